Source: an optimization exercise on an open RTL-to-GDS flow (aim: a short achievable clock period and few clock cycles). Production flows keep margins and buffers that such runs may drop. RTL that was checked went through simulation tests only; none was proved equivalent to the original. Order is by start time. A run may have started before the one above it ended, and the first run may already hold edits. Some runs may be left out. An edit can pass the tests and still lose a function that they never use. For runs 2 and 3, only the layout was checked, not whether the RTL still works. Power is estimated from default activity; no workload was simulated.

<file path="design/flow/config.mk">
export PLATFORM = sky130hd
export DESIGN_NAME = myCPU
export DESIGN_NICKNAME = myCPU
export VERILOG_FILES = /design/flow/design.v
export SDC_FILE = /design/flow/constraint.sdc
export NUM_CORES = 8
export LEC_CHECK = 0
export CAP_MARGIN = 20
export CORE_MARGIN = 2
export CORE_UTILIZATION = 40
export SLEW_MARGIN = 20
</file>
<file path="design/flow/constraint.sdc">
create_clock -name core_clock -period 8.0 [get_ports {cpu_clk}]
set_input_delay 1.6000 -clock core_clock [delete_from_list [all_inputs] [get_ports {cpu_clk}]]
set_output_delay 1.6000 -clock core_clock [all_outputs]
set_load 0.01 [all_outputs]
</file>
<file path="design/flow/design.v">
module ALU (
    input  wire signed [31:0] a,
    input  wire signed [31:0] b,
    input  wire        [ 3:0] op,
    output reg         [31:0] c,
    output reg                comp
);
  always @(*) begin
    case (op)
      'b0000:  c = a + b;
      'b0001:  c = a - b;
      'b0010:  c = a & b;
      'b0011:   c = a | b;
      'b0100:  c = a ^ b;
      'b0101:  c = a << b[4:0];
      'b0110:  c = a >> b[4:0];
      'b0111:  c = a >>> b[4:0];
      'b1100:  c = a < b;
      'b1101: c = $unsigned(a) < $unsigned(b);
      default:   c = 32'd0;
    endcase
  end
  always @(*) begin
    case (op)
      'b1000:  comp = a == b;
      'b1001:  comp = a != b;
      'b1010:  comp = a < b;
      'b1011:  comp = a >= b;
      'b1110: comp = $unsigned(a) < $unsigned(b);
      'b1111: comp = $unsigned(a) >= $unsigned(b);
      default:  comp = 1'b0;
    endcase
  end
endmodule
module Controller (
    input  wire [6:0] opcode,
    input  wire [2:0] funct3,
    input  wire [6:0] funct7,
    output reg  [1:0] npc_op,
    output reg        rf_we,
    output reg  [1:0] rf_wsel,
    output reg  [2:0] sext_op,
    output reg  [3:0] alu_op,
    output reg        alu_asel,
    output reg        alu_bsel,
    output reg        ram_we,
    output reg  [2:0] ram_r_op,
    output reg  [1:0] ram_w_op,
    output reg        rf_rf1,     
    output reg        rf_rf2      
);
  always @(*) begin
    case (opcode)
      7'b0110011, 7'b0010011, 7'b0000011, 7'b0100011, 7'b0110111, 7'b0010111: npc_op = 'b00;
      7'b1100111: npc_op = 'b01;
      7'b1101111: npc_op = 'b11;
      7'b1100011: npc_op = 'b10;
      default: npc_op = 'b00;
    endcase
  end
  always @(*) begin
    case (opcode)
      7'b0110011, 7'b0010011, 7'b0000011, 7'b1100111, 7'b0110111, 7'b1101111, 7'b0010111: rf_we = 1'b1;
      7'b0100011, 7'b1100011: rf_we = 1'b0;
      default: rf_we = 1'b0;
    endcase
  end
  always @(*) begin
    case (opcode)
      7'b0110011, 7'b0010011, 7'b0010111: rf_wsel = 'b00;
      7'b0000011: rf_wsel = 'b01;
      7'b1100111, 7'b1101111: rf_wsel = 'b10;
      7'b0110111: rf_wsel = 'b11;
      default: rf_wsel = 'b00;
    endcase
  end
  always @(*) begin
    case (opcode)
      7'b0010011, 7'b0000011, 7'b1100111: sext_op = 'b000;
      7'b0100011: sext_op = 'b001;
      7'b1100011: sext_op = 'b010;
      7'b0110111, 7'b0010111: sext_op = 'b011;
      7'b1101111: sext_op = 'b100;
      default: sext_op = 'b000;
    endcase
  end
  always @(*) begin
    case (opcode)
      7'b0110011: begin
        case (funct3)
          3'b000:  alu_op = (funct7[5]) ? 'b0001 : 'b0000;
          3'b111:  alu_op = 'b0010;
          3'b110:  alu_op = 'b0011;
          3'b100:  alu_op = 'b0100;
          3'b001:  alu_op = 'b0101;
          3'b101:  alu_op = (funct7[5]) ? 'b0111 : 'b0110;
          3'b010:  alu_op = 'b1100;
          3'b011:  alu_op = 'b1101;
          default: alu_op = 'b0000;
        endcase
      end
      7'b0010011: begin
        case (funct3)
          3'b000:  alu_op = 'b0000;
          3'b111:  alu_op = 'b0010;
          3'b110:  alu_op = 'b0011;
          3'b100:  alu_op = 'b0100;
          3'b001:  alu_op = 'b0101;
          3'b101:  alu_op = (funct7[5]) ? 'b0111 : 'b0110;
          3'b010:  alu_op = 'b1100;
          3'b011:  alu_op = 'b1101;
          default: alu_op = 'b0000;
        endcase
      end
      7'b0000011, 7'b1100111, 7'b0100011, 7'b0010111: begin
        alu_op = 'b0000;
      end
      7'b1100011: begin
        case (funct3)
          3'b000:  alu_op = 'b1000;
          3'b001:  alu_op = 'b1001;
          3'b100:  alu_op = 'b1010;
          3'b101:  alu_op = 'b1011;
          3'b110:  alu_op = 'b1110;
          3'b111:  alu_op = 'b1111;
          default: alu_op = 'b1000;
        endcase
      end
      default: alu_op = 'b0000;
    endcase
  end
  always @(*) begin
    case (opcode)
      7'b0010111: alu_asel = 'b1;
      default:   alu_asel = 'b0;
    endcase
  end
  always @(*) begin
    case (opcode)
      7'b0110011, 7'b1100011: alu_bsel = 'b0;
      7'b0010011, 7'b0000011, 7'b1100111, 7'b0100011, 7'b0010111: alu_bsel = 'b1;
      default: alu_bsel = 'b0;
    endcase
  end
  always @(*) begin
    case (opcode)
      7'b0100011:   ram_we = 1'b1;
      default: ram_we = 1'b0;
    endcase
  end
  always @(*) begin
    case (opcode)
      7'b0000011: begin
        case (funct3)
          3'b000:  ram_r_op = 'b000;
          3'b100:  ram_r_op = 'b001;
          3'b001:  ram_r_op = 'b010;
          3'b101:  ram_r_op = 'b011;
          3'b010:  ram_r_op = 'b100;
          default: ram_r_op = 'b100;
        endcase
      end
      default: ram_r_op = 'b100;
    endcase
  end
  always @(*) begin
    case (opcode)
      7'b0100011: begin
        case (funct3)
          3'b000:  ram_w_op = 'b00;
          3'b001:  ram_w_op = 'b01;
          3'b010:  ram_w_op = 'b10;
          default: ram_w_op = 'b10;
        endcase
      end
      default: ram_w_op = 'b10;
    endcase
  end
  always @(*) begin
    case (opcode)
      7'b0110011, 7'b0010011, 7'b0000011, 7'b1100111, 7'b0100011, 7'b1100011: rf_rf1 = 1'd1;
      7'b0110111, 7'b1101111, 7'b0010111: rf_rf1 = 1'd0;
      default: rf_rf1 = 1'd0;
    endcase
  end
  always @(*) begin
    case (opcode)
      7'b0110011, 7'b0100011, 7'b1100011: rf_rf2 = 1'b1;
      7'b0010011, 7'b0000011, 7'b1100111, 7'b0110111, 7'b1101111, 7'b0010111: rf_rf2 = 1'b0;
      default: rf_rf2 = 1'b0;
    endcase
  end
endmodule
module EX_MEM (
    input  wire        clk,
    input  wire        rst,
    input  wire        pipeline_stop,
    input  wire        id_mem_hazard,
    input  wire        ex_have_inst,
    input  wire [31:0] ex_pc,
    input  wire [31:0] ex_c,
    input  wire        ex_comp,
    input  wire [31:0] ex_ext,
    input  wire [31:0] ex_pc4,
    input  wire [31:0] ex_rD2,
    input  wire [ 1:0] ex_npc_op,
    input  wire        ex_ram_we,
    input  wire [ 2:0] ex_ram_r_op,
    input  wire [ 1:0] ex_ram_w_op,
    input  wire        ex_rf_we,
    input  wire [ 1:0] ex_rf_wsel,
    input  wire [ 4:0] ex_wR,
    output reg         mem_have_inst,
    output reg  [31:0] mem_pc,
    output reg  [31:0] mem_c,
    output reg  [31:0] mem_ext,
    output reg  [31:0] mem_pc4,
    output reg  [31:0] mem_rD2,
    output reg         mem_ram_we,
    output reg  [ 2:0] mem_ram_r_op,
    output reg  [ 1:0] mem_ram_w_op,
    output reg         mem_rf_we,
    output reg  [ 1:0] mem_rf_wsel,
    output reg  [ 4:0] mem_wR,
    output reg  [31:0] if_pc,
    output reg  [31:0] if_c,
    output reg         if_comp,
    output reg  [31:0] if_ext,
    output reg  [ 1:0] if_npc_op
);
  always @(posedge clk or posedge rst) begin
    if (rst) mem_have_inst <= 1'd0;
    else if (id_mem_hazard) mem_have_inst <= 1'd0;
    else mem_have_inst <= ex_have_inst;
  end
  always @(posedge clk or posedge rst) begin
    if (rst) mem_c <= 32'd0;
    else if (pipeline_stop) mem_c <= mem_c;
    else mem_c <= ex_c;
  end
  always @(posedge clk or posedge rst) begin
    if (rst) mem_ext <= 32'd0;
    else if (pipeline_stop) mem_ext <= mem_ext;
    else mem_ext <= ex_ext;
  end
  always @(posedge clk or posedge rst) begin
    if (rst) mem_pc <= 32'd0;
    else if (pipeline_stop) mem_pc <= mem_pc;
    else mem_pc <= ex_pc;
  end
  always @(posedge clk or posedge rst) begin
    if (rst) mem_pc4 <= 32'd0;
    else if (pipeline_stop) mem_pc4 <= mem_pc4;
    else mem_pc4 <= ex_pc4;
  end
  always @(posedge clk or posedge rst) begin
    if (rst) mem_rD2 <= 32'd0;
    else if (pipeline_stop) mem_rD2 <= mem_rD2;
    else mem_rD2 <= ex_rD2;
  end
  always @(posedge clk or posedge rst) begin
    if (rst) mem_ram_we <= 1'd0;
    else if (pipeline_stop) mem_ram_we <= mem_ram_we;
    else mem_ram_we <= ex_ram_we;
  end
  always @(posedge clk or posedge rst) begin
    if (rst) mem_ram_r_op <= 3'd0;
    else if (pipeline_stop) mem_ram_r_op <= ex_ram_r_op;
    else mem_ram_r_op <= ex_ram_r_op;
  end
  always @(posedge clk or posedge rst) begin
    if (rst) mem_ram_w_op <= 2'd0;
    else if (pipeline_stop) mem_ram_w_op <= ex_ram_w_op;
    else mem_ram_w_op <= ex_ram_w_op;
  end
  always @(posedge clk or posedge rst) begin
    if (rst) mem_rf_we <= 1'd0;
    else if (pipeline_stop) mem_rf_we <= mem_rf_we;
    else mem_rf_we <= ex_rf_we;
  end
  always @(posedge clk or posedge rst) begin
    if (rst) mem_rf_wsel <= 2'd0;
    else if (pipeline_stop) mem_rf_wsel <= mem_rf_wsel;
    else mem_rf_wsel <= ex_rf_wsel;
  end
  always @(posedge clk or posedge rst) begin
    if (rst) mem_wR <= 5'd0;
    else if (pipeline_stop) mem_wR <= mem_wR;
    else mem_wR <= ex_wR;
  end
  always @(posedge clk or posedge rst) begin
    if (rst) if_pc <= 32'd0;
    else if (pipeline_stop) if_pc <= if_pc;
    else if_pc <= ex_pc;
  end
  always @(posedge clk or posedge rst) begin
    if (rst) if_c <= 32'd0;
    else if (pipeline_stop) if_c <= if_c;
    else if_c <= ex_c;
  end
  always @(posedge clk or posedge rst) begin
    if (rst) if_comp <= 1'd0;
    else if (pipeline_stop) if_comp <= if_comp;
    else if_comp <= ex_comp;
  end
  always @(posedge clk or posedge rst) begin
    if (rst) if_ext <= 32'd0;
    else if (pipeline_stop) if_ext <= if_ext;
    else if_ext <= ex_ext;
  end
  always @(posedge clk or posedge rst) begin
    if (rst) if_npc_op <= 2'd0;
    else if (pipeline_stop) if_npc_op <= if_npc_op;
    else if_npc_op <= ex_npc_op;
  end
endmodule
module HazardDetection (
    input  wire        clk,
    input  wire        rst,
    input  wire [ 6:0] id_opcode,
    input  wire [ 4:0] id_rR1,
    input  wire [ 4:0] id_rR2,
    input  wire        id_rf_rf1,
    input  wire        id_rf_rf2,
    input  wire [ 6:0] ex_opcode,
    input  wire [ 4:0] ex_wR,
    input  wire        ex_rf_we,
    input  wire [ 1:0] ex_rf_wsel,
    input  wire [31:0] ex_c,
    input  wire [31:0] ex_ext,
    input  wire [31:0] ex_pc4,
    input  wire [ 4:0] mem_wR,
    input  wire        mem_rf_we,
    input  wire [ 1:0] mem_rf_wsel,
    input  wire [31:0] mem_c,
    input  wire [31:0] mem_ext,
    input  wire [31:0] mem_pc4,
    input  wire [31:0] mem_rdo,
    input  wire [ 4:0] wb_wR,
    input  wire        wb_rf_we,
    input  wire [ 1:0] wb_rf_wsel,
    input  wire [31:0] wb_c,
    input  wire [31:0] wb_ext,
    input  wire [31:0] wb_pc4,
    input  wire [31:0] wb_rdo,
    output reg  [31:0] forward_rD1,
    output reg  [31:0] forward_rD2,
    output wire        rs1_id_data_hazard,
    output wire        rs2_id_data_hazard,
    output wire        control_hazard_update_pc,
    output wire        id_ex_hazard,
    output wire        id_mem_hazard,
    output wire        id_wb_hazard,
    output wire        id_control_hazard,
    output wire        if_id_pipeline_stop,
    output wire        id_ex_pipeline_stop,
    output wire        ex_mem_pipeline_stop,
    output wire        mem_wb_pipeline_stop
);
  wire rs1_id_ex_hazard;
  wire rs2_id_ex_hazard;
  wire rs1_id_mem_hazard;
  wire rs2_id_mem_hazard;
  wire rs1_id_wb_hazard;
  wire rs2_id_wb_hazard;
  wire id_ex_ld_hazard;
  reg [3:0] data_hazard_cycle_cnt;
  reg [3:0] control_hazard_cycle_cnt;
  reg start;
  always @(posedge clk or posedge rst) begin
    if (rst) start <= 1'd0;
    else start <= 1'd1;
  end
  assign rs1_id_ex_hazard = (ex_wR == id_rR1) && ex_rf_we && id_rf_rf1 && ex_wR;
  assign rs2_id_ex_hazard = (ex_wR == id_rR2) && ex_rf_we && id_rf_rf2 && ex_wR;
  assign rs1_id_mem_hazard = (mem_wR == id_rR1) && mem_rf_we && id_rf_rf1 && mem_wR;
  assign rs2_id_mem_hazard = (mem_wR == id_rR2) && mem_rf_we && id_rf_rf2 && mem_wR;
  assign rs1_id_wb_hazard = (wb_wR == id_rR1) && wb_rf_we && id_rf_rf1 && wb_wR;
  assign rs2_id_wb_hazard = (wb_wR == id_rR2) && wb_rf_we && id_rf_rf2 && wb_wR;
  assign rs1_id_data_hazard = rs1_id_ex_hazard || rs1_id_mem_hazard || rs1_id_wb_hazard;
  assign rs2_id_data_hazard = rs2_id_ex_hazard || rs2_id_mem_hazard || rs2_id_wb_hazard;
  assign id_ex_ld_hazard = (rs1_id_ex_hazard || rs2_id_ex_hazard) && (ex_opcode == 7'b0000011) && (data_hazard_cycle_cnt < 4'd1);
  assign id_control_hazard = ((id_opcode == 7'b1100011) || (id_opcode == 7'b1101111) || (id_opcode == 7'b1100111))
                                && (control_hazard_cycle_cnt < 4'd3) && (!id_ex_ld_hazard) && (start);
  assign control_hazard_update_pc = control_hazard_cycle_cnt == 4'd2;
  assign id_ex_hazard = id_ex_ld_hazard;
  assign id_mem_hazard = 0;
  assign id_wb_hazard = 0;
  assign if_id_pipeline_stop = id_ex_hazard || id_mem_hazard || id_wb_hazard || id_control_hazard;  
  assign id_ex_pipeline_stop = id_ex_hazard || id_mem_hazard || id_wb_hazard;   
  assign ex_mem_pipeline_stop = id_mem_hazard || id_wb_hazard;   
  assign mem_wb_pipeline_stop = id_wb_hazard;   
  always @(posedge clk or posedge rst) begin
    if (rst) data_hazard_cycle_cnt <= 4'd0;
    else if (id_ex_ld_hazard) data_hazard_cycle_cnt <= data_hazard_cycle_cnt + 4'd1;
    else if (!id_control_hazard) data_hazard_cycle_cnt <= 4'd0;
  end
  always @(posedge clk or posedge rst) begin
    if (rst) control_hazard_cycle_cnt <= 4'd0;
    else if (id_control_hazard) control_hazard_cycle_cnt <= control_hazard_cycle_cnt + 4'd1;
    else control_hazard_cycle_cnt <= 4'd0;
  end
  always @(*) begin
    if (rs1_id_ex_hazard && (ex_opcode != 7'b0000011)) begin
      case (ex_rf_wsel)
        'b00: forward_rD1 = ex_c;
        'b10: forward_rD1 = ex_pc4;
        'b11: forward_rD1 = ex_ext;
        default: forward_rD1 = ex_c;
      endcase
    end else if (rs1_id_mem_hazard) begin
      case (mem_rf_wsel)
        'b00: forward_rD1 = mem_c;
        'b01: forward_rD1 = mem_rdo;
        'b10: forward_rD1 = mem_pc4;
        'b11: forward_rD1 = mem_ext;
        default: forward_rD1 = mem_c;
      endcase
    end else if (rs1_id_wb_hazard) begin
      case (wb_rf_wsel)
        'b00: forward_rD1 = wb_c;
        'b01: forward_rD1 = wb_rdo;
        'b10: forward_rD1 = wb_pc4;
        'b11: forward_rD1 = wb_ext;
        default: forward_rD1 = wb_c;
      endcase
    end else begin
      forward_rD1 = 32'd0;
    end
  end
  always @(*) begin
    if (rs2_id_ex_hazard && (ex_opcode != 7'b0000011)) begin
      case (ex_rf_wsel)
        'b00: forward_rD2 = ex_c;
        'b10: forward_rD2 = ex_pc4;
        'b11: forward_rD2 = ex_ext;
        default: forward_rD2 = ex_c;
      endcase
    end else if (rs2_id_mem_hazard) begin
      case (mem_rf_wsel)
        'b00: forward_rD2 = mem_c;
        'b01: forward_rD2 = mem_rdo;
        'b10: forward_rD2 = mem_pc4;
        'b11: forward_rD2 = mem_ext;
        default: forward_rD2 = mem_c;
      endcase
    end else if (rs2_id_wb_hazard) begin
      case (wb_rf_wsel)
        'b00: forward_rD2 = wb_c;
        'b01: forward_rD2 = wb_rdo;
        'b10: forward_rD2 = wb_pc4;
        'b11: forward_rD2 = wb_ext;
        default: forward_rD2 = wb_c;
      endcase
    end else begin
      forward_rD2 = 32'd0;
    end
  end
endmodule
module ID_EX (
    input  wire        clk,
    input  wire        rst,
    input  wire        pipeline_stop,
    input  wire        id_ex_hazard,
    input  wire        id_have_inst,
    input  wire [ 6:0] id_opcode,
    input  wire [31:0] id_ext,
    input  wire [31:0] id_pc,
    input  wire [31:0] id_pc4,
    input  wire [31:0] id_rD1,
    input  wire [31:0] id_rD2,
    input  wire [ 1:0] id_npc_op,
    input  wire        id_ram_we,
    input  wire [ 2:0] id_ram_r_op,
    input  wire [ 1:0] id_ram_w_op,
    input  wire [ 3:0] id_alu_op,
    input  wire        id_alu_asel,
    input  wire        id_alu_bsel,
    input  wire        id_rf_we,
    input  wire [ 1:0] id_rf_wsel,
    input  wire [ 4:0] id_wR,
    output reg         ex_have_inst,
    output reg  [ 6:0] ex_opcode,
    output reg  [31:0] ex_ext,
    output reg  [31:0] ex_pc,
    output reg  [31:0] ex_pc4,
    output reg  [31:0] ex_rD1,
    output reg  [31:0] ex_rD2,
    output reg  [ 1:0] ex_npc_op,
    output reg         ex_ram_we,
    output reg  [ 2:0] ex_ram_r_op,
    output reg  [ 1:0] ex_ram_w_op,
    output reg  [ 3:0] ex_alu_op,
    output reg         ex_alu_asel,
    output reg         ex_alu_bsel,
    output reg         ex_rf_we,
    output reg  [ 1:0] ex_rf_wsel,
    output reg  [ 4:0] ex_wR
);
  always @(posedge clk or posedge rst) begin
    if (rst) ex_have_inst <= 1'd0;
    else if (id_ex_hazard) ex_have_inst <= 1'd0;
    else ex_have_inst <= id_have_inst;
  end
  always @(posedge clk or posedge rst) begin
    if (rst) ex_opcode <= 7'd0;
    else if (pipeline_stop) ex_opcode <= ex_opcode;
    else ex_opcode <= id_opcode;
  end
  always @(posedge clk or posedge rst) begin
    if (rst) ex_ext <= 32'd0;
    else if (pipeline_stop) ex_ext <= ex_ext;
    else ex_ext <= id_ext;
  end
  always @(posedge clk or posedge rst) begin
    if (rst) ex_pc <= 32'd0;
    else if (pipeline_stop) ex_pc <= ex_pc;
    else ex_pc <= id_pc;
  end
  always @(posedge clk or posedge rst) begin
    if (rst) ex_pc4 <= 32'd0;
    else if (pipeline_stop) ex_pc4 <= ex_pc4;
    else ex_pc4 <= id_pc4;
  end
  always @(posedge clk or posedge rst) begin
    if (rst) ex_rD1 <= 32'd0;
    else if (pipeline_stop) ex_rD1 <= ex_rD1;
    else ex_rD1 <= id_rD1;
  end
  always @(posedge clk or posedge rst) begin
    if (rst) ex_rD2 <= 32'd0;
    else if (pipeline_stop) ex_rD2 <= ex_rD2;
    else ex_rD2 <= id_rD2;
  end
  always @(posedge clk or posedge rst) begin
    if (rst) ex_npc_op <= 2'd0;
    else if (pipeline_stop) ex_npc_op <= ex_npc_op;
    else ex_npc_op <= id_npc_op;
  end
  always @(posedge clk or posedge rst) begin
    if (rst) ex_ram_we <= 1'd0;
    else if (pipeline_stop) ex_ram_we <= ex_ram_we;
    else ex_ram_we <= id_ram_we;
  end
  always @(posedge clk or posedge rst) begin
    if (rst) ex_ram_r_op <= 3'd0;
    else if (pipeline_stop) ex_ram_r_op <= ex_ram_r_op;
    else ex_ram_r_op <= id_ram_r_op;
  end
  always @(posedge clk or posedge rst) begin
    if (rst) ex_ram_w_op <= 2'd0;
    else if (pipeline_stop) ex_ram_w_op <= ex_ram_w_op;
    else ex_ram_w_op <= id_ram_w_op;
  end
  always @(posedge clk or posedge rst) begin
    if (rst) ex_alu_op <= 4'd0;
    else if (pipeline_stop) ex_alu_op <= ex_alu_op;
    else ex_alu_op <= id_alu_op;
  end
  always @(posedge clk or posedge rst) begin
    if (rst) ex_alu_asel <= 1'd0;
    else if (pipeline_stop) ex_alu_asel <= ex_alu_asel;
    else ex_alu_asel <= id_alu_asel;
  end
  always @(posedge clk or posedge rst) begin
    if (rst) ex_alu_bsel <= 1'd0;
    else if (pipeline_stop) ex_alu_bsel <= ex_alu_bsel;
    else ex_alu_bsel <= id_alu_bsel;
  end
  always @(posedge clk or posedge rst) begin
    if (rst) ex_rf_we <= 1'd0;
    else if (pipeline_stop) ex_rf_we <= ex_rf_we;
    else ex_rf_we <= id_rf_we;
  end
  always @(posedge clk or posedge rst) begin
    if (rst) ex_rf_wsel <= 2'd0;
    else if (pipeline_stop) ex_rf_wsel <= ex_rf_wsel;
    else ex_rf_wsel <= id_rf_wsel;
  end
  always @(posedge clk or posedge rst) begin
    if (rst) ex_wR <= 5'd0;
    else if (pipeline_stop) ex_wR <= ex_wR;
    else ex_wR <= id_wR;
  end
endmodule
module IF_ID (
    input  wire        clk,
    input  wire        rst,
    input  wire        pipeline_stop,
    input  wire        control_hazard,
    input  wire [31:0] if_inst,
    input  wire [31:0] if_pc,
    input  wire [31:0] if_pc4,
    output reg         id_have_inst,
    output reg  [31:0] id_inst,
    output reg  [31:0] id_pc,
    output reg  [31:0] id_pc4
);
  always @(posedge clk or posedge rst) begin
    if (rst) id_have_inst <= 1'd0;
    else if (control_hazard) id_have_inst <= 1'd0;
    else id_have_inst <= 1'd1;
  end
  always @(posedge clk or posedge rst) begin
    if (rst) id_inst <= 32'd0;
    else if (pipeline_stop) id_inst <= id_inst;
    else id_inst <= if_inst;
  end
  always @(posedge clk or posedge rst) begin
    if (rst) id_pc <= 32'd0;
    else if (pipeline_stop) id_pc <= id_pc;
    else id_pc <= if_pc;
  end
  always @(posedge clk or posedge rst) begin
    if (rst) id_pc4 <= 32'd0;
    else if (pipeline_stop) id_pc4 <= id_pc4;
    else id_pc4 <= if_pc4;
  end
endmodule
module MEM_WB (
    input  wire        clk,
    input  wire        rst,
    input  wire        pipeline_stop,
    input  wire        id_wb_hazard,
    input  wire        mem_have_inst,
    input  wire [31:0] mem_c,
    input  wire [31:0] mem_ext,
    input  wire [31:0] mem_pc,
    input  wire [31:0] mem_pc4,
    input  wire [31:0] mem_rdo,
    input  wire        mem_rf_we,
    input  wire [ 1:0] mem_rf_wsel,
    input  wire [ 4:0] mem_wR,
    output reg         wb_have_inst,
    output reg  [31:0] wb_pc,
    output reg  [31:0] wb_c,
    output reg  [31:0] wb_ext,
    output reg  [31:0] wb_pc4,
    output reg  [31:0] wb_rdo,
    output reg         wb_rf_we,
    output reg  [ 1:0] wb_rf_wsel,
    output reg  [ 4:0] wb_wR
);
  always @(posedge clk or posedge rst) begin
    if (rst) wb_have_inst <= 1'd0;
    else if (id_wb_hazard) wb_have_inst <= 1'd0;
    else wb_have_inst <= mem_have_inst;
  end
  always @(posedge clk or posedge rst) begin
    if (rst) wb_pc <= 32'd0;
    else if (pipeline_stop) wb_pc <= wb_pc;
    else wb_pc <= mem_pc;
  end
  always @(posedge clk or posedge rst) begin
    if (rst) wb_c <= 32'd0;
    else if (pipeline_stop) wb_c <= wb_c;
    else wb_c <= mem_c;
  end
  always @(posedge clk or posedge rst) begin
    if (rst) wb_ext <= 32'd0;
    else if (pipeline_stop) wb_ext <= wb_ext;
    else wb_ext <= mem_ext;
  end
  always @(posedge clk or posedge rst) begin
    if (rst) wb_pc4 <= 32'd0;
    else if (pipeline_stop) wb_pc4 <= wb_pc4;
    else wb_pc4 <= mem_pc4;
  end
  always @(posedge clk or posedge rst) begin
    if (rst) wb_rdo <= 32'd0;
    else if (pipeline_stop) wb_rdo <= wb_rdo;
    else wb_rdo <= mem_rdo;
  end
  always @(posedge clk or posedge rst) begin
    if (rst) wb_rf_we <= 1'd0;
    else if (pipeline_stop) wb_rf_we <= wb_rf_we;
    else wb_rf_we <= mem_rf_we;
  end
  always @(posedge clk or posedge rst) begin
    if (rst) wb_rf_wsel <= 2'd0;
    else if (pipeline_stop) wb_rf_wsel <= wb_rf_wsel;
    else wb_rf_wsel <= mem_rf_wsel;
  end
  always @(posedge clk or posedge rst) begin
    if (rst) wb_wR <= 5'd0;
    else if (pipeline_stop) wb_wR <= wb_wR;
    else wb_wR <= mem_wR;
  end
endmodule
module MUX (
    input wire [ 1:0] rf_wsel,
    input wire [31:0] rf_wD_npc_pc4,
    input wire [31:0] rf_wD_sext_ext,
    input wire [31:0] rf_wD_alu_c,
    input wire [31:0] rf_wD_dram_rdo,
    input wire        alu_asel,
    input wire [31:0] alu_a_rf_rD1,
    input wire [31:0] alu_a_pc_pc,
    input wire        alu_bsel,
    input wire [31:0] alu_b_rf_rD2,
    input wire [31:0] alu_b_sext_ext,
    output reg [31:0] rf_wD,
    output reg [31:0] alu_a,
    output reg [31:0] alu_b
);
  always @(*) begin
    case (rf_wsel)
      'b00: rf_wD = rf_wD_alu_c;
      'b01: rf_wD = rf_wD_dram_rdo;
      'b10: rf_wD = rf_wD_npc_pc4;
      'b11: rf_wD = rf_wD_sext_ext;
      default: rf_wD = 32'd0;
    endcase
  end
  always @(*) begin
    case (alu_asel)
      'b0: alu_a = alu_a_rf_rD1;
      'b1: alu_a = alu_a_pc_pc;
      default: alu_a = 32'd0;
    endcase
  end
  always @(*) begin
    case (alu_bsel)
      'b0: alu_b = alu_b_rf_rD2;
      'b1: alu_b = alu_b_sext_ext;
      default: alu_b = 32'd0;
    endcase
  end
endmodule
module NPC (
    input  wire [31:0] if_pc,
    input  wire        control_hazard_update_pc,
    input  wire        pipeline_stop,
    input  wire [31:0] pc,
    input  wire [31:0] offset,
    input  wire        br,
    input  wire [31:0] next,
    input  wire [ 1:0] op,
    output reg  [31:0] npc,
    output wire [31:0] pc4
);
  assign pc4 = pc + 32'd4;
  always @(*) begin
    if (control_hazard_update_pc) begin
      case (op)
        'b00: npc = if_pc + 32'd4;
        'b01: npc = next;
        'b10: npc = br ? if_pc + offset : if_pc + 32'd4;
        'b11: npc = if_pc + offset;
        default:  npc = if_pc + 32'd4;
      endcase
    end else if (pipeline_stop) begin
      npc = pc;
    end else begin
      npc = pc + 32'd4;
    end
  end
endmodule
module PC (
    input  wire        rst,
    input  wire        clk,
    input  wire [31:0] din,
    output reg  [31:0] pc
);
  always @(posedge clk or posedge rst) begin
    if (rst) pc <= 0;
    else pc <= din;
  end
endmodule
module RAM (
    input  wire [31:0] Bus_rdata,
    input  wire [31:0] Bus_addr,
    input  wire [31:0] wdin,
    input  wire [ 2:0] r_op,
    input  wire [ 1:0] w_op,
    output reg  [31:0] Bus_wdata,
    output reg  [31:0] rdo
);
  wire [1:0] low_addr;
  assign low_addr = Bus_addr[1:0];
  always @(*) begin
    case (r_op)
      'b000: begin
        case (low_addr)
          2'b00:   rdo = {{24{Bus_rdata[7]}}, Bus_rdata[7:0]};
          2'b01:   rdo = {{24{Bus_rdata[15]}}, Bus_rdata[15:8]};
          2'b10:   rdo = {{24{Bus_rdata[23]}}, Bus_rdata[23:16]};
          2'b11:   rdo = {{24{Bus_rdata[31]}}, Bus_rdata[31:24]};
          default: rdo = {{24{Bus_rdata[7]}}, Bus_rdata[7:0]};
        endcase
      end
      'b001: begin
        case (low_addr)
          2'b00:   rdo = {24'd0, Bus_rdata[7:0]};
          2'b01:   rdo = {24'd0, Bus_rdata[15:8]};
          2'b10:   rdo = {24'd0, Bus_rdata[23:16]};
          2'b11:   rdo = {24'd0, Bus_rdata[31:24]};
          default: rdo = {24'd0, Bus_rdata[7:0]};
        endcase
      end
      'b010: begin
        case (low_addr[1])
          1'b0: rdo = {{16{Bus_rdata[15]}}, Bus_rdata[15:0]};
          1'b1: rdo = {{16{Bus_rdata[31]}}, Bus_rdata[31:16]};
          default: rdo = {{16{Bus_rdata[15]}}, Bus_rdata[15:0]};
        endcase
      end
      'b011: begin
        case (low_addr[1])
          1'b0: rdo = {16'd0, Bus_rdata[15:0]};
          1'b1: rdo = {16'd0, Bus_rdata[31:16]};
          default: rdo = {16'd0, Bus_rdata[15:0]};
        endcase
      end
      'b100: rdo = Bus_rdata;
      default:  rdo = Bus_rdata;
    endcase
  end
  always @(*) begin
    case (w_op)
      'b00: begin
        case (low_addr)
          2'b00:   Bus_wdata = {Bus_rdata[31:8], wdin[7:0]};
          2'b01:   Bus_wdata = {Bus_rdata[31:16], wdin[7:0], Bus_rdata[7:0]};
          2'b10:   Bus_wdata = {Bus_rdata[31:24], wdin[7:0], Bus_rdata[15:0]};
          2'b11:   Bus_wdata = {wdin[7:0], Bus_rdata[23:0]};
          default: Bus_wdata = {Bus_rdata[31:8], wdin[7:0]};
        endcase
      end
      'b01: begin
        case (low_addr[1])
          1'b0: Bus_wdata = {Bus_rdata[31:16], wdin[15:0]};
          1'b1: Bus_wdata = {wdin[15:0], Bus_rdata[15:0]};
          default: Bus_wdata = {Bus_rdata[31:16], wdin[15:0]};
        endcase
      end
      'b10: Bus_wdata = wdin;
      default:  Bus_wdata = wdin;
    endcase
  end
endmodule
module RF (
    input  wire        rst,
    input  wire        clk,
    input  wire [ 4:0] rR1,
    input  wire [ 4:0] rR2,
    input  wire [31:0] forward_rD1,
    input  wire [31:0] forward_rD2,
    input  wire        rs1_id_data_hazard,
    input  wire        rs2_id_data_hazard,
    input  wire [ 4:0] wR,
    input  wire        we,
    input  wire [31:0] wD,
    output wire [31:0] rD1,
    output wire [31:0] rD2
);
  reg [31:0] rf[0:31];
  assign rD1 = rs1_id_data_hazard ? forward_rD1 : rf[rR1];
  assign rD2 = rs2_id_data_hazard ? forward_rD2 : rf[rR2];
  integer i;
  always @(posedge clk or posedge rst) begin
    if (rst) begin
      for (i = 0; i < 32; i = i + 1) begin
        rf[i] <= 32'd0;
      end
    end else if (we && (wR != 5'd0)) begin
      rf[wR] <= wD;
    end
  end
endmodule
module SEXT (
    input  wire [ 2:0] op,
    input  wire [24:0] din,
    output reg  [31:0] ext
);
  always @(*) begin
    case (op)
      'b000:  ext = {{20{din[24]}}, din[24:13]};
      'b001:  ext = {{20{din[24]}}, din[24:18], din[4:0]};
      'b010:  ext = {{20{din[24]}}, din[0], din[23:18], din[4:1], 1'b0};
      'b011:  ext = {din[24:5], 12'd0};
      'b100:  ext = {{12{din[24]}}, din[12:5], din[13], din[23:14], 1'b0};
      default: ext = 32'd0;
    endcase
  end
endmodule
`timescale 1ns / 1ps
module myCPU (
    input wire cpu_rst,
    input wire cpu_clk,
    output wire [13:0] inst_addr,
    input  wire [31:0] inst,
    output wire [31:0] Bus_addr,
    input  wire [31:0] Bus_rdata,
    output wire        Bus_wen,
    output wire [31:0] Bus_wdata
    , 
    (*mark_debug = "true"*) output wire        debug_wb_have_inst,
    (*mark_debug = "true"*) output wire [31:0] debug_wb_pc,
    (*mark_debug = "true"*) output             debug_wb_ena,
    (*mark_debug = "true"*) output wire [ 4:0] debug_wb_reg,
    (*mark_debug = "true"*) output wire [31:0] debug_wb_value
);
  wire [31:0] pc;
  wire [31:0] npc_npc;
  wire [31:0] if_inst;
  wire [31:0] if_pc;
  wire [31:0] if_pc4;
  wire        id_ex_hazard;
  wire        id_mem_hazard;
  wire        id_wb_hazard;
  wire        id_control_hazard;
  wire        id_have_inst;
  wire [31:0] id_inst;
  wire [ 6:0] id_opcode;
  wire [31:0] id_pc;
  wire [31:0] id_pc4;
  wire [31:0] id_ext;
  wire [31:0] id_rD1;
  wire [31:0] id_rD2;
  wire [ 1:0] id_npc_op;
  wire [ 2:0] id_sext_op;
  wire        id_ram_we;
  wire [ 2:0] id_ram_r_op;
  wire [ 1:0] id_ram_w_op;
  wire [ 3:0] id_alu_op;
  wire        id_alu_asel;
  wire        id_alu_bsel;
  wire        id_rf_rf1;
  wire        id_rf_rf2;
  wire        id_rf_we;
  wire [ 1:0] id_rf_wsel;
  wire [ 4:0] id_rR1;
  wire [ 4:0] id_rR2;
  wire [ 4:0] id_wR;
  wire        ex_have_inst;
  wire [ 6:0] ex_opcode;
  wire [31:0] ex_a;
  wire [31:0] ex_b;
  wire [31:0] ex_c;
  wire        ex_comp;
  wire [31:0] ex_ext;
  wire [31:0] ex_pc;
  wire [31:0] ex_pc4;
  wire [31:0] ex_rD1;
  wire [31:0] ex_rD2;
  wire [ 1:0] ex_npc_op;
  wire        ex_ram_we;
  wire [ 2:0] ex_ram_r_op;
  wire [ 1:0] ex_ram_w_op;
  wire [ 3:0] ex_alu_op;
  wire        ex_alu_asel;
  wire        ex_alu_bsel;
  wire        ex_rf_we;
  wire [ 1:0] ex_rf_wsel;
  wire [ 4:0] ex_wR;
  wire        mem_have_inst;
  wire [31:0] mem_c;
  wire [31:0] mem_ext;
  wire [31:0] mem_pc;
  wire [31:0] mem_pc4;
  wire [31:0] mem_rD2;
  wire [31:0] mem_rdo;
  wire [31:0] mem_addr;
  wire [31:0] mem_rdata;
  wire [31:0] mem_wdata;
  wire        mem_ram_we;
  wire [ 2:0] mem_ram_r_op;
  wire [ 1:0] mem_ram_w_op;
  wire        mem_rf_we;
  wire [ 1:0] mem_rf_wsel;
  wire [ 4:0] mem_wR;
  wire [31:0] if_c;
  wire        if_comp;
  wire [31:0] if_ext;
  wire [ 1:0] if_npc_op;
  (*mark_debug = "true"*) wire        wb_have_inst;
  (*mark_debug = "true"*) wire [31:0] wb_pc;
  wire [31:0] wb_c;
  wire [31:0] wb_ext;
  wire [31:0] wb_pc4;
  wire [31:0] wb_rdo;
  (*mark_debug = "true"*) wire [31:0] wb_wD;
  wire        wb_rf_we;
  wire [ 1:0] wb_rf_wsel;
  (*mark_debug = "true"*) wire [ 4:0] wb_wR;
  wire [31:0] forward_rD1;
  wire [31:0] forward_rD2;
  wire        rs1_id_data_hazard;
  wire        rs2_id_data_hazard;
  wire        if_id_pipeline_stop;
  wire        id_ex_pipeline_stop;
  wire        ex_mem_pipeline_stop;
  wire        mem_wb_pipeline_stop;
  wire        control_hazard_update_pc;
  assign if_inst = inst;
  assign id_opcode = id_inst[6:0];
  assign id_rR1 = id_inst[19:15];
  assign id_rR2 = id_inst[24:20];
  assign id_wR = id_inst[11:7];
  assign inst_addr = pc[15:2];
  assign Bus_wdata = mem_wdata;
  assign mem_rdata = Bus_rdata;
  assign mem_addr = mem_c;
  assign Bus_wen = mem_ram_we;
  assign Bus_addr = mem_addr;
  NPC U_NPC (
      .if_pc                   (if_pc),
      .control_hazard_update_pc(control_hazard_update_pc),
      .pipeline_stop           (if_id_pipeline_stop),
      .pc                      (pc),
      .offset                  (if_ext),
      .br                      (if_comp),
      .next                    (if_c),
      .op                      (if_npc_op),
      .npc                     (npc_npc),
      .pc4                     (if_pc4)
  );
  PC U_PC (
      .rst(cpu_rst),
      .clk(cpu_clk),
      .din(npc_npc),
      .pc (pc)
  );
  SEXT U_SEXT (
      .op (id_sext_op),
      .din(id_inst[31:7]),
      .ext(id_ext)
  );
  ALU U_ALU (
      .a   (ex_a),
      .b   (ex_b),
      .op  (ex_alu_op),
      .c   (ex_c),
      .comp(ex_comp)
  );
  RAM U_RAM (
      .Bus_rdata(mem_rdata),
      .Bus_addr (mem_addr),
      .wdin     (mem_rD2),
      .r_op     (mem_ram_r_op),
      .w_op     (mem_ram_w_op),
      .Bus_wdata(mem_wdata),
      .rdo      (mem_rdo)
  );
  Controller U_Controller (
      .opcode  (id_inst[6:0]),
      .funct3  (id_inst[14:12]),
      .funct7  (id_inst[31:25]),
      .npc_op  (id_npc_op),
      .rf_we   (id_rf_we),
      .rf_wsel (id_rf_wsel),
      .sext_op (id_sext_op),
      .alu_op  (id_alu_op),
      .alu_asel(id_alu_asel),
      .alu_bsel(id_alu_bsel),
      .ram_we  (id_ram_we),
      .ram_r_op(id_ram_r_op),
      .ram_w_op(id_ram_w_op),
      .rf_rf1  (id_rf_rf1),
      .rf_rf2  (id_rf_rf2)
  );
  RF U_RF (
      .rst               (cpu_rst),
      .clk               (cpu_clk),
      .rR1               (id_rR1),
      .rR2               (id_rR2),
      .forward_rD1       (forward_rD1),
      .forward_rD2       (forward_rD2),
      .rs1_id_data_hazard(rs1_id_data_hazard),
      .rs2_id_data_hazard(rs2_id_data_hazard),
      .wR                (wb_wR),
      .we                (wb_rf_we),
      .wD                (wb_wD),
      .rD1               (id_rD1),
      .rD2               (id_rD2)
  );
  MUX U_MUX (
      .rf_wsel       (wb_rf_wsel),
      .rf_wD_npc_pc4 (wb_pc4),
      .rf_wD_sext_ext(wb_ext),
      .rf_wD_alu_c   (wb_c),
      .rf_wD_dram_rdo(wb_rdo),
      .alu_asel      (ex_alu_asel),
      .alu_a_rf_rD1  (ex_rD1),
      .alu_a_pc_pc   (ex_pc),
      .alu_bsel      (ex_alu_bsel),
      .alu_b_rf_rD2  (ex_rD2),
      .alu_b_sext_ext(ex_ext),
      .rf_wD         (wb_wD),
      .alu_a         (ex_a),
      .alu_b         (ex_b)
  );
  IF_ID U_IF_ID (
      .clk           (cpu_clk),
      .rst           (cpu_rst),
      .pipeline_stop (if_id_pipeline_stop),
      .control_hazard(id_control_hazard),
      .if_inst       (if_inst),
      .if_pc         (pc),
      .if_pc4        (if_pc4),
      .id_have_inst  (id_have_inst),
      .id_inst       (id_inst),
      .id_pc         (id_pc),
      .id_pc4        (id_pc4)
  );
  ID_EX U_ID_EX (
      .clk          (cpu_clk),
      .rst          (cpu_rst),
      .pipeline_stop(id_ex_pipeline_stop),
      .id_ex_hazard (id_ex_hazard),
      .id_have_inst (id_have_inst),
      .id_opcode    (id_opcode),
      .id_ext       (id_ext),
      .id_pc        (id_pc),
      .id_pc4       (id_pc4),
      .id_rD1       (id_rD1),
      .id_rD2       (id_rD2),
      .id_npc_op    (id_npc_op),
      .id_ram_we    (id_ram_we),
      .id_ram_r_op  (id_ram_r_op),
      .id_ram_w_op  (id_ram_w_op),
      .id_alu_op    (id_alu_op),
      .id_alu_asel  (id_alu_asel),
      .id_alu_bsel  (id_alu_bsel),
      .id_rf_we     (id_rf_we),
      .id_rf_wsel   (id_rf_wsel),
      .id_wR        (id_wR),
      .ex_have_inst (ex_have_inst),
      .ex_opcode    (ex_opcode),
      .ex_ext       (ex_ext),
      .ex_pc        (ex_pc),
      .ex_pc4       (ex_pc4),
      .ex_rD1       (ex_rD1),
      .ex_rD2       (ex_rD2),
      .ex_npc_op    (ex_npc_op),
      .ex_ram_we    (ex_ram_we),
      .ex_ram_r_op  (ex_ram_r_op),
      .ex_ram_w_op  (ex_ram_w_op),
      .ex_alu_op    (ex_alu_op),
      .ex_alu_asel  (ex_alu_asel),
      .ex_alu_bsel  (ex_alu_bsel),
      .ex_rf_we     (ex_rf_we),
      .ex_rf_wsel   (ex_rf_wsel),
      .ex_wR        (ex_wR)
  );
  EX_MEM U_EX_MEM (
      .clk          (cpu_clk),
      .rst          (cpu_rst),
      .pipeline_stop(ex_mem_pipeline_stop),
      .id_mem_hazard(id_mem_hazard),
      .ex_have_inst (ex_have_inst),
      .ex_pc        (ex_pc),
      .ex_c         (ex_c),
      .ex_comp      (ex_comp),
      .ex_ext       (ex_ext),
      .ex_pc4       (ex_pc4),
      .ex_rD2       (ex_rD2),
      .ex_npc_op    (ex_npc_op),
      .ex_ram_we    (ex_ram_we),
      .ex_ram_r_op  (ex_ram_r_op),
      .ex_ram_w_op  (ex_ram_w_op),
      .ex_rf_we     (ex_rf_we),
      .ex_rf_wsel   (ex_rf_wsel),
      .ex_wR        (ex_wR),
      .mem_have_inst(mem_have_inst),
      .mem_pc       (mem_pc),
      .mem_c        (mem_c),
      .mem_ext      (mem_ext),
      .mem_pc4      (mem_pc4),
      .mem_rD2      (mem_rD2),
      .mem_ram_we   (mem_ram_we),
      .mem_ram_r_op (mem_ram_r_op),
      .mem_ram_w_op (mem_ram_w_op),
      .mem_rf_we    (mem_rf_we),
      .mem_rf_wsel  (mem_rf_wsel),
      .mem_wR       (mem_wR),
      .if_pc        (if_pc),
      .if_c         (if_c),
      .if_comp      (if_comp),
      .if_ext       (if_ext),
      .if_npc_op    (if_npc_op)
  );
  MEM_WB U_MEM_WB (
      .clk          (cpu_clk),
      .rst          (cpu_rst),
      .pipeline_stop(mem_wb_pipeline_stop),
      .id_wb_hazard (id_wb_hazard),
      .mem_have_inst(mem_have_inst),
      .mem_pc       (mem_pc),
      .mem_c        (mem_c),
      .mem_ext      (mem_ext),
      .mem_pc4      (mem_pc4),
      .mem_rdo      (mem_rdo),
      .mem_rf_we    (mem_rf_we),
      .mem_rf_wsel  (mem_rf_wsel),
      .mem_wR       (mem_wR),
      .wb_have_inst (wb_have_inst),
      .wb_pc        (wb_pc),
      .wb_c         (wb_c),
      .wb_ext       (wb_ext),
      .wb_pc4       (wb_pc4),
      .wb_rdo       (wb_rdo),
      .wb_rf_we     (wb_rf_we),
      .wb_rf_wsel   (wb_rf_wsel),
      .wb_wR        (wb_wR)
  );
  HazardDetection U_HazardDetection (
      .clk                     (cpu_clk),
      .rst                     (cpu_rst),
      .id_opcode               (id_opcode),
      .id_rR1                  (id_rR1),
      .id_rR2                  (id_rR2),
      .id_rf_rf1               (id_rf_rf1),
      .id_rf_rf2               (id_rf_rf2),
      .ex_opcode               (ex_opcode),
      .ex_wR                   (ex_wR),
      .ex_rf_we                (ex_rf_we),
      .ex_rf_wsel              (ex_rf_wsel),
      .ex_c                    (ex_c),
      .ex_ext                  (ex_ext),
      .ex_pc4                  (ex_pc4),
      .mem_wR                  (mem_wR),
      .mem_rf_we               (mem_rf_we),
      .mem_rf_wsel             (mem_rf_wsel),
      .mem_c                   (mem_c),
      .mem_rdo                 (mem_rdo),
      .mem_ext                 (mem_ext),
      .mem_pc4                 (mem_pc4),
      .wb_wR                   (wb_wR),
      .wb_rf_we                (wb_rf_we),
      .wb_rf_wsel              (wb_rf_wsel),
      .wb_c                    (wb_c),
      .wb_rdo                  (wb_rdo),
      .wb_ext                  (wb_ext),
      .wb_pc4                  (wb_pc4),
      .forward_rD1             (forward_rD1),
      .forward_rD2             (forward_rD2),
      .rs1_id_data_hazard      (rs1_id_data_hazard),
      .rs2_id_data_hazard      (rs2_id_data_hazard),
      .control_hazard_update_pc(control_hazard_update_pc),
      .id_ex_hazard            (id_ex_hazard),
      .id_mem_hazard           (id_mem_hazard),
      .id_wb_hazard            (id_wb_hazard),
      .id_control_hazard       (id_control_hazard),
      .if_id_pipeline_stop     (if_id_pipeline_stop),
      .id_ex_pipeline_stop     (id_ex_pipeline_stop),
      .ex_mem_pipeline_stop    (ex_mem_pipeline_stop),
      .mem_wb_pipeline_stop    (mem_wb_pipeline_stop)
  );
  assign debug_wb_have_inst = wb_have_inst;
  assign debug_wb_pc        = wb_pc;
  assign debug_wb_ena       = wb_rf_we;
  assign debug_wb_reg       = wb_wR;
  assign debug_wb_value     = wb_wD;
endmodule
</file>
<file path="design/flow/run.sh">
#!/bin/bash
# synth_recipe.tcl (not shown) runs the flow's synth.tcl, then flattens the netlist and writes it again
# the make line also repeats each setting of config.mk as NAME=value (left out here)
make -C /OpenROAD-flow-scripts/flow DESIGN_CONFIG=/design/flow/config.mk WORK_HOME=/design/flow/orfs CLKGATE_MAP_FILE= SYNTH_SCRIPT=/design/flow/synth_recipe.tcl finish
</file>
==> results of run 1 <==
==> cells by family after synthesis <==
family	Yosys count	share of synthesized area, %
other	2	0.008474
buffers and inverters	1051	4.677
AO/OA/AOI/OAI	3283	23.42
adder cells (fa/ha/maj)	139	1.988
XOR/XNOR	148	1.463
AND/OR/NAND/NOR	3211	15.16
flip-flops	1691	47.75
multiplexers	397	5.545
==> cell type report <==
| cell class | count | area [sq um] |
|---|---|---|
| Clock buffer | 271 | 5415 |
| Inverter | 172 | 651.9 |
| Antenna cell | 32 | 80.08 |
| Timing Repair Buffer | 516 | 4667 |
| Tap cell | 2958 | 3701 |
| Sequential cell | 1691 | 42330 |
| Clock inverter | 63 | 782.0 |
| Fill cell | 21320 | 119100 |
| Multi-Input combinational cell | 7181 | 43240 |
==> flip-flops by register name, summed over array words and instances (netlist names), 32 cells and up <==
register          flops
U_ID_EX.ex_ext       32
U_PC.pc              32
U_EX_MEM.mem_pc      32
U_EX_MEM.if_c        32
U_ID_EX.ex_pc4       32
U_IF_ID.id_pc        32
U_MEM_WB.wb_ext      32
U_ID_EX.ex_rD1       32
U_IF_ID.id_inst      32
U_EX_MEM.mem_rD2     32
U_MEM_WB.wb_pc4      32
U_RF.rf            1024
U_MEM_WB.wb_c        32
U_MEM_WB.wb_rdo      32
U_EX_MEM.if_ext      32
U_ID_EX.ex_rD2       32
==> final timing paths <==
| kind | startpoint | slack (ns) | depth (start not counted) | to |
|---|---|---|---|---|
| max in group asynchronous | cpu_rst | 4.78 | 5 | U_ID_EX.ex_ram_we |
| min | U_EX_MEM.mem_have_inst | 0.36 | 0 | U_MEM_WB.wb_have_inst |
| max | U_MEM_WB.wb_rf_wsel[0] | 1.77 | 5 | debug_wb_value[5] |
| min reg2reg | U_EX_MEM.mem_have_inst | 0.36 | 0 | U_MEM_WB.wb_have_inst |
| max reg2reg | U_ID_EX.ex_alu_bsel | 1.93 | 13 | U_ID_EX.ex_rD2[31] |
| min in group asynchronous | cpu_rst | 1.18 | 2 | U_RF.rf[28][24] |
==> routing by layer <==
layer	vias to the layer above	global-route usage, %	wire [um]
met5	-	0.6057	457
met4	48	27.60	39320
met3	1990	18.44	77490
met2	7600	57.43	192800
met1	43030	58.40	193100
li1	35200	-	-
==> power breakdown <==
group          switching (uW)  total (uW)  internal [uW]  leakage (uW)
Clock                    3890        8890           5000       0.00304
Sequential                638        9610           8970        0.0229
Combinational            2070        2920            856        0.0186
==> synthesized netlist by cell type (all sizes together), types with 28 or more instances <==
master     n
mux2i    265
o211ai    83
o21ai   1317
a222oi    29
a31oi     43
a21oi    397
nor4      82
nand2   2196
nor2     385
buf      142
nand3    114
a211oi    60
ha       136
inv      169
o31ai     29
a22oi    971
nand4    101
mux2      78
a221oi    48
mux4      54
clkbuf   737
o221ai    28
xnor2     75
nor3     138
nor2b     28
xor2      73
a221o     28
o22ai     34
dfrtp   1691
a21o      39
==> through the flow <==
| step | util, % | setup WS (ns) | power (uW) | cells | area, sq um |
|---|---|---|---|---|---|
| 4_1_cts | 45.76 | 1.814 | 21260 | 12850 | 100600 |
| 3_5_place_dp | 42.94 | 2.172 | 12520 | 12510 | 94440 |
| 5_1_grt | 45.83 | 1.751 | 21880 | 12850 | 100800 |
| 2_1_floorplan | - | -17.04 | 10940 | 9923 | 88640 |
| 3_3_place_gp | 42.92 | 2.010 | 12490 | 12510 | 94400 |
| 6_report | 45.86 | 1.774 | 21420 | 12880 | 100900 |
==> critical path: cells and delay by family, from the launching register on <==
family	cells	cell delay (ns)
DFF	1	0.88
buffers and inverters	3	1.55
muxes	1	0.42
AOI/OAI and AO/OA	1	0.84
==> impl_metrics.csv, run 1 <==
group,metric,value,unit
run_status,status,"timing/DRC/antenna clean",
power,power.density,212.4,nW/um^2
clock_network,clk_latency,0.91,ns
floorplanning,core_area,219900,sq um
setup_path,cpMaxStageDelayCell,"dfrtp_4",
timing,relSlewSlack,9.114,%
floorplanning,dieArea,225400,sq um
route,wl,503.1,mm
route,drtIter0Drc,15800,
timing,post-route-min-period,6.226,ns
clock_network,path_clk_slew,0.06,ns
worst_hold_path,hp-class,"flip-flop to flip-flop",
clock_network,hold_buffers,0,
power,p_leak,0.04455,uW
route,via_per_inst,6.820,
clock_network,cts-buffers-inserted,183,
logic_synthesis,yosysTopAreaCell,"dfrtp_1",
global_routing,grt_usage,43.71,%
global_routing,grt-ovfl-total,0,
logic_synthesis,ys_async_sr_fraction,100.0,%
route,wl_per_cell,39.05,um
logic_synthesis,ys_ff_latch,1691,
finish,drive_gt1_share,9.753,%
global_routing,grt_max_degree,163,
floorplanning,dieWidth,474.7,um
logic_synthesis,synth_area,88630,sq um
setup_path,path_max_fanout,39,
clock_network,cts-root-buf,"clkbuf_16",
logic_synthesis,ys_seq_area_share,47.75,%
finish,layout_common_cells,"nand2_1, dfrtp_1, o21ai_0, a22oi_1, a21oi_1",
route,drcViolationCount,0,
timing,hold_slack,0.3591,ns
setup_path,worstPathRequired,6.40,ns
floorplanning,start_util,40.30,%
clock_network,clockBufferDepth,3,
finish,final_common_cell,"nand2_1",
global_routing,grt_first_pass_wirelength,683.2,mm
global_routing,grt_pass1_vias,81870,
placed_design,port_buffers,215,
logic_synthesis,syn_avg_cell_area,8.932,sq um
logic_synthesis,netlist-cell-type-count,97,
timing,slew_violations,0,
placed_design,place_hpwl,329.8,mm
setup_path,worstSetupEndpointType,"output pin",
timing,rsz0062_at_grt,"no",
finish,nNetsFinal,9950,
timing,min_period_over_period,77.82,%
timing,timing_hold_violations_final,0,
global_routing,antenna_found_initial,62,
logic_synthesis,yosys_warnings,14,
route,vias,87870,
timing,fin_skew,0.06630,ns
power,irDropWorstVdd,0.2320,mV
logic_synthesis,synth_edf_count,0,
route,antenna_left,0,
timing,worst_pin_slew,1.355,ns
setup_path,crit_chain,"buf_4, mux2_2, o21ai_4, inv_1, clkdlybuf4s50_1",
floorplanning,num_io_pins,216,
logic_synthesis,yosys.area.top_type_share,47.75,%
logic_synthesis,ys.flop_type,"dfrtp_1",
setup_path,worst_setup_path_start_kind,"flip-flop",
setup_path,worstPathArrival,4.63,ns
timing,max_freq,160.6,MHz
placed_design,place_congestion,1.063,
finish,syn2layout_area_growth,13.82,%
floorplanning,die_y,474.7,um
clock_network,cts_sinks,1691,
route,dr.pass1.iters,13,
flow_run,drv_cap,0,
clock_network,cts_tree,"yes",
setup_path,path_class,"flip-flop to output pin",
clock_network,htree_levels,4,
timing,setup_viol,0,
floorplanning,num_rows,172,
timing,setup-tns-final,0,ns
logic_synthesis,yosys-top-cells-area,"dfrtp_1, nand2_1, a22oi_1",
clock_network,cts_setup_buffers,0,
setup_path,crit_path_max_incr_delay,0.88,ns
logic_synthesis,synthCells,9922,
clock_network,cts_resized,0,
Testbench counts, summed over its fixed seeds: cycles 130,781.
==> run 2: changes to the inputs <==
==> design/flow/design.v (replaced) <==
`timescale 1ns / 1ps
module myCPU (
    input wire cpu_rst,
    input wire cpu_clk,
    output wire [13:0] inst_addr,
    input  wire [31:0] inst,
    output wire [31:0] Bus_addr,
    input  wire [31:0] Bus_rdata,
    output wire        Bus_wen,
    output wire [31:0] Bus_wdata
    , 
    output wire        debug_wb_have_inst,
    output wire [31:0] debug_wb_pc,
    output             debug_wb_ena,
    output wire [ 4:0] debug_wb_reg,
    output wire [31:0] debug_wb_value
);
  localparam IB = 5;             
  localparam NB = 1 << IB;       
  localparam TB = 14 - IB;       
  wire clk = cpu_clk;
  wire rst = cpu_rst;
  reg  [31:0] pc_f;
  reg         d_valid;
  reg  [31:0] d_inst;
  reg  [31:0] d_pc;
  reg  [31:0] d_pnpc;
  reg         d_hit;
  reg         d_ptaken;
  reg  [ 1:0] d_ctr;
  reg         e_valid;
  reg  [31:0] e_pc;
  reg  [31:0] e_pc4;
  reg  [31:0] e_tgt;
  reg  [31:0] e_pnpc;
  reg  [31:0] e_a;
  reg  [31:0] e_b;
  reg  [31:0] e_sd;
  reg  [31:0] e_pre;
  reg         e_aM, e_aW, e_bM, e_bW, e_sM, e_sW;
  reg         e_r_add, e_r_slt, e_r_sltu, e_r_and, e_r_or, e_r_xor, e_r_sll, e_r_sr, e_r_pre;
  reg         e_sub, e_sra;
  reg  [ 4:0] e_rd;
  reg         e_rfwe;
  reg         e_ld;
  reg         e_st;
  reg         e_sw;
  reg         e_sbsh;
  reg  [ 2:0] e_f3;
  reg         e_br;
  reg         e_jal;
  reg         e_jalr;
  reg         e_tok;
  reg         e_nok;
  reg         e_hit;
  reg  [ 1:0] e_ctr;
  reg         e_ret;
  reg         e_call;
  reg         m_valid;
  reg  [31:0] m_pc;
  reg  [31:0] m_res;
  reg  [ 4:0] m_rd;
  reg         m_rfwe;
  reg         m_ld;
  reg  [ 2:0] m_f3;
  reg  [ 1:0] m_alo;
  reg         m_sbsh;
  reg  [31:0] m_sd;
  reg         w_valid;
  reg  [31:0] w_pc;
  reg         w_rfwe;
  reg  [ 4:0] w_rd;
  reg  [31:0] w_val;
  reg  [31:0] bus_addr_r;
  reg         bus_wen_r;
  reg  [31:0] bus_wdata_r;
  reg         r_redir;
  reg  [31:0] r_rpc;
  reg         r_call;
  reg  [31:0] r_link;
  reg         u_valid;
  reg  [IB-1:0] u_idx;
  reg  [TB-1:0] u_tag;
  reg  [13:0] u_tgt;
  reg         u_taken;
  reg         u_br;
  reg         u_hit;
  reg  [ 1:0] u_ctr;
  reg         u_ret;
  reg         u_call;
  reg  [31:0] ras;
  reg         btb_v   [0:NB-1];
  reg  [TB-1:0] btb_tag [0:NB-1];
  reg  [13:0] btb_tgt [0:NB-1];
  reg  [ 1:0] btb_ctr [0:NB-1];
  reg         btb_ret [0:NB-1];
  reg         btb_call[0:NB-1];
  reg  [31:0] rf      [1:31];
  wire [IB-1:0] f_idx = pc_f[IB+1:2];
  wire          f_hit = btb_v[f_idx] && (btb_tag[f_idx] == pc_f[15:IB+2]);
  wire [ 1:0]   f_ctr = btb_ctr[f_idx];
  wire          f_ptaken = f_hit && f_ctr[1];
  wire [31:0]   f_pc4 = pc_f + 32'd4;
  wire [31:0]   f_btgt = btb_ret[f_idx] ? ras : {pc_f[31:16], btb_tgt[f_idx], 2'b00};
  wire [31:0]   f_pnpc = f_ptaken ? f_btgt : f_pc4;
  wire          f_call = f_ptaken && btb_call[f_idx];
  assign inst_addr = pc_f[15:2];
  wire [ 6:0] d_op  = d_inst[6:0];
  wire [ 4:0] d_rd  = d_inst[11:7];
  wire [ 2:0] d_f3  = d_inst[14:12];
  wire [ 4:0] d_rs1 = d_inst[19:15];
  wire [ 4:0] d_rs2 = d_inst[24:20];
  wire        d_f7b = d_inst[30];
  wire d_is_lui   = d_op == 7'b0110111;
  wire d_is_auipc = d_op == 7'b0010111;
  wire d_is_jal   = d_op == 7'b1101111;
  wire d_is_jalr  = d_op == 7'b1100111;
  wire d_is_br    = d_op == 7'b1100011;
  wire d_is_ld    = d_op == 7'b0000011;
  wire d_is_st    = d_op == 7'b0100011;
  wire d_is_opi   = d_op == 7'b0010011;
  wire d_is_op    = d_op == 7'b0110011;
  wire d_is_ctl   = d_is_jal | d_is_jalr | d_is_br;
  wire d_is_mem   = d_is_ld | d_is_st;
  wire [31:0] d_immI = {{20{d_inst[31]}}, d_inst[31:20]};
  wire [31:0] d_immS = {{20{d_inst[31]}}, d_inst[31:25], d_inst[11:7]};
  wire [31:0] d_immB = {{20{d_inst[31]}}, d_inst[7], d_inst[30:25], d_inst[11:8], 1'b0};
  wire [31:0] d_immU = {d_inst[31:12], 12'd0};
  wire [31:0] d_immJ = {{12{d_inst[31]}}, d_inst[19:12], d_inst[20], d_inst[30:21], 1'b0};
  wire [31:0] d_pc4   = d_pc + 32'd4;
  wire [31:0] d_tgtB  = d_pc + d_immB;
  wire [31:0] d_tgtJ  = d_pc + d_immJ;
  wire [31:0] d_auipc = d_pc + d_immU;
  wire [31:0] d_tgt   = d_is_jal ? d_tgtJ : d_tgtB;
  wire d_use1 = ~(d_is_lui | d_is_auipc | d_is_jal);
  wire d_use2 = d_is_op | d_is_br | d_is_st;
  wire d_rfwe = ~(d_is_br | d_is_st);
  wire        w_we = w_valid && w_rfwe && (w_rd != 5'd0);
  wire [31:0] d_rv1 = (d_rs1 == 5'd0) ? 32'd0 : (w_we && w_rd == d_rs1) ? w_val : rf[d_rs1];
  wire [31:0] d_rv2 = (d_rs2 == 5'd0) ? 32'd0 : (w_we && w_rd == d_rs2) ? w_val : rf[d_rs2];
  wire e_wr = e_valid && e_rfwe && (e_rd != 5'd0);
  wire m_wr = m_valid && m_rfwe && (m_rd != 5'd0);
  wire d_1E = e_wr && (e_rd == d_rs1);
  wire d_2E = e_wr && (e_rd == d_rs2);
  wire d_1M = m_wr && (m_rd == d_rs1);
  wire d_2M = m_wr && (m_rd == d_rs2);
  wire d_lduse = e_ld && ((d_use1 && d_1E) || (d_use2 && d_2E));
  wire d_memrmw = e_valid && e_sbsh && d_is_mem;
  wire stall_d = d_valid && (d_lduse || d_memrmw);
  wire d_back = d_inst[31];
  wire d_rd_tgt = (d_is_jal && !d_ptaken) || (d_is_br && d_back && !d_hit);
  wire d_rd_seq = !d_is_ctl && d_ptaken;
  wire redir_d = d_valid && !stall_d && !r_redir && (d_rd_tgt || d_rd_seq);
  wire [31:0] d_rdpc = d_rd_seq ? d_pc4 : d_tgt;
  wire [31:0] d_pnpc2 = redir_d ? d_rdpc : d_pnpc;
  wire d_tok = (d_pnpc2 == d_tgt);
  wire d_nok = (d_pnpc2 == d_pc4);
  wire d_alu = d_is_op || d_is_opi;
  wire d_r_add  = (d_alu && d_f3 == 3'b000) || d_is_mem;
  wire d_r_sll  = d_alu && d_f3 == 3'b001;
  wire d_r_slt  = d_alu && d_f3 == 3'b010;
  wire d_r_sltu = d_alu && d_f3 == 3'b011;
  wire d_r_xor  = d_alu && d_f3 == 3'b100;
  wire d_r_sr   = d_alu && d_f3 == 3'b101;
  wire d_r_or   = d_alu && d_f3 == 3'b110;
  wire d_r_and  = d_alu && d_f3 == 3'b111;
  wire d_r_pre  = d_is_lui || d_is_auipc || d_is_jal || d_is_jalr;
  wire [31:0] d_pre = d_is_lui ? d_immU : d_is_auipc ? d_auipc : d_pc4;
  wire [31:0] d_bimm = d_is_st ? d_immS : d_immI;
  wire [31:0] m_fwd = m_res;
  wire [31:0] ea = e_aM ? m_fwd : e_aW ? w_val : e_a;
  wire [31:0] eb = e_bM ? m_fwd : e_bW ? w_val : e_b;
  wire [31:0] es = e_sM ? m_fwd : e_sW ? w_val : e_sd;
  wire [31:0] e_sum = ea + (e_sub ? ~eb : eb) + {31'd0, e_sub};
  wire        e_eq  = (ea == eb);
  wire        e_lt  = ($signed(ea) < $signed(eb));
  wire        e_ltu = (ea < eb);
  wire [31:0] e_sll = ea << eb[4:0];
  wire [31:0] e_sr  = $signed({e_sra & ea[31], ea}) >>> eb[4:0];
  wire [31:0] e_res = ({32{e_r_add}} & e_sum)
                    | ({32{e_r_slt}} & {31'd0, e_lt})
                    | ({32{e_r_sltu}} & {31'd0, e_ltu})
                    | ({32{e_r_and}} & (ea & eb))
                    | ({32{e_r_or}} & (ea | eb))
                    | ({32{e_r_xor}} & (ea ^ eb))
                    | ({32{e_r_sll}} & e_sll)
                    | ({32{e_r_sr}} & e_sr)
                    | ({32{e_r_pre}} & e_pre);
  wire e_cond = (e_f3[2] ? (e_f3[1] ? e_ltu : e_lt) : e_eq) ^ e_f3[0];
  wire e_taken = e_jal || (e_br && e_cond);
  wire [31:0] e_jt = {e_sum[31:1], 1'b0};
  wire e_mis = e_jalr ? (e_jt != e_pnpc) : (e_taken ? !e_tok : !e_nok);
  wire [31:0] e_rpc = e_jalr ? e_jt : e_taken ? e_tgt : e_pc4;
  wire e_live = e_valid && !r_redir;
  wire [31:0] m_rsh = Bus_rdata >> {m_alo, 3'b000};
  wire [31:0] m_ldv = m_f3[1] ? Bus_rdata :
                      m_f3[0] ? {{16{~m_f3[2] & m_rsh[15]}}, m_rsh[15:0]} :
                                {{24{~m_f3[2] & m_rsh[7]}}, m_rsh[7:0]};
  wire [31:0] m_merge;
  assign m_merge[7:0]   = (m_f3[0] ? !m_alo[1] : m_alo == 2'd0) ? m_sd[7:0] : Bus_rdata[7:0];
  assign m_merge[15:8]  = m_f3[0] ? (!m_alo[1] ? m_sd[15:8] : Bus_rdata[15:8])
                                  : (m_alo == 2'd1 ? m_sd[7:0] : Bus_rdata[15:8]);
  assign m_merge[23:16] = (m_f3[0] ? m_alo[1] : m_alo == 2'd2) ? m_sd[7:0] : Bus_rdata[23:16];
  assign m_merge[31:24] = m_f3[0] ? (m_alo[1] ? m_sd[15:8] : Bus_rdata[31:24])
                                  : (m_alo == 2'd3 ? m_sd[7:0] : Bus_rdata[31:24]);
  assign Bus_addr  = bus_addr_r;
  assign Bus_wen   = bus_wen_r;
  assign Bus_wdata = bus_wdata_r;
  integer i;
  always @(posedge clk or posedge rst) begin
    if (rst) begin
      pc_f <= 32'd0;
    end else if (r_redir) begin
      pc_f <= r_rpc;
    end else if (redir_d) begin
      pc_f <= d_rdpc;
    end else if (!stall_d) begin
      pc_f <= f_pnpc;
    end
  end
  always @(posedge clk or posedge rst) begin
    if (rst) begin
      d_valid <= 1'b0;
    end else if (r_redir || redir_d) begin
      d_valid <= 1'b0;
    end else if (!stall_d) begin
      d_valid <= 1'b1;
    end
  end
  always @(posedge clk) begin
    if (!stall_d) begin
      d_inst   <= inst;
      d_pc     <= pc_f;
      d_pnpc   <= f_pnpc;
      d_hit    <= f_hit;
      d_ptaken <= f_ptaken;
      d_ctr    <= f_ctr;
    end
  end
  always @(posedge clk or posedge rst) begin
    if (rst) begin
      e_valid <= 1'b0;
    end else begin
      e_valid <= d_valid && !stall_d && !r_redir;
    end
  end
  always @(posedge clk) begin
    e_pc    <= d_pc;
    e_pc4   <= d_pc4;
    e_tgt   <= d_tgt;
    e_pnpc  <= d_pnpc2;
    e_a     <= d_rv1;
    e_b     <= d_use2 && !d_is_st ? d_rv2 : d_bimm;
    e_sd    <= d_rv2;
    e_pre   <= d_pre;
    e_aM    <= d_1E;
    e_aW    <= !d_1E && d_1M;
    e_bM    <= d_use2 && !d_is_st && d_2E;
    e_bW    <= d_use2 && !d_is_st && !d_2E && d_2M;
    e_sM    <= d_2E;
    e_sW    <= !d_2E && d_2M;
    e_r_add <= d_r_add;
    e_r_slt <= d_r_slt;
    e_r_sltu <= d_r_sltu;
    e_r_and <= d_r_and;
    e_r_or  <= d_r_or;
    e_r_xor <= d_r_xor;
    e_r_sll <= d_r_sll;
    e_r_sr  <= d_r_sr;
    e_r_pre <= d_r_pre;
    e_sub   <= d_is_op && d_f7b && d_f3 == 3'b000;
    e_sra   <= d_f7b;
    e_rd    <= d_rd;
    e_rfwe  <= d_rfwe;
    e_ld    <= d_is_ld;
    e_st    <= d_is_st;
    e_sw    <= d_is_st && d_f3[1];
    e_sbsh  <= d_is_st && !d_f3[1];
    e_f3    <= d_f3;
    e_br    <= d_is_br;
    e_jal   <= d_is_jal;
    e_jalr  <= d_is_jalr;
    e_tok   <= d_tok;
    e_nok   <= d_nok;
    e_hit   <= d_hit;
    e_ctr   <= d_ctr;
    e_ret   <= d_is_jalr && d_rd == 5'd0 && d_inst[31:20] == 12'd0;
    e_call  <= (d_is_jal || d_is_jalr) && d_rd != 5'd0;
  end
  always @(posedge clk or posedge rst) begin
    if (rst) begin
      m_valid <= 1'b0;
      m_sbsh  <= 1'b0;
      bus_wen_r <= 1'b0;
      r_redir <= 1'b0;
      r_call  <= 1'b0;
      u_valid <= 1'b0;
    end else begin
      m_valid <= e_live;
      m_sbsh  <= e_live && e_sbsh;
      bus_wen_r <= (e_live && e_sw) || m_sbsh;
      r_redir <= e_live && e_mis;
      r_call  <= e_live && e_mis && e_call;
      u_valid <= e_live && (e_taken || e_jalr || (e_br && e_hit));
    end
  end
  always @(posedge clk) begin
    m_pc   <= e_pc;
    m_res  <= e_res;
    m_rd   <= e_rd;
    m_rfwe <= e_rfwe;
    m_ld   <= e_ld;
    m_f3   <= e_f3;
    m_alo  <= e_sum[1:0];
    m_sd   <= es;
    if (!m_sbsh) bus_addr_r <= e_sum;
    bus_wdata_r <= m_sbsh ? m_merge : es;
    r_rpc  <= e_rpc;
    r_link <= e_pc4;
    u_idx  <= e_pc[IB+1:2];
    u_tag  <= e_pc[15:IB+2];
    u_tgt  <= e_jalr ? e_jt[15:2] : e_tgt[15:2];
    u_taken <= e_taken || e_jalr;
    u_br   <= e_br;
    u_hit  <= e_hit;
    u_ctr  <= e_ctr;
    u_ret  <= e_ret;
    u_call <= e_call;
  end
  always @(posedge clk or posedge rst) begin
    if (rst) begin
      w_valid <= 1'b0;
    end else begin
      w_valid <= m_valid;
    end
  end
  always @(posedge clk) begin
    w_pc   <= m_pc;
    w_rfwe <= m_rfwe;
    w_rd   <= m_rd;
    w_val  <= m_ld ? m_ldv : m_res;
  end
  always @(posedge clk or posedge rst) begin
    if (rst) begin
      for (i = 1; i < 32; i = i + 1) rf[i] <= 32'd0;
    end else if (w_we) begin
      rf[w_rd] <= w_val;
    end
  end
  always @(posedge clk or posedge rst) begin
    if (rst) begin
      ras <= 32'd0;
    end else if (r_redir) begin
      if (r_call) ras <= r_link;
    end else if (redir_d) begin
      if (d_is_jal && d_rd != 5'd0) ras <= d_pc4;
    end else if (!stall_d && f_call) begin
      ras <= f_pc4;
    end
  end
  wire [1:0] u_ctr_inc = (u_ctr == 2'b11) ? 2'b11 : u_ctr + 2'b01;
  wire [1:0] u_ctr_dec = (u_ctr == 2'b00) ? 2'b00 : u_ctr - 2'b01;
  always @(posedge clk or posedge rst) begin
    if (rst) begin
      for (i = 0; i < NB; i = i + 1) begin
        btb_v[i]   <= 1'b0;
        btb_ctr[i] <= 2'b00;
      end
    end else if (u_valid) begin
      btb_v[u_idx] <= 1'b1;
      if (!u_br) btb_ctr[u_idx] <= 2'b11;
      else if (u_taken) btb_ctr[u_idx] <= u_hit ? u_ctr_inc : 2'b10;
      else btb_ctr[u_idx] <= u_ctr_dec;
    end
  end
  always @(posedge clk) begin
    if (u_valid) begin
      btb_tag[u_idx]  <= u_tag;
      btb_ret[u_idx]  <= u_ret;
      btb_call[u_idx] <= u_call;
      if (u_taken) btb_tgt[u_idx] <= u_tgt;
    end
  end
  assign debug_wb_have_inst = w_valid;
  assign debug_wb_pc        = w_pc;
  assign debug_wb_ena       = w_rfwe;
  assign debug_wb_reg       = w_rd;
  assign debug_wb_value     = w_val;
endmodule
--- a/design/flow/config.mk
+++ b/design/flow/config.mk
@@ -8,4 +8,5 @@
 export CAP_MARGIN = 20
 export CORE_MARGIN = 2
 export CORE_UTILIZATION = 40
+export SETUP_SLACK_MARGIN = 4.5
 export SLEW_MARGIN = 20
==> impl_metrics.csv, run 2 <==
group,metric,value,unit
run_status,status,"timing/DRC/antenna clean",
floorplanning,dieWidth,562.1,um
logic_synthesis,yosys_warnings,4,
floorplanning,core_area,309400,sq um
timing,setup-tns-final,0,ns
route,vias,102800,
power,irDropWorstVdd,0.2404,mV
timing,post-route-min-period,4.988,ns
global_routing,grt_usage,35.67,%
timing,worst_pin_slew,1.289,ns
clock_network,hold_buffers,0,
clock_network,clockBufferDepth,4,
logic_synthesis,synth_area,124600,sq um
timing,fin_skew,0.08877,ns
global_routing,antenna_found_initial,38,
logic_synthesis,yosys.area.top_type_share,23.32,%
power,p_switching,15690,uW
power,seqPwrFrac,39.6,%
finish,finalInstanceArea,152900,sq um
timing,max_freq,200.5,MHz
setup_path,worstPathArrival,5.78,ns
power,p_leak,0.06201,uW
flow_run,drv_cap,0,
clock_network,cts_tree,"yes",
route,drtIter0Drc,17460,
floorplanning,num_rows,204,
logic_synthesis,ys.flop_type,"dfrtp_1",
floorplanning,dieArea,316000,sq um
logic_synthesis,ys_seq_area_share,54.92,%
route,drcViolationCount,0,
timing,timing_hold_violations_final,0,
logic_synthesis,synthTopCellsByCount,"dfrtp_1, mux2_2, edfxtp_1",
timing,relSlewSlack,13.86,%
timing,worst_slack,3.012,ns
clock_network,cts-buffers-inserted,291,
power,p_comb_share,29.8,%
timing,slew_violations,0,
setup_path,worst_setup_path_start_kind,"flip-flop",
finish,drive_gt1_share,30.56,%
power,cellInternalPower,29420,uW
placed_design,port_buffers,215,
route,wl,581.8,mm
power,power_switching_share,34.78,%
setup_path,path_max_fanout,9,
setup_path,worstSetupEndpointType,"flip-flop",
logic_synthesis,yosys-top-cells-area,"dfrtp_1, edfxtp_1, mux2_2",
finish,final_common_cell,"dfrtp_1",
worst_hold_path,hp-class,"flip-flop to flip-flop",
clock_network,htree_levels,5,
clock_network,clk_latency,0.96,ns
power,p_clk_share,30.6,%
floorplanning,start_util,40.27,%
clock_network,cts-root-buf,"clkbuf_16",
route,antenna_left,0,
logic_synthesis,netlist-cell-type-count,94,
finish,largest_reg_flops,992,
global_routing,grt_pass1_vias,97870,
finish,nNetsFinal,11170,
setup_path,path_class,"flip-flop to flip-flop",
logic_synthesis,ys_async_sr_fraction,43.61,%
logic_synthesis,yosysTopAreaCell,"dfrtp_1",
logic_synthesis,syn_avg_cell_area,11.99,sq um
timing,min_period_over_period,62.35,%
power,power.density,295.0,nW/um^2
finish,top_regs,"rf x992, btb_tgt x448, btb_tag x288",
placed_design,dp_slack,1.584,ns
clock_network,cts_sinks,2662,
global_routing,grt-ovfl-total,0,
floorplanning,num_io_pins,216,
finish,syn2layout_area_growth,22.74,%
finish,layout_common_cells,"dfrtp_1, mux2_2, edfxtp_1, a22oi_1, nor2_1",
logic_synthesis,yosysMostFrequentCell,"dfrtp_1",
timing,setup_viol,0,
route,wl_per_cell,38.03,um
timing,rsz0062_at_grt,"yes",
placed_design,place_hpwl,347.7,mm
clock_network,path_clk_slew,0.06,ns
logic_synthesis,synth_edf_count,932,
route,dr.pass1.iters,10,
placed_design,place_congestion,1.012,
finish,regMostFlops,"rf",
route,via_per_inst,6.720,
global_routing,grt_first_pass_wirelength,795.5,mm
global_routing,grt_max_degree,158,
placed_design,placed_area,132500,sq um
floorplanning,die_y,562.1,um
setup_path,worstPathRequired,8.80,ns
logic_synthesis,ys_ff_latch,2662,
logic_synthesis,synthCells,10390,
## run 2: final timing paths
path                           from   endpoint  slack (ns)  cells past startpoint
setup reg to reg               e_aW     r_call        3.01                     17
setup / recovery               e_aW     r_call        3.01                     17
max in group asynchronous   cpu_rst  rf[7][14]        4.88                      5
hold / removal             m_pc[25]   w_pc[25]        0.24                      0
hold reg to reg            m_pc[25]   w_pc[25]        0.24                      0
min in group asynchronous   cpu_rst     m_sbsh        1.16                      2
## run 2: power groups by stage
stage	registers (uW)	clock network, uW	logic (uW)
2_1_floorplan	17100	0	6420
3_3_place_gp	18300	0	9990
4_1_cts	17800	13900	12200
5_1_grt	18000	14400	13900
6_report	17900	13800	13400
3_5_place_dp	18300	0	10100
## run 2: what timing repair did
action | in CTS | in global routing
gates cloned | 35 | 5
gates resized for setup | 957 | 500
setup buffers | 328 | 120
setup endpoints to repair | 563 | 391
pin swaps | 153 | 212
## run 2: cells by family (layout without fill, tap and decap cells)
logic type | after synthesis | in the layout | share of synthesized area (%)
buffers and inverters | 1054 | 1801 | 3.262
XOR/XNOR | 292 | 292 | 2.237
AO/OA/AOI/OAI | 2567 | 2567 | 14.21
adder cells (fa/ha/maj) | 189 | 189 | 1.916
other | 0 | 30 | 0
AND/OR/NAND/NOR | 2145 | 2151 | 8.011
flip-flops | 2662 | 2662 | 54.92
multiplexers | 1484 | 1484 | 15.44
## run 2: final cells by class
class | instances | area (sq um)
Clock buffer | 402 | 8159
Timing Repair Buffer | 1064 | 11390
Sequential cell | 2662 | 68610
Antenna cell | 30 | 75.07
Inverter | 207 | 823.3
Multi-Input combinational cell | 6683 | 57180
Fill cell | 26960 | 156400
Tap cell | 4120 | 5155
Timing Repair inverter | 1 | 8.758
Clock inverter | 127 | 1520
## run 2: worst max-delay path, stage by stage, from the launching register on
cell       delay, ns
dfxtp_4         0.43
buf_4           0.20
mux2_2          0.37
mux2i_4         0.26
inv_1           0.14
ha_1            0.57
nand4_1         0.22
buf_4           0.21
nor3_2          0.34
a211oi_1        0.20
a2111oi_4       0.27
nand4_1         0.17
nor4_1          0.21
or4b_4          0.54
nor4b_4         0.26
nand4_1         0.16
nor4_2          0.23
a211oi_1        0.12
## run 2: stage by stage
| step | utilization [%] | hold WS [ns] | cells | total power (uW) |
|---|---|---|---|---|
| 2_1_floorplan | - | 0.3096 | 10390 | 23500 |
| 3_3_place_gp | 42.83 | 0.3101 | 14250 | 28250 |
| 3_5_place_dp | 42.84 | 0.3121 | 14250 | 28360 |
| 4_1_cts | 48.38 | 0.2937 | 15140 | 43860 |
| 5_1_grt | 49.42 | 0.2884 | 15280 | 46310 |
| 6_report | 49.43 | 0.2426 | 15300 | 45110 |
## run 2: routing by layer
layer / GRT usage (%) / part of all wire, %
met2: 50.99 / 41
met5: 0.6777 / 0.050
met3: 11.23 / 13
met4: 24.08 / 8.6
met1: 46.13 / 37
==> run 3: changes to the inputs <==
--- a/design/flow/config.mk
+++ b/design/flow/config.mk
@@ -8,5 +8,4 @@
 export CAP_MARGIN = 20
 export CORE_MARGIN = 2
 export CORE_UTILIZATION = 40
-export SETUP_SLACK_MARGIN = 4.5
 export SLEW_MARGIN = 20
==> impl_metrics.csv, run 3 <==
group,metric,value,unit
setup_path,r2r_cells,16,
timing,worst_pin_slew,1.361,ns
logic_synthesis,ys.flop_type,"dfrtp_1",
global_routing,grt-ovfl-total,0,
clock_network,hold_buffers,0,
logic_synthesis,yosysMostFrequentCell,"dfrtp_1",
setup_path,path_max_fanout,24,
finish,stdcell_count,14830,
setup_path,worstSetupEndpointType,"flip-flop",
floorplanning,num_io_pins,216,
setup_path,worstPathArrival,7.61,ns
timing,slew_violations,0,
route,vias,98850,
route,antenna_left,0,
setup_path,crit_buf_inv,1,
clock_network,cts_sinks,2662,
setup_path,cp-endpoint,"r_call",
global_routing,grt_usage,33.85,%
floorplanning,dieArea,316000,sq um
floorplanning,num_rows,204,
timing,post-route-min-period,6.833,ns
logic_synthesis,yosysTopAreaCell,"dfrtp_1",
timing,worst_slack,1.167,ns
floorplanning,core_area,309400,sq um
floorplanning,start_util,40.27,%
setup_path,crit_path_max_incr_delay,0.87,ns
global_routing,grt_max_degree,184,
finish,fin_util,46.14,%
clock_network,cts-buffers-inserted,295,
power,irDropWorstVdd,0.2122,mV
setup_path,cpMaxStageDelayCell,"o21ai_0",
setup_path,crit_cells,16,
power,p_comb_share,24.4,%
power,cellInternalPower,28100,uW
route,dr.pass1.iters,11,
clock_network,clk_latency,0.92,ns
placed_design,port_buffers,215,
global_routing,grt_first_pass_wirelength,758.9,mm
logic_synthesis,ys_async_sr_fraction,43.61,%
logic_synthesis,synthTopCellsByCount,"dfrtp_1, mux2_2, edfxtp_1",
finish,layout_common_cells,"dfrtp_1, mux2_2, edfxtp_1, a22oi_1, nand2_1",
setup_path,timing.rr.end,"r_call",
setup_path,cp_top_family,"simple AND/OR/NAND/NOR gates",
finish,nNetsFinal,10690,
logic_synthesis,synth_area,124600,sq um
logic_synthesis,ys_seq_area_share,54.92,%
timing,setup_viol,0,
global_routing,antenna_found_initial,48,
setup_path,crit_chain,"buf_4, mux2i_1, o21ai_0, ha_1, a21oi_1, o21ai_0, o2bb2ai_1, nor4_1, nor2_1, a41oi_1, xnor3_1, or4b_1, nor4b_1, nand4_1, nor4_1, a211oi_1",
floorplanning,dieWidth,562.1,um
route,wl,550.3,mm
timing,min_period_over_period,85.42,%
timing,relSlewSlack,8.525,%
placed_design,place_hpwl,350.4,mm
setup_path,r2r_slack,1.17,ns
logic_synthesis,ys_ff_latch,2662,
placed_design,dp_slack,1.372,ns
logic_synthesis,synthCells,10390,
logic_synthesis,yosys.area.top_type_share,23.32,%
finish,syn2layout_area_growth,14.56,%
finish,final_common_cell,"dfrtp_1",
placed_design,dp.cells,14250,
power,seqPwrFrac,42.5,%
power,p_leak,0.05791,uW
clock_network,clockBufferDepth,4,
setup_path,worstPathRequired,8.77,ns
route,drtIter0Drc,16730,
timing,max_freq,146.3,MHz
route,drcViolationCount,0,
worst_hold_path,hp-class,"flip-flop to flip-flop",
clock_network,cts_setup_buffers,0,
floorplanning,die_y,562.1,um
timing,rsz0062_at_grt,"no",
route,via_per_inst,6.667,
timing,fin_skew,0.08027,ns
setup_path,r2r_start,"e_aW",
setup_path,worst_setup_path_start_kind,"flip-flop",
logic_synthesis,synth_edf_count,932,
setup_path,crit_start,"e_aW",
clock_network,cts_resized,0,
setup_path,path_class,"flip-flop to flip-flop",
global_routing,grt_pass1_vias,95020,
power,power_switching_share,33.78,%
placed_design,place_congestion,1.010,
power,power.density,297.3,nW/um^2
logic_synthesis,yosys-top-cells-area,"dfrtp_1, edfxtp_1, mux2_2",
power,p_clk_share,33.2,%
clock_network,path_clk_slew,0.06,ns
timing,setup-tns-final,0,ns
run_status,status,"timing/DRC/antenna clean",
finish,top_regs,"rf x992, btb_tgt x448, btb_tag x288",
logic_synthesis,yosys_warnings,4,
finish,drive_gt1_share,22.00,%
flow_run,drv_cap,0,
route,wl_per_cell,37.11,um
timing,timing_hold_violations_final,0,
logic_synthesis,netlist-cell-type-count,94,
finish,regMostFlops,"rf",
clock_network,htree_levels,5,
logic_synthesis,syn_avg_cell_area,11.99,sq um
clock_network,cts_tree,"yes",
power,p_switching,14340,uW
clock_network,cts-root-buf,"clkbuf_16",
finish,largest_reg_flops,992,
==> run 3: cell counts after synthesis <==
Identical to the previous run, type by type.
==> run 3: cell type report <==
class	instances	area (sq um)
antenna	30	75.07
clock buffer	422	8572
clock inverter	120	1349
fill	27860	166600
inverter	207	785.8
multi-input combinational	6677	53090
sequential	2662	68480
tap	4120	5155
timing repair buffer	590	5226
==> run 3: metrics by stage <==
step | hold slack (ns) | area (sq um) | total power, uW
2_1_floorplan | 0.3096 | 124600 | 23490
3_3_place_gp | 0.3144 | 132500 | 28230
3_5_place_dp | 0.3121 | 132600 | 28350
4_1_cts | 0.3169 | 142600 | 42330
5_1_grt | 0.3241 | 142700 | 43770
6_report | 0.2830 | 142700 | 42440
==> run 3: cell families (layout without fill, tap and decap cells) <==
| logic type | after synthesis | after routing | synth area share (%) |
|---|---|---|---|
| flops | 2662 | 2662 | 54.92 |
| buf+inv | 1054 | 1339 | 3.262 |
| simple gates | 2145 | 2145 | 8.011 |
| xor+xnor | 292 | 292 | 2.237 |
| fa+ha+maj | 189 | 189 | 1.916 |
| compound gates | 2567 | 2567 | 14.21 |
| other cells | 0 | 30 | 0 |
| mux | 1484 | 1484 | 15.44 |
==> run 3: metal layers <==
| layer | vias up | wire [um] | share of wire [%] | GRT usage [%] |
|---|---|---|---|---|
| met5 | - | 189 | 0.034 | 0.1205 |
| met4 | 26 | 43790 | 8.0 | 22.29 |
| met3 | 2075 | 67010 | 12 | 10.48 |
| met2 | 7348 | 230200 | 42 | 48.59 |
| met1 | 49900 | 209100 | 38 | 43.97 |
| li1 | 39500 | - | - | - |
==> run 3: power by group through the flow <==
stage	Clock (uW)	Combinational, uW	Sequential, uW
global route	14700	10900	18200
CTS	14200	10200	18000
floorplan	0	6410	17100
global placement	0	10100	18200
detailed placement	0	10100	18200
finish	14100	10300	18000
==> run 3: how the worst min path moves through the flow <==
| stage | startpoint | endpoint | slack, ns | depth (start not counted) |
|---|---|---|---|---|
| after floorplan | e_pc[15] | m_pc[15] | 0.31 | 0 |
| after global placement | e_pc[7] | u_tag[0] | 0.31 | 0 |
| after detailed placement | e_ret | u_ret | 0.31 | 0 |
| final | m_pc[24] | w_pc[24] | 0.28 | 0 |
| after global routing | m_pc[22] | w_pc[22] | 0.32 | 0 |
| after CTS | e_pc[10] | u_tag[3] | 0.32 | 0 |
==> run 4: changes to the inputs <==
==> design/flow/design.v (replaced) <==
`timescale 1ns / 1ps
module myCPU (
    input wire cpu_rst,
    input wire cpu_clk,
    output wire [13:0] inst_addr,
    input  wire [31:0] inst,
    output wire [31:0] Bus_addr,
    input  wire [31:0] Bus_rdata,
    output wire        Bus_wen,
    output wire [31:0] Bus_wdata
    , 
    output wire        debug_wb_have_inst,
    output wire [31:0] debug_wb_pc,
    output             debug_wb_ena,
    output wire [ 4:0] debug_wb_reg,
    output wire [31:0] debug_wb_value
);
  localparam IB = 5;             
  localparam NB = 1 << IB;       
  localparam TB = 14 - IB;       
  wire clk = cpu_clk;
  wire rst = cpu_rst;
  reg  [31:0] pc_f;
  reg  [13:0] pc_o;              
  reg         d_valid;
  reg  [31:0] d_inst;
  reg  [31:0] d_pc;
  reg  [31:0] d_pc4;
  reg  [31:0] d_tq;              
  reg  [31:0] d_pnpc;
  reg         d_hit;
  reg         d_ptaken;
  reg  [ 1:0] d_ctr;
  reg         d_is_lui, d_is_auipc, d_is_jal, d_is_jalr, d_is_br, d_is_ld, d_is_st, d_is_alu;
  reg         d_use1, d_use2;
  reg         e_valid;
  reg  [31:0] e_pc;
  reg  [31:0] e_pc4;
  reg  [31:0] e_tgt;
  reg  [31:0] e_pnpc;
  reg  [31:0] e_a;
  reg  [31:0] e_b;
  reg  [31:0] e_sd;
  reg  [31:0] e_pre;
  reg         e_fas, e_fao, e_fbs, e_fbo, e_fss, e_fso;
  reg         e_r_add, e_r_slt, e_r_sltu, e_r_and, e_r_or, e_r_xor, e_r_sll, e_r_sr, e_r_pre;
  reg         e_sub, e_sra;
  reg  [ 4:0] e_rd;
  reg         e_rfwe;
  reg         e_ld;
  reg         e_sw;
  reg         e_sbsh;
  reg  [ 2:0] e_f3;
  reg         e_br;
  reg         e_jal;
  reg         e_jalr;
  reg         e_tok;
  reg         e_nok;
  reg         e_hit;
  reg  [ 1:0] e_ctr;
  reg         e_ret;
  reg         e_call;
  reg         m_valid;
  reg  [31:0] m_pc;
  reg  [31:0] m_sum;
  reg  [31:0] m_oth;
  reg         m_add;
  reg  [ 4:0] m_rd;
  reg         m_rfwe;
  reg         m_ld;
  reg  [ 2:0] m_f3;
  reg  [ 1:0] m_alo;
  reg         m_sbsh;
  reg  [31:0] m_sd;
  reg         w_we;
  reg  [ 4:0] w_rd;
  reg  [31:0] w_val;
  reg  [31:1] w_sel;
  reg         o_have;
  reg  [31:0] o_pc;
  reg         o_ena;
  reg  [ 4:0] o_rd;
  reg  [31:0] o_val;
  reg  [31:0] bus_addr_r;
  reg         bus_wen_r;
  reg  [31:0] bus_wdata_r;
  reg         r_redir;
  reg         r_sj, r_st;
  reg  [31:0] r_jt;
  reg  [31:0] r_tgt;
  reg  [31:0] r_pc4;
  reg         u_valid;
  reg  [IB-1:0] u_idx;
  reg  [TB-1:0] u_tag;
  reg  [13:0] u_tgt;
  reg         u_taken;
  reg         u_br;
  reg         u_hit;
  reg  [ 1:0] u_ctr;
  reg         u_ret;
  reg         u_call;
  reg  [31:0] ras;
  reg         btb_v   [0:NB-1];
  reg  [TB-1:0] btb_tag [0:NB-1];
  reg  [13:0] btb_tgt [0:NB-1];
  reg  [ 1:0] btb_ctr [0:NB-1];
  reg         btb_ret [0:NB-1];
  reg         btb_call[0:NB-1];
  reg  [31:0] rf      [1:31];
  reg  [31:1] rf_ok;             
  wire [IB-1:0] f_idx = pc_f[IB+1:2];
  wire          f_hit = btb_v[f_idx] && (btb_tag[f_idx] == pc_f[15:IB+2]);
  wire [ 1:0]   f_ctr = btb_ctr[f_idx];
  wire          f_ptaken = f_hit && f_ctr[1];
  wire [31:0]   f_pc4 = pc_f + 32'd4;
  wire [31:0]   f_btgt = btb_ret[f_idx] ? ras : {pc_f[31:16], btb_tgt[f_idx], 2'b00};
  wire [31:0]   f_pnpc = f_ptaken ? f_btgt : f_pc4;
  assign inst_addr = pc_o;
  wire [6:0] f_op = inst[6:0];
  wire f_is_lui   = f_op == 7'b0110111;
  wire f_is_auipc = f_op == 7'b0010111;
  wire f_is_jal   = f_op == 7'b1101111;
  wire f_is_jalr  = f_op == 7'b1100111;
  wire f_is_br    = f_op == 7'b1100011;
  wire f_is_ld    = f_op == 7'b0000011;
  wire f_is_st    = f_op == 7'b0100011;
  wire f_is_opi   = f_op == 7'b0010011;
  wire f_is_op    = f_op == 7'b0110011;
  wire [15:0] f_immB = {{4{inst[31]}}, inst[7], inst[30:25], inst[11:8], 1'b0};
  wire [15:0] f_immJ = {inst[15:12], inst[20], inst[30:21], 1'b0};
  wire [15:0] f_tqB  = pc_f[15:0] + f_immB;
  wire [15:0] f_tqJ  = pc_f[15:0] + f_immJ;
  wire [31:0] f_tq   = {pc_f[31:16], f_is_jal ? f_tqJ : f_tqB};
  wire [ 4:0] d_rd  = d_inst[11:7];
  wire [ 2:0] d_f3  = d_inst[14:12];
  wire [ 4:0] d_rs1 = d_inst[19:15];
  wire [ 4:0] d_rs2 = d_inst[24:20];
  wire        d_f7b = d_inst[30];
  wire        d_is_ctl = d_is_jal | d_is_jalr | d_is_br;
  wire        d_is_mem = d_is_ld | d_is_st;
  wire        d_rfwe = ~(d_is_br | d_is_st);
  wire        d_sub = d_is_alu && d_inst[5] && d_f7b && d_f3 == 3'b000;
  wire        d_call = (d_is_jal || d_is_jalr) && d_rd != 5'd0;
  wire [31:0] d_immI = {{20{d_inst[31]}}, d_inst[31:20]};
  wire [31:0] d_immS = {{20{d_inst[31]}}, d_inst[31:25], d_inst[11:7]};
  wire [31:0] d_immB = {{20{d_inst[31]}}, d_inst[7], d_inst[30:25], d_inst[11:8], 1'b0};
  wire [31:0] d_immJ = {{12{d_inst[31]}}, d_inst[19:12], d_inst[20], d_inst[30:21], 1'b0};
  wire [31:0] d_immU = {d_inst[31:12], 12'd0};
  wire [31:0] d_timm = d_is_jal ? d_immJ : d_immB;
  wire [31:0] d_tgt  = d_pc + d_timm;
  wire [31:0] d_auipc = {d_pc[31:12] + d_inst[31:12], d_pc[11:0]};
  function automatic addeq(input [31:0] a, input [31:0] b, input [31:0] x);
    reg [31:0] k, co;
    begin
      k  = a ^ b ^ x;
      co = (a & b) | ((a ^ b) & k);
      addeq = !k[0] && (k[31:1] == co[30:0]);
    end
  endfunction
  wire [31:0] m_rsh = Bus_rdata >> {m_alo, 3'b000};
  wire [31:0] m_ldv = m_f3[1] ? Bus_rdata :
                      m_f3[0] ? {{16{~m_f3[2] & m_rsh[15]}}, m_rsh[15:0]} :
                                {{24{~m_f3[2] & m_rsh[7]}}, m_rsh[7:0]};
  wire [31:0] m_val = m_ld ? m_ldv : m_add ? m_sum : m_oth;
  wire e_wr = e_valid && e_rfwe && (e_rd != 5'd0);
  wire m_wr = m_valid && m_rfwe && (m_rd != 5'd0);
  wire d_1E = e_wr && (e_rd == d_rs1);
  wire d_2E = e_wr && (e_rd == d_rs2);
  wire d_1M = m_wr && (m_rd == d_rs1);
  wire d_2M = m_wr && (m_rd == d_rs2);
  wire d_1W = w_we && (w_rd == d_rs1);
  wire d_2W = w_we && (w_rd == d_rs2);
  wire [31:0] d_rf1 = (d_rs1 != 5'd0 && rf_ok[d_rs1]) ? rf[d_rs1] : 32'd0;
  wire [31:0] d_rf2 = (d_rs2 != 5'd0 && rf_ok[d_rs2]) ? rf[d_rs2] : 32'd0;
  wire [31:0] d_v1 = d_1M ? m_val : d_1W ? w_val : d_rf1;
  wire [31:0] d_v2 = d_2M ? m_val : d_2W ? w_val : d_rf2;
  wire d_bsel = d_use2 && !d_is_st;    
  wire d_lduse = e_ld && ((d_use1 && d_1E) || (d_use2 && d_2E));
  wire d_subfw = d_sub && d_2E;
  wire d_memrmw = e_valid && e_sbsh && d_is_mem;
  wire stall_d = d_valid && (d_lduse || d_subfw || d_memrmw);
  wire d_back = d_inst[31];
  wire d_rd_tgt = (d_is_jal && !d_ptaken) || (d_is_br && d_back && !d_hit);
  wire d_rd_seq = !d_is_ctl && d_ptaken;
  wire redir_d = d_valid && !stall_d && !r_redir && (d_rd_tgt || d_rd_seq);
  wire [31:0] d_rdpc = d_rd_seq ? d_pc4 : d_tq;
  wire d_tok_p = addeq(d_pc, d_timm, d_pnpc);
  wire d_tok_q = addeq(d_pc, d_timm, d_tq);
  wire d_tok = d_rd_tgt ? d_tok_q : (!d_rd_seq && d_tok_p);
  wire d_nok = d_rd_seq || (!d_rd_tgt && d_pnpc == d_pc4);
  wire d_r_add  = (d_is_alu && d_f3 == 3'b000) || d_is_mem;
  wire d_r_sll  = d_is_alu && d_f3 == 3'b001;
  wire d_r_slt  = d_is_alu && d_f3 == 3'b010;
  wire d_r_sltu = d_is_alu && d_f3 == 3'b011;
  wire d_r_xor  = d_is_alu && d_f3 == 3'b100;
  wire d_r_sr   = d_is_alu && d_f3 == 3'b101;
  wire d_r_or   = d_is_alu && d_f3 == 3'b110;
  wire d_r_and  = d_is_alu && d_f3 == 3'b111;
  wire d_r_pre  = d_is_lui || d_is_auipc || d_is_jal || d_is_jalr;
  wire [31:0] d_pre = d_is_lui ? d_immU : d_is_auipc ? d_auipc : d_pc4;
  wire [31:0] ea = e_a  | ({32{e_fas}} & m_sum) | ({32{e_fao}} & m_oth);
  wire [31:0] eb = e_b  | ({32{e_fbs}} & m_sum) | ({32{e_fbo}} & m_oth);
  wire [31:0] es = e_sd | ({32{e_fss}} & m_sum) | ({32{e_fso}} & m_oth);
  wire [31:0] e_sum = ea + eb + {31'd0, e_sub};
  wire        e_eq  = (ea == eb);
  wire        e_ltu = (ea < eb);
  wire        e_lt  = (ea[31] != eb[31]) ? ea[31] : e_ltu;
  wire [31:0] e_sll = ea << eb[4:0];
  wire signed [32:0] e_srx = {e_sra & ea[31], ea};
  wire [32:0] e_srs = e_srx >>> eb[4:0];
  wire [31:0] e_sr  = e_srs[31:0];
  wire [31:0] e_oth = ({32{e_r_slt}} & {31'd0, e_lt})
                    | ({32{e_r_sltu}} & {31'd0, e_ltu})
                    | ({32{e_r_and}} & (ea & eb))
                    | ({32{e_r_or}} & (ea | eb))
                    | ({32{e_r_xor}} & (ea ^ eb))
                    | ({32{e_r_sll}} & e_sll)
                    | ({32{e_r_sr}} & e_sr)
                    | ({32{e_r_pre}} & e_pre);
  wire [31:0] e_jk = ea ^ eb ^ e_pnpc;
  wire [31:0] e_jg = ea & eb;
  wire [31:0] e_jco = e_jg | ((ea ^ eb) & e_jk);
  wire        e_jok = (e_jk[1] == e_jg[0]) && (e_jk[31:2] == e_jco[30:1]);
  wire e_cond = (e_f3[2] ? (e_f3[1] ? e_ltu : e_lt) : e_eq) ^ e_f3[0];
  wire e_taken = e_jal || (e_br && e_cond);
  wire [31:0] e_jt = {e_sum[31:1], 1'b0};
  wire e_mis = e_jalr ? !e_jok : (e_taken ? !e_tok : !e_nok);
  wire e_live = e_valid && !r_redir;
  wire [31:0] r_rpc = r_sj ? r_jt : r_st ? r_tgt : r_pc4;
  wire [31:0] m_merge;
  assign m_merge[7:0]   = (m_f3[0] ? !m_alo[1] : m_alo == 2'd0) ? m_sd[7:0] : Bus_rdata[7:0];
  assign m_merge[15:8]  = m_f3[0] ? (!m_alo[1] ? m_sd[15:8] : Bus_rdata[15:8])
                                  : (m_alo == 2'd1 ? m_sd[7:0] : Bus_rdata[15:8]);
  assign m_merge[23:16] = (m_f3[0] ? m_alo[1] : m_alo == 2'd2) ? m_sd[7:0] : Bus_rdata[23:16];
  assign m_merge[31:24] = m_f3[0] ? (m_alo[1] ? m_sd[15:8] : Bus_rdata[31:24])
                                  : (m_alo == 2'd3 ? m_sd[7:0] : Bus_rdata[31:24]);
  assign Bus_addr  = bus_addr_r;
  assign Bus_wen   = bus_wen_r;
  assign Bus_wdata = bus_wdata_r;
  integer i;
  wire [31:0] pc_next = r_redir ? r_rpc : redir_d ? d_rdpc : f_pnpc;
  always @(posedge clk or posedge rst) begin
    if (rst) begin
      pc_f <= 32'd0;
    end else if (r_redir || redir_d || !stall_d) begin
      pc_f <= pc_next;
    end
  end
  always @(posedge clk or posedge rst) begin
    if (rst) begin
      pc_o <= 14'd0;
    end else begin
      pc_o <= (r_redir || redir_d || !stall_d) ? pc_next[15:2] : pc_f[15:2];
    end
  end
  always @(posedge clk or posedge rst) begin
    if (rst) begin
      d_valid <= 1'b0;
    end else if (r_redir || redir_d) begin
      d_valid <= 1'b0;
    end else if (!stall_d) begin
      d_valid <= 1'b1;
    end
  end
  always @(posedge clk) begin
    if (!stall_d) begin
      d_inst     <= inst;
      d_pc       <= pc_f;
      d_pc4      <= f_pc4;
      d_tq       <= f_tq;
      d_pnpc     <= f_pnpc;
      d_hit      <= f_hit;
      d_ptaken   <= f_ptaken;
      d_ctr      <= f_ctr;
      d_is_lui   <= f_is_lui;
      d_is_auipc <= f_is_auipc;
      d_is_jal   <= f_is_jal;
      d_is_jalr  <= f_is_jalr;
      d_is_br    <= f_is_br;
      d_is_ld    <= f_is_ld;
      d_is_st    <= f_is_st;
      d_is_alu   <= f_is_op || f_is_opi;
      d_use1     <= !(f_is_lui || f_is_auipc || f_is_jal);
      d_use2     <= f_is_op || f_is_br || f_is_st;
    end
  end
  always @(posedge clk or posedge rst) begin
    if (rst) begin
      e_valid <= 1'b0;
    end else begin
      e_valid <= d_valid && !stall_d && !r_redir;
    end
  end
  always @(posedge clk) begin
    e_pc    <= d_pc;
    e_pc4   <= d_pc4;
    e_tgt   <= d_tgt;
    e_pnpc  <= redir_d ? d_rdpc : d_pnpc;
    e_a     <= d_1E ? 32'd0 : d_v1;
    e_b     <= !d_bsel ? (d_is_st ? d_immS : d_immI) : d_2E ? 32'd0 : d_sub ? ~d_v2 : d_v2;
    e_sd    <= d_2E ? 32'd0 : d_v2;
    e_fas   <= d_1E && e_r_add;
    e_fao   <= d_1E && !e_r_add;
    e_fbs   <= d_bsel && d_2E && e_r_add;
    e_fbo   <= d_bsel && d_2E && !e_r_add;
    e_fss   <= d_2E && e_r_add;
    e_fso   <= d_2E && !e_r_add;
    e_pre   <= d_pre;
    e_r_add <= d_r_add;
    e_r_slt <= d_r_slt;
    e_r_sltu <= d_r_sltu;
    e_r_and <= d_r_and;
    e_r_or  <= d_r_or;
    e_r_xor <= d_r_xor;
    e_r_sll <= d_r_sll;
    e_r_sr  <= d_r_sr;
    e_r_pre <= d_r_pre;
    e_sub   <= d_sub;
    e_sra   <= d_f7b;
    e_rd    <= d_rd;
    e_rfwe  <= d_rfwe;
    e_ld    <= d_is_ld;
    e_sw    <= d_is_st && d_f3[1];
    e_sbsh  <= d_is_st && !d_f3[1];
    e_f3    <= d_f3;
    e_br    <= d_is_br;
    e_jal   <= d_is_jal;
    e_jalr  <= d_is_jalr;
    e_tok   <= d_tok;
    e_nok   <= d_nok;
    e_hit   <= d_hit;
    e_ctr   <= d_ctr;
    e_ret   <= d_is_jalr && d_rd == 5'd0 && d_inst[31:20] == 12'd0;
    e_call  <= d_call;
  end
  always @(posedge clk or posedge rst) begin
    if (rst) begin
      m_valid <= 1'b0;
      m_sbsh  <= 1'b0;
      bus_wen_r <= 1'b0;
      r_redir <= 1'b0;
      u_valid <= 1'b0;
    end else begin
      m_valid <= e_live;
      m_sbsh  <= e_live && e_sbsh;
      bus_wen_r <= (e_live && e_sw) || m_sbsh;
      r_redir <= e_live && e_mis;
      u_valid <= e_live && (e_taken || e_jalr || (e_br && e_hit));
    end
  end
  always @(posedge clk) begin
    m_pc   <= e_pc;
    m_sum  <= e_sum;
    m_oth  <= e_oth;
    m_add  <= e_r_add;
    m_rd   <= e_rd;
    m_rfwe <= e_rfwe;
    m_ld   <= e_ld;
    m_f3   <= e_f3;
    m_alo  <= e_sum[1:0];
    m_sd   <= es;
    if (!m_sbsh) bus_addr_r <= e_sum;
    bus_wdata_r <= m_sbsh ? m_merge : es;
    r_sj   <= e_jalr;
    r_st   <= e_taken;
    r_jt   <= e_jt;
    r_tgt  <= e_tgt;
    r_pc4  <= e_pc4;
    u_idx  <= e_pc[IB+1:2];
    u_tag  <= e_pc[15:IB+2];
    u_tgt  <= e_jalr ? e_jt[15:2] : e_tgt[15:2];
    u_taken <= e_taken || e_jalr;
    u_br   <= e_br;
    u_hit  <= e_hit;
    u_ctr  <= e_ctr;
    u_ret  <= e_ret;
    u_call <= e_call;
  end
  always @(posedge clk or posedge rst) begin
    if (rst) begin
      w_we  <= 1'b0;
      w_sel <= 31'd0;
    end else begin
      w_we  <= m_wr;
      for (i = 1; i < 32; i = i + 1) w_sel[i] <= m_wr && m_rd == i;
    end
  end
  always @(posedge clk) begin
    w_rd  <= m_rd;
    w_val <= m_val;
  end
  always @(posedge clk or posedge rst) begin
    if (rst) begin
      o_have <= 1'b0;
    end else begin
      o_have <= m_valid;
    end
  end
  always @(posedge clk) begin
    if (m_valid) begin
      o_pc  <= m_pc;
      o_ena <= m_rfwe;
      o_rd  <= m_rd;
      o_val <= m_val;
    end
  end
  always @(posedge clk) begin
    for (i = 1; i < 32; i = i + 1) begin
      if (w_sel[i]) rf[i] <= w_val;
    end
  end
  always @(posedge clk or posedge rst) begin
    if (rst) begin
      rf_ok <= 31'd0;
    end else begin
      rf_ok <= rf_ok | w_sel;
    end
  end
  always @(posedge clk or posedge rst) begin
    if (rst) begin
      ras <= 32'd0;
    end else if (d_valid && !stall_d && !r_redir && d_call) begin
      ras <= d_pc4;
    end
  end
  wire [1:0] u_ctr_inc = (u_ctr == 2'b11) ? 2'b11 : u_ctr + 2'b01;
  wire [1:0] u_ctr_dec = (u_ctr == 2'b00) ? 2'b00 : u_ctr - 2'b01;
  always @(posedge clk or posedge rst) begin
    if (rst) begin
      for (i = 0; i < NB; i = i + 1) begin
        btb_v[i]   <= 1'b0;
        btb_ctr[i] <= 2'b00;
      end
    end else if (u_valid) begin
      btb_v[u_idx] <= 1'b1;
      if (!u_br) btb_ctr[u_idx] <= 2'b11;
      else if (u_taken) btb_ctr[u_idx] <= u_hit ? u_ctr_inc : 2'b10;
      else btb_ctr[u_idx] <= u_ctr_dec;
    end
  end
  always @(posedge clk) begin
    if (u_valid) begin
      btb_tag[u_idx]  <= u_tag;
      btb_ret[u_idx]  <= u_ret;
      btb_call[u_idx] <= u_call;
      if (u_taken) btb_tgt[u_idx] <= u_tgt;
    end
  end
  assign debug_wb_have_inst = o_have;
  assign debug_wb_pc        = o_pc;
  assign debug_wb_ena       = o_ena;
  assign debug_wb_reg       = o_rd;
  assign debug_wb_value     = o_val;
endmodule
--- a/design/flow/config.mk
+++ b/design/flow/config.mk
@@ -8,4 +8,5 @@
 export CAP_MARGIN = 20
 export CORE_MARGIN = 2
 export CORE_UTILIZATION = 40
+export SETUP_SLACK_MARGIN = 4.5
 export SLEW_MARGIN = 20
==> impl_metrics.csv, run 4 <==
group,metric,value,unit
floorplanning,dieWidth,557.2,um
logic_synthesis,yosysTopAreaCell,"edfxtp_1",
clock_network,cts_tree,"yes",
logic_synthesis,yosys_warnings,36,
logic_synthesis,synth_area,122400,sq um
route,wl_per_cell,38.26,um
setup_path,crit_chain,"buf_8, ha_4, buf_12, clkinv_8, nor3_4, ha_2, a222oi_1, o2111ai_2, a2111oi_4, nor4_4, and3_4, buf_12, mux2_4, a221oi_4, a21oi_2",
setup_path,worstPathArrival,4.65,ns
logic_synthesis,synthCells,9071,
clock_network,cts-buffers-inserted,305,
timing,fin_skew,0.09949,ns
logic_synthesis,netlist-cell-type-count,96,
logic_synthesis,synth_edf_count,2011,
logic_synthesis,yosysMostFrequentCell,"edfxtp_1",
logic_synthesis,syn_avg_cell_area,13.50,sq um
route,routed-wl-met3,78.00,mm
power,p_leak,0.05370,uW
placed_design,placed_area,130600,sq um
finish,layout_common_cells,"edfxtp_1, dfxtp_1, buf_4, nand2_1, nor2_1",
timing,min_period_over_period,48.86,%
floorplanning,dieArea,310500,sq um
route,via_per_inst,6.691,
setup_path,crit_path_max_incr_delay,0.63,ns
finish,finalInstanceArea,150100,sq um
clock_network,clockBufferDepth,4,
finish,top_regs,"rf x992, btb_tgt x448, btb_tag x288",
logic_synthesis,yosys-top-cells-area,"edfxtp_1, dfxtp_1, dfrtp_1",
route,wl,540.8,mm
floorplanning,core_area,305000,sq um
worst_hold_path,hp-class,"flip-flop to flip-flop",
global_routing,grt_max_degree,147,
timing,worst_pin_slew,1.246,ns
setup_path,worst_setup_path_start_kind,"flip-flop",
logic_synthesis,ys_async_sr_fraction,8.685,%
placed_design,port_buffers,215,
flow_run,drv_cap,0,
finish,final_common_cell,"edfxtp_1",
logic_synthesis,ys_ff_latch,2821,
route,drcViolationCount,0,
timing,slew_violations,0,
finish,regMostFlops,"rf",
finish,n_fill_cell,25910,
floorplanning,num_rows,203,
global_routing,antenna_found_initial,43,
global_routing,grt_first_pass_wirelength,727.4,mm
power,irDropWorstVdd,0.1932,mV
route,antenna_left,0,
route,vias,94590,
finish,nNetsFinal,10090,
timing,post-route-min-period,3.909,ns
route,drtIter0Drc,20060,
setup_path,cp_common_cell,"buf_12",
finish,largest_reg_flops,992,
route,dr.pass1.iters,14,
route,wl_met2,222.9,mm
finish,fin_util,49.21,%
logic_synthesis,yosys.area.top_type_share,49.33,%
setup_path,path_max_fanout,7,
timing,max_freq,255.8,MHz
logic_synthesis,synthTopCellsByCount,"edfxtp_1, dfxtp_1, nor2_1",
timing,rsz0062_at_grt,"yes",
setup_path,path_class,"flip-flop to flip-flop",
setup_path,worstPathRequired,8.74,ns
route,m1WireLength,196.7,mm
floorplanning,start_util,40.13,%
placed_design,place_congestion,1.027,
timing,setup_viol,0,
global_routing,grt_usage,33.55,%
finish,syn2layout_area_growth,22.63,%
global_routing,grt-ovfl-total,0,
timing,timing_hold_violations_final,0,
setup_path,cpMaxStageDelayCell,"a222oi_1",
clock_network,cts-root-buf,"clkbuf_16",
clock_network,cts_sinks,2821,
timing,worst_slack,4.091,ns
timing,relSlewSlack,16.92,%
route,topRoutingLayerUsed,"met5",
logic_synthesis,ys.flop_type,"edfxtp_1",
placed_design,place_hpwl,322.1,mm
finish,drive_gt1_share,23.00,%
clock_network,clk_latency,0.97,ns
floorplanning,die_y,557.2,um
clock_network,htree_levels,5,
timing,setup-tns-final,0,ns
floorplanning,num_io_pins,216,
clock_network,path_clk_slew,0.06,ns
placed_design,dp_slack,2.164,ns
setup_path,worstSetupEndpointType,"flip-flop",
logic_synthesis,ys_seq_area_share,63.58,%
run_status,status,"timing/DRC/antenna clean",
power,power.density,325.1,nW/um^2
global_routing,grt_pass1_vias,88970,
## run 4: changes by cell type after synthesis, sizes merged, moves of 103 or more
| cell | delta |
|---|---|
| clkbuf | -223 |
| a22oi | -198 |
| o21ai | -103 |
| edfxtp | +1079 |
| mux2 | -949 |
| dfrtp | -916 |
| nor2 | -115 |
## run 4: final cells by class
class	instances	area, sq um	area share [%]
Clock buffer	401	8362	5.570
Multi-Input combinational cell	5352	45240	30.13
Timing Repair inverter	2	13.76	0.009168
Antenna cell	29	72.57	0.04834
Tap cell	4100	5130	3.417
Timing Repair Buffer	966	10330	6.880
Clock inverter	161	1747	1.163
Sequential cell	2821	78020	51.97
Inverter	305	1211	0.8068
## run 4: where the power goes
part	internal [uW]	switching, uW	total (uW)
clock	8250	6160	14400
sequential	17900	2330	20300
combinational	5940	8210	14100
## run 4: critical path, delay by kind of cell, from the launching register on
family | cells | cell delay (ns)
AOI/OAI and AO/OA | 5 | 1.71
DFF | 1 | 0.52
buffers and inverters | 4 | 0.48
adders and majority gates | 2 | 0.35
and+or+nand+nor | 3 | 0.33
muxes | 1 | 0.33
## run 4: worst paths after layout
check | startpoint | end | slack [ns] | depth (start not counted)
max | pc_f[2] | pc_f[3] | 4.09 | 15
min | e_pc4[6] | r_pc4[6] | 0.30 | 0
max reg2reg | pc_f[2] | pc_f[3] | 4.09 | 15
min reg2reg | e_pc4[6] | r_pc4[6] | 0.30 | 0
max in group asynchronous | cpu_rst | pc_o[13] | 5.30 | 4
min in group asynchronous | cpu_rst | o_have | 0.99 | 2
## run 4: cells by family after synthesis
| group | share of synthesized area (%) |
|---|---|
| adder cells (fa/ha/maj) | 3.271 |
| multiplexers | 6.774 |
| buffers and inverters | 2.957 |
| XOR/XNOR | 2.118 |
| AND/OR/NAND/NOR | 7.221 |
| flip-flops | 63.58 |
| AO/OA/AOI/OAI | 14.08 |
## run 4: metrics by stage
stage	cells	hold WS [ns]	power, uW
6_report	14140	0.3039	48800
3_5_place_dp	13090	0.3121	31660
5_1_grt	14120	0.3123	50040
2_1_floorplan	9071	0.3096	26110
3_3_place_gp	13090	0.3098	31580
4_1_cts	13950	0.3052	47440
## run 4: per-layer routing
| metal | up-vias | global-route usage, % |
|---|---|---|
| li1 | 36770 | - |
| met1 | 46860 | 44.11 |
| met2 | 8719 | 47.81 |
| met3 | 2211 | 10.99 |
| met4 | 30 | 20.79 |
| met5 | - | 0.04631 |
## run 4: what timing repair did
action	4_1_cts	5_1_grt
hold buffers	0	0
gates cloned	32	13
setup buffers	266	143
resized for setup	752	363
endpoints found under the setup margin	565	287
pin swaps	163	210
Testbench counts for the RTL of run 4, summed over its fixed seeds: cycles 88,022.
==> run 5: changes to the inputs <==
--- a/design/flow/design.v
+++ b/design/flow/design.v
@@ -1,3 +1,141 @@
+module ks_inv (input a, output y);
+  assign y = ~a;
+endmodule
+module ks_nand2 (input a, input b, output y);
+  assign y = ~(a & b);
+endmodule
+module ks_nor2 (input a, input b, output y);
+  assign y = ~(a | b);
+endmodule
+module ks_xor2 (input a, input b, output y);
+  assign y = a ^ b;
+endmodule
+module ks_xnor2 (input a, input b, output y);
+  assign y = ~(a ^ b);
+endmodule
+module ks_aoi21 (input a, input b, input c, output y);
+  assign y = ~(a | (b & c));
+endmodule
+module ks_oai21 (input a, input b, input c, output y);
+  assign y = ~(a & (b | c));
+endmodule
+module ks_majn (input a, input b, input c, output y);
+  assign y = ~((a & b) | ((a | b) & c));
+endmodule
+module ks_prefix #(parameter N = 32) (
+    input  [N-1:0] gn,    
+    input  [N-1:0] tn,    
+    output [N-1:0] c      
+);
+  localparam L = (N <= 2) ? 1 : (N <= 4) ? 2 : (N <= 8) ? 3 : (N <= 16) ? 4 : 5;
+  wire [N-1:0] G[0:L];
+  wire [N-1:0] T[0:L];
+  assign G[0] = gn;
+  assign T[0] = tn;
+  genvar l, i;
+  generate
+    for (l = 1; l <= L; l = l + 1) begin : LV
+      for (i = 0; i < N; i = i + 1) begin : C
+        if (i >= (1 << (l - 1))) begin : CMB
+          if (l % 2 == 1) begin : LH
+            ks_oai21 ug (.a(G[l-1][i]), .b(T[l-1][i]), .c(G[l-1][i-(1<<(l-1))]), .y(G[l][i]));
+            if (i >= (1 << l)) begin : BT
+              ks_nor2 ut (.a(T[l-1][i]), .b(T[l-1][i-(1<<(l-1))]), .y(T[l][i]));
+            end else begin : NT
+              assign T[l][i] = 1'b0;
+            end
+          end else begin : HL
+            ks_aoi21 ug (.a(G[l-1][i]), .b(T[l-1][i]), .c(G[l-1][i-(1<<(l-1))]), .y(G[l][i]));
+            if (i >= (1 << l)) begin : BT
+              ks_nand2 ut (.a(T[l-1][i]), .b(T[l-1][i-(1<<(l-1))]), .y(T[l][i]));
+            end else begin : NT
+              assign T[l][i] = 1'b0;
+            end
+          end
+        end else begin : PASS
+          ks_inv ug (.a(G[l-1][i]), .y(G[l][i]));
+          assign T[l][i] = 1'b0;
+        end
+      end
+    end
+    if (L % 2 == 1) begin : OH
+      assign c = G[L];
+    end else begin : OL
+      for (i = 0; i < N; i = i + 1) begin : CI
+        ks_inv u (.a(G[L][i]), .y(c[i]));
+      end
+    end
+  endgenerate
+endmodule
+module ks_add #(parameter N = 32) (
+    input  [N-1:0] a,
+    input  [N-1:0] b,
+    input          cin,
+    output [N-1:0] s
+);
+  wire [N-1:0] x, gn, tn, c;
+  genvar i;
+  generate
+    for (i = 0; i < N; i = i + 1) begin : B
+      ks_xor2 ux (.a(a[i]), .b(b[i]), .y(x[i]));
+      if (i == 0) begin : B0
+        ks_majn ug (.a(a[0]), .b(b[0]), .c(cin), .y(gn[0]));
+        assign tn[0] = 1'b1;
+        ks_xor2 us (.a(x[0]), .b(cin), .y(s[0]));
+      end else begin : BI
+        ks_nand2 ug (.a(a[i]), .b(b[i]), .y(gn[i]));
+        ks_nor2  ut (.a(a[i]), .b(b[i]), .y(tn[i]));
+        ks_xor2  us (.a(x[i]), .b(c[i-1]), .y(s[i]));
+      end
+    end
+  endgenerate
+  ks_prefix #(.N(N)) up (.gn(gn), .tn(tn), .c(c));
+endmodule
+module ks_inc #(parameter N = 30) (
+    input  [N-1:0] a,
+    output [N-1:0] s
+);
+  wire [N-1:0] gn, tn, c;
+  genvar i;
+  generate
+    for (i = 0; i < N; i = i + 1) begin : B
+      if (i == 0) begin : B0
+        ks_inv ug (.a(a[0]), .y(gn[0]));
+        assign tn[0] = 1'b1;
+        ks_inv us (.a(a[0]), .y(s[0]));
+      end else begin : BI
+        assign gn[i] = 1'b1;
+        ks_inv ut (.a(a[i]), .y(tn[i]));
+        ks_xor2 us (.a(a[i]), .b(c[i-1]), .y(s[i]));
+      end
+    end
+  endgenerate
+  ks_prefix #(.N(N)) up (.gn(gn), .tn(tn), .c(c));
+endmodule
+module ks_lt #(parameter N = 32) (
+    input  [N-1:0] a,
+    input  [N-1:0] b,
+    input          sgn,
+    output         lt
+);
+  wire [N-1:0] aa, bn, gn, tn, c;
+  assign aa = {a[N-1] ^ sgn, a[N-2:0]};
+  assign bn = ~{b[N-1] ^ sgn, b[N-2:0]};
+  genvar i;
+  generate
+    for (i = 0; i < N; i = i + 1) begin : B
+      if (i == 0) begin : B0
+        ks_nor2 ug (.a(aa[0]), .b(bn[0]), .y(gn[0]));
+        assign tn[0] = 1'b1;
+      end else begin : BI
+        ks_nand2 ug (.a(aa[i]), .b(bn[i]), .y(gn[i]));
+        ks_nor2  ut (.a(aa[i]), .b(bn[i]), .y(tn[i]));
+      end
+    end
+  endgenerate
+  ks_prefix #(.N(N)) up (.gn(gn), .tn(tn), .c(c));
+  assign lt = ~c[N-1];
+endmodule
 `timescale 1ns / 1ps
 module myCPU (
     input wire cpu_rst,
@@ -22,6 +160,7 @@
   wire rst = cpu_rst;
   reg  [31:0] pc_f;
   reg  [13:0] pc_o;              
+  reg  [13:0] pc_b;              
   reg         d_valid;
   reg  [31:0] d_inst;
   reg  [31:0] d_pc;
@@ -36,15 +175,14 @@
   reg         e_valid;
   reg  [31:0] e_pc;
   reg  [31:0] e_pc4;
-  reg  [31:0] e_tgt;
   reg  [31:0] e_pnpc;
   reg  [31:0] e_a;
   reg  [31:0] e_b;
   reg  [31:0] e_sd;
-  reg  [31:0] e_pre;
+  reg  [31:0] e_timm;
   reg         e_fas, e_fao, e_fbs, e_fbo, e_fss, e_fso;
   reg         e_r_add, e_r_slt, e_r_sltu, e_r_and, e_r_or, e_r_xor, e_r_sll, e_r_sr, e_r_pre;
-  reg         e_sub, e_sra;
+  reg         e_sub, e_sra, e_sgn;
   reg  [ 4:0] e_rd;
   reg         e_rfwe;
   reg         e_ld;
@@ -69,7 +207,7 @@
   reg         m_rfwe;
   reg         m_ld;
   reg  [ 2:0] m_f3;
-  reg  [ 1:0] m_alo;
+  reg  [31:0] m_addr;
   reg         m_sbsh;
   reg  [31:0] m_sd;
   reg         w_we;
@@ -108,11 +246,13 @@
   reg         btb_call[0:NB-1];
   reg  [31:0] rf      [1:31];
   reg  [31:1] rf_ok;             
-  wire [IB-1:0] f_idx = pc_f[IB+1:2];
-  wire          f_hit = btb_v[f_idx] && (btb_tag[f_idx] == pc_f[15:IB+2]);
+  wire [IB-1:0] f_idx = pc_b[IB-1:0];
+  wire          f_hit = btb_v[f_idx] && (btb_tag[f_idx] == pc_b[13:IB]);
   wire [ 1:0]   f_ctr = btb_ctr[f_idx];
   wire          f_ptaken = f_hit && f_ctr[1];
-  wire [31:0]   f_pc4 = pc_f + 32'd4;
+  wire [31:0]   f_pc4;
+  assign f_pc4[1:0] = pc_f[1:0];
+  ks_inc #(.N(30)) u_finc (.a(pc_f[31:2]), .s(f_pc4[31:2]));
   wire [31:0]   f_btgt = btb_ret[f_idx] ? ras : {pc_f[31:16], btb_tgt[f_idx], 2'b00};
   wire [31:0]   f_pnpc = f_ptaken ? f_btgt : f_pc4;
   assign inst_addr = pc_o;
@@ -128,8 +268,9 @@
   wire f_is_op    = f_op == 7'b0110011;
   wire [15:0] f_immB = {{4{inst[31]}}, inst[7], inst[30:25], inst[11:8], 1'b0};
   wire [15:0] f_immJ = {inst[15:12], inst[20], inst[30:21], 1'b0};
-  wire [15:0] f_tqB  = pc_f[15:0] + f_immB;
-  wire [15:0] f_tqJ  = pc_f[15:0] + f_immJ;
+  wire [15:0] f_tqB, f_tqJ;
+  ks_add #(.N(16)) u_ftqb (.a(pc_f[15:0]), .b(f_immB), .cin(1'b0), .s(f_tqB));
+  ks_add #(.N(16)) u_ftqj (.a(pc_f[15:0]), .b(f_immJ), .cin(1'b0), .s(f_tqJ));
   wire [31:0] f_tq   = {pc_f[31:16], f_is_jal ? f_tqJ : f_tqB};
   wire [ 4:0] d_rd  = d_inst[11:7];
   wire [ 2:0] d_f3  = d_inst[14:12];
@@ -147,8 +288,6 @@
   wire [31:0] d_immJ = {{12{d_inst[31]}}, d_inst[19:12], d_inst[20], d_inst[30:21], 1'b0};
   wire [31:0] d_immU = {d_inst[31:12], 12'd0};
   wire [31:0] d_timm = d_is_jal ? d_immJ : d_immB;
-  wire [31:0] d_tgt  = d_pc + d_timm;
-  wire [31:0] d_auipc = {d_pc[31:12] + d_inst[31:12], d_pc[11:0]};
   function automatic addeq(input [31:0] a, input [31:0] b, input [31:0] x);
     reg [31:0] k, co;
     begin
@@ -157,6 +296,7 @@
       addeq = !k[0] && (k[31:1] == co[30:0]);
     end
   endfunction
+  wire [1:0]  m_alo = m_addr[1:0];
   wire [31:0] m_rsh = Bus_rdata >> {m_alo, 3'b000};
   wire [31:0] m_ldv = m_f3[1] ? Bus_rdata :
                       m_f3[0] ? {{16{~m_f3[2] & m_rsh[15]}}, m_rsh[15:0]} :
@@ -188,7 +328,7 @@
   wire d_tok_q = addeq(d_pc, d_timm, d_tq);
   wire d_tok = d_rd_tgt ? d_tok_q : (!d_rd_seq && d_tok_p);
   wire d_nok = d_rd_seq || (!d_rd_tgt && d_pnpc == d_pc4);
-  wire d_r_add  = (d_is_alu && d_f3 == 3'b000) || d_is_mem;
+  wire d_r_add  = (d_is_alu && d_f3 == 3'b000) || d_is_mem || d_is_lui || d_is_auipc;
   wire d_r_sll  = d_is_alu && d_f3 == 3'b001;
   wire d_r_slt  = d_is_alu && d_f3 == 3'b010;
   wire d_r_sltu = d_is_alu && d_f3 == 3'b011;
@@ -196,32 +336,33 @@
   wire d_r_sr   = d_is_alu && d_f3 == 3'b101;
   wire d_r_or   = d_is_alu && d_f3 == 3'b110;
   wire d_r_and  = d_is_alu && d_f3 == 3'b111;
-  wire d_r_pre  = d_is_lui || d_is_auipc || d_is_jal || d_is_jalr;
-  wire [31:0] d_pre = d_is_lui ? d_immU : d_is_auipc ? d_auipc : d_pc4;
+  wire d_r_pre  = d_is_jal || d_is_jalr;
   wire [31:0] ea = e_a  | ({32{e_fas}} & m_sum) | ({32{e_fao}} & m_oth);
   wire [31:0] eb = e_b  | ({32{e_fbs}} & m_sum) | ({32{e_fbo}} & m_oth);
   wire [31:0] es = e_sd | ({32{e_fss}} & m_sum) | ({32{e_fso}} & m_oth);
-  wire [31:0] e_sum = ea + eb + {31'd0, e_sub};
+  wire [31:0] e_sum;
+  ks_add #(.N(32)) u_eadd (.a(ea), .b(eb), .cin(e_sub), .s(e_sum));
   wire        e_eq  = (ea == eb);
-  wire        e_ltu = (ea < eb);
-  wire        e_lt  = (ea[31] != eb[31]) ? ea[31] : e_ltu;
+  wire        e_lt;              
+  ks_lt #(.N(32)) u_elt (.a(ea), .b(eb), .sgn(e_sgn), .lt(e_lt));
+  wire [31:0] e_tgt;
+  ks_add #(.N(32)) u_etgt (.a(e_pc), .b(e_timm), .cin(1'b0), .s(e_tgt));
   wire [31:0] e_sll = ea << eb[4:0];
   wire signed [32:0] e_srx = {e_sra & ea[31], ea};
   wire [32:0] e_srs = e_srx >>> eb[4:0];
   wire [31:0] e_sr  = e_srs[31:0];
-  wire [31:0] e_oth = ({32{e_r_slt}} & {31'd0, e_lt})
-                    | ({32{e_r_sltu}} & {31'd0, e_ltu})
+  wire [31:0] e_oth = ({32{e_r_slt | e_r_sltu}} & {31'd0, e_lt})
                     | ({32{e_r_and}} & (ea & eb))
                     | ({32{e_r_or}} & (ea | eb))
                     | ({32{e_r_xor}} & (ea ^ eb))
                     | ({32{e_r_sll}} & e_sll)
                     | ({32{e_r_sr}} & e_sr)
-                    | ({32{e_r_pre}} & e_pre);
+                    | ({32{e_r_pre}} & e_pc4);
   wire [31:0] e_jk = ea ^ eb ^ e_pnpc;
   wire [31:0] e_jg = ea & eb;
   wire [31:0] e_jco = e_jg | ((ea ^ eb) & e_jk);
   wire        e_jok = (e_jk[1] == e_jg[0]) && (e_jk[31:2] == e_jco[30:1]);
-  wire e_cond = (e_f3[2] ? (e_f3[1] ? e_ltu : e_lt) : e_eq) ^ e_f3[0];
+  wire e_cond = (e_f3[2] ? e_lt : e_eq) ^ e_f3[0];
   wire e_taken = e_jal || (e_br && e_cond);
   wire [31:0] e_jt = {e_sum[31:1], 1'b0};
   wire e_mis = e_jalr ? !e_jok : (e_taken ? !e_tok : !e_nok);
@@ -242,15 +383,18 @@
   always @(posedge clk or posedge rst) begin
     if (rst) begin
       pc_f <= 32'd0;
-    end else if (r_redir || redir_d || !stall_d) begin
+    end else if (pc_upd) begin
       pc_f <= pc_next;
     end
   end
+  wire pc_upd = r_redir || redir_d || !stall_d;
   always @(posedge clk or posedge rst) begin
     if (rst) begin
       pc_o <= 14'd0;
+      pc_b <= 14'd0;
     end else begin
-      pc_o <= (r_redir || redir_d || !stall_d) ? pc_next[15:2] : pc_f[15:2];
+      pc_o <= pc_upd ? pc_next[15:2] : pc_f[15:2];
+      pc_b <= pc_upd ? pc_next[15:2] : pc_o;
     end
   end
   always @(posedge clk or posedge rst) begin
@@ -294,18 +438,18 @@
   always @(posedge clk) begin
     e_pc    <= d_pc;
     e_pc4   <= d_pc4;
-    e_tgt   <= d_tgt;
+    e_timm  <= d_timm;
     e_pnpc  <= redir_d ? d_rdpc : d_pnpc;
-    e_a     <= d_1E ? 32'd0 : d_v1;
-    e_b     <= !d_bsel ? (d_is_st ? d_immS : d_immI) : d_2E ? 32'd0 : d_sub ? ~d_v2 : d_v2;
+    e_a     <= d_is_auipc ? d_pc : (!d_use1 || d_1E) ? 32'd0 : d_v1;
+    e_b     <= !d_bsel ? (d_is_st ? d_immS : (d_is_lui || d_is_auipc) ? d_immU : d_immI)
+             : d_2E ? 32'd0 : d_sub ? ~d_v2 : d_v2;
     e_sd    <= d_2E ? 32'd0 : d_v2;
-    e_fas   <= d_1E && e_r_add;
-    e_fao   <= d_1E && !e_r_add;
+    e_fas   <= d_use1 && d_1E && e_r_add;
+    e_fao   <= d_use1 && d_1E && !e_r_add;
     e_fbs   <= d_bsel && d_2E && e_r_add;
     e_fbo   <= d_bsel && d_2E && !e_r_add;
     e_fss   <= d_2E && e_r_add;
     e_fso   <= d_2E && !e_r_add;
-    e_pre   <= d_pre;
     e_r_add <= d_r_add;
     e_r_slt <= d_r_slt;
     e_r_sltu <= d_r_sltu;
@@ -317,6 +461,7 @@
     e_r_pre <= d_r_pre;
     e_sub   <= d_sub;
     e_sra   <= d_f7b;
+    e_sgn   <= d_is_br ? !d_f3[1] : !d_f3[0];
     e_rd    <= d_rd;
     e_rfwe  <= d_rfwe;
     e_ld    <= d_is_ld;
@@ -357,9 +502,9 @@
     m_rfwe <= e_rfwe;
     m_ld   <= e_ld;
     m_f3   <= e_f3;
-    m_alo  <= e_sum[1:0];
+    m_addr <= e_sum;
     m_sd   <= es;
-    if (!m_sbsh) bus_addr_r <= e_sum;
+    bus_addr_r <= m_sbsh ? m_addr : e_sum;
     bus_wdata_r <= m_sbsh ? m_merge : es;
     r_sj   <= e_jalr;
     r_st   <= e_taken;
@@ -386,8 +531,10 @@
     end
   end
   always @(posedge clk) begin
-    w_rd  <= m_rd;
-    w_val <= m_val;
+    if (m_wr) begin
+      w_rd  <= m_rd;
+      w_val <= m_val;
+    end
   end
   always @(posedge clk or posedge rst) begin
     if (rst) begin
@@ -397,12 +544,10 @@
     end
   end
   always @(posedge clk) begin
-    if (m_valid) begin
-      o_pc  <= m_pc;
-      o_ena <= m_rfwe;
-      o_rd  <= m_rd;
-      o_val <= m_val;
-    end
+    o_pc  <= m_pc;
+    o_ena <= m_rfwe;
+    o_rd  <= m_rd;
+    o_val <= m_val;
   end
   always @(posedge clk) begin
     for (i = 1; i < 32; i = i + 1) begin
--- a/design/flow/config.mk
+++ b/design/flow/config.mk
@@ -8,5 +8,6 @@
 export CAP_MARGIN = 20
 export CORE_MARGIN = 2
 export CORE_UTILIZATION = 40
-export SETUP_SLACK_MARGIN = 4.5
+export SETUP_SLACK_MARGIN = 5
 export SLEW_MARGIN = 20
+export SYNTH_HIERARCHICAL = 1
==> impl_metrics.csv, run 5 <==
group,metric,value,unit
floorplanning,start_util,40.18,%
finish,largest_reg_flops,992,
global_routing,grt_pass1_vias,99020,
placed_design,placed_area,136800,sq um
clock_network,cts-root-buf,"clkbuf_16",
timing,slew_violations,0,
setup_path,crit_start,"d_inst[21]",
logic_synthesis,yosys_warnings,77,
finish,n_fill_cell,26670,
route,drcViolationCount,0,
finish,seqCellArea,76980,sq um
finish,finalInstanceArea,162400,sq um
route,antenna_left,0,
timing,post-route-min-period,3.744,ns
setup_path,timing.rr.end,"e_b[12]",
power,irDropWorstVdd,0.2298,mV
setup_path,worst_setup_path_start_kind,"flip-flop",
route,wl,633.1,mm
route,vias,107100,
floorplanning,num_rows,207,
timing,relSlewSlack,14.08,%
finish,syn2layout_area_growth,27.11,%
logic_synthesis,syn_avg_cell_area,12.71,sq um
global_routing,antenna_found_initial,60,
finish,nNetsFinal,11290,
timing,worst_slack,4.256,ns
floorplanning,dieWidth,569.2,um
floorplanning,dieArea,324000,sq um
global_routing,grt_util_met3,16.46,%
global_routing,grt_first_pass_wirelength,834.3,mm
placed_design,place_congestion,1.005,
setup_path,path_max_fanout,6,
timing,setup-tns-final,0,ns
worst_hold_path,hp-class,"flip-flop to flip-flop",
route,dr.pass1.iters,14,
route,wl_per_cell,40.81,um
logic_synthesis,synthCells,10060,
placed_design,place_hpwl,360.5,mm
timing,setup_viol,0,
setup_path,cp-endpoint,"e_b[12]",
global_routing,busiest_layer,"met2",
clock_network,path_clk_slew,0.06,ns
timing,min_period_over_period,46.80,%
finish,layout_common_cells,"edfxtp_1, nand2_1, nor2_1, buf_4, dfxtp_1",
setup_path,r2r_slack,4.26,ns
setup_path,worstPathRequired,8.82,ns
flow_run,drv_cap,0,
timing,fin_skew,0.1078,ns
setup_path,worstSetupEndpointType,"flip-flop",
floorplanning,die_y,569.2,um
power,total_power,56010,uW
power,power.density,344.8,nW/um^2
power,p_leak,0.06001,uW
clock_network,cts_sinks,2794,
clock_network,hold_buffers,0,
placed_design,port_buffers,215,
timing,max_freq,267.1,MHz
route,drtIter0Drc,21410,
clock_network,cts-buffers-inserted,303,
timing,worst_pin_slew,1.289,ns
global_routing,grt-ovfl-total,0,
global_routing,grt_util_met2,51.30,%
clock_network,cts_tree,"yes",
logic_synthesis,synth_area,127800,sq um
finish,drive_gt1_share,29.47,%
clock_network,clockBufferDepth,4,
route,via_per_inst,6.903,
finish,multiInputGateArea,53910,sq um
finish,top_regs,"rf x992, btb_tgt x448, btb_tag x288",
setup_path,path_class,"flip-flop to flip-flop",
global_routing,use_met1,46.69,%
global_routing,grt_max_degree,134,
finish,final_common_cell,"edfxtp_1",
finish,regMostFlops,"rf",
setup_path,worstPathArrival,4.56,ns
clock_network,htree_levels,5,
timing,rsz0062_at_grt,"yes",
setup_path,r2r_start,"d_inst[21]",
placed_design,dp_slack,2.033,ns
global_routing,grt_usage,37.35,%
setup_path,r2r_cells,15,
run_status,status,"timing/DRC/antenna clean",
floorplanning,num_io_pins,216,
floorplanning,core_area,318100,sq um
timing,timing_hold_violations_final,0,
clock_network,clk_latency,1.00,ns
## run 5: worst min-delay path by stage
stage | startpoint | cells after the start | to | slack [ns]
floorplan | e_f3[1] | 0 | m_f3[1] | 0.31
global placement | m_pc[16] | 0 | o_pc[16] | 0.31
detailed placement | e_f3[1] | 0 | m_f3[1] | 0.31
CTS | m_pc[17] | 0 | o_pc[17] | 0.33
global route | e_f3[1] | 0 | m_f3[1] | 0.33
finish | m_pc[17] | 0 | o_pc[17] | 0.32
## run 5: layout make-up
class,count,area share (%)
multi-input cells,6290,33.19
repair buffers,1212,8.944
flip-flops and latches,2794,47.39
clock buffers,381,5.099
repair inverters,3,0.01309
inverters,441,1.122
diodes,42,0.06470
well taps,4180,3.220
clock inverters,170,0.9612
## run 5: critical path, cell delays in order, from the launching register on
cell      delay [ns]
edfxtp_1        0.41
buf_12          0.16
buf_6           0.11
buf_12          0.12
ha_4            0.17
buf_12          0.15
buf_12          0.14
and4b_4         0.28
buf_12          0.17
a22o_1          0.25
a221oi_2        0.29
nand4_1         0.21
a2111o_1        0.53
a31oi_4         0.28
mux2i_1         0.11
a211o_1         0.24
## run 5: layer usage
layer	wire, um	share of wire [%]	vias to the layer above
met2	250400	40	10380
li1	-	-	40850
met3	100400	16	3140
met4	60730	9.6	57
met1	220700	35	52660
met5	884	0.14	-
## run 5: where the power goes
| group | switching [uW] | leakage (uW) | internal, uW |
|---|---|---|---|
| logic | 12000 | 0.0291 | 7860 |
| registers | 3530 | 0.0261 | 18500 |
| clock network | 6150 | 0.00482 | 8010 |
| total | 21600 | 0.0600 | 34400 |
## run 5: per-stage QoR
step	hold WS, ns	util (%)	std cells
floorplan	0.3096	-	10130
finish	0.3245	51.08	15510
CTS	0.3268	49.48	15230
detailed placement	0.3121	43.01	14180
global route	0.3316	51.05	15480
global placement	0.3145	43.01	14180
## run 5: what timing repair did
action	4_1_cts	5_1_grt
setup buffers	401	202
cloned	97	25
gates resized for setup	1841	592
pin swaps	307	257
setup endpoints to repair	788	523
Testbench counts for the RTL of run 5, summed over its fixed seeds: cycles 88,022.
==> run 6: changes to the inputs <==
--- a/design/flow/design.v
+++ b/design/flow/design.v
@@ -136,6 +136,40 @@
   ks_prefix #(.N(N)) up (.gn(gn), .tn(tn), .c(c));
   assign lt = ~c[N-1];
 endmodule
+module ks_eq #(parameter N = 32) (
+    input  [N-1:0] a,
+    input  [N-1:0] b,
+    output         eq
+);
+  wire [N-1:0] e;
+  genvar i;
+  generate
+    for (i = 0; i < N; i = i + 1) begin : B
+      ks_xnor2 u (.a(a[i]), .b(b[i]), .y(e[i]));
+    end
+  endgenerate
+  wire [15:0] l1;
+  wire [7:0]  l2;
+  wire [3:0]  l3;
+  wire [1:0]  l4;
+  wire        l5;
+  generate
+    for (i = 0; i < 16; i = i + 1) begin : C1
+      ks_nand2 u (.a(e[2*i]), .b(e[2*i+1]), .y(l1[i]));
+    end
+    for (i = 0; i < 8; i = i + 1) begin : C2
+      ks_nor2 u (.a(l1[2*i]), .b(l1[2*i+1]), .y(l2[i]));
+    end
+    for (i = 0; i < 4; i = i + 1) begin : C3
+      ks_nand2 u (.a(l2[2*i]), .b(l2[2*i+1]), .y(l3[i]));
+    end
+    for (i = 0; i < 2; i = i + 1) begin : C4
+      ks_nor2 u (.a(l3[2*i]), .b(l3[2*i+1]), .y(l4[i]));
+    end
+  endgenerate
+  ks_nand2 u5 (.a(l4[0]), .b(l4[1]), .y(l5));
+  ks_inv u6 (.a(l5), .y(eq));
+endmodule
 `timescale 1ns / 1ps
 module myCPU (
     input wire cpu_rst,
@@ -153,9 +187,8 @@
     output wire [ 4:0] debug_wb_reg,
     output wire [31:0] debug_wb_value
 );
-  localparam IB = 5;             
-  localparam NB = 1 << IB;       
-  localparam TB = 14 - IB;       
+  localparam NB = 8;             
+  localparam NL = 4;             
   wire clk = cpu_clk;
   wire rst = cpu_rst;
   reg  [31:0] pc_f;
@@ -165,13 +198,14 @@
   reg  [31:0] d_inst;
   reg  [31:0] d_pc;
   reg  [31:0] d_pc4;
-  reg  [31:0] d_tq;              
   reg  [31:0] d_pnpc;
   reg         d_hit;
   reg         d_ptaken;
-  reg  [ 1:0] d_ctr;
   reg         d_is_lui, d_is_auipc, d_is_jal, d_is_jalr, d_is_br, d_is_ld, d_is_st, d_is_alu;
   reg         d_use1, d_use2;
+  reg         p_1E, p_2E, p_1M, p_2M, p_1W, p_2W;    
+  reg  [31:1]  q_oh1, q_oh2;     
+  reg         d_bpos, d_bneg;    
   reg         e_valid;
   reg  [31:0] e_pc;
   reg  [31:0] e_pc4;
@@ -180,7 +214,9 @@
   reg  [31:0] e_b;
   reg  [31:0] e_sd;
   reg  [31:0] e_timm;
-  reg         e_fas, e_fao, e_fbs, e_fbo, e_fss, e_fso;
+  reg         e_fan, e_fas, e_fao, e_fbn, e_fbs, e_fbo, e_fsn, e_fss, e_fso;
+  reg         e_xan, e_xas, e_xao, e_xbn, e_xbs, e_xbo;    
+  reg         e_t1, e_t0, e_m1, e_m0, e_uselt;
   reg         e_r_add, e_r_slt, e_r_sltu, e_r_and, e_r_or, e_r_xor, e_r_sll, e_r_sr, e_r_pre;
   reg         e_sub, e_sra, e_sgn;
   reg  [ 4:0] e_rd;
@@ -194,8 +230,6 @@
   reg         e_jalr;
   reg         e_tok;
   reg         e_nok;
-  reg         e_hit;
-  reg  [ 1:0] e_ctr;
   reg         e_ret;
   reg         e_call;
   reg         m_valid;
@@ -228,32 +262,65 @@
   reg  [31:0] r_tgt;
   reg  [31:0] r_pc4;
   reg         u_valid;
-  reg  [IB-1:0] u_idx;
-  reg  [TB-1:0] u_tag;
+  reg  [13:0] u_tag;
   reg  [13:0] u_tgt;
   reg         u_taken;
   reg         u_br;
-  reg         u_hit;
-  reg  [ 1:0] u_ctr;
   reg         u_ret;
   reg         u_call;
   reg  [31:0] ras;
+  reg  [NL-1:0] lv;
+  reg  [13:0] ltag  [0:NL-1];
+  reg  [ 6:0] llast [0:NL-1];
+  reg  [ 6:0] lcur  [0:NL-1];
+  reg  [ 6:0] lccur [0:NL-1];
+  reg  [NL-1:0] lex;
+  reg  [ 1:0] lptr;
+  reg         d_lhit, d_lx;
+  reg  [NL-1:0] d_lsel;
+  reg         e_lback, e_lx;
+  reg  [NL-1:0] e_lsel;
+  reg  [ 6:0] e_lcnt;
+  reg         u_lv, u_lx;
+  reg  [NL-1:0] u_lsel;
+  reg  [ 6:0] u_lcnt;
+  reg  [NL-1:0] u_lok;
   reg         btb_v   [0:NB-1];
-  reg  [TB-1:0] btb_tag [0:NB-1];
+  reg  [13:0] btb_tag [0:NB-1];
+  reg  [ 2:0] btb_ptr;
   reg  [13:0] btb_tgt [0:NB-1];
   reg  [ 1:0] btb_ctr [0:NB-1];
   reg         btb_ret [0:NB-1];
   reg         btb_call[0:NB-1];
   reg  [31:0] rf      [1:31];
   reg  [31:1] rf_ok;             
-  wire [IB-1:0] f_idx = pc_b[IB-1:0];
-  wire          f_hit = btb_v[f_idx] && (btb_tag[f_idx] == pc_b[13:IB]);
-  wire [ 1:0]   f_ctr = btb_ctr[f_idx];
-  wire          f_ptaken = f_hit && f_ctr[1];
+  reg  [NB-1:0] f_m;
+  reg           f_hit, f_ret;
+  reg  [ 1:0]   f_ctr;
+  reg  [13:0]   f_tgt;
+  integer k;
+  always @(*) begin
+    f_hit = 1'b0; f_ret = 1'b0; f_ctr = 2'b00; f_tgt = 14'd0;
+    for (k = 0; k < NB; k = k + 1) begin
+      f_m[k] = btb_v[k] && (btb_tag[k] == pc_b);
+      f_hit  = f_hit | f_m[k];
+      f_ret  = f_ret | (f_m[k] & btb_ret[k]);
+      f_ctr  = f_ctr | ({2{f_m[k]}} & btb_ctr[k]);
+      f_tgt  = f_tgt | ({14{f_m[k]}} & btb_tgt[k]);
+    end
+  end
+  reg  [NL-1:0] f_lm;
+  integer kk;
+  always @(*) begin
+    for (kk = 0; kk < NL; kk = kk + 1) f_lm[kk] = lv[kk] && (ltag[kk] == pc_b);
+  end
+  wire          f_lhit = |f_lm;
+  wire          f_lx = |(f_lm & lex & ~({NL{d_valid && d_lhit}} & d_lsel));
+  wire          f_ptaken = f_hit && f_ctr[1] && !f_lx;
   wire [31:0]   f_pc4;
   assign f_pc4[1:0] = pc_f[1:0];
   ks_inc #(.N(30)) u_finc (.a(pc_f[31:2]), .s(f_pc4[31:2]));
-  wire [31:0]   f_btgt = btb_ret[f_idx] ? ras : {pc_f[31:16], btb_tgt[f_idx], 2'b00};
+  wire [31:0]   f_btgt = f_ret ? ras : {pc_f[31:16], f_tgt, 2'b00};
   wire [31:0]   f_pnpc = f_ptaken ? f_btgt : f_pc4;
   assign inst_addr = pc_o;
   wire [6:0] f_op = inst[6:0];
@@ -272,6 +339,13 @@
   ks_add #(.N(16)) u_ftqb (.a(pc_f[15:0]), .b(f_immB), .cin(1'b0), .s(f_tqB));
   ks_add #(.N(16)) u_ftqj (.a(pc_f[15:0]), .b(f_immJ), .cin(1'b0), .s(f_tqJ));
   wire [31:0] f_tq   = {pc_f[31:16], f_is_jal ? f_tqJ : f_tqB};
+  wire f_rdt_n = f_is_jal || (f_is_br && inst[31] && !f_lx);
+  wire f_rdr_n = f_is_jalr && inst[11:7] == 5'd0 && inst[31:20] == 12'd0;
+  wire f_rd_t = (f_is_jal && !f_ptaken) || (f_is_br && inst[31] && !f_hit && !f_lx);
+  wire f_rd_r = f_rdr_n && !f_ptaken;
+  wire [31:0] f_nohit = f_rdt_n ? f_tq : f_rdr_n ? ras : f_pc4;
+  wire [31:0] f_yhit  = (f_ctr[1] && !f_lx) ? f_btgt : f_pc4;
+  wire [31:0] f_pnpc2 = f_hit ? f_yhit : f_nohit;
   wire [ 4:0] d_rd  = d_inst[11:7];
   wire [ 2:0] d_f3  = d_inst[14:12];
   wire [ 4:0] d_rs1 = d_inst[19:15];
@@ -304,30 +378,70 @@
   wire [31:0] m_val = m_ld ? m_ldv : m_add ? m_sum : m_oth;
   wire e_wr = e_valid && e_rfwe && (e_rd != 5'd0);
   wire m_wr = m_valid && m_rfwe && (m_rd != 5'd0);
-  wire d_1E = e_wr && (e_rd == d_rs1);
-  wire d_2E = e_wr && (e_rd == d_rs2);
-  wire d_1M = m_wr && (m_rd == d_rs1);
-  wire d_2M = m_wr && (m_rd == d_rs2);
-  wire d_1W = w_we && (w_rd == d_rs1);
-  wire d_2W = w_we && (w_rd == d_rs2);
-  wire [31:0] d_rf1 = (d_rs1 != 5'd0 && rf_ok[d_rs1]) ? rf[d_rs1] : 32'd0;
-  wire [31:0] d_rf2 = (d_rs2 != 5'd0 && rf_ok[d_rs2]) ? rf[d_rs2] : 32'd0;
-  wire [31:0] d_v1 = d_1M ? m_val : d_1W ? w_val : d_rf1;
-  wire [31:0] d_v2 = d_2M ? m_val : d_2W ? w_val : d_rf2;
+  wire d_1E = p_1E;
+  wire d_2E = p_2E;
+  wire d_1M = p_1M;
+  wire d_2M = p_2M;
+  wire d_1W = p_1W;
+  wire d_2W = p_2W;
+  reg  [31:0] d_rf1, d_rf2;
+  always @(*) begin
+    d_rf1 = 32'd0;
+    d_rf2 = 32'd0;
+    for (k = 1; k < 32; k = k + 1) begin
+      d_rf1 = d_rf1 | ({32{q_oh1[k]}} & rf[k]);
+      d_rf2 = d_rf2 | ({32{q_oh2[k]}} & rf[k]);
+    end
+  end
+  wire [31:0] d_v1 = ({32{d_1M}} & m_val) | ({32{d_1W}} & w_val) | d_rf1;
+  wire [31:0] d_v2 = ({32{d_2M}} & m_val) | ({32{d_2W}} & w_val) | d_rf2;
   wire d_bsel = d_use2 && !d_is_st;    
   wire d_lduse = e_ld && ((d_use1 && d_1E) || (d_use2 && d_2E));
-  wire d_subfw = d_sub && d_2E;
+  wire d_subfw = d_bneg && d_2E;
   wire d_memrmw = e_valid && e_sbsh && d_is_mem;
   wire stall_d = d_valid && (d_lduse || d_subfw || d_memrmw);
+  wire       d_wr   = d_valid && d_rfwe && (d_rd != 5'd0);
+  wire       e_wrl  = e_live && e_rfwe && (e_rd != 5'd0);
+  wire [4:0] i_rs1 = inst[19:15];
+  wire [4:0] i_rs2 = inst[24:20];
+  wire n_1E = !stall_d && d_wr && (d_rd == i_rs1);
+  wire n_2E = !stall_d && d_wr && (d_rd == i_rs2);
+  wire f_1M = e_wrl && (e_rd == i_rs1);
+  wire f_2M = e_wrl && (e_rd == i_rs2);
+  wire f_1W = m_wr && (m_rd == i_rs1) && !f_1M;
+  wire f_2W = m_wr && (m_rd == i_rs2) && !f_2M;
+  wire s_1M = e_wrl && (e_rd == d_rs1);
+  wire s_2M = e_wrl && (e_rd == d_rs2);
+  wire s_1W = m_wr && (m_rd == d_rs1) && !s_1M;
+  wire s_2W = m_wr && (m_rd == d_rs2) && !s_2M;
+  wire n_1M = stall_d ? s_1M : f_1M;
+  wire n_2M = stall_d ? s_2M : f_2M;
+  wire n_1W = stall_d ? s_1W : f_1W;
+  wire n_2W = stall_d ? s_2W : f_2W;
+  reg  [31:1] f_oh1, f_oh2, s_oh1, s_oh2;
+  integer q;
+  always @(*) begin
+    for (q = 1; q < 32; q = q + 1) begin
+      f_oh1[q] = (i_rs1 == q) && (rf_ok[q] || w_sel[q]) && !f_1M && !f_1W;
+      f_oh2[q] = (i_rs2 == q) && (rf_ok[q] || w_sel[q]) && !f_2M && !f_2W;
+      s_oh1[q] = (d_rs1 == q) && (rf_ok[q] || w_sel[q]) && !s_1M && !s_1W;
+      s_oh2[q] = (d_rs2 == q) && (rf_ok[q] || w_sel[q]) && !s_2M && !s_2W;
+    end
+  end
+  wire [31:1] n_oh1 = stall_d ? s_oh1 : f_oh1;
+  wire [31:1] n_oh2 = stall_d ? s_oh2 : f_oh2;
   wire d_back = d_inst[31];
-  wire d_rd_tgt = (d_is_jal && !d_ptaken) || (d_is_br && d_back && !d_hit);
   wire d_rd_seq = !d_is_ctl && d_ptaken;
-  wire redir_d = d_valid && !stall_d && !r_redir && (d_rd_tgt || d_rd_seq);
-  wire [31:0] d_rdpc = d_rd_seq ? d_pc4 : d_tq;
+  wire redir_d = d_valid && !stall_d && !r_redir && d_rd_seq;
+  wire [31:0] d_rdpc = d_pc4;
   wire d_tok_p = addeq(d_pc, d_timm, d_pnpc);
-  wire d_tok_q = addeq(d_pc, d_timm, d_tq);
-  wire d_tok = d_rd_tgt ? d_tok_q : (!d_rd_seq && d_tok_p);
-  wire d_nok = d_rd_seq || (!d_rd_tgt && d_pnpc == d_pc4);
+  wire d_tok = !d_rd_seq && d_tok_p;
+  wire d_nok = d_rd_seq || d_pnpc == d_pc4;
+  wire d_t1 = d_is_jal || (d_is_br && !d_f3[0]);
+  wire d_t0 = d_is_jal || (d_is_br && d_f3[0]);
+  wire d_m1 = d_t1 ? !d_tok : !d_nok;
+  wire d_m0 = d_t0 ? !d_tok : !d_nok;
+  wire d_shift = d_is_alu && d_f3[1:0] == 2'b01;
   wire d_r_add  = (d_is_alu && d_f3 == 3'b000) || d_is_mem || d_is_lui || d_is_auipc;
   wire d_r_sll  = d_is_alu && d_f3 == 3'b001;
   wire d_r_slt  = d_is_alu && d_f3 == 3'b010;
@@ -337,19 +451,22 @@
   wire d_r_or   = d_is_alu && d_f3 == 3'b110;
   wire d_r_and  = d_is_alu && d_f3 == 3'b111;
   wire d_r_pre  = d_is_jal || d_is_jalr;
-  wire [31:0] ea = e_a  | ({32{e_fas}} & m_sum) | ({32{e_fao}} & m_oth);
-  wire [31:0] eb = e_b  | ({32{e_fbs}} & m_sum) | ({32{e_fbo}} & m_oth);
-  wire [31:0] es = e_sd | ({32{e_fss}} & m_sum) | ({32{e_fso}} & m_oth);
+  wire [31:0] ea = ({32{e_fan}} & e_a)  | ({32{e_fas}} & m_sum) | ({32{e_fao}} & m_oth);
+  wire [31:0] eb = ({32{e_fbn}} & e_b)  | ({32{e_fbs}} & m_sum) | ({32{e_fbo}} & m_oth);
+  wire [31:0] es = ({32{e_fsn}} & e_sd) | ({32{e_fss}} & m_sum) | ({32{e_fso}} & m_oth);
+  wire [31:0] xa = ({32{e_xan}} & e_a)  | ({32{e_xas}} & m_sum) | ({32{e_xao}} & m_oth);
+  wire [ 4:0] xb = ({5{e_xbn}} & e_b[4:0]) | ({5{e_xbs}} & m_sum[4:0]) | ({5{e_xbo}} & m_oth[4:0]);
   wire [31:0] e_sum;
   ks_add #(.N(32)) u_eadd (.a(ea), .b(eb), .cin(e_sub), .s(e_sum));
-  wire        e_eq  = (ea == eb);
+  wire        e_eq;
+  ks_eq #(.N(32)) u_eeq (.a(ea), .b(eb), .eq(e_eq));
   wire        e_lt;              
   ks_lt #(.N(32)) u_elt (.a(ea), .b(eb), .sgn(e_sgn), .lt(e_lt));
   wire [31:0] e_tgt;
   ks_add #(.N(32)) u_etgt (.a(e_pc), .b(e_timm), .cin(1'b0), .s(e_tgt));
-  wire [31:0] e_sll = ea << eb[4:0];
-  wire signed [32:0] e_srx = {e_sra & ea[31], ea};
-  wire [32:0] e_srs = e_srx >>> eb[4:0];
+  wire [31:0] e_sll = xa << xb;
+  wire signed [32:0] e_srx = {e_sra & xa[31], xa};
+  wire [32:0] e_srs = e_srx >>> xb;
   wire [31:0] e_sr  = e_srs[31:0];
   wire [31:0] e_oth = ({32{e_r_slt | e_r_sltu}} & {31'd0, e_lt})
                     | ({32{e_r_and}} & (ea & eb))
@@ -362,10 +479,10 @@
   wire [31:0] e_jg = ea & eb;
   wire [31:0] e_jco = e_jg | ((ea ^ eb) & e_jk);
   wire        e_jok = (e_jk[1] == e_jg[0]) && (e_jk[31:2] == e_jco[30:1]);
-  wire e_cond = (e_f3[2] ? e_lt : e_eq) ^ e_f3[0];
-  wire e_taken = e_jal || (e_br && e_cond);
+  wire e_raw = e_uselt ? e_lt : e_eq;
+  wire e_taken = e_raw ? e_t1 : e_t0;
   wire [31:0] e_jt = {e_sum[31:1], 1'b0};
-  wire e_mis = e_jalr ? !e_jok : (e_taken ? !e_tok : !e_nok);
+  wire e_mis = e_jalr ? !e_jok : (e_raw ? e_m1 : e_m0);
   wire e_live = e_valid && !r_redir;
   wire [31:0] r_rpc = r_sj ? r_jt : r_st ? r_tgt : r_pc4;
   wire [31:0] m_merge;
@@ -379,7 +496,7 @@
   assign Bus_wen   = bus_wen_r;
   assign Bus_wdata = bus_wdata_r;
   integer i;
-  wire [31:0] pc_next = r_redir ? r_rpc : redir_d ? d_rdpc : f_pnpc;
+  wire [31:0] pc_next = r_redir ? r_rpc : redir_d ? d_rdpc : f_pnpc2;
   always @(posedge clk or posedge rst) begin
     if (rst) begin
       pc_f <= 32'd0;
@@ -411,11 +528,12 @@
       d_inst     <= inst;
       d_pc       <= pc_f;
       d_pc4      <= f_pc4;
-      d_tq       <= f_tq;
-      d_pnpc     <= f_pnpc;
+      d_pnpc     <= f_pnpc2;
       d_hit      <= f_hit;
-      d_ptaken   <= f_ptaken;
-      d_ctr      <= f_ctr;
+      d_ptaken   <= f_ptaken || f_rd_t || f_rd_r;
+      d_lhit     <= f_lhit;
+      d_lsel     <= f_lm;
+      d_lx       <= f_lx;
       d_is_lui   <= f_is_lui;
       d_is_auipc <= f_is_auipc;
       d_is_jal   <= f_is_jal;
@@ -426,8 +544,20 @@
       d_is_alu   <= f_is_op || f_is_opi;
       d_use1     <= !(f_is_lui || f_is_auipc || f_is_jal);
       d_use2     <= f_is_op || f_is_br || f_is_st;
+      d_bpos     <= f_is_br || (f_is_op && !(inst[30] && inst[14:12] == 3'b000));
+      d_bneg     <= f_is_op && inst[30] && inst[14:12] == 3'b000;
     end
   end
+  always @(posedge clk) begin
+    p_1E <= n_1E;
+    p_2E <= n_2E;
+    p_1M <= n_1M;
+    p_2M <= n_2M;
+    p_1W <= n_1W;
+    p_2W <= n_2W;
+    q_oh1 <= n_oh1;
+    q_oh2 <= n_oh2;
+  end
   always @(posedge clk or posedge rst) begin
     if (rst) begin
       e_valid <= 1'b0;
@@ -440,10 +570,24 @@
     e_pc4   <= d_pc4;
     e_timm  <= d_timm;
     e_pnpc  <= redir_d ? d_rdpc : d_pnpc;
-    e_a     <= d_is_auipc ? d_pc : (!d_use1 || d_1E) ? 32'd0 : d_v1;
-    e_b     <= !d_bsel ? (d_is_st ? d_immS : (d_is_lui || d_is_auipc) ? d_immU : d_immI)
-             : d_2E ? 32'd0 : d_sub ? ~d_v2 : d_v2;
-    e_sd    <= d_2E ? 32'd0 : d_v2;
+    e_a     <= ({32{d_is_auipc}} & d_pc) | ({32{d_use1}} & d_v1);
+    e_b     <= ({32{!d_bsel}} & (d_is_st ? d_immS : (d_is_lui || d_is_auipc) ? d_immU : d_immI))
+             | ({32{d_bpos}} & d_v2) | ({32{d_bneg}} & ~d_v2);
+    e_sd    <= d_v2;
+    e_fan   <= !(d_use1 && d_1E);
+    e_fbn   <= !(d_bsel && d_2E);
+    e_fsn   <= !d_2E;
+    e_xan   <= d_shift && !d_1E;
+    e_xas   <= d_shift && d_1E && e_r_add;
+    e_xao   <= d_shift && d_1E && !e_r_add;
+    e_xbn   <= d_shift && !(d_bsel && d_2E);
+    e_xbs   <= d_shift && d_bsel && d_2E && e_r_add;
+    e_xbo   <= d_shift && d_bsel && d_2E && !e_r_add;
+    e_t1    <= d_t1;
+    e_t0    <= d_t0;
+    e_m1    <= d_m1;
+    e_m0    <= d_m0;
+    e_uselt <= d_f3[2];
     e_fas   <= d_use1 && d_1E && e_r_add;
     e_fao   <= d_use1 && d_1E && !e_r_add;
     e_fbs   <= d_bsel && d_2E && e_r_add;
@@ -473,10 +617,12 @@
     e_jalr  <= d_is_jalr;
     e_tok   <= d_tok;
     e_nok   <= d_nok;
-    e_hit   <= d_hit;
-    e_ctr   <= d_ctr;
     e_ret   <= d_is_jalr && d_rd == 5'd0 && d_inst[31:20] == 12'd0;
     e_call  <= d_call;
+    e_lback <= d_is_br && d_back;
+    e_lx    <= d_lx;
+    e_lsel  <= d_lhit ? d_lsel : l_new;
+    e_lcnt  <= d_lhit ? d_lcur : 7'd0;
   end
   always @(posedge clk or posedge rst) begin
     if (rst) begin
@@ -485,12 +631,14 @@
       bus_wen_r <= 1'b0;
       r_redir <= 1'b0;
       u_valid <= 1'b0;
+      u_lv    <= 1'b0;
     end else begin
       m_valid <= e_live;
       m_sbsh  <= e_live && e_sbsh;
       bus_wen_r <= (e_live && e_sw) || m_sbsh;
       r_redir <= e_live && e_mis;
-      u_valid <= e_live && (e_taken || e_jalr || (e_br && e_hit));
+      u_valid <= e_live && (e_jal || e_jalr || e_br);
+      u_lv    <= e_live && e_lback;
     end
   end
   always @(posedge clk) begin
@@ -511,13 +659,14 @@
     r_jt   <= e_jt;
     r_tgt  <= e_tgt;
     r_pc4  <= e_pc4;
-    u_idx  <= e_pc[IB+1:2];
-    u_tag  <= e_pc[15:IB+2];
+    u_tag  <= e_pc[15:2];
     u_tgt  <= e_jalr ? e_jt[15:2] : e_tgt[15:2];
     u_taken <= e_taken || e_jalr;
+    u_lx    <= e_lx;
+    u_lsel  <= e_lsel;
+    u_lcnt  <= e_lcnt;
+    for (i = 0; i < NL; i = i + 1) u_lok[i] <= e_lsel[i] && ltag[i] == e_pc[15:2];
     u_br   <= e_br;
-    u_hit  <= e_hit;
-    u_ctr  <= e_ctr;
     u_ret  <= e_ret;
     u_call <= e_call;
   end
@@ -568,27 +717,115 @@
       ras <= d_pc4;
     end
   end
+  reg  [ 6:0] d_lcur;
+  reg  [NL-1:0] l_new;
+  integer kl;
+  always @(*) begin
+    d_lcur = 7'd0;
+    for (kl = 0; kl < NL; kl = kl + 1) begin
+      d_lcur   = d_lcur | ({7{d_lsel[kl]}} & lcur[kl]);
+      l_new[kl] = (lptr == kl);
+    end
+  end
+  wire       l_dgo = d_valid && !stall_d && !r_redir && d_is_br && d_back;
+  wire [6:0] u_lcnt1 = (u_lcnt == 7'h7f) ? 7'h7f : u_lcnt + 7'd1;
+  reg  [6:0] l_cur_n  [0:NL-1];
+  reg  [6:0] l_last_n [0:NL-1];
+  reg  [6:0] l_ccur_n [0:NL-1];
+  reg  [NL-1:0] l_ex_n;
+  always @(*) begin
+    for (kl = 0; kl < NL; kl = kl + 1) begin
+      l_last_n[kl] = llast[kl];
+      l_ccur_n[kl] = lccur[kl];
+      l_cur_n[kl]  = lcur[kl];
+      if (u_lv && u_lok[kl]) begin
+        if (u_taken) begin
+          l_ccur_n[kl] = u_lcnt1;
+          if (u_lx) l_last_n[kl] = 7'd0;
+        end else begin
+          l_ccur_n[kl] = 7'd0;
+          l_last_n[kl] = (u_lcnt == 7'h7f) ? 7'd0 : u_lcnt1;
+        end
+      end
+      l_ex_n[kl] = (l_last_n[kl] != 7'd0) &&
+                   (r_redir ? (l_ccur_n[kl] + 7'd1 == l_last_n[kl]) :
+                    (l_dgo && d_lhit && d_lsel[kl]) ? (d_lx ? (l_last_n[kl] == 7'd1) : (lcur[kl] + 7'd2 == l_last_n[kl])) :
+                    (l_dgo && !d_lhit && l_new[kl]) ? 1'b0 :
+                    (lcur[kl] + 7'd1 == l_last_n[kl]));
+      if (r_redir) begin
+        l_cur_n[kl] = l_ccur_n[kl];
+      end else if (l_dgo && d_lhit && d_lsel[kl]) begin
+        l_cur_n[kl] = d_lx ? 7'd0 : (lcur[kl] == 7'h7f) ? 7'h7f : lcur[kl] + 7'd1;
+      end else if (l_dgo && !d_lhit && l_new[kl]) begin
+        l_cur_n[kl]  = 7'd1;
+        l_last_n[kl] = 7'd0;
+        l_ccur_n[kl] = 7'd0;
+      end
+    end
+  end
+  always @(posedge clk or posedge rst) begin
+    if (rst) begin
+      lv   <= {NL{1'b0}};
+      lptr <= 2'd0;
+      lex  <= {NL{1'b0}};
+    end else begin
+      if (l_dgo && !d_lhit) begin
+        lv   <= lv | l_new;
+        lptr <= lptr + 2'd1;
+      end
+      for (i = 0; i < NL; i = i + 1)
+        lex[i] <= l_ex_n[i];
+    end
+  end
+  always @(posedge clk) begin
+    for (i = 0; i < NL; i = i + 1) begin
+      lcur[i]  <= l_cur_n[i];
+      llast[i] <= l_last_n[i];
+      lccur[i] <= l_ccur_n[i];
+      if (l_dgo && !d_lhit && l_new[i]) ltag[i] <= d_pc[15:2];
+    end
+  end
+  reg  [NB-1:0] u_m;
+  integer j;
+  reg           u_hit;
+  reg  [ 1:0]   u_ctr;
+  always @(*) begin
+    u_hit = 1'b0; u_ctr = 2'b00;
+    for (j = 0; j < NB; j = j + 1) begin
+      u_m[j] = btb_v[j] && (btb_tag[j] == u_tag);
+      u_hit  = u_hit | u_m[j];
+      u_ctr  = u_ctr | ({2{u_m[j]}} & btb_ctr[j]);
+    end
+  end
   wire [1:0] u_ctr_inc = (u_ctr == 2'b11) ? 2'b11 : u_ctr + 2'b01;
   wire [1:0] u_ctr_dec = (u_ctr == 2'b00) ? 2'b00 : u_ctr - 2'b01;
+  wire       u_alloc = u_valid && !u_hit && u_taken;
+  wire [1:0] u_ctr_new = !u_br ? 2'b11 : !u_hit ? 2'b10 : u_taken ? u_ctr_inc : u_ctr_dec;
   always @(posedge clk or posedge rst) begin
     if (rst) begin
+      btb_ptr <= 3'd0;
       for (i = 0; i < NB; i = i + 1) begin
         btb_v[i]   <= 1'b0;
         btb_ctr[i] <= 2'b00;
       end
-    end else if (u_valid) begin
-      btb_v[u_idx] <= 1'b1;
-      if (!u_br) btb_ctr[u_idx] <= 2'b11;
-      else if (u_taken) btb_ctr[u_idx] <= u_hit ? u_ctr_inc : 2'b10;
-      else btb_ctr[u_idx] <= u_ctr_dec;
+    end else begin
+      if (u_alloc) btb_ptr <= btb_ptr + 3'd1;
+      for (i = 0; i < NB; i = i + 1) begin
+        if (u_valid && (u_hit ? u_m[i] : (u_taken && btb_ptr == i))) begin
+          btb_v[i]   <= 1'b1;
+          btb_ctr[i] <= u_ctr_new;
+        end
+      end
     end
   end
   always @(posedge clk) begin
-    if (u_valid) begin
-      btb_tag[u_idx]  <= u_tag;
-      btb_ret[u_idx]  <= u_ret;
-      btb_call[u_idx] <= u_call;
-      if (u_taken) btb_tgt[u_idx] <= u_tgt;
+    for (i = 0; i < NB; i = i + 1) begin
+      if (u_valid && (u_hit ? u_m[i] : (u_taken && btb_ptr == i))) begin
+        btb_tag[i]  <= u_tag;
+        btb_ret[i]  <= u_ret;
+        btb_call[i] <= u_call;
+        if (u_taken) btb_tgt[i] <= u_tgt;
+      end
     end
   end
   assign debug_wb_have_inst = o_have;
--- a/design/flow/config.mk
+++ b/design/flow/config.mk
@@ -7,7 +7,7 @@
 export LEC_CHECK = 0
 export CAP_MARGIN = 20
 export CORE_MARGIN = 2
-export CORE_UTILIZATION = 40
+export CORE_UTILIZATION = 45
 export SETUP_SLACK_MARGIN = 5
 export SLEW_MARGIN = 20
 export SYNTH_HIERARCHICAL = 1
==> impl_metrics.csv, run 6 <==
group,metric,value,unit
setup_path,worstPathRequired,8.82,ns
timing,rsz0062_at_grt,"yes",
setup_path,worstSetupEndpointType,"flip-flop",
timing,worst_pin_slew,1.352,ns
route,drcViolationCount,0,
finish,largest_reg_flops,992,
route,vias,100200,
run_status,status,"timing/DRC/antenna clean",
finish,nNetsFinal,10970,
timing,relSlewSlack,9.041,%
finish,drive_gt1_share,23.55,%
finish,syn2layout_area_growth,21.51,%
power,power.density,326.5,nW/um^2
floorplanning,start_util,45.16,%
floorplanning,dieWidth,508.3,um
logic_synthesis,synthCells,10010,
route,wl,566.7,mm
logic_synthesis,synth_area,114500,sq um
placed_design,place_congestion,1.015,
route,drtIter0Drc,19520,
clock_network,path_clk_slew,0.06,ns
route,via_per_inst,6.983,
finish,top_regs,"rf x992, btb_tag x112, btb_tgt x112",
clock_network,cts_sinks,2421,
worst_hold_path,hp-class,"flip-flop to flip-flop",
clock_network,clk_latency,0.99,ns
global_routing,grt-ovfl-total,0,
timing,max_freq,303.1,MHz
power,p_leak,0.05130,uW
timing,post-route-min-period,3.299,ns
timing,slew_violations,0,
floorplanning,die_y,508.3,um
timing,fin_skew,0.1309,ns
global_routing,grt_usage,42.01,%
placed_design,place_hpwl,355.2,mm
clock_network,cts-buffers-inserted,281,
power,irDropWorstVdd,0.2660,mV
clock_network,clockBufferDepth,4,
clock_network,cts-root-buf,"clkbuf_16",
clock_network,cts_tree,"yes",
global_routing,grt_max_degree,106,
flow_run,drv_cap,0,
route,dr.pass1.iters,17,
timing,setup_viol,0,
setup_path,path_max_fanout,10,
timing,setup-tns-final,0,ns
setup_path,worst_setup_path_start_kind,"flip-flop",
finish,regMostFlops,"rf",
logic_synthesis,syn_avg_cell_area,11.43,sq um
route,wl_per_cell,39.49,um
floorplanning,core_area,253500,sq um
finish,seqCellArea,64820,sq um
finish,n_fill_cell,21460,
placed_design,port_buffers,215,
floorplanning,num_io_pins,216,
logic_synthesis,yosys_warnings,24,
finish,layout_common_cells,"edfxtp_1, nand2_1, nor2_1, dfxtp_1, buf_4",
finish,multiInputGateArea,50120,sq um
clock_network,hold_buffers,0,
route,antenna_left,0,
global_routing,grt_pass1_vias,92920,
global_routing,grt_first_pass_wirelength,754.8,mm
finish,final_common_cell,"edfxtp_1",
global_routing,antenna_found_initial,40,
timing,timing_hold_violations_final,0,
floorplanning,num_rows,185,
setup_path,worstPathArrival,4.11,ns
power,total_power,45400,uW
clock_network,htree_levels,5,
timing,min_period_over_period,41.24,%
setup_path,path_class,"flip-flop to flip-flop",
floorplanning,dieArea,258400,sq um
[run 6: cell type report]
| type | count | share of cell area (%) |
|---|---|---|
| Clock buffer | 388 | 5.734 |
| Inverter | 427 | 1.226 |
| Sequential cell | 2421 | 46.61 |
| Clock inverter | 98 | 0.7108 |
| Antenna cell | 25 | 0.04499 |
| Multi-Input combinational cell | 6669 | 36.04 |
| Timing Repair Buffer | 956 | 6.604 |
| Tap cell | 3366 | 3.028 |
[run 6: timing repair]
action                     in CTS  in global routing
pin swaps                     178                194
gates resized for setup      1478                452
buffers inserted              262                175
cloned                         33                  8
setup endpoints to repair    1016                516
[run 6: worst max-delay path: stages, from the launching register on]
cell and delay, ns:
dfrtp_4 0.50, buf_12 0.16, buf_4 0.14, xnor2_1 0.16, nand3_1 0.15, nor4_4 0.06, buf_12 0.16, buf_4 0.14
a22oi_2 0.18, nand4_1 0.46, mux2_4 0.47, mux2i_4 0.19, a211oi_2 0.11, a211o_1 0.26
[run 6: final timing paths]
kind / from / to / slack (ns) / cells after the start
worst min register to register: e_lcnt[1] / u_lcnt[1] / 0.32 / 0
min in group asynchronous: cpu_rst / rf_ok[26] / 1.04 / 2
worst min-delay path: e_lcnt[1] / u_lcnt[1] / 0.32 / 0
max in group asynchronous: cpu_rst / r_redir / 5.61 / 3
worst max register to register: pc_b[10] / pc_o[10] / 4.70 / 13
worst max-delay path: pc_b[10] / pc_o[10] / 4.70 / 13
[run 6: per-layer routing]
metal	GRT usage (%)	wire [um]	up-vias
met5	0.2037	332	-
li1	-	-	39490
met3	14.94	83490	2528
met2	60.10	233300	9079
met4	27.99	48460	42
met1	53.35	201200	49070
[run 6: where the power goes]
| group | switching [uW] | internal (uW) | leakage [uW] |
|---|---|---|---|
| Clock | 5280 | 7480 | 0.00441 |
| Combinational | 8440 | 4960 | 0.0245 |
| Sequential | 3400 | 15900 | 0.0224 |
[run 6: through the flow]
| stage | hold WS [ns] | instance area (sq um) | utilization, % | instances | worst slack [ns] |
|---|---|---|---|---|---|
| floorplan | 0.3096 | 115200 | - | 10080 | 3.812 |
| global placement | 0.3096 | 121500 | 47.92 | 13350 | 2.939 |
| detailed placement | 0.3121 | 121500 | 47.94 | 13350 | 2.884 |
| CTS | 0.3218 | 135500 | 53.46 | 14130 | 4.781 |
| global route | 0.3301 | 139000 | 54.85 | 14330 | 4.655 |
| finish | 0.3216 | 139100 | 54.87 | 14350 | 4.701 |
Testbench counts for the RTL of run 6, summed over its fixed seeds: cycles 83,222.
==> run 7: changes to the inputs <==
--- a/design/flow/design.v
+++ b/design/flow/design.v
@@ -344,8 +344,22 @@
   wire f_rd_t = (f_is_jal && !f_ptaken) || (f_is_br && inst[31] && !f_hit && !f_lx);
   wire f_rd_r = f_rdr_n && !f_ptaken;
   wire [31:0] f_nohit = f_rdt_n ? f_tq : f_rdr_n ? ras : f_pc4;
-  wire [31:0] f_yhit  = (f_ctr[1] && !f_lx) ? f_btgt : f_pc4;
-  wire [31:0] f_pnpc2 = f_hit ? f_yhit : f_nohit;
+  reg  [13:0] f_tsel;
+  reg         f_anyt, f_anyr, f_any4;
+  integer kt;
+  always @(*) begin
+    f_tsel = 14'd0; f_anyt = 1'b0; f_anyr = 1'b0; f_any4 = 1'b0;
+    for (kt = 0; kt < NB; kt = kt + 1) begin
+      f_tsel = f_tsel | ({14{f_m[kt] & btb_ctr[kt][1] & !btb_ret[kt] & !f_lx}} & btb_tgt[kt]);
+      f_anyt = f_anyt | (f_m[kt] & btb_ctr[kt][1] & !btb_ret[kt] & !f_lx);
+      f_anyr = f_anyr | (f_m[kt] & btb_ctr[kt][1] & btb_ret[kt] & !f_lx);
+      f_any4 = f_any4 | (f_m[kt] & (!btb_ctr[kt][1] | f_lx));
+    end
+  end
+  wire [31:0] f_pnpc2 = {({16{f_anyt}} & pc_f[31:16]), f_tsel, 2'b00}
+                      | ({32{f_anyr}} & ras)
+                      | ({32{f_any4}} & f_pc4)
+                      | ({32{!f_hit}} & f_nohit);
   wire [ 4:0] d_rd  = d_inst[11:7];
   wire [ 2:0] d_f3  = d_inst[14:12];
   wire [ 4:0] d_rs1 = d_inst[19:15];
@@ -505,13 +519,14 @@
     end
   end
   wire pc_upd = r_redir || redir_d || !stall_d;
+  always @(posedge clk) begin
+    pc_b <= pc_upd ? pc_next[15:2] : pc_o;
+  end
   always @(posedge clk or posedge rst) begin
     if (rst) begin
       pc_o <= 14'd0;
-      pc_b <= 14'd0;
     end else begin
       pc_o <= pc_upd ? pc_next[15:2] : pc_f[15:2];
-      pc_b <= pc_upd ? pc_next[15:2] : pc_o;
     end
   end
   always @(posedge clk or posedge rst) begin
==> impl_metrics.csv, run 7 <==
group,metric,value,unit
timing,post-route-min-period,3.353,ns
clock_network,clk_latency,0.98,ns
route,dr.pass1.iters,17,
setup_path,worst_setup_path_start_kind,"input port",
timing,fin_skew,0.1112,ns
timing,setup-tns-final,0,ns
power,seqPwrFrac,42.0,%
global_routing,grt_usage,40.93,%
power,irDropWorstVdd,0.2622,mV
power,power_switching_share,37.12,%
global_routing,antenna_found_initial,52,
run_status,status,"timing/DRC/antenna clean",
route,wl_per_cell,38.60,um
global_routing,grt-ovfl-total,0,
flow_run,drv_cap,0,
finish,syn2layout_area_growth,20.62,%
power,p_leak,0.05017,uW
finish,top_regs,"rf x992, btb_tag x112, btb_tgt x112",
placed_design,port_buffers,215,
finish,n_fill_cell,21310,
setup_path,crit_path_max_incr_delay,0.40,ns
floorplanning,num_rows,184,
power,p_comb_share,29.1,%
power,total_power,45330,uW
timing,max_freq,298.3,MHz
finish,regMostFlops,"rf",
worst_hold_path,min_from,"m_pc[16]",
setup_path,crit_chain,"buf_6, nand3b_1, buf_6, nor2_4, and3_4, nand2_2, or3_4, buf_4, buf_6, o221a_4, a22oi_2, nor3b_4, inv_1",
setup_path,r2r_cells,16,
clock_network,hold_buffers,0,
logic_synthesis,yosys_warnings,24,
finish,drive_gt1_share,22.11,%
clock_network,path_clk_slew,0.06,ns
floorplanning,num_io_pins,216,
clock_network,clockBufferDepth,4,
setup_path,crit_cells,13,
timing,relSlewSlack,10.09,%
setup_path,cpMaxStageDelayCell,"or3_4",
power,p_clk_share,29.0,%
logic_synthesis,synth_area,113900,sq um
global_routing,grt_first_pass_wirelength,737.7,mm
clock_network,cts_tree,"yes",
setup_path,worstSetupEndpointType,"flip-flop",
logic_synthesis,syn_avg_cell_area,11.36,sq um
timing,setup_viol,0,
power,cellInternalPower,28500,uW
clock_network,cts-root-buf,"clkbuf_16",
clock_network,cts-buffers-inserted,282,
setup_path,cp_top_family,"simple AND/OR/NAND/NOR gates",
route,drcViolationCount,0,
logic_synthesis,synthCells,10030,
power,power.density,330.0,nW/um^2
floorplanning,start_util,45.29,%
route,drtIter0Drc,19490,
placed_design,place_hpwl,343.6,mm
finish,layout_common_cells,"edfxtp_1, nand2_1, nor2_1, dfxtp_1, a22oi_1",
timing,rsz0062_at_grt,"yes",
setup_path,cp_common_cell,"buf_6",
placed_design,place_congestion,1.012,
timing,min_period_over_period,41.91,%
floorplanning,core_area,251400,sq um
timing,slew_violations,0,
route,vias,99650,
setup_path,crit_start,"inst[3]",
route,wl,549.9,mm
setup_path,worstPathArrival,4.05,ns
floorplanning,dieWidth,507.0,um
clock_network,cts_sinks,2421,
setup_path,worstPathRequired,8.70,ns
clock_network,htree_levels,5,
route,via_per_inst,6.996,
finish,final_common_cell,"edfxtp_1",
floorplanning,die_y,507.0,um
global_routing,grt_pass1_vias,92270,
setup_path,r2r_start,"e_fbs",
worst_hold_path,hp-class,"flip-flop to flip-flop",
setup_path,crit_buf_inv,5,
power,p_switching,16830,uW
finish,nNetsFinal,10880,
timing,timing_hold_violations_final,0,
setup_path,path_max_fanout,5,
worst_hold_path,hold_depth,0,
timing,worst_pin_slew,1.340,ns
setup_path,path_class,"input port to flip-flop",
finish,largest_reg_flops,992,
global_routing,grt_max_degree,119,
floorplanning,dieArea,257100,sq um
route,antenna_left,0,
[run 7: layer usage]
layer | track usage (%) | up-vias | share of wire [%]
li1 | - | 39310 | -
met2 | 57.60 | 9261 | 40
met1 | 52.22 | 48440 | 35
met5 | 0.1852 | - | 0.11
met3 | 15.80 | 2597 | 15
met4 | 26.82 | 46 | 8.5
[run 7: repair_timing]
action                                   CTS  global route
pin swaps                                148           164
setup buffers                            220           130
resized for setup                       1352           467
endpoints found under the setup margin  1050           592
cloned                                    16             7
[run 7: power by group through the flow]
stage               Sequential (uW)  Clock [uW]  Combinational, uW
finish                        19000       13100              13200
global route                  19000       13600              13800
global placement              19000           0              11400
CTS                           18800       13100              12100
floorplan                     17400           0               6930
detailed placement            19000           0              11400
[run 7: cell type report]
class,instances,area [sq um],share of cell area [%]
clock buffers,364,7884,5.740
diodes,22,55.05,0.04008
multi-input cells,6629,48960,35.64
clock inverters,125,1389,1.011
flip-flops and latches,2421,64740,47.13
well taps,3348,4189,3.050
inverters,474,1879,1.368
repair buffers,862,8262,6.015
[run 7: worst paths after layout]
check / endpoint / slack, ns
hold / removal: o_pc[16] / 0.31
setup reg to reg: u_taken / 4.74
max in group asynchronous: m_sbsh / 5.25
setup / recovery: d_pnpc[15] / 4.65
min in group asynchronous: rf_ok[8] / 1.19
hold reg to reg: o_pc[16] / 0.31
[run 7: per-stage QoR]
| step | setup slack, ns | instances | util (%) | hold slack, ns | instance area (sq um) |
|---|---|---|---|---|---|
| after CTS | 4.676 | 14080 | 53.44 | 0.3140 | 134300 |
| after floorplan | 4.007 | 10090 | - | 0.3096 | 114800 |
| after global placement | 2.658 | 13350 | 48.19 | 0.3098 | 121100 |
| final | 4.647 | 14250 | 54.64 | 0.3080 | 137400 |
| after global routing | 4.671 | 14230 | 54.62 | 0.3124 | 137300 |
| after detailed placement | 2.682 | 13360 | 48.20 | 0.3121 | 121200 |
Testbench counts for the RTL of run 7, summed over its fixed seeds: cycles 83,222.
==> run 8: changes to the inputs <==
--- a/design/flow/design.v
+++ b/design/flow/design.v
@@ -214,8 +214,8 @@
   reg  [31:0] e_b;
   reg  [31:0] e_sd;
   reg  [31:0] e_timm;
-  reg         e_fan, e_fas, e_fao, e_fbn, e_fbs, e_fbo, e_fsn, e_fss, e_fso;
-  reg         e_xan, e_xas, e_xao, e_xbn, e_xbs, e_xbo;    
+  reg  [31:0] m_fa, m_fb, m_fs, m_fxa;
+  reg  [ 4:0] m_fxb;
   reg         e_t1, e_t0, e_m1, e_m0, e_uselt;
   reg         e_r_add, e_r_slt, e_r_sltu, e_r_and, e_r_or, e_r_xor, e_r_sll, e_r_sr, e_r_pre;
   reg         e_sub, e_sra, e_sgn;
@@ -465,11 +465,11 @@
   wire d_r_or   = d_is_alu && d_f3 == 3'b110;
   wire d_r_and  = d_is_alu && d_f3 == 3'b111;
   wire d_r_pre  = d_is_jal || d_is_jalr;
-  wire [31:0] ea = ({32{e_fan}} & e_a)  | ({32{e_fas}} & m_sum) | ({32{e_fao}} & m_oth);
-  wire [31:0] eb = ({32{e_fbn}} & e_b)  | ({32{e_fbs}} & m_sum) | ({32{e_fbo}} & m_oth);
-  wire [31:0] es = ({32{e_fsn}} & e_sd) | ({32{e_fss}} & m_sum) | ({32{e_fso}} & m_oth);
-  wire [31:0] xa = ({32{e_xan}} & e_a)  | ({32{e_xas}} & m_sum) | ({32{e_xao}} & m_oth);
-  wire [ 4:0] xb = ({5{e_xbn}} & e_b[4:0]) | ({5{e_xbs}} & m_sum[4:0]) | ({5{e_xbo}} & m_oth[4:0]);
+  wire [31:0] ea = e_a  | m_fa;
+  wire [31:0] eb = e_b  | m_fb;
+  wire [31:0] es = e_sd | m_fs;
+  wire [31:0] xa = e_a  | m_fxa;
+  wire [ 4:0] xb = e_b[4:0] | m_fxb;
   wire [31:0] e_sum;
   ks_add #(.N(32)) u_eadd (.a(ea), .b(eb), .cin(e_sub), .s(e_sum));
   wire        e_eq;
@@ -585,30 +585,20 @@
     e_pc4   <= d_pc4;
     e_timm  <= d_timm;
     e_pnpc  <= redir_d ? d_rdpc : d_pnpc;
-    e_a     <= ({32{d_is_auipc}} & d_pc) | ({32{d_use1}} & d_v1);
+    e_a     <= ({32{d_is_auipc}} & d_pc) | ({32{d_use1 && !d_1E}} & d_v1);
     e_b     <= ({32{!d_bsel}} & (d_is_st ? d_immS : (d_is_lui || d_is_auipc) ? d_immU : d_immI))
-             | ({32{d_bpos}} & d_v2) | ({32{d_bneg}} & ~d_v2);
-    e_sd    <= d_v2;
-    e_fan   <= !(d_use1 && d_1E);
-    e_fbn   <= !(d_bsel && d_2E);
-    e_fsn   <= !d_2E;
-    e_xan   <= d_shift && !d_1E;
-    e_xas   <= d_shift && d_1E && e_r_add;
-    e_xao   <= d_shift && d_1E && !e_r_add;
-    e_xbn   <= d_shift && !(d_bsel && d_2E);
-    e_xbs   <= d_shift && d_bsel && d_2E && e_r_add;
-    e_xbo   <= d_shift && d_bsel && d_2E && !e_r_add;
+             | ({32{d_bpos && !d_2E}} & d_v2) | ({32{d_bneg}} & ~d_v2);
+    e_sd    <= {32{!d_2E}} & d_v2;
+    m_fa    <= ({32{d_use1 && d_1E && e_r_add}} & e_sum) | ({32{d_use1 && d_1E && !e_r_add}} & e_oth);
+    m_fb    <= ({32{d_bsel && d_2E && e_r_add}} & e_sum) | ({32{d_bsel && d_2E && !e_r_add}} & e_oth);
+    m_fs    <= ({32{d_2E && e_r_add}} & e_sum) | ({32{d_2E && !e_r_add}} & e_oth);
+    m_fxa   <= ({32{d_shift && d_1E && e_r_add}} & e_sum) | ({32{d_shift && d_1E && !e_r_add}} & e_oth);
+    m_fxb   <= ({5{d_shift && d_bsel && d_2E && e_r_add}} & e_sum[4:0]) | ({5{d_shift && d_bsel && d_2E && !e_r_add}} & e_oth[4:0]);
     e_t1    <= d_t1;
     e_t0    <= d_t0;
     e_m1    <= d_m1;
     e_m0    <= d_m0;
     e_uselt <= d_f3[2];
-    e_fas   <= d_use1 && d_1E && e_r_add;
-    e_fao   <= d_use1 && d_1E && !e_r_add;
-    e_fbs   <= d_bsel && d_2E && e_r_add;
-    e_fbo   <= d_bsel && d_2E && !e_r_add;
-    e_fss   <= d_2E && e_r_add;
-    e_fso   <= d_2E && !e_r_add;
     e_r_add <= d_r_add;
     e_r_slt <= d_r_slt;
     e_r_sltu <= d_r_sltu;
==> impl_metrics.csv, run 8 <==
group,metric,value,unit
setup_path,crit_cells,17,
timing,max_freq,305.8,MHz
setup_path,cp_common_cell,"buf_6",
clock_network,cts_sinks,2539,
timing,rsz0062_at_grt,"yes",
floorplanning,dieWidth,515.4,um
route,wl_per_cell,38.75,um
worst_hold_path,hold_depth,0,
setup_path,worstPathRequired,8.62,ns
setup_path,r2r_slack,4.73,ns
floorplanning,core_area,259900,sq um
timing,relSlewSlack,18.36,%
clock_network,cts_tree,"yes",
setup_path,crit_buf_inv,10,
finish,final_common_cell,"edfxtp_1",
setup_path,crit_path_max_incr_delay,0.39,ns
global_routing,grt_max_degree,99,
logic_synthesis,synth_area,117700,sq um
logic_synthesis,yosys_warnings,24,
global_routing,grt_usage,41.51,%
global_routing,antenna_found_initial,46,
setup_path,cp_top_family,"buffers and inverters",
timing,setup_viol,0,
clock_network,hold_buffers,0,
timing,worst_pin_slew,1.225,ns
power,power.density,328.9,nW/um^2
run_status,status,"timing/DRC/antenna clean",
placed_design,port_buffers,215,
worst_hold_path,hp-class,"flip-flop to flip-flop",
timing,timing_hold_violations_final,0,
clock_network,clk_latency,0.92,ns
placed_design,place_congestion,1.036,
clock_network,cts-buffers-inserted,285,
global_routing,grt-ovfl-total,0,
logic_synthesis,syn_avg_cell_area,11.32,sq um
route,drtIter0Drc,18920,
setup_path,worst_setup_path_start_kind,"flip-flop",
timing,fin_skew,0.09088,ns
finish,drive_gt1_share,23.21,%
power,p_leak,0.05170,uW
route,via_per_inst,6.889,
global_routing,grt_pass1_vias,95200,
finish,layout_common_cells,"edfxtp_1, nor2_1, dfxtp_1, nand2_1, a22oi_1",
floorplanning,num_rows,187,
route,wl,573.7,mm
worst_hold_path,min_from,"e_lcnt[0]",
finish,regMostFlops,"rf",
floorplanning,die_y,515.4,um
floorplanning,dieArea,265600,sq um
setup_path,worstPathArrival,3.89,ns
finish,syn2layout_area_growth,21.68,%
setup_path,r2r_start,"pc_b[9]",
timing,slew_violations,0,
finish,largest_reg_flops,992,
logic_synthesis,synthCells,10400,
timing,hold_slack,0.3258,ns
route,drcViolationCount,0,
clock_network,cts-root-buf,"clkbuf_16",
setup_path,crit_start,"pc_b[9]",
route,dr.pass1.iters,8,
finish,nNetsFinal,11280,
timing,min_period_over_period,40.88,%
placed_design,place_hpwl,368.4,mm
setup_path,path_max_fanout,8,
global_routing,grt_first_pass_wirelength,769.6,mm
flow_run,drv_cap,0,
setup_path,path_class,"flip-flop to flip-flop",
clock_network,htree_levels,5,
power,total_power,47110,uW
timing,post-route-min-period,3.270,ns
setup_path,cpMaxStageDelayCell,"a221oi_4",
floorplanning,start_util,45.28,%
route,antenna_left,0,
floorplanning,num_io_pins,216,
setup_path,r2r_cells,17,
route,vias,102000,
setup_path,worstSetupEndpointType,"flip-flop",
timing,setup-tns-final,0,ns
power,irDropWorstVdd,0.2012,mV
clock_network,path_clk_slew,0.06,ns
finish,top_regs,"rf x992, btb_tag x112, btb_tgt x112",
clock_network,clockBufferDepth,4,
setup_path,crit_chain,"buf_12, buf_12, xnor2_2, nand3b_1, nor4_4, buf_6, buf_4, buf_6, a22oi_2, and4_4, o221ai_4, buf_4, buf_6, buf_12, buf_6, a221oi_4, inv_1",
## run 8: changes by cell type in the layout (fill, tap and decap cells not counted), moves of 38 or more
cell / delta
o21ai_0: -69
nor2_1: +143
a222oi_1: -150
dfxtp_1: +153
nand2_1: -79
inv_1: +52
or2_4: +47
inv_2: -41
a21oi_1: +63
buf_2: +38
## run 8: repair_timing
item / CTS / global route
gates resized for setup: 1554 / 484
setup endpoints to repair: 1213 / 592
cloned: 13 / 12
buffers inserted: 210 / 150
pin swaps: 125 / 137
## run 8: worst paths after layout
kind                        endpoint
setup / recovery           d_pnpc[3]
hold reg to reg            u_lcnt[0]
min in group asynchronous  w_sel[18]
max in group asynchronous       u_lv
hold / removal             u_lcnt[0]
setup reg to reg           d_pnpc[3]
## run 8: stage by stage
step / utilization (%) / area, sq um / instances / setup slack (ns)
finish: 55.09 / 143200 / 14810 / 4.730
global route: 55.06 / 143100 / 14780 / 4.702
CTS: 53.55 / 139200 / 14610 / 4.736
detailed placement: 48.12 / 125100 / 13880 / 2.310
global placement: 48.07 / 125000 / 13880 / 2.087
floorplan: - / 118500 / 10460 / 4.007
## run 8: per-layer routing
metal  share of wire, %  track usage, %
met1                 35           51.40
met2                 42           60.51
met3                 15           14.86
met4                8.8           28.20
met5               0.10          0.7489
## run 8: cell type report
type	instances	area, sq um
Sequential cell	2539	67020
Fill cell	21850	116700
Timing Repair Buffer	870	8394
Inverter	464	1823
Multi-Input combinational cell	6902	52320
Clock inverter	126	1227
Timing Repair inverter	1	8.758
Tap cell	3496	4374
Clock buffer	379	7959
Antenna cell	30	75.07
## run 8: where the power goes
| group | leakage, uW | internal (uW) | switching (uW) |
|---|---|---|---|
| sequential | 0.0233 | 16400 | 3230 |
| combinational | 0.0239 | 5180 | 9100 |
| clock | 0.00449 | 7580 | 5610 |
| total | 0.0517 | 29200 | 17900 |
## run 8: worst register-to-register path, delay by kind of cell (launching register included)
family / cells / cell delay [ns]
flops: 1 / 0.33
buf+inv: 10 / 1.37
xor+xnor: 1 / 0.14
simple gates: 3 / 0.49
compound gates: 3 / 0.69
Testbench counts for the RTL of run 8, summed over its fixed seeds: cycles 83,222.
==> run 9: changes to the inputs <==
--- a/design/flow/design.v
+++ b/design/flow/design.v
@@ -198,7 +198,6 @@
   reg  [31:0] d_inst;
   reg  [31:0] d_pc;
   reg  [31:0] d_pc4;
-  reg  [31:0] d_pnpc;
   reg         d_hit;
   reg         d_ptaken;
   reg         d_is_lui, d_is_auipc, d_is_jal, d_is_jalr, d_is_br, d_is_ld, d_is_st, d_is_alu;
@@ -448,6 +447,7 @@
   wire d_rd_seq = !d_is_ctl && d_ptaken;
   wire redir_d = d_valid && !stall_d && !r_redir && d_rd_seq;
   wire [31:0] d_rdpc = d_pc4;
+  wire [31:0] d_pnpc = pc_f;
   wire d_tok_p = addeq(d_pc, d_timm, d_pnpc);
   wire d_tok = !d_rd_seq && d_tok_p;
   wire d_nok = d_rd_seq || d_pnpc == d_pc4;
@@ -543,7 +543,6 @@
       d_inst     <= inst;
       d_pc       <= pc_f;
       d_pc4      <= f_pc4;
-      d_pnpc     <= f_pnpc2;
       d_hit      <= f_hit;
       d_ptaken   <= f_ptaken || f_rd_t || f_rd_r;
       d_lhit     <= f_lhit;
==> impl_metrics.csv, run 9 <==
group,metric,value,unit
run_status,status,"timing/DRC/antenna clean",
setup_path,timing.rr.end,"e_b[0]",
power,p_leak,0.05234,uW
timing,fin_skew,0.09355,ns
power,power.density,331.3,nW/um^2
clock_network,cts_tree,"yes",
finish,fin_util,55.99,%
timing,post-route-min-period,3.164,ns
global_routing,grt_max_degree,127,
finish,final_common_cell,"edfxtp_1",
route,wl_per_cell,39.58,um
worst_hold_path,holdPathEnd,"o_pc[18]",
power,p_clk_share,28.3,%
floorplanning,dieWidth,512.9,um
floorplanning,dieArea,263100,sq um
timing,rsz0062_at_grt,"yes",
setup_path,r2r_cells,7,
setup_path,worstPathArrival,3.88,ns
setup_path,worst_setup_path_start_kind,"flip-flop",
clock_network,cts-buffers-inserted,293,
route,via_per_inst,6.924,
global_routing,antenna_found_initial,45,
logic_synthesis,synth_area,116500,sq um
finish,top_regs,"rf x992, btb_tag x112, btb_tgt x112",
global_routing,grt_first_pass_wirelength,770.2,mm
clock_network,htree_levels,5,
finish,nNetsFinal,11280,
finish,finalInstanceArea,144000,sq um
floorplanning,core_area,257200,sq um
route,vias,101800,
global_routing,grt_pass1_vias,94410,
clock_network,path_clk_slew,0.07,ns
placed_design,placed_area,124400,sq um
floorplanning,num_rows,186,
timing,setup_viol,0,
placed_design,place_congestion,1.030,
timing,timing_hold_violations_final,0,
route,dr.pass1.iters,8,
timing,worst_pin_slew,1.244,ns
floorplanning,num_io_pins,216,
power,cellInternalPower,29580,uW
timing,setup-tns-final,0,ns
logic_synthesis,synthCells,10310,
setup_path,r2r_start,"q_oh2[18]",
global_routing,grt_usage,42.11,%
timing,slew_violations,0,
finish,regMostFlops,"rf",
setup_path,path_class,"flip-flop to flip-flop",
timing,worst_slack,4.836,ns
worst_hold_path,min_from,"m_pc[18]",
timing,relSlewSlack,16.58,%
route,wl,581.6,mm
clock_network,cts-root-buf,"clkbuf_16",
finish,drive_gt1_share,24.75,%
timing,max_freq,316.1,MHz
setup_path,worstSetupEndpointType,"flip-flop",
placed_design,dp_slack,2.848,ns
placed_design,port_buffers,215,
logic_synthesis,yosys_warnings,24,
route,drtIter0Drc,18440,
placed_design,place_hpwl,372.0,mm
floorplanning,start_util,45.32,%
setup_path,crit_start,"q_oh2[18]",
global_routing,grt-ovfl-total,0,
finish,seqCellArea,66140,sq um
finish,n_fill_cell,21370,
finish,multiInputGateArea,52630,sq um
route,drcViolationCount,0,
setup_path,worstPathRequired,8.72,ns
power,seqPwrFrac,40.9,%
worst_hold_path,hp-class,"flip-flop to flip-flop",
finish,largest_reg_flops,992,
finish,layout_common_cells,"edfxtp_1, nand2_1, nor2_1, dfxtp_1, a22oi_1",
power,p_switching,18120,uW
power,p_comb_share,30.8,%
power,power_switching_share,37.99,%
worst_hold_path,hold_depth,0,
power,total_power,47700,uW
setup_path,path_max_fanout,18,
finish,syn2layout_area_growth,23.54,%
timing,min_period_over_period,39.55,%
clock_network,cts_sinks,2507,
floorplanning,die_y,512.9,um
clock_network,clk_latency,0.98,ns
setup_path,r2r_slack,4.84,ns
flow_run,drv_cap,0,
power,irDropWorstVdd,0.2968,mV
logic_synthesis,syn_avg_cell_area,11.30,sq um
route,antenna_left,0,
clock_network,clockBufferDepth,4,
## run 9: critical path, stage by stage (launching register included)
cell	delay, ns
dfxtp_2	0.62
buf_4	0.49
a22oi_1	0.25
nand4_1	0.19
nor4_4	0.63
o21ai_2	0.16
mux2i_1	0.25
o211ai_1	0.35
## run 9: power by group through the flow
stage	Combinational [uW]	Sequential, uW	Clock [uW]
after floorplan	7510	17600	0
after global placement	12300	19400	0
after detailed placement	12400	19400	0
after CTS	13100	19200	13500
after global routing	15300	19400	14000
final	14700	19500	13500
## run 9: worst max-delay path by stage
stage / end / slack [ns] / depth (start not counted)
after global placement: e_a[15] / 2.52 / 8
after floorplan: btb_ctr[0][0] / 4.01 / 1
final: e_b[0] / 4.84 / 7
after detailed placement: pc_f[21] / 2.85 / 8
after CTS: Bus_wen / 4.82 / 1
after global routing: lex[1] / 4.78 / 10
## run 9: metrics by stage
stage | hold WS, ns | cells
after floorplan | 0.3096 | 10380
after global placement | 0.3104 | 13730
after detailed placement | 0.3121 | 13730
after CTS | 0.3258 | 14440
after global routing | 0.3273 | 14670
final | 0.3245 | 14700
## run 9: repair_timing
item	4_1_cts	5_1_grt
hold buffers	0	0
gates cloned	19	22
resized for setup	1611	591
endpoints found under the setup margin	1013	620
pin swaps	132	187
buffers inserted	181	194
## run 9: routing by layer
metal	part of all wire [%]	up-vias	track usage, %
li1	-	40180	-
met1	35	49590	52.09
met2	41	9237	60.86
met3	15	2726	15.08
met4	9.1	34	30.01
met5	0.048	-	0
## run 9: cell type report
cell class,count,area share (%)
Antenna cell,30,0.05214
Clock buffer,373,5.568
Clock inverter,142,1.023
Inverter,453,1.202
Multi-Input combinational cell,6875,36.56
Sequential cell,2507,45.94
Tap cell,3384,2.941
Timing Repair Buffer,933,6.715
Testbench counts for the RTL of run 9, summed over its fixed seeds: cycles 83,222.
==> run 10: changes to the inputs <==
--- a/design/flow/design.v
+++ b/design/flow/design.v
@@ -243,6 +243,9 @@
   reg  [31:0] m_addr;
   reg         m_sbsh;
   reg  [31:0] m_sd;
+  reg  [ 3:0] l_b0, l_s7;
+  reg  [ 1:0] l_b1;
+  reg         l_b2, l_b3, l_sx1, l_sx23, l_sum, l_oth;
   reg         w_we;
   reg  [ 4:0] w_rd;
   reg  [31:0] w_val;
@@ -384,11 +387,17 @@
     end
   endfunction
   wire [1:0]  m_alo = m_addr[1:0];
-  wire [31:0] m_rsh = Bus_rdata >> {m_alo, 3'b000};
-  wire [31:0] m_ldv = m_f3[1] ? Bus_rdata :
-                      m_f3[0] ? {{16{~m_f3[2] & m_rsh[15]}}, m_rsh[15:0]} :
-                                {{24{~m_f3[2] & m_rsh[7]}}, m_rsh[7:0]};
-  wire [31:0] m_val = m_ld ? m_ldv : m_add ? m_sum : m_oth;
+  wire [31:0] r = Bus_rdata;
+  wire        l_sgn = (l_s7[0] & r[7]) | (l_s7[1] & r[15]) | (l_s7[2] & r[23]) | (l_s7[3] & r[31]);
+  wire [31:0] m_val;
+  assign m_val[7:0]   = ({8{l_b0[0]}} & r[7:0]) | ({8{l_b0[1]}} & r[15:8]) | ({8{l_b0[2]}} & r[23:16])
+                      | ({8{l_b0[3]}} & r[31:24]) | ({8{l_sum}} & m_sum[7:0]) | ({8{l_oth}} & m_oth[7:0]);
+  assign m_val[15:8]  = ({8{l_b1[0]}} & r[15:8]) | ({8{l_b1[1]}} & r[31:24]) | {8{l_sx1 & l_sgn}}
+                      | ({8{l_sum}} & m_sum[15:8]) | ({8{l_oth}} & m_oth[15:8]);
+  assign m_val[23:16] = ({8{l_b2}} & r[23:16]) | {8{l_sx23 & l_sgn}}
+                      | ({8{l_sum}} & m_sum[23:16]) | ({8{l_oth}} & m_oth[23:16]);
+  assign m_val[31:24] = ({8{l_b3}} & r[31:24]) | {8{l_sx23 & l_sgn}}
+                      | ({8{l_sum}} & m_sum[31:24]) | ({8{l_oth}} & m_oth[31:24]);
   wire e_wr = e_valid && e_rfwe && (e_rd != 5'd0);
   wire m_wr = m_valid && m_rfwe && (m_rd != 5'd0);
   wire d_1E = p_1E;
@@ -654,6 +663,18 @@
     m_rfwe <= e_rfwe;
     m_ld   <= e_ld;
     m_f3   <= e_f3;
+    l_b0   <= {4{e_ld}} & (e_f3[1] ? 4'b0001 :
+                           e_f3[0] ? (e_sum[1] ? 4'b0100 : 4'b0001) :
+                                     (4'b0001 << e_sum[1:0]));
+    l_b1   <= {2{e_ld}} & (e_f3[1] ? 2'b01 : e_f3[0] ? (e_sum[1] ? 2'b10 : 2'b01) : 2'b00);
+    l_b2   <= e_ld && e_f3[1];
+    l_b3   <= e_ld && e_f3[1];
+    l_sx1  <= e_ld && !e_f3[1] && !e_f3[0];
+    l_sx23 <= e_ld && !e_f3[1];
+    l_s7   <= {4{e_ld && !e_f3[2] && !e_f3[1]}} &
+              (e_f3[0] ? (e_sum[1] ? 4'b1000 : 4'b0010) : (4'b0001 << e_sum[1:0]));
+    l_sum  <= !e_ld && e_r_add;
+    l_oth  <= !e_ld && !e_r_add;
     m_addr <= e_sum;
     m_sd   <= es;
     bus_addr_r <= m_sbsh ? m_addr : e_sum;
==> impl_metrics.csv, run 10 <==
group,metric,value,unit
finish,drive_gt1_share,24.81,%
logic_synthesis,syn_avg_cell_area,11.37,sq um
clock_network,clk_latency,1.03,ns
power,cellInternalPower,29390,uW
timing,rsz0062_at_grt,"yes",
logic_synthesis,yosys_warnings,24,
logic_synthesis,synthCells,10200,
clock_network,path_clk_slew,0.06,ns
global_routing,grt_first_pass_wirelength,772.6,mm
power,power_switching_share,37.53,%
floorplanning,core_area,256500,sq um
setup_path,worstPathRequired,8.78,ns
clock_network,clockBufferDepth,4,
global_routing,antenna_found_initial,42,
route,dr.pass1.iters,11,
timing,relSlewSlack,18.53,%
power,p_clk_share,28.7,%
global_routing,grt_usage,42.36,%
power,seqPwrFrac,41.1,%
setup_path,path_max_fanout,5,
worst_hold_path,hp-class,"flip-flop to flip-flop",
route,vias,101500,
placed_design,port_buffers,215,
finish,nNetsFinal,11210,
route,wl,582.3,mm
placed_design,place_congestion,1.059,
power,irDropWorstVdd,0.2868,mV
route,via_per_inst,6.940,
placed_design,dp.cells,13610,
finish,n_fill_cell,21370,
timing,timing_hold_violations_final,0,
route,antenna_left,0,
power,p_leak,0.05236,uW
global_routing,grt_max_degree,101,
route,drcViolationCount,0,
power,p_switching,17660,uW
global_routing,grt_pass1_vias,94200,
floorplanning,die_y,511.5,um
finish,regMostFlops,"rf",
timing,min_period_over_period,40.13,%
setup_path,worstSetupEndpointType,"flip-flop",
route,wl_per_cell,39.81,um
run_status,status,"timing/DRC/antenna clean",
floorplanning,num_io_pins,216,
timing,slew_violations,0,
finish,syn2layout_area_growth,23.33,%
timing,setup_viol,0,
floorplanning,dieWidth,511.5,um
timing,fin_skew,0.1621,ns
placed_design,place_hpwl,373.5,mm
finish,layout_common_cells,"edfxtp_1, nand2_1, nor2_1, dfxtp_1, buf_4",
timing,max_freq,311.5,MHz
clock_network,htree_levels,5,
finish,top_regs,"rf x992, btb_tag x112, btb_tgt x112",
setup_path,worstPathArrival,3.99,ns
clock_network,hold_buffers,0,
timing,setup-tns-final,0,ns
power,power.density,329.1,nW/um^2
clock_network,cts_tree,"yes",
floorplanning,dieArea,261700,sq um
clock_network,cts-buffers-inserted,292,
clock_network,cts-root-buf,"clkbuf_16",
floorplanning,num_rows,186,
setup_path,path_class,"flip-flop to flip-flop",
global_routing,grt-ovfl-total,0,
clock_network,cts_sinks,2518,
power,p_comb_share,30.3,%
route,drtIter0Drc,19780,
timing,worst_pin_slew,1.222,ns
logic_synthesis,synth_area,115900,sq um
finish,final_common_cell,"edfxtp_1",
finish,stdcell_count,14630,
flow_run,drv_cap,0,
setup_path,worst_setup_path_start_kind,"flip-flop",
timing,post-route-min-period,3.211,ns
floorplanning,start_util,45.20,%
finish,largest_reg_flops,992,
[run 10: final cells by class]
type / instances / area, sq um / share of cell area [%]
antenna: 27 / 67.56 / 0.04726
tap: 3384 / 4234 / 2.962
timing repair buffer: 971 / 9792 / 6.850
clock buffer: 362 / 7951 / 5.562
multi-input combinational: 6789 / 51470 / 36.00
clock inverter: 149 / 1490 / 1.042
sequential: 2518 / 66300 / 46.38
inverter: 427 / 1653 / 1.156
[run 10: what timing repair did]
| item | CTS | global route |
|---|---|---|
| buffers inserted | 242 | 202 |
| setup endpoints to repair | 1040 | 457 |
| pin swaps | 158 | 232 |
| gates cloned | 17 | 14 |
| gates resized for setup | 1615 | 592 |
[run 10: worst paths after layout]
| check | startpoint | slack, ns | cells past startpoint | end |
|---|---|---|---|---|
| setup / recovery | m_fxb[0] | 4.79 | 11 | m_fs[10] |
| hold / removal | m_pc[23] | 0.29 | 0 | o_pc[23] |
| setup reg to reg | m_fxb[0] | 4.79 | 11 | m_fs[10] |
| hold reg to reg | m_pc[23] | 0.29 | 0 | o_pc[23] |
| max in group asynchronous | cpu_rst | 5.37 | 4 | m_sbsh |
| min in group asynchronous | cpu_rst | 1.23 | 3 | btb_v[5] |
[run 10: metal layers]
layer  track usage [%]  up-vias  wire length [um]
met5            0.1096        -               346
met4             30.48       26             55840
met3             15.67     2867             83890
met2             61.15     9313            239500
met1             52.05    49410            202700
li1                  -    39890                 -
[run 10: worst max-delay path, cell delays in order, from the launching register on]
cell and delay, ns:
dfxtp_4 0.36, buf_12 0.14, buf_16 0.15, nor4_4 0.38
a21oi_2 0.09, mux4_2 0.49, and2_4 0.18, a311oi_2 0.29
a21oi_2 0.09, a221o_2 0.51, mux2i_4 0.28, nor2_2 0.07
[run 10: metrics by stage]
stage / hold WS, ns / setup WS, ns / area (sq um) / util, % / total power (uW)
3_5_place_dp: 0.3121 / 2.786 / 123100 / 48.01 / 30840
4_1_cts: 0.3004 / 4.800 / 138400 / 53.98 / 45090
3_3_place_gp: 0.3113 / 2.877 / 123100 / 48.00 / 30800
6_report: 0.2884 / 4.789 / 143000 / 55.74 / 47040
5_1_grt: 0.3065 / 4.767 / 142900 / 55.72 / 47960
2_1_floorplan: 0.3096 / 4.007 / 116600 / - / 24500
[run 10: power groups by stage]
| stage | Combinational (uW) | Sequential, uW | Clock, uW |
|---|---|---|---|
| floorplan | 6920 | 17600 | 0 |
| global placement | 11600 | 19200 | 0 |
| detailed placement | 11600 | 19200 | 0 |
| CTS | 12600 | 19100 | 13400 |
| global route | 14700 | 19300 | 14000 |
| finish | 14200 | 19300 | 13500 |
Testbench counts for the RTL of run 10, summed over its fixed seeds: cycles 83,222.
==> run 11: changes to the inputs <==
--- a/design/flow/design.v
+++ b/design/flow/design.v
@@ -243,9 +243,6 @@
   reg  [31:0] m_addr;
   reg         m_sbsh;
   reg  [31:0] m_sd;
-  reg  [ 3:0] l_b0, l_s7;
-  reg  [ 1:0] l_b1;
-  reg         l_b2, l_b3, l_sx1, l_sx23, l_sum, l_oth;
   reg         w_we;
   reg  [ 4:0] w_rd;
   reg  [31:0] w_val;
@@ -387,17 +384,11 @@
     end
   endfunction
   wire [1:0]  m_alo = m_addr[1:0];
-  wire [31:0] r = Bus_rdata;
-  wire        l_sgn = (l_s7[0] & r[7]) | (l_s7[1] & r[15]) | (l_s7[2] & r[23]) | (l_s7[3] & r[31]);
-  wire [31:0] m_val;
-  assign m_val[7:0]   = ({8{l_b0[0]}} & r[7:0]) | ({8{l_b0[1]}} & r[15:8]) | ({8{l_b0[2]}} & r[23:16])
-                      | ({8{l_b0[3]}} & r[31:24]) | ({8{l_sum}} & m_sum[7:0]) | ({8{l_oth}} & m_oth[7:0]);
-  assign m_val[15:8]  = ({8{l_b1[0]}} & r[15:8]) | ({8{l_b1[1]}} & r[31:24]) | {8{l_sx1 & l_sgn}}
-                      | ({8{l_sum}} & m_sum[15:8]) | ({8{l_oth}} & m_oth[15:8]);
-  assign m_val[23:16] = ({8{l_b2}} & r[23:16]) | {8{l_sx23 & l_sgn}}
-                      | ({8{l_sum}} & m_sum[23:16]) | ({8{l_oth}} & m_oth[23:16]);
-  assign m_val[31:24] = ({8{l_b3}} & r[31:24]) | {8{l_sx23 & l_sgn}}
-                      | ({8{l_sum}} & m_sum[31:24]) | ({8{l_oth}} & m_oth[31:24]);
+  wire [31:0] m_rsh = Bus_rdata >> {m_alo, 3'b000};
+  wire [31:0] m_ldv = m_f3[1] ? Bus_rdata :
+                      m_f3[0] ? {{16{~m_f3[2] & m_rsh[15]}}, m_rsh[15:0]} :
+                                {{24{~m_f3[2] & m_rsh[7]}}, m_rsh[7:0]};
+  wire [31:0] m_val = m_ld ? m_ldv : m_add ? m_sum : m_oth;
   wire e_wr = e_valid && e_rfwe && (e_rd != 5'd0);
   wire m_wr = m_valid && m_rfwe && (m_rd != 5'd0);
   wire d_1E = p_1E;
@@ -663,18 +654,6 @@
     m_rfwe <= e_rfwe;
     m_ld   <= e_ld;
     m_f3   <= e_f3;
-    l_b0   <= {4{e_ld}} & (e_f3[1] ? 4'b0001 :
-                           e_f3[0] ? (e_sum[1] ? 4'b0100 : 4'b0001) :
-                                     (4'b0001 << e_sum[1:0]));
-    l_b1   <= {2{e_ld}} & (e_f3[1] ? 2'b01 : e_f3[0] ? (e_sum[1] ? 2'b10 : 2'b01) : 2'b00);
-    l_b2   <= e_ld && e_f3[1];
-    l_b3   <= e_ld && e_f3[1];
-    l_sx1  <= e_ld && !e_f3[1] && !e_f3[0];
-    l_sx23 <= e_ld && !e_f3[1];
-    l_s7   <= {4{e_ld && !e_f3[2] && !e_f3[1]}} &
-              (e_f3[0] ? (e_sum[1] ? 4'b1000 : 4'b0010) : (4'b0001 << e_sum[1:0]));
-    l_sum  <= !e_ld && e_r_add;
-    l_oth  <= !e_ld && !e_r_add;
     m_addr <= e_sum;
     m_sd   <= es;
     bus_addr_r <= m_sbsh ? m_addr : e_sum;
--- a/design/flow/config.mk
+++ b/design/flow/config.mk
@@ -7,7 +7,7 @@
 export LEC_CHECK = 0
 export CAP_MARGIN = 20
 export CORE_MARGIN = 2
-export CORE_UTILIZATION = 45
+export CORE_UTILIZATION = 50
 export SETUP_SLACK_MARGIN = 5
 export SLEW_MARGIN = 20
 export SYNTH_HIERARCHICAL = 1
==> impl_metrics.csv, run 11 <==
group,metric,value,unit
clock_network,cts-root-buf,"clkbuf_16",
route,wl_per_cell,40.22,um
setup_path,worstPathRequired,8.81,ns
run_status,status,"timing/DRC/antenna clean",
clock_network,path_clk_slew,0.06,ns
power,irDropWorstVdd,0.2173,mV
global_routing,grt_usage,46.55,%
placed_design,dp_slack,2.584,ns
setup_path,cp-endpoint,"pc_f[19]",
route,antenna_left,0,
flow_run,drv_cap,0,
route,dr.pass1.iters,10,
route,drtIter0Drc,18360,
global_routing,grt_max_degree,120,
floorplanning,die_y,486.8,um
setup_path,r2r_cells,14,
global_routing,grt_util_met2,66.01,%
route,drcViolationCount,0,
logic_synthesis,synth_area,116500,sq um
setup_path,crit_path_max_incr_delay,0.68,ns
finish,final_common_cell,"edfxtp_1",
setup_path,worstPathArrival,4.10,ns
clock_network,clockBufferDepth,4,
clock_network,cts_tree,"yes",
global_routing,busiest_layer,"met2",
global_routing,grt-ovfl-total,0,
floorplanning,core_area,232100,sq um
setup_path,worst_setup_path_start_kind,"flip-flop",
timing,worst_pin_slew,1.266,ns
global_routing,grt_pass1_vias,94700,
floorplanning,start_util,50.21,%
global_routing,grt_first_pass_wirelength,765.4,mm
finish,nNetsFinal,11230,
timing,slew_violations,0,
global_routing,use_met1,58.54,%
clock_network,htree_levels,5,
floorplanning,num_rows,177,
timing,setup-tns-final,0,ns
placed_design,dp.cells,13390,
setup_path,r2r_start,"pc_b[12]",
route,via_per_inst,7.113,
finish,regMostFlops,"rf",
logic_synthesis,synthCells,10310,
finish,stdcell_count,14300,
timing,max_freq,304.7,MHz
power,p_leak,0.05214,uW
setup_path,crit_chain,"buf_6, buf_16, buf_6, xor2_4, nand3b_1, nor4_4, a2111oi_4, a211oi_4, o21bai_4, buf_12, buf_16, a31o_4, a211oi_2, a211oi_2",
setup_path,crit_start,"pc_b[12]",
floorplanning,dieArea,237000,sq um
worst_hold_path,hp-class,"flip-flop to flip-flop",
timing,relSlewSlack,14.85,%
placed_design,place_congestion,1.026,
timing,fin_skew,0.1304,ns
timing,worst_slack,4.718,ns
global_routing,grt_util_met3,17.49,%
timing,rsz0062_at_grt,"yes",
finish,drive_gt1_share,24.74,%
route,wl,575.4,mm
route,vias,101700,
timing,min_period_over_period,41.03,%
timing,timing_hold_violations_final,0,
power,power.density,331.4,nW/um^2
logic_synthesis,yosys_warnings,24,
global_routing,antenna_found_initial,43,
placed_design,place_hpwl,367.8,mm
logic_synthesis,syn_avg_cell_area,11.30,sq um
setup_path,worstSetupEndpointType,"flip-flop",
clock_network,cts-buffers-inserted,287,
placed_design,port_buffers,215,
setup_path,timing.rr.end,"pc_f[19]",
setup_path,cpMaxStageDelayCell,"a2111oi_4",
setup_path,path_max_fanout,7,
timing,post-route-min-period,3.282,ns
finish,layout_common_cells,"edfxtp_1, nand2_1, nor2_1, dfxtp_1, a22oi_1",
finish,syn2layout_area_growth,22.53,%
timing,setup_viol,0,
floorplanning,num_io_pins,216,
finish,largest_reg_flops,992,
floorplanning,dieWidth,486.8,um
setup_path,r2r_slack,4.72,ns
clock_network,cts_sinks,2507,
finish,top_regs,"rf x992, btb_tag x112, btb_tgt x112",
clock_network,clk_latency,1.03,ns
clock_network,hold_buffers,0,
setup_path,path_class,"flip-flop to flip-flop",
-- run 11: metrics by stage --
step | cell area, sq um | util [%] | hold slack (ns) | power (uW)
after floorplan | 117700 | - | 0.3096 | 25110
final | 142800 | 61.53 | 0.3231 | 47320
after CTS | 139000 | 59.88 | 0.3236 | 45830
after global routing | 142700 | 61.50 | 0.3230 | 48400
after global placement | 123900 | 53.39 | 0.3103 | 31370
after detailed placement | 124000 | 53.43 | 0.3121 | 31480
-- run 11: where the power goes --
part | total, uW | internal, uW | switching [uW]
Clock | 13300 | 7780 | 5550
Combinational | 14800 | 5540 | 9220
Sequential | 19200 | 16100 | 3100
-- run 11: repair_timing --
item,in CTS,in global routing
gates resized for setup,1646,474
setup endpoints to repair,1034,553
cloned,20,16
endpoints found under the hold margin,0,0
buffers inserted,206,135
pin swaps,167,180
-- run 11: worst min-delay path by stage --
stage / from / end / cells past startpoint
finish: e_lcnt[3] / u_lcnt[3] / 0
global placement: e_f3[1] / m_f3[1] / 0
floorplan: e_f3[0] / m_f3[0] / 0
global route: e_lcnt[3] / u_lcnt[3] / 0
CTS: e_lcnt[2] / u_lcnt[2] / 0
detailed placement: e_lcnt[2] / u_lcnt[2] / 0
-- run 11: critical path, delay by kind of cell (launching register included) --
family                 cells  cell delay [ns]
flip-flops                 1             0.37
AND/OR/NAND/NOR            2             0.24
AO/OA/AOI/OAI              6             1.64
XOR/XNOR                   1             0.17
buffers and inverters      5             0.71
-- run 11: final cells by class --
class / count / area (sq um)
diodes: 33 / 82.58
clock buffers: 378 / 7944
clock inverters: 122 / 1344
fillers: 18350 / 89300
inverters: 453 / 1743
multi-input cells: 6875 / 52700
flip-flops and latches: 2507 / 66120
well taps: 3043 / 3807
repair buffers: 893 / 9052
-- run 11: routing by layer --
metal  part of all wire [%]  up-vias  wire length [um]
met1                     35    49730            203200
met4                    9.1       31             52290
met3                     15     2754             84490
li1                       -    40060                 -
met2                     41     9175            235100
met5                  0.061        -               353
Testbench counts for the RTL of run 11, summed over its fixed seeds: cycles 83,222.
==> run 12: changes to the inputs <==
--- a/design/flow/config.mk
+++ b/design/flow/config.mk
@@ -7,7 +7,8 @@
 export LEC_CHECK = 0
 export CAP_MARGIN = 20
 export CORE_MARGIN = 2
-export CORE_UTILIZATION = 50
+export CORE_UTILIZATION = 45
+export PLACE_DENSITY = 0.7
 export SETUP_SLACK_MARGIN = 5
 export SLEW_MARGIN = 20
 export SYNTH_HIERARCHICAL = 1
==> impl_metrics.csv, run 12 <==
group,metric,value,unit
logic_synthesis,synthCells,10310,
timing,fin_skew,0.1368,ns
global_routing,grt-ovfl-total,0,
timing,timing_hold_violations_final,0,
global_routing,grt_pass1_vias,94640,
timing,max_freq,304.3,MHz
finish,top_regs,"rf x992, btb_tag x112, btb_tgt x112",
floorplanning,core_area,257200,sq um
timing,post-route-min-period,3.287,ns
floorplanning,start_util,45.32,%
setup_path,path_class,"flip-flop to flip-flop",
power,p_leak,0.05211,uW
floorplanning,num_rows,186,
run_status,status,"timing/DRC/antenna clean",
global_routing,grt_usage,40.78,%
route,dr.pass1.iters,12,
power,irDropWorstVdd,0.2955,mV
placed_design,port_buffers,215,
floorplanning,dieWidth,512.9,um
timing,slew_violations,0,
clock_network,path_clk_slew,0.06,ns
route,antenna_left,0,
finish,drive_gt1_share,24.62,%
setup_path,path_max_fanout,12,
floorplanning,dieArea,263100,sq um
finish,finalInstanceArea,143700,sq um
flow_run,drv_cap,0,
floorplanning,die_y,512.9,um
timing,min_period_over_period,41.08,%
route,vias,103000,
finish,nNetsFinal,11190,
clock_network,clk_latency,1.03,ns
setup_path,worstSetupEndpointType,"flip-flop",
clock_network,htree_levels,5,
global_routing,antenna_found_initial,54,
clock_network,cts_sinks,2507,
timing,rsz0062_at_grt,"yes",
finish,final_common_cell,"edfxtp_1",
finish,n_fill_cell,20790,
setup_path,worstPathArrival,4.11,ns
finish,layout_common_cells,"edfxtp_1, nand2_1, nor2_1, dfxtp_1, a22oi_1",
route,drcViolationCount,0,
global_routing,grt_first_pass_wirelength,751.4,mm
power,power.density,333.4,nW/um^2
timing,relSlewSlack,16.07,%
worst_hold_path,hp-class,"flip-flop to flip-flop",
route,wl_per_cell,38.86,um
finish,regMostFlops,"rf",
logic_synthesis,yosys_warnings,24,
clock_network,cts_tree,"yes",
route,via_per_inst,7.055,
global_routing,grt_max_degree,126,
placed_design,placed_area,124000,sq um
clock_network,cts-buffers-inserted,283,
placed_design,place_congestion,1.055,
logic_synthesis,synth_area,116500,sq um
route,wl,567.6,mm
placed_design,place_hpwl,356.4,mm
route,drtIter0Drc,20380,
finish,largest_reg_flops,992,
timing,setup_viol,0,
setup_path,worst_setup_path_start_kind,"flip-flop",
floorplanning,num_io_pins,216,
setup_path,worstPathRequired,8.82,ns
clock_network,clockBufferDepth,4,
finish,syn2layout_area_growth,23.31,%
clock_network,cts-root-buf,"clkbuf_16",
finish,fin_util,55.88,%
logic_synthesis,syn_avg_cell_area,11.30,sq um
timing,worst_pin_slew,1.246,ns
timing,setup-tns-final,0,ns
run 12: cell count changes in the layout (fill, tap and decap cells not counted), moves of 13 or more:
cell	delta
buf_4	-46
dfrtp_2	-38
a21oi_2	+27
dfxtp_4	+23
dfrtp_4	+22
buf_6	+21
dfxtp_2	-20
a21oi_1	-18
buf_2	-16
dfrtp_1	+16
nor2_1	-15
nor4_2	-15
or2_4	+14
or2_2	-13
run 12: final timing paths:
check	slack, ns	endpoint	cells after the start	from
worst min-delay path	0.31	m_f3[0]	0	e_f3[0]
worst max-delay path	4.71	pc_f[20]	13	pc_b[10]
min in group asynchronous	0.94	pc_o[10]	2	cpu_rst
worst max register to register	4.71	pc_f[20]	13	pc_b[10]
worst min register to register	0.31	m_f3[0]	0	e_f3[0]
max in group asynchronous	5.48	pc_o[1]	4	cpu_rst
run 12: power breakdown:
part	switching (uW)	internal (uW)
logic	9540	5640
clock network	5510	7950
registers	3150	16100
run 12: layout make-up:
class	count	area [sq um]	area share (%)
Multi-Input combinational cell	6871	53050	36.91
Tap cell	3384	4234	2.946
Inverter	453	1749	1.217
Antenna cell	37	92.59	0.06443
Sequential cell	2507	66220	46.08
Timing Repair Buffer	860	8974	6.244
Clock buffer	373	8008	5.572
Clock inverter	119	1380	0.9603
Timing Repair inverter	1	5.005	0.003483
run 12: through the flow:
step                hold WS, ns  setup slack, ns  total power [uW]  std cells
floorplan                0.3096            4.007             25110      10380
global placement         0.3103            1.541             31440      13650
detailed placement       0.3128            2.741             31570      13660
CTS                      0.3129            4.778             45670      14360
global route             0.3183            4.687             48780      14570
finish                   0.3094            4.713             47920      14610
run 12: worst max-delay path, stage by stage, from the launching register on:
cell and delay (ns):
dfxtp_1 0.32, buf_8 0.18, xnor2_1 0.27, nand4_1 0.18, nor4_4 0.36, a32o_2 0.39, buf_6 0.15, nor3_4 0.05
or4_4 0.52, a21oi_4 0.20, buf_6 0.12, buf_12 0.14, nor2_4 0.04, a211oi_2 0.18
run 12: per-layer routing:
| metal | wire length, um | share of wire (%) | track usage (%) |
|---|---|---|---|
| met5 | 520 | 0.092 | 0.5662 |
| met4 | 53960 | 9.5 | 28.75 |
| met3 | 89380 | 16 | 16.18 |
| met2 | 230500 | 41 | 57.91 |
| met1 | 193200 | 34 | 50.39 |
run 12: repair_timing:
action / in CTS / in global routing
gates cloned: 18 / 15
resized for setup: 1591 / 661
endpoints found under the setup margin: 1087 / 613
pin swaps: 165 / 229
hold buffers: 0 / 0
setup buffers: 187 / 193
==> run 13: changes to the inputs <==
==> design/flow/config.mk (replaced) <==
export PLATFORM = sky130hd
export DESIGN_NAME = myCPU
export DESIGN_NICKNAME = myCPU
export VERILOG_FILES = /design/flow/design.v
export SDC_FILE = /design/flow/constraint.sdc
export NUM_CORES = 8
export LEC_CHECK = 0
export CAP_MARGIN = 60
export CORE_MARGIN = 2
export CORE_UTILIZATION = 45
export SETUP_SLACK_MARGIN = 5
export SLEW_MARGIN = 60
export SYNTH_HIERARCHICAL = 1
==> impl_metrics.csv, run 13 <==
group,metric,value,unit
placed_design,placed_area,127600,sq um
floorplanning,dieArea,263100,sq um
finish,stdcell_count,14760,
power,irDropWorstVdd,0.2825,mV
clock_network,cts-root-buf,"clkbuf_16",
clock_network,cts-buffers-inserted,291,
finish,finalInstanceArea,144700,sq um
worst_hold_path,holdPathEnd,"o_pc[16]",
finish,drive_gt1_share,24.97,%
floorplanning,dieWidth,512.9,um
worst_hold_path,hold_depth,0,
global_routing,grt_max_degree,78,
finish,final_common_cell,"edfxtp_1",
setup_path,path_class,"flip-flop to output pin",
route,vias,102200,
finish,regMostFlops,"rf",
clock_network,cts_tree,"yes",
finish,largest_reg_flops,992,
timing,min_period_over_period,39.66,%
route,dr.pass1.iters,10,
finish,top_regs,"rf x992, btb_tag x112, btb_tgt x112",
floorplanning,core_area,257200,sq um
setup_path,worst_setup_path_start_kind,"flip-flop",
finish,n_fill_cell,21250,
placed_design,place_congestion,1.030,
setup_path,crit_path_max_incr_delay,0.44,ns
clock_network,path_clk_slew,0.06,ns
timing,relSlewSlack,52.02,%
setup_path,timing.rr.end,"pc_f[17]",
power,power.density,329.2,nW/um^2
timing,hold_slack,0.3193,ns
floorplanning,die_y,512.9,um
global_routing,grt_first_pass_wirelength,772.7,mm
route,wl_per_cell,39.31,um
flow_run,drv_cap,0,
setup_path,cp_top_family,"flip-flops",
logic_synthesis,syn_avg_cell_area,11.30,sq um
timing,worst_pin_slew,0.7198,ns
timing,setup-tns-final,0,ns
floorplanning,start_util,45.32,%
logic_synthesis,yosys_warnings,24,
setup_path,crit_chain,"buf_2",
finish,syn2layout_area_growth,24.18,%
placed_design,place_hpwl,385.3,mm
global_routing,grt-ovfl-total,0,
clock_network,htree_levels,5,
clock_network,clk_latency,1.01,ns
timing,slew_violations,0,
floorplanning,num_rows,186,
timing,rsz0062_at_grt,"yes",
timing,fin_skew,0.1301,ns
global_routing,grt_pass1_vias,94650,
clock_network,clockBufferDepth,4,
setup_path,worstPathRequired,6.40,ns
setup_path,r2r_cells,14,
route,drtIter0Drc,17940,
logic_synthesis,synth_area,116500,sq um
finish,layout_common_cells,"edfxtp_1, nand2_1, nor2_1, dfxtp_1, a22oi_1",
timing,post-route-min-period,3.173,ns
run_status,status,"timing/DRC/antenna clean",
worst_hold_path,min_from,"m_pc[16]",
setup_path,worstPathArrival,1.57,ns
placed_design,dp.cells,13900,
route,via_per_inst,6.924,
route,drcViolationCount,0,
finish,nNetsFinal,11340,
route,antenna_left,0,
timing,timing_hold_violations_final,0,
setup_path,r2r_start,"pc_b[5]",
timing,max_freq,315.2,MHz
power,p_leak,0.05261,uW
route,wl,580.2,mm
setup_path,path_max_fanout,2,
timing,setup_viol,0,
clock_network,cts_sinks,2507,
placed_design,port_buffers,215,
global_routing,grt_usage,42.24,%
floorplanning,num_io_pins,216,
setup_path,crit_buf_inv,1,
global_routing,antenna_found_initial,43,
worst_hold_path,hp-class,"flip-flop to flip-flop",
setup_path,cpMaxStageDelayCell,"dfrtp_1",
setup_path,worstSetupEndpointType,"output pin",
logic_synthesis,synthCells,10310,
power,total_power,47650,uW
setup_path,r2r_slack,4.87,ns
==> run 13: changes by cell type in the layout (fill, tap and decap cells not counted), moves of 23 or more <==
cell     previous run  this run
buf_4             435       458
buf_6             185       221
buf_8              22        66
dfrtp_2            12        45
dfrtp_4            32         2
dfxtp_1           653       627
dfxtp_2           140       165
xnor2_1           423       467
xnor2_2            53        17
==> run 13: what timing repair did <==
action / 4_1_cts / 5_1_grt
pin swaps: 102 / 120
setup endpoints to repair: 863 / 516
resized for setup: 1422 / 439
hold buffers: 0 / 0
gates cloned: 18 / 17
setup buffers: 147 / 127
==> run 13: report_power, final <==
group	internal, uW	total [uW]	switching, uW
Combinational	5640	15200	9550
Sequential	16100	19100	2980
Clock	7770	13300	5560
Total	29500	47600	18100
==> run 13: layout make-up <==
| cell class | count | area [sq um] | area share, % |
|---|---|---|---|
| Antenna cell | 33 | 82.58 | 0.05706 |
| Clock buffer | 371 | 7941 | 5.487 |
| Clock inverter | 137 | 1383 | 0.9553 |
| Inverter | 453 | 1730 | 1.196 |
| Multi-Input combinational cell | 6874 | 52150 | 36.03 |
| Sequential cell | 2507 | 66180 | 45.73 |
| Tap cell | 3384 | 4234 | 2.926 |
| Timing Repair Buffer | 1001 | 11020 | 7.614 |
==> run 13: layer usage <==
metal	track usage, %	vias up	share of wire [%]
met3	15.54	2652	15
met1	51.84	49820	35
met5	0.4201	-	0.084
li1	-	40320	-
met2	61.27	9360	42
met4	29.91	45	9.0
==> run 13: per-stage QoR <==
stage | utilization, % | setup WS (ns)
floorplan | - | 4.007
global placement | 48.36 | 2.524
detailed placement | 49.61 | 3.310
CTS | 54.75 | 4.797
global route | 56.25 | 4.791
finish | 56.28 | 4.827
==> run 13: worst max-delay path by stage <==
stage          cells after the start            end          start  slack (ns)
2_1_floorplan                      1  btb_ctr[0][0]        cpu_rst        4.01
3_3_place_gp                       8        e_a[15]  Bus_rdata[31]        2.52
3_5_place_dp                      10        e_a[15]  Bus_rdata[31]        3.31
4_1_cts                            1   inst_addr[4]        pc_o[4]        4.80
5_1_grt                            1   inst_addr[4]        pc_o[4]        4.79
6_report                           1   inst_addr[4]        pc_o[4]        4.83
==> run 14: changes to the inputs <==
--- a/design/flow/design.v
+++ b/design/flow/design.v
@@ -205,6 +205,10 @@
   reg         p_1E, p_2E, p_1M, p_2M, p_1W, p_2W;    
   reg  [31:1]  q_oh1, q_oh2;     
   reg         d_bpos, d_bneg;    
+  reg  [31:0] d_tq;              
+  reg         d_fz;              
+  reg         d_zeq, d_zgt, d_zinv;    
+  reg         e_dec;             
   reg         e_valid;
   reg  [31:0] e_pc;
   reg  [31:0] e_pc4;
@@ -445,12 +449,24 @@
   wire [31:1] n_oh2 = stall_d ? s_oh2 : f_oh2;
   wire d_back = d_inst[31];
   wire d_rd_seq = !d_is_ctl && d_ptaken;
-  wire redir_d = d_valid && !stall_d && !r_redir && d_rd_seq;
-  wire [31:0] d_rdpc = d_pc4;
+  wire [31:0] ea;
+  wire [4:0] d_brr = (d_rs1 == 5'd0) ? d_rs2 : d_rs1;
+  wire d_early = d_fz && e_live && e_dec && (e_rd == d_brr);
+  wire d_eq1 = (ea == 32'd1);
+  wire d_imin = ea[31] && (ea[30:0] == 31'd0);
+  wire d_gt1 = (!ea[31] && (ea[30:1] != 30'd0)) || d_imin;
+  wire d_lt1 = (ea[31] && !d_imin) || (ea == 32'd0);
+  wire d_et = (d_zeq ? d_eq1 : d_zgt ? d_gt1 : d_lt1) ^ d_zinv;
+  wire d_emis = d_early && (d_et != d_ptaken);
+  wire redir_d = d_valid && !stall_d && !r_redir && (d_rd_seq || d_emis);
+  wire d_rdt = d_emis && d_et;
+  wire [31:0] d_rdpc = d_rdt ? d_tq : d_pc4;
+  wire d_lxe = d_early ? !d_et : d_lx;
   wire [31:0] d_pnpc = pc_f;
   wire d_tok_p = addeq(d_pc, d_timm, d_pnpc);
-  wire d_tok = !d_rd_seq && d_tok_p;
-  wire d_nok = d_rd_seq || d_pnpc == d_pc4;
+  wire d_tok_q = addeq(d_pc, d_timm, d_tq);
+  wire d_tok = d_emis ? (d_et && d_tok_q) : (!d_rd_seq && d_tok_p);
+  wire d_nok = d_emis ? !d_et : (d_rd_seq || d_pnpc == d_pc4);
   wire d_t1 = d_is_jal || (d_is_br && !d_f3[0]);
   wire d_t0 = d_is_jal || (d_is_br && d_f3[0]);
   wire d_m1 = d_t1 ? !d_tok : !d_nok;
@@ -465,7 +481,7 @@
   wire d_r_or   = d_is_alu && d_f3 == 3'b110;
   wire d_r_and  = d_is_alu && d_f3 == 3'b111;
   wire d_r_pre  = d_is_jal || d_is_jalr;
-  wire [31:0] ea = e_a  | m_fa;
+  assign ea = e_a | m_fa;
   wire [31:0] eb = e_b  | m_fb;
   wire [31:0] es = e_sd | m_fs;
   wire [31:0] xa = e_a  | m_fxa;
@@ -560,6 +576,11 @@
       d_use2     <= f_is_op || f_is_br || f_is_st;
       d_bpos     <= f_is_br || (f_is_op && !(inst[30] && inst[14:12] == 3'b000));
       d_bneg     <= f_is_op && inst[30] && inst[14:12] == 3'b000;
+      d_tq       <= f_tq;
+      d_fz       <= f_is_br && ((inst[19:15] == 5'd0) != (inst[24:20] == 5'd0)) && inst[13] == 1'b0;
+      d_zeq      <= !inst[14];
+      d_zgt      <= inst[14] && inst[19:15] == 5'd0;
+      d_zinv     <= inst[12];
     end
   end
   always @(posedge clk) begin
@@ -624,7 +645,8 @@
     e_ret   <= d_is_jalr && d_rd == 5'd0 && d_inst[31:20] == 12'd0;
     e_call  <= d_call;
     e_lback <= d_is_br && d_back;
-    e_lx    <= d_lx;
+    e_lx    <= d_lxe;
+    e_dec   <= d_is_alu && !d_inst[5] && d_f3 == 3'b000 && d_rd == d_rs1 && d_rd != 5'd0 && d_inst[31:20] == 12'hfff;
     e_lsel  <= d_lhit ? d_lsel : l_new;
     e_lcnt  <= d_lhit ? d_lcur : 7'd0;
   end
@@ -753,13 +775,13 @@
       end
       l_ex_n[kl] = (l_last_n[kl] != 7'd0) &&
                    (r_redir ? (l_ccur_n[kl] + 7'd1 == l_last_n[kl]) :
-                    (l_dgo && d_lhit && d_lsel[kl]) ? (d_lx ? (l_last_n[kl] == 7'd1) : (lcur[kl] + 7'd2 == l_last_n[kl])) :
+                    (l_dgo && d_lhit && d_lsel[kl]) ? (d_lxe ? (l_last_n[kl] == 7'd1) : (lcur[kl] + 7'd2 == l_last_n[kl])) :
                     (l_dgo && !d_lhit && l_new[kl]) ? 1'b0 :
                     (lcur[kl] + 7'd1 == l_last_n[kl]));
       if (r_redir) begin
         l_cur_n[kl] = l_ccur_n[kl];
       end else if (l_dgo && d_lhit && d_lsel[kl]) begin
-        l_cur_n[kl] = d_lx ? 7'd0 : (lcur[kl] == 7'h7f) ? 7'h7f : lcur[kl] + 7'd1;
+        l_cur_n[kl] = d_lxe ? 7'd0 : (lcur[kl] == 7'h7f) ? 7'h7f : lcur[kl] + 7'd1;
       end else if (l_dgo && !d_lhit && l_new[kl]) begin
         l_cur_n[kl]  = 7'd1;
         l_last_n[kl] = 7'd0;
==> design/flow/config.mk (replaced) <==
export PLATFORM = sky130hd
export DESIGN_NAME = myCPU
export DESIGN_NICKNAME = myCPU
export VERILOG_FILES = /design/flow/design.v
export SDC_FILE = /design/flow/constraint.sdc
export NUM_CORES = 8
export LEC_CHECK = 0
export CAP_MARGIN = 20
export CORE_MARGIN = 2
export CORE_UTILIZATION = 45
export SETUP_SLACK_MARGIN = 5
export SLEW_MARGIN = 20
export SYNTH_HIERARCHICAL = 1
==> impl_metrics.csv, run 14 <==
group,metric,value,unit
run_status,status,"timing/DRC/antenna clean",
global_routing,grt_max_degree,136,
clock_network,path_clk_slew,0.07,ns
worst_hold_path,holdPathEnd,"o_pc[31]",
placed_design,placed_area,125300,sq um
power,p_leak,0.05219,uW
route,via_per_inst,6.918,
placed_design,port_buffers,215,
setup_path,path_class,"flip-flop to flip-flop",
setup_path,path_max_fanout,8,
floorplanning,num_io_pins,216,
setup_path,worstPathArrival,4.62,ns
setup_path,crit_buf_inv,2,
route,wl,591.2,mm
setup_path,cp_top_family,"simple AND/OR/NAND/NOR gates",
worst_hold_path,min_from,"m_pc[31]",
setup_path,worstSetupEndpointType,"flip-flop",
global_routing,grt_usage,42.91,%
route,vias,102200,
route,dr.pass1.iters,12,
timing,max_freq,263.3,MHz
clock_network,cts-root-buf,"clkbuf_16",
placed_design,place_hpwl,381.1,mm
logic_synthesis,syn_avg_cell_area,11.26,sq um
finish,largest_reg_flops,992,
clock_network,hold_buffers,0,
floorplanning,num_rows,187,
setup_path,crit_path_max_incr_delay,0.58,ns
setup_path,cpMaxStageDelayCell,"or4_4",
setup_path,worst_setup_path_start_kind,"flip-flop",
logic_synthesis,yosys_warnings,24,
placed_design,place_congestion,1.055,
finish,drive_gt1_share,23.66,%
timing,setup-tns-final,0,ns
clock_network,cts_sinks,2527,
logic_synthesis,synthCells,10420,
floorplanning,dieWidth,514.6,um
timing,timing_hold_violations_final,0,
setup_path,r2r_start,"d_inst[16]",
floorplanning,dieArea,264800,sq um
timing,min_period_over_period,47.48,%
timing,worst_pin_slew,1.231,ns
finish,syn2layout_area_growth,22.56,%
finish,nNetsFinal,11400,
global_routing,grt-ovfl-total,0,
route,drcViolationCount,0,
finish,seqCellArea,66640,sq um
logic_synthesis,synth_area,117300,sq um
setup_path,cp_common_cell,"or4_4",
setup_path,crit_chain,"buf_12, nor2b_4, a2111oi_4, nand4_1, or4_4, or2_4, or4_4, buf_6, mux2i_1, o22ai_2, a21oi_1, nor3_1",
setup_path,r2r_slack,4.20,ns
clock_network,clockBufferDepth,4,
clock_network,cts_tree,"yes",
worst_hold_path,hp-class,"flip-flop to flip-flop",
route,antenna_left,0,
timing,setup_viol,0,
global_routing,grt_pass1_vias,95210,
setup_path,r2r_cells,12,
floorplanning,core_area,259500,sq um
floorplanning,start_util,45.22,%
timing,rsz0062_at_grt,"yes",
worst_hold_path,hold_depth,0,
finish,finalInstanceArea,143800,sq um
finish,top_regs,"rf x992, btb_tag x112, btb_tgt x112",
finish,n_fill_cell,21760,
finish,layout_common_cells,"edfxtp_1, nor2_1, nand2_1, dfxtp_1, a22oi_1",
clock_network,htree_levels,5,
setup_path,timing.rr.end,"pc_f[1]",
timing,slew_violations,0,
finish,regMostFlops,"rf",
flow_run,drv_cap,0,
timing,relSlewSlack,17.04,%
floorplanning,die_y,514.6,um
route,wl_per_cell,40.01,um
global_routing,antenna_found_initial,50,
clock_network,cts-buffers-inserted,288,
route,drtIter0Drc,18780,
finish,multiInputGateArea,52590,sq um
finish,final_common_cell,"edfxtp_1",
timing,fin_skew,0.1066,ns
clock_network,clk_latency,0.99,ns
power,power.density,334.9,nW/um^2
setup_path,worstPathRequired,8.82,ns
timing,post-route-min-period,3.798,ns
power,irDropWorstVdd,0.2943,mV
global_routing,grt_first_pass_wirelength,786.3,mm
run 14: layout make-up:
type                            instances  area share (%)
Multi-Input combinational cell       6959           36.57
Timing Repair Buffer                  908           6.361
Antenna cell                           28         0.04872
Sequential cell                      2527           46.34
Tap cell                             3402           2.960
Clock inverter                        130          0.9744
Inverter                              454           1.250
Clock buffer                          368           5.499
run 14: repair_timing:
item,in CTS,in global routing
gates cloned,23,14
resized for setup,1578,601
pin swaps,108,183
setup buffers,228,123
endpoints found under the setup margin,1270,767
run 14: worst max path at each step:
stage	startpoint	endpoint	slack, ns	cells after the start
after floorplan	cpu_rst	btb_ctr[0][0]	4.01	1
after global placement	Bus_rdata[13]	e_a[5]	1.32	8
after detailed placement	inst[5]	pc_f[14]	2.34	9
after CTS	d_inst[16]	pc_f[13]	4.13	11
after global routing	d_inst[16]	pc_f[12]	4.14	11
final	d_inst[16]	pc_f[1]	4.20	12
run 14: report_power, final:
part	leakage (uW)	switching (uW)	internal [uW]	total (uW)
logic	0.0244	9770	5510	15300
clock network	0.00457	5540	7800	13300
registers	0.0232	3250	16300	19500
run 14: metal layers:
metal	track usage (%)	wire length (um)	up-vias
met3	15.89	86290	2752
met1	52.79	205900	49910
li1	-	-	40330
met4	31.56	56180	34
met5	0.5114	242	-
met2	61.44	242700	9198
run 14: stage by stage:
stage	std cells	hold WS, ns	total power (uW)	worst slack (ns)	util [%]
6_report	14780	0.2909	48160	4.202	55.42
5_1_grt	14750	0.3048	49160	4.139	55.40
4_1_cts	14600	0.3003	46660	4.135	53.93
3_5_place_dp	13860	0.3121	32640	2.344	48.28
3_3_place_gp	13850	0.3118	32630	1.316	48.23
2_1_floorplan	10490	0.3096	25480	4.007	-
Testbench counts for the RTL of run 14, summed over its fixed seeds: cycles 81,724.
==> run 15: changes to the inputs <==
--- a/design/flow/design.v
+++ b/design/flow/design.v
@@ -203,12 +203,18 @@
   reg         d_is_lui, d_is_auipc, d_is_jal, d_is_jalr, d_is_br, d_is_ld, d_is_st, d_is_alu;
   reg         d_use1, d_use2;
   reg         p_1E, p_2E, p_1M, p_2M, p_1W, p_2W;    
-  reg  [31:1]  q_oh1, q_oh2;     
+  reg         p_1X, p_2X;
+  reg  [31:0] d_rv1, d_rv2;      
+  reg         x_we;              
+  reg  [ 4:0] x_rd;
+  reg  [31:0] x_val;
   reg         d_bpos, d_bneg;    
   reg  [31:0] d_tq;              
   reg         d_fz;              
   reg         d_zeq, d_zgt, d_zinv;    
   reg         e_dec;             
+  reg         e_zeq1, e_zgt1, e_zlt1;    
+  reg         p_dec;             
   reg         e_valid;
   reg  [31:0] e_pc;
   reg  [31:0] e_pc4;
@@ -220,6 +226,10 @@
   reg  [31:0] m_fa, m_fb, m_fs, m_fxa;
   reg  [ 4:0] m_fxb;
   reg         e_t1, e_t0, e_m1, e_m0, e_uselt;
+  reg         e_m1a, e_m0a;      
+  reg         q_fr;              
+  reg         e_er, e_ed;        
+  reg  [31:0] e_tq;
   reg         e_r_add, e_r_slt, e_r_sltu, e_r_and, e_r_or, e_r_xor, e_r_sll, e_r_sr, e_r_pre;
   reg         e_sub, e_sra, e_sgn;
   reg  [ 4:0] e_rd;
@@ -231,8 +241,6 @@
   reg         e_br;
   reg         e_jal;
   reg         e_jalr;
-  reg         e_tok;
-  reg         e_nok;
   reg         e_ret;
   reg         e_call;
   reg         m_valid;
@@ -246,6 +254,8 @@
   reg  [ 2:0] m_f3;
   reg  [31:0] m_addr;
   reg         m_sbsh;
+  reg         e_rdy;             
+  reg  [ 1:0] e_ralo;
   reg  [31:0] m_sd;
   reg         w_we;
   reg  [ 4:0] w_rd;
@@ -277,7 +287,13 @@
   reg  [ 6:0] llast [0:NL-1];
   reg  [ 6:0] lcur  [0:NL-1];
   reg  [ 6:0] lccur [0:NL-1];
-  reg  [NL-1:0] lex;
+  wire [NL-1:0] lex;             
+  genvar gl;
+  generate
+    for (gl = 0; gl < NL; gl = gl + 1) begin : LEX
+      assign lex[gl] = (llast[gl] != 7'd0) && (lcur[gl] + 7'd1 == llast[gl]);
+    end
+  endgenerate
   reg  [ 1:0] lptr;
   reg         d_lhit, d_lx;
   reg  [NL-1:0] d_lsel;
@@ -401,22 +417,16 @@
   wire d_2M = p_2M;
   wire d_1W = p_1W;
   wire d_2W = p_2W;
-  reg  [31:0] d_rf1, d_rf2;
-  always @(*) begin
-    d_rf1 = 32'd0;
-    d_rf2 = 32'd0;
-    for (k = 1; k < 32; k = k + 1) begin
-      d_rf1 = d_rf1 | ({32{q_oh1[k]}} & rf[k]);
-      d_rf2 = d_rf2 | ({32{q_oh2[k]}} & rf[k]);
-    end
-  end
-  wire [31:0] d_v1 = ({32{d_1M}} & m_val) | ({32{d_1W}} & w_val) | d_rf1;
-  wire [31:0] d_v2 = ({32{d_2M}} & m_val) | ({32{d_2W}} & w_val) | d_rf2;
+  wire [31:0] d_u1 = ({32{p_1W}} & w_val) | ({32{p_1X}} & x_val) | d_rv1;
+  wire [31:0] d_u2 = ({32{p_2W}} & w_val) | ({32{p_2X}} & x_val) | d_rv2;
+  wire [31:0] d_v1 = ({32{d_1M}} & m_val) | d_u1;
+  wire [31:0] d_v2 = ({32{d_2M}} & m_val) | d_u2;
   wire d_bsel = d_use2 && !d_is_st;    
   wire d_lduse = e_ld && ((d_use1 && d_1E) || (d_use2 && d_2E));
   wire d_subfw = d_bneg && d_2E;
-  wire d_memrmw = e_valid && e_sbsh && d_is_mem;
+  wire d_memrmw = e_valid && e_sbsh && !e_rdy && d_is_mem;
   wire stall_d = d_valid && (d_lduse || d_subfw || d_memrmw);
+  wire e_live = e_valid && !r_redir;
   wire       d_wr   = d_valid && d_rfwe && (d_rd != 5'd0);
   wire       e_wrl  = e_live && e_rfwe && (e_rd != 5'd0);
   wire [4:0] i_rs1 = inst[19:15];
@@ -431,42 +441,57 @@
   wire s_2M = e_wrl && (e_rd == d_rs2);
   wire s_1W = m_wr && (m_rd == d_rs1) && !s_1M;
   wire s_2W = m_wr && (m_rd == d_rs2) && !s_2M;
+  wire f_1X = w_we && (w_rd == i_rs1) && !f_1M && !f_1W;
+  wire f_2X = w_we && (w_rd == i_rs2) && !f_2M && !f_2W;
+  wire s_1X = w_we && (w_rd == d_rs1) && !s_1M && !s_1W;
+  wire s_2X = w_we && (w_rd == d_rs2) && !s_2M && !s_2W;
+  wire n_1X = stall_d ? s_1X : f_1X;
+  wire n_2X = stall_d ? s_2X : f_2X;
   wire n_1M = stall_d ? s_1M : f_1M;
   wire n_2M = stall_d ? s_2M : f_2M;
   wire n_1W = stall_d ? s_1W : f_1W;
   wire n_2W = stall_d ? s_2W : f_2W;
-  reg  [31:1] f_oh1, f_oh2, s_oh1, s_oh2;
+  reg  [31:0] f_rv1, f_rv2;
   integer q;
   always @(*) begin
+    f_rv1 = 32'd0; f_rv2 = 32'd0;
     for (q = 1; q < 32; q = q + 1) begin
-      f_oh1[q] = (i_rs1 == q) && (rf_ok[q] || w_sel[q]) && !f_1M && !f_1W;
-      f_oh2[q] = (i_rs2 == q) && (rf_ok[q] || w_sel[q]) && !f_2M && !f_2W;
-      s_oh1[q] = (d_rs1 == q) && (rf_ok[q] || w_sel[q]) && !s_1M && !s_1W;
-      s_oh2[q] = (d_rs2 == q) && (rf_ok[q] || w_sel[q]) && !s_2M && !s_2W;
+      f_rv1 = f_rv1 | ({32{i_rs1 == q && rf_ok[q]}} & rf[q]);
+      f_rv2 = f_rv2 | ({32{i_rs2 == q && rf_ok[q]}} & rf[q]);
     end
   end
-  wire [31:1] n_oh1 = stall_d ? s_oh1 : f_oh1;
-  wire [31:1] n_oh2 = stall_d ? s_oh2 : f_oh2;
+  wire [31:0] s_rv1 = p_1X ? x_val : d_rv1;
+  wire [31:0] s_rv2 = p_2X ? x_val : d_rv2;
+  wire [31:0] n_rv1 = stall_d ? ({32{!(s_1M || s_1W || s_1X)}} & s_rv1) : ({32{!(f_1M || f_1W || f_1X)}} & f_rv1);
+  wire [31:0] n_rv2 = stall_d ? ({32{!(s_2M || s_2W || s_2X)}} & s_rv2) : ({32{!(f_2M || f_2W || f_2X)}} & f_rv2);
   wire d_back = d_inst[31];
   wire d_rd_seq = !d_is_ctl && d_ptaken;
   wire [31:0] ea;
-  wire [4:0] d_brr = (d_rs1 == 5'd0) ? d_rs2 : d_rs1;
-  wire d_early = d_fz && e_live && e_dec && (e_rd == d_brr);
-  wire d_eq1 = (ea == 32'd1);
-  wire d_imin = ea[31] && (ea[30:0] == 31'd0);
-  wire d_gt1 = (!ea[31] && (ea[30:1] != 30'd0)) || d_imin;
-  wire d_lt1 = (ea[31] && !d_imin) || (ea == 32'd0);
-  wire d_et = (d_zeq ? d_eq1 : d_zgt ? d_gt1 : d_lt1) ^ d_zinv;
+  wire d_isdec = d_is_alu && !d_inst[5] && d_f3 == 3'b000 && d_rd == d_rs1 && d_rd != 5'd0 && d_inst[31:20] == 12'hfff;
+  wire d_imin = d_u1[31] && (d_u1[30:0] == 31'd0);
+  wire d_xeq1 = (d_u1 == 32'd1);
+  wire d_xgt1 = (!d_u1[31] && (d_u1[30:1] != 30'd0)) || d_imin;
+  wire d_xlt1 = (d_u1[31] && !d_imin) || (d_u1 == 32'd0);
+  wire d_edec = (d_zeq ? e_zeq1 : d_zgt ? e_zgt1 : e_zlt1) ^ d_zinv;
+  wire d_efar = d_is_br && !p_1E && !p_2E && !p_1M && !p_2M;
+  wire d_feq;
+  ks_eq #(.N(32)) u_deq (.a(d_u1), .b(d_u2), .eq(d_feq));
+  wire d_flt;
+  ks_lt #(.N(32)) u_dlt (.a(d_u1), .b(d_u2), .sgn(!d_f3[1]), .lt(d_flt));
+  wire d_fet = (d_f3[2] ? d_flt : d_feq) ^ d_f3[0];
+  wire kd = r_redir || q_fr;    
+  wire d_early = p_dec && e_live && e_dec;
+  wire d_et = d_edec;
   wire d_emis = d_early && (d_et != d_ptaken);
-  wire redir_d = d_valid && !stall_d && !r_redir && (d_rd_seq || d_emis);
+  wire redir_d = d_valid && !stall_d && !kd && (d_rd_seq || d_emis);
+  wire d_fmis = d_valid && !stall_d && !kd && d_efar && (d_fet != d_ptaken);
   wire d_rdt = d_emis && d_et;
   wire [31:0] d_rdpc = d_rdt ? d_tq : d_pc4;
-  wire d_lxe = d_early ? !d_et : d_lx;
   wire [31:0] d_pnpc = pc_f;
   wire d_tok_p = addeq(d_pc, d_timm, d_pnpc);
   wire d_tok_q = addeq(d_pc, d_timm, d_tq);
-  wire d_tok = d_emis ? (d_et && d_tok_q) : (!d_rd_seq && d_tok_p);
-  wire d_nok = d_emis ? !d_et : (d_rd_seq || d_pnpc == d_pc4);
+  wire d_tok = !d_rd_seq && d_tok_p;
+  wire d_nok = d_rd_seq || d_pnpc == d_pc4;
   wire d_t1 = d_is_jal || (d_is_br && !d_f3[0]);
   wire d_t0 = d_is_jal || (d_is_br && d_f3[0]);
   wire d_m1 = d_t1 ? !d_tok : !d_nok;
@@ -512,21 +537,30 @@
   wire e_raw = e_uselt ? e_lt : e_eq;
   wire e_taken = e_raw ? e_t1 : e_t0;
   wire [31:0] e_jt = {e_sum[31:1], 1'b0};
-  wire e_mis = e_jalr ? !e_jok : (e_raw ? e_m1 : e_m0);
-  wire e_live = e_valid && !r_redir;
+  wire e_m1x = e_er ? (e_ed ? e_m1a : e_t1) : e_m1;
+  wire e_m0x = e_er ? (e_ed ? e_m0a : e_t0) : e_m0;
+  wire e_mis = e_jalr ? !e_jok : (e_raw ? e_m1x : e_m0x);
   wire [31:0] r_rpc = r_sj ? r_jt : r_st ? r_tgt : r_pc4;
-  wire [31:0] m_merge;
-  assign m_merge[7:0]   = (m_f3[0] ? !m_alo[1] : m_alo == 2'd0) ? m_sd[7:0] : Bus_rdata[7:0];
-  assign m_merge[15:8]  = m_f3[0] ? (!m_alo[1] ? m_sd[15:8] : Bus_rdata[15:8])
-                                  : (m_alo == 2'd1 ? m_sd[7:0] : Bus_rdata[15:8]);
-  assign m_merge[23:16] = (m_f3[0] ? m_alo[1] : m_alo == 2'd2) ? m_sd[7:0] : Bus_rdata[23:16];
-  assign m_merge[31:24] = m_f3[0] ? (m_alo[1] ? m_sd[15:8] : Bus_rdata[31:24])
-                                  : (m_alo == 2'd3 ? m_sd[7:0] : Bus_rdata[31:24]);
+  function automatic [31:0] merge(input [31:0] w, input [31:0] sd, input [1:0] a, input h);
+    begin
+      merge[7:0]   = (h ? !a[1] : a == 2'd0) ? sd[7:0] : w[7:0];
+      merge[15:8]  = h ? (!a[1] ? sd[15:8] : w[15:8]) : (a == 2'd1 ? sd[7:0] : w[15:8]);
+      merge[23:16] = (h ? a[1] : a == 2'd2) ? sd[7:0] : w[23:16];
+      merge[31:24] = h ? (a[1] ? sd[15:8] : w[31:24]) : (a == 2'd3 ? sd[7:0] : w[31:24]);
+    end
+  endfunction
+  wire [31:0] m_merge = merge(Bus_rdata, m_sd, m_alo, m_f3[0]);
+  wire [31:0] e_merge = merge(Bus_rdata, es, e_ralo, e_f3[0]);
   assign Bus_addr  = bus_addr_r;
   assign Bus_wen   = bus_wen_r;
   assign Bus_wdata = bus_wdata_r;
+  wire [31:0] d_saddr;
+  ks_add #(.N(32)) u_dsa (.a(d_u1), .b(d_immS), .cin(1'b0), .s(d_saddr));
+  wire d_er = d_valid && !stall_d && !kd && d_is_st && !d_f3[1] && !p_1E && !p_1M &&
+              !m_sbsh && !(e_live && (e_ld || e_sw || e_sbsh));
   integer i;
-  wire [31:0] pc_next = r_redir ? r_rpc : redir_d ? d_rdpc : f_pnpc2;
+  wire [31:0] pc_next = r_redir ? r_rpc : q_fr ? (e_ed ? e_tq : e_pc4) : redir_d ? d_rdpc : f_pnpc2;
+  wire pc_upd = r_redir || q_fr || redir_d || !stall_d;
   always @(posedge clk or posedge rst) begin
     if (rst) begin
       pc_f <= 32'd0;
@@ -534,7 +568,6 @@
       pc_f <= pc_next;
     end
   end
-  wire pc_upd = r_redir || redir_d || !stall_d;
   always @(posedge clk) begin
     pc_b <= pc_upd ? pc_next[15:2] : pc_o;
   end
@@ -548,7 +581,7 @@
   always @(posedge clk or posedge rst) begin
     if (rst) begin
       d_valid <= 1'b0;
-    end else if (r_redir || redir_d) begin
+    end else if (kd || redir_d) begin
       d_valid <= 1'b0;
     end else if (!stall_d) begin
       d_valid <= 1'b1;
@@ -590,21 +623,28 @@
     p_2M <= n_2M;
     p_1W <= n_1W;
     p_2W <= n_2W;
-    q_oh1 <= n_oh1;
-    q_oh2 <= n_oh2;
+    p_1X <= n_1X;
+    p_dec <= !stall_d && d_valid && d_isdec && f_is_br && inst[13] == 1'b0 &&
+             ((inst[19:15] == 5'd0) != (inst[24:20] == 5'd0)) &&
+             (d_rd == ((inst[19:15] == 5'd0) ? inst[24:20] : inst[19:15]));
+    p_2X <= n_2X;
+    d_rv1 <= n_rv1;
+    d_rv2 <= n_rv2;
+    x_rd  <= w_rd;
+    x_val <= w_val;
   end
   always @(posedge clk or posedge rst) begin
     if (rst) begin
       e_valid <= 1'b0;
     end else begin
-      e_valid <= d_valid && !stall_d && !r_redir;
+      e_valid <= d_valid && !stall_d && !kd;
     end
   end
   always @(posedge clk) begin
     e_pc    <= d_pc;
     e_pc4   <= d_pc4;
     e_timm  <= d_timm;
-    e_pnpc  <= redir_d ? d_rdpc : d_pnpc;
+    e_pnpc  <= d_pnpc;    
     e_a     <= ({32{d_is_auipc}} & d_pc) | ({32{d_use1 && !d_1E}} & d_v1);
     e_b     <= ({32{!d_bsel}} & (d_is_st ? d_immS : (d_is_lui || d_is_auipc) ? d_immU : d_immI))
              | ({32{d_bpos && !d_2E}} & d_v2) | ({32{d_bneg}} & ~d_v2);
@@ -618,6 +658,11 @@
     e_t0    <= d_t0;
     e_m1    <= d_m1;
     e_m0    <= d_m0;
+    e_m1a   <= d_t1 ? !d_tok_q : 1'b1;
+    e_m0a   <= d_t0 ? !d_tok_q : 1'b1;
+    e_er    <= d_emis || (d_efar && (d_fet != d_ptaken));
+    e_ed    <= d_efar ? d_fet : d_et;
+    e_tq    <= d_tq;
     e_uselt <= d_f3[2];
     e_r_add <= d_r_add;
     e_r_slt <= d_r_slt;
@@ -636,17 +681,20 @@
     e_ld    <= d_is_ld;
     e_sw    <= d_is_st && d_f3[1];
     e_sbsh  <= d_is_st && !d_f3[1];
+    e_rdy   <= d_er;
+    e_ralo  <= d_saddr[1:0];
     e_f3    <= d_f3;
     e_br    <= d_is_br;
     e_jal   <= d_is_jal;
     e_jalr  <= d_is_jalr;
-    e_tok   <= d_tok;
-    e_nok   <= d_nok;
     e_ret   <= d_is_jalr && d_rd == 5'd0 && d_inst[31:20] == 12'd0;
     e_call  <= d_call;
     e_lback <= d_is_br && d_back;
-    e_lx    <= d_lxe;
-    e_dec   <= d_is_alu && !d_inst[5] && d_f3 == 3'b000 && d_rd == d_rs1 && d_rd != 5'd0 && d_inst[31:20] == 12'hfff;
+    e_lx    <= d_lx;
+    e_dec   <= d_isdec && !p_1E && !p_1M;
+    e_zeq1  <= d_xeq1;
+    e_zgt1  <= d_xgt1;
+    e_zlt1  <= d_xlt1;
     e_lsel  <= d_lhit ? d_lsel : l_new;
     e_lcnt  <= d_lhit ? d_lcur : 7'd0;
   end
@@ -656,13 +704,15 @@
       m_sbsh  <= 1'b0;
       bus_wen_r <= 1'b0;
       r_redir <= 1'b0;
+      q_fr    <= 1'b0;
       u_valid <= 1'b0;
       u_lv    <= 1'b0;
     end else begin
       m_valid <= e_live;
-      m_sbsh  <= e_live && e_sbsh;
-      bus_wen_r <= (e_live && e_sw) || m_sbsh;
+      m_sbsh  <= e_live && e_sbsh && !e_rdy;
+      bus_wen_r <= (e_live && (e_sw || (e_sbsh && e_rdy))) || m_sbsh;
       r_redir <= e_live && e_mis;
+      q_fr    <= d_fmis;
       u_valid <= e_live && (e_jal || e_jalr || e_br);
       u_lv    <= e_live && e_lback;
     end
@@ -678,8 +728,8 @@
     m_f3   <= e_f3;
     m_addr <= e_sum;
     m_sd   <= es;
-    bus_addr_r <= m_sbsh ? m_addr : e_sum;
-    bus_wdata_r <= m_sbsh ? m_merge : es;
+    bus_addr_r <= m_sbsh ? m_addr : (e_live && (e_ld || e_sw || e_sbsh)) ? e_sum : d_saddr;
+    bus_wdata_r <= m_sbsh ? m_merge : e_rdy ? e_merge : es;
     r_sj   <= e_jalr;
     r_st   <= e_taken;
     r_jt   <= e_jt;
@@ -699,9 +749,11 @@
   always @(posedge clk or posedge rst) begin
     if (rst) begin
       w_we  <= 1'b0;
+      x_we  <= 1'b0;
       w_sel <= 31'd0;
     end else begin
       w_we  <= m_wr;
+      x_we  <= w_we;
       for (i = 1; i < 32; i = i + 1) w_sel[i] <= m_wr && m_rd == i;
     end
   end
@@ -739,7 +791,7 @@
   always @(posedge clk or posedge rst) begin
     if (rst) begin
       ras <= 32'd0;
-    end else if (d_valid && !stall_d && !r_redir && d_call) begin
+    end else if (d_valid && !stall_d && !kd && d_call) begin
       ras <= d_pc4;
     end
   end
@@ -753,12 +805,11 @@
       l_new[kl] = (lptr == kl);
     end
   end
-  wire       l_dgo = d_valid && !stall_d && !r_redir && d_is_br && d_back;
+  wire       l_dgo = d_valid && !stall_d && !kd && d_is_br && d_back;
   wire [6:0] u_lcnt1 = (u_lcnt == 7'h7f) ? 7'h7f : u_lcnt + 7'd1;
   reg  [6:0] l_cur_n  [0:NL-1];
   reg  [6:0] l_last_n [0:NL-1];
   reg  [6:0] l_ccur_n [0:NL-1];
-  reg  [NL-1:0] l_ex_n;
   always @(*) begin
     for (kl = 0; kl < NL; kl = kl + 1) begin
       l_last_n[kl] = llast[kl];
@@ -771,17 +822,13 @@
         end else begin
           l_ccur_n[kl] = 7'd0;
           l_last_n[kl] = (u_lcnt == 7'h7f) ? 7'd0 : u_lcnt1;
+          l_cur_n[kl]  = 7'd0;
         end
       end
-      l_ex_n[kl] = (l_last_n[kl] != 7'd0) &&
-                   (r_redir ? (l_ccur_n[kl] + 7'd1 == l_last_n[kl]) :
-                    (l_dgo && d_lhit && d_lsel[kl]) ? (d_lxe ? (l_last_n[kl] == 7'd1) : (lcur[kl] + 7'd2 == l_last_n[kl])) :
-                    (l_dgo && !d_lhit && l_new[kl]) ? 1'b0 :
-                    (lcur[kl] + 7'd1 == l_last_n[kl]));
       if (r_redir) begin
         l_cur_n[kl] = l_ccur_n[kl];
       end else if (l_dgo && d_lhit && d_lsel[kl]) begin
-        l_cur_n[kl] = d_lxe ? 7'd0 : (lcur[kl] == 7'h7f) ? 7'h7f : lcur[kl] + 7'd1;
+        l_cur_n[kl] = d_lx ? 7'd0 : (l_cur_n[kl] == 7'h7f) ? 7'h7f : l_cur_n[kl] + 7'd1;
       end else if (l_dgo && !d_lhit && l_new[kl]) begin
         l_cur_n[kl]  = 7'd1;
         l_last_n[kl] = 7'd0;
@@ -793,14 +840,11 @@
     if (rst) begin
       lv   <= {NL{1'b0}};
       lptr <= 2'd0;
-      lex  <= {NL{1'b0}};
     end else begin
       if (l_dgo && !d_lhit) begin
         lv   <= lv | l_new;
         lptr <= lptr + 2'd1;
       end
-      for (i = 0; i < NL; i = i + 1)
-        lex[i] <= l_ex_n[i];
     end
   end
   always @(posedge clk) begin
==> impl_metrics.csv, run 15 <==
group,metric,value,unit
placed_design,port_buffers,215,
power,irDropWorstVdd,0.2194,mV
power,p_leak,0.05875,uW
finish,layout_common_cells,"edfxtp_1, nand2_1, dfxtp_1, nor2_1, buf_4",
setup_path,r2r_cells,17,
timing,fin_skew,0.1012,ns
route,drtIter0Drc,22390,
floorplanning,die_y,530.8,um
clock_network,cts_tree,"yes",
power,total_power,52570,uW
global_routing,grt-ovfl-total,0,
clock_network,path_clk_slew,0.06,ns
clock_network,cts-root-buf,"clkbuf_16",
finish,top_regs,"rf x992, btb_tag x112, btb_tgt x112",
worst_hold_path,min_from,"m_pc[23]",
global_routing,grt_usage,44.49,%
finish,multiInputGateArea,62130,sq um
finish,nNetsFinal,12700,
finish,finalInstanceArea,158200,sq um
setup_path,worstSetupEndpointType,"flip-flop",
timing,rsz0062_at_grt,"yes",
setup_path,path_class,"input port to flip-flop",
timing,post-route-min-period,3.453,ns
logic_synthesis,syn_avg_cell_area,10.88,sq um
finish,drive_gt1_share,28.70,%
route,wl,655.2,mm
floorplanning,core_area,276300,sq um
global_routing,grt_max_degree,129,
timing,setup-tns-final,0,ns
clock_network,clockBufferDepth,4,
worst_hold_path,hp-class,"flip-flop to flip-flop",
global_routing,grt_first_pass_wirelength,867.2,mm
placed_design,place_hpwl,389.7,mm
setup_path,worst_setup_path_start_kind,"input port",
floorplanning,num_rows,193,
clock_network,clk_latency,1.00,ns
placed_design,place_congestion,1.040,
clock_network,cts-buffers-inserted,288,
floorplanning,start_util,45.21,%
route,antenna_left,0,
setup_path,worstPathRequired,8.80,ns
setup_path,timing.rr.end,"pc_f[20]",
finish,final_common_cell,"edfxtp_1",
finish,syn2layout_area_growth,26.69,%
timing,setup_viol,0,
route,drcViolationCount,0,
clock_network,htree_levels,5,
flow_run,drv_cap,0,
floorplanning,num_io_pins,216,
setup_path,worstPathArrival,4.25,ns
worst_hold_path,hold_depth,0,
setup_path,r2r_start,"pc_b[12]",
setup_path,r2r_slack,4.57,ns
finish,seqCellArea,67560,sq um
route,vias,115200,
floorplanning,dieArea,281800,sq um
logic_synthesis,synthCells,11480,
route,dr.pass1.iters,19,
logic_synthesis,yosys_warnings,24,
route,wl_per_cell,39.83,um
worst_hold_path,holdPathEnd,"o_pc[23]",
finish,largest_reg_flops,992,
placed_design,placed_area,134700,sq um
logic_synthesis,synth_area,124900,sq um
timing,max_freq,289.6,MHz
run_status,status,"timing/DRC/antenna clean",
setup_path,path_max_fanout,11,
timing,slew_violations,0,
finish,n_fill_cell,22870,
timing,worst_pin_slew,1.354,ns
route,via_per_inst,7.005,
timing,min_period_over_period,43.16,%
finish,regMostFlops,"rf",
timing,relSlewSlack,9.740,%
global_routing,antenna_found_initial,71,
power,power.density,332.2,nW/um^2
global_routing,grt_pass1_vias,105300,
timing,timing_hold_violations_final,0,
floorplanning,dieWidth,530.8,um
clock_network,cts_sinks,2592,
## run 15: where the power goes
| part | switching, uW | leakage [uW] | internal, uW | total (uW) |
|---|---|---|---|---|
| clock network | 5980 | 0.00461 | 7610 | 13600 |
| registers | 3120 | 0.0236 | 16800 | 19900 |
| logic | 12100 | 0.0305 | 7020 | 19100 |
| total | 21200 | 0.0587 | 31400 | 52600 |
## run 15: final cells by class
cell class | count | share of cell area, %
clock inverter | 130 | 0.8405
sequential | 2592 | 42.70
inverter | 518 | 1.252
timing repair inverter | 2 | 0.006326
antenna | 66 | 0.1044
clock buffer | 395 | 5.163
timing repair buffer | 1228 | 7.746
multi-input combinational | 7813 | 39.26
tap | 3705 | 2.930
## run 15: layer usage
layer	GRT usage [%]	vias to the layer above	part of all wire, %
met5	3.863	-	0.31
met2	61.65	11040	40
met4	35.04	65	10
met1	53.96	55900	35
met3	18.51	3588	15
li1	-	44640	-
## run 15: through the flow
step	cells	worst slack [ns]	utilization (%)	hold slack (ns)
floorplan	11560	3.346	-	0.3096
global placement	15080	2.155	48.73	0.3115
detailed placement	15080	2.272	48.75	0.3121
CTS	16150	4.692	55.49	0.3252
global route	16400	4.496	57.24	0.3281
finish	16450	4.547	57.28	0.3246
## run 15: how the worst max path moves through the flow
| stage | start | to | slack (ns) |
|---|---|---|---|
| after floorplan | d_inst[31] | e_m0 | 3.35 |
| after global placement | inst[26] | pc_b[0] | 2.16 |
| after detailed placement | inst[26] | pc_b[0] | 2.27 |
| after CTS | inst[29] | pc_b[0] | 4.69 |
| after global routing | pc_b[12] | pc_f[23] | 4.50 |
| final | inst[1] | pc_f[20] | 4.55 |
## run 15: timing repair
item,CTS,global route
gates cloned,49,14
pin swaps,199,213
gates resized for setup,1743,627
setup endpoints to repair,1147,713
hold buffers,0,0
setup buffers,500,215
## run 15: critical path: stages
cell             delay [ns]
clkdlybuf4s50_1        0.50
nand2_4                0.15
nand4b_1               0.29
nor2_4                 0.23
and2_1                 0.20
and3_4                 0.32
nand2_8                0.10
a31o_4                 0.30
clkbuf_16              0.20
a221oi_2               0.24
nor2_1                 0.07
Testbench counts for the RTL of run 15, summed over its fixed seeds: cycles 80,275.
==> run 16: changes to the inputs <==
==> design/flow/config.mk (replaced) <==
export PLATFORM = sky130hd
export DESIGN_NAME = myCPU
export DESIGN_NICKNAME = myCPU
export VERILOG_FILES = /design/flow/design.v
export SDC_FILE = /design/flow/constraint.sdc
export NUM_CORES = 8
export LEC_CHECK = 0
export CAP_MARGIN = 60
export CORE_MARGIN = 2
export CORE_UTILIZATION = 45
export SETUP_SLACK_MARGIN = 5
export SLEW_MARGIN = 60
export SYNTH_HIERARCHICAL = 1
==> impl_metrics.csv, run 16 <==
group,metric,value,unit
setup_path,path_max_fanout,7,
setup_path,worstSetupEndpointType,"flip-flop",
placed_design,place_congestion,1.040,
floorplanning,dieWidth,530.8,um
logic_synthesis,yosys_warnings,24,
timing,fin_skew,0.1110,ns
clock_network,cts-buffers-inserted,286,
setup_path,worst_setup_path_start_kind,"flip-flop",
route,wl,626.0,mm
timing,timing_hold_violations_final,0,
finish,fin_util,58.09,%
floorplanning,dieArea,281800,sq um
timing,relSlewSlack,46.81,%
floorplanning,core_area,276300,sq um
finish,syn2layout_area_growth,28.47,%
clock_network,cts-root-buf,"clkbuf_16",
global_routing,busiest_layer,"met2",
floorplanning,start_util,45.21,%
finish,drive_gt1_share,29.03,%
global_routing,grt_max_degree,69,
clock_network,cts_tree,"yes",
finish,top_regs,"rf x992, btb_tag x112, btb_tgt x112",
route,vias,112500,
logic_synthesis,synthCells,11480,
finish,nNetsFinal,12750,
timing,hold_slack,0.3224,ns
logic_synthesis,synth_area,124900,sq um
power,irDropWorstVdd,0.1935,mV
timing,setup_viol,0,
placed_design,port_buffers,215,
setup_path,worstPathRequired,8.81,ns
timing,slew_violations,0,
timing,post-route-min-period,3.311,ns
power,total_power,52730,uW
floorplanning,num_io_pins,216,
placed_design,placed_area,138900,sq um
timing,rsz0062_at_grt,"yes",
placed_design,place_hpwl,415.7,mm
clock_network,clk_latency,1.02,ns
finish,largest_reg_flops,992,
floorplanning,die_y,530.8,um
route,wl_per_cell,38.01,um
floorplanning,num_rows,193,
power,p_leak,0.05985,uW
finish,n_fill_cell,22480,
global_routing,grt_util_met2,60.91,%
route,drtIter0Drc,20740,
finish,finalInstanceArea,160500,sq um
timing,setup-tns-final,0,ns
global_routing,antenna_found_initial,51,
timing,max_freq,302.0,MHz
timing,worst_pin_slew,0.7978,ns
logic_synthesis,syn_avg_cell_area,10.88,sq um
worst_hold_path,hp-class,"flip-flop to flip-flop",
clock_network,path_clk_slew,0.06,ns
run_status,status,"timing/DRC/antenna clean",
finish,regMostFlops,"rf",
finish,layout_common_cells,"edfxtp_1, nand2_1, nor2_1, dfxtp_1, buf_4",
timing,min_period_over_period,41.39,%
global_routing,use_met1,52.71,%
clock_network,cts_sinks,2592,
setup_path,worstPathArrival,4.12,ns
clock_network,htree_levels,5,
clock_network,clockBufferDepth,4,
route,drcViolationCount,0,
route,antenna_left,0,
route,via_per_inst,6.831,
global_routing,grt-ovfl-total,0,
route,dr.pass1.iters,12,
power,power.density,328.6,nW/um^2
setup_path,path_class,"flip-flop to flip-flop",
global_routing,grt_usage,42.38,%
finish,final_common_cell,"edfxtp_1",
flow_run,drv_cap,0,
global_routing,grt_pass1_vias,104100,
global_routing,grt_first_pass_wirelength,835.3,mm
global_routing,grt_util_met3,14.64,%
## run 16: layout make-up
type | instances | area [sq um] | share of cell area, %
timing repair buffer | 1312 | 14370 | 8.957
multi-input combinational | 7787 | 61910 | 38.58
sequential | 2592 | 67560 | 42.10
tap | 3705 | 4636 | 2.889
clock inverter | 141 | 1832 | 1.142
timing repair inverter | 1 | 5.005 | 0.003119
antenna | 33 | 82.58 | 0.05146
inverter | 518 | 1983 | 1.236
clock buffer | 382 | 8083 | 5.037
## run 16: critical path, cell delays in order (launching register included)
cell      delay (ns)
dfxtp_2         0.34
buf_12          0.16
buf_4           0.17
xnor2_2         0.19
nand4_1         0.16
nor4_4          0.40
nand4_1         0.34
buf_6           0.27
and2b_4         0.21
buf_6           0.12
buf_6           0.11
buf_6           0.12
nand3_2         0.07
o21ai_2         0.06
a211oi_2        0.32
nor3_2          0.09
## run 16: through the flow
| stage | setup WS, ns | cells |
|---|---|---|
| after floorplan | 3.346 | 11560 |
| after global placement | 2.155 | 15080 |
| after detailed placement | 2.681 | 15280 |
| after CTS | 4.678 | 16170 |
| after global routing | 4.610 | 16450 |
| final | 4.689 | 16470 |
## run 16: metal layers
layer	vias up	share of wire (%)
met5	-	0.11
met4	30	9.2
met3	2916	14
met2	10150	41
met1	54750	36
li1	44670	-
## run 16: final timing paths
check / start / to / slack [ns] / cells after the start
worst min-delay path: m_pc[17] / o_pc[17] / 0.32 / 0
worst max register to register: pc_b[3] / pc_f[6] / 4.69 / 15
worst min register to register: m_pc[17] / o_pc[17] / 0.32 / 0
min in group asynchronous: cpu_rst / btb_v[3] / 1.23 / 2
worst max-delay path: pc_b[3] / pc_f[6] / 4.69 / 15
max in group asynchronous: cpu_rst / pc_f[24] / 5.36 / 6
## run 16: where the power goes
group	leakage (uW)	switching, uW	internal [uW]
clock network	0.00486	5920	8220
registers	0.0236	2820	16800
logic	0.0314	12000	7020
## run 16: timing repair
action / CTS / global route
setup buffers: 345 / 236
gates cloned: 24 / 14
endpoints found under the setup margin: 929 / 562
hold endpoints to repair: 0 / 0
hold buffers: 0 / 0
resized for setup: 1459 / 503
pin swaps: 168 / 230
==> run 17: changes to the inputs <==
--- a/design/flow/design.v
+++ b/design/flow/design.v
@@ -257,6 +257,9 @@
   reg         e_rdy;             
   reg  [ 1:0] e_ralo;
   reg  [31:0] m_sd;
+  reg  [ 3:0] l_b0, l_s7;
+  reg  [ 1:0] l_b1;
+  reg         l_b2, l_b3, l_sx1, l_sx23, l_sum, l_oth;
   reg         w_we;
   reg  [ 4:0] w_rd;
   reg  [31:0] w_val;
@@ -404,11 +407,17 @@
     end
   endfunction
   wire [1:0]  m_alo = m_addr[1:0];
-  wire [31:0] m_rsh = Bus_rdata >> {m_alo, 3'b000};
-  wire [31:0] m_ldv = m_f3[1] ? Bus_rdata :
-                      m_f3[0] ? {{16{~m_f3[2] & m_rsh[15]}}, m_rsh[15:0]} :
-                                {{24{~m_f3[2] & m_rsh[7]}}, m_rsh[7:0]};
-  wire [31:0] m_val = m_ld ? m_ldv : m_add ? m_sum : m_oth;
+  wire [31:0] r = Bus_rdata;
+  wire        l_sgn = (l_s7[0] & r[7]) | (l_s7[1] & r[15]) | (l_s7[2] & r[23]) | (l_s7[3] & r[31]);
+  wire [31:0] m_val;
+  assign m_val[7:0]   = ({8{l_b0[0]}} & r[7:0]) | ({8{l_b0[1]}} & r[15:8]) | ({8{l_b0[2]}} & r[23:16])
+                      | ({8{l_b0[3]}} & r[31:24]) | ({8{l_sum}} & m_sum[7:0]) | ({8{l_oth}} & m_oth[7:0]);
+  assign m_val[15:8]  = ({8{l_b1[0]}} & r[15:8]) | ({8{l_b1[1]}} & r[31:24]) | {8{l_sx1 & l_sgn}}
+                      | ({8{l_sum}} & m_sum[15:8]) | ({8{l_oth}} & m_oth[15:8]);
+  assign m_val[23:16] = ({8{l_b2}} & r[23:16]) | {8{l_sx23 & l_sgn}}
+                      | ({8{l_sum}} & m_sum[23:16]) | ({8{l_oth}} & m_oth[23:16]);
+  assign m_val[31:24] = ({8{l_b3}} & r[31:24]) | {8{l_sx23 & l_sgn}}
+                      | ({8{l_sum}} & m_sum[31:24]) | ({8{l_oth}} & m_oth[31:24]);
   wire e_wr = e_valid && e_rfwe && (e_rd != 5'd0);
   wire m_wr = m_valid && m_rfwe && (m_rd != 5'd0);
   wire d_1E = p_1E;
@@ -726,6 +735,18 @@
     m_rfwe <= e_rfwe;
     m_ld   <= e_ld;
     m_f3   <= e_f3;
+    l_b0   <= {4{e_ld}} & (e_f3[1] ? 4'b0001 :
+                           e_f3[0] ? (e_sum[1] ? 4'b0100 : 4'b0001) :
+                                     (4'b0001 << e_sum[1:0]));
+    l_b1   <= {2{e_ld}} & (e_f3[1] ? 2'b01 : e_f3[0] ? (e_sum[1] ? 2'b10 : 2'b01) : 2'b00);
+    l_b2   <= e_ld && e_f3[1];
+    l_b3   <= e_ld && e_f3[1];
+    l_sx1  <= e_ld && !e_f3[1] && !e_f3[0];
+    l_sx23 <= e_ld && !e_f3[1];
+    l_s7   <= {4{e_ld && !e_f3[2] && !e_f3[1]}} &
+              (e_f3[0] ? (e_sum[1] ? 4'b1000 : 4'b0010) : (4'b0001 << e_sum[1:0]));
+    l_sum  <= !e_ld && e_r_add;
+    l_oth  <= !e_ld && !e_r_add;
     m_addr <= e_sum;
     m_sd   <= es;
     bus_addr_r <= m_sbsh ? m_addr : (e_live && (e_ld || e_sw || e_sbsh)) ? e_sum : d_saddr;
@@ -855,6 +876,7 @@
       if (l_dgo && !d_lhit && l_new[i]) ltag[i] <= d_pc[15:2];
     end
   end
+  reg  [NB-1:0] e_bm;
   reg  [NB-1:0] u_m;
   integer j;
   reg           u_hit;
@@ -862,11 +884,12 @@
   always @(*) begin
     u_hit = 1'b0; u_ctr = 2'b00;
     for (j = 0; j < NB; j = j + 1) begin
-      u_m[j] = btb_v[j] && (btb_tag[j] == u_tag);
+      e_bm[j] = btb_v[j] && (btb_tag[j] == e_pc[15:2]);
       u_hit  = u_hit | u_m[j];
       u_ctr  = u_ctr | ({2{u_m[j]}} & btb_ctr[j]);
     end
   end
+  always @(posedge clk) u_m <= e_bm;
   wire [1:0] u_ctr_inc = (u_ctr == 2'b11) ? 2'b11 : u_ctr + 2'b01;
   wire [1:0] u_ctr_dec = (u_ctr == 2'b00) ? 2'b00 : u_ctr - 2'b01;
   wire       u_alloc = u_valid && !u_hit && u_taken;
==> impl_metrics.csv, run 17 <==
group,metric,value,unit
placed_design,place_congestion,1.078,
clock_network,cts_tree,"yes",
setup_path,worstPathArrival,4.15,ns
clock_network,cts-buffers-inserted,287,
global_routing,grt_usage,42.65,%
logic_synthesis,syn_avg_cell_area,10.88,sq um
logic_synthesis,synth_area,124500,sq um
timing,fin_skew,0.1125,ns
finish,layout_common_cells,"edfxtp_1, nand2_1, dfxtp_1, nor2_1, buf_4",
finish,top_regs,"rf x992, btb_tag x112, btb_tgt x112",
floorplanning,dieArea,280800,sq um
timing,max_freq,297.1,MHz
finish,finalInstanceArea,158400,sq um
clock_network,htree_levels,5,
setup_path,worstPathRequired,8.78,ns
placed_design,dp_slack,2.721,ns
setup_path,r2r_cells,17,
timing,rsz0062_at_grt,"yes",
route,antenna_left,0,
run_status,status,"timing/DRC/antenna clean",
clock_network,cts_sinks,2611,
route,dr.pass1.iters,22,
timing,min_period_over_period,42.07,%
finish,drive_gt1_share,27.98,%
timing,worst_pin_slew,0.7028,ns
floorplanning,core_area,275800,sq um
floorplanning,num_io_pins,216,
placed_design,placed_area,138400,sq um
setup_path,path_class,"flip-flop to flip-flop",
finish,largest_reg_flops,992,
route,wl,623.2,mm
route,vias,112700,
clock_network,cts-root-buf,"clkbuf_16",
worst_hold_path,hp-class,"flip-flop to flip-flop",
timing,timing_hold_violations_final,0,
floorplanning,start_util,45.13,%
clock_network,clockBufferDepth,4,
logic_synthesis,yosys_warnings,24,
timing,worst_slack,4.634,ns
power,irDropWorstVdd,0.2334,mV
global_routing,grt_max_degree,71,
power,power.density,329.5,nW/um^2
setup_path,path_max_fanout,5,
timing,setup_viol,0,
clock_network,path_clk_slew,0.06,ns
route,drtIter0Drc,21680,
finish,fin_util,57.46,%
power,p_leak,0.05856,uW
setup_path,worstSetupEndpointType,"flip-flop",
route,via_per_inst,6.911,
timing,setup-tns-final,0,ns
finish,final_common_cell,"edfxtp_1",
power,total_power,52210,uW
floorplanning,die_y,529.9,um
worst_hold_path,hold_depth,0,
global_routing,grt_pass1_vias,105300,
route,wl_per_cell,38.23,um
timing,post-route-min-period,3.366,ns
global_routing,grt_first_pass_wirelength,838.5,mm
flow_run,drv_cap,0,
route,drcViolationCount,0,
global_routing,antenna_found_initial,43,
timing,relSlewSlack,52.81,%
logic_synthesis,synthCells,11440,
timing,slew_violations,0,
finish,nNetsFinal,12590,
finish,syn2layout_area_growth,27.31,%
finish,regMostFlops,"rf",
global_routing,grt-ovfl-total,0,
placed_design,port_buffers,215,
setup_path,worst_setup_path_start_kind,"flip-flop",
placed_design,place_hpwl,415.1,mm
floorplanning,num_rows,193,
floorplanning,dieWidth,529.9,um
clock_network,clk_latency,1.01,ns
-- run 17: cell type report --
| class | instances | area (sq um) |
|---|---|---|
| diodes | 27 | 67.56 |
| clock buffers | 375 | 7946 |
| clock inverters | 150 | 1689 |
| fillers | 22520 | 117300 |
| inverters | 557 | 2147 |
| multi-input cells | 7692 | 61000 |
| flip-flops and latches | 2611 | 67890 |
| well taps | 3705 | 4636 |
| repair buffers | 1184 | 13070 |
-- run 17: per-stage QoR --
stage	cells	hold WS, ns
floorplan	11510	0.3096
global placement	15020	0.3108
detailed placement	15260	0.3121
CTS	16080	0.3142
global route	16280	0.3279
finish	16300	0.3048
-- run 17: critical path, cell delays in order (launching register included) --
cell and delay, ns:
dfxtp_4 0.39, buf_12 0.16, buf_4 0.14, xnor2_1 0.20, nand4_1 0.18, nor4_4 0.24
buf_4 0.19, and4b_2 0.32, buf_4 0.15, a21oi_4 0.10, buf_6 0.15, a21oi_4 0.21
buf_12 0.16, buf_12 0.11, buf_4 0.11, a21oi_4 0.03, a2111oi_4 0.27, a211oi_2 0.09
-- run 17: report_power, final --
group          internal, uW  switching, uW  leakage (uW)  total (uW)
Combinational          6700          11700        0.0301       18400
Sequential            16900           3180        0.0237       20100
Clock                  7950           5830       0.00471       13800
Total                 31500          20700        0.0586       52200
-- run 17: timing repair --
item                                    4_1_cts  5_1_grt
gates cloned                                 20        9
buffers inserted                            277      165
endpoints found under the setup margin      573      359
gates resized for setup                    1499      479
pin swaps                                   204      215
hold buffers                                  0        0
-- run 17: final timing paths --
kind                            slack, ns  startpoint        to
worst max-delay path                 4.63    pc_b[11]   pc_o[4]
worst min-delay path                 0.30    m_pc[29]  o_pc[29]
worst max register to register       4.63    pc_b[11]   pc_o[4]
worst min register to register       0.30    m_pc[29]  o_pc[29]
max in group asynchronous            6.01     cpu_rst  w_sel[4]
min in group asynchronous            1.06     cpu_rst  btb_v[5]
-- run 17: layer usage --
metal	GRT usage [%]	part of all wire, %	vias to the layer above
met5	1.316	0.11	-
met4	33.57	10	45
met3	16.26	15	3309
met2	60.48	40	10370
met1	51.72	35	54660
li1	-	-	44260
Testbench counts for the RTL of run 17, summed over its fixed seeds: cycles 80,270.
==> run 18: changes to the inputs <==
--- a/design/flow/design.v
+++ b/design/flow/design.v
@@ -378,10 +378,11 @@
       f_any4 = f_any4 | (f_m[kt] & (!btb_ctr[kt][1] | f_lx));
     end
   end
-  wire [31:0] f_pnpc2 = {({16{f_anyt}} & pc_f[31:16]), f_tsel, 2'b00}
-                      | ({32{f_anyr}} & ras)
-                      | ({32{f_any4}} & f_pc4)
-                      | ({32{!f_hit}} & f_nohit);
+  wire [15:0] f_plo = {f_tsel, 2'b00}
+                    | ({16{f_anyr}} & ras[15:0])
+                    | ({16{f_any4}} & f_pc4[15:0])
+                    | ({16{!f_hit}} & f_nohit[15:0]);
+  wire [31:0] f_pnpc2 = {f_pc4[31:16], f_plo};
   wire [ 4:0] d_rd  = d_inst[11:7];
   wire [ 2:0] d_f3  = d_inst[14:12];
   wire [ 4:0] d_rs1 = d_inst[19:15];
@@ -568,8 +569,14 @@
   wire d_er = d_valid && !stall_d && !kd && d_is_st && !d_f3[1] && !p_1E && !p_1M &&
               !m_sbsh && !(e_live && (e_ld || e_sw || e_sbsh));
   integer i;
-  wire [31:0] pc_next = r_redir ? r_rpc : q_fr ? (e_ed ? e_tq : e_pc4) : redir_d ? d_rdpc : f_pnpc2;
-  wire pc_upd = r_redir || q_fr || redir_d || !stall_d;
+  wire pc_sr = r_redir;
+  wire pc_sq = !r_redir && q_fr;
+  wire pc_sd = !r_redir && !q_fr && redir_d;
+  wire pc_sf = !r_redir && !q_fr && !redir_d && !stall_d;
+  wire pc_sh = !r_redir && !q_fr && !redir_d && stall_d;
+  wire [31:0] pc_next = ({32{pc_sr}} & r_rpc) | ({32{pc_sq}} & (e_ed ? e_tq : e_pc4))
+                      | ({32{pc_sd}} & d_rdpc) | ({32{pc_sf}} & f_pnpc2);
+  wire pc_upd = !pc_sh;
   always @(posedge clk or posedge rst) begin
     if (rst) begin
       pc_f <= 32'd0;
@@ -578,13 +585,13 @@
     end
   end
   always @(posedge clk) begin
-    pc_b <= pc_upd ? pc_next[15:2] : pc_o;
+    pc_b <= pc_next[15:2] | ({14{pc_sh}} & pc_o);
   end
   always @(posedge clk or posedge rst) begin
     if (rst) begin
       pc_o <= 14'd0;
     end else begin
-      pc_o <= pc_upd ? pc_next[15:2] : pc_f[15:2];
+      pc_o <= pc_next[15:2] | ({14{pc_sh}} & pc_f[15:2]);
     end
   end
   always @(posedge clk or posedge rst) begin
==> impl_metrics.csv, run 18 <==
group,metric,value,unit
run_status,status,"timing/DRC/antenna clean",
clock_network,cts_sinks,2595,
setup_path,cpMaxStageDelayCell,"or4b_4",
clock_network,htree_levels,5,
timing,relSlewSlack,53.70,%
floorplanning,die_y,525.4,um
timing,hold_slack,0.3208,ns
finish,largest_reg_flops,992,
global_routing,grt_max_degree,64,
timing,fin_skew,0.04747,ns
finish,layout_common_cells,"edfxtp_1, dfxtp_1, nor2_1, nand2_1, inv_1",
route,drtIter0Drc,20270,
global_routing,grt_usage,44.71,%
placed_design,place_hpwl,444.6,mm
finish,seqCellArea,67490,sq um
floorplanning,dieArea,276100,sq um
power,power.density,342.5,nW/um^2
logic_synthesis,yosys_warnings,24,
finish,drive_gt1_share,25.06,%
timing,setup-tns-final,0,ns
logic_synthesis,synth_area,122300,sq um
timing,worst_pin_slew,0.6811,ns
timing,timing_hold_violations_final,0,
floorplanning,core_area,270500,sq um
setup_path,cp_common_cell,"buf_12",
global_routing,grt_pass1_vias,100100,
global_routing,grt-ovfl-total,0,
route,wl_per_cell,40.97,um
route,wl,645.4,mm
power,irDropWorstVdd,0.1861,mV
setup_path,path_max_fanout,6,
timing,max_freq,280.0,MHz
floorplanning,dieWidth,525.4,um
route,vias,108400,
route,via_per_inst,6.882,
power,p_leak,0.05609,uW
timing,slew_violations,0,
timing,setup_viol,0,
floorplanning,num_rows,191,
placed_design,place_congestion,1.042,
clock_network,cts-root-buf,"clkbuf_16",
route,dr.pass1.iters,13,
clock_network,clk_latency,0.95,ns
finish,syn2layout_area_growth,24.51,%
finish,regMostFlops,"rf",
floorplanning,start_util,45.22,%
route,antenna_left,0,
global_routing,grt_util_met3,14.49,%
flow_run,drv_cap,0,
clock_network,cts-buffers-inserted,285,
setup_path,crit_chain,"buf_12, xnor2_2, nand4_1, nor4_4, buf_4, buf_6, or4b_4, o21a_4, a21oi_4, buf_12, buf_12, mux2_4, a221oi_4, o21ai_1",
global_routing,antenna_found_initial,62,
finish,top_regs,"rf x992, btb_tag x112, btb_tgt x112",
global_routing,grt_first_pass_wirelength,852.7,mm
clock_network,path_clk_slew,0.06,ns
global_routing,use_met1,56.49,%
floorplanning,num_io_pins,216,
logic_synthesis,syn_avg_cell_area,11.05,sq um
timing,post-route-min-period,3.571,ns
setup_path,worstPathArrival,4.37,ns
placed_design,port_buffers,215,
setup_path,crit_path_max_incr_delay,0.55,ns
global_routing,grt_util_met2,63.86,%
setup_path,worstPathRequired,8.80,ns
route,drcViolationCount,0,
setup_path,worst_setup_path_start_kind,"flip-flop",
finish,n_fill_cell,22770,
logic_synthesis,synthCells,11070,
global_routing,busiest_layer,"met2",
finish,nNetsFinal,12170,
setup_path,path_class,"flip-flop to flip-flop",
clock_network,clockBufferDepth,4,
setup_path,worstSetupEndpointType,"flip-flop",
timing,rsz0062_at_grt,"yes",
worst_hold_path,hp-class,"flip-flop to flip-flop",
timing,min_period_over_period,44.64,%
finish,final_common_cell,"edfxtp_1",
finish,multiInputGateArea,56470,sq um
clock_network,cts_tree,"yes",
-- run 18: stage by stage --
stage	area (sq um)	power, uW	std cells	util [%]	setup WS, ns
after detailed placement	134900	36030	14820	49.87	3.093
after global routing	152300	53330	15730	56.29	4.383
after CTS	148500	50540	15540	54.89	4.524
final	152300	52170	15750	56.31	4.429
after global placement	129800	35440	14570	47.97	2.603
after floorplan	123400	27320	11140	-	3.587
-- run 18: path summary, 6_finish.rpt --
| kind | startpoint | end | slack (ns) | cells after the start |
|---|---|---|---|---|
| setup / recovery | pc_b[12] | pc_f[3] | 4.43 | 14 |
| hold / removal | m_pc[23] | o_pc[23] | 0.32 | 0 |
| setup reg to reg | pc_b[12] | pc_f[3] | 4.43 | 14 |
| hold reg to reg | m_pc[23] | o_pc[23] | 0.32 | 0 |
| max in group asynchronous | cpu_rst | pc_f[25] | 5.85 | 5 |
| min in group asynchronous | cpu_rst | btb_v[3] | 0.95 | 2 |
-- run 18: critical path, delay by kind of cell (launching register included) --
kind / cells / cell delay (ns)
compound gates: 4 / 0.80
flops: 1 / 0.38
mux: 1 / 0.33
simple gates: 3 / 1.02
xor+xnor: 1 / 0.11
buf+inv: 5 / 0.77
-- run 18: power breakdown --
part           switching [uW]  leakage (uW)  internal (uW)  total, uW
clock network            5890       0.00469           7830      13700
logic                   11900        0.0278           6550      18400
registers                3260        0.0236          16800      20000
-- run 18: area by class of cell --
cell class | count | area share [%]
antenna | 33 | 0.05421
clock buffer | 379 | 5.214
clock inverter | 143 | 1.065
inverter | 564 | 1.401
multi-input combinational | 7372 | 37.07
sequential | 2595 | 44.30
tap | 3570 | 2.932
timing repair buffer | 1095 | 7.957
-- run 18: layer usage --
layer / vias to the layer above / routed length, um
met1: 53190 / 233700
met5: - / 1047
met2: 9656 / 265000
met4: 28 / 59540
met3: 2768 / 86000
li1: 42750 / -
-- run 18: what timing repair did --
item,4_1_cts,5_1_grt
setup buffers,178,163
setup endpoints to repair,558,358
gates resized for setup,1358,414
pin swaps,132,186
hold buffers,0,0
cloned,14,11
Testbench counts for the RTL of run 18, summed over its fixed seeds: cycles 80,270.
==> run 19: changes to the inputs <==
--- a/design/flow/design.v
+++ b/design/flow/design.v
@@ -337,7 +337,7 @@
     for (kk = 0; kk < NL; kk = kk + 1) f_lm[kk] = lv[kk] && (ltag[kk] == pc_b);
   end
   wire          f_lhit = |f_lm;
-  wire          f_lx = |(f_lm & lex & ~({NL{d_valid && d_lhit}} & d_lsel));
+  wire          f_lx = 1'b0;
   wire          f_ptaken = f_hit && f_ctr[1] && !f_lx;
   wire [31:0]   f_pc4;
   assign f_pc4[1:0] = pc_f[1:0];
==> impl_metrics.csv, run 19 <==
group,metric,value,unit
timing,min_period_over_period,40.00,%
clock_network,htree_levels,5,
placed_design,place_congestion,1.056,
finish,multiInputGateArea,53280,sq um
floorplanning,dieArea,258600,sq um
setup_path,path_class,"flip-flop to flip-flop",
placed_design,dp.cells,13840,
power,irDropWorstVdd,0.2623,mV
clock_network,path_clk_slew,0.06,ns
clock_network,hold_buffers,0,
placed_design,port_buffers,215,
timing,setup-tns-final,0,ns
finish,layout_common_cells,"edfxtp_1, dfxtp_1, nand2_1, nor2_1, inv_1",
flow_run,drv_cap,0,
setup_path,worst_setup_path_start_kind,"flip-flop",
setup_path,cpMaxStageDelayCell,"dfxtp_1",
power,p_leak,0.05276,uW
global_routing,grt_max_degree,69,
route,drtIter0Drc,19960,
finish,final_common_cell,"edfxtp_1",
finish,regMostFlops,"rf",
route,vias,102200,
power,power.density,338.1,nW/um^2
global_routing,grt-ovfl-total,0,
clock_network,cts_sinks,2417,
route,antenna_left,0,
floorplanning,num_rows,185,
clock_network,clk_latency,0.96,ns
setup_path,path_max_fanout,44,
finish,n_fill_cell,21180,
finish,syn2layout_area_growth,25.14,%
floorplanning,die_y,508.6,um
route,dr.pass1.iters,11,
floorplanning,dieWidth,508.6,um
route,wl,602.3,mm
setup_path,crit_buf_inv,2,
logic_synthesis,synth_area,114600,sq um
finish,seqCellArea,63280,sq um
clock_network,clockBufferDepth,4,
route,via_per_inst,6.940,
route,drcViolationCount,0,
logic_synthesis,synthCells,10320,
global_routing,grt_pass1_vias,95300,
finish,drive_gt1_share,27.11,%
setup_path,worstPathRequired,8.81,ns
timing,relSlewSlack,52.25,%
setup_path,cp_top_family,"multiplexers",
timing,post-route-min-period,3.200,ns
setup_path,worstSetupEndpointType,"flip-flop",
setup_path,crit_path_max_incr_delay,0.58,ns
worst_hold_path,hp-class,"flip-flop to flip-flop",
timing,setup_viol,0,
finish,stdcell_count,14730,
global_routing,grt_usage,45.04,%
floorplanning,core_area,253700,sq um
placed_design,place_hpwl,407.9,mm
floorplanning,num_io_pins,216,
global_routing,antenna_found_initial,44,
route,wl_per_cell,40.90,um
logic_synthesis,syn_avg_cell_area,11.10,sq um
timing,rsz0062_at_grt,"yes",
logic_synthesis,yosys_warnings,24,
finish,nNetsFinal,11360,
timing,fin_skew,0.07315,ns
timing,slew_violations,0,
timing,max_freq,312.5,MHz
timing,worst_pin_slew,0.7140,ns
setup_path,worstPathArrival,4.01,ns
clock_network,cts-buffers-inserted,280,
clock_network,cts_tree,"yes",
floorplanning,start_util,45.16,%
setup_path,crit_chain,"or2_2, buf_12, mux4_2, mux4_2, a211o_4, mux2i_4, buf_12, nor2_1",
finish,fin_util,56.51,%
global_routing,grt_first_pass_wirelength,800.9,mm
run_status,status,"timing/DRC/antenna clean",
timing,timing_hold_violations_final,0,
finish,top_regs,"rf x992, btb_tag x112, btb_tgt x112",
clock_network,cts-root-buf,"clkbuf_16",
finish,largest_reg_flops,992,
## run 19: changes by cell type in the layout (fill, tap and decap cells not counted), sizes merged, moves of 109 or more
| cell | delta |
|---|---|
| a22o | -149 |
| xnor2 | -186 |
| a221oi | -151 |
| a21oi | -119 |
| a22oi | +244 |
| o21ai | -195 |
| dfxtp | -109 |
| nand3 | +116 |
| nor3 | +152 |
## run 19: layer usage
layer  GRT usage, %  vias up  routed length (um)
li1               -    40020                   -
met1          55.14    49910              210200
met2          64.94     9392              248100
met3          16.29     2864               84600
met4          33.67       28               58700
met5         0.4259        -                 637
## run 19: through the flow
stage	total power, uW	worst slack (ns)	area, sq um	hold WS [ns]
global placement	32890	2.818	122100	0.3096
finish	48470	4.800	143400	0.3248
global route	49580	4.798	143300	0.3321
detailed placement	33420	2.941	126500	0.3121
CTS	46910	4.789	139900	0.3254
floorplan	25670	3.590	116500	0.3096
## run 19: what timing repair did
| action | 4_1_cts | 5_1_grt |
|---|---|---|
| setup buffers | 202 | 125 |
| cloned | 16 | 7 |
| gates resized for setup | 1401 | 446 |
| setup endpoints to repair | 560 | 343 |
| endpoints found under the hold margin | 0 | 0 |
| pin swaps | 143 | 184 |
## run 19: worst paths after layout
kind / start / end / slack [ns] / depth (start not counted)
setup / recovery: e_b[2] / m_fs[5] / 4.80 / 8
hold / removal: m_pc[31] / o_pc[31] / 0.32 / 0
setup reg to reg: e_b[2] / m_fs[5] / 4.80 / 8
hold reg to reg: m_pc[31] / o_pc[31] / 0.32 / 0
max in group asynchronous: cpu_rst / w_sel[3] / 5.81 / 5
min in group asynchronous: cpu_rst / btb_v[1] / 1.03 / 2
## run 19: layout make-up
cell class,count,share of cell area (%)
Sequential cell,2417,44.14
Clock buffer,374,5.433
Inverter,556,1.471
Timing Repair Buffer,1043,7.951
Multi-Input combinational cell,6823,37.16
Tap cell,3366,2.938
Antenna cell,34,0.05934
Clock inverter,114,0.8500
## run 19: report_power, final
| group | switching [uW] | leakage, uW | internal, uW | total [uW] |
|---|---|---|---|---|
| clock | 5330 | 0.00442 | 7560 | 12900 |
| sequential | 2920 | 0.0220 | 15700 | 18700 |
| combinational | 10900 | 0.0263 | 5970 | 16900 |
| total | 19200 | 0.0528 | 29300 | 48500 |
Testbench counts for the RTL of run 19, summed over its fixed seeds: cycles 81,177.
==> run 20: changes to the inputs <==
==> design/flow/config.mk (replaced) <==
export PLATFORM = sky130hd
export DESIGN_NAME = myCPU
export DESIGN_NICKNAME = myCPU
export VERILOG_FILES = /design/flow/design.v
export SDC_FILE = /design/flow/constraint.sdc
export NUM_CORES = 8
export LEC_CHECK = 0
export CAP_MARGIN = 20
export CORE_MARGIN = 2
export CORE_UTILIZATION = 45
export SETUP_SLACK_MARGIN = 5
export SLEW_MARGIN = 20
export SYNTH_HIERARCHICAL = 1
==> impl_metrics.csv, run 20 <==
group,metric,value,unit
run_status,status,"timing/DRC/antenna clean",
timing,rsz0062_at_grt,"yes",
timing,setup-tns-final,0,ns
finish,top_regs,"rf x992, btb_tag x112, btb_tgt x112",
logic_synthesis,yosys_warnings,24,
floorplanning,start_util,45.16,%
logic_synthesis,syn_avg_cell_area,11.10,sq um
global_routing,grt_first_pass_wirelength,836.9,mm
clock_network,clockBufferDepth,4,
placed_design,place_congestion,1.056,
clock_network,hold_buffers,0,
power,p_leak,0.05294,uW
timing,max_freq,309.8,MHz
floorplanning,die_y,508.6,um
setup_path,worstPathRequired,8.89,ns
route,antenna_left,0,
timing,setup_viol,0,
floorplanning,dieArea,258600,sq um
finish,finalInstanceArea,143700,sq um
route,dr.pass1.iters,17,
timing,slew_violations,0,
global_routing,grt_max_degree,81,
power,seqPwrFrac,38.3,%
floorplanning,num_io_pins,216,
power,power_switching_share,40.14,%
flow_run,drv_cap,0,
setup_path,worstSetupEndpointType,"flip-flop",
timing,timing_hold_violations_final,0,
logic_synthesis,synth_area,114600,sq um
setup_path,worst_setup_path_start_kind,"input port",
timing,worst_pin_slew,1.372,ns
finish,nNetsFinal,11410,
floorplanning,dieWidth,508.6,um
timing,min_period_over_period,40.35,%
route,drcViolationCount,0,
global_routing,antenna_found_initial,79,
global_routing,grt_pass1_vias,96150,
clock_network,cts-buffers-inserted,282,
finish,final_common_cell,"edfxtp_1",
clock_network,cts_sinks,2417,
power,p_comb_share,35.1,%
route,drtIter0Drc,22640,
clock_network,htree_levels,5,
route,via_per_inst,7.172,
route,wl_per_cell,43.16,um
setup_path,cpMaxStageDelayCell,"and3_2",
global_routing,grt-ovfl-total,0,
clock_network,cts-root-buf,"clkbuf_16",
setup_path,crit_chain,"buf_8, buf_4, bufbuf_16, nor2b_2, and3_2, a221oi_1, nand4_1, nor3_1, o32ai_2",
power,power.density,342.1,nW/um^2
worst_hold_path,hp-class,"flip-flop to flip-flop",
finish,layout_common_cells,"edfxtp_1, dfxtp_1, nand2_1, nor2_1, inv_1",
setup_path,path_class,"input port to flip-flop",
setup_path,worstPathArrival,4.12,ns
logic_synthesis,synthCells,10320,
global_routing,grt_usage,47.64,%
clock_network,clk_latency,0.99,ns
placed_design,place_hpwl,379.6,mm
route,wl,639.7,mm
placed_design,placed_area,122200,sq um
timing,fin_skew,0.08638,ns
finish,syn2layout_area_growth,25.42,%
setup_path,path_max_fanout,10,
power,cellInternalPower,29430,uW
power,p_clk_share,26.6,%
floorplanning,core_area,253700,sq um
finish,drive_gt1_share,27.17,%
setup_path,crit_path_max_incr_delay,0.83,ns
route,vias,106300,
clock_network,path_clk_slew,0.06,ns
timing,relSlewSlack,7.893,%
finish,largest_reg_flops,992,
power,p_switching,19730,uW
placed_design,port_buffers,215,
clock_network,cts_tree,"yes",
timing,post-route-min-period,3.228,ns
finish,regMostFlops,"rf",
floorplanning,num_rows,185,
power,irDropWorstVdd,0.2561,mV
[run 20: cell types whose count changed in the layout (fill, tap and decap cells not counted), sizes merged, moves of 5 or more]
cell	before	now
and3	92	120
buf	986	993
clkinv	69	77
bufbuf	7	14
clkinvlp	11	18
diode	34	80
clkbuf	384	379
[run 20: layer usage]
metal / vias to the layer above / GRT usage [%] / wire length, um
li1: 40220 / - / -
met1: 51540 / 56.28 / 217000
met2: 10900 / 65.94 / 256700
met3: 3579 / 21.78 / 96910
met4: 68 / 37.98 / 66820
met5: - / 6.111 / 2314
[run 20: power groups by stage]
stage,sequential (uW),clock [uW],combinational (uW)
after floorplan,17300,0,8360
after detailed placement,19000,0,14000
final,18800,13100,17200
after CTS,18600,13000,15600
after global routing,18800,13500,17800
after global placement,19000,0,13900
[run 20: stage by stage]
step | setup WS, ns | power, uW | cells | util, % | hold WS (ns)
after CTS | 4.790 | 47230 | 14550 | 54.87 | 0.3250
after detailed placement | 2.704 | 33010 | 13630 | 48.17 | 0.3121
after global placement | 2.818 | 32890 | 13620 | 48.12 | 0.3096
after floorplan | 3.590 | 25670 | 10390 | - | 0.3096
final | 4.772 | 49160 | 14820 | 56.64 | 0.3247
after global routing | 4.776 | 50080 | 14760 | 56.58 | 0.3322
[run 20: final cells by class]
cell class,count,area (sq um)
well taps,3366,4212
flip-flops and latches,2417,63260
clock buffers,364,7756
diodes,80,200.2
inverters,556,2102
multi-input cells,6851,53430
repair buffers,1060,11330
fillers,21100,110000
clock inverters,129,1390
[run 20: repair_timing]
action	in CTS	in global routing
setup endpoints to repair	743	561
pin swaps	190	200
gates cloned	49	11
setup buffers	381	183
resized for setup	1688	528
[run 20: path summary, 6_finish.rpt]
kind	start	to	slack, ns	cells past startpoint
min	m_pc[30]	o_pc[30]	0.32	0
max in group asynchronous	cpu_rst	w_sel[12]	5.34	4
max	inst[23]	d_rv2[20]	4.77	9
min reg2reg	m_pc[30]	o_pc[30]	0.32	0
max reg2reg	e_b[0]	m_fxa[5]	4.78	11
min in group asynchronous	cpu_rst	btb_v[1]	1.02	2
[run 20: worst max-delay path, delay by kind of cell]
| kind | cells | cell delay (ns) |
|---|---|---|
| buf+inv | 3 | 0.47 |
| simple gates | 4 | 1.56 |
| compound gates | 2 | 0.48 |

afterwards: timing with drivers on the ports:
Ports are ideal in the flow. The routed layouts listed here were re-timed in OpenROAD.
Step 1 assumes that a clkbuf_16 drives the clock port and a buf_2 every other input.
Step 2 moves the port delays by t, midway between the first and last clock arrival at a register: inputs arrive t later, outputs are due t later. That takes back most of the time a late clock gives input paths.
Slacks: ideal / step 1 / step 2; pairs: ideal / step 1.
| run | t (ns) | setup WS [ns] | worst setup path at the end | worst data-port slew with drivers (ns) |
|---|---|---|---|---|
| run 1 | 0.966 | 1.774 / 1.685 / 1.929 | register to register | 0.12 |
| run 2 | 1.010 | 3.012 / 3.012 / 3.012 | register to register | 0.06 |
| run 3 | 0.996 | 1.167 / 1.167 / 1.167 | register to register | 0.06 |
| run 4 | 1.020 | 4.091 / 4.091 / 3.130 | input to register | 0.06 |
| run 5 | 1.063 | 4.256 / 4.256 / 3.569 | input to register | 0.22 |
| run 6 | 1.030 | 4.701 / 4.698 / 3.792 | input to register | 0.11 |
| run 7 | 1.034 | 4.647 / 4.719 / 3.685 | input to register | 0.22 |
| run 8 | 0.979 | 4.730 / 4.730 / 3.868 | input to register | 0.16 |
| run 9 | 1.042 | 4.836 / 4.737 / 3.869 | input to register | 0.10 |
| run 10 | 1.050 | 4.789 / 4.717 / 3.920 | input to register | 0.08 |
| run 11 | 1.078 | 4.718 / 4.700 / 3.733 | input to register | 0.12 |
| run 12 | 1.060 | 4.713 / 4.671 / 3.697 | input to register | 0.21 |
| run 13 | 1.043 | 4.827 / 4.726 / 3.896 | input to register | 0.10 |
| run 14 | 1.050 | 4.202 / 4.202 / 3.265 | input to register | 0.15 |
| run 15 | 1.059 | 4.547 / 4.503 / 3.444 | input to register | 0.24 |
| run 16 | 1.054 | 4.689 / 4.678 / 3.624 | input to register | 0.24 |
| run 17 | 1.056 | 4.634 / 4.634 / 3.759 | input to register | 0.32 |
| run 18 | 1.035 | 4.429 / 4.429 / 3.679 | input to register | 0.27 |
| run 19 | 1.039 | 4.800 / 4.714 / 3.692 | input to register | 0.23 |
| run 20 | 1.052 | 4.772 / 4.688 / 3.637 | input to register | 0.25 |
After both steps setup and hold are still met in every run listed. The setup slack of run 20, which loses most, moves by -0.084 ns with the drivers and by -1.135 ns with both steps.
